What follows belongs to an exercise in optimizing a design on an open flow for small area, a short achievable clock period and few clock cycles per item; a production flow would make more cautious choices. Where RTL was checked, it was by simulation tests only, not by an equivalence proof against the original. Runs are listed by start time; runs that overlapped did not see each other's results, and the first one shown may already differ from the original design. Not every run is shown, and edits may drop behaviour that the tests do not exercise. No functional check of the RTL was part of runs 2 to 7 and 9 to 13.

**flow/constraint.sdc**
```tcl
create_clock -name core_clock -period 7.0 [get_ports {clk}]
set_input_delay 1.4000 -clock core_clock [delete_from_list [all_inputs] [get_ports {clk}]]
set_output_delay 1.4000 -clock core_clock [all_outputs]
set_load 0.01 [all_outputs]
```
**flow/design.v**
```verilog
`timescale 1ns / 1ps
module cnn_top (
    clk,
    rst_n,
    start,
    done,
    data_bram_wen, data_bram_addr, data_bram_din,
    weight_bram_wen, weight_bram_addr, weight_bram_din,
    feature_bram_wen, feature_bram_addr, feature_bram_din,
    dense_w_bram_wen, dense_w_bram_addr, dense_w_bram_din,
    final_class_out
);
    input             clk;
    input             rst_n;
    input             start;
    output reg        done;
    input             data_bram_wen;
    input      [3:0]  data_bram_addr;
    input      [7:0]  data_bram_din;
    input             weight_bram_wen;
    input      [3:0]  weight_bram_addr;
    input      [7:0]  weight_bram_din;
    input             feature_bram_wen;
    input      [4:0]  feature_bram_addr;
    input      [23:0] feature_bram_din;
    input             dense_w_bram_wen;
    input      [4:0]  dense_w_bram_addr;
    input      [7:0]  dense_w_bram_din;
    output     [1:0]  final_class_out;
    reg [3:0] cnt;                  
    wire busy = (cnt != 4'd0);
    always @(posedge clk or negedge rst_n) begin
        if (!rst_n) begin
            cnt  <= 4'd0;
            done <= 1'b0;
        end else begin
            if (!busy)
                cnt <= start ? 4'd1 : 4'd0;
            else
                cnt <= (cnt == 4'd8) ? 4'd0 : cnt + 4'd1;
            done <= (cnt == 4'd7);
        end
    end
    wire rot_w = busy && (cnt <= 4'd6);
    reg signed [7:0] x [0:7];
    reg signed [7:0] k [0:2];
    reg signed [7:0] w0 [0:5];
    reg signed [7:0] w1 [0:5];
    reg signed [7:0] w2 [0:5];
    integer i;
    always @(posedge clk) begin
        for (i = 0; i < 8; i = i + 1)
            if (data_bram_wen && data_bram_addr == i)
                x[i] <= data_bram_din;
            else if (busy)
                x[i] <= x[(i + 1) % 8];
        for (i = 0; i < 3; i = i + 1)
            if (weight_bram_wen && weight_bram_addr == i)
                k[i] <= weight_bram_din;
        for (i = 0; i < 6; i = i + 1) begin
            if (dense_w_bram_wen && dense_w_bram_addr == i)
                w0[i] <= dense_w_bram_din;
            else if (rot_w)
                w0[i] <= w0[(i + 1) % 6];
            if (dense_w_bram_wen && dense_w_bram_addr == i + 6)
                w1[i] <= dense_w_bram_din;
            else if (rot_w)
                w1[i] <= w1[(i + 1) % 6];
            if (dense_w_bram_wen && dense_w_bram_addr == i + 12)
                w2[i] <= dense_w_bram_din;
            else if (rot_w)
                w2[i] <= w2[(i + 1) % 6];
        end
    end
    wire signed [17:0] conv = x[0] * k[0] + x[1] * k[1] + x[2] * k[2];
    reg        [15:0] feat;
    reg signed [8:0]  d1, d2;
    always @(posedge clk) begin
        feat <= conv[17] ? 16'd0 : conv[15:0];
        d1   <= w0[0] - w1[0];
        d2   <= w0[0] - w2[0];
    end
    reg signed [27:0] acc1, acc2;
    wire first = (cnt == 4'd2);
    wire signed [16:0] feat_s = {1'b0, feat};
    always @(posedge clk) begin
        acc1 <= (first ? 28'sd0 : acc1) + feat_s * d1;
        acc2 <= (first ? 28'sd0 : acc2) + feat_s * d2;
    end
    assign final_class_out = (!acc1[27] && !acc2[27]) ? 2'd0 :
                             (acc2 >= acc1)           ? 2'd1 : 2'd2;
endmodule
```
**flow/run.sh**
```bash
#!/bin/bash
# synth_recipe.tcl (not shown) runs the flow's synth.tcl, then flattens the netlist and writes it again
# the make line also repeats each setting of config.mk as NAME=value (left out here)
make -C /OpenROAD-flow-scripts/flow DESIGN_CONFIG=/design/flow/config.mk WORK_HOME=/design/flow/orfs CLKGATE_MAP_FILE= SYNTH_SCRIPT=/design/flow/synth_recipe.tcl finish
```
**flow/config.mk**
```make
export PLATFORM = sky130hd
export DESIGN_NAME = cnn_top
export DESIGN_NICKNAME = cnn_top
export VERILOG_FILES = /design/flow/design.v
export SDC_FILE = /design/flow/constraint.sdc
export NUM_CORES = 4
export LEC_CHECK = 0
export CAP_MARGIN = 20
export CORE_MARGIN = 2
export CORE_UTILIZATION = 40
export PLACE_DENSITY = 0.6
export SLEW_MARGIN = 20
```
==> results of run 1 <==
==> metrics by stage <==
step | utilization | cell area, µm² | setup WS (ps) | instances | hold WS, ps
after floorplan | - | 32800 | 624 | 3048 | 467
after global placement | 0.425 | 34700 | 272 | 4136 | 495
after detailed placement | 0.425 | 34700 | 226 | 4136 | 501
after CTS | 0.442 | 36100 | 181 | 4214 | 515
after global routing | 0.443 | 36100 | 9.36 | 4217 | 537
final | 0.443 | 36100 | 346 | 4217 | 510
==> logic make-up (layout without fill, tap and decap cells) <==
kind of cell / count (synthesis) / in the layout / synth area share
DFF: 327 / 327 / 0.271
muxes: 203 / 203 / 0.0696
AOI/OAI and AO/OA: 205 / 205 / 0.0419
and+or+nand+nor: 805 / 805 / 0.121
adders and majority gates: 757 / 757 / 0.398
xor gates and xnor gates: 76 / 76 / 0.0203
buffers and inverters: 675 / 774 / 0.0776
==> path summary, 6_finish.rpt <==
kind | from | to | cells past startpoint
worst max-delay path | x[0][7] | feat[15] | 21
min in group asynchronous | rst_n | done | 1
worst min register to register | cnt[0] | cnt[0] | 1
worst min-delay path | cnt[0] | cnt[0] | 1
max in group asynchronous | rst_n | cnt[2] | 1
worst max register to register | x[0][7] | feat[15] | 21
==> routing by layer <==
metal / vias up / track usage / part of all wire
met5: - / 0 / 0
met4: 0 / 0.0615 / 0.035
met3: 114 / 0.0218 / 0.037
met2: 343 / 0.321 / 0.50
met1: 10500 / 0.234 / 0.43
li1: 9791 / - / -
==> layout make-up <==
type	count	area, µm²	share of cell area
inverters	601	2260	0.0625
well taps	1070	1340	0.0371
repair buffers	95	838	0.0232
flip-flops and latches	327	8890	0.246
multi-input cells	2046	21400	0.592
clock buffers	57	1140	0.0315
clock inverters	21	254	0.00703
==> flip-flops by register name, summed over array words and instances (netlist names), 16 cells and up <==
name	flops
x	64
w0	48
w1	48
w2	48
acc1	28
acc2	28
k	24
feat	16
==> layout by cell type, fill, tap and decap left out, types with 13 or more instances in the layout <==
cell             synthesis  routed
nor2_1                 113     113
edfxtp_1               232     232
a21oi_1                 46      46
inv_1                  600     600
nor2b_1                 24      24
fa_1                   478     478
nand2_1                304     304
buf_4                    0      49
mux2_2                 201     201
a211oi_1                14      14
ha_1                   279     279
xnor2_1                 52      51
clkbuf_16                0      43
a21o_1                  29      29
and2_1                 221     219
clkbuf_1                72      13
nand2b_1                55      55
and3_1                  14      14
xor2_1                  24      24
o21ai_0                 48      48
clkdlybuf4s50_1          0      45
nor3_1                  26      25
dfxtp_1                 90      90
==> worst max-delay path: stages (launching register included) <==
cell      delay [ps]
edfxtp_1         590
nand2_1          190
inv_1            100
fa_1             640
inv_1            140
fa_1             480
fa_1             540
inv_1             50
fa_1             500
inv_1             50
fa_1             560
fa_1             430
fa_1             490
inv_1             40
ha_1             370
nand3_1          110
a211o_1          280
and3_1           190
o21a_1           220
a211oi_4         280
buf_12           180
nor2_1            60
==> timing repair <==
action | 4_1_cts | 5_1_grt
setup buffers | 0 | 3
setup endpoints to repair | 0 | 16
gates resized for setup | 0 | 4
==> flow_summary.toml, run 1 <==
[run_status]
outcome = "timing/DRC/antenna clean"

[clock_tree]
root_buffer = "clkbuf_16"
cts_hold_buf = 0
clockBufferDepth = 3
clk_pin_slew_ps = 60
cts_tree = "built"
cts_sinks = 327
clk_latency_ps = 590
cts_buffers = 42
cts_htree_levels = 2

[placement]
place_hpwl_um = 59300
port_buffers = 45
gp_congestion = 0.830

[logic_synthesis]
ys.flop_type = "edfxtp_1"
syn_area_mm2 = 0.0328
synth-seq-cells = 327
synth_top_cell_by_area = "fa_1"
synth_common_cells = "inv_1 (600), fa_1 (478), nand2_1 (304)"
async_flop_share = 0.0153
avgSynthCellArea_um2 = 10.8
synth_warnings = 6
synth_top_area_share = 0.292
synth.most_common_cell = "inv_1"
yosysSeqAreaShare = 0.271
synthCells = 3048
synth-edff-count = 232
synthTopCellsByArea = "fa_1 (29%), edfxtp_1 (21%), ha_1 (11%), mux2_2 (6.9%), inv_1 (6.9%)"
ys_types = 69

[finish]
layout-drive-gt1-share = 0.106
diodes = 0
syn2layout_area_growth_pct = 10.1
nets = 3943
fill_cells = 7772

[floorplanning]
die-area_mm2 = 0.0843
die_y_um = 290
initial_core_util = 0.402
die_w_um = 290
ioPinCount = 76
core_mm2 = 0.0816
rows = 105

[setup_path]
arrival_ps = 7090
critPathMaxFanout = 16
endpoint_kind = "register"
critPathKind = "reg -> reg"
r2r_slack_ps = 350
required_ps = 7440
start_kind = "register"

[route]
wl_per_cell_um = 17.4
ant_nets = 0
postRouteWirelength_um = 73600
post_drt_via_cell_ratio = 4.92
drc = 0
routed-via-count = 20800
drt_iter0_markers = 986
drt_first_pass_iters = 5

[grt]
grt_max_degree = 26
grt_pass1_wl_um = 122000
grt_use_total = 0.183
grt_overflow = 0
antenna_found_initial = 2
grt_pass1_vias = 22700

[timing]
worstMarginPinSlew_ps = 984
slew_headroom = 0.340
setup_viol = 0
slew_viol_final = 0
period_share = 0.951
setup-tns-final_ps = 0
finalHoldViolCount = 0
fmax_ghz = 0.150
rsz0062_at_grt = "false"
skew_ps = 35.8
timing.final.crit_period_ps = 6650

[flow_run]
maxCapViolCount = 0

[worst_hold_path]
hold_class = "reg -> reg"
Testbench counts, summed over its fixed seeds: cycles 5,120, inferences 320.
Power of run 1 is not shown: default switching activity piles up to over one toggle a cycle in this logic, so the estimate is an artifact.
==> inputs of run 2 (changes only) <==
==> flow/design.v (replaced) <==
module conv_s1 (
    input [7:0] x0,
    input [7:0] x1,
    input [7:0] x2,
    input [7:0] k0,
    input [7:0] k1,
    input [7:0] k2,
    output [44:0] r
);
  wire e0o1 = k0[0] ^ 1'b0;
  wire e0t2 = (k0[1] & ~k0[0] & ~1'b0) | (~k0[1] & k0[0] & 1'b0);
  wire e0n3 = k0[1];
  wire e0o4 = k0[2] ^ k0[1];
  wire e0t5 = (k0[3] & ~k0[2] & ~k0[1]) | (~k0[3] & k0[2] & k0[1]);
  wire e0n6 = k0[3];
  wire e0o7 = k0[4] ^ k0[3];
  wire e0t8 = (k0[5] & ~k0[4] & ~k0[3]) | (~k0[5] & k0[4] & k0[3]);
  wire e0n9 = k0[5];
  wire e0o10 = k0[6] ^ k0[5];
  wire e0t11 = (k0[7] & ~k0[6] & ~k0[5]) | (~k0[7] & k0[6] & k0[5]);
  wire e0n12 = k0[7];
  wire p13 = (e0o1 & x0[0]) ^ e0n3;
  wire p14 = ((e0o1 & x0[1]) | (e0t2 & x0[0])) ^ e0n3;
  wire p15 = ((e0o1 & x0[2]) | (e0t2 & x0[1])) ^ e0n3;
  wire p16 = ((e0o1 & x0[3]) | (e0t2 & x0[2])) ^ e0n3;
  wire p17 = ((e0o1 & x0[4]) | (e0t2 & x0[3])) ^ e0n3;
  wire p18 = ((e0o1 & x0[5]) | (e0t2 & x0[4])) ^ e0n3;
  wire p19 = ((e0o1 & x0[6]) | (e0t2 & x0[5])) ^ e0n3;
  wire p20 = ((e0o1 & x0[7]) | (e0t2 & x0[6])) ^ e0n3;
  wire p21 = ((e0o1 & x0[7]) | (e0t2 & x0[7])) ^ e0n3;
  wire p22 = ~p21;
  wire p23 = (e0o4 & x0[0]) ^ e0n6;
  wire p24 = ((e0o4 & x0[1]) | (e0t5 & x0[0])) ^ e0n6;
  wire p25 = ((e0o4 & x0[2]) | (e0t5 & x0[1])) ^ e0n6;
  wire p26 = ((e0o4 & x0[3]) | (e0t5 & x0[2])) ^ e0n6;
  wire p27 = ((e0o4 & x0[4]) | (e0t5 & x0[3])) ^ e0n6;
  wire p28 = ((e0o4 & x0[5]) | (e0t5 & x0[4])) ^ e0n6;
  wire p29 = ((e0o4 & x0[6]) | (e0t5 & x0[5])) ^ e0n6;
  wire p30 = ((e0o4 & x0[7]) | (e0t5 & x0[6])) ^ e0n6;
  wire p31 = ((e0o4 & x0[7]) | (e0t5 & x0[7])) ^ e0n6;
  wire p32 = ~p31;
  wire p33 = (e0o7 & x0[0]) ^ e0n9;
  wire p34 = ((e0o7 & x0[1]) | (e0t8 & x0[0])) ^ e0n9;
  wire p35 = ((e0o7 & x0[2]) | (e0t8 & x0[1])) ^ e0n9;
  wire p36 = ((e0o7 & x0[3]) | (e0t8 & x0[2])) ^ e0n9;
  wire p37 = ((e0o7 & x0[4]) | (e0t8 & x0[3])) ^ e0n9;
  wire p38 = ((e0o7 & x0[5]) | (e0t8 & x0[4])) ^ e0n9;
  wire p39 = ((e0o7 & x0[6]) | (e0t8 & x0[5])) ^ e0n9;
  wire p40 = ((e0o7 & x0[7]) | (e0t8 & x0[6])) ^ e0n9;
  wire p41 = ((e0o7 & x0[7]) | (e0t8 & x0[7])) ^ e0n9;
  wire p42 = ~p41;
  wire p43 = (e0o10 & x0[0]) ^ e0n12;
  wire p44 = ((e0o10 & x0[1]) | (e0t11 & x0[0])) ^ e0n12;
  wire p45 = ((e0o10 & x0[2]) | (e0t11 & x0[1])) ^ e0n12;
  wire p46 = ((e0o10 & x0[3]) | (e0t11 & x0[2])) ^ e0n12;
  wire p47 = ((e0o10 & x0[4]) | (e0t11 & x0[3])) ^ e0n12;
  wire p48 = ((e0o10 & x0[5]) | (e0t11 & x0[4])) ^ e0n12;
  wire p49 = ((e0o10 & x0[6]) | (e0t11 & x0[5])) ^ e0n12;
  wire p50 = ((e0o10 & x0[7]) | (e0t11 & x0[6])) ^ e0n12;
  wire p51 = ((e0o10 & x0[7]) | (e0t11 & x0[7])) ^ e0n12;
  wire p52 = ~p51;
  wire e1o53 = k1[0] ^ 1'b0;
  wire e1t54 = (k1[1] & ~k1[0] & ~1'b0) | (~k1[1] & k1[0] & 1'b0);
  wire e1n55 = k1[1];
  wire e1o56 = k1[2] ^ k1[1];
  wire e1t57 = (k1[3] & ~k1[2] & ~k1[1]) | (~k1[3] & k1[2] & k1[1]);
  wire e1n58 = k1[3];
  wire e1o59 = k1[4] ^ k1[3];
  wire e1t60 = (k1[5] & ~k1[4] & ~k1[3]) | (~k1[5] & k1[4] & k1[3]);
  wire e1n61 = k1[5];
  wire e1o62 = k1[6] ^ k1[5];
  wire e1t63 = (k1[7] & ~k1[6] & ~k1[5]) | (~k1[7] & k1[6] & k1[5]);
  wire e1n64 = k1[7];
  wire p65 = (e1o53 & x1[0]) ^ e1n55;
  wire p66 = ((e1o53 & x1[1]) | (e1t54 & x1[0])) ^ e1n55;
  wire p67 = ((e1o53 & x1[2]) | (e1t54 & x1[1])) ^ e1n55;
  wire p68 = ((e1o53 & x1[3]) | (e1t54 & x1[2])) ^ e1n55;
  wire p69 = ((e1o53 & x1[4]) | (e1t54 & x1[3])) ^ e1n55;
  wire p70 = ((e1o53 & x1[5]) | (e1t54 & x1[4])) ^ e1n55;
  wire p71 = ((e1o53 & x1[6]) | (e1t54 & x1[5])) ^ e1n55;
  wire p72 = ((e1o53 & x1[7]) | (e1t54 & x1[6])) ^ e1n55;
  wire p73 = ((e1o53 & x1[7]) | (e1t54 & x1[7])) ^ e1n55;
  wire p74 = ~p73;
  wire p75 = (e1o56 & x1[0]) ^ e1n58;
  wire p76 = ((e1o56 & x1[1]) | (e1t57 & x1[0])) ^ e1n58;
  wire p77 = ((e1o56 & x1[2]) | (e1t57 & x1[1])) ^ e1n58;
  wire p78 = ((e1o56 & x1[3]) | (e1t57 & x1[2])) ^ e1n58;
  wire p79 = ((e1o56 & x1[4]) | (e1t57 & x1[3])) ^ e1n58;
  wire p80 = ((e1o56 & x1[5]) | (e1t57 & x1[4])) ^ e1n58;
  wire p81 = ((e1o56 & x1[6]) | (e1t57 & x1[5])) ^ e1n58;
  wire p82 = ((e1o56 & x1[7]) | (e1t57 & x1[6])) ^ e1n58;
  wire p83 = ((e1o56 & x1[7]) | (e1t57 & x1[7])) ^ e1n58;
  wire p84 = ~p83;
  wire p85 = (e1o59 & x1[0]) ^ e1n61;
  wire p86 = ((e1o59 & x1[1]) | (e1t60 & x1[0])) ^ e1n61;
  wire p87 = ((e1o59 & x1[2]) | (e1t60 & x1[1])) ^ e1n61;
  wire p88 = ((e1o59 & x1[3]) | (e1t60 & x1[2])) ^ e1n61;
  wire p89 = ((e1o59 & x1[4]) | (e1t60 & x1[3])) ^ e1n61;
  wire p90 = ((e1o59 & x1[5]) | (e1t60 & x1[4])) ^ e1n61;
  wire p91 = ((e1o59 & x1[6]) | (e1t60 & x1[5])) ^ e1n61;
  wire p92 = ((e1o59 & x1[7]) | (e1t60 & x1[6])) ^ e1n61;
  wire p93 = ((e1o59 & x1[7]) | (e1t60 & x1[7])) ^ e1n61;
  wire p94 = ~p93;
  wire p95 = (e1o62 & x1[0]) ^ e1n64;
  wire p96 = ((e1o62 & x1[1]) | (e1t63 & x1[0])) ^ e1n64;
  wire p97 = ((e1o62 & x1[2]) | (e1t63 & x1[1])) ^ e1n64;
  wire p98 = ((e1o62 & x1[3]) | (e1t63 & x1[2])) ^ e1n64;
  wire p99 = ((e1o62 & x1[4]) | (e1t63 & x1[3])) ^ e1n64;
  wire p100 = ((e1o62 & x1[5]) | (e1t63 & x1[4])) ^ e1n64;
  wire p101 = ((e1o62 & x1[6]) | (e1t63 & x1[5])) ^ e1n64;
  wire p102 = ((e1o62 & x1[7]) | (e1t63 & x1[6])) ^ e1n64;
  wire p103 = ((e1o62 & x1[7]) | (e1t63 & x1[7])) ^ e1n64;
  wire p104 = ~p103;
  wire e2o105 = k2[0] ^ 1'b0;
  wire e2t106 = (k2[1] & ~k2[0] & ~1'b0) | (~k2[1] & k2[0] & 1'b0);
  wire e2n107 = k2[1];
  wire e2o108 = k2[2] ^ k2[1];
  wire e2t109 = (k2[3] & ~k2[2] & ~k2[1]) | (~k2[3] & k2[2] & k2[1]);
  wire e2n110 = k2[3];
  wire e2o111 = k2[4] ^ k2[3];
  wire e2t112 = (k2[5] & ~k2[4] & ~k2[3]) | (~k2[5] & k2[4] & k2[3]);
  wire e2n113 = k2[5];
  wire e2o114 = k2[6] ^ k2[5];
  wire e2t115 = (k2[7] & ~k2[6] & ~k2[5]) | (~k2[7] & k2[6] & k2[5]);
  wire e2n116 = k2[7];
  wire p117 = (e2o105 & x2[0]) ^ e2n107;
  wire p118 = ((e2o105 & x2[1]) | (e2t106 & x2[0])) ^ e2n107;
  wire p119 = ((e2o105 & x2[2]) | (e2t106 & x2[1])) ^ e2n107;
  wire p120 = ((e2o105 & x2[3]) | (e2t106 & x2[2])) ^ e2n107;
  wire p121 = ((e2o105 & x2[4]) | (e2t106 & x2[3])) ^ e2n107;
  wire p122 = ((e2o105 & x2[5]) | (e2t106 & x2[4])) ^ e2n107;
  wire p123 = ((e2o105 & x2[6]) | (e2t106 & x2[5])) ^ e2n107;
  wire p124 = ((e2o105 & x2[7]) | (e2t106 & x2[6])) ^ e2n107;
  wire p125 = ((e2o105 & x2[7]) | (e2t106 & x2[7])) ^ e2n107;
  wire p126 = ~p125;
  wire p127 = (e2o108 & x2[0]) ^ e2n110;
  wire p128 = ((e2o108 & x2[1]) | (e2t109 & x2[0])) ^ e2n110;
  wire p129 = ((e2o108 & x2[2]) | (e2t109 & x2[1])) ^ e2n110;
  wire p130 = ((e2o108 & x2[3]) | (e2t109 & x2[2])) ^ e2n110;
  wire p131 = ((e2o108 & x2[4]) | (e2t109 & x2[3])) ^ e2n110;
  wire p132 = ((e2o108 & x2[5]) | (e2t109 & x2[4])) ^ e2n110;
  wire p133 = ((e2o108 & x2[6]) | (e2t109 & x2[5])) ^ e2n110;
  wire p134 = ((e2o108 & x2[7]) | (e2t109 & x2[6])) ^ e2n110;
  wire p135 = ((e2o108 & x2[7]) | (e2t109 & x2[7])) ^ e2n110;
  wire p136 = ~p135;
  wire p137 = (e2o111 & x2[0]) ^ e2n113;
  wire p138 = ((e2o111 & x2[1]) | (e2t112 & x2[0])) ^ e2n113;
  wire p139 = ((e2o111 & x2[2]) | (e2t112 & x2[1])) ^ e2n113;
  wire p140 = ((e2o111 & x2[3]) | (e2t112 & x2[2])) ^ e2n113;
  wire p141 = ((e2o111 & x2[4]) | (e2t112 & x2[3])) ^ e2n113;
  wire p142 = ((e2o111 & x2[5]) | (e2t112 & x2[4])) ^ e2n113;
  wire p143 = ((e2o111 & x2[6]) | (e2t112 & x2[5])) ^ e2n113;
  wire p144 = ((e2o111 & x2[7]) | (e2t112 & x2[6])) ^ e2n113;
  wire p145 = ((e2o111 & x2[7]) | (e2t112 & x2[7])) ^ e2n113;
  wire p146 = ~p145;
  wire p147 = (e2o114 & x2[0]) ^ e2n116;
  wire p148 = ((e2o114 & x2[1]) | (e2t115 & x2[0])) ^ e2n116;
  wire p149 = ((e2o114 & x2[2]) | (e2t115 & x2[1])) ^ e2n116;
  wire p150 = ((e2o114 & x2[3]) | (e2t115 & x2[2])) ^ e2n116;
  wire p151 = ((e2o114 & x2[4]) | (e2t115 & x2[3])) ^ e2n116;
  wire p152 = ((e2o114 & x2[5]) | (e2t115 & x2[4])) ^ e2n116;
  wire p153 = ((e2o114 & x2[6]) | (e2t115 & x2[5])) ^ e2n116;
  wire p154 = ((e2o114 & x2[7]) | (e2t115 & x2[6])) ^ e2n116;
  wire p155 = ((e2o114 & x2[7]) | (e2t115 & x2[7])) ^ e2n116;
  wire p156 = ~p155;
  wire s157 = e0n3 ^ e1n55 ^ e2n107;
  wire c158 = (e0n3 & e1n55) | (e0n3 & e2n107) | (e1n55 & e2n107);
  wire s159 = p13 ^ p65 ^ p117;
  wire c160 = (p13 & p65) | (p13 & p117) | (p65 & p117);
  wire s161 = p14 ^ p66 ^ p118;
  wire c162 = (p14 & p66) | (p14 & p118) | (p66 & p118);
  wire s163 = c158 ^ c160 ^ s161;
  wire c164 = (c158 & c160) | (c158 & s161) | (c160 & s161);
  wire s165 = e0n6 ^ e1n58 ^ e2n110;
  wire c166 = (e0n6 & e1n58) | (e0n6 & e2n110) | (e1n58 & e2n110);
  wire s167 = p15 ^ p23 ^ p67;
  wire c168 = (p15 & p23) | (p15 & p67) | (p23 & p67);
  wire s169 = p75 ^ p119 ^ p127;
  wire c170 = (p75 & p119) | (p75 & p127) | (p119 & p127);
  wire s171 = s165 ^ c162 ^ s167;
  wire c172 = (s165 & c162) | (s165 & s167) | (c162 & s167);
  wire s173 = s169 ^ c164 ^ s171;
  wire c174 = (s169 & c164) | (s169 & s171) | (c164 & s171);
  wire s175 = p16 ^ p24 ^ p68;
  wire c176 = (p16 & p24) | (p16 & p68) | (p24 & p68);
  wire s177 = p76 ^ p120 ^ p128;
  wire c178 = (p76 & p120) | (p76 & p128) | (p120 & p128);
  wire s179 = c166 ^ c168 ^ c170;
  wire c180 = (c166 & c168) | (c166 & c170) | (c168 & c170);
  wire s181 = s175 ^ s177 ^ c172;
  wire c182 = (s175 & s177) | (s175 & c172) | (s177 & c172);
  wire s183 = e0n9 ^ e1n61 ^ e2n113;
  wire c184 = (e0n9 & e1n61) | (e0n9 & e2n113) | (e1n61 & e2n113);
  wire s185 = p17 ^ p25 ^ p33;
  wire c186 = (p17 & p25) | (p17 & p33) | (p25 & p33);
  wire s187 = p69 ^ p77 ^ p85;
  wire c188 = (p69 & p77) | (p69 & p85) | (p77 & p85);
  wire s189 = p121 ^ p129 ^ p137;
  wire c190 = (p121 & p129) | (p121 & p137) | (p129 & p137);
  wire s191 = s183 ^ c176 ^ c178;
  wire c192 = (s183 & c176) | (s183 & c178) | (c176 & c178);
  wire s193 = s185 ^ s187 ^ s189;
  wire c194 = (s185 & s187) | (s185 & s189) | (s187 & s189);
  wire s195 = c180 ^ s191 ^ s193;
  wire c196 = (c180 & s191) | (c180 & s193) | (s191 & s193);
  wire s197 = p18 ^ p26 ^ p34;
  wire c198 = (p18 & p26) | (p18 & p34) | (p26 & p34);
  wire s199 = p70 ^ p78 ^ p86;
  wire c200 = (p70 & p78) | (p70 & p86) | (p78 & p86);
  wire s201 = p122 ^ p130 ^ p138;
  wire c202 = (p122 & p130) | (p122 & p138) | (p130 & p138);
  wire s203 = c184 ^ c186 ^ c188;
  wire c204 = (c184 & c186) | (c184 & c188) | (c186 & c188);
  wire s205 = c190 ^ s197 ^ s199;
  wire c206 = (c190 & s197) | (c190 & s199) | (s197 & s199);
  wire s207 = s201 ^ c192 ^ c194;
  wire c208 = (s201 & c192) | (s201 & c194) | (c192 & c194);
  wire s209 = e0n12 ^ e1n64 ^ e2n116;
  wire c210 = (e0n12 & e1n64) | (e0n12 & e2n116) | (e1n64 & e2n116);
  wire s211 = p19 ^ p27 ^ p35;
  wire c212 = (p19 & p27) | (p19 & p35) | (p27 & p35);
  wire s213 = p43 ^ p71 ^ p79;
  wire c214 = (p43 & p71) | (p43 & p79) | (p71 & p79);
  wire s215 = p87 ^ p95 ^ p123;
  wire c216 = (p87 & p95) | (p87 & p123) | (p95 & p123);
  wire s217 = p131 ^ p139 ^ p147;
  wire c218 = (p131 & p139) | (p131 & p147) | (p139 & p147);
  wire s219 = s209 ^ c198 ^ c200;
  wire c220 = (s209 & c198) | (s209 & c200) | (c198 & c200);
  wire s221 = c202 ^ s211 ^ s213;
  wire c222 = (c202 & s211) | (c202 & s213) | (s211 & s213);
  wire s223 = s215 ^ s217 ^ c204;
  wire c224 = (s215 & s217) | (s215 & c204) | (s217 & c204);
  wire s225 = c206 ^ s219 ^ s221;
  wire c226 = (c206 & s219) | (c206 & s221) | (s219 & s221);
  wire s227 = p20 ^ p28 ^ p36;
  wire c228 = (p20 & p28) | (p20 & p36) | (p28 & p36);
  wire s229 = p44 ^ p72 ^ p80;
  wire c230 = (p44 & p72) | (p44 & p80) | (p72 & p80);
  wire s231 = p88 ^ p96 ^ p124;
  wire c232 = (p88 & p96) | (p88 & p124) | (p96 & p124);
  wire s233 = p132 ^ p140 ^ p148;
  wire c234 = (p132 & p140) | (p132 & p148) | (p140 & p148);
  wire s235 = c210 ^ c212 ^ c214;
  wire c236 = (c210 & c212) | (c210 & c214) | (c212 & c214);
  wire s237 = c216 ^ c218 ^ s227;
  wire c238 = (c216 & c218) | (c216 & s227) | (c218 & s227);
  wire s239 = s229 ^ s231 ^ s233;
  wire c240 = (s229 & s231) | (s229 & s233) | (s231 & s233);
  wire s241 = c220 ^ c222 ^ s235;
  wire c242 = (c220 & c222) | (c220 & s235) | (c222 & s235);
  wire s243 = p22 ^ p29 ^ p37;
  wire c244 = (p22 & p29) | (p22 & p37) | (p29 & p37);
  wire s245 = p45 ^ p74 ^ p81;
  wire c246 = (p45 & p74) | (p45 & p81) | (p74 & p81);
  wire s247 = p89 ^ p97 ^ p126;
  wire c248 = (p89 & p97) | (p89 & p126) | (p97 & p126);
  wire s249 = p133 ^ p141 ^ p149;
  wire c250 = (p133 & p141) | (p133 & p149) | (p141 & p149);
  wire s251 = c228 ^ c230 ^ c232;
  wire c252 = (c228 & c230) | (c228 & c232) | (c230 & c232);
  wire s253 = c234 ^ s243 ^ s245;
  wire c254 = (c234 & s243) | (c234 & s245) | (s243 & s245);
  wire s255 = s247 ^ s249 ^ c236;
  wire c256 = (s247 & s249) | (s247 & c236) | (s249 & c236);
  wire s257 = c238 ^ c240 ^ s251;
  wire c258 = (c238 & c240) | (c238 & s251) | (c240 & s251);
  wire s259 = p30 ^ p38 ^ p46;
  wire c260 = (p30 & p38) | (p30 & p46) | (p38 & p46);
  wire s261 = p82 ^ p90 ^ p98;
  wire c262 = (p82 & p90) | (p82 & p98) | (p90 & p98);
  wire s263 = p134 ^ p142 ^ p150;
  wire c264 = (p134 & p142) | (p134 & p150) | (p142 & p150);
  wire s265 = c244 ^ c246 ^ c248;
  wire c266 = (c244 & c246) | (c244 & c248) | (c246 & c248);
  wire s267 = c250 ^ s259 ^ s261;
  wire c268 = (c250 & s259) | (c250 & s261) | (s259 & s261);
  wire s269 = s263 ^ c252 ^ c254;
  wire c270 = (s263 & c252) | (s263 & c254) | (c252 & c254);
  wire s271 = p32 ^ p39 ^ p47;
  wire c272 = (p32 & p39) | (p32 & p47) | (p39 & p47);
  wire s273 = p84 ^ p91 ^ p99;
  wire c274 = (p84 & p91) | (p84 & p99) | (p91 & p99);
  wire s275 = p136 ^ p143 ^ p151;
  wire c276 = (p136 & p143) | (p136 & p151) | (p143 & p151);
  wire s277 = c260 ^ c262 ^ c264;
  wire c278 = (c260 & c262) | (c260 & c264) | (c262 & c264);
  wire s279 = s271 ^ s273 ^ s275;
  wire c280 = (s271 & s273) | (s271 & s275) | (s273 & s275);
  wire s281 = c266 ^ c268 ^ s277;
  wire c282 = (c266 & c268) | (c266 & s277) | (c268 & s277);
  wire s283 = p40 ^ p48 ^ p92;
  wire c284 = (p40 & p48) | (p40 & p92) | (p48 & p92);
  wire s285 = p100 ^ p144 ^ p152;
  wire c286 = (p100 & p144) | (p100 & p152) | (p144 & p152);
  wire s287 = c272 ^ c274 ^ c276;
  wire c288 = (c272 & c274) | (c272 & c276) | (c274 & c276);
  wire s289 = s283 ^ s285 ^ c278;
  wire c290 = (s283 & s285) | (s283 & c278) | (s285 & c278);
  wire s291 = p42 ^ p49 ^ p94;
  wire c292 = (p42 & p49) | (p42 & p94) | (p49 & p94);
  wire s293 = p101 ^ p146 ^ p153;
  wire c294 = (p101 & p146) | (p101 & p153) | (p146 & p153);
  wire s295 = c284 ^ c286 ^ s291;
  wire c296 = (c284 & c286) | (c284 & s291) | (c286 & s291);
  wire s297 = s293 ^ c288 ^ s295;
  wire c298 = (s293 & c288) | (s293 & s295) | (c288 & s295);
  wire s299 = p50 ^ p102 ^ p154;
  wire c300 = (p50 & p102) | (p50 & p154) | (p102 & p154);
  wire s301 = c292 ^ c294 ^ s299;
  wire c302 = (c292 & c294) | (c292 & s299) | (c294 & s299);
  wire s303 = p52 ^ p104 ^ p156;
  wire c304 = (p52 & p104) | (p52 & p156) | (p104 & p156);
  wire s305 = c300 ^ s303 ^ c302;
  wire c306 = (c300 & s303) | (c300 & c302) | (s303 & c302);
  assign r[0] = s157;
  assign r[1] = s159;
  assign r[2] = s163;
  assign r[3] = s173;
  assign r[4] = s179;
  assign r[5] = c174;
  assign r[6] = s181;
  assign r[7] = c182;
  assign r[8] = s195;
  assign r[9] = s203;
  assign r[10] = s205;
  assign r[11] = c196;
  assign r[12] = s207;
  assign r[13] = c208;
  assign r[14] = s223;
  assign r[15] = s225;
  assign r[16] = s237;
  assign r[17] = s239;
  assign r[18] = c224;
  assign r[19] = c226;
  assign r[20] = s241;
  assign r[21] = s253;
  assign r[22] = c242;
  assign r[23] = s255;
  assign r[24] = s257;
  assign r[25] = s265;
  assign r[26] = s267;
  assign r[27] = c256;
  assign r[28] = c258;
  assign r[29] = s269;
  assign r[30] = s279;
  assign r[31] = c270;
  assign r[32] = s281;
  assign r[33] = c280;
  assign r[34] = s287;
  assign r[35] = c282;
  assign r[36] = s289;
  assign r[37] = c290;
  assign r[38] = s297;
  assign r[39] = c296;
  assign r[40] = s301;
  assign r[41] = c298;
  assign r[42] = s305;
  assign r[43] = c304;
  assign r[44] = c306;
endmodule
module conv_s2 (
    input [44:0] r,
    output [15:0] feat
);
  wire s307 = r[4] ^ r[5] ^ r[6];
  wire c308 = (r[4] & r[5]) | (r[4] & r[6]) | (r[5] & r[6]);
  wire s309 = r[7] ^ r[8] ^ c308;
  wire c310 = (r[7] & r[8]) | (r[7] & c308) | (r[8] & c308);
  wire s311 = r[9] ^ r[10] ^ r[11];
  wire c312 = (r[9] & r[10]) | (r[9] & r[11]) | (r[10] & r[11]);
  wire s313 = r[12] ^ s311 ^ c310;
  wire c314 = (r[12] & s311) | (r[12] & c310) | (s311 & c310);
  wire s315 = r[13] ^ r[14] ^ r[15];
  wire c316 = (r[13] & r[14]) | (r[13] & r[15]) | (r[14] & r[15]);
  wire s317 = c312 ^ s315 ^ c314;
  wire c318 = (c312 & s315) | (c312 & c314) | (s315 & c314);
  wire s319 = r[16] ^ r[17] ^ r[18];
  wire c320 = (r[16] & r[17]) | (r[16] & r[18]) | (r[17] & r[18]);
  wire s321 = r[19] ^ r[20] ^ c316;
  wire c322 = (r[19] & r[20]) | (r[19] & c316) | (r[20] & c316);
  wire s323 = s319 ^ s321 ^ c318;
  wire c324 = (s319 & s321) | (s319 & c318) | (s321 & c318);
  wire s325 = r[21] ^ r[22] ^ r[23];
  wire c326 = (r[21] & r[22]) | (r[21] & r[23]) | (r[22] & r[23]);
  wire s327 = r[24] ^ 1'b1 ^ c320;
  wire c328 = (r[24] & 1'b1) | (r[24] & c320) | (1'b1 & c320);
  wire s329 = s325 ^ c322 ^ s327;
  wire c330 = (s325 & c322) | (s325 & s327) | (c322 & s327);
  wire s331 = r[25] ^ r[26] ^ r[27];
  wire c332 = (r[25] & r[26]) | (r[25] & r[27]) | (r[26] & r[27]);
  wire s333 = r[28] ^ r[29] ^ c326;
  wire c334 = (r[28] & r[29]) | (r[28] & c326) | (r[29] & c326);
  wire s335 = s331 ^ c328 ^ s333;
  wire c336 = (s331 & c328) | (s331 & s333) | (c328 & s333);
  wire s337 = r[30] ^ r[31] ^ r[32];
  wire c338 = (r[30] & r[31]) | (r[30] & r[32]) | (r[31] & r[32]);
  wire s339 = c332 ^ s337 ^ c334;
  wire c340 = (c332 & s337) | (c332 & c334) | (s337 & c334);
  wire s341 = r[33] ^ r[34] ^ r[35];
  wire c342 = (r[33] & r[34]) | (r[33] & r[35]) | (r[34] & r[35]);
  wire s343 = r[36] ^ c338 ^ s341;
  wire c344 = (r[36] & c338) | (r[36] & s341) | (c338 & s341);
  wire s345 = r[37] ^ r[38] ^ c342;
  wire c346 = (r[37] & r[38]) | (r[37] & c342) | (r[38] & c342);
  wire s347 = r[39] ^ r[40] ^ r[41];
  wire c348 = (r[39] & r[40]) | (r[39] & r[41]) | (r[40] & r[41]);
  wire [16:0] ra = {1'b1, r[43], r[42], c346, c344, c340, c336, c330, c324, s323, s317, s313, s309, s307, r[3], r[2], r[0]};
  wire [16:0] rb = {1'b0, r[44], c348, s347, s345, s343, s339, s335, s329, 1'b0, 1'b0, 1'b0, 1'b0, 1'b0, 1'b0, 1'b0, r[1]};
  wire [16:0] sum = ra + rb;
  assign feat = sum[16] ? 16'd0 : sum[15:0];
endmodule
module conv_pipe (
    input clk,
    input [7:0] x0,
    input [7:0] x1,
    input [7:0] x2,
    input [7:0] k0,
    input [7:0] k1,
    input [7:0] k2,
    output reg [15:0] feat
);
  wire [44:0] r;
  reg [44:0] r_q;
  wire [15:0] feat_d;
  conv_s1 u_s1 (.x0(x0), .x1(x1), .x2(x2), .k0(k0), .k1(k1), .k2(k2), .r(r));
  conv_s2 u_s2 (.r(r_q), .feat(feat_d));
  always @(posedge clk) begin
    r_q <= r;
    feat <= feat_d;
  end
endmodule
module final_cmp (
    input [27:0] s1,
    input [27:0] c1,
    input [27:0] s2,
    input [27:0] c2,
    output [1:0] cls
);
  wire s349 = s2[0] ^ c2[0] ^ ~s1[0];
  wire c350 = (s2[0] & c2[0]) | (s2[0] & ~s1[0]) | (c2[0] & ~s1[0]);
  wire s351 = s2[1] ^ c2[1] ^ 1'b1;
  wire c352 = (s2[1] & c2[1]) | (s2[1] & 1'b1) | (c2[1] & 1'b1);
  wire s353 = ~s1[1] ^ ~c1[1] ^ c350;
  wire c354 = (~s1[1] & ~c1[1]) | (~s1[1] & c350) | (~c1[1] & c350);
  wire s355 = s2[2] ^ c2[2] ^ ~s1[2];
  wire c356 = (s2[2] & c2[2]) | (s2[2] & ~s1[2]) | (c2[2] & ~s1[2]);
  wire s357 = ~c1[2] ^ c352 ^ s355;
  wire c358 = (~c1[2] & c352) | (~c1[2] & s355) | (c352 & s355);
  wire s359 = s2[3] ^ c2[3] ^ ~s1[3];
  wire c360 = (s2[3] & c2[3]) | (s2[3] & ~s1[3]) | (c2[3] & ~s1[3]);
  wire s361 = ~c1[3] ^ c356 ^ s359;
  wire c362 = (~c1[3] & c356) | (~c1[3] & s359) | (c356 & s359);
  wire s363 = s2[4] ^ c2[4] ^ ~s1[4];
  wire c364 = (s2[4] & c2[4]) | (s2[4] & ~s1[4]) | (c2[4] & ~s1[4]);
  wire s365 = ~c1[4] ^ c360 ^ s363;
  wire c366 = (~c1[4] & c360) | (~c1[4] & s363) | (c360 & s363);
  wire s367 = s2[5] ^ c2[5] ^ ~s1[5];
  wire c368 = (s2[5] & c2[5]) | (s2[5] & ~s1[5]) | (c2[5] & ~s1[5]);
  wire s369 = ~c1[5] ^ c364 ^ s367;
  wire c370 = (~c1[5] & c364) | (~c1[5] & s367) | (c364 & s367);
  wire s371 = s2[6] ^ c2[6] ^ ~s1[6];
  wire c372 = (s2[6] & c2[6]) | (s2[6] & ~s1[6]) | (c2[6] & ~s1[6]);
  wire s373 = ~c1[6] ^ c368 ^ s371;
  wire c374 = (~c1[6] & c368) | (~c1[6] & s371) | (c368 & s371);
  wire s375 = s2[7] ^ c2[7] ^ ~s1[7];
  wire c376 = (s2[7] & c2[7]) | (s2[7] & ~s1[7]) | (c2[7] & ~s1[7]);
  wire s377 = ~c1[7] ^ c372 ^ s375;
  wire c378 = (~c1[7] & c372) | (~c1[7] & s375) | (c372 & s375);
  wire s379 = s2[8] ^ c2[8] ^ ~s1[8];
  wire c380 = (s2[8] & c2[8]) | (s2[8] & ~s1[8]) | (c2[8] & ~s1[8]);
  wire s381 = ~c1[8] ^ c376 ^ s379;
  wire c382 = (~c1[8] & c376) | (~c1[8] & s379) | (c376 & s379);
  wire s383 = s2[9] ^ c2[9] ^ ~s1[9];
  wire c384 = (s2[9] & c2[9]) | (s2[9] & ~s1[9]) | (c2[9] & ~s1[9]);
  wire s385 = ~c1[9] ^ c380 ^ s383;
  wire c386 = (~c1[9] & c380) | (~c1[9] & s383) | (c380 & s383);
  wire s387 = s2[10] ^ c2[10] ^ ~s1[10];
  wire c388 = (s2[10] & c2[10]) | (s2[10] & ~s1[10]) | (c2[10] & ~s1[10]);
  wire s389 = ~c1[10] ^ c384 ^ s387;
  wire c390 = (~c1[10] & c384) | (~c1[10] & s387) | (c384 & s387);
  wire s391 = s2[11] ^ c2[11] ^ ~s1[11];
  wire c392 = (s2[11] & c2[11]) | (s2[11] & ~s1[11]) | (c2[11] & ~s1[11]);
  wire s393 = ~c1[11] ^ c388 ^ s391;
  wire c394 = (~c1[11] & c388) | (~c1[11] & s391) | (c388 & s391);
  wire s395 = s2[12] ^ c2[12] ^ ~s1[12];
  wire c396 = (s2[12] & c2[12]) | (s2[12] & ~s1[12]) | (c2[12] & ~s1[12]);
  wire s397 = ~c1[12] ^ c392 ^ s395;
  wire c398 = (~c1[12] & c392) | (~c1[12] & s395) | (c392 & s395);
  wire s399 = s2[13] ^ c2[13] ^ ~s1[13];
  wire c400 = (s2[13] & c2[13]) | (s2[13] & ~s1[13]) | (c2[13] & ~s1[13]);
  wire s401 = ~c1[13] ^ c396 ^ s399;
  wire c402 = (~c1[13] & c396) | (~c1[13] & s399) | (c396 & s399);
  wire s403 = s2[14] ^ c2[14] ^ ~s1[14];
  wire c404 = (s2[14] & c2[14]) | (s2[14] & ~s1[14]) | (c2[14] & ~s1[14]);
  wire s405 = ~c1[14] ^ c400 ^ s403;
  wire c406 = (~c1[14] & c400) | (~c1[14] & s403) | (c400 & s403);
  wire s407 = s2[15] ^ c2[15] ^ ~s1[15];
  wire c408 = (s2[15] & c2[15]) | (s2[15] & ~s1[15]) | (c2[15] & ~s1[15]);
  wire s409 = ~c1[15] ^ c404 ^ s407;
  wire c410 = (~c1[15] & c404) | (~c1[15] & s407) | (c404 & s407);
  wire s411 = s2[16] ^ c2[16] ^ ~s1[16];
  wire c412 = (s2[16] & c2[16]) | (s2[16] & ~s1[16]) | (c2[16] & ~s1[16]);
  wire s413 = ~c1[16] ^ c408 ^ s411;
  wire c414 = (~c1[16] & c408) | (~c1[16] & s411) | (c408 & s411);
  wire s415 = s2[17] ^ c2[17] ^ ~s1[17];
  wire c416 = (s2[17] & c2[17]) | (s2[17] & ~s1[17]) | (c2[17] & ~s1[17]);
  wire s417 = ~c1[17] ^ c412 ^ s415;
  wire c418 = (~c1[17] & c412) | (~c1[17] & s415) | (c412 & s415);
  wire s419 = s2[18] ^ c2[18] ^ ~s1[18];
  wire c420 = (s2[18] & c2[18]) | (s2[18] & ~s1[18]) | (c2[18] & ~s1[18]);
  wire s421 = ~c1[18] ^ c416 ^ s419;
  wire c422 = (~c1[18] & c416) | (~c1[18] & s419) | (c416 & s419);
  wire s423 = s2[19] ^ c2[19] ^ ~s1[19];
  wire c424 = (s2[19] & c2[19]) | (s2[19] & ~s1[19]) | (c2[19] & ~s1[19]);
  wire s425 = ~c1[19] ^ c420 ^ s423;
  wire c426 = (~c1[19] & c420) | (~c1[19] & s423) | (c420 & s423);
  wire s427 = s2[20] ^ c2[20] ^ ~s1[20];
  wire c428 = (s2[20] & c2[20]) | (s2[20] & ~s1[20]) | (c2[20] & ~s1[20]);
  wire s429 = ~c1[20] ^ c424 ^ s427;
  wire c430 = (~c1[20] & c424) | (~c1[20] & s427) | (c424 & s427);
  wire s431 = s2[21] ^ c2[21] ^ ~s1[21];
  wire c432 = (s2[21] & c2[21]) | (s2[21] & ~s1[21]) | (c2[21] & ~s1[21]);
  wire s433 = ~c1[21] ^ c428 ^ s431;
  wire c434 = (~c1[21] & c428) | (~c1[21] & s431) | (c428 & s431);
  wire s435 = s2[22] ^ c2[22] ^ ~s1[22];
  wire c436 = (s2[22] & c2[22]) | (s2[22] & ~s1[22]) | (c2[22] & ~s1[22]);
  wire s437 = ~c1[22] ^ c432 ^ s435;
  wire c438 = (~c1[22] & c432) | (~c1[22] & s435) | (c432 & s435);
  wire s439 = s2[23] ^ c2[23] ^ ~s1[23];
  wire c440 = (s2[23] & c2[23]) | (s2[23] & ~s1[23]) | (c2[23] & ~s1[23]);
  wire s441 = ~c1[23] ^ c436 ^ s439;
  wire c442 = (~c1[23] & c436) | (~c1[23] & s439) | (c436 & s439);
  wire s443 = s2[24] ^ c2[24] ^ ~s1[24];
  wire c444 = (s2[24] & c2[24]) | (s2[24] & ~s1[24]) | (c2[24] & ~s1[24]);
  wire s445 = ~c1[24] ^ c440 ^ s443;
  wire c446 = (~c1[24] & c440) | (~c1[24] & s443) | (c440 & s443);
  wire s447 = s2[25] ^ c2[25] ^ ~s1[25];
  wire c448 = (s2[25] & c2[25]) | (s2[25] & ~s1[25]) | (c2[25] & ~s1[25]);
  wire s449 = ~c1[25] ^ c444 ^ s447;
  wire c450 = (~c1[25] & c444) | (~c1[25] & s447) | (c444 & s447);
  wire s451 = s2[26] ^ c2[26] ^ ~s1[26];
  wire c452 = (s2[26] & c2[26]) | (s2[26] & ~s1[26]) | (c2[26] & ~s1[26]);
  wire s453 = ~c1[26] ^ c448 ^ s451;
  wire c454 = (~c1[26] & c448) | (~c1[26] & s451) | (c448 & s451);
  wire s455 = s2[27] ^ c2[27] ^ ~s1[27];
  wire c456 = (s2[27] & c2[27]) | (s2[27] & ~s1[27]) | (c2[27] & ~s1[27]);
  wire s457 = ~c1[27] ^ c452 ^ s455;
  wire c458 = (~c1[27] & c452) | (~c1[27] & s455) | (c452 & s455);
  wire [27:0] ra = {c454, c450, c446, c442, c438, c434, c430, c426, c422, c418, c414, c410, c406, c402, c398, c394, c390, c386, c382, c378, c374, c370, c366, c362, c358, c354, s351, ~c1[0]};
  wire [27:0] rb = {s457, s453, s449, s445, s441, s437, s433, s429, s425, s421, s417, s413, s409, s405, s401, s397, s393, s389, s385, s381, s377, s373, s369, s365, s361, s357, s353, s349};
  wire [27:0] t1 = s1 + c1;
  wire [27:0] t2 = s2 + c2;
  wire [27:0] t3 = ra + rb;
  assign cls = (!t1[27] && !t2[27]) ? 2'd0 : !t3[27] ? 2'd1 : 2'd2;
endmodule
module dense_mac (
    input [15:0] f,
    input [14:0] de,
    input first,
    input [27:0] as,
    input [27:0] ac,
    output [27:0] ns,
    output [27:0] nc
);
  wire [27:0] as_g = first ? 28'd262144 : as;
  wire [27:0] ac_g = first ? 28'd0 : ac;
  wire p459 = (de[0] & f[0]) ^ de[2];
  wire p460 = ((de[0] & f[1]) | (de[1] & f[0])) ^ de[2];
  wire p461 = ((de[0] & f[2]) | (de[1] & f[1])) ^ de[2];
  wire p462 = ((de[0] & f[3]) | (de[1] & f[2])) ^ de[2];
  wire p463 = ((de[0] & f[4]) | (de[1] & f[3])) ^ de[2];
  wire p464 = ((de[0] & f[5]) | (de[1] & f[4])) ^ de[2];
  wire p465 = ((de[0] & f[6]) | (de[1] & f[5])) ^ de[2];
  wire p466 = ((de[0] & f[7]) | (de[1] & f[6])) ^ de[2];
  wire p467 = ((de[0] & f[8]) | (de[1] & f[7])) ^ de[2];
  wire p468 = ((de[0] & f[9]) | (de[1] & f[8])) ^ de[2];
  wire p469 = ((de[0] & f[10]) | (de[1] & f[9])) ^ de[2];
  wire p470 = ((de[0] & f[11]) | (de[1] & f[10])) ^ de[2];
  wire p471 = ((de[0] & f[12]) | (de[1] & f[11])) ^ de[2];
  wire p472 = ((de[0] & f[13]) | (de[1] & f[12])) ^ de[2];
  wire p473 = ((de[0] & f[14]) | (de[1] & f[13])) ^ de[2];
  wire p474 = ((de[0] & f[15]) | (de[1] & f[14])) ^ de[2];
  wire p475 = ((de[0] & 1'b0) | (de[1] & f[15])) ^ de[2];
  wire p476 = ((de[0] & 1'b0) | (de[1] & 1'b0)) ^ de[2];
  wire p477 = ~p476;
  wire p478 = (de[3] & f[0]) ^ de[5];
  wire p479 = ((de[3] & f[1]) | (de[4] & f[0])) ^ de[5];
  wire p480 = ((de[3] & f[2]) | (de[4] & f[1])) ^ de[5];
  wire p481 = ((de[3] & f[3]) | (de[4] & f[2])) ^ de[5];
  wire p482 = ((de[3] & f[4]) | (de[4] & f[3])) ^ de[5];
  wire p483 = ((de[3] & f[5]) | (de[4] & f[4])) ^ de[5];
  wire p484 = ((de[3] & f[6]) | (de[4] & f[5])) ^ de[5];
  wire p485 = ((de[3] & f[7]) | (de[4] & f[6])) ^ de[5];
  wire p486 = ((de[3] & f[8]) | (de[4] & f[7])) ^ de[5];
  wire p487 = ((de[3] & f[9]) | (de[4] & f[8])) ^ de[5];
  wire p488 = ((de[3] & f[10]) | (de[4] & f[9])) ^ de[5];
  wire p489 = ((de[3] & f[11]) | (de[4] & f[10])) ^ de[5];
  wire p490 = ((de[3] & f[12]) | (de[4] & f[11])) ^ de[5];
  wire p491 = ((de[3] & f[13]) | (de[4] & f[12])) ^ de[5];
  wire p492 = ((de[3] & f[14]) | (de[4] & f[13])) ^ de[5];
  wire p493 = ((de[3] & f[15]) | (de[4] & f[14])) ^ de[5];
  wire p494 = ((de[3] & 1'b0) | (de[4] & f[15])) ^ de[5];
  wire p495 = ((de[3] & 1'b0) | (de[4] & 1'b0)) ^ de[5];
  wire p496 = ~p495;
  wire p497 = (de[6] & f[0]) ^ de[8];
  wire p498 = ((de[6] & f[1]) | (de[7] & f[0])) ^ de[8];
  wire p499 = ((de[6] & f[2]) | (de[7] & f[1])) ^ de[8];
  wire p500 = ((de[6] & f[3]) | (de[7] & f[2])) ^ de[8];
  wire p501 = ((de[6] & f[4]) | (de[7] & f[3])) ^ de[8];
  wire p502 = ((de[6] & f[5]) | (de[7] & f[4])) ^ de[8];
  wire p503 = ((de[6] & f[6]) | (de[7] & f[5])) ^ de[8];
  wire p504 = ((de[6] & f[7]) | (de[7] & f[6])) ^ de[8];
  wire p505 = ((de[6] & f[8]) | (de[7] & f[7])) ^ de[8];
  wire p506 = ((de[6] & f[9]) | (de[7] & f[8])) ^ de[8];
  wire p507 = ((de[6] & f[10]) | (de[7] & f[9])) ^ de[8];
  wire p508 = ((de[6] & f[11]) | (de[7] & f[10])) ^ de[8];
  wire p509 = ((de[6] & f[12]) | (de[7] & f[11])) ^ de[8];
  wire p510 = ((de[6] & f[13]) | (de[7] & f[12])) ^ de[8];
  wire p511 = ((de[6] & f[14]) | (de[7] & f[13])) ^ de[8];
  wire p512 = ((de[6] & f[15]) | (de[7] & f[14])) ^ de[8];
  wire p513 = ((de[6] & 1'b0) | (de[7] & f[15])) ^ de[8];
  wire p514 = ((de[6] & 1'b0) | (de[7] & 1'b0)) ^ de[8];
  wire p515 = ~p514;
  wire p516 = (de[9] & f[0]) ^ de[11];
  wire p517 = ((de[9] & f[1]) | (de[10] & f[0])) ^ de[11];
  wire p518 = ((de[9] & f[2]) | (de[10] & f[1])) ^ de[11];
  wire p519 = ((de[9] & f[3]) | (de[10] & f[2])) ^ de[11];
  wire p520 = ((de[9] & f[4]) | (de[10] & f[3])) ^ de[11];
  wire p521 = ((de[9] & f[5]) | (de[10] & f[4])) ^ de[11];
  wire p522 = ((de[9] & f[6]) | (de[10] & f[5])) ^ de[11];
  wire p523 = ((de[9] & f[7]) | (de[10] & f[6])) ^ de[11];
  wire p524 = ((de[9] & f[8]) | (de[10] & f[7])) ^ de[11];
  wire p525 = ((de[9] & f[9]) | (de[10] & f[8])) ^ de[11];
  wire p526 = ((de[9] & f[10]) | (de[10] & f[9])) ^ de[11];
  wire p527 = ((de[9] & f[11]) | (de[10] & f[10])) ^ de[11];
  wire p528 = ((de[9] & f[12]) | (de[10] & f[11])) ^ de[11];
  wire p529 = ((de[9] & f[13]) | (de[10] & f[12])) ^ de[11];
  wire p530 = ((de[9] & f[14]) | (de[10] & f[13])) ^ de[11];
  wire p531 = ((de[9] & f[15]) | (de[10] & f[14])) ^ de[11];
  wire p532 = ((de[9] & 1'b0) | (de[10] & f[15])) ^ de[11];
  wire p533 = ((de[9] & 1'b0) | (de[10] & 1'b0)) ^ de[11];
  wire p534 = ~p533;
  wire p535 = (de[12] & f[0]) ^ de[14];
  wire p536 = ((de[12] & f[1]) | (de[13] & f[0])) ^ de[14];
  wire p537 = ((de[12] & f[2]) | (de[13] & f[1])) ^ de[14];
  wire p538 = ((de[12] & f[3]) | (de[13] & f[2])) ^ de[14];
  wire p539 = ((de[12] & f[4]) | (de[13] & f[3])) ^ de[14];
  wire p540 = ((de[12] & f[5]) | (de[13] & f[4])) ^ de[14];
  wire p541 = ((de[12] & f[6]) | (de[13] & f[5])) ^ de[14];
  wire p542 = ((de[12] & f[7]) | (de[13] & f[6])) ^ de[14];
  wire p543 = ((de[12] & f[8]) | (de[13] & f[7])) ^ de[14];
  wire p544 = ((de[12] & f[9]) | (de[13] & f[8])) ^ de[14];
  wire p545 = ((de[12] & f[10]) | (de[13] & f[9])) ^ de[14];
  wire p546 = ((de[12] & f[11]) | (de[13] & f[10])) ^ de[14];
  wire p547 = ((de[12] & f[12]) | (de[13] & f[11])) ^ de[14];
  wire p548 = ((de[12] & f[13]) | (de[13] & f[12])) ^ de[14];
  wire p549 = ((de[12] & f[14]) | (de[13] & f[13])) ^ de[14];
  wire p550 = ((de[12] & f[15]) | (de[13] & f[14])) ^ de[14];
  wire p551 = ((de[12] & 1'b0) | (de[13] & f[15])) ^ de[14];
  wire p552 = ((de[12] & 1'b0) | (de[13] & 1'b0)) ^ de[14];
  wire p553 = ~p552;
  wire s554 = as_g[0] ^ ac_g[0] ^ de[2];
  wire c555 = (as_g[0] & ac_g[0]) | (as_g[0] & de[2]) | (ac_g[0] & de[2]);
  wire s556 = as_g[1] ^ ac_g[1] ^ p460;
  wire c557 = (as_g[1] & ac_g[1]) | (as_g[1] & p460) | (ac_g[1] & p460);
  wire s558 = as_g[2] ^ ac_g[2] ^ de[5];
  wire c559 = (as_g[2] & ac_g[2]) | (as_g[2] & de[5]) | (ac_g[2] & de[5]);
  wire s560 = p461 ^ p478 ^ s558;
  wire c561 = (p461 & p478) | (p461 & s558) | (p478 & s558);
  wire s562 = as_g[3] ^ ac_g[3] ^ p462;
  wire c563 = (as_g[3] & ac_g[3]) | (as_g[3] & p462) | (ac_g[3] & p462);
  wire s564 = p479 ^ c559 ^ s562;
  wire c565 = (p479 & c559) | (p479 & s562) | (c559 & s562);
  wire s566 = as_g[4] ^ ac_g[4] ^ de[8];
  wire c567 = (as_g[4] & ac_g[4]) | (as_g[4] & de[8]) | (ac_g[4] & de[8]);
  wire s568 = p463 ^ p480 ^ p497;
  wire c569 = (p463 & p480) | (p463 & p497) | (p480 & p497);
  wire s570 = s566 ^ c563 ^ s568;
  wire c571 = (s566 & c563) | (s566 & s568) | (c563 & s568);
  wire s572 = as_g[5] ^ ac_g[5] ^ p464;
  wire c573 = (as_g[5] & ac_g[5]) | (as_g[5] & p464) | (ac_g[5] & p464);
  wire s574 = p481 ^ p498 ^ c567;
  wire c575 = (p481 & p498) | (p481 & c567) | (p498 & c567);
  wire s576 = c569 ^ s572 ^ s574;
  wire c577 = (c569 & s572) | (c569 & s574) | (s572 & s574);
  wire s578 = as_g[6] ^ ac_g[6] ^ de[11];
  wire c579 = (as_g[6] & ac_g[6]) | (as_g[6] & de[11]) | (ac_g[6] & de[11]);
  wire s580 = p465 ^ p482 ^ p499;
  wire c581 = (p465 & p482) | (p465 & p499) | (p482 & p499);
  wire s582 = p516 ^ s578 ^ c573;
  wire c583 = (p516 & s578) | (p516 & c573) | (s578 & c573);
  wire s584 = s580 ^ c575 ^ s582;
  wire c585 = (s580 & c575) | (s580 & s582) | (c575 & s582);
  wire s586 = as_g[7] ^ ac_g[7] ^ p466;
  wire c587 = (as_g[7] & ac_g[7]) | (as_g[7] & p466) | (ac_g[7] & p466);
  wire s588 = p483 ^ p500 ^ p517;
  wire c589 = (p483 & p500) | (p483 & p517) | (p500 & p517);
  wire s590 = c579 ^ c581 ^ s586;
  wire c591 = (c579 & c581) | (c579 & s586) | (c581 & s586);
  wire s592 = s588 ^ c583 ^ s590;
  wire c593 = (s588 & c583) | (s588 & s590) | (c583 & s590);
  wire s594 = as_g[8] ^ ac_g[8] ^ de[14];
  wire c595 = (as_g[8] & ac_g[8]) | (as_g[8] & de[14]) | (ac_g[8] & de[14]);
  wire s596 = p467 ^ p484 ^ p501;
  wire c597 = (p467 & p484) | (p467 & p501) | (p484 & p501);
  wire s598 = p518 ^ p535 ^ s594;
  wire c599 = (p518 & p535) | (p518 & s594) | (p535 & s594);
  wire s600 = c587 ^ c589 ^ s596;
  wire c601 = (c587 & c589) | (c587 & s596) | (c589 & s596);
  wire s602 = s598 ^ c591 ^ s600;
  wire c603 = (s598 & c591) | (s598 & s600) | (c591 & s600);
  wire s604 = as_g[9] ^ ac_g[9] ^ p468;
  wire c605 = (as_g[9] & ac_g[9]) | (as_g[9] & p468) | (ac_g[9] & p468);
  wire s606 = p485 ^ p502 ^ p519;
  wire c607 = (p485 & p502) | (p485 & p519) | (p502 & p519);
  wire s608 = p536 ^ c595 ^ c597;
  wire c609 = (p536 & c595) | (p536 & c597) | (c595 & c597);
  wire s610 = s604 ^ s606 ^ c599;
  wire c611 = (s604 & s606) | (s604 & c599) | (s606 & c599);
  wire s612 = c601 ^ s608 ^ s610;
  wire c613 = (c601 & s608) | (c601 & s610) | (s608 & s610);
  wire s614 = as_g[10] ^ ac_g[10] ^ p469;
  wire c615 = (as_g[10] & ac_g[10]) | (as_g[10] & p469) | (ac_g[10] & p469);
  wire s616 = p486 ^ p503 ^ p520;
  wire c617 = (p486 & p503) | (p486 & p520) | (p503 & p520);
  wire s618 = p537 ^ c605 ^ c607;
  wire c619 = (p537 & c605) | (p537 & c607) | (c605 & c607);
  wire s620 = s614 ^ s616 ^ c609;
  wire c621 = (s614 & s616) | (s614 & c609) | (s616 & c609);
  wire s622 = s618 ^ c611 ^ s620;
  wire c623 = (s618 & c611) | (s618 & s620) | (c611 & s620);
  wire s624 = as_g[11] ^ ac_g[11] ^ p470;
  wire c625 = (as_g[11] & ac_g[11]) | (as_g[11] & p470) | (ac_g[11] & p470);
  wire s626 = p487 ^ p504 ^ p521;
  wire c627 = (p487 & p504) | (p487 & p521) | (p504 & p521);
  wire s628 = p538 ^ c615 ^ c617;
  wire c629 = (p538 & c615) | (p538 & c617) | (c615 & c617);
  wire s630 = s624 ^ s626 ^ c619;
  wire c631 = (s624 & s626) | (s624 & c619) | (s626 & c619);
  wire s632 = s628 ^ c621 ^ s630;
  wire c633 = (s628 & c621) | (s628 & s630) | (c621 & s630);
  wire s634 = as_g[12] ^ ac_g[12] ^ p471;
  wire c635 = (as_g[12] & ac_g[12]) | (as_g[12] & p471) | (ac_g[12] & p471);
  wire s636 = p488 ^ p505 ^ p522;
  wire c637 = (p488 & p505) | (p488 & p522) | (p505 & p522);
  wire s638 = p539 ^ c625 ^ c627;
  wire c639 = (p539 & c625) | (p539 & c627) | (c625 & c627);
  wire s640 = s634 ^ s636 ^ c629;
  wire c641 = (s634 & s636) | (s634 & c629) | (s636 & c629);
  wire s642 = s638 ^ c631 ^ s640;
  wire c643 = (s638 & c631) | (s638 & s640) | (c631 & s640);
  wire s644 = as_g[13] ^ ac_g[13] ^ p472;
  wire c645 = (as_g[13] & ac_g[13]) | (as_g[13] & p472) | (ac_g[13] & p472);
  wire s646 = p489 ^ p506 ^ p523;
  wire c647 = (p489 & p506) | (p489 & p523) | (p506 & p523);
  wire s648 = p540 ^ c635 ^ c637;
  wire c649 = (p540 & c635) | (p540 & c637) | (c635 & c637);
  wire s650 = s644 ^ s646 ^ c639;
  wire c651 = (s644 & s646) | (s644 & c639) | (s646 & c639);
  wire s652 = s648 ^ c641 ^ s650;
  wire c653 = (s648 & c641) | (s648 & s650) | (c641 & s650);
  wire s654 = as_g[14] ^ ac_g[14] ^ p473;
  wire c655 = (as_g[14] & ac_g[14]) | (as_g[14] & p473) | (ac_g[14] & p473);
  wire s656 = p490 ^ p507 ^ p524;
  wire c657 = (p490 & p507) | (p490 & p524) | (p507 & p524);
  wire s658 = p541 ^ c645 ^ c647;
  wire c659 = (p541 & c645) | (p541 & c647) | (c645 & c647);
  wire s660 = s654 ^ s656 ^ c649;
  wire c661 = (s654 & s656) | (s654 & c649) | (s656 & c649);
  wire s662 = s658 ^ c651 ^ s660;
  wire c663 = (s658 & c651) | (s658 & s660) | (c651 & s660);
  wire s664 = as_g[15] ^ ac_g[15] ^ p474;
  wire c665 = (as_g[15] & ac_g[15]) | (as_g[15] & p474) | (ac_g[15] & p474);
  wire s666 = p491 ^ p508 ^ p525;
  wire c667 = (p491 & p508) | (p491 & p525) | (p508 & p525);
  wire s668 = p542 ^ c655 ^ c657;
  wire c669 = (p542 & c655) | (p542 & c657) | (c655 & c657);
  wire s670 = s664 ^ s666 ^ c659;
  wire c671 = (s664 & s666) | (s664 & c659) | (s666 & c659);
  wire s672 = s668 ^ c661 ^ s670;
  wire c673 = (s668 & c661) | (s668 & s670) | (c661 & s670);
  wire s674 = as_g[16] ^ ac_g[16] ^ p475;
  wire c675 = (as_g[16] & ac_g[16]) | (as_g[16] & p475) | (ac_g[16] & p475);
  wire s676 = p492 ^ p509 ^ p526;
  wire c677 = (p492 & p509) | (p492 & p526) | (p509 & p526);
  wire s678 = p543 ^ c665 ^ c667;
  wire c679 = (p543 & c665) | (p543 & c667) | (c665 & c667);
  wire s680 = s674 ^ s676 ^ c669;
  wire c681 = (s674 & s676) | (s674 & c669) | (s676 & c669);
  wire s682 = s678 ^ c671 ^ s680;
  wire c683 = (s678 & c671) | (s678 & s680) | (c671 & s680);
  wire s684 = as_g[17] ^ ac_g[17] ^ p477;
  wire c685 = (as_g[17] & ac_g[17]) | (as_g[17] & p477) | (ac_g[17] & p477);
  wire s686 = p493 ^ p510 ^ p527;
  wire c687 = (p493 & p510) | (p493 & p527) | (p510 & p527);
  wire s688 = p544 ^ c675 ^ c677;
  wire c689 = (p544 & c675) | (p544 & c677) | (c675 & c677);
  wire s690 = s684 ^ s686 ^ c679;
  wire c691 = (s684 & s686) | (s684 & c679) | (s686 & c679);
  wire s692 = s688 ^ c681 ^ s690;
  wire c693 = (s688 & c681) | (s688 & s690) | (c681 & s690);
  wire s694 = as_g[18] ^ ac_g[18] ^ p494;
  wire c695 = (as_g[18] & ac_g[18]) | (as_g[18] & p494) | (ac_g[18] & p494);
  wire s696 = p511 ^ p528 ^ p545;
  wire c697 = (p511 & p528) | (p511 & p545) | (p528 & p545);
  wire s698 = c685 ^ c687 ^ s694;
  wire c699 = (c685 & c687) | (c685 & s694) | (c687 & s694);
  wire s700 = s696 ^ c689 ^ s698;
  wire c701 = (s696 & c689) | (s696 & s698) | (c689 & s698);
  wire s702 = c691 ^ s700 ^ c693;
  wire c703 = (c691 & s700) | (c691 & c693) | (s700 & c693);
  wire s704 = as_g[19] ^ ac_g[19] ^ p496;
  wire c705 = (as_g[19] & ac_g[19]) | (as_g[19] & p496) | (ac_g[19] & p496);
  wire s706 = p512 ^ p529 ^ p546;
  wire c707 = (p512 & p529) | (p512 & p546) | (p529 & p546);
  wire s708 = c695 ^ c697 ^ s704;
  wire c709 = (c695 & c697) | (c695 & s704) | (c697 & s704);
  wire s710 = s706 ^ c699 ^ s708;
  wire c711 = (s706 & c699) | (s706 & s708) | (c699 & s708);
  wire s712 = c701 ^ s710 ^ c703;
  wire c713 = (c701 & s710) | (c701 & c703) | (s710 & c703);
  wire s714 = as_g[20] ^ ac_g[20] ^ p513;
  wire c715 = (as_g[20] & ac_g[20]) | (as_g[20] & p513) | (ac_g[20] & p513);
  wire s716 = p530 ^ p547 ^ c705;
  wire c717 = (p530 & p547) | (p530 & c705) | (p547 & c705);
  wire s718 = c707 ^ s714 ^ c709;
  wire c719 = (c707 & s714) | (c707 & c709) | (s714 & c709);
  wire s720 = s716 ^ c711 ^ s718;
  wire c721 = (s716 & c711) | (s716 & s718) | (c711 & s718);
  wire s722 = as_g[21] ^ ac_g[21] ^ p515;
  wire c723 = (as_g[21] & ac_g[21]) | (as_g[21] & p515) | (ac_g[21] & p515);
  wire s724 = p531 ^ p548 ^ c715;
  wire c725 = (p531 & p548) | (p531 & c715) | (p548 & c715);
  wire s726 = s722 ^ c717 ^ s724;
  wire c727 = (s722 & c717) | (s722 & s724) | (c717 & s724);
  wire s728 = c719 ^ s726 ^ c721;
  wire c729 = (c719 & s726) | (c719 & c721) | (s726 & c721);
  wire s730 = as_g[22] ^ ac_g[22] ^ p532;
  wire c731 = (as_g[22] & ac_g[22]) | (as_g[22] & p532) | (ac_g[22] & p532);
  wire s732 = p549 ^ c723 ^ s730;
  wire c733 = (p549 & c723) | (p549 & s730) | (c723 & s730);
  wire s734 = c725 ^ s732 ^ c727;
  wire c735 = (c725 & s732) | (c725 & c727) | (s732 & c727);
  wire s736 = as_g[23] ^ ac_g[23] ^ p534;
  wire c737 = (as_g[23] & ac_g[23]) | (as_g[23] & p534) | (ac_g[23] & p534);
  wire s738 = p550 ^ c731 ^ s736;
  wire c739 = (p550 & c731) | (p550 & s736) | (c731 & s736);
  wire s740 = c733 ^ s738 ^ c735;
  wire c741 = (c733 & s738) | (c733 & c735) | (s738 & c735);
  wire s742 = as_g[24] ^ ac_g[24] ^ p551;
  wire c743 = (as_g[24] & ac_g[24]) | (as_g[24] & p551) | (ac_g[24] & p551);
  wire s744 = c737 ^ s742 ^ c739;
  wire c745 = (c737 & s742) | (c737 & c739) | (s742 & c739);
  wire s746 = as_g[25] ^ ac_g[25] ^ p553;
  wire c747 = (as_g[25] & ac_g[25]) | (as_g[25] & p553) | (ac_g[25] & p553);
  wire s748 = c743 ^ s746 ^ c745;
  wire c749 = (c743 & s746) | (c743 & c745) | (s746 & c745);
  wire s750 = as_g[26] ^ ac_g[26] ^ c747;
  wire c751 = (as_g[26] & ac_g[26]) | (as_g[26] & c747) | (ac_g[26] & c747);
  wire s752 = as_g[27] ^ ac_g[27] ^ c751;
  wire c753 = (as_g[27] & ac_g[27]) | (as_g[27] & c751) | (ac_g[27] & c751);
  assign ns = {s752, c749, s748, c741, s740, c729, s728, c713, s712, s702, c683, c673, c663, c653, c643, c633, c623, c613, c603, c593, c585, c577, c571, c565, c561, c557, c555, p459};
  assign nc = {1'b0, s750, 1'b0, s744, 1'b0, s734, 1'b0, s720, 1'b0, 1'b0, s692, s682, s672, s662, s652, s642, s632, s622, s612, s602, s592, s584, s576, s570, s564, s560, s556, s554};
endmodule
`timescale 1ns / 1ps
module cnn_top (
    clk,
    rst_n,
    start,
    done,
    data_bram_wen, data_bram_addr, data_bram_din,
    weight_bram_wen, weight_bram_addr, weight_bram_din,
    feature_bram_wen, feature_bram_addr, feature_bram_din,
    dense_w_bram_wen, dense_w_bram_addr, dense_w_bram_din,
    final_class_out
);
    input             clk;
    input             rst_n;
    input             start;
    output reg        done;
    input             data_bram_wen;
    input      [3:0]  data_bram_addr;
    input      [7:0]  data_bram_din;
    input             weight_bram_wen;
    input      [3:0]  weight_bram_addr;
    input      [7:0]  weight_bram_din;
    input             feature_bram_wen;
    input      [4:0]  feature_bram_addr;
    input      [23:0] feature_bram_din;
    input             dense_w_bram_wen;
    input      [4:0]  dense_w_bram_addr;
    input      [7:0]  dense_w_bram_din;
    output reg [1:0]  final_class_out;
    reg [3:0] cnt;                  
    wire busy = (cnt != 4'd0);
    always @(posedge clk or negedge rst_n) begin
        if (!rst_n) begin
            cnt  <= 4'd0;
            done <= 1'b0;
        end else begin
            if (!busy)
                cnt <= start ? 4'd1 : 4'd0;
            else
                cnt <= (cnt == 4'd10) ? 4'd0 : cnt + 4'd1;
            done <= (cnt == 4'd9);
        end
    end
    wire rot_x = busy && (cnt <= 4'd8);
    reg [7:0] x [0:7];
    reg [7:0] k [0:2];
    reg [7:0] w0 [0:5];
    reg [7:0] w1 [0:5];
    reg [7:0] w2 [0:5];
    integer i;
    always @(posedge clk) begin
        for (i = 0; i < 8; i = i + 1)
            if (data_bram_wen && data_bram_addr == i)
                x[i] <= data_bram_din;
            else if (rot_x)
                x[i] <= x[(i + 1) % 8];
        for (i = 0; i < 3; i = i + 1)
            if (weight_bram_wen && weight_bram_addr == i)
                k[i] <= weight_bram_din;
        for (i = 0; i < 6; i = i + 1) begin
            if (dense_w_bram_wen && dense_w_bram_addr == i)
                w0[i] <= dense_w_bram_din;
            if (dense_w_bram_wen && dense_w_bram_addr == i + 6)
                w1[i] <= dense_w_bram_din;
            if (dense_w_bram_wen && dense_w_bram_addr == i + 12)
                w2[i] <= dense_w_bram_din;
        end
    end
    wire [15:0] feat;
    conv_pipe u_conv (.clk(clk), .x0(x[0]), .x1(x[1]), .x2(x[2]),
                      .k0(k[0]), .k1(k[1]), .k2(k[2]), .feat(feat));
    reg [7:0] a0, a1, a2;
    always @(*) begin
        case (cnt)
            4'd3:    begin a0 = w0[1]; a1 = w1[1]; a2 = w2[1]; end
            4'd4:    begin a0 = w0[2]; a1 = w1[2]; a2 = w2[2]; end
            4'd5:    begin a0 = w0[3]; a1 = w1[3]; a2 = w2[3]; end
            4'd6:    begin a0 = w0[4]; a1 = w1[4]; a2 = w2[4]; end
            4'd7:    begin a0 = w0[5]; a1 = w1[5]; a2 = w2[5]; end
            default: begin a0 = w0[0]; a1 = w1[0]; a2 = w2[0]; end
        endcase
    end
    wire [8:0] da = {a0[7], a0} - {a1[7], a1};
    wire [8:0] db = {a0[7], a0} - {a2[7], a2};
    function [14:0] benc;           
        input [8:0] v;
        reg [10:0] b;
        integer j;
        begin
            b = {v[8], v, 1'b0};
            for (j = 0; j < 5; j = j + 1) begin
                benc[3*j]   = b[2*j+1] ^ b[2*j];
                benc[3*j+1] = (b[2*j+2] & ~b[2*j+1] & ~b[2*j]) |
                              (~b[2*j+2] & b[2*j+1] & b[2*j]);
                benc[3*j+2] = b[2*j+2];
            end
        end
    endfunction
    reg [14:0] ea, eb;
    always @(posedge clk) begin
        ea <= benc(da);
        eb <= benc(db);
    end
    reg  [27:0] s1, c1a, s2, c2a;
    wire [27:0] ns1, nc1, ns2, nc2;
    wire first = (cnt == 4'd3);
    dense_mac u_d1 (.f(feat), .de(ea), .first(first), .as(s1), .ac(c1a), .ns(ns1), .nc(nc1));
    dense_mac u_d2 (.f(feat), .de(eb), .first(first), .as(s2), .ac(c2a), .ns(ns2), .nc(nc2));
    always @(posedge clk) begin
        s1 <= ns1; c1a <= nc1;
        s2 <= ns2; c2a <= nc2;
    end
    wire [1:0] cls;
    final_cmp u_f (.s1(s1), .c1(c1a), .s2(s2), .c2(c2a), .cls(cls));
    always @(posedge clk)
        if (cnt == 4'd9)
            final_class_out <= cls;
endmodule
--- a/flow/config.mk
+++ b/flow/config.mk
@@ -7,2 +7,3 @@
 export LEC_CHECK = 0
+export ABC_CLOCK_PERIOD_IN_PS = 2800
 export CAP_MARGIN = 20
@@ -11,2 +12,3 @@
 export PLACE_DENSITY = 0.6
+export SETUP_SLACK_MARGIN = 4.0
 export SLEW_MARGIN = 20
==> run 2 against run 1 <==
First-iteration DRC count grew 95%. Hold slack gained 2.0 ps. Final cell count grew 0.90%. Critical path type unchanged. Critical endpoint is now s1[19]. Count of clock-buffer cells in the layout grew 9. Sequential share of layout area grew 4.2 points.
==> flow_summary.toml, run 2 <==
[run_status]
outcome = "timing/DRC/antenna clean"

[clock_tree]
clk_latency_ps = 620
clockBufferDepth = 3
cts_sinks = 428
clk_pin_slew_ps = 60
root_buffer = "clkbuf_16"
cts_hold_buf = 0
cts_buffers = 48
cts_htree_levels = 2
cts_tree = "built"

[setup_path]
required_ps = 7500
arrival_ps = 4130
start_kind = "register"
critPathMaxFanout = 7
endpoint_kind = "register"
critPathKind = "reg -> reg"
rr_worst_depth = 8

[logic_synthesis]
avgSynthCellArea_um2 = 10.3
synth_common_cells = "inv_1 (417), fa_1 (327), nand2_1 (270)"
syn_area_mm2 = 0.0311
synth_warnings = 12
synth.most_common_cell = "inv_1"
synth_compound_area_frac = 0.120
async_flop_share = 0.0117
synthMuxAreaShare = 0.0258
synth_top_area_share = 0.226
synth_top_family_by_area = "adder cells"
synth-adder-area-share = 0.268
synthCells = 3009
synth-seq-cells = 428
synthTopCellsByArea = "edfxtp_1 (23%), fa_1 (21%), dfxtp_1 (12%), xnor2_1 (5.7%), inv_1 (5.0%)"
synth_top_cell_by_area = "edfxtp_1"
synthXorXnorAreaFrac = 0.0679
synth-edff-count = 234
ys.flop_type = "edfxtp_1"
ys_types = 69
synthSimpleGateAreaFrac = 0.0897
yosysSeqAreaShare = 0.352

[timing]
timing.final.crit_period_ps = 3620
finalHoldViolCount = 0
rsz0062_at_grt = "true"
slew_viol_final = 0
period_share = 0.517
setup_viol = 0
slew_headroom = 0.416
worstMarginPinSlew_ps = 873
fmax_ghz = 0.276
skew_ps = 39.1
setup-tns-final_ps = 0

[grt]
grt_max_degree = 44
grt_overflow = 0
grt_pass1_wl_um = 128000
grt_use_total = 0.206
antenna_found_initial = 0
grt_pass1_vias = 22500

[worst_hold_path]
worstHoldPathCells = 2
hold_class = "reg -> reg"

[finish]
largest_reg_flops = 64
layout_commonest_cell = "inv_1"
final_core_util = 0.495
nets = 3694
syn2layout_area_growth_pct = 23.1
instances_no_fill = 4255
top_register = "x"
layout-drive-gt1-share = 0.262
most-common-layout-cells = "inv_1 (342), fa_1 (248), edfxtp_1 (234)"

[route]
drt_first_pass_iters = 6
met3_length_um = 4210
drc = 0
wl_met2_um = 40400
postRouteWirelength_um = 83100
post_drt_via_cell_ratio = 5.26
ant_nets = 0
wl_per_cell_um = 19.5
routed-via-count = 22400
drt_iter0_markers = 1925
top_layer = "met4"
met1_length_um = 35300

[floorplanning]
die_y_um = 283
die_w_um = 283
die-area_mm2 = 0.0799
ioPinCount = 76
rows = 102
initial_core_util = 0.402
core_mm2 = 0.0772

[placement]
gp_congestion = 0.849
placed_cells = 3923
port_buffers = 45
place_hpwl_um = 55100

[flow_run]
maxCapViolCount = 0
## run 2: cell types whose count changed after synthesis, moves of 99 or more
cell      change
mux2_2      -136
dfxtp_1      +99
clkbuf_1    +101
fa_1        -151
ha_1        -161
xnor2_1     +152
and2_1      -197
a22oi_1     +171
inv_1       -183
## run 2: cell type report
cell class | instances | area, µm²
fill | 6798 | 39000
timing repair buffer | 319 | 3360
clock buffer | 66 | 1410
tap | 1040 | 1300
inverter | 423 | 1630
clock inverter | 22 | 318
antenna | 1 | 2.50
sequential | 428 | 11000
multi-input combinational | 1956 | 19200
## run 2: routing by layer
| layer | GRT usage | vias to the layer above |
|---|---|---|
| li1 | - | 10400 |
| met1 | 0.274 | 11100 |
| met2 | 0.350 | 710 |
| met3 | 0.0220 | 155 |
| met4 | 0.0760 | 0 |
| met5 | 0 | - |
## run 2: logic make-up (layout without fill, tap and decap cells)
kind of cell             count (synthesis)  in the layout
buffers and inverters                  627            830
AND/OR/NAND/NOR                        608            610
AO/OA/AOI/OAI                          557            557
adder cells (fa/ha/maj)                476            476
flip-flops                             428            428
XOR/XNOR                               241            241
multiplexers                            72             72
other                                    0              1
## run 2: stage by stage
stage,hold slack [ps],instance area (µm²),setup WS (ps)
after floorplan,488,31300,3300
after global placement,501,32400,2670
after detailed placement,508,32400,2610
after CTS,516,36900,3330
after global routing,533,38300,3280
final,512,38300,3380
## run 2: what timing repair did
action / 4_1_cts / 5_1_grt
gates cloned: 10 / 7
pin swaps: 95 / 113
setup buffers: 154 / 72
gates resized for setup: 374 / 193
endpoints found under the setup margin: 166 / 154
## run 2: final timing paths
kind | from | to | slack (ps)
worst max-delay path | cnt[2] | s1[19] | 3380
worst min-delay path | s2[27] | s2[27] | 510
worst max register to register | cnt[2] | s1[19] | 3380
worst min register to register | s2[27] | s2[27] | 510
max in group asynchronous | rst_n | cnt[2] | 5800
min in group asynchronous | rst_n | done | 990
## run 2: worst max-delay path, cell delays in order, from the launching register on
cell and delay (ps):
dfrtp_4 490, or3_4 490, and2_4 180, fa_2 380, fa_2 350, fa_1 480, fa_2 370, fa_2 340
fa_1 420
Power of run 2 is left out for the same reason.
==> inputs of run 3 (changes only) <==
--- a/flow/config.mk
+++ b/flow/config.mk
@@ -7,3 +7,2 @@
 export LEC_CHECK = 0
-export ABC_CLOCK_PERIOD_IN_PS = 2800
 export CAP_MARGIN = 20
@@ -12,3 +11,2 @@
 export PLACE_DENSITY = 0.6
-export SETUP_SLACK_MARGIN = 4.0
 export SLEW_MARGIN = 20
==> run 3 against run 2 <==
Die area is the same. Still clean. Count of clock-buffer cells in the layout decreased by 5. Maximum frequency shrank 18%. Synthesized cell count stayed put. Critical path type unchanged. Non-clock buffer count fell by 241. Sequential cell count unchanged. Design area decreased by 11%. Critical path depth is 1 higher.
==> flow_summary.toml, run 3 <==
[route]
drc = 0
post_drt_via_cell_ratio = 5.23
met3_length_um = 4260
wl_met2_um = 34800
drt_first_pass_iters = 6
ant_nets = 0
postRouteWirelength_um = 74100
drt_iter0_markers = 1708
met1_length_um = 32800
top_layer = "met4"
wl_per_cell_um = 18.5
routed-via-count = 21000

[timing]
timing.final.crit_period_ps = 4430
rsz0062_at_grt = "false"
skew_ps = 50.7
slew_viol_final = 0
holdWs_ps = 516
period_share = 0.633
fmax_ghz = 0.226
worstMarginPinSlew_ps = 1050
setup_viol = 0
finalHoldViolCount = 0
setup-tns-final_ps = 0
slew_headroom = 0.300

[grt]
grt_use_total = 0.189
grt_overflow = 0
grt_pass1_vias = 21000
grt_max_degree = 59
grt_pass1_wl_um = 118000
antenna_found_initial = 0

[worst_hold_path]
min_from = "s2[27]"
hold_class = "reg -> reg"
hold_end = "s2[27]"
worstHoldPathCells = 2

[placement]
port_buffers = 45
gp_congestion = 0.866
place_hpwl_um = 54700
placed_cells = 3923

[clock_tree]
clk_pin_slew_ps = 70
cts_htree_levels = 2
post-cts-setup-buffer-count = 0
root_buffer = "clkbuf_16"
cts_tree = "built"
cts_hold_buf = 0
clk_latency_ps = 630
cts_sinks = 428
clockBufferDepth = 3
cts_buffers = 49
ctsResizeCount = 0

[logic_synthesis]
synthMuxAreaShare = 0.0258
synth_warnings = 12
syn_area_mm2 = 0.0311
synth_compound_area_frac = 0.120
avgSynthCellArea_um2 = 10.3
synthTopCellsByArea = "edfxtp_1 (23%), fa_1 (21%), dfxtp_1 (12%), xnor2_1 (5.7%), inv_1 (5.0%)"
synthXorXnorAreaFrac = 0.0679
yosysSeqAreaShare = 0.352
synth-adder-area-share = 0.268
synth_top_area_share = 0.226
synthSimpleGateAreaFrac = 0.0897
ys_types = 69
synth.most_common_cell = "inv_1"
ys.flop_type = "edfxtp_1"
synth_top_cell_by_area = "edfxtp_1"
synth-edff-count = 234
synth-seq-cells = 428
synth_top_family_by_area = "adder cells"
async_flop_share = 0.0117
synthCells = 3009
synth_common_cells = "inv_1 (417), fa_1 (327), nand2_1 (270)"

[finish]
most-common-layout-cells = "inv_1 (417), fa_1 (327), nand2_1 (270)"
top_register = "x"
multiInputGateArea_mm2 = 0.0178
fill_cells = 7231
layout_commonest_cell = "inv_1"
syn2layout_area_growth_pct = 9.75
register_area_mm2 = 0.0109
instances_no_fill = 4014
layout-drive-gt1-share = 0.0669
diodes = 0
largest_reg_flops = 64
nets = 3452

[floorplanning]
die_y_um = 283
die_w_um = 283
core_mm2 = 0.0772
rows = 102
die-area_mm2 = 0.0799
ioPinCount = 76
initial_core_util = 0.402

[setup_path]
r2r_end = "s1[19]"
arrival_ps = 4940
critPathMaxFanout = 29
start_kind = "register"
required_ps = 7510
rr_worst_depth = 9
critPathKind = "reg -> reg"
endpoint_kind = "register"
cp-startpoint = "cnt[0]"
reg2reg_from = "cnt[0]"
r2r_slack_ps = 2570

[flow_run]
maxCapViolCount = 0

[run_status]
outcome = "timing/DRC/antenna clean"
==> run 3: metrics by stage <==
step / setup WS (ps) / utilization / cell area [µm²]
2_1_floorplan: 2960 / - / 31100
3_3_place_gp: 2580 / 0.419 / 32300
6_report: 2570 / 0.442 / 34100
5_1_grt: 2370 / 0.442 / 34100
4_1_cts: 2560 / 0.442 / 34100
3_5_place_dp: 2570 / 0.419 / 32300
==> run 3: layout make-up <==
| cell class | instances | share of cell area |
|---|---|---|
| Clock buffer | 61 | 0.0406 |
| Clock inverter | 30 | 0.0118 |
| Inverter | 423 | 0.0466 |
| Multi-Input combinational cell | 1954 | 0.522 |
| Sequential cell | 428 | 0.321 |
| Tap cell | 1040 | 0.0382 |
| Timing Repair Buffer | 78 | 0.0205 |
==> run 3: how the worst max path moves through the flow <==
stage,slack (ps),cells past startpoint,end
floorplan,2960,12,s1[19]
global placement,2580,9,s1[19]
detailed placement,2570,9,s1[19]
CTS,2560,9,s1[19]
global route,2370,13,s2[19]
finish,2570,9,s1[19]
==> run 3: worst max-delay path: stages (launching register included) <==
cell and delay, ps:
dfrtp_1 530, nand2_1 190, or3_2 730, and2_1 300, fa_1 440, fa_1 430, fa_1 460, fa_1 390
fa_1 390, fa_1 430
==> run 3: logic make-up (layout without fill, tap and decap cells) <==
family | Yosys count | count (layout)
multiplexers | 72 | 72
adder cells (fa/ha/maj) | 476 | 476
AND/OR/NAND/NOR | 608 | 608
buffers and inverters | 627 | 592
AO/OA/AOI/OAI | 557 | 557
XOR/XNOR | 241 | 241
flip-flops | 428 | 428
==> run 3: routing by layer <==
layer,GRT usage,up-vias
li1,-,9917
met1,0.253,10300
met2,0.312,609
met3,0.0313,114
met4,0.0654,0
met5,0,-
Power of run 3 is left out for the same reason.
## Run 4: large edit since run 3, in outline
flow/design.v: 983 -> 1075 lines; modules unchanged: 0
  conv_s1: edited, 361 -> 325 lines, not shown
  conv_s2: edited, 51 -> 69 lines
  conv_pipe: edited, 20 -> 20 lines
  final_cmp: edited, 124 -> 180 lines, not shown
  dense_mac: edited, 309 -> 345 lines, shown in part
  cnn_top: edited, 117 -> 135 lines
==> module conv_s2 as of run 4 <==
module conv_s2 (
    input [60:0] r,
    output [15:0] feat
);
  wire s255 = r[0] ^ r[1];
  wire c256 = r[0] & r[1];
  wire s257 = r[4] ^ r[5] ^ r[6];
  wire c258 = (r[4] & r[5]) | (r[4] & r[6]) | (r[5] & r[6]);
  wire s259 = r[8] ^ r[9] ^ r[10];
  wire c260 = (r[8] & r[9]) | (r[8] & r[10]) | (r[9] & r[10]);
  wire s261 = r[12] ^ r[13] ^ r[14];
  wire c262 = (r[12] & r[13]) | (r[12] & r[14]) | (r[13] & r[14]);
  wire s263 = r[16] ^ r[17] ^ r[18];
  wire c264 = (r[16] & r[17]) | (r[16] & r[18]) | (r[17] & r[18]);
  wire s265 = r[20] ^ r[21] ^ r[22];
  wire c266 = (r[20] & r[21]) | (r[20] & r[22]) | (r[21] & r[22]);
  wire s267 = r[24] ^ r[25] ^ r[26];
  wire c268 = (r[24] & r[25]) | (r[24] & r[26]) | (r[25] & r[26]);
  wire s269 = r[28] ^ r[29] ^ r[30];
  wire c270 = (r[28] & r[29]) | (r[28] & r[30]) | (r[29] & r[30]);
  wire s271 = r[32] ^ r[33] ^ r[34];
  wire c272 = (r[32] & r[33]) | (r[32] & r[34]) | (r[33] & r[34]);
  wire s273 = r[36] ^ r[37] ^ r[38];
  wire c274 = (r[36] & r[37]) | (r[36] & r[38]) | (r[37] & r[38]);
  wire s275 = r[40] ^ r[41] ^ r[42];
  wire c276 = (r[40] & r[41]) | (r[40] & r[42]) | (r[41] & r[42]);
  wire s277 = r[44] ^ r[45] ^ r[46];
  wire c278 = (r[44] & r[45]) | (r[44] & r[46]) | (r[45] & r[46]);
  wire s279 = r[48] ^ r[49] ^ r[50];
  wire c280 = (r[48] & r[49]) | (r[48] & r[50]) | (r[49] & r[50]);
  wire s281 = r[52] ^ r[53] ^ r[54];
  wire c282 = (r[52] & r[53]) | (r[52] & r[54]) | (r[53] & r[54]);
  wire s283 = r[56] ^ r[57] ^ r[58];
  wire c284 = (r[56] & r[57]) | (r[56] & r[58]) | (r[57] & r[58]);
  wire s285 = r[2] ^ r[3];
  wire c286 = r[2] & r[3];
  wire s287 = r[7] ^ c256 ^ s257;
  wire c288 = (r[7] & c256) | (r[7] & s257) | (c256 & s257);
  wire s289 = r[11] ^ c258 ^ s259;
  wire c290 = (r[11] & c258) | (r[11] & s259) | (c258 & s259);
  wire s291 = r[15] ^ c260 ^ s261;
  wire c292 = (r[15] & c260) | (r[15] & s261) | (c260 & s261);
  wire s293 = r[19] ^ c262 ^ s263;
  wire c294 = (r[19] & c262) | (r[19] & s263) | (c262 & s263);
  wire s295 = r[23] ^ c264 ^ s265;
  wire c296 = (r[23] & c264) | (r[23] & s265) | (c264 & s265);
  wire s297 = r[27] ^ c266 ^ s267;
  wire c298 = (r[27] & c266) | (r[27] & s267) | (c266 & s267);
  wire s299 = r[31] ^ c268 ^ s269;
  wire c300 = (r[31] & c268) | (r[31] & s269) | (c268 & s269);
  wire s301 = r[35] ^ c270 ^ s271;
  wire c302 = (r[35] & c270) | (r[35] & s271) | (c270 & s271);
  wire s303 = r[39] ^ c272 ^ s273;
  wire c304 = (r[39] & c272) | (r[39] & s273) | (c272 & s273);
  wire s305 = r[43] ^ c274 ^ s275;
  wire c306 = (r[43] & c274) | (r[43] & s275) | (c274 & s275);
  wire s307 = r[47] ^ c276 ^ s277;
  wire c308 = (r[47] & c276) | (r[47] & s277) | (c276 & s277);
  wire s309 = r[51] ^ c278 ^ s279;
  wire c310 = (r[51] & c278) | (r[51] & s279) | (c278 & s279);
  wire s311 = r[55] ^ c280 ^ s281;
  wire c312 = (r[55] & c280) | (r[55] & s281) | (c280 & s281);
  wire s313 = r[59] ^ c282 ^ s283;
  wire c314 = (r[59] & c282) | (r[59] & s283) | (c282 & s283);
  wire [16:0] ra = {r[60], c314, c312, c310, c308, c306, c304, c302, c300, c298, c296, c294, c292, c290, c288, c286, s285};
  wire [16:0] rb = {1'b0, c284, s313, s311, s309, s307, s305, s303, s301, s299, s297, s295, s293, s291, s289, s287, s255};
  wire [16:0] sum = ra + rb;
  assign feat = sum[16] ? 16'd0 : sum[15:0];
endmodule
==> module conv_pipe, changes in run 4 <==
@@ -5,9 +5,9 @@
     input [7:0] x2,
-    input [7:0] k0,
-    input [7:0] k1,
-    input [7:0] k2,
+    input [11:0] k0,
+    input [11:0] k1,
+    input [11:0] k2,
     output reg [15:0] feat
 );
-  wire [44:0] r;
-  reg [44:0] r_q;
+  wire [60:0] r;
+  reg [60:0] r_q;
   wire [15:0] feat_d;
==> module dense_mac as of run 4, first 39 of 345 lines <==
module dense_mac (
    input [15:0] f,
    input [14:0] de,
    input first,
    input [27:0] as,
    input [27:0] ac,
    output [27:0] ns,
    output [27:0] nc
);
  wire [27:0] as_g = first ? 28'd262144 : as;
  wire [27:0] ac_g = first ? 28'd0 : ac;
  wire p481 = (de[0] & f[0]) ^ de[2];
  wire p482 = ((de[0] & f[1]) | (de[1] & f[0])) ^ de[2];
  wire p483 = ((de[0] & f[2]) | (de[1] & f[1])) ^ de[2];
  wire p484 = ((de[0] & f[3]) | (de[1] & f[2])) ^ de[2];
  wire p485 = ((de[0] & f[4]) | (de[1] & f[3])) ^ de[2];
  wire p486 = ((de[0] & f[5]) | (de[1] & f[4])) ^ de[2];
  wire p487 = ((de[0] & f[6]) | (de[1] & f[5])) ^ de[2];
  wire p488 = ((de[0] & f[7]) | (de[1] & f[6])) ^ de[2];
  wire p489 = ((de[0] & f[8]) | (de[1] & f[7])) ^ de[2];
  wire p490 = ((de[0] & f[9]) | (de[1] & f[8])) ^ de[2];
  wire p491 = ((de[0] & f[10]) | (de[1] & f[9])) ^ de[2];
  wire p492 = ((de[0] & f[11]) | (de[1] & f[10])) ^ de[2];
  wire p493 = ((de[0] & f[12]) | (de[1] & f[11])) ^ de[2];
  wire p494 = ((de[0] & f[13]) | (de[1] & f[12])) ^ de[2];
  wire p495 = ((de[0] & f[14]) | (de[1] & f[13])) ^ de[2];
  wire p496 = ((de[0] & f[15]) | (de[1] & f[14])) ^ de[2];
  wire p497 = ((de[0] & 1'b0) | (de[1] & f[15])) ^ de[2];
  wire p498 = ((de[0] & 1'b0) | (de[1] & 1'b0)) ^ de[2];
  wire p499 = ~p498;
  wire p500 = (de[3] & f[0]) ^ de[5];
  wire p501 = ((de[3] & f[1]) | (de[4] & f[0])) ^ de[5];
  wire p502 = ((de[3] & f[2]) | (de[4] & f[1])) ^ de[5];
  wire p503 = ((de[3] & f[3]) | (de[4] & f[2])) ^ de[5];
  wire p504 = ((de[3] & f[4]) | (de[4] & f[3])) ^ de[5];
  wire p505 = ((de[3] & f[5]) | (de[4] & f[4])) ^ de[5];
  wire p506 = ((de[3] & f[6]) | (de[4] & f[5])) ^ de[5];
  wire p507 = ((de[3] & f[7]) | (de[4] & f[6])) ^ de[5];
  wire p508 = ((de[3] & f[8]) | (de[4] & f[7])) ^ de[5];
==> module cnn_top, changes in run 4 <==
@@ -43,4 +43,18 @@
     wire rot_x = busy && (cnt <= 4'd8);
+    function [11:0] benc8;
+        input [7:0] v;
+        reg [8:0] b;
+        integer j;
+        begin
+            b = {v, 1'b0};
+            for (j = 0; j < 4; j = j + 1) begin
+                benc8[3*j]   = b[2*j+1] ^ b[2*j];
+                benc8[3*j+1] = (b[2*j+2] & ~b[2*j+1] & ~b[2*j]) |
+                               (~b[2*j+2] & b[2*j+1] & b[2*j]);
+                benc8[3*j+2] = b[2*j+2];
+            end
+        end
+    endfunction
     reg [7:0] x [0:7];
-    reg [7:0] k [0:2];
+    reg [11:0] k [0:2];             
     reg [7:0] w0 [0:5];
@@ -57,3 +71,3 @@
             if (weight_bram_wen && weight_bram_addr == i)
-                k[i] <= weight_bram_din;
+                k[i] <= benc8(weight_bram_din);
         for (i = 0; i < 6; i = i + 1) begin
@@ -70,12 +84,14 @@
                       .k0(k[0]), .k1(k[1]), .k2(k[2]), .feat(feat));
+    reg [5:0] wsel;                 
+    always @(posedge clk)
+        for (i = 0; i < 6; i = i + 1)
+            wsel[i] <= (cnt == i + 1);
     reg [7:0] a0, a1, a2;
     always @(*) begin
-        case (cnt)
-            4'd3:    begin a0 = w0[1]; a1 = w1[1]; a2 = w2[1]; end
-            4'd4:    begin a0 = w0[2]; a1 = w1[2]; a2 = w2[2]; end
-            4'd5:    begin a0 = w0[3]; a1 = w1[3]; a2 = w2[3]; end
-            4'd6:    begin a0 = w0[4]; a1 = w1[4]; a2 = w2[4]; end
-            4'd7:    begin a0 = w0[5]; a1 = w1[5]; a2 = w2[5]; end
-            default: begin a0 = w0[0]; a1 = w1[0]; a2 = w2[0]; end
-        endcase
+        a0 = 8'd0; a1 = 8'd0; a2 = 8'd0;
+        for (i = 0; i < 6; i = i + 1) begin
+            a0 = a0 | ({8{wsel[i]}} & w0[i]);
+            a1 = a1 | ({8{wsel[i]}} & w1[i]);
+            a2 = a2 | ({8{wsel[i]}} & w2[i]);
+        end
     end
@@ -104,3 +120,5 @@
     wire [27:0] ns1, nc1, ns2, nc2;
-    wire first = (cnt == 4'd3);
+    reg first;                      
+    always @(posedge clk)
+        first <= (cnt == 4'd2);
     dense_mac u_d1 (.f(feat), .de(ea), .first(first), .as(s1), .ac(c1a), .ns(ns1), .nc(nc1));
--- a/flow/config.mk
+++ b/flow/config.mk
@@ -11,2 +11,3 @@
 export PLACE_DENSITY = 0.6
+export SETUP_SLACK_MARGIN = 3.5
 export SLEW_MARGIN = 20
==> run 4 against run 3 <==
Sequential cell count is 45 higher. Register-to-register slack better by 1000 ps. Global-route usage down 1.7 points. First-iteration DRC count decreased by 35%. Maximum frequency grew 31%. Count of clock-buffer cells in the layout grew 17. Critical path type unchanged.
==> flow_summary.toml, run 4 <==
[run_status]
outcome = "timing/DRC/antenna clean"

[setup_path]
required_ps = 7470
cp-startpoint = "u_conv.feat[10]"
critPathKind = "reg -> reg"
rr_worst_depth = 9
r2r_slack_ps = 3610
endpoint_kind = "register"
start_kind = "register"
reg2reg_from = "u_conv.feat[10]"
r2r_end = "c1a[12]"
crit_end = "c1a[12]"
arrival_ps = 3860
critPathMaxFanout = 18

[logic_synthesis]
synth_common_cells = "inv_1 (416), fa_1 (328), a22oi_1 (261)"
yosysSeqAreaShare = 0.375
ys_types = 74
synth-seq-cells = 473
avgSynthCellArea_um2 = 11.5
ys.flop_type = "edfxtp_1"
synth_top_area_share = 0.232
synthCells = 2776
syn_area_mm2 = 0.0319
synthTopCellsByArea = "edfxtp_1 (23%), fa_1 (21%), dfxtp_1 (14%), ha_1 (7.5%), xnor2_1 (6.2%)"
async_flop_share = 0.0106
synth.most_common_cell = "inv_1"
synth_warnings = 12
synth_top_cell_by_area = "edfxtp_1"
synth-edff-count = 246

[route]
drt_first_pass_iters = 5
drc = 0
ant_nets = 0
postRouteWirelength_um = 69100
post_drt_via_cell_ratio = 5.05
wl_per_cell_um = 18.1
drt_iter0_markers = 1117
routed-via-count = 19300

[finish]
reg_top3 = "x (64), u_conv.r_q (60)"
nets = 3310
final_cell_area_mm2 = 0.0352
diodes = 0
largest_reg_flops = 64
layout-drive-gt1-share = 0.0873
most-common-layout-cells = "inv_1 (416), fa_1 (328), a22oi_1 (261)"
syn2layout_area_growth_pct = 10.4
top_register = "x"
layout_commonest_cell = "inv_1"

[placement]
place_hpwl_um = 51900
place_area_mm2 = 0.0331
gp_congestion = 0.853
port_buffers = 45

[grt]
grt_max_degree = 64
grt_pass1_wl_um = 113000
antenna_found_initial = 0
grt_overflow = 0
grt_pass1_vias = 20900
grt_use_total = 0.172

[floorplanning]
die-area_mm2 = 0.0819
rows = 103
die_y_um = 286
ioPinCount = 76
initial_core_util = 0.404
die_w_um = 286
core_mm2 = 0.0789

[timing]
rsz0062_at_grt = "true"
worstMarginPinSlew_ps = 1060
setup_viol = 0
fmax_ghz = 0.295
period_share = 0.484
finalHoldViolCount = 0
slew_viol_final = 0
skew_ps = 23.3
timing.final.crit_period_ps = 3390
setup-tns-final_ps = 0
holdWs_ps = 536
slew_headroom = 0.290

[flow_run]
maxCapViolCount = 0

[clock_tree]
clk_pin_slew_ps = 60
cts_tree = "built"
cts_sinks = 473
root_buffer = "clkbuf_16"
cts_buffers = 53
cts_hold_buf = 0
cts_htree_levels = 2
clk_latency_ps = 610
clockBufferDepth = 3

[worst_hold_path]
hold_class = "reg -> reg"
## run 4: cells by family (layout without fill, tap and decap cells)
group,Yosys count,after routing,share of synthesized area
xor gates and xnor gates,316,316,0.0869
buffers and inverters,594,578,0.0705
muxes,72,72,0.0252
AOI/OAI and AO/OA,422,422,0.0973
DFF,473,473,0.375
and+or+nand+nor,380,380,0.0636
adders and majority gates,519,519,0.281
## run 4: worst min-delay path by stage
stage	start	slack [ps]	cells after the start	to
CTS	x[3][3]	540	1	x[2][3]
detailed placement	x[5][0]	530	1	x[4][0]
floorplan	cnt[0]	500	1	cnt[0]
finish	x[3][3]	540	1	x[2][3]
global route	x[3][3]	550	1	x[2][3]
global placement	x[6][0]	530	1	x[5][0]
## run 4: final cells by class
type,count,area [µm²]
Sequential cell,473,12000
Fill cell,7194,43700
Clock buffer,78,1630
Inverter,418,1570
Clock inverter,19,205
Timing Repair Buffer,63,634
Tap cell,1050,1310
Multi-Input combinational cell,1709,17800
## run 4: what timing repair did
action                     CTS  global route
setup buffers                0             5
setup endpoints to repair   30            25
resized for setup           14            27
pin swaps                    6             5
## run 4: critical path, stage by stage (launching register included)
cell and delay (ps):
dfxtp_1 930, a22oi_1 230, xor2_1 200, fa_1 510, inv_1 50, fa_1 350
inv_1 80, fa_1 420, inv_1 80, fa_1 400
## run 4: per-stage QoR
| stage | instances | setup WS, ps | utilization |
|---|---|---|---|
| floorplan | 2776 | 3790 | - |
| global placement | 3708 | 3150 | 0.419 |
| detailed placement | 3708 | 3140 | 0.419 |
| CTS | 3805 | 3500 | 0.443 |
| global route | 3810 | 3450 | 0.446 |
| finish | 3810 | 3610 | 0.446 |
## run 4: layer usage
layer | GRT usage | routed length, µm
met5 | 0 | 0
met4 | 0.0500 | 1760
met3 | 0.0215 | 2900
met2 | 0.293 | 33400
met1 | 0.230 | 31100
Power of run 4 is left out for the same reason.
==> inputs of run 5 (changes only) <==
--- a/flow/config.mk
+++ b/flow/config.mk
@@ -7,2 +7,3 @@
 export LEC_CHECK = 0
+export ABC_CLOCK_PERIOD_IN_PS = 2800
 export CAP_MARGIN = 20
@@ -11,3 +12,3 @@
 export PLACE_DENSITY = 0.6
-export SETUP_SLACK_MARGIN = 3.5
+export SETUP_SLACK_MARGIN = 4.2
 export SLEW_MARGIN = 20
==> run 5 against run 4 <==
Still clean. Worst setup slack better by 170 ps. Area after synthesis stayed put. Via count is 3.7% higher. Hold slack worse by 2.8 ps. Maximum frequency increased by 5.1%. Final cell count is 2.8% higher. Routed wire length grew 6.9%. Sequential share of layout area is 2.1 points lower. Synthesized cell count unchanged. Non-clock buffer count is 106 higher. Global-route usage increased by 0.88 points. Utilization increased by 3.3 points. Critical endpoint is now final_class_out[0].
==> flow_summary.toml, run 5 <==
[run_status]
outcome = "timing/DRC/antenna clean"

[floorplanning]
rows = 103
initial_core_util = 0.404
ioPinCount = 76
die_y_um = 286
die_w_um = 286
core_mm2 = 0.0789
die-area_mm2 = 0.0819

[timing]
finalHoldViolCount = 0
fmax_ghz = 0.310
worstMarginPinSlew_ps = 1080
setup-tns-final_ps = 0
period_share = 0.460
slew_viol_final = 0
skew_ps = 50.9
rsz0062_at_grt = "true"
timing.final.crit_period_ps = 3220
setup_viol = 0
slew_headroom = 0.278

[placement]
port_buffers = 45
place_hpwl_um = 52400
gp_congestion = 0.893

[route]
drt_first_pass_iters = 6
drt_iter0_markers = 1110
ant_nets = 0
post_drt_via_cell_ratio = 5.10
routed-via-count = 20000
wl_per_cell_um = 18.9
drc = 0
postRouteWirelength_um = 73900

[logic_synthesis]
ys_types = 74
async_flop_share = 0.0106
synth_top_area_share = 0.232
ys.flop_type = "edfxtp_1"
synthTopCellsByArea = "edfxtp_1 (23%), fa_1 (21%), dfxtp_1 (14%), ha_1 (7.5%), xnor2_1 (6.2%)"
yosysSeqAreaShare = 0.375
synthCells = 2776
synth.most_common_cell = "inv_1"
synth_top_cell_by_area = "edfxtp_1"
synth_warnings = 12
syn_area_mm2 = 0.0319
synth-seq-cells = 473
synth_common_cells = "inv_1 (416), fa_1 (328), a22oi_1 (261)"
avgSynthCellArea_um2 = 11.5
synth-edff-count = 246

[clock_tree]
cts_htree_levels = 2
clockBufferDepth = 3
clk_latency_ps = 630
cts_buffers = 52
clk_pin_slew_ps = 70
cts_sinks = 473
cts_tree = "built"
root_buffer = "clkbuf_16"

[worst_hold_path]
min_from = "x[5][2]"
hold_class = "reg -> reg"

[finish]
reg_top3 = "x (64), u_conv.r_q (60)"
layout_commonest_cell = "inv_1"
syn2layout_area_growth_pct = 18.4
most-common-layout-cells = "inv_1 (358), fa_1 (271), a22oi_1 (256)"
largest_reg_flops = 64
layout-drive-gt1-share = 0.235
top_register = "x"
nets = 3415
diodes = 0

[grt]
grt_use_total = 0.181
grt_max_degree = 25
grt_pass1_vias = 21500
grt_overflow = 0
antenna_found_initial = 0
grt_pass1_wl_um = 117000

[setup_path]
cp_slowest_cell = "fa_1"
critPathTopFamily = "adder cells"
crit_chain = "ha_4, inv_2, fa_1, fa_1, inv_2, ha_4, and4_1, a221oi_2, o221ai_2, a31oi_4, xnor2_2, a21boi_2"
reg2reg_from = "c2a[16]"
critPathMaxFanout = 3
required_ps = 7360
cpPeakStageDelay_ps = 510
worst-path-buf-inv = 2
endpoint_kind = "register"
cp-startpoint = "c2a[16]"
start_kind = "register"
arrival_ps = 3580
critPathKind = "reg -> reg"

[flow_run]
maxCapViolCount = 0
-- run 5: cell counts after synthesis --
No cell type changed its count.
-- run 5: final cells by class --
class,instances,area (µm²)
multi-input combinational,1709,19100
inverter,418,1570
sequential,473,12100
clock buffer,74,1550
fill,6955,41100
clock inverter,24,234
timing repair buffer,169,1930
tap,1050,1310
-- run 5: layer usage --
| layer | vias up | track usage | routed length, µm |
|---|---|---|---|
| met4 | 0 | 0.0598 | 2190 |
| met3 | 131 | 0.0252 | 3480 |
| met5 | - | 0 | 0 |
| li1 | 9253 | - | - |
| met1 | 10100 | 0.232 | 31300 |
| met2 | 531 | 0.315 | 37000 |
-- run 5: path summary, 6_finish.rpt --
| check | endpoint | slack [ps] | depth (start not counted) |
|---|---|---|---|
| setup / recovery | final_class_out[0] | 3780 | 12 |
| hold / removal | x[4][2] | 530 | 1 |
| setup reg to reg | final_class_out[0] | 3780 | 12 |
| hold reg to reg | x[4][2] | 530 | 1 |
| max in group asynchronous | cnt[3] | 5830 | 1 |
| min in group asynchronous | done | 990 | 1 |
-- run 5: repair_timing --
action / CTS / global route
hold buffers: 0 / 0
pin swaps: 89 / 94
gates resized for setup: 244 / 188
endpoints found under the setup margin: 204 / 175
buffers inserted: 54 / 45
gates cloned: 11 / 0
-- run 5: cells by family (layout without fill, tap and decap cells) --
group,after synthesis,after routing,synth area share
AO/OA/AOI/OAI,422,422,0.0973
XOR/XNOR,316,316,0.0869
adder cells (fa/ha/maj),519,519,0.281
buffers and inverters,594,685,0.0705
flip-flops,473,473,0.375
multiplexers,72,72,0.0252
AND/OR/NAND/NOR,380,380,0.0636
-- run 5: through the flow --
stage	hold WS [ps]	area (µm²)	setup WS (ps)	cells	util
after global routing	558	37700	3630	3917	0.478
after detailed placement	530	33300	3380	3709	0.423
after global placement	531	33300	3390	3707	0.422
final	533	37700	3780	3917	0.478
after floorplan	501	32300	4020	2776	-
after CTS	541	36700	3760	3872	0.465
Power of run 5 is left out for the same reason.
==> inputs of run 6 (changes only) <==
==> flow/design.v (replaced) <==
module conv_s1 (
    input [7:0] x0,
    input [7:0] x1,
    input [7:0] x2,
    input [11:0] k0,
    input [11:0] k1,
    input [11:0] k2,
    output [60:0] r
);
  wire p1 = (k0[0] & x0[0]) ^ k0[2];
  wire p2 = ((k0[0] & x0[1]) | (k0[1] & x0[0])) ^ k0[2];
  wire p3 = ((k0[0] & x0[2]) | (k0[1] & x0[1])) ^ k0[2];
  wire p4 = ((k0[0] & x0[3]) | (k0[1] & x0[2])) ^ k0[2];
  wire p5 = ((k0[0] & x0[4]) | (k0[1] & x0[3])) ^ k0[2];
  wire p6 = ((k0[0] & x0[5]) | (k0[1] & x0[4])) ^ k0[2];
  wire p7 = ((k0[0] & x0[6]) | (k0[1] & x0[5])) ^ k0[2];
  wire p8 = ((k0[0] & x0[7]) | (k0[1] & x0[6])) ^ k0[2];
  wire p9 = ((k0[0] & x0[7]) | (k0[1] & x0[7])) ^ k0[2];
  wire p10 = ~p9;
  wire p11 = (k0[3] & x0[0]) ^ k0[5];
  wire p12 = ((k0[3] & x0[1]) | (k0[4] & x0[0])) ^ k0[5];
  wire p13 = ((k0[3] & x0[2]) | (k0[4] & x0[1])) ^ k0[5];
  wire p14 = ((k0[3] & x0[3]) | (k0[4] & x0[2])) ^ k0[5];
  wire p15 = ((k0[3] & x0[4]) | (k0[4] & x0[3])) ^ k0[5];
  wire p16 = ((k0[3] & x0[5]) | (k0[4] & x0[4])) ^ k0[5];
  wire p17 = ((k0[3] & x0[6]) | (k0[4] & x0[5])) ^ k0[5];
  wire p18 = ((k0[3] & x0[7]) | (k0[4] & x0[6])) ^ k0[5];
  wire p19 = ((k0[3] & x0[7]) | (k0[4] & x0[7])) ^ k0[5];
  wire p20 = ~p19;
  wire p21 = (k0[6] & x0[0]) ^ k0[8];
  wire p22 = ((k0[6] & x0[1]) | (k0[7] & x0[0])) ^ k0[8];
  wire p23 = ((k0[6] & x0[2]) | (k0[7] & x0[1])) ^ k0[8];
  wire p24 = ((k0[6] & x0[3]) | (k0[7] & x0[2])) ^ k0[8];
  wire p25 = ((k0[6] & x0[4]) | (k0[7] & x0[3])) ^ k0[8];
  wire p26 = ((k0[6] & x0[5]) | (k0[7] & x0[4])) ^ k0[8];
  wire p27 = ((k0[6] & x0[6]) | (k0[7] & x0[5])) ^ k0[8];
  wire p28 = ((k0[6] & x0[7]) | (k0[7] & x0[6])) ^ k0[8];
  wire p29 = ((k0[6] & x0[7]) | (k0[7] & x0[7])) ^ k0[8];
  wire p30 = ~p29;
  wire p31 = (k0[9] & x0[0]) ^ k0[11];
  wire p32 = ((k0[9] & x0[1]) | (k0[10] & x0[0])) ^ k0[11];
  wire p33 = ((k0[9] & x0[2]) | (k0[10] & x0[1])) ^ k0[11];
  wire p34 = ((k0[9] & x0[3]) | (k0[10] & x0[2])) ^ k0[11];
  wire p35 = ((k0[9] & x0[4]) | (k0[10] & x0[3])) ^ k0[11];
  wire p36 = ((k0[9] & x0[5]) | (k0[10] & x0[4])) ^ k0[11];
  wire p37 = ((k0[9] & x0[6]) | (k0[10] & x0[5])) ^ k0[11];
  wire p38 = ((k0[9] & x0[7]) | (k0[10] & x0[6])) ^ k0[11];
  wire p39 = ((k0[9] & x0[7]) | (k0[10] & x0[7])) ^ k0[11];
  wire p40 = ~p39;
  wire p41 = (k1[0] & x1[0]) ^ k1[2];
  wire p42 = ((k1[0] & x1[1]) | (k1[1] & x1[0])) ^ k1[2];
  wire p43 = ((k1[0] & x1[2]) | (k1[1] & x1[1])) ^ k1[2];
  wire p44 = ((k1[0] & x1[3]) | (k1[1] & x1[2])) ^ k1[2];
  wire p45 = ((k1[0] & x1[4]) | (k1[1] & x1[3])) ^ k1[2];
  wire p46 = ((k1[0] & x1[5]) | (k1[1] & x1[4])) ^ k1[2];
  wire p47 = ((k1[0] & x1[6]) | (k1[1] & x1[5])) ^ k1[2];
  wire p48 = ((k1[0] & x1[7]) | (k1[1] & x1[6])) ^ k1[2];
  wire p49 = ((k1[0] & x1[7]) | (k1[1] & x1[7])) ^ k1[2];
  wire p50 = ~p49;
  wire p51 = (k1[3] & x1[0]) ^ k1[5];
  wire p52 = ((k1[3] & x1[1]) | (k1[4] & x1[0])) ^ k1[5];
  wire p53 = ((k1[3] & x1[2]) | (k1[4] & x1[1])) ^ k1[5];
  wire p54 = ((k1[3] & x1[3]) | (k1[4] & x1[2])) ^ k1[5];
  wire p55 = ((k1[3] & x1[4]) | (k1[4] & x1[3])) ^ k1[5];
  wire p56 = ((k1[3] & x1[5]) | (k1[4] & x1[4])) ^ k1[5];
  wire p57 = ((k1[3] & x1[6]) | (k1[4] & x1[5])) ^ k1[5];
  wire p58 = ((k1[3] & x1[7]) | (k1[4] & x1[6])) ^ k1[5];
  wire p59 = ((k1[3] & x1[7]) | (k1[4] & x1[7])) ^ k1[5];
  wire p60 = ~p59;
  wire p61 = (k1[6] & x1[0]) ^ k1[8];
  wire p62 = ((k1[6] & x1[1]) | (k1[7] & x1[0])) ^ k1[8];
  wire p63 = ((k1[6] & x1[2]) | (k1[7] & x1[1])) ^ k1[8];
  wire p64 = ((k1[6] & x1[3]) | (k1[7] & x1[2])) ^ k1[8];
  wire p65 = ((k1[6] & x1[4]) | (k1[7] & x1[3])) ^ k1[8];
  wire p66 = ((k1[6] & x1[5]) | (k1[7] & x1[4])) ^ k1[8];
  wire p67 = ((k1[6] & x1[6]) | (k1[7] & x1[5])) ^ k1[8];
  wire p68 = ((k1[6] & x1[7]) | (k1[7] & x1[6])) ^ k1[8];
  wire p69 = ((k1[6] & x1[7]) | (k1[7] & x1[7])) ^ k1[8];
  wire p70 = ~p69;
  wire p71 = (k1[9] & x1[0]) ^ k1[11];
  wire p72 = ((k1[9] & x1[1]) | (k1[10] & x1[0])) ^ k1[11];
  wire p73 = ((k1[9] & x1[2]) | (k1[10] & x1[1])) ^ k1[11];
  wire p74 = ((k1[9] & x1[3]) | (k1[10] & x1[2])) ^ k1[11];
  wire p75 = ((k1[9] & x1[4]) | (k1[10] & x1[3])) ^ k1[11];
  wire p76 = ((k1[9] & x1[5]) | (k1[10] & x1[4])) ^ k1[11];
  wire p77 = ((k1[9] & x1[6]) | (k1[10] & x1[5])) ^ k1[11];
  wire p78 = ((k1[9] & x1[7]) | (k1[10] & x1[6])) ^ k1[11];
  wire p79 = ((k1[9] & x1[7]) | (k1[10] & x1[7])) ^ k1[11];
  wire p80 = ~p79;
  wire p81 = (k2[0] & x2[0]) ^ k2[2];
  wire p82 = ((k2[0] & x2[1]) | (k2[1] & x2[0])) ^ k2[2];
  wire p83 = ((k2[0] & x2[2]) | (k2[1] & x2[1])) ^ k2[2];
  wire p84 = ((k2[0] & x2[3]) | (k2[1] & x2[2])) ^ k2[2];
  wire p85 = ((k2[0] & x2[4]) | (k2[1] & x2[3])) ^ k2[2];
  wire p86 = ((k2[0] & x2[5]) | (k2[1] & x2[4])) ^ k2[2];
  wire p87 = ((k2[0] & x2[6]) | (k2[1] & x2[5])) ^ k2[2];
  wire p88 = ((k2[0] & x2[7]) | (k2[1] & x2[6])) ^ k2[2];
  wire p89 = ((k2[0] & x2[7]) | (k2[1] & x2[7])) ^ k2[2];
  wire p90 = ~p89;
  wire p91 = (k2[3] & x2[0]) ^ k2[5];
  wire p92 = ((k2[3] & x2[1]) | (k2[4] & x2[0])) ^ k2[5];
  wire p93 = ((k2[3] & x2[2]) | (k2[4] & x2[1])) ^ k2[5];
  wire p94 = ((k2[3] & x2[3]) | (k2[4] & x2[2])) ^ k2[5];
  wire p95 = ((k2[3] & x2[4]) | (k2[4] & x2[3])) ^ k2[5];
  wire p96 = ((k2[3] & x2[5]) | (k2[4] & x2[4])) ^ k2[5];
  wire p97 = ((k2[3] & x2[6]) | (k2[4] & x2[5])) ^ k2[5];
  wire p98 = ((k2[3] & x2[7]) | (k2[4] & x2[6])) ^ k2[5];
  wire p99 = ((k2[3] & x2[7]) | (k2[4] & x2[7])) ^ k2[5];
  wire p100 = ~p99;
  wire p101 = (k2[6] & x2[0]) ^ k2[8];
  wire p102 = ((k2[6] & x2[1]) | (k2[7] & x2[0])) ^ k2[8];
  wire p103 = ((k2[6] & x2[2]) | (k2[7] & x2[1])) ^ k2[8];
  wire p104 = ((k2[6] & x2[3]) | (k2[7] & x2[2])) ^ k2[8];
  wire p105 = ((k2[6] & x2[4]) | (k2[7] & x2[3])) ^ k2[8];
  wire p106 = ((k2[6] & x2[5]) | (k2[7] & x2[4])) ^ k2[8];
  wire p107 = ((k2[6] & x2[6]) | (k2[7] & x2[5])) ^ k2[8];
  wire p108 = ((k2[6] & x2[7]) | (k2[7] & x2[6])) ^ k2[8];
  wire p109 = ((k2[6] & x2[7]) | (k2[7] & x2[7])) ^ k2[8];
  wire p110 = ~p109;
  wire p111 = (k2[9] & x2[0]) ^ k2[11];
  wire p112 = ((k2[9] & x2[1]) | (k2[10] & x2[0])) ^ k2[11];
  wire p113 = ((k2[9] & x2[2]) | (k2[10] & x2[1])) ^ k2[11];
  wire p114 = ((k2[9] & x2[3]) | (k2[10] & x2[2])) ^ k2[11];
  wire p115 = ((k2[9] & x2[4]) | (k2[10] & x2[3])) ^ k2[11];
  wire p116 = ((k2[9] & x2[5]) | (k2[10] & x2[4])) ^ k2[11];
  wire p117 = ((k2[9] & x2[6]) | (k2[10] & x2[5])) ^ k2[11];
  wire p118 = ((k2[9] & x2[7]) | (k2[10] & x2[6])) ^ k2[11];
  wire p119 = ((k2[9] & x2[7]) | (k2[10] & x2[7])) ^ k2[11];
  wire p120 = ~p119;
  wire s121 = k0[11] ^ k1[11] ^ k2[11];
  wire c122 = (k0[11] & k1[11]) | (k0[11] & k2[11]) | (k1[11] & k2[11]);
  wire s123 = k0[8] ^ k1[8] ^ k2[8];
  wire c124 = (k0[8] & k1[8]) | (k0[8] & k2[8]) | (k1[8] & k2[8]);
  wire s125 = p5 ^ p13;
  wire c126 = p5 & p13;
  wire s127 = p6 ^ p14 ^ p22;
  wire c128 = (p6 & p14) | (p6 & p22) | (p14 & p22);
  wire s129 = p7 ^ p15 ^ p23;
  wire c130 = (p7 & p15) | (p7 & p23) | (p15 & p23);
  wire s131 = p31 ^ p47 ^ p55;
  wire c132 = (p31 & p47) | (p31 & p55) | (p47 & p55);
  wire s133 = p63 ^ p71;
  wire c134 = p63 & p71;
  wire s135 = p8 ^ p16 ^ p24;
  wire c136 = (p8 & p16) | (p8 & p24) | (p16 & p24);
  wire s137 = p32 ^ p48 ^ p56;
  wire c138 = (p32 & p48) | (p32 & p56) | (p48 & p56);
  wire s139 = p64 ^ p72 ^ p88;
  wire c140 = (p64 & p72) | (p64 & p88) | (p72 & p88);
  wire s141 = p96 ^ p104;
  wire c142 = p96 & p104;
  wire s143 = 1'b1 ^ p10 ^ p17;
  wire c144 = (1'b1 & p10) | (1'b1 & p17) | (p10 & p17);
  wire s145 = p25 ^ p33 ^ p50;
  wire c146 = (p25 & p33) | (p25 & p50) | (p33 & p50);
  wire s147 = p57 ^ p65 ^ p73;
  wire c148 = (p57 & p65) | (p57 & p73) | (p65 & p73);
  wire s149 = p90 ^ p97 ^ p105;
  wire c150 = (p90 & p97) | (p90 & p105) | (p97 & p105);
  wire s151 = p18 ^ p26 ^ p34;
  wire c152 = (p18 & p26) | (p18 & p34) | (p26 & p34);
  wire s153 = p58 ^ p66 ^ p74;
  wire c154 = (p58 & p66) | (p58 & p74) | (p66 & p74);
  wire s155 = p20 ^ p27 ^ p35;
  wire c156 = (p20 & p27) | (p20 & p35) | (p27 & p35);
  wire s157 = k0[5] ^ k1[5] ^ k2[5];
  wire c158 = (k0[5] & k1[5]) | (k0[5] & k2[5]) | (k1[5] & k2[5]);
  wire s159 = p3 ^ p11;
  wire c160 = p3 & p11;
  wire s161 = p4 ^ p12 ^ p44;
  wire c162 = (p4 & p12) | (p4 & p44) | (p12 & p44);
  wire s163 = p21 ^ p45 ^ p53;
  wire c164 = (p21 & p45) | (p21 & p53) | (p45 & p53);
  wire s165 = p61 ^ p85 ^ p93;
  wire c166 = (p61 & p85) | (p61 & p93) | (p85 & p93);
  wire s167 = p46 ^ p54 ^ p62;
  wire c168 = (p46 & p54) | (p46 & p62) | (p54 & p62);
  wire s169 = p86 ^ p94 ^ p102;
  wire c170 = (p86 & p94) | (p86 & p102) | (p94 & p102);
  wire s171 = c126 ^ c124;
  wire c172 = c126 & c124;
  wire s173 = p87 ^ p95 ^ p103;
  wire c174 = (p87 & p95) | (p87 & p103) | (p95 & p103);
  wire s175 = p111 ^ s133 ^ s121;
  wire c176 = (p111 & s133) | (p111 & s121) | (s133 & s121);
  wire s177 = c128 ^ s129 ^ s131;
  wire c178 = (c128 & s129) | (c128 & s131) | (s129 & s131);
  wire s179 = p112 ^ c134 ^ c122;
  wire c180 = (p112 & c134) | (p112 & c122) | (c134 & c122);
  wire s181 = s141 ^ c130 ^ c132;
  wire c182 = (s141 & c130) | (s141 & c132) | (c130 & c132);
  wire s183 = s135 ^ s137 ^ s139;
  wire c184 = (s135 & s137) | (s135 & s139) | (s137 & s139);
  wire s185 = p113 ^ c142 ^ c136;
  wire c186 = (p113 & c142) | (p113 & c136) | (c142 & c136);
  wire s187 = c138 ^ c140 ^ s143;
  wire c188 = (c138 & c140) | (c138 & s143) | (c140 & s143);
  wire s189 = s145 ^ s147 ^ s149;
  wire c190 = (s145 & s147) | (s145 & s149) | (s147 & s149);
  wire s191 = p98 ^ p106 ^ p114;
  wire c192 = (p98 & p106) | (p98 & p114) | (p106 & p114);
  wire s193 = c144 ^ c146 ^ c148;
  wire c194 = (c144 & c146) | (c144 & c148) | (c146 & c148);
  wire s195 = c150 ^ s151 ^ s153;
  wire c196 = (c150 & s151) | (c150 & s153) | (s151 & s153);
  wire s197 = p60 ^ p67 ^ p75;
  wire c198 = (p60 & p67) | (p60 & p75) | (p67 & p75);
  wire s199 = p100 ^ p107 ^ p115;
  wire c200 = (p100 & p107) | (p100 & p115) | (p107 & p115);
  wire s201 = c152 ^ c154 ^ s155;
  wire c202 = (c152 & c154) | (c152 & s155) | (c154 & s155);
  wire s203 = p28 ^ p36 ^ p68;
  wire c204 = (p28 & p36) | (p28 & p68) | (p36 & p68);
  wire s205 = p76 ^ p108 ^ p116;
  wire c206 = (p76 & p108) | (p76 & p116) | (p108 & p116);
  wire s207 = p30 ^ p37 ^ p70;
  wire c208 = (p30 & p37) | (p30 & p70) | (p37 & p70);
  wire s209 = k0[2] ^ k1[2] ^ k2[2];
  wire c210 = (k0[2] & k1[2]) | (k0[2] & k2[2]) | (k1[2] & k2[2]);
  wire s211 = p43 ^ p51 ^ p83;
  wire c212 = (p43 & p51) | (p43 & p83) | (p51 & p83);
  wire s213 = p52 ^ p84 ^ p92;
  wire c214 = (p52 & p84) | (p52 & p92) | (p84 & p92);
  wire s215 = c160 ^ c158;
  wire c216 = c160 & c158;
  wire s217 = p101 ^ s123 ^ s125;
  wire c218 = (p101 & s123) | (p101 & s125) | (s123 & s125);
  wire s219 = c162 ^ s163 ^ s165;
  wire c220 = (c162 & s163) | (c162 & s165) | (s163 & s165);
  wire s221 = c164 ^ c166 ^ s167;
  wire c222 = (c164 & c166) | (c164 & s167) | (c166 & s167);
  wire s223 = s169 ^ s127 ^ s171;
  wire c224 = (s169 & s127) | (s169 & s171) | (s127 & s171);
  wire s225 = c168 ^ c170 ^ s173;
  wire c226 = (c168 & c170) | (c168 & s173) | (c170 & s173);
  wire s227 = c172 ^ s175 ^ s177;
  wire c228 = (c172 & s175) | (c172 & s177) | (s175 & s177);
  wire s229 = c174 ^ c176 ^ s179;
  wire c230 = (c174 & c176) | (c174 & s179) | (c176 & s179);
  wire s231 = c178 ^ s181 ^ s183;
  wire c232 = (c178 & s181) | (c178 & s183) | (s181 & s183);
  wire s233 = c180 ^ c182 ^ c184;
  wire c234 = (c180 & c182) | (c180 & c184) | (c182 & c184);
  wire s235 = s185 ^ s187 ^ s189;
  wire c236 = (s185 & s187) | (s185 & s189) | (s187 & s189);
  wire s237 = s191 ^ c186 ^ c188;
  wire c238 = (s191 & c186) | (s191 & c188) | (c186 & c188);
  wire s239 = c190 ^ s193 ^ s195;
  wire c240 = (c190 & s193) | (c190 & s195) | (s193 & s195);
  wire s241 = c192 ^ s197 ^ s199;
  wire c242 = (c192 & s197) | (c192 & s199) | (s197 & s199);
  wire s243 = c194 ^ c196 ^ s201;
  wire c244 = (c194 & c196) | (c194 & s201) | (c196 & s201);
  wire s245 = c198 ^ c200 ^ c156;
  wire c246 = (c198 & c200) | (c198 & c156) | (c200 & c156);
  wire s247 = s203 ^ s205 ^ c202;
  wire c248 = (s203 & s205) | (s203 & c202) | (s205 & c202);
  wire s249 = p77 ^ p110 ^ p117;
  wire c250 = (p77 & p110) | (p77 & p117) | (p110 & p117);
  wire s251 = c204 ^ c206 ^ s207;
  wire c252 = (c204 & c206) | (c204 & s207) | (c206 & s207);
  wire s253 = p38 ^ p78 ^ p118;
  wire c254 = (p38 & p78) | (p38 & p118) | (p78 & p118);
  assign r[0] = s209;
  assign r[1] = p1;
  assign r[2] = p41;
  assign r[3] = p81;
  assign r[4] = c210;
  assign r[5] = p2;
  assign r[6] = p42;
  assign r[7] = p82;
  assign r[8] = s211;
  assign r[9] = p91;
  assign r[10] = s157;
  assign r[11] = s159;
  assign r[12] = c212;
  assign r[13] = s213;
  assign r[14] = s215;
  assign r[15] = s161;
  assign r[16] = c214;
  assign r[17] = c216;
  assign r[18] = s217;
  assign r[19] = s219;
  assign r[20] = c218;
  assign r[21] = c220;
  assign r[22] = s221;
  assign r[23] = s223;
  assign r[24] = c222;
  assign r[25] = c224;
  assign r[26] = s225;
  assign r[27] = s227;
  assign r[28] = c226;
  assign r[29] = c228;
  assign r[30] = s229;
  assign r[31] = s231;
  assign r[32] = c230;
  assign r[33] = c232;
  assign r[34] = s233;
  assign r[35] = s235;
  assign r[36] = c234;
  assign r[37] = c236;
  assign r[38] = s237;
  assign r[39] = s239;
  assign r[40] = c238;
  assign r[41] = c240;
  assign r[42] = s241;
  assign r[43] = s243;
  assign r[44] = c242;
  assign r[45] = c244;
  assign r[46] = s245;
  assign r[47] = s247;
  assign r[48] = c246;
  assign r[49] = c248;
  assign r[50] = s249;
  assign r[51] = s251;
  assign r[52] = c250;
  assign r[53] = c252;
  assign r[54] = s253;
  assign r[55] = c208;
  assign r[56] = c254;
  assign r[57] = p40;
  assign r[58] = p80;
  assign r[59] = p120;
  assign r[60] = 1'b1;
endmodule
module conv_s2 (
    input [60:0] r,
    output [15:0] feat
);
  wire s255 = r[0] ^ r[1];
  wire c256 = r[0] & r[1];
  wire s257 = r[4] ^ r[5] ^ r[6];
  wire c258 = (r[4] & r[5]) | (r[4] & r[6]) | (r[5] & r[6]);
  wire s259 = r[8] ^ r[9] ^ r[10];
  wire c260 = (r[8] & r[9]) | (r[8] & r[10]) | (r[9] & r[10]);
  wire s261 = r[12] ^ r[13] ^ r[14];
  wire c262 = (r[12] & r[13]) | (r[12] & r[14]) | (r[13] & r[14]);
  wire s263 = r[16] ^ r[17] ^ r[18];
  wire c264 = (r[16] & r[17]) | (r[16] & r[18]) | (r[17] & r[18]);
  wire s265 = r[20] ^ r[21] ^ r[22];
  wire c266 = (r[20] & r[21]) | (r[20] & r[22]) | (r[21] & r[22]);
  wire s267 = r[24] ^ r[25] ^ r[26];
  wire c268 = (r[24] & r[25]) | (r[24] & r[26]) | (r[25] & r[26]);
  wire s269 = r[28] ^ r[29] ^ r[30];
  wire c270 = (r[28] & r[29]) | (r[28] & r[30]) | (r[29] & r[30]);
  wire s271 = r[32] ^ r[33] ^ r[34];
  wire c272 = (r[32] & r[33]) | (r[32] & r[34]) | (r[33] & r[34]);
  wire s273 = r[36] ^ r[37] ^ r[38];
  wire c274 = (r[36] & r[37]) | (r[36] & r[38]) | (r[37] & r[38]);
  wire s275 = r[40] ^ r[41] ^ r[42];
  wire c276 = (r[40] & r[41]) | (r[40] & r[42]) | (r[41] & r[42]);
  wire s277 = r[44] ^ r[45] ^ r[46];
  wire c278 = (r[44] & r[45]) | (r[44] & r[46]) | (r[45] & r[46]);
  wire s279 = r[48] ^ r[49] ^ r[50];
  wire c280 = (r[48] & r[49]) | (r[48] & r[50]) | (r[49] & r[50]);
  wire s281 = r[52] ^ r[53] ^ r[54];
  wire c282 = (r[52] & r[53]) | (r[52] & r[54]) | (r[53] & r[54]);
  wire s283 = r[56] ^ r[57] ^ r[58];
  wire c284 = (r[56] & r[57]) | (r[56] & r[58]) | (r[57] & r[58]);
  wire s285 = r[2] ^ r[3];
  wire c286 = r[2] & r[3];
  wire s287 = r[7] ^ c256 ^ s257;
  wire c288 = (r[7] & c256) | (r[7] & s257) | (c256 & s257);
  wire s289 = r[11] ^ c258 ^ s259;
  wire c290 = (r[11] & c258) | (r[11] & s259) | (c258 & s259);
  wire s291 = r[15] ^ c260 ^ s261;
  wire c292 = (r[15] & c260) | (r[15] & s261) | (c260 & s261);
  wire s293 = r[19] ^ c262 ^ s263;
  wire c294 = (r[19] & c262) | (r[19] & s263) | (c262 & s263);
  wire s295 = r[23] ^ c264 ^ s265;
  wire c296 = (r[23] & c264) | (r[23] & s265) | (c264 & s265);
  wire s297 = r[27] ^ c266 ^ s267;
  wire c298 = (r[27] & c266) | (r[27] & s267) | (c266 & s267);
  wire s299 = r[31] ^ c268 ^ s269;
  wire c300 = (r[31] & c268) | (r[31] & s269) | (c268 & s269);
  wire s301 = r[35] ^ c270 ^ s271;
  wire c302 = (r[35] & c270) | (r[35] & s271) | (c270 & s271);
  wire s303 = r[39] ^ c272 ^ s273;
  wire c304 = (r[39] & c272) | (r[39] & s273) | (c272 & s273);
  wire s305 = r[43] ^ c274 ^ s275;
  wire c306 = (r[43] & c274) | (r[43] & s275) | (c274 & s275);
  wire s307 = r[47] ^ c276 ^ s277;
  wire c308 = (r[47] & c276) | (r[47] & s277) | (c276 & s277);
  wire s309 = r[51] ^ c278 ^ s279;
  wire c310 = (r[51] & c278) | (r[51] & s279) | (c278 & s279);
  wire s311 = r[55] ^ c280 ^ s281;
  wire c312 = (r[55] & c280) | (r[55] & s281) | (c280 & s281);
  wire s313 = r[59] ^ c282 ^ s283;
  wire c314 = (r[59] & c282) | (r[59] & s283) | (c282 & s283);
  wire [16:0] ra = {r[60], c314, c312, c310, c308, c306, c304, c302, c300, c298, c296, c294, c292, c290, c288, c286, s285};
  wire [16:0] rb = {1'b0, c284, s313, s311, s309, s307, s305, s303, s301, s299, s297, s295, s293, s291, s289, s287, s255};
  wire [16:0] sum = ra + rb;
  assign feat = sum[16] ? 16'd0 : sum[15:0];
endmodule
module conv_pipe (
    input clk,
    input [7:0] x0,
    input [7:0] x1,
    input [7:0] x2,
    input [11:0] k0,
    input [11:0] k1,
    input [11:0] k2,
    output reg [15:0] feat
);
  wire [60:0] r;
  reg [60:0] r_q;
  wire [15:0] feat_d;
  conv_s1 u_s1 (.x0(x0), .x1(x1), .x2(x2), .k0(k0), .k1(k1), .k2(k2), .r(r));
  conv_s2 u_s2 (.r(r_q), .feat(feat_d));
  always @(posedge clk) begin
    r_q <= r;
    feat <= feat_d;
  end
endmodule
module final_cmp (
    input [27:0] s1,
    input [27:0] c1,
    input [27:0] s2,
    input [27:0] c2,
    output [1:0] cls
);
  wire s315 = s2[0] ^ c2[0];
  wire c316 = s2[0] & c2[0];
  wire s317 = s2[1] ^ c2[1] ^ s1[1];
  wire c318 = (s2[1] & c2[1]) | (s2[1] & s1[1]) | (c2[1] & s1[1]);
  wire s319 = s2[2] ^ c2[2] ^ s1[2];
  wire c320 = (s2[2] & c2[2]) | (s2[2] & s1[2]) | (c2[2] & s1[2]);
  wire s321 = s2[3] ^ c2[3] ^ s1[3];
  wire c322 = (s2[3] & c2[3]) | (s2[3] & s1[3]) | (c2[3] & s1[3]);
  wire s323 = s2[4] ^ c2[4] ^ s1[4];
  wire c324 = (s2[4] & c2[4]) | (s2[4] & s1[4]) | (c2[4] & s1[4]);
  wire s325 = s2[5] ^ c2[5] ^ s1[5];
  wire c326 = (s2[5] & c2[5]) | (s2[5] & s1[5]) | (c2[5] & s1[5]);
  wire s327 = s2[6] ^ c2[6] ^ s1[6];
  wire c328 = (s2[6] & c2[6]) | (s2[6] & s1[6]) | (c2[6] & s1[6]);
  wire s329 = s2[7] ^ c2[7] ^ s1[7];
  wire c330 = (s2[7] & c2[7]) | (s2[7] & s1[7]) | (c2[7] & s1[7]);
  wire s331 = s2[8] ^ c2[8] ^ s1[8];
  wire c332 = (s2[8] & c2[8]) | (s2[8] & s1[8]) | (c2[8] & s1[8]);
  wire s333 = s2[9] ^ c2[9] ^ s1[9];
  wire c334 = (s2[9] & c2[9]) | (s2[9] & s1[9]) | (c2[9] & s1[9]);
  wire s335 = s2[10] ^ c2[10] ^ s1[10];
  wire c336 = (s2[10] & c2[10]) | (s2[10] & s1[10]) | (c2[10] & s1[10]);
  wire s337 = s2[11] ^ c2[11] ^ s1[11];
  wire c338 = (s2[11] & c2[11]) | (s2[11] & s1[11]) | (c2[11] & s1[11]);
  wire s339 = s2[12] ^ c2[12] ^ s1[12];
  wire c340 = (s2[12] & c2[12]) | (s2[12] & s1[12]) | (c2[12] & s1[12]);
  wire s341 = s2[13] ^ c2[13] ^ s1[13];
  wire c342 = (s2[13] & c2[13]) | (s2[13] & s1[13]) | (c2[13] & s1[13]);
  wire s343 = s2[14] ^ c2[14] ^ s1[14];
  wire c344 = (s2[14] & c2[14]) | (s2[14] & s1[14]) | (c2[14] & s1[14]);
  wire s345 = s2[15] ^ c2[15] ^ s1[15];
  wire c346 = (s2[15] & c2[15]) | (s2[15] & s1[15]) | (c2[15] & s1[15]);
  wire s347 = s2[16] ^ c2[16] ^ s1[16];
  wire c348 = (s2[16] & c2[16]) | (s2[16] & s1[16]) | (c2[16] & s1[16]);
  wire s349 = s2[17] ^ c2[17] ^ s1[17];
  wire c350 = (s2[17] & c2[17]) | (s2[17] & s1[17]) | (c2[17] & s1[17]);
  wire s351 = s2[18] ^ c2[18] ^ s1[18];
  wire c352 = (s2[18] & c2[18]) | (s2[18] & s1[18]) | (c2[18] & s1[18]);
  wire s353 = s2[19] ^ c2[19] ^ s1[19];
  wire c354 = (s2[19] & c2[19]) | (s2[19] & s1[19]) | (c2[19] & s1[19]);
  wire s355 = s2[20] ^ c2[20] ^ s1[20];
  wire c356 = (s2[20] & c2[20]) | (s2[20] & s1[20]) | (c2[20] & s1[20]);
  wire s357 = s2[21] ^ c2[21] ^ s1[21];
  wire c358 = (s2[21] & c2[21]) | (s2[21] & s1[21]) | (c2[21] & s1[21]);
  wire s359 = s2[22] ^ c2[22] ^ s1[22];
  wire c360 = (s2[22] & c2[22]) | (s2[22] & s1[22]) | (c2[22] & s1[22]);
  wire s361 = s2[23] ^ c2[23] ^ s1[23];
  wire c362 = (s2[23] & c2[23]) | (s2[23] & s1[23]) | (c2[23] & s1[23]);
  wire s363 = s2[24] ^ c2[24] ^ s1[24];
  wire c364 = (s2[24] & c2[24]) | (s2[24] & s1[24]) | (c2[24] & s1[24]);
  wire s365 = s2[25] ^ c2[25] ^ s1[25];
  wire c366 = (s2[25] & c2[25]) | (s2[25] & s1[25]) | (c2[25] & s1[25]);
  wire s367 = s2[26] ^ c2[26] ^ s1[26];
  wire c368 = (s2[26] & c2[26]) | (s2[26] & s1[26]) | (c2[26] & s1[26]);
  wire s369 = s2[27] ^ c2[27] ^ s1[27];
  wire c370 = (s2[27] & c2[27]) | (s2[27] & s1[27]) | (c2[27] & s1[27]);
  wire s371 = s1[0] ^ c1[0];
  wire c372 = s1[0] & c1[0];
  wire s373 = c1[1] ^ c316 ^ s317;
  wire c374 = (c1[1] & c316) | (c1[1] & s317) | (c316 & s317);
  wire s375 = c1[2] ^ c318 ^ s319;
  wire c376 = (c1[2] & c318) | (c1[2] & s319) | (c318 & s319);
  wire s377 = c1[3] ^ c320 ^ s321;
  wire c378 = (c1[3] & c320) | (c1[3] & s321) | (c320 & s321);
  wire s379 = c1[4] ^ c322 ^ s323;
  wire c380 = (c1[4] & c322) | (c1[4] & s323) | (c322 & s323);
  wire s381 = c1[5] ^ c324 ^ s325;
  wire c382 = (c1[5] & c324) | (c1[5] & s325) | (c324 & s325);
  wire s383 = c1[6] ^ c326 ^ s327;
  wire c384 = (c1[6] & c326) | (c1[6] & s327) | (c326 & s327);
  wire s385 = c1[7] ^ c328 ^ s329;
  wire c386 = (c1[7] & c328) | (c1[7] & s329) | (c328 & s329);
  wire s387 = c1[8] ^ c330 ^ s331;
  wire c388 = (c1[8] & c330) | (c1[8] & s331) | (c330 & s331);
  wire s389 = c1[9] ^ c332 ^ s333;
  wire c390 = (c1[9] & c332) | (c1[9] & s333) | (c332 & s333);
  wire s391 = c1[10] ^ c334 ^ s335;
  wire c392 = (c1[10] & c334) | (c1[10] & s335) | (c334 & s335);
  wire s393 = c1[11] ^ c336 ^ s337;
  wire c394 = (c1[11] & c336) | (c1[11] & s337) | (c336 & s337);
  wire s395 = c1[12] ^ c338 ^ s339;
  wire c396 = (c1[12] & c338) | (c1[12] & s339) | (c338 & s339);
  wire s397 = c1[13] ^ c340 ^ s341;
  wire c398 = (c1[13] & c340) | (c1[13] & s341) | (c340 & s341);
  wire s399 = c1[14] ^ c342 ^ s343;
  wire c400 = (c1[14] & c342) | (c1[14] & s343) | (c342 & s343);
  wire s401 = c1[15] ^ c344 ^ s345;
  wire c402 = (c1[15] & c344) | (c1[15] & s345) | (c344 & s345);
  wire s403 = c1[16] ^ c346 ^ s347;
  wire c404 = (c1[16] & c346) | (c1[16] & s347) | (c346 & s347);
  wire s405 = c1[17] ^ c348 ^ s349;
  wire c406 = (c1[17] & c348) | (c1[17] & s349) | (c348 & s349);
  wire s407 = c1[18] ^ c350 ^ s351;
  wire c408 = (c1[18] & c350) | (c1[18] & s351) | (c350 & s351);
  wire s409 = c1[19] ^ c352 ^ s353;
  wire c410 = (c1[19] & c352) | (c1[19] & s353) | (c352 & s353);
  wire s411 = c1[20] ^ c354 ^ s355;
  wire c412 = (c1[20] & c354) | (c1[20] & s355) | (c354 & s355);
  wire s413 = c1[21] ^ c356 ^ s357;
  wire c414 = (c1[21] & c356) | (c1[21] & s357) | (c356 & s357);
  wire s415 = c1[22] ^ c358 ^ s359;
  wire c416 = (c1[22] & c358) | (c1[22] & s359) | (c358 & s359);
  wire s417 = c1[23] ^ c360 ^ s361;
  wire c418 = (c1[23] & c360) | (c1[23] & s361) | (c360 & s361);
  wire s419 = c1[24] ^ c362 ^ s363;
  wire c420 = (c1[24] & c362) | (c1[24] & s363) | (c362 & s363);
  wire s421 = c1[25] ^ c364 ^ s365;
  wire c422 = (c1[25] & c364) | (c1[25] & s365) | (c364 & s365);
  wire s423 = c1[26] ^ c366 ^ s367;
  wire c424 = (c1[26] & c366) | (c1[26] & s367) | (c366 & s367);
  wire s425 = c1[27] ^ c368 ^ s369;
  wire c426 = (c1[27] & c368) | (c1[27] & s369) | (c368 & s369);
  wire [27:0] ra = {c424, c422, c420, c418, c416, c414, c412, c410, c408, c406, c404, c402, c400, c398, c396, c394, c392, c390, c388, c386, c384, c382, c380, c378, c376, c374, c372, s371};
  wire [27:0] rb = {s425, s423, s421, s419, s417, s415, s413, s411, s409, s407, s405, s403, s401, s399, s397, s395, s393, s391, s389, s387, s385, s383, s381, s379, s377, s375, s373, s315};
  wire [27:0] t1 = s1 + c1;
  wire [27:0] t2 = s2 + c2;
  wire [27:0] u = ra + rb;
  wire ge01 = t1[27];
  wire ge02 = !t2[27];
  wire ge12 = !u[27] | (&(ra ^ rb));
  assign cls = (ge01 && ge02) ? 2'd0 : ge12 ? 2'd1 : 2'd2;
endmodule
module dense_mac (
    input [15:0] f,
    input [14:0] de,
    input first,
    input [27:0] as,
    input [27:0] ac,
    output [27:0] ns,
    output [27:0] nc
);
  parameter INIT = 0;
  wire [27:0] as_g = first ? (28'd262144 + INIT) : as;
  wire [27:0] ac_g = first ? 28'd0 : ac;
  wire p427 = (de[0] & f[0]) ^ de[2];
  wire p428 = ((de[0] & f[1]) | (de[1] & f[0])) ^ de[2];
  wire p429 = ((de[0] & f[2]) | (de[1] & f[1])) ^ de[2];
  wire p430 = ((de[0] & f[3]) | (de[1] & f[2])) ^ de[2];
  wire p431 = ((de[0] & f[4]) | (de[1] & f[3])) ^ de[2];
  wire p432 = ((de[0] & f[5]) | (de[1] & f[4])) ^ de[2];
  wire p433 = ((de[0] & f[6]) | (de[1] & f[5])) ^ de[2];
  wire p434 = ((de[0] & f[7]) | (de[1] & f[6])) ^ de[2];
  wire p435 = ((de[0] & f[8]) | (de[1] & f[7])) ^ de[2];
  wire p436 = ((de[0] & f[9]) | (de[1] & f[8])) ^ de[2];
  wire p437 = ((de[0] & f[10]) | (de[1] & f[9])) ^ de[2];
  wire p438 = ((de[0] & f[11]) | (de[1] & f[10])) ^ de[2];
  wire p439 = ((de[0] & f[12]) | (de[1] & f[11])) ^ de[2];
  wire p440 = ((de[0] & f[13]) | (de[1] & f[12])) ^ de[2];
  wire p441 = ((de[0] & f[14]) | (de[1] & f[13])) ^ de[2];
  wire p442 = ((de[0] & f[15]) | (de[1] & f[14])) ^ de[2];
  wire p443 = ((de[0] & 1'b0) | (de[1] & f[15])) ^ de[2];
  wire p444 = ((de[0] & 1'b0) | (de[1] & 1'b0)) ^ de[2];
  wire p445 = ~p444;
  wire p446 = (de[3] & f[0]) ^ de[5];
  wire p447 = ((de[3] & f[1]) | (de[4] & f[0])) ^ de[5];
  wire p448 = ((de[3] & f[2]) | (de[4] & f[1])) ^ de[5];
  wire p449 = ((de[3] & f[3]) | (de[4] & f[2])) ^ de[5];
  wire p450 = ((de[3] & f[4]) | (de[4] & f[3])) ^ de[5];
  wire p451 = ((de[3] & f[5]) | (de[4] & f[4])) ^ de[5];
  wire p452 = ((de[3] & f[6]) | (de[4] & f[5])) ^ de[5];
  wire p453 = ((de[3] & f[7]) | (de[4] & f[6])) ^ de[5];
  wire p454 = ((de[3] & f[8]) | (de[4] & f[7])) ^ de[5];
  wire p455 = ((de[3] & f[9]) | (de[4] & f[8])) ^ de[5];
  wire p456 = ((de[3] & f[10]) | (de[4] & f[9])) ^ de[5];
  wire p457 = ((de[3] & f[11]) | (de[4] & f[10])) ^ de[5];
  wire p458 = ((de[3] & f[12]) | (de[4] & f[11])) ^ de[5];
  wire p459 = ((de[3] & f[13]) | (de[4] & f[12])) ^ de[5];
  wire p460 = ((de[3] & f[14]) | (de[4] & f[13])) ^ de[5];
  wire p461 = ((de[3] & f[15]) | (de[4] & f[14])) ^ de[5];
  wire p462 = ((de[3] & 1'b0) | (de[4] & f[15])) ^ de[5];
  wire p463 = ((de[3] & 1'b0) | (de[4] & 1'b0)) ^ de[5];
  wire p464 = ~p463;
  wire p465 = (de[6] & f[0]) ^ de[8];
  wire p466 = ((de[6] & f[1]) | (de[7] & f[0])) ^ de[8];
  wire p467 = ((de[6] & f[2]) | (de[7] & f[1])) ^ de[8];
  wire p468 = ((de[6] & f[3]) | (de[7] & f[2])) ^ de[8];
  wire p469 = ((de[6] & f[4]) | (de[7] & f[3])) ^ de[8];
  wire p470 = ((de[6] & f[5]) | (de[7] & f[4])) ^ de[8];
  wire p471 = ((de[6] & f[6]) | (de[7] & f[5])) ^ de[8];
  wire p472 = ((de[6] & f[7]) | (de[7] & f[6])) ^ de[8];
  wire p473 = ((de[6] & f[8]) | (de[7] & f[7])) ^ de[8];
  wire p474 = ((de[6] & f[9]) | (de[7] & f[8])) ^ de[8];
  wire p475 = ((de[6] & f[10]) | (de[7] & f[9])) ^ de[8];
  wire p476 = ((de[6] & f[11]) | (de[7] & f[10])) ^ de[8];
  wire p477 = ((de[6] & f[12]) | (de[7] & f[11])) ^ de[8];
  wire p478 = ((de[6] & f[13]) | (de[7] & f[12])) ^ de[8];
  wire p479 = ((de[6] & f[14]) | (de[7] & f[13])) ^ de[8];
  wire p480 = ((de[6] & f[15]) | (de[7] & f[14])) ^ de[8];
  wire p481 = ((de[6] & 1'b0) | (de[7] & f[15])) ^ de[8];
  wire p482 = ((de[6] & 1'b0) | (de[7] & 1'b0)) ^ de[8];
  wire p483 = ~p482;
  wire p484 = (de[9] & f[0]) ^ de[11];
  wire p485 = ((de[9] & f[1]) | (de[10] & f[0])) ^ de[11];
  wire p486 = ((de[9] & f[2]) | (de[10] & f[1])) ^ de[11];
  wire p487 = ((de[9] & f[3]) | (de[10] & f[2])) ^ de[11];
  wire p488 = ((de[9] & f[4]) | (de[10] & f[3])) ^ de[11];
  wire p489 = ((de[9] & f[5]) | (de[10] & f[4])) ^ de[11];
  wire p490 = ((de[9] & f[6]) | (de[10] & f[5])) ^ de[11];
  wire p491 = ((de[9] & f[7]) | (de[10] & f[6])) ^ de[11];
  wire p492 = ((de[9] & f[8]) | (de[10] & f[7])) ^ de[11];
  wire p493 = ((de[9] & f[9]) | (de[10] & f[8])) ^ de[11];
  wire p494 = ((de[9] & f[10]) | (de[10] & f[9])) ^ de[11];
  wire p495 = ((de[9] & f[11]) | (de[10] & f[10])) ^ de[11];
  wire p496 = ((de[9] & f[12]) | (de[10] & f[11])) ^ de[11];
  wire p497 = ((de[9] & f[13]) | (de[10] & f[12])) ^ de[11];
  wire p498 = ((de[9] & f[14]) | (de[10] & f[13])) ^ de[11];
  wire p499 = ((de[9] & f[15]) | (de[10] & f[14])) ^ de[11];
  wire p500 = ((de[9] & 1'b0) | (de[10] & f[15])) ^ de[11];
  wire p501 = ((de[9] & 1'b0) | (de[10] & 1'b0)) ^ de[11];
  wire p502 = ~p501;
  wire p503 = (de[12] & f[0]) ^ de[14];
  wire p504 = ((de[12] & f[1]) | (de[13] & f[0])) ^ de[14];
  wire p505 = ((de[12] & f[2]) | (de[13] & f[1])) ^ de[14];
  wire p506 = ((de[12] & f[3]) | (de[13] & f[2])) ^ de[14];
  wire p507 = ((de[12] & f[4]) | (de[13] & f[3])) ^ de[14];
  wire p508 = ((de[12] & f[5]) | (de[13] & f[4])) ^ de[14];
  wire p509 = ((de[12] & f[6]) | (de[13] & f[5])) ^ de[14];
  wire p510 = ((de[12] & f[7]) | (de[13] & f[6])) ^ de[14];
  wire p511 = ((de[12] & f[8]) | (de[13] & f[7])) ^ de[14];
  wire p512 = ((de[12] & f[9]) | (de[13] & f[8])) ^ de[14];
  wire p513 = ((de[12] & f[10]) | (de[13] & f[9])) ^ de[14];
  wire p514 = ((de[12] & f[11]) | (de[13] & f[10])) ^ de[14];
  wire p515 = ((de[12] & f[12]) | (de[13] & f[11])) ^ de[14];
  wire p516 = ((de[12] & f[13]) | (de[13] & f[12])) ^ de[14];
  wire p517 = ((de[12] & f[14]) | (de[13] & f[13])) ^ de[14];
  wire p518 = ((de[12] & f[15]) | (de[13] & f[14])) ^ de[14];
  wire p519 = ((de[12] & 1'b0) | (de[13] & f[15])) ^ de[14];
  wire p520 = ((de[12] & 1'b0) | (de[13] & 1'b0)) ^ de[14];
  wire p521 = ~p520;
  wire s522 = as_g[6] ^ ac_g[6];
  wire c523 = as_g[6] & ac_g[6];
  wire s524 = as_g[7] ^ ac_g[7];
  wire c525 = as_g[7] & ac_g[7];
  wire s526 = as_g[8] ^ ac_g[8] ^ de[14];
  wire c527 = (as_g[8] & ac_g[8]) | (as_g[8] & de[14]) | (ac_g[8] & de[14]);
  wire s528 = p435 ^ p452;
  wire c529 = p435 & p452;
  wire s530 = as_g[9] ^ ac_g[9] ^ p436;
  wire c531 = (as_g[9] & ac_g[9]) | (as_g[9] & p436) | (ac_g[9] & p436);
  wire s532 = p453 ^ p470;
  wire c533 = p453 & p470;
  wire s534 = as_g[10] ^ ac_g[10] ^ p437;
  wire c535 = (as_g[10] & ac_g[10]) | (as_g[10] & p437) | (ac_g[10] & p437);
  wire s536 = p454 ^ p471;
  wire c537 = p454 & p471;
  wire s538 = as_g[11] ^ ac_g[11] ^ p438;
  wire c539 = (as_g[11] & ac_g[11]) | (as_g[11] & p438) | (ac_g[11] & p438);
  wire s540 = p455 ^ p472;
  wire c541 = p455 & p472;
  wire s542 = as_g[12] ^ ac_g[12] ^ p439;
  wire c543 = (as_g[12] & ac_g[12]) | (as_g[12] & p439) | (ac_g[12] & p439);
  wire s544 = p456 ^ p473;
  wire c545 = p456 & p473;
  wire s546 = as_g[13] ^ ac_g[13] ^ p440;
  wire c547 = (as_g[13] & ac_g[13]) | (as_g[13] & p440) | (ac_g[13] & p440);
  wire s548 = p457 ^ p474;
  wire c549 = p457 & p474;
  wire s550 = as_g[14] ^ ac_g[14] ^ p441;
  wire c551 = (as_g[14] & ac_g[14]) | (as_g[14] & p441) | (ac_g[14] & p441);
  wire s552 = p458 ^ p475;
  wire c553 = p458 & p475;
  wire s554 = as_g[15] ^ ac_g[15] ^ p442;
  wire c555 = (as_g[15] & ac_g[15]) | (as_g[15] & p442) | (ac_g[15] & p442);
  wire s556 = p459 ^ p476;
  wire c557 = p459 & p476;
  wire s558 = as_g[16] ^ ac_g[16] ^ p443;
  wire c559 = (as_g[16] & ac_g[16]) | (as_g[16] & p443) | (ac_g[16] & p443);
  wire s560 = p460 ^ p477;
  wire c561 = p460 & p477;
  wire s562 = as_g[17] ^ ac_g[17] ^ p445;
  wire c563 = (as_g[17] & ac_g[17]) | (as_g[17] & p445) | (ac_g[17] & p445);
  wire s564 = p461 ^ p478;
  wire c565 = p461 & p478;
  wire s566 = as_g[18] ^ ac_g[18] ^ p462;
  wire c567 = (as_g[18] & ac_g[18]) | (as_g[18] & p462) | (ac_g[18] & p462);
  wire s568 = as_g[19] ^ ac_g[19];
  wire c569 = as_g[19] & ac_g[19];
  wire s570 = as_g[2] ^ ac_g[2];
  wire c571 = as_g[2] & ac_g[2];
  wire s572 = as_g[3] ^ ac_g[3];
  wire c573 = as_g[3] & ac_g[3];
  wire s574 = as_g[4] ^ ac_g[4] ^ de[8];
  wire c575 = (as_g[4] & ac_g[4]) | (as_g[4] & de[8]) | (ac_g[4] & de[8]);
  wire s576 = p431 ^ p448;
  wire c577 = p431 & p448;
  wire s578 = as_g[5] ^ ac_g[5] ^ p432;
  wire c579 = (as_g[5] & ac_g[5]) | (as_g[5] & p432) | (ac_g[5] & p432);
  wire s580 = p449 ^ p466;
  wire c581 = p449 & p466;
  wire s582 = de[11] ^ p433 ^ p450;
  wire c583 = (de[11] & p433) | (de[11] & p450) | (p433 & p450);
  wire s584 = p467 ^ p484 ^ s522;
  wire c585 = (p467 & p484) | (p467 & s522) | (p484 & s522);
  wire s586 = p434 ^ p451 ^ p468;
  wire c587 = (p434 & p451) | (p434 & p468) | (p451 & p468);
  wire s588 = p485 ^ c523 ^ s524;
  wire c589 = (p485 & c523) | (p485 & s524) | (c523 & s524);
  wire s590 = p469 ^ p486 ^ p503;
  wire c591 = (p469 & p486) | (p469 & p503) | (p486 & p503);
  wire s592 = c525 ^ s526 ^ s528;
  wire c593 = (c525 & s526) | (c525 & s528) | (s526 & s528);
  wire s594 = p487 ^ p504 ^ c529;
  wire c595 = (p487 & p504) | (p487 & c529) | (p504 & c529);
  wire s596 = c527 ^ s532 ^ s530;
  wire c597 = (c527 & s532) | (c527 & s530) | (s532 & s530);
  wire s598 = p488 ^ p505 ^ c533;
  wire c599 = (p488 & p505) | (p488 & c533) | (p505 & c533);
  wire s600 = s536 ^ c531 ^ s534;
  wire c601 = (s536 & c531) | (s536 & s534) | (c531 & s534);
  wire s602 = p489 ^ p506 ^ c537;
  wire c603 = (p489 & p506) | (p489 & c537) | (p506 & c537);
  wire s604 = s540 ^ c535 ^ s538;
  wire c605 = (s540 & c535) | (s540 & s538) | (c535 & s538);
  wire s606 = p490 ^ p507 ^ c541;
  wire c607 = (p490 & p507) | (p490 & c541) | (p507 & c541);
  wire s608 = s544 ^ c539 ^ s542;
  wire c609 = (s544 & c539) | (s544 & s542) | (c539 & s542);
  wire s610 = p491 ^ p508 ^ c545;
  wire c611 = (p491 & p508) | (p491 & c545) | (p508 & c545);
  wire s612 = s548 ^ c543 ^ s546;
  wire c613 = (s548 & c543) | (s548 & s546) | (c543 & s546);
  wire s614 = p492 ^ p509 ^ c549;
  wire c615 = (p492 & p509) | (p492 & c549) | (p509 & c549);
  wire s616 = s552 ^ c547 ^ s550;
  wire c617 = (s552 & c547) | (s552 & s550) | (c547 & s550);
  wire s618 = p493 ^ p510 ^ c553;
  wire c619 = (p493 & p510) | (p493 & c553) | (p510 & c553);
  wire s620 = s556 ^ c551 ^ s554;
  wire c621 = (s556 & c551) | (s556 & s554) | (c551 & s554);
  wire s622 = p494 ^ p511 ^ c557;
  wire c623 = (p494 & p511) | (p494 & c557) | (p511 & c557);
  wire s624 = s560 ^ c555 ^ s558;
  wire c625 = (s560 & c555) | (s560 & s558) | (c555 & s558);
  wire s626 = p495 ^ p512 ^ c561;
  wire c627 = (p495 & p512) | (p495 & c561) | (p512 & c561);
  wire s628 = s564 ^ c559 ^ s562;
  wire c629 = (s564 & c559) | (s564 & s562) | (c559 & s562);
  wire s630 = p479 ^ p496 ^ p513;
  wire c631 = (p479 & p496) | (p479 & p513) | (p496 & p513);
  wire s632 = c565 ^ c563 ^ s566;
  wire c633 = (c565 & c563) | (c565 & s566) | (c563 & s566);
  wire s634 = p464 ^ p480 ^ p497;
  wire c635 = (p464 & p480) | (p464 & p497) | (p480 & p497);
  wire s636 = p514 ^ s568 ^ c567;
  wire c637 = (p514 & s568) | (p514 & c567) | (s568 & c567);
  wire s638 = as_g[20] ^ ac_g[20] ^ p481;
  wire c639 = (as_g[20] & ac_g[20]) | (as_g[20] & p481) | (ac_g[20] & p481);
  wire s640 = p498 ^ p515 ^ c569;
  wire c641 = (p498 & p515) | (p498 & c569) | (p515 & c569);
  wire s642 = as_g[21] ^ ac_g[21] ^ p483;
  wire c643 = (as_g[21] & ac_g[21]) | (as_g[21] & p483) | (ac_g[21] & p483);
  wire s644 = p499 ^ p516;
  wire c645 = p499 & p516;
  wire s646 = as_g[22] ^ ac_g[22] ^ p500;
  wire c647 = (as_g[22] & ac_g[22]) | (as_g[22] & p500) | (ac_g[22] & p500);
  wire s648 = as_g[23] ^ ac_g[23];
  wire c649 = as_g[23] & ac_g[23];
  wire s650 = as_g[0] ^ ac_g[0];
  wire c651 = as_g[0] & ac_g[0];
  wire s652 = as_g[1] ^ ac_g[1];
  wire c653 = as_g[1] & ac_g[1];
  wire s654 = de[5] ^ p429 ^ p446;
  wire c655 = (de[5] & p429) | (de[5] & p446) | (p429 & p446);
  wire s656 = p430 ^ p447 ^ c571;
  wire c657 = (p430 & p447) | (p430 & c571) | (p447 & c571);
  wire s658 = p465 ^ c573 ^ s574;
  wire c659 = (p465 & c573) | (p465 & s574) | (c573 & s574);
  wire s660 = c577 ^ c575 ^ s580;
  wire c661 = (c577 & c575) | (c577 & s580) | (c575 & s580);
  wire s662 = c581 ^ c579 ^ s582;
  wire c663 = (c581 & c579) | (c581 & s582) | (c579 & s582);
  wire s664 = c583 ^ s586 ^ c585;
  wire c665 = (c583 & s586) | (c583 & c585) | (s586 & c585);
  wire s666 = c587 ^ s590 ^ c589;
  wire c667 = (c587 & s590) | (c587 & c589) | (s590 & c589);
  wire s668 = c591 ^ s594 ^ c593;
  wire c669 = (c591 & s594) | (c591 & c593) | (s594 & c593);
  wire s670 = c595 ^ s598 ^ c597;
  wire c671 = (c595 & s598) | (c595 & c597) | (s598 & c597);
  wire s672 = c599 ^ s602 ^ c601;
  wire c673 = (c599 & s602) | (c599 & c601) | (s602 & c601);
  wire s674 = c603 ^ s606 ^ c605;
  wire c675 = (c603 & s606) | (c603 & c605) | (s606 & c605);
  wire s676 = c607 ^ s610 ^ c609;
  wire c677 = (c607 & s610) | (c607 & c609) | (s610 & c609);
  wire s678 = c611 ^ s614 ^ c613;
  wire c679 = (c611 & s614) | (c611 & c613) | (s614 & c613);
  wire s680 = c615 ^ s618 ^ c617;
  wire c681 = (c615 & s618) | (c615 & c617) | (s618 & c617);
  wire s682 = c619 ^ s622 ^ c621;
  wire c683 = (c619 & s622) | (c619 & c621) | (s622 & c621);
  wire s684 = c623 ^ s626 ^ c625;
  wire c685 = (c623 & s626) | (c623 & c625) | (s626 & c625);
  wire s686 = s630 ^ c627 ^ c629;
  wire c687 = (s630 & c627) | (s630 & c629) | (c627 & c629);
  wire s688 = c631 ^ s634 ^ c633;
  wire c689 = (c631 & s634) | (c631 & c633) | (s634 & c633);
  wire s690 = c635 ^ s638 ^ s640;
  wire c691 = (c635 & s638) | (c635 & s640) | (s638 & s640);
  wire s692 = s644 ^ c639 ^ c641;
  wire c693 = (s644 & c639) | (s644 & c641) | (c639 & c641);
  wire s694 = p517 ^ c645 ^ c643;
  wire c695 = (p517 & c645) | (p517 & c643) | (c645 & c643);
  wire s696 = p502 ^ p518 ^ s648;
  wire c697 = (p502 & p518) | (p502 & s648) | (p518 & s648);
  wire s698 = as_g[24] ^ ac_g[24] ^ p519;
  wire c699 = (as_g[24] & ac_g[24]) | (as_g[24] & p519) | (ac_g[24] & p519);
  wire s700 = as_g[25] ^ ac_g[25];
  wire c701 = as_g[25] & ac_g[25];
  wire s702 = de[2] ^ p427;
  wire c703 = de[2] & p427;
  wire s704 = p428 ^ c651 ^ s652;
  wire c705 = (p428 & c651) | (p428 & s652) | (c651 & s652);
  wire s706 = c653 ^ s570 ^ s654;
  wire c707 = (c653 & s570) | (c653 & s654) | (s570 & s654);
  wire s708 = s572 ^ c655 ^ s656;
  wire c709 = (s572 & c655) | (s572 & s656) | (c655 & s656);
  wire s710 = s576 ^ c657 ^ s658;
  wire c711 = (s576 & c657) | (s576 & s658) | (c657 & s658);
  wire s712 = s578 ^ c659 ^ s660;
  wire c713 = (s578 & c659) | (s578 & s660) | (c659 & s660);
  wire s714 = s584 ^ c661 ^ s662;
  wire c715 = (s584 & c661) | (s584 & s662) | (c661 & s662);
  wire s716 = s588 ^ c663 ^ s664;
  wire c717 = (s588 & c663) | (s588 & s664) | (c663 & s664);
  wire s718 = s592 ^ c665 ^ s666;
  wire c719 = (s592 & c665) | (s592 & s666) | (c665 & s666);
  wire s720 = s596 ^ c667 ^ s668;
  wire c721 = (s596 & c667) | (s596 & s668) | (c667 & s668);
  wire s722 = s600 ^ c669 ^ s670;
  wire c723 = (s600 & c669) | (s600 & s670) | (c669 & s670);
  wire s724 = s604 ^ c671 ^ s672;
  wire c725 = (s604 & c671) | (s604 & s672) | (c671 & s672);
  wire s726 = s608 ^ c673 ^ s674;
  wire c727 = (s608 & c673) | (s608 & s674) | (c673 & s674);
  wire s728 = s612 ^ c675 ^ s676;
  wire c729 = (s612 & c675) | (s612 & s676) | (c675 & s676);
  wire s730 = s616 ^ c677 ^ s678;
  wire c731 = (s616 & c677) | (s616 & s678) | (c677 & s678);
  wire s732 = s620 ^ c679 ^ s680;
  wire c733 = (s620 & c679) | (s620 & s680) | (c679 & s680);
  wire s734 = s624 ^ c681 ^ s682;
  wire c735 = (s624 & c681) | (s624 & s682) | (c681 & s682);
  wire s736 = s628 ^ c683 ^ s684;
  wire c737 = (s628 & c683) | (s628 & s684) | (c683 & s684);
  wire s738 = s632 ^ c685 ^ s686;
  wire c739 = (s632 & c685) | (s632 & s686) | (c685 & s686);
  wire s740 = s636 ^ c687 ^ s688;
  wire c741 = (s636 & c687) | (s636 & s688) | (c687 & s688);
  wire s742 = c637 ^ s690 ^ c689;
  wire c743 = (c637 & s690) | (c637 & c689) | (s690 & c689);
  wire s744 = s642 ^ c691 ^ s692;
  wire c745 = (s642 & c691) | (s642 & s692) | (c691 & s692);
  wire s746 = s646 ^ c693 ^ s694;
  wire c747 = (s646 & c693) | (s646 & s694) | (c693 & s694);
  wire s748 = c647 ^ s696 ^ c695;
  wire c749 = (c647 & s696) | (c647 & c695) | (s696 & c695);
  wire s750 = c649 ^ s698 ^ c697;
  wire c751 = (c649 & s698) | (c649 & c697) | (s698 & c697);
  wire s752 = p521 ^ s700 ^ c699;
  wire c753 = (p521 & s700) | (p521 & c699) | (s700 & c699);
  wire s754 = as_g[26] ^ ac_g[26] ^ c701;
  wire c755 = (as_g[26] & ac_g[26]) | (as_g[26] & c701) | (ac_g[26] & c701);
  wire s756 = as_g[27] ^ ac_g[27];
  wire c757 = as_g[27] & ac_g[27];
  assign ns = {c755, c753, c751, c749, c747, c745, c743, c741, c739, c737, c735, c733, c731, c729, c727, c725, c723, c721, c719, c717, c715, c713, c711, c709, c707, c705, c703, s702};
  assign nc = {s756, s754, s752, s750, s748, s746, s744, s742, s740, s738, s736, s734, s732, s730, s728, s726, s724, s722, s720, s718, s716, s714, s712, s710, s708, s706, s704, s650};
endmodule
`timescale 1ns / 1ps
module cnn_top (
    clk,
    rst_n,
    start,
    done,
    data_bram_wen, data_bram_addr, data_bram_din,
    weight_bram_wen, weight_bram_addr, weight_bram_din,
    feature_bram_wen, feature_bram_addr, feature_bram_din,
    dense_w_bram_wen, dense_w_bram_addr, dense_w_bram_din,
    final_class_out
);
    input             clk;
    input             rst_n;
    input             start;
    output reg        done;
    input             data_bram_wen;
    input      [3:0]  data_bram_addr;
    input      [7:0]  data_bram_din;
    input             weight_bram_wen;
    input      [3:0]  weight_bram_addr;
    input      [7:0]  weight_bram_din;
    input             feature_bram_wen;
    input      [4:0]  feature_bram_addr;
    input      [23:0] feature_bram_din;
    input             dense_w_bram_wen;
    input      [4:0]  dense_w_bram_addr;
    input      [7:0]  dense_w_bram_din;
    output reg [1:0]  final_class_out;
    reg [3:0] cnt;                  
    wire busy = (cnt != 4'd0);
    always @(posedge clk or negedge rst_n) begin
        if (!rst_n) begin
            cnt  <= 4'd0;
            done <= 1'b0;
        end else begin
            if (!busy)
                cnt <= start ? 4'd1 : 4'd0;
            else
                cnt <= (cnt == 4'd10) ? 4'd0 : cnt + 4'd1;
            done <= (cnt == 4'd9);
        end
    end
    wire rot_x = busy && (cnt <= 4'd8);
    function [11:0] benc8;
        input [7:0] v;
        reg [8:0] b;
        integer j;
        begin
            b = {v, 1'b0};
            for (j = 0; j < 4; j = j + 1) begin
                benc8[3*j]   = b[2*j+1] ^ b[2*j];
                benc8[3*j+1] = (b[2*j+2] & ~b[2*j+1] & ~b[2*j]) |
                               (~b[2*j+2] & b[2*j+1] & b[2*j]);
                benc8[3*j+2] = b[2*j+2];
            end
        end
    endfunction
    reg [7:0] x [0:7];
    reg [11:0] k [0:2];             
    reg [7:0] w0 [0:5];
    reg [7:0] w1 [0:5];
    reg [7:0] w2 [0:5];
    integer i;
    always @(posedge clk) begin
        for (i = 0; i < 8; i = i + 1)
            if (data_bram_wen && data_bram_addr == i)
                x[i] <= data_bram_din;
            else if (rot_x)
                x[i] <= x[(i + 1) % 8];
        for (i = 0; i < 3; i = i + 1)
            if (weight_bram_wen && weight_bram_addr == i)
                k[i] <= benc8(weight_bram_din);
        for (i = 0; i < 6; i = i + 1) begin
            if (dense_w_bram_wen && dense_w_bram_addr == i)
                w0[i] <= dense_w_bram_din;
            if (dense_w_bram_wen && dense_w_bram_addr == i + 6)
                w1[i] <= dense_w_bram_din;
            if (dense_w_bram_wen && dense_w_bram_addr == i + 12)
                w2[i] <= dense_w_bram_din;
        end
    end
    wire [15:0] feat;
    conv_pipe u_conv (.clk(clk), .x0(x[0]), .x1(x[1]), .x2(x[2]),
                      .k0(k[0]), .k1(k[1]), .k2(k[2]), .feat(feat));
    reg [5:0] wsel;                 
    always @(posedge clk)
        for (i = 0; i < 6; i = i + 1)
            wsel[i] <= (cnt == i);
    reg [7:0] a0, a1, a2;
    always @(posedge clk) begin : colsel
        reg [7:0] m0, m1, m2;
        m0 = 8'd0; m1 = 8'd0; m2 = 8'd0;
        for (i = 0; i < 6; i = i + 1) begin
            m0 = m0 | ({8{wsel[i]}} & w0[i]);
            m1 = m1 | ({8{wsel[i]}} & w1[i]);
            m2 = m2 | ({8{wsel[i]}} & w2[i]);
        end
        a0 <= m0; a1 <= m1; a2 <= m2;
    end
    wire [8:0] da = {a1[7], a1} - {a0[7], a0};
    wire [8:0] db = {a0[7], a0} - {a2[7], a2};
    function [14:0] benc;           
        input [8:0] v;
        reg [10:0] b;
        integer j;
        begin
            b = {v[8], v, 1'b0};
            for (j = 0; j < 5; j = j + 1) begin
                benc[3*j]   = b[2*j+1] ^ b[2*j];
                benc[3*j+1] = (b[2*j+2] & ~b[2*j+1] & ~b[2*j]) |
                              (~b[2*j+2] & b[2*j+1] & b[2*j]);
                benc[3*j+2] = b[2*j+2];
            end
        end
    endfunction
    reg [14:0] ea, eb;
    always @(posedge clk) begin
        ea <= benc(da);
        eb <= benc(db);
    end
    reg  [27:0] s1, c1a, s2, c2a;
    wire [27:0] ns1, nc1, ns2, nc2;
    reg first;                      
    always @(posedge clk)
        first <= (cnt == 4'd2);
    dense_mac #(.INIT(-1)) u_d1 (.f(feat), .de(ea), .first(first), .as(s1), .ac(c1a), .ns(ns1), .nc(nc1));
    dense_mac u_d2 (.f(feat), .de(eb), .first(first), .as(s2), .ac(c2a), .ns(ns2), .nc(nc2));
    always @(posedge clk) begin
        s1 <= ns1; c1a <= nc1;
        s2 <= ns2; c2a <= nc2;
    end
    wire [1:0] cls;
    final_cmp u_f (.s1(s1), .c1(c1a), .s2(s2), .c2(c2a), .cls(cls));
    always @(posedge clk)           
        final_class_out <= cls;
endmodule
--- a/flow/config.mk
+++ b/flow/config.mk
@@ -7,3 +7,2 @@
 export LEC_CHECK = 0
-export ABC_CLOCK_PERIOD_IN_PS = 2800
 export CAP_MARGIN = 20
@@ -12,3 +11,3 @@
 export PLACE_DENSITY = 0.6
-export SETUP_SLACK_MARGIN = 4.2
+export SETUP_SLACK_MARGIN = 4.0
 export SLEW_MARGIN = 20
==> run 6 against run 5 <==
Synthesized cell count rose by 1.8%. Non-clock buffer count is 96 lower. Area after synthesis increased by 0.58%. Utilization is 2.5 points lower. Clock skew shrank 8.1 ps. Final cell count fell by 1.1%. Worst setup slack better by 52 ps. Count of clock-buffer cells in the layout up 2. Design area down 4.9%. Still clean on timing, DRC and antenna.
==> flow_summary.toml, run 6 <==
[timing]
skew_ps = 42.8
timing.final.crit_period_ps = 3170
finalHoldViolCount = 0
setup_slack_ps = 3830
worstMarginPinSlew_ps = 1020
period_share = 0.453
setup_viol = 0
setup-tns-final_ps = 0
fmax_ghz = 0.315
slew_viol_final = 0
rsz0062_at_grt = "true"
slew_headroom = 0.318

[route]
ant_nets = 0
postRouteWirelength_um = 72600
drc = 0
drt_first_pass_iters = 7
routed-via-count = 19800
drt_iter0_markers = 1239
wl_per_cell_um = 18.8
post_drt_via_cell_ratio = 5.11

[clock_tree]
root_buffer = "clkbuf_16"
clk_latency_ps = 630
cts_tree = "built"
cts_htree_levels = 2
cts_buffers = 54
cts_sinks = 497
clk_pin_slew_ps = 60
clockBufferDepth = 3

[finish]
instances_no_fill = 3872
reg_top3 = "x (64), u_conv.r_q (60)"
largest_reg_flops = 64
syn2layout_area_growth_pct = 12.0
diodes = 0
most-common-layout-cells = "inv_1 (440), fa_1 (324), a22oi_1 (276)"
fill_cells = 7165
nets = 3344
register_area_mm2 = 0.0125
multiInputGateArea_mm2 = 0.0176
top_register = "x"
layout-drive-gt1-share = 0.122
layout_commonest_cell = "inv_1"

[floorplanning]
core_mm2 = 0.0791
die_y_um = 287
die-area_mm2 = 0.0824
die_w_um = 287
ioPinCount = 76
initial_core_util = 0.405
rows = 103

[setup_path]
r2r_slack_ps = 3830
required_ps = 7480
r2r_end = "u_conv.feat[4]"
rr_worst_depth = 13
arrival_ps = 3650
cpPeakStageDelay_ps = 530
crit_chain = "inv_2, fa_2, fa_1, inv_2, fa_2, a211oi_4, o211ai_2, nand3_2, a31o_4, a21oi_4, a21oi_4, buf_12, nor3_2"
critPathMaxFanout = 8
start_kind = "register"
endpoint_kind = "register"
reg2reg_from = "u_conv.r_q[6]"
cp_slowest_cell = "fa_1"
critPathKind = "reg -> reg"

[logic_synthesis]
async_flop_share = 0.0101
synthCells = 2827
synth-edff-count = 244
synthTopCellsByArea = "edfxtp_1 (23%), fa_1 (21%), dfxtp_1 (15%), xnor2_1 (6.5%), ha_1 (6.5%)"
synth_common_cells = "inv_1 (449), fa_1 (329), a22oi_1 (276)"
yosysSeqAreaShare = 0.388
ys_types = 63
avgSynthCellArea_um2 = 11.3
synth_top_cell_by_area = "edfxtp_1"
synth.most_common_cell = "inv_1"
synth_top_area_share = 0.229
synth_warnings = 12
syn_area_mm2 = 0.0320
ys.flop_type = "dfxtp_1"
synth-seq-cells = 497

[placement]
place_hpwl_um = 53200
placed_cells = 3752
port_buffers = 45
pre_cts_ws_ps = 3370
gp_congestion = 0.880

[flow_run]
maxCapViolCount = 0

[grt]
grt_overflow = 0
grt_use_total = 0.179
grt_pass1_vias = 21200
antenna_found_initial = 1
grt_max_degree = 59
grt_pass1_wl_um = 117000

[worst_hold_path]
hold_class = "reg -> reg"
worstHoldPathCells = 2
min_from = "w2[0][4]"
hold_end = "a2[4]"

[run_status]
outcome = "timing/DRC/antenna clean"
==> run 6: cell types whose count changed after synthesis, sizes merged, moves of 13 or more <==
| cell | previous run | this run |
|---|---|---|
| ha | 191 | 166 |
| xnor2 | 225 | 239 |
| nand2b | 70 | 57 |
| xor2 | 91 | 73 |
| or2 | 6 | 22 |
| nand2 | 105 | 90 |
| nand3 | 19 | 33 |
| a22oi | 261 | 276 |
| dfxtp | 222 | 248 |
| a221oi | 20 | 1 |
| inv | 417 | 450 |
| nor2 | 77 | 94 |
==> run 6: logic make-up (layout without fill, tap and decap cells) <==
family / count (synthesis) / in the layout / synth area share
buf+inv: 632 / 627 / 0.0747
compound gates: 420 / 420 / 0.0938
flops: 497 / 497 / 0.388
fa+ha+maj: 495 / 495 / 0.270
simple gates: 400 / 400 / 0.0633
mux: 71 / 71 / 0.0248
xor+xnor: 312 / 312 / 0.0855
==> run 6: worst max-delay path by stage <==
stage	startpoint	endpoint	cells after the start	slack, ps
6_report	u_conv.r_q[6]	u_conv.feat[4]	13	3830
5_1_grt	u_conv.r_q[6]	u_conv.feat[4]	13	3720
3_5_place_dp	data_bram_wen	x[3][0]	4	3370
4_1_cts	u_conv.r_q[4]	u_conv.feat[4]	13	3760
2_1_floorplan	wsel[2]	c2a[9]	10	3990
3_3_place_gp	data_bram_wen	x[3][6]	4	3430
==> run 6: through the flow <==
step	utilization	cell area (µm²)	hold slack, ps
floorplan	-	32100	438
global placement	0.420	33200	451
detailed placement	0.420	33200	450
CTS	0.449	35500	464
global route	0.454	35900	491
finish	0.454	35900	463
==> run 6: worst max-delay path, delay by kind of cell (launching register included) <==
family,cells,cell delay [ps]
AOI/OAI and AO/OA,5,870
adders and majority gates,3,1360
buffers and inverters,3,280
DFF,1,320
and+or+nand+nor,2,180
==> run 6: cell type report <==
| type | count | area share |
|---|---|---|
| Clock buffer | 76 | 0.0469 |
| Timing Repair Buffer | 73 | 0.0209 |
| Multi-Input combinational cell | 1698 | 0.490 |
| Tap cell | 1050 | 0.0366 |
| Sequential cell | 497 | 0.349 |
| Inverter | 452 | 0.0473 |
| Clock inverter | 26 | 0.00920 |
==> run 6: what timing repair did <==
item | CTS | global route
hold buffers | 0 | 0
setup endpoints to repair | 94 | 119
resized for setup | 69 | 70
buffers inserted | 13 | 4
pin swaps | 14 | 21
gates cloned | 0 | 1
==> run 6: layer usage <==
metal	up-vias	GRT usage	wire length [µm]
li1	9181	-	-
met1	9991	0.237	32000
met2	501	0.307	35300
met3	112	0.0226	3280
met4	0	0.0543	2100
met5	-	0	0
Power of run 6 is left out for the same reason.
==> inputs of run 7 (changes only) <==
--- a/flow/config.mk
+++ b/flow/config.mk
@@ -9,4 +9,4 @@
 export CORE_MARGIN = 2
-export CORE_UTILIZATION = 40
-export PLACE_DENSITY = 0.6
+export CORE_UTILIZATION = 60
+export PLACE_DENSITY = 0.75
 export SETUP_SLACK_MARGIN = 4.0
==> run 7 against run 6 <==
Still clean on timing, DRC and antenna. Sequential share of layout area up 0.78 points. Count of clock-buffer cells in the layout is 6 higher. Via count increased by 1.4%. Sequential cell count is the same. Final cell count decreased by 9.3%. Die area decreased by 33%. Global-route usage is 7.8 points higher. Clock skew up 10 ps. Non-clock buffer count grew 8.
==> flow_summary.toml, run 7 <==
[logic_synthesis]
synth-edff-count = 244
synth-seq-cells = 497
synth.most_common_cell = "inv_1"
async_flop_share = 0.0101
avgSynthCellArea_um2 = 11.3
yosysSeqAreaShare = 0.388
synthCells = 2827
synth_top_cell_by_area = "edfxtp_1"
synth_top_area_share = 0.229
ys.flop_type = "dfxtp_1"
syn_area_mm2 = 0.0320
synth_warnings = 12
synthTopCellsByArea = "edfxtp_1 (23%), fa_1 (21%), dfxtp_1 (15%), xnor2_1 (6.5%), ha_1 (6.5%)"
ys_types = 63
synth_common_cells = "inv_1 (449), fa_1 (329), a22oi_1 (276)"

[finish]
layout_commonest_cell = "inv_1"
largest_reg_flops = 64
diodes = 0
layout-drive-gt1-share = 0.111
final_cell_area_mm2 = 0.0351
most-common-layout-cells = "inv_1 (441), fa_1 (325), a22oi_1 (276)"
top_register = "x"
nets = 3349
reg_top3 = "x (64), u_conv.r_q (60)"
syn2layout_area_growth_pct = 9.52
fill_cells = 3810

[floorplanning]
die-area_mm2 = 0.0553
die_w_um = 235
rows = 84
initial_core_util = 0.608
ioPinCount = 76
die_y_um = 235
core_mm2 = 0.0527

[placement]
place_area_mm2 = 0.0328
place_hpwl_um = 50700
gp_congestion = 0.905
port_buffers = 45

[setup_path]
critPathMaxFanout = 8
critPathKind = "reg -> reg"
arrival_ps = 3690
r2r_slack_ps = 3780
endpoint_kind = "register"
crit_end = "u_conv.feat[3]"
r2r_end = "u_conv.feat[3]"
rr_worst_depth = 13
required_ps = 7470
crit_chain = "inv_2, fa_1, fa_1, inv_2, fa_2, a211oi_4, o211ai_2, nand3_2, a31o_4, a21oi_4, a21oi_4, buf_12, nor3_1"
cp_slowest_cell = "fa_1"
cp-startpoint = "u_conv.r_q[6]"
start_kind = "register"
reg2reg_from = "u_conv.r_q[6]"
cpPeakStageDelay_ps = 540

[grt]
grt_max_degree = 38
grt_pass1_wl_um = 113000
grt_use_total = 0.257
grt_pass1_vias = 21300
grt_overflow = 0
antenna_found_initial = 0

[route]
routed-via-count = 20100
postRouteWirelength_um = 70400
ant_nets = 0
drt_iter0_markers = 1441
wl_per_cell_um = 20.1
post_drt_via_cell_ratio = 5.71
drt_first_pass_iters = 6
drc = 0

[worst_hold_path]
hold_class = "reg -> reg"
min_from = "w0[2][4]"
worstHoldPathCells = 2

[clock_tree]
cts_htree_levels = 2
clockBufferDepth = 3
root_buffer = "clkbuf_16"
cts_tree = "built"
cts_sinks = 497
clk_pin_slew_ps = 70
cts_buffers = 51
clk_latency_ps = 640
cts_hold_buf = 0

[timing]
setup_viol = 0
skew_ps = 53.3
rsz0062_at_grt = "true"
holdWs_ps = 466
period_share = 0.460
setup-tns-final_ps = 0
fmax_ghz = 0.310
worstMarginPinSlew_ps = 1150
timing.final.crit_period_ps = 3220
slew_viol_final = 0
finalHoldViolCount = 0
slew_headroom = 0.234

[run_status]
outcome = "timing/DRC/antenna clean"

[flow_run]
maxCapViolCount = 0
## run 7: cell counts after synthesis
Identical to the previous run, type by type.
## run 7: how the worst min path moves through the flow
stage	end	slack [ps]
after detailed placement	a2[4]	460
after CTS	a2[3]	470
after global routing	a2[3]	480
after floorplan	a0[0]	440
after global placement	a0[0]	450
final	a0[4]	470
## run 7: cell type report
type,count,area [µm²],area share
Multi-Input combinational cell,1698,17500,0.498
Sequential cell,497,12500,0.357
Inverter,452,1710,0.0487
Clock buffer,82,1510,0.0430
Tap cell,688,861,0.0245
Timing Repair Buffer,81,855,0.0244
Clock inverter,14,173,0.00492
## run 7: kinds of logic after synthesis
group	share of synthesized area
AO/OA/AOI/OAI	0.0938
adder cells (fa/ha/maj)	0.270
AND/OR/NAND/NOR	0.0633
XOR/XNOR	0.0855
flip-flops	0.388
buffers and inverters	0.0747
multiplexers	0.0248
## run 7: per-layer routing
| metal | wire length [µm] | track usage |
|---|---|---|
| met3 | 4410 | 0.0374 |
| met4 | 1550 | 0.0786 |
| met2 | 35500 | 0.439 |
| met5 | 0 | 0 |
| met1 | 29000 | 0.341 |
## run 7: per-stage QoR
stage	setup WS (ps)	utilization	instances
floorplan	3990	-	2827
detailed placement	3290	0.622	3390
finish	3780	0.666	3512
CTS	3780	0.660	3499
global placement	3360	0.622	3389
global route	3690	0.666	3512
## run 7: timing repair
action | 4_1_cts | 5_1_grt
pin swaps | 13 | 28
resized for setup | 55 | 68
cloned | 1 | 2
setup endpoints to repair | 105 | 55
setup buffers | 12 | 11
## run 7: worst max-delay path, delay by kind of cell, from the launching register on
kind	cells	cell delay, ps
fa+ha+maj	3	1400
compound gates	5	870
flops	1	320
buf+inv	3	270
simple gates	2	180
Power of run 7 is left out for the same reason.
==> inputs of run 8 (changes only) <==
--- a/flow/design.v
+++ b/flow/design.v
@@ -394,22 +394,2 @@
 endmodule
-module conv_pipe (
-    input clk,
-    input [7:0] x0,
-    input [7:0] x1,
-    input [7:0] x2,
-    input [11:0] k0,
-    input [11:0] k1,
-    input [11:0] k2,
-    output reg [15:0] feat
-);
-  wire [60:0] r;
-  reg [60:0] r_q;
-  wire [15:0] feat_d;
-  conv_s1 u_s1 (.x0(x0), .x1(x1), .x2(x2), .k0(k0), .k1(k1), .k2(k2), .r(r));
-  conv_s2 u_s2 (.r(r_q), .feat(feat_d));
-  always @(posedge clk) begin
-    r_q <= r;
-    feat <= feat_d;
-  end
-endmodule
 module final_cmp (
@@ -971,5 +951,14 @@
     end
-    wire [15:0] feat;
-    conv_pipe u_conv (.clk(clk), .x0(x[0]), .x1(x[1]), .x2(x[2]),
-                      .k0(k[0]), .k1(k[1]), .k2(k[2]), .feat(feat));
+    localparam C1_W = 61;           
+    wire [C1_W-1:0] c1;
+    reg  [C1_W-1:0] c1_q;
+    wire [15:0] feat_d;
+    reg  [15:0] feat;
+    conv_s1 u_c1 (.x0(x[0]), .x1(x[1]), .x2(x[2]),
+                  .k0(k[0]), .k1(k[1]), .k2(k[2]), .r(c1));
+    conv_s2 u_c2 (.r(c1_q), .feat(feat_d));
+    always @(posedge clk) begin
+        c1_q <= c1;
+        feat <= feat_d;
+    end
     reg [5:0] wsel;                 
==> run 8 against run 7 <==
Worst setup slack got worse by 40 ps. Final cell count rose by 0.34%. Global-route usage rose by 0.065 points. Routed wire length rose by 0.39%. Design area rose by 0.63%. Hold slack improved by 8.9 ps. Critical path depth fell by 1. Non-clock buffer count rose by 15. Clock skew fell by 15 ps. Die area fell by 0.40%. Sequential share of layout area fell by 0.13 points. Register-to-register slack got worse by 40 ps.
==> flow_summary.toml, run 8 <==
[route]
drc = 0
ant_nets = 0
drt_iter0_markers = 1626
routed-via-count = 20100
drt_first_pass_iters = 5
postRouteWirelength_um = 70700
wl_per_cell_um = 20.1
post_drt_via_cell_ratio = 5.70

[finish]
syn2layout_area_growth_pct = 10.7
most-common-layout-cells = "inv_1 (435), fa_1 (324), a22oi_1 (276)"
reg_top3 = "x (64), c1_q (60)"
register_area_mm2 = 0.0126
diodes = 0
top_register = "x"
layout-drive-gt1-share = 0.128
multiInputGateArea_mm2 = 0.0175
fill_cells = 3791
nets = 3363
layout_commonest_cell = "inv_1"
largest_reg_flops = 64

[timing]
timing.final.crit_period_ps = 3260
rsz0062_at_grt = "true"
fmax_ghz = 0.307
setup-tns-final_ps = 0
worstMarginPinSlew_ps = 1140
setup_viol = 0
finalHoldViolCount = 0
period_share = 0.466
slew_viol_final = 0
skew_ps = 37.8
slew_headroom = 0.237

[setup_path]
arrival_ps = 3780
critPathMaxFanout = 3
cp-startpoint = "s1[26]"
start_kind = "register"
endpoint_kind = "register"
critPathKind = "reg -> reg"
reg2reg_from = "s1[26]"
required_ps = 7510

[flow_run]
maxCapViolCount = 0

[floorplanning]
die-area_mm2 = 0.0550
initial_core_util = 0.607
rows = 84
die_w_um = 235
core_mm2 = 0.0526
die_y_um = 235
ioPinCount = 76

[logic_synthesis]
synthSimpleGateAreaFrac = 0.0612
ys.flop_type = "dfxtp_1"
synthCells = 2824
synthXorXnorAreaFrac = 0.0867
async_flop_share = 0.0101
synth-seq-cells = 497
synth_compound_area_frac = 0.0928
syn_area_mm2 = 0.0319
synth.most_common_cell = "inv_1"
synth_top_family_by_area = "adder cells"
synth_common_cells = "inv_1 (450), fa_1 (329), a22oi_1 (276)"
yosysSeqAreaShare = 0.389
ys_types = 56
synthMuxAreaShare = 0.0242
synth_top_area_share = 0.230
synthTopCellsByArea = "edfxtp_1 (23%), fa_1 (21%), dfxtp_1 (16%), xnor2_1 (6.6%), ha_1 (6.5%)"
avgSynthCellArea_um2 = 11.3
synth-adder-area-share = 0.271
synth_top_cell_by_area = "edfxtp_1"
synth-edff-count = 244
synth_warnings = 11

[placement]
gp_congestion = 0.916
place_hpwl_um = 50200
port_buffers = 45

[run_status]
outcome = "timing/DRC/antenna clean"

[clock_tree]
clk_latency_ps = 630
cts_hold_buf = 0
cts_tree = "built"
cts_htree_levels = 2
clk_pin_slew_ps = 60
clockBufferDepth = 3
cts_buffers = 51
root_buffer = "clkbuf_16"
cts_sinks = 497

[grt]
grt_pass1_wl_um = 113000
grt_use_total = 0.258
grt_overflow = 0
grt_pass1_vias = 21500
grt_max_degree = 57
antenna_found_initial = 0

[worst_hold_path]
min_from = "w0[2][3]"
hold_class = "reg -> reg"
## run 8: cell count changes after synthesis, sizes merged, moves of 6 or more
cell | before | now
a21o | 21 | 11
buf | 21 | 13
clkbuf | 159 | 166
nand2 | 90 | 98
o21ai | 43 | 52
o21bai | 1 | 7
## run 8: worst paths after layout
check,endpoint,slack [ps],depth (start not counted)
min in group asynchronous,cnt[3],1000,1
worst min register to register,a0[3],480,2
worst max register to register,final_class_out[1],3740,12
worst max-delay path,final_class_out[1],3740,12
max in group asynchronous,cnt[0],5810,1
worst min-delay path,a0[3],480,2
## run 8: final cells by class
class | instances | share of cell area
Multi-Input combinational cell | 1696 | 0.495
Sequential cell | 497 | 0.356
Inverter | 453 | 0.0483
Clock inverter | 25 | 0.00996
Tap cell | 688 | 0.0244
Clock buffer | 69 | 0.0404
Timing Repair Buffer | 96 | 0.0266
## run 8: through the flow
stage	std cells	hold WS (ps)	instance area, µm²	worst slack, ps	util
2_1_floorplan	2824	438	32000	3940	-
3_3_place_gp	3387	446	32700	3290	0.621
3_5_place_dp	3387	463	32700	3280	0.621
4_1_cts	3504	474	34900	3650	0.663
5_1_grt	3524	493	35300	3610	0.672
6_report	3524	475	35300	3740	0.672
## run 8: repair_timing
action	4_1_cts	5_1_grt
setup endpoints to repair	93	55
pin swaps	34	33
gates resized for setup	86	78
gates cloned	1	2
setup buffers	22	17
## run 8: cells by family after synthesis
| logic type | Yosys count |
|---|---|
| AO/OA/AOI/OAI | 420 |
| buffers and inverters | 632 |
| adder cells (fa/ha/maj) | 495 |
| XOR/XNOR | 316 |
| multiplexers | 69 |
| flip-flops | 497 |
| AND/OR/NAND/NOR | 395 |
## run 8: routing by layer
metal	routed length (µm)	vias up	track usage
li1	-	9206	-
met1	28300	10100	0.326
met2	35800	672	0.449
met3	4510	130	0.0449
met4	2170	0	0.0846
met5	0	-	0
## run 8: critical path: stages (launching register included)
cell      delay [ps]
dfxtp_2          350
inv_1             60
fa_1             480
fa_1             490
inv_1             50
ha_1             330
nand3_4          100
nor4_4           370
and2_4           230
o31a_1           310
o31ai_2          100
o21a_1           120
a21boi_2         140
Testbench counts for the RTL of run 8, summed over its fixed seeds: cycles 5,760, inferences 320.
Power of run 8 is left out for the same reason.
==> inputs of run 9 (changes only) <==
==> flow/design.v (replaced) <==
module conv_s1 (
    input [7:0] x0,
    input [7:0] x1,
    input [7:0] x2,
    input [11:0] k0,
    input [11:0] k1,
    input [11:0] k2,
    output [60:0] r
);
  wire p1 = (k0[0] & x0[0]) ^ k0[2];
  wire p2 = ((k0[0] & x0[1]) | (k0[1] & x0[0])) ^ k0[2];
  wire p3 = ((k0[0] & x0[2]) | (k0[1] & x0[1])) ^ k0[2];
  wire p4 = ((k0[0] & x0[3]) | (k0[1] & x0[2])) ^ k0[2];
  wire p5 = ((k0[0] & x0[4]) | (k0[1] & x0[3])) ^ k0[2];
  wire p6 = ((k0[0] & x0[5]) | (k0[1] & x0[4])) ^ k0[2];
  wire p7 = ((k0[0] & x0[6]) | (k0[1] & x0[5])) ^ k0[2];
  wire p8 = ((k0[0] & x0[7]) | (k0[1] & x0[6])) ^ k0[2];
  wire p9 = ((k0[0] & x0[7]) | (k0[1] & x0[7])) ^ k0[2];
  wire p10 = ~p9;
  wire p11 = (k0[3] & x0[0]) ^ k0[5];
  wire p12 = ((k0[3] & x0[1]) | (k0[4] & x0[0])) ^ k0[5];
  wire p13 = ((k0[3] & x0[2]) | (k0[4] & x0[1])) ^ k0[5];
  wire p14 = ((k0[3] & x0[3]) | (k0[4] & x0[2])) ^ k0[5];
  wire p15 = ((k0[3] & x0[4]) | (k0[4] & x0[3])) ^ k0[5];
  wire p16 = ((k0[3] & x0[5]) | (k0[4] & x0[4])) ^ k0[5];
  wire p17 = ((k0[3] & x0[6]) | (k0[4] & x0[5])) ^ k0[5];
  wire p18 = ((k0[3] & x0[7]) | (k0[4] & x0[6])) ^ k0[5];
  wire p19 = ((k0[3] & x0[7]) | (k0[4] & x0[7])) ^ k0[5];
  wire p20 = ~p19;
  wire p21 = (k0[6] & x0[0]) ^ k0[8];
  wire p22 = ((k0[6] & x0[1]) | (k0[7] & x0[0])) ^ k0[8];
  wire p23 = ((k0[6] & x0[2]) | (k0[7] & x0[1])) ^ k0[8];
  wire p24 = ((k0[6] & x0[3]) | (k0[7] & x0[2])) ^ k0[8];
  wire p25 = ((k0[6] & x0[4]) | (k0[7] & x0[3])) ^ k0[8];
  wire p26 = ((k0[6] & x0[5]) | (k0[7] & x0[4])) ^ k0[8];
  wire p27 = ((k0[6] & x0[6]) | (k0[7] & x0[5])) ^ k0[8];
  wire p28 = ((k0[6] & x0[7]) | (k0[7] & x0[6])) ^ k0[8];
  wire p29 = ((k0[6] & x0[7]) | (k0[7] & x0[7])) ^ k0[8];
  wire p30 = ~p29;
  wire p31 = (k0[9] & x0[0]) ^ k0[11];
  wire p32 = ((k0[9] & x0[1]) | (k0[10] & x0[0])) ^ k0[11];
  wire p33 = ((k0[9] & x0[2]) | (k0[10] & x0[1])) ^ k0[11];
  wire p34 = ((k0[9] & x0[3]) | (k0[10] & x0[2])) ^ k0[11];
  wire p35 = ((k0[9] & x0[4]) | (k0[10] & x0[3])) ^ k0[11];
  wire p36 = ((k0[9] & x0[5]) | (k0[10] & x0[4])) ^ k0[11];
  wire p37 = ((k0[9] & x0[6]) | (k0[10] & x0[5])) ^ k0[11];
  wire p38 = ((k0[9] & x0[7]) | (k0[10] & x0[6])) ^ k0[11];
  wire p39 = ((k0[9] & x0[7]) | (k0[10] & x0[7])) ^ k0[11];
  wire p40 = ~p39;
  wire p41 = (k1[0] & x1[0]) ^ k1[2];
  wire p42 = ((k1[0] & x1[1]) | (k1[1] & x1[0])) ^ k1[2];
  wire p43 = ((k1[0] & x1[2]) | (k1[1] & x1[1])) ^ k1[2];
  wire p44 = ((k1[0] & x1[3]) | (k1[1] & x1[2])) ^ k1[2];
  wire p45 = ((k1[0] & x1[4]) | (k1[1] & x1[3])) ^ k1[2];
  wire p46 = ((k1[0] & x1[5]) | (k1[1] & x1[4])) ^ k1[2];
  wire p47 = ((k1[0] & x1[6]) | (k1[1] & x1[5])) ^ k1[2];
  wire p48 = ((k1[0] & x1[7]) | (k1[1] & x1[6])) ^ k1[2];
  wire p49 = ((k1[0] & x1[7]) | (k1[1] & x1[7])) ^ k1[2];
  wire p50 = ~p49;
  wire p51 = (k1[3] & x1[0]) ^ k1[5];
  wire p52 = ((k1[3] & x1[1]) | (k1[4] & x1[0])) ^ k1[5];
  wire p53 = ((k1[3] & x1[2]) | (k1[4] & x1[1])) ^ k1[5];
  wire p54 = ((k1[3] & x1[3]) | (k1[4] & x1[2])) ^ k1[5];
  wire p55 = ((k1[3] & x1[4]) | (k1[4] & x1[3])) ^ k1[5];
  wire p56 = ((k1[3] & x1[5]) | (k1[4] & x1[4])) ^ k1[5];
  wire p57 = ((k1[3] & x1[6]) | (k1[4] & x1[5])) ^ k1[5];
  wire p58 = ((k1[3] & x1[7]) | (k1[4] & x1[6])) ^ k1[5];
  wire p59 = ((k1[3] & x1[7]) | (k1[4] & x1[7])) ^ k1[5];
  wire p60 = ~p59;
  wire p61 = (k1[6] & x1[0]) ^ k1[8];
  wire p62 = ((k1[6] & x1[1]) | (k1[7] & x1[0])) ^ k1[8];
  wire p63 = ((k1[6] & x1[2]) | (k1[7] & x1[1])) ^ k1[8];
  wire p64 = ((k1[6] & x1[3]) | (k1[7] & x1[2])) ^ k1[8];
  wire p65 = ((k1[6] & x1[4]) | (k1[7] & x1[3])) ^ k1[8];
  wire p66 = ((k1[6] & x1[5]) | (k1[7] & x1[4])) ^ k1[8];
  wire p67 = ((k1[6] & x1[6]) | (k1[7] & x1[5])) ^ k1[8];
  wire p68 = ((k1[6] & x1[7]) | (k1[7] & x1[6])) ^ k1[8];
  wire p69 = ((k1[6] & x1[7]) | (k1[7] & x1[7])) ^ k1[8];
  wire p70 = ~p69;
  wire p71 = (k1[9] & x1[0]) ^ k1[11];
  wire p72 = ((k1[9] & x1[1]) | (k1[10] & x1[0])) ^ k1[11];
  wire p73 = ((k1[9] & x1[2]) | (k1[10] & x1[1])) ^ k1[11];
  wire p74 = ((k1[9] & x1[3]) | (k1[10] & x1[2])) ^ k1[11];
  wire p75 = ((k1[9] & x1[4]) | (k1[10] & x1[3])) ^ k1[11];
  wire p76 = ((k1[9] & x1[5]) | (k1[10] & x1[4])) ^ k1[11];
  wire p77 = ((k1[9] & x1[6]) | (k1[10] & x1[5])) ^ k1[11];
  wire p78 = ((k1[9] & x1[7]) | (k1[10] & x1[6])) ^ k1[11];
  wire p79 = ((k1[9] & x1[7]) | (k1[10] & x1[7])) ^ k1[11];
  wire p80 = ~p79;
  wire p81 = (k2[0] & x2[0]) ^ k2[2];
  wire p82 = ((k2[0] & x2[1]) | (k2[1] & x2[0])) ^ k2[2];
  wire p83 = ((k2[0] & x2[2]) | (k2[1] & x2[1])) ^ k2[2];
  wire p84 = ((k2[0] & x2[3]) | (k2[1] & x2[2])) ^ k2[2];
  wire p85 = ((k2[0] & x2[4]) | (k2[1] & x2[3])) ^ k2[2];
  wire p86 = ((k2[0] & x2[5]) | (k2[1] & x2[4])) ^ k2[2];
  wire p87 = ((k2[0] & x2[6]) | (k2[1] & x2[5])) ^ k2[2];
  wire p88 = ((k2[0] & x2[7]) | (k2[1] & x2[6])) ^ k2[2];
  wire p89 = ((k2[0] & x2[7]) | (k2[1] & x2[7])) ^ k2[2];
  wire p90 = ~p89;
  wire p91 = (k2[3] & x2[0]) ^ k2[5];
  wire p92 = ((k2[3] & x2[1]) | (k2[4] & x2[0])) ^ k2[5];
  wire p93 = ((k2[3] & x2[2]) | (k2[4] & x2[1])) ^ k2[5];
  wire p94 = ((k2[3] & x2[3]) | (k2[4] & x2[2])) ^ k2[5];
  wire p95 = ((k2[3] & x2[4]) | (k2[4] & x2[3])) ^ k2[5];
  wire p96 = ((k2[3] & x2[5]) | (k2[4] & x2[4])) ^ k2[5];
  wire p97 = ((k2[3] & x2[6]) | (k2[4] & x2[5])) ^ k2[5];
  wire p98 = ((k2[3] & x2[7]) | (k2[4] & x2[6])) ^ k2[5];
  wire p99 = ((k2[3] & x2[7]) | (k2[4] & x2[7])) ^ k2[5];
  wire p100 = ~p99;
  wire p101 = (k2[6] & x2[0]) ^ k2[8];
  wire p102 = ((k2[6] & x2[1]) | (k2[7] & x2[0])) ^ k2[8];
  wire p103 = ((k2[6] & x2[2]) | (k2[7] & x2[1])) ^ k2[8];
  wire p104 = ((k2[6] & x2[3]) | (k2[7] & x2[2])) ^ k2[8];
  wire p105 = ((k2[6] & x2[4]) | (k2[7] & x2[3])) ^ k2[8];
  wire p106 = ((k2[6] & x2[5]) | (k2[7] & x2[4])) ^ k2[8];
  wire p107 = ((k2[6] & x2[6]) | (k2[7] & x2[5])) ^ k2[8];
  wire p108 = ((k2[6] & x2[7]) | (k2[7] & x2[6])) ^ k2[8];
  wire p109 = ((k2[6] & x2[7]) | (k2[7] & x2[7])) ^ k2[8];
  wire p110 = ~p109;
  wire p111 = (k2[9] & x2[0]) ^ k2[11];
  wire p112 = ((k2[9] & x2[1]) | (k2[10] & x2[0])) ^ k2[11];
  wire p113 = ((k2[9] & x2[2]) | (k2[10] & x2[1])) ^ k2[11];
  wire p114 = ((k2[9] & x2[3]) | (k2[10] & x2[2])) ^ k2[11];
  wire p115 = ((k2[9] & x2[4]) | (k2[10] & x2[3])) ^ k2[11];
  wire p116 = ((k2[9] & x2[5]) | (k2[10] & x2[4])) ^ k2[11];
  wire p117 = ((k2[9] & x2[6]) | (k2[10] & x2[5])) ^ k2[11];
  wire p118 = ((k2[9] & x2[7]) | (k2[10] & x2[6])) ^ k2[11];
  wire p119 = ((k2[9] & x2[7]) | (k2[10] & x2[7])) ^ k2[11];
  wire p120 = ~p119;
  wire s121, c122;
  fa3 us121 (.a(k0[11]), .b(k1[11]), .c(k2[11]), .s(s121), .co(c122));
  wire s123, c124;
  fa3 us123 (.a(k0[8]), .b(k1[8]), .c(k2[8]), .s(s123), .co(c124));
  wire s125, c126;
  ha2 us125 (.a(p5), .b(p13), .s(s125), .co(c126));
  wire s127, c128;
  fa3 us127 (.a(p6), .b(p14), .c(p22), .s(s127), .co(c128));
  wire s129, c130;
  fa3 us129 (.a(p7), .b(p15), .c(p23), .s(s129), .co(c130));
  wire s131, c132;
  fa3 us131 (.a(p31), .b(p47), .c(p55), .s(s131), .co(c132));
  wire s133, c134;
  ha2 us133 (.a(p63), .b(p71), .s(s133), .co(c134));
  wire s135, c136;
  fa3 us135 (.a(p8), .b(p16), .c(p24), .s(s135), .co(c136));
  wire s137, c138;
  fa3 us137 (.a(p32), .b(p48), .c(p56), .s(s137), .co(c138));
  wire s139, c140;
  fa3 us139 (.a(p64), .b(p72), .c(p88), .s(s139), .co(c140));
  wire s141, c142;
  ha2 us141 (.a(p96), .b(p104), .s(s141), .co(c142));
  wire s143 = ~(p10 ^ p17);
  wire c144 = p10 | p17;
  wire s145, c146;
  fa3 us145 (.a(p25), .b(p33), .c(p50), .s(s145), .co(c146));
  wire s147, c148;
  fa3 us147 (.a(p57), .b(p65), .c(p73), .s(s147), .co(c148));
  wire s149, c150;
  fa3 us149 (.a(p90), .b(p97), .c(p105), .s(s149), .co(c150));
  wire s151, c152;
  fa3 us151 (.a(p18), .b(p26), .c(p34), .s(s151), .co(c152));
  wire s153, c154;
  fa3 us153 (.a(p58), .b(p66), .c(p74), .s(s153), .co(c154));
  wire s155, c156;
  fa3 us155 (.a(p20), .b(p27), .c(p35), .s(s155), .co(c156));
  wire s157, c158;
  fa3 us157 (.a(k0[5]), .b(k1[5]), .c(k2[5]), .s(s157), .co(c158));
  wire s159, c160;
  ha2 us159 (.a(p3), .b(p11), .s(s159), .co(c160));
  wire s161, c162;
  fa3 us161 (.a(p4), .b(p12), .c(p44), .s(s161), .co(c162));
  wire s163, c164;
  fa3 us163 (.a(p21), .b(p45), .c(p53), .s(s163), .co(c164));
  wire s165, c166;
  fa3 us165 (.a(p61), .b(p85), .c(p93), .s(s165), .co(c166));
  wire s167, c168;
  fa3 us167 (.a(p46), .b(p54), .c(p62), .s(s167), .co(c168));
  wire s169, c170;
  fa3 us169 (.a(p86), .b(p94), .c(p102), .s(s169), .co(c170));
  wire s171, c172;
  ha2 us171 (.a(c126), .b(c124), .s(s171), .co(c172));
  wire s173, c174;
  fa3 us173 (.a(p87), .b(p95), .c(p103), .s(s173), .co(c174));
  wire s175, c176;
  fa3 us175 (.a(p111), .b(s133), .c(s121), .s(s175), .co(c176));
  wire s177, c178;
  fa3 us177 (.a(c128), .b(s129), .c(s131), .s(s177), .co(c178));
  wire s179, c180;
  fa3 us179 (.a(p112), .b(c134), .c(c122), .s(s179), .co(c180));
  wire s181, c182;
  fa3 us181 (.a(s141), .b(c130), .c(c132), .s(s181), .co(c182));
  wire s183, c184;
  fa3 us183 (.a(s135), .b(s137), .c(s139), .s(s183), .co(c184));
  wire s185, c186;
  fa3 us185 (.a(p113), .b(c142), .c(c136), .s(s185), .co(c186));
  wire s187, c188;
  fa3 us187 (.a(c138), .b(c140), .c(s143), .s(s187), .co(c188));
  wire s189, c190;
  fa3 us189 (.a(s145), .b(s147), .c(s149), .s(s189), .co(c190));
  wire s191, c192;
  fa3 us191 (.a(p98), .b(p106), .c(p114), .s(s191), .co(c192));
  wire s193, c194;
  fa3 us193 (.a(c144), .b(c146), .c(c148), .s(s193), .co(c194));
  wire s195, c196;
  fa3 us195 (.a(c150), .b(s151), .c(s153), .s(s195), .co(c196));
  wire s197, c198;
  fa3 us197 (.a(p60), .b(p67), .c(p75), .s(s197), .co(c198));
  wire s199, c200;
  fa3 us199 (.a(p100), .b(p107), .c(p115), .s(s199), .co(c200));
  wire s201, c202;
  fa3 us201 (.a(c152), .b(c154), .c(s155), .s(s201), .co(c202));
  wire s203, c204;
  fa3 us203 (.a(p28), .b(p36), .c(p68), .s(s203), .co(c204));
  wire s205, c206;
  fa3 us205 (.a(p76), .b(p108), .c(p116), .s(s205), .co(c206));
  wire s207, c208;
  fa3 us207 (.a(p30), .b(p37), .c(p70), .s(s207), .co(c208));
  wire s209, c210;
  fa3 us209 (.a(k0[2]), .b(k1[2]), .c(k2[2]), .s(s209), .co(c210));
  wire s211, c212;
  fa3 us211 (.a(p43), .b(p51), .c(p83), .s(s211), .co(c212));
  wire s213, c214;
  fa3 us213 (.a(p52), .b(p84), .c(p92), .s(s213), .co(c214));
  wire s215, c216;
  ha2 us215 (.a(c160), .b(c158), .s(s215), .co(c216));
  wire s217, c218;
  fa3 us217 (.a(p101), .b(s123), .c(s125), .s(s217), .co(c218));
  wire s219, c220;
  fa3 us219 (.a(c162), .b(s163), .c(s165), .s(s219), .co(c220));
  wire s221, c222;
  fa3 us221 (.a(c164), .b(c166), .c(s167), .s(s221), .co(c222));
  wire s223, c224;
  fa3 us223 (.a(s169), .b(s127), .c(s171), .s(s223), .co(c224));
  wire s225, c226;
  fa3 us225 (.a(c168), .b(c170), .c(s173), .s(s225), .co(c226));
  wire s227, c228;
  fa3 us227 (.a(c172), .b(s175), .c(s177), .s(s227), .co(c228));
  wire s229, c230;
  fa3 us229 (.a(c174), .b(c176), .c(s179), .s(s229), .co(c230));
  wire s231, c232;
  fa3 us231 (.a(c178), .b(s181), .c(s183), .s(s231), .co(c232));
  wire s233, c234;
  fa3 us233 (.a(c180), .b(c182), .c(c184), .s(s233), .co(c234));
  wire s235, c236;
  fa3 us235 (.a(s185), .b(s187), .c(s189), .s(s235), .co(c236));
  wire s237, c238;
  fa3 us237 (.a(s191), .b(c186), .c(c188), .s(s237), .co(c238));
  wire s239, c240;
  fa3 us239 (.a(c190), .b(s193), .c(s195), .s(s239), .co(c240));
  wire s241, c242;
  fa3 us241 (.a(c192), .b(s197), .c(s199), .s(s241), .co(c242));
  wire s243, c244;
  fa3 us243 (.a(c194), .b(c196), .c(s201), .s(s243), .co(c244));
  wire s245, c246;
  fa3 us245 (.a(c198), .b(c200), .c(c156), .s(s245), .co(c246));
  wire s247, c248;
  fa3 us247 (.a(s203), .b(s205), .c(c202), .s(s247), .co(c248));
  wire s249, c250;
  fa3 us249 (.a(p77), .b(p110), .c(p117), .s(s249), .co(c250));
  wire s251, c252;
  fa3 us251 (.a(c204), .b(c206), .c(s207), .s(s251), .co(c252));
  wire s253, c254;
  fa3 us253 (.a(p38), .b(p78), .c(p118), .s(s253), .co(c254));
  assign r[0] = s209;
  assign r[1] = p1;
  assign r[2] = p41;
  assign r[3] = p81;
  assign r[4] = c210;
  assign r[5] = p2;
  assign r[6] = p42;
  assign r[7] = p82;
  assign r[8] = s211;
  assign r[9] = p91;
  assign r[10] = s157;
  assign r[11] = s159;
  assign r[12] = c212;
  assign r[13] = s213;
  assign r[14] = s215;
  assign r[15] = s161;
  assign r[16] = c214;
  assign r[17] = c216;
  assign r[18] = s217;
  assign r[19] = s219;
  assign r[20] = c218;
  assign r[21] = c220;
  assign r[22] = s221;
  assign r[23] = s223;
  assign r[24] = c222;
  assign r[25] = c224;
  assign r[26] = s225;
  assign r[27] = s227;
  assign r[28] = c226;
  assign r[29] = c228;
  assign r[30] = s229;
  assign r[31] = s231;
  assign r[32] = c230;
  assign r[33] = c232;
  assign r[34] = s233;
  assign r[35] = s235;
  assign r[36] = c234;
  assign r[37] = c236;
  assign r[38] = s237;
  assign r[39] = s239;
  assign r[40] = c238;
  assign r[41] = c240;
  assign r[42] = s241;
  assign r[43] = s243;
  assign r[44] = c242;
  assign r[45] = c244;
  assign r[46] = s245;
  assign r[47] = s247;
  assign r[48] = c246;
  assign r[49] = c248;
  assign r[50] = s249;
  assign r[51] = s251;
  assign r[52] = c250;
  assign r[53] = c252;
  assign r[54] = s253;
  assign r[55] = c208;
  assign r[56] = c254;
  assign r[57] = p40;
  assign r[58] = p80;
  assign r[59] = p120;
  assign r[60] = 1'b1;
endmodule
module conv_s2 (
    input [60:0] r,
    output [15:0] feat
);
  wire s255, c256;
  ha2 us255 (.a(r[0]), .b(r[1]), .s(s255), .co(c256));
  wire s257, c258;
  fa3 us257 (.a(r[4]), .b(r[5]), .c(r[6]), .s(s257), .co(c258));
  wire s259, c260;
  fa3 us259 (.a(r[8]), .b(r[9]), .c(r[10]), .s(s259), .co(c260));
  wire s261, c262;
  fa3 us261 (.a(r[12]), .b(r[13]), .c(r[14]), .s(s261), .co(c262));
  wire s263, c264;
  fa3 us263 (.a(r[16]), .b(r[17]), .c(r[18]), .s(s263), .co(c264));
  wire s265, c266;
  fa3 us265 (.a(r[20]), .b(r[21]), .c(r[22]), .s(s265), .co(c266));
  wire s267, c268;
  fa3 us267 (.a(r[24]), .b(r[25]), .c(r[26]), .s(s267), .co(c268));
  wire s269, c270;
  fa3 us269 (.a(r[28]), .b(r[29]), .c(r[30]), .s(s269), .co(c270));
  wire s271, c272;
  fa3 us271 (.a(r[32]), .b(r[33]), .c(r[34]), .s(s271), .co(c272));
  wire s273, c274;
  fa3 us273 (.a(r[36]), .b(r[37]), .c(r[38]), .s(s273), .co(c274));
  wire s275, c276;
  fa3 us275 (.a(r[40]), .b(r[41]), .c(r[42]), .s(s275), .co(c276));
  wire s277, c278;
  fa3 us277 (.a(r[44]), .b(r[45]), .c(r[46]), .s(s277), .co(c278));
  wire s279, c280;
  fa3 us279 (.a(r[48]), .b(r[49]), .c(r[50]), .s(s279), .co(c280));
  wire s281, c282;
  fa3 us281 (.a(r[52]), .b(r[53]), .c(r[54]), .s(s281), .co(c282));
  wire s283, c284;
  fa3 us283 (.a(r[56]), .b(r[57]), .c(r[58]), .s(s283), .co(c284));
  wire s285, c286;
  ha2 us285 (.a(r[2]), .b(r[3]), .s(s285), .co(c286));
  wire s287, c288;
  fa3 us287 (.a(r[7]), .b(c256), .c(s257), .s(s287), .co(c288));
  wire s289, c290;
  fa3 us289 (.a(r[11]), .b(c258), .c(s259), .s(s289), .co(c290));
  wire s291, c292;
  fa3 us291 (.a(r[15]), .b(c260), .c(s261), .s(s291), .co(c292));
  wire s293, c294;
  fa3 us293 (.a(r[19]), .b(c262), .c(s263), .s(s293), .co(c294));
  wire s295, c296;
  fa3 us295 (.a(r[23]), .b(c264), .c(s265), .s(s295), .co(c296));
  wire s297, c298;
  fa3 us297 (.a(r[27]), .b(c266), .c(s267), .s(s297), .co(c298));
  wire s299, c300;
  fa3 us299 (.a(r[31]), .b(c268), .c(s269), .s(s299), .co(c300));
  wire s301, c302;
  fa3 us301 (.a(r[35]), .b(c270), .c(s271), .s(s301), .co(c302));
  wire s303, c304;
  fa3 us303 (.a(r[39]), .b(c272), .c(s273), .s(s303), .co(c304));
  wire s305, c306;
  fa3 us305 (.a(r[43]), .b(c274), .c(s275), .s(s305), .co(c306));
  wire s307, c308;
  fa3 us307 (.a(r[47]), .b(c276), .c(s277), .s(s307), .co(c308));
  wire s309, c310;
  fa3 us309 (.a(r[51]), .b(c278), .c(s279), .s(s309), .co(c310));
  wire s311, c312;
  fa3 us311 (.a(r[55]), .b(c280), .c(s281), .s(s311), .co(c312));
  wire s313, c314;
  fa3 us313 (.a(r[59]), .b(c282), .c(s283), .s(s313), .co(c314));
  wire [16:0] ra = {r[60], c314, c312, c310, c308, c306, c304, c302, c300, c298, c296, c294, c292, c290, c288, c286, s285};
  wire [16:0] rb = {1'b0, c284, s313, s311, s309, s307, s305, s303, s301, s299, s297, s295, s293, s291, s289, s287, s255};
  wire [16:0] sum = ra + rb;
  assign feat = sum[16] ? 16'd0 : sum[15:0];
endmodule
module final_cmp (
    input [27:0] s1,
    input [27:0] c1,
    input [27:0] s2,
    input [27:0] c2,
    output [1:0] cls
);
  wire s315, c316;
  ha2 us315 (.a(s2[0]), .b(c2[0]), .s(s315), .co(c316));
  wire s317, c318;
  fa3 us317 (.a(s2[1]), .b(c2[1]), .c(s1[1]), .s(s317), .co(c318));
  wire s319, c320;
  fa3 us319 (.a(s2[2]), .b(c2[2]), .c(s1[2]), .s(s319), .co(c320));
  wire s321, c322;
  fa3 us321 (.a(s2[3]), .b(c2[3]), .c(s1[3]), .s(s321), .co(c322));
  wire s323, c324;
  fa3 us323 (.a(s2[4]), .b(c2[4]), .c(s1[4]), .s(s323), .co(c324));
  wire s325, c326;
  fa3 us325 (.a(s2[5]), .b(c2[5]), .c(s1[5]), .s(s325), .co(c326));
  wire s327, c328;
  fa3 us327 (.a(s2[6]), .b(c2[6]), .c(s1[6]), .s(s327), .co(c328));
  wire s329, c330;
  fa3 us329 (.a(s2[7]), .b(c2[7]), .c(s1[7]), .s(s329), .co(c330));
  wire s331, c332;
  fa3 us331 (.a(s2[8]), .b(c2[8]), .c(s1[8]), .s(s331), .co(c332));
  wire s333, c334;
  fa3 us333 (.a(s2[9]), .b(c2[9]), .c(s1[9]), .s(s333), .co(c334));
  wire s335, c336;
  fa3 us335 (.a(s2[10]), .b(c2[10]), .c(s1[10]), .s(s335), .co(c336));
  wire s337, c338;
  fa3 us337 (.a(s2[11]), .b(c2[11]), .c(s1[11]), .s(s337), .co(c338));
  wire s339, c340;
  fa3 us339 (.a(s2[12]), .b(c2[12]), .c(s1[12]), .s(s339), .co(c340));
  wire s341, c342;
  fa3 us341 (.a(s2[13]), .b(c2[13]), .c(s1[13]), .s(s341), .co(c342));
  wire s343, c344;
  fa3 us343 (.a(s2[14]), .b(c2[14]), .c(s1[14]), .s(s343), .co(c344));
  wire s345, c346;
  fa3 us345 (.a(s2[15]), .b(c2[15]), .c(s1[15]), .s(s345), .co(c346));
  wire s347, c348;
  fa3 us347 (.a(s2[16]), .b(c2[16]), .c(s1[16]), .s(s347), .co(c348));
  wire s349, c350;
  fa3 us349 (.a(s2[17]), .b(c2[17]), .c(s1[17]), .s(s349), .co(c350));
  wire s351, c352;
  fa3 us351 (.a(s2[18]), .b(c2[18]), .c(s1[18]), .s(s351), .co(c352));
  wire s353, c354;
  fa3 us353 (.a(s2[19]), .b(c2[19]), .c(s1[19]), .s(s353), .co(c354));
  wire s355, c356;
  fa3 us355 (.a(s2[20]), .b(c2[20]), .c(s1[20]), .s(s355), .co(c356));
  wire s357, c358;
  fa3 us357 (.a(s2[21]), .b(c2[21]), .c(s1[21]), .s(s357), .co(c358));
  wire s359, c360;
  fa3 us359 (.a(s2[22]), .b(c2[22]), .c(s1[22]), .s(s359), .co(c360));
  wire s361, c362;
  fa3 us361 (.a(s2[23]), .b(c2[23]), .c(s1[23]), .s(s361), .co(c362));
  wire s363, c364;
  fa3 us363 (.a(s2[24]), .b(c2[24]), .c(s1[24]), .s(s363), .co(c364));
  wire s365, c366;
  fa3 us365 (.a(s2[25]), .b(c2[25]), .c(s1[25]), .s(s365), .co(c366));
  wire s367, c368;
  fa3 us367 (.a(s2[26]), .b(c2[26]), .c(s1[26]), .s(s367), .co(c368));
  wire s369, c370;
  fa3 us369 (.a(s2[27]), .b(c2[27]), .c(s1[27]), .s(s369), .co(c370));
  wire s371, c372;
  ha2 us371 (.a(s1[0]), .b(c1[0]), .s(s371), .co(c372));
  wire s373, c374;
  fa3 us373 (.a(c1[1]), .b(c316), .c(s317), .s(s373), .co(c374));
  wire s375, c376;
  fa3 us375 (.a(c1[2]), .b(c318), .c(s319), .s(s375), .co(c376));
  wire s377, c378;
  fa3 us377 (.a(c1[3]), .b(c320), .c(s321), .s(s377), .co(c378));
  wire s379, c380;
  fa3 us379 (.a(c1[4]), .b(c322), .c(s323), .s(s379), .co(c380));
  wire s381, c382;
  fa3 us381 (.a(c1[5]), .b(c324), .c(s325), .s(s381), .co(c382));
  wire s383, c384;
  fa3 us383 (.a(c1[6]), .b(c326), .c(s327), .s(s383), .co(c384));
  wire s385, c386;
  fa3 us385 (.a(c1[7]), .b(c328), .c(s329), .s(s385), .co(c386));
  wire s387, c388;
  fa3 us387 (.a(c1[8]), .b(c330), .c(s331), .s(s387), .co(c388));
  wire s389, c390;
  fa3 us389 (.a(c1[9]), .b(c332), .c(s333), .s(s389), .co(c390));
  wire s391, c392;
  fa3 us391 (.a(c1[10]), .b(c334), .c(s335), .s(s391), .co(c392));
  wire s393, c394;
  fa3 us393 (.a(c1[11]), .b(c336), .c(s337), .s(s393), .co(c394));
  wire s395, c396;
  fa3 us395 (.a(c1[12]), .b(c338), .c(s339), .s(s395), .co(c396));
  wire s397, c398;
  fa3 us397 (.a(c1[13]), .b(c340), .c(s341), .s(s397), .co(c398));
  wire s399, c400;
  fa3 us399 (.a(c1[14]), .b(c342), .c(s343), .s(s399), .co(c400));
  wire s401, c402;
  fa3 us401 (.a(c1[15]), .b(c344), .c(s345), .s(s401), .co(c402));
  wire s403, c404;
  fa3 us403 (.a(c1[16]), .b(c346), .c(s347), .s(s403), .co(c404));
  wire s405, c406;
  fa3 us405 (.a(c1[17]), .b(c348), .c(s349), .s(s405), .co(c406));
  wire s407, c408;
  fa3 us407 (.a(c1[18]), .b(c350), .c(s351), .s(s407), .co(c408));
  wire s409, c410;
  fa3 us409 (.a(c1[19]), .b(c352), .c(s353), .s(s409), .co(c410));
  wire s411, c412;
  fa3 us411 (.a(c1[20]), .b(c354), .c(s355), .s(s411), .co(c412));
  wire s413, c414;
  fa3 us413 (.a(c1[21]), .b(c356), .c(s357), .s(s413), .co(c414));
  wire s415, c416;
  fa3 us415 (.a(c1[22]), .b(c358), .c(s359), .s(s415), .co(c416));
  wire s417, c418;
  fa3 us417 (.a(c1[23]), .b(c360), .c(s361), .s(s417), .co(c418));
  wire s419, c420;
  fa3 us419 (.a(c1[24]), .b(c362), .c(s363), .s(s419), .co(c420));
  wire s421, c422;
  fa3 us421 (.a(c1[25]), .b(c364), .c(s365), .s(s421), .co(c422));
  wire s423, c424;
  fa3 us423 (.a(c1[26]), .b(c366), .c(s367), .s(s423), .co(c424));
  wire s425, c426;
  fa3 us425 (.a(c1[27]), .b(c368), .c(s369), .s(s425), .co(c426));
  wire [27:0] ra = {c424, c422, c420, c418, c416, c414, c412, c410, c408, c406, c404, c402, c400, c398, c396, c394, c392, c390, c388, c386, c384, c382, c380, c378, c376, c374, c372, s371};
  wire [27:0] rb = {s425, s423, s421, s419, s417, s415, s413, s411, s409, s407, s405, s403, s401, s399, s397, s395, s393, s391, s389, s387, s385, s383, s381, s379, s377, s375, s373, s315};
  wire [27:0] t1 = s1 + c1;
  wire [27:0] t2 = s2 + c2;
  wire [27:0] u = ra + rb;
  wire ge01 = t1[27];
  wire ge02 = !t2[27];
  wire ge12 = !u[27] | (&(ra ^ rb));
  assign cls = (ge01 && ge02) ? 2'd0 : ge12 ? 2'd1 : 2'd2;
endmodule
module dense_mac (
    input [15:0] f,
    input [14:0] de,
    input first,
    input [27:0] as,
    input [27:0] ac,
    output [27:0] ns,
    output [27:0] nc
);
  parameter INIT = 0;
  wire [27:0] as_g = first ? (28'd262144 + INIT) : as;
  wire [27:0] ac_g = first ? 28'd0 : ac;
  wire p427 = (de[0] & f[0]) ^ de[2];
  wire p428 = ((de[0] & f[1]) | (de[1] & f[0])) ^ de[2];
  wire p429 = ((de[0] & f[2]) | (de[1] & f[1])) ^ de[2];
  wire p430 = ((de[0] & f[3]) | (de[1] & f[2])) ^ de[2];
  wire p431 = ((de[0] & f[4]) | (de[1] & f[3])) ^ de[2];
  wire p432 = ((de[0] & f[5]) | (de[1] & f[4])) ^ de[2];
  wire p433 = ((de[0] & f[6]) | (de[1] & f[5])) ^ de[2];
  wire p434 = ((de[0] & f[7]) | (de[1] & f[6])) ^ de[2];
  wire p435 = ((de[0] & f[8]) | (de[1] & f[7])) ^ de[2];
  wire p436 = ((de[0] & f[9]) | (de[1] & f[8])) ^ de[2];
  wire p437 = ((de[0] & f[10]) | (de[1] & f[9])) ^ de[2];
  wire p438 = ((de[0] & f[11]) | (de[1] & f[10])) ^ de[2];
  wire p439 = ((de[0] & f[12]) | (de[1] & f[11])) ^ de[2];
  wire p440 = ((de[0] & f[13]) | (de[1] & f[12])) ^ de[2];
  wire p441 = ((de[0] & f[14]) | (de[1] & f[13])) ^ de[2];
  wire p442 = ((de[0] & f[15]) | (de[1] & f[14])) ^ de[2];
  wire p443 = ((de[0] & 1'b0) | (de[1] & f[15])) ^ de[2];
  wire p444 = ((de[0] & 1'b0) | (de[1] & 1'b0)) ^ de[2];
  wire p445 = ~p444;
  wire p446 = (de[3] & f[0]) ^ de[5];
  wire p447 = ((de[3] & f[1]) | (de[4] & f[0])) ^ de[5];
  wire p448 = ((de[3] & f[2]) | (de[4] & f[1])) ^ de[5];
  wire p449 = ((de[3] & f[3]) | (de[4] & f[2])) ^ de[5];
  wire p450 = ((de[3] & f[4]) | (de[4] & f[3])) ^ de[5];
  wire p451 = ((de[3] & f[5]) | (de[4] & f[4])) ^ de[5];
  wire p452 = ((de[3] & f[6]) | (de[4] & f[5])) ^ de[5];
  wire p453 = ((de[3] & f[7]) | (de[4] & f[6])) ^ de[5];
  wire p454 = ((de[3] & f[8]) | (de[4] & f[7])) ^ de[5];
  wire p455 = ((de[3] & f[9]) | (de[4] & f[8])) ^ de[5];
  wire p456 = ((de[3] & f[10]) | (de[4] & f[9])) ^ de[5];
  wire p457 = ((de[3] & f[11]) | (de[4] & f[10])) ^ de[5];
  wire p458 = ((de[3] & f[12]) | (de[4] & f[11])) ^ de[5];
  wire p459 = ((de[3] & f[13]) | (de[4] & f[12])) ^ de[5];
  wire p460 = ((de[3] & f[14]) | (de[4] & f[13])) ^ de[5];
  wire p461 = ((de[3] & f[15]) | (de[4] & f[14])) ^ de[5];
  wire p462 = ((de[3] & 1'b0) | (de[4] & f[15])) ^ de[5];
  wire p463 = ((de[3] & 1'b0) | (de[4] & 1'b0)) ^ de[5];
  wire p464 = ~p463;
  wire p465 = (de[6] & f[0]) ^ de[8];
  wire p466 = ((de[6] & f[1]) | (de[7] & f[0])) ^ de[8];
  wire p467 = ((de[6] & f[2]) | (de[7] & f[1])) ^ de[8];
  wire p468 = ((de[6] & f[3]) | (de[7] & f[2])) ^ de[8];
  wire p469 = ((de[6] & f[4]) | (de[7] & f[3])) ^ de[8];
  wire p470 = ((de[6] & f[5]) | (de[7] & f[4])) ^ de[8];
  wire p471 = ((de[6] & f[6]) | (de[7] & f[5])) ^ de[8];
  wire p472 = ((de[6] & f[7]) | (de[7] & f[6])) ^ de[8];
  wire p473 = ((de[6] & f[8]) | (de[7] & f[7])) ^ de[8];
  wire p474 = ((de[6] & f[9]) | (de[7] & f[8])) ^ de[8];
  wire p475 = ((de[6] & f[10]) | (de[7] & f[9])) ^ de[8];
  wire p476 = ((de[6] & f[11]) | (de[7] & f[10])) ^ de[8];
  wire p477 = ((de[6] & f[12]) | (de[7] & f[11])) ^ de[8];
  wire p478 = ((de[6] & f[13]) | (de[7] & f[12])) ^ de[8];
  wire p479 = ((de[6] & f[14]) | (de[7] & f[13])) ^ de[8];
  wire p480 = ((de[6] & f[15]) | (de[7] & f[14])) ^ de[8];
  wire p481 = ((de[6] & 1'b0) | (de[7] & f[15])) ^ de[8];
  wire p482 = ((de[6] & 1'b0) | (de[7] & 1'b0)) ^ de[8];
  wire p483 = ~p482;
  wire p484 = (de[9] & f[0]) ^ de[11];
  wire p485 = ((de[9] & f[1]) | (de[10] & f[0])) ^ de[11];
  wire p486 = ((de[9] & f[2]) | (de[10] & f[1])) ^ de[11];
  wire p487 = ((de[9] & f[3]) | (de[10] & f[2])) ^ de[11];
  wire p488 = ((de[9] & f[4]) | (de[10] & f[3])) ^ de[11];
  wire p489 = ((de[9] & f[5]) | (de[10] & f[4])) ^ de[11];
  wire p490 = ((de[9] & f[6]) | (de[10] & f[5])) ^ de[11];
  wire p491 = ((de[9] & f[7]) | (de[10] & f[6])) ^ de[11];
  wire p492 = ((de[9] & f[8]) | (de[10] & f[7])) ^ de[11];
  wire p493 = ((de[9] & f[9]) | (de[10] & f[8])) ^ de[11];
  wire p494 = ((de[9] & f[10]) | (de[10] & f[9])) ^ de[11];
  wire p495 = ((de[9] & f[11]) | (de[10] & f[10])) ^ de[11];
  wire p496 = ((de[9] & f[12]) | (de[10] & f[11])) ^ de[11];
  wire p497 = ((de[9] & f[13]) | (de[10] & f[12])) ^ de[11];
  wire p498 = ((de[9] & f[14]) | (de[10] & f[13])) ^ de[11];
  wire p499 = ((de[9] & f[15]) | (de[10] & f[14])) ^ de[11];
  wire p500 = ((de[9] & 1'b0) | (de[10] & f[15])) ^ de[11];
  wire p501 = ((de[9] & 1'b0) | (de[10] & 1'b0)) ^ de[11];
  wire p502 = ~p501;
  wire p503 = (de[12] & f[0]) ^ de[14];
  wire p504 = ((de[12] & f[1]) | (de[13] & f[0])) ^ de[14];
  wire p505 = ((de[12] & f[2]) | (de[13] & f[1])) ^ de[14];
  wire p506 = ((de[12] & f[3]) | (de[13] & f[2])) ^ de[14];
  wire p507 = ((de[12] & f[4]) | (de[13] & f[3])) ^ de[14];
  wire p508 = ((de[12] & f[5]) | (de[13] & f[4])) ^ de[14];
  wire p509 = ((de[12] & f[6]) | (de[13] & f[5])) ^ de[14];
  wire p510 = ((de[12] & f[7]) | (de[13] & f[6])) ^ de[14];
  wire p511 = ((de[12] & f[8]) | (de[13] & f[7])) ^ de[14];
  wire p512 = ((de[12] & f[9]) | (de[13] & f[8])) ^ de[14];
  wire p513 = ((de[12] & f[10]) | (de[13] & f[9])) ^ de[14];
  wire p514 = ((de[12] & f[11]) | (de[13] & f[10])) ^ de[14];
  wire p515 = ((de[12] & f[12]) | (de[13] & f[11])) ^ de[14];
  wire p516 = ((de[12] & f[13]) | (de[13] & f[12])) ^ de[14];
  wire p517 = ((de[12] & f[14]) | (de[13] & f[13])) ^ de[14];
  wire p518 = ((de[12] & f[15]) | (de[13] & f[14])) ^ de[14];
  wire p519 = ((de[12] & 1'b0) | (de[13] & f[15])) ^ de[14];
  wire p520 = ((de[12] & 1'b0) | (de[13] & 1'b0)) ^ de[14];
  wire p521 = ~p520;
  wire s522, c523;
  ha2 us522 (.a(as_g[6]), .b(ac_g[6]), .s(s522), .co(c523));
  wire s524, c525;
  ha2 us524 (.a(as_g[7]), .b(ac_g[7]), .s(s524), .co(c525));
  wire s526, c527;
  fa3 us526 (.a(as_g[8]), .b(ac_g[8]), .c(de[14]), .s(s526), .co(c527));
  wire s528, c529;
  ha2 us528 (.a(p435), .b(p452), .s(s528), .co(c529));
  wire s530, c531;
  fa3 us530 (.a(as_g[9]), .b(ac_g[9]), .c(p436), .s(s530), .co(c531));
  wire s532, c533;
  ha2 us532 (.a(p453), .b(p470), .s(s532), .co(c533));
  wire s534, c535;
  fa3 us534 (.a(as_g[10]), .b(ac_g[10]), .c(p437), .s(s534), .co(c535));
  wire s536, c537;
  ha2 us536 (.a(p454), .b(p471), .s(s536), .co(c537));
  wire s538, c539;
  fa3 us538 (.a(as_g[11]), .b(ac_g[11]), .c(p438), .s(s538), .co(c539));
  wire s540, c541;
  ha2 us540 (.a(p455), .b(p472), .s(s540), .co(c541));
  wire s542, c543;
  fa3 us542 (.a(as_g[12]), .b(ac_g[12]), .c(p439), .s(s542), .co(c543));
  wire s544, c545;
  ha2 us544 (.a(p456), .b(p473), .s(s544), .co(c545));
  wire s546, c547;
  fa3 us546 (.a(as_g[13]), .b(ac_g[13]), .c(p440), .s(s546), .co(c547));
  wire s548, c549;
  ha2 us548 (.a(p457), .b(p474), .s(s548), .co(c549));
  wire s550, c551;
  fa3 us550 (.a(as_g[14]), .b(ac_g[14]), .c(p441), .s(s550), .co(c551));
  wire s552, c553;
  ha2 us552 (.a(p458), .b(p475), .s(s552), .co(c553));
  wire s554, c555;
  fa3 us554 (.a(as_g[15]), .b(ac_g[15]), .c(p442), .s(s554), .co(c555));
  wire s556, c557;
  ha2 us556 (.a(p459), .b(p476), .s(s556), .co(c557));
  wire s558, c559;
  fa3 us558 (.a(as_g[16]), .b(ac_g[16]), .c(p443), .s(s558), .co(c559));
  wire s560, c561;
  ha2 us560 (.a(p460), .b(p477), .s(s560), .co(c561));
  wire s562, c563;
  fa3 us562 (.a(as_g[17]), .b(ac_g[17]), .c(p445), .s(s562), .co(c563));
  wire s564, c565;
  ha2 us564 (.a(p461), .b(p478), .s(s564), .co(c565));
  wire s566, c567;
  fa3 us566 (.a(as_g[18]), .b(ac_g[18]), .c(p462), .s(s566), .co(c567));
  wire s568, c569;
  ha2 us568 (.a(as_g[19]), .b(ac_g[19]), .s(s568), .co(c569));
  wire s570, c571;
  ha2 us570 (.a(as_g[2]), .b(ac_g[2]), .s(s570), .co(c571));
  wire s572, c573;
  ha2 us572 (.a(as_g[3]), .b(ac_g[3]), .s(s572), .co(c573));
  wire s574, c575;
  fa3 us574 (.a(as_g[4]), .b(ac_g[4]), .c(de[8]), .s(s574), .co(c575));
  wire s576, c577;
  ha2 us576 (.a(p431), .b(p448), .s(s576), .co(c577));
  wire s578, c579;
  fa3 us578 (.a(as_g[5]), .b(ac_g[5]), .c(p432), .s(s578), .co(c579));
  wire s580, c581;
  ha2 us580 (.a(p449), .b(p466), .s(s580), .co(c581));
  wire s582, c583;
  fa3 us582 (.a(de[11]), .b(p433), .c(p450), .s(s582), .co(c583));
  wire s584, c585;
  fa3 us584 (.a(p467), .b(p484), .c(s522), .s(s584), .co(c585));
  wire s586, c587;
  fa3 us586 (.a(p434), .b(p451), .c(p468), .s(s586), .co(c587));
  wire s588, c589;
  fa3 us588 (.a(p485), .b(c523), .c(s524), .s(s588), .co(c589));
  wire s590, c591;
  fa3 us590 (.a(p469), .b(p486), .c(p503), .s(s590), .co(c591));
  wire s592, c593;
  fa3 us592 (.a(c525), .b(s526), .c(s528), .s(s592), .co(c593));
  wire s594, c595;
  fa3 us594 (.a(p487), .b(p504), .c(c529), .s(s594), .co(c595));
  wire s596, c597;
  fa3 us596 (.a(c527), .b(s532), .c(s530), .s(s596), .co(c597));
  wire s598, c599;
  fa3 us598 (.a(p488), .b(p505), .c(c533), .s(s598), .co(c599));
  wire s600, c601;
  fa3 us600 (.a(s536), .b(c531), .c(s534), .s(s600), .co(c601));
  wire s602, c603;
  fa3 us602 (.a(p489), .b(p506), .c(c537), .s(s602), .co(c603));
  wire s604, c605;
  fa3 us604 (.a(s540), .b(c535), .c(s538), .s(s604), .co(c605));
  wire s606, c607;
  fa3 us606 (.a(p490), .b(p507), .c(c541), .s(s606), .co(c607));
  wire s608, c609;
  fa3 us608 (.a(s544), .b(c539), .c(s542), .s(s608), .co(c609));
  wire s610, c611;
  fa3 us610 (.a(p491), .b(p508), .c(c545), .s(s610), .co(c611));
  wire s612, c613;
  fa3 us612 (.a(s548), .b(c543), .c(s546), .s(s612), .co(c613));
  wire s614, c615;
  fa3 us614 (.a(p492), .b(p509), .c(c549), .s(s614), .co(c615));
  wire s616, c617;
  fa3 us616 (.a(s552), .b(c547), .c(s550), .s(s616), .co(c617));
  wire s618, c619;
  fa3 us618 (.a(p493), .b(p510), .c(c553), .s(s618), .co(c619));
  wire s620, c621;
  fa3 us620 (.a(s556), .b(c551), .c(s554), .s(s620), .co(c621));
  wire s622, c623;
  fa3 us622 (.a(p494), .b(p511), .c(c557), .s(s622), .co(c623));
  wire s624, c625;
  fa3 us624 (.a(s560), .b(c555), .c(s558), .s(s624), .co(c625));
  wire s626, c627;
  fa3 us626 (.a(p495), .b(p512), .c(c561), .s(s626), .co(c627));
  wire s628, c629;
  fa3 us628 (.a(s564), .b(c559), .c(s562), .s(s628), .co(c629));
  wire s630, c631;
  fa3 us630 (.a(p479), .b(p496), .c(p513), .s(s630), .co(c631));
  wire s632, c633;
  fa3 us632 (.a(c565), .b(c563), .c(s566), .s(s632), .co(c633));
  wire s634, c635;
  fa3 us634 (.a(p464), .b(p480), .c(p497), .s(s634), .co(c635));
  wire s636, c637;
  fa3 us636 (.a(p514), .b(s568), .c(c567), .s(s636), .co(c637));
  wire s638, c639;
  fa3 us638 (.a(as_g[20]), .b(ac_g[20]), .c(p481), .s(s638), .co(c639));
  wire s640, c641;
  fa3 us640 (.a(p498), .b(p515), .c(c569), .s(s640), .co(c641));
  wire s642, c643;
  fa3 us642 (.a(as_g[21]), .b(ac_g[21]), .c(p483), .s(s642), .co(c643));
  wire s644, c645;
  ha2 us644 (.a(p499), .b(p516), .s(s644), .co(c645));
  wire s646, c647;
  fa3 us646 (.a(as_g[22]), .b(ac_g[22]), .c(p500), .s(s646), .co(c647));
  wire s648, c649;
  ha2 us648 (.a(as_g[23]), .b(ac_g[23]), .s(s648), .co(c649));
  wire s650, c651;
  ha2 us650 (.a(as_g[0]), .b(ac_g[0]), .s(s650), .co(c651));
  wire s652, c653;
  ha2 us652 (.a(as_g[1]), .b(ac_g[1]), .s(s652), .co(c653));
  wire s654, c655;
  fa3 us654 (.a(de[5]), .b(p429), .c(p446), .s(s654), .co(c655));
  wire s656, c657;
  fa3 us656 (.a(p430), .b(p447), .c(c571), .s(s656), .co(c657));
  wire s658, c659;
  fa3 us658 (.a(p465), .b(c573), .c(s574), .s(s658), .co(c659));
  wire s660, c661;
  fa3 us660 (.a(c577), .b(c575), .c(s580), .s(s660), .co(c661));
  wire s662, c663;
  fa3 us662 (.a(c581), .b(c579), .c(s582), .s(s662), .co(c663));
  wire s664, c665;
  fa3 us664 (.a(c583), .b(s586), .c(c585), .s(s664), .co(c665));
  wire s666, c667;
  fa3 us666 (.a(c587), .b(s590), .c(c589), .s(s666), .co(c667));
  wire s668, c669;
  fa3 us668 (.a(c591), .b(s594), .c(c593), .s(s668), .co(c669));
  wire s670, c671;
  fa3 us670 (.a(c595), .b(s598), .c(c597), .s(s670), .co(c671));
  wire s672, c673;
  fa3 us672 (.a(c599), .b(s602), .c(c601), .s(s672), .co(c673));
  wire s674, c675;
  fa3 us674 (.a(c603), .b(s606), .c(c605), .s(s674), .co(c675));
  wire s676, c677;
  fa3 us676 (.a(c607), .b(s610), .c(c609), .s(s676), .co(c677));
  wire s678, c679;
  fa3 us678 (.a(c611), .b(s614), .c(c613), .s(s678), .co(c679));
  wire s680, c681;
  fa3 us680 (.a(c615), .b(s618), .c(c617), .s(s680), .co(c681));
  wire s682, c683;
  fa3 us682 (.a(c619), .b(s622), .c(c621), .s(s682), .co(c683));
  wire s684, c685;
  fa3 us684 (.a(c623), .b(s626), .c(c625), .s(s684), .co(c685));
  wire s686, c687;
  fa3 us686 (.a(s630), .b(c627), .c(c629), .s(s686), .co(c687));
  wire s688, c689;
  fa3 us688 (.a(c631), .b(s634), .c(c633), .s(s688), .co(c689));
  wire s690, c691;
  fa3 us690 (.a(c635), .b(s638), .c(s640), .s(s690), .co(c691));
  wire s692, c693;
  fa3 us692 (.a(s644), .b(c639), .c(c641), .s(s692), .co(c693));
  wire s694, c695;
  fa3 us694 (.a(p517), .b(c645), .c(c643), .s(s694), .co(c695));
  wire s696, c697;
  fa3 us696 (.a(p502), .b(p518), .c(s648), .s(s696), .co(c697));
  wire s698, c699;
  fa3 us698 (.a(as_g[24]), .b(ac_g[24]), .c(p519), .s(s698), .co(c699));
  wire s700, c701;
  ha2 us700 (.a(as_g[25]), .b(ac_g[25]), .s(s700), .co(c701));
  wire s702, c703;
  ha2 us702 (.a(de[2]), .b(p427), .s(s702), .co(c703));
  wire s704, c705;
  fa3 us704 (.a(p428), .b(c651), .c(s652), .s(s704), .co(c705));
  wire s706, c707;
  fa3 us706 (.a(c653), .b(s570), .c(s654), .s(s706), .co(c707));
  wire s708, c709;
  fa3 us708 (.a(s572), .b(c655), .c(s656), .s(s708), .co(c709));
  wire s710, c711;
  fa3 us710 (.a(s576), .b(c657), .c(s658), .s(s710), .co(c711));
  wire s712, c713;
  fa3 us712 (.a(s578), .b(c659), .c(s660), .s(s712), .co(c713));
  wire s714, c715;
  fa3 us714 (.a(s584), .b(c661), .c(s662), .s(s714), .co(c715));
  wire s716, c717;
  fa3 us716 (.a(s588), .b(c663), .c(s664), .s(s716), .co(c717));
  wire s718, c719;
  fa3 us718 (.a(s592), .b(c665), .c(s666), .s(s718), .co(c719));
  wire s720, c721;
  fa3 us720 (.a(s596), .b(c667), .c(s668), .s(s720), .co(c721));
  wire s722, c723;
  fa3 us722 (.a(s600), .b(c669), .c(s670), .s(s722), .co(c723));
  wire s724, c725;
  fa3 us724 (.a(s604), .b(c671), .c(s672), .s(s724), .co(c725));
  wire s726, c727;
  fa3 us726 (.a(s608), .b(c673), .c(s674), .s(s726), .co(c727));
  wire s728, c729;
  fa3 us728 (.a(s612), .b(c675), .c(s676), .s(s728), .co(c729));
  wire s730, c731;
  fa3 us730 (.a(s616), .b(c677), .c(s678), .s(s730), .co(c731));
  wire s732, c733;
  fa3 us732 (.a(s620), .b(c679), .c(s680), .s(s732), .co(c733));
  wire s734, c735;
  fa3 us734 (.a(s624), .b(c681), .c(s682), .s(s734), .co(c735));
  wire s736, c737;
  fa3 us736 (.a(s628), .b(c683), .c(s684), .s(s736), .co(c737));
  wire s738, c739;
  fa3 us738 (.a(s632), .b(c685), .c(s686), .s(s738), .co(c739));
  wire s740, c741;
  fa3 us740 (.a(s636), .b(c687), .c(s688), .s(s740), .co(c741));
  wire s742, c743;
  fa3 us742 (.a(c637), .b(s690), .c(c689), .s(s742), .co(c743));
  wire s744, c745;
  fa3 us744 (.a(s642), .b(c691), .c(s692), .s(s744), .co(c745));
  wire s746, c747;
  fa3 us746 (.a(s646), .b(c693), .c(s694), .s(s746), .co(c747));
  wire s748, c749;
  fa3 us748 (.a(c647), .b(s696), .c(c695), .s(s748), .co(c749));
  wire s750, c751;
  fa3 us750 (.a(c649), .b(s698), .c(c697), .s(s750), .co(c751));
  wire s752, c753;
  fa3 us752 (.a(p521), .b(s700), .c(c699), .s(s752), .co(c753));
  wire s754, c755;
  fa3 us754 (.a(as_g[26]), .b(ac_g[26]), .c(c701), .s(s754), .co(c755));
  wire s756, c757;
  ha2 us756 (.a(as_g[27]), .b(ac_g[27]), .s(s756), .co(c757));
  assign ns = {c755, c753, c751, c749, c747, c745, c743, c741, c739, c737, c735, c733, c731, c729, c727, c725, c723, c721, c719, c717, c715, c713, c711, c709, c707, c705, c703, s702};
  assign nc = {s756, s754, s752, s750, s748, s746, s744, s742, s740, s738, s736, s734, s732, s730, s728, s726, s724, s722, s720, s718, s716, s714, s712, s710, s708, s706, s704, s650};
endmodule
module fa3 (input a, input b, input c, output s, output co);
  assign s = a ^ b ^ c;
  assign co = (a & b) | (a & c) | (b & c);
endmodule
module ha2 (input a, input b, output s, output co);
  assign s = a ^ b;
  assign co = a & b;
endmodule
`timescale 1ns / 1ps
module cnn_top (
    clk,
    rst_n,
    start,
    done,
    data_bram_wen, data_bram_addr, data_bram_din,
    weight_bram_wen, weight_bram_addr, weight_bram_din,
    feature_bram_wen, feature_bram_addr, feature_bram_din,
    dense_w_bram_wen, dense_w_bram_addr, dense_w_bram_din,
    final_class_out
);
    input             clk;
    input             rst_n;
    input             start;
    output reg        done;
    input             data_bram_wen;
    input      [3:0]  data_bram_addr;
    input      [7:0]  data_bram_din;
    input             weight_bram_wen;
    input      [3:0]  weight_bram_addr;
    input      [7:0]  weight_bram_din;
    input             feature_bram_wen;
    input      [4:0]  feature_bram_addr;
    input      [23:0] feature_bram_din;
    input             dense_w_bram_wen;
    input      [4:0]  dense_w_bram_addr;
    input      [7:0]  dense_w_bram_din;
    output reg [1:0]  final_class_out;
    reg [3:0] cnt;                  
    wire busy = (cnt != 4'd0);
    always @(posedge clk or negedge rst_n) begin
        if (!rst_n) begin
            cnt  <= 4'd0;
            done <= 1'b0;
        end else begin
            if (!busy)
                cnt <= start ? 4'd1 : 4'd0;
            else
                cnt <= (cnt == 4'd10) ? 4'd0 : cnt + 4'd1;
            done <= (cnt == 4'd9);
        end
    end
    wire rot_x = busy && (cnt <= 4'd8);
    function [11:0] benc8;
        input [7:0] v;
        reg [8:0] b;
        integer j;
        begin
            b = {v, 1'b0};
            for (j = 0; j < 4; j = j + 1) begin
                benc8[3*j]   = b[2*j+1] ^ b[2*j];
                benc8[3*j+1] = (b[2*j+2] & ~b[2*j+1] & ~b[2*j]) |
                               (~b[2*j+2] & b[2*j+1] & b[2*j]);
                benc8[3*j+2] = b[2*j+2];
            end
        end
    endfunction
    reg [7:0] x [0:7];
    reg [11:0] k [0:2];             
    reg [7:0] w0 [0:5];
    reg [7:0] w1 [0:5];
    reg [7:0] w2 [0:5];
    integer i;
    always @(posedge clk) begin
        for (i = 0; i < 8; i = i + 1)
            if (data_bram_wen && data_bram_addr == i)
                x[i] <= data_bram_din;
            else if (rot_x)
                x[i] <= x[(i + 1) % 8];
        for (i = 0; i < 3; i = i + 1)
            if (weight_bram_wen && weight_bram_addr == i)
                k[i] <= benc8(weight_bram_din);
        for (i = 0; i < 6; i = i + 1) begin
            if (dense_w_bram_wen && dense_w_bram_addr == i)
                w0[i] <= dense_w_bram_din;
            if (dense_w_bram_wen && dense_w_bram_addr == i + 6)
                w1[i] <= dense_w_bram_din;
            if (dense_w_bram_wen && dense_w_bram_addr == i + 12)
                w2[i] <= dense_w_bram_din;
        end
    end
    localparam C1_W = 61;           
    wire [C1_W-1:0] c1;
    reg  [C1_W-1:0] c1_q;
    wire [15:0] feat_d;
    reg  [15:0] feat;
    conv_s1 u_c1 (.x0(x[0]), .x1(x[1]), .x2(x[2]),
                  .k0(k[0]), .k1(k[1]), .k2(k[2]), .r(c1));
    conv_s2 u_c2 (.r(c1_q), .feat(feat_d));
    always @(posedge clk) begin
        c1_q <= c1;
        feat <= feat_d;
    end
    reg [5:0] wsel;                 
    always @(posedge clk)
        for (i = 0; i < 6; i = i + 1)
            wsel[i] <= (cnt == i);
    reg [7:0] a0, a1, a2;
    always @(posedge clk) begin : colsel
        reg [7:0] m0, m1, m2;
        m0 = 8'd0; m1 = 8'd0; m2 = 8'd0;
        for (i = 0; i < 6; i = i + 1) begin
            m0 = m0 | ({8{wsel[i]}} & w0[i]);
            m1 = m1 | ({8{wsel[i]}} & w1[i]);
            m2 = m2 | ({8{wsel[i]}} & w2[i]);
        end
        a0 <= m0; a1 <= m1; a2 <= m2;
    end
    wire [8:0] da = {a1[7], a1} - {a0[7], a0};
    wire [8:0] db = {a0[7], a0} - {a2[7], a2};
    function [14:0] benc;           
        input [8:0] v;
        reg [10:0] b;
        integer j;
        begin
            b = {v[8], v, 1'b0};
            for (j = 0; j < 5; j = j + 1) begin
                benc[3*j]   = b[2*j+1] ^ b[2*j];
                benc[3*j+1] = (b[2*j+2] & ~b[2*j+1] & ~b[2*j]) |
                              (~b[2*j+2] & b[2*j+1] & b[2*j]);
                benc[3*j+2] = b[2*j+2];
            end
        end
    endfunction
    reg [14:0] ea, eb;
    always @(posedge clk) begin
        ea <= benc(da);
        eb <= benc(db);
    end
    reg  [27:0] s1, c1a, s2, c2a;
    wire [27:0] ns1, nc1, ns2, nc2;
    reg first;                      
    always @(posedge clk)
        first <= (cnt == 4'd2);
    dense_mac #(.INIT(-1)) u_d1 (.f(feat), .de(ea), .first(first), .as(s1), .ac(c1a), .ns(ns1), .nc(nc1));
    dense_mac u_d2 (.f(feat), .de(eb), .first(first), .as(s2), .ac(c2a), .ns(ns2), .nc(nc2));
    always @(posedge clk) begin
        s1 <= ns1; c1a <= nc1;
        s2 <= ns2; c2a <= nc2;
    end
    wire [1:0] cls;
    final_cmp u_f (.s1(s1), .c1(c1a), .s2(s2), .c2(c2a), .cls(cls));
    always @(posedge clk)           
        final_class_out <= cls;
endmodule
--- a/flow/config.mk
+++ b/flow/config.mk
@@ -13 +13,2 @@
 export SLEW_MARGIN = 20
+export SYNTH_HIERARCHICAL = 1
==> run 9 against run 8 <==
Still clean on timing, DRC and antenna. Synthesized cell count decreased by 6.7%. Hold slack gained 6.2 ps. Sequential cell count up 1. Critical endpoint is now feat[6]. Highest routed layer unchanged.
==> flow_summary.toml, run 9 <==
[run_status]
outcome = "timing/DRC/antenna clean"

[grt]
grt_use_total = 0.252
grt_pass1_wl_um = 114000
grt_max_degree = 37
grt_overflow = 0
antenna_found_initial = 0
grt_pass1_vias = 21000

[setup_path]
crit_chain = "fa_1, fa_1, inv_1, fa_2, and2b_2, o2111ai_4, a32oi_4, a311oi_2, a211oi_4, buf_6, buf_6, nor2_2"
required_ps = 7460
critPathMaxFanout = 6
cp_slowest_cell = "fa_1"
arrival_ps = 3880
critPathKind = "reg -> reg"
critPathTopFamily = "adder cells"
worst-path-buf-inv = 3
start_kind = "register"
cpPeakStageDelay_ps = 540
cp-startpoint = "c1_q[4]"
reg2reg_from = "c1_q[4]"
endpoint_kind = "register"

[logic_synthesis]
syn_area_mm2 = 0.0336
synth_top_cell_by_area = "edfxtp_1"
async_flop_share = 0.0100
yosysSeqAreaShare = 0.370
ys.flop_type = "dfxtp_1"
synth_common_cells = "fa_1 (333), xnor2_1 (281), dfxtp_1 (249)"
synth.most_common_cell = "fa_1"
synthTopCellsByArea = "edfxtp_1 (22%), fa_1 (20%), dfxtp_1 (15%), xnor2_1 (7.3%), ha_1 (6.4%)"
avgSynthCellArea_um2 = 12.8
synth_top_area_share = 0.218
synth-seq-cells = 498
ys_types = 76
synth_warnings = 17
synth-edff-count = 244
synthCells = 2634

[clock_tree]
clk_latency_ps = 640
cts_buffers = 52
cts_htree_levels = 2
clk_pin_slew_ps = 60
cts_hold_buf = 0
clockBufferDepth = 3
cts_tree = "built"
root_buffer = "clkbuf_16"
cts_sinks = 498

[route]
wl_per_cell_um = 22.0
ant_nets = 0
routed-via-count = 19300
drc = 0
post_drt_via_cell_ratio = 6.02
drt_iter0_markers = 1520
postRouteWirelength_um = 70600
drt_first_pass_iters = 7

[finish]
diodes = 0
nets = 2994
fill_cells = 4207
reg_top3 = "x (64), c1_q (61)"
instances_no_fill = 3208
layout_commonest_cell = "fa_1"
final_core_util = 0.628
top_register = "x"
largest_reg_flops = 64
syn2layout_area_growth_pct = 3.21
most-common-layout-cells = "fa_1 (331), xnor2_1 (281), edfxtp_1 (244)"
layout-drive-gt1-share = 0.158

[timing]
slew_headroom = 0.222
setup_viol = 0
finalHoldViolCount = 0
timing.final.crit_period_ps = 3420
worstMarginPinSlew_ps = 1160
holdWs_ps = 482
slew_viol_final = 0
setup-tns-final_ps = 0
fmax_ghz = 0.292
period_share = 0.489
skew_ps = 62.1
rsz0062_at_grt = "true"

[floorplanning]
core_mm2 = 0.0553
die_y_um = 241
ioPinCount = 76
die-area_mm2 = 0.0580
initial_core_util = 0.608
die_w_um = 241
rows = 86

[placement]
gp_congestion = 0.885
placed_cells = 3093
port_buffers = 45
place_hpwl_um = 50800

[flow_run]
maxCapViolCount = 0

[worst_hold_path]
hold_class = "reg -> reg"
min_from = "w1[4][0]"
run 9: cell count changes in the layout (fill, tap and decap cells not counted), moves of 42 or more:
| cell | change |
|---|---|
| xor2_1 | -45 |
| inv_1 | -393 |
| nor2_1 | -44 |
| a22oi_1 | -79 |
| nand2b_1 | -43 |
| nor2b_1 | +77 |
| xnor2_1 | +42 |
| a22oi_2 | +109 |
run 9: kinds of logic after synthesis:
logic type / synth area share
buf+inv: 0.0849
compound gates: 0.117
other cells: 0.000223
fa+ha+maj: 0.262
flops: 0.370
simple gates: 0.0618
xor+xnor: 0.0812
mux: 0.0227
run 9: worst min-delay path, delay by kind of cell, from the launching register on:
kind	cells	cell delay, ps
compound gates	1	60
simple gates	1	70
flops	1	320
run 9: Yosys stat by module, one instance, submodules excluded, excerpt:
module | cells | area (µm²) | copies in the design | flip-flops and latches
cnn_top | 905 | 15300 | 1 | 498
dense_mac | 339 | 2770 | 1 | 0
conv_s1 | 338 | 2740 | 1 | 0
final_cmp | 206 | 1740 | 1 | 0
conv_s2 | 119 | 923 | 1 | 0
fa3 | 1 | 20.0 | 330 | 0
ha2 | 1 | 12.5 | 58 | 0
run 9: final timing paths:
path                       endpoint  slack [ps]  depth (start not counted)
max reg2reg                 feat[6]        3580                         12
min in group asynchronous      done         980                          1
max                         feat[6]        3580                         12
min reg2reg                   a1[0]         480                          2
min                           a1[0]         480                          2
max in group asynchronous    cnt[1]        5830                          1
run 9: per-layer routing:
metal / vias up / global-route usage / wire length [µm]
met5: - / 0 / 0
met4: 0 / 0.0920 / 2350
li1: 8617 / - / -
met3: 156 / 0.0400 / 4680
met1: 9758 / 0.329 / 29200
met2: 769 / 0.427 / 34300
run 9: per-stage QoR:
step	worst slack (ps)	area, µm²
3_3_place_gp	3070	32500
4_1_cts	3600	34600
2_1_floorplan	3850	33600
3_5_place_dp	3020	32500
5_1_grt	3480	34700
6_report	3580	34700
run 9: area by class of cell:
type | instances | area (µm²) | area share
clock buffers | 71 | 1450 | 0.0418
multi-input cells | 1742 | 18500 | 0.532
clock inverters | 27 | 353 | 0.0102
inverters | 40 | 150 | 0.00433
flip-flops and latches | 498 | 12500 | 0.361
well taps | 748 | 936 | 0.0270
repair buffers | 82 | 841 | 0.0242
run 9: what timing repair did:
| action | CTS | global route |
|---|---|---|
| resized for setup | 60 | 26 |
| gates cloned | 1 | 0 |
| setup buffers | 14 | 2 |
| setup endpoints to repair | 82 | 82 |
| pin swaps | 17 | 4 |
Power of run 9 is left out for the same reason.
==> inputs of run 10 (changes only) <==
--- a/flow/design.v
+++ b/flow/design.v
@@ -7,3 +7,3 @@
     input [11:0] k2,
-    output [60:0] r
+    output [46:0] r
 );
@@ -263,130 +263,116 @@
   fa3 us253 (.a(p38), .b(p78), .c(p118), .s(s253), .co(c254));
-  assign r[0] = s209;
-  assign r[1] = p1;
-  assign r[2] = p41;
-  assign r[3] = p81;
-  assign r[4] = c210;
-  assign r[5] = p2;
-  assign r[6] = p42;
-  assign r[7] = p82;
-  assign r[8] = s211;
-  assign r[9] = p91;
-  assign r[10] = s157;
-  assign r[11] = s159;
-  assign r[12] = c212;
-  assign r[13] = s213;
-  assign r[14] = s215;
-  assign r[15] = s161;
-  assign r[16] = c214;
-  assign r[17] = c216;
-  assign r[18] = s217;
-  assign r[19] = s219;
-  assign r[20] = c218;
-  assign r[21] = c220;
-  assign r[22] = s221;
-  assign r[23] = s223;
-  assign r[24] = c222;
-  assign r[25] = c224;
-  assign r[26] = s225;
-  assign r[27] = s227;
-  assign r[28] = c226;
-  assign r[29] = c228;
-  assign r[30] = s229;
-  assign r[31] = s231;
-  assign r[32] = c230;
-  assign r[33] = c232;
-  assign r[34] = s233;
-  assign r[35] = s235;
-  assign r[36] = c234;
-  assign r[37] = c236;
-  assign r[38] = s237;
-  assign r[39] = s239;
-  assign r[40] = c238;
-  assign r[41] = c240;
-  assign r[42] = s241;
-  assign r[43] = s243;
-  assign r[44] = c242;
-  assign r[45] = c244;
-  assign r[46] = s245;
-  assign r[47] = s247;
-  assign r[48] = c246;
-  assign r[49] = c248;
-  assign r[50] = s249;
-  assign r[51] = s251;
-  assign r[52] = c250;
-  assign r[53] = c252;
-  assign r[54] = s253;
-  assign r[55] = c208;
-  assign r[56] = c254;
-  assign r[57] = p40;
-  assign r[58] = p80;
-  assign r[59] = p120;
-  assign r[60] = 1'b1;
-endmodule
-module conv_s2 (
-    input [60:0] r,
-    output [15:0] feat
-);
   wire s255, c256;
-  ha2 us255 (.a(r[0]), .b(r[1]), .s(s255), .co(c256));
+  ha2 us255 (.a(p1), .b(p41), .s(s255), .co(c256));
   wire s257, c258;
-  fa3 us257 (.a(r[4]), .b(r[5]), .c(r[6]), .s(s257), .co(c258));
+  fa3 us257 (.a(p2), .b(p42), .c(p82), .s(s257), .co(c258));
   wire s259, c260;
-  fa3 us259 (.a(r[8]), .b(r[9]), .c(r[10]), .s(s259), .co(c260));
+  fa3 us259 (.a(p91), .b(s157), .c(s159), .s(s259), .co(c260));
   wire s261, c262;
-  fa3 us261 (.a(r[12]), .b(r[13]), .c(r[14]), .s(s261), .co(c262));
+  fa3 us261 (.a(c212), .b(s213), .c(s161), .s(s261), .co(c262));
   wire s263, c264;
-  fa3 us263 (.a(r[16]), .b(r[17]), .c(r[18]), .s(s263), .co(c264));
+  fa3 us263 (.a(c214), .b(c216), .c(s217), .s(s263), .co(c264));
   wire s265, c266;
-  fa3 us265 (.a(r[20]), .b(r[21]), .c(r[22]), .s(s265), .co(c266));
+  fa3 us265 (.a(c218), .b(c220), .c(s221), .s(s265), .co(c266));
   wire s267, c268;
-  fa3 us267 (.a(r[24]), .b(r[25]), .c(r[26]), .s(s267), .co(c268));
+  fa3 us267 (.a(c222), .b(s225), .c(c224), .s(s267), .co(c268));
   wire s269, c270;
-  fa3 us269 (.a(r[28]), .b(r[29]), .c(r[30]), .s(s269), .co(c270));
+  fa3 us269 (.a(c226), .b(s229), .c(c228), .s(s269), .co(c270));
   wire s271, c272;
-  fa3 us271 (.a(r[32]), .b(r[33]), .c(r[34]), .s(s271), .co(c272));
+  fa3 us271 (.a(c230), .b(c232), .c(s233), .s(s271), .co(c272));
   wire s273, c274;
-  fa3 us273 (.a(r[36]), .b(r[37]), .c(r[38]), .s(s273), .co(c274));
+  fa3 us273 (.a(c234), .b(c236), .c(s237), .s(s273), .co(c274));
   wire s275, c276;
-  fa3 us275 (.a(r[40]), .b(r[41]), .c(r[42]), .s(s275), .co(c276));
+  fa3 us275 (.a(s241), .b(c238), .c(c240), .s(s275), .co(c276));
   wire s277, c278;
-  fa3 us277 (.a(r[44]), .b(r[45]), .c(r[46]), .s(s277), .co(c278));
+  fa3 us277 (.a(c242), .b(s245), .c(c244), .s(s277), .co(c278));
   wire s279, c280;
-  fa3 us279 (.a(r[48]), .b(r[49]), .c(r[50]), .s(s279), .co(c280));
+  fa3 us279 (.a(s249), .b(c246), .c(s251), .s(s279), .co(c280));
   wire s281, c282;
-  fa3 us281 (.a(r[52]), .b(r[53]), .c(r[54]), .s(s281), .co(c282));
+  fa3 us281 (.a(c250), .b(c208), .c(s253), .s(s281), .co(c282));
   wire s283, c284;
-  fa3 us283 (.a(r[56]), .b(r[57]), .c(r[58]), .s(s283), .co(c284));
+  fa3 us283 (.a(p40), .b(p80), .c(p120), .s(s283), .co(c284));
+  assign r[0] = s255;
+  assign r[1] = p81;
+  assign r[2] = s209;
+  assign r[3] = c256;
+  assign r[4] = s257;
+  assign r[5] = c210;
+  assign r[6] = c258;
+  assign r[7] = s259;
+  assign r[8] = s211;
+  assign r[9] = c260;
+  assign r[10] = s261;
+  assign r[11] = s215;
+  assign r[12] = c262;
+  assign r[13] = s263;
+  assign r[14] = s219;
+  assign r[15] = c264;
+  assign r[16] = s265;
+  assign r[17] = s223;
+  assign r[18] = c266;
+  assign r[19] = s267;
+  assign r[20] = s227;
+  assign r[21] = c268;
+  assign r[22] = s269;
+  assign r[23] = s231;
+  assign r[24] = c270;
+  assign r[25] = s271;
+  assign r[26] = s235;
+  assign r[27] = c272;
+  assign r[28] = s273;
+  assign r[29] = s239;
+  assign r[30] = c274;
+  assign r[31] = s275;
+  assign r[32] = s243;
+  assign r[33] = c276;
+  assign r[34] = s277;
+  assign r[35] = s247;
+  assign r[36] = c278;
+  assign r[37] = s279;
+  assign r[38] = c248;
+  assign r[39] = c280;
+  assign r[40] = s281;
+  assign r[41] = c252;
+  assign r[42] = c282;
+  assign r[43] = s283;
+  assign r[44] = c254;
+  assign r[45] = c284;
+  assign r[46] = 1'b1;
+endmodule
+module conv_s2 (
+    input [46:0] r,
+    output [15:0] feat
+);
   wire s285, c286;
-  ha2 us285 (.a(r[2]), .b(r[3]), .s(s285), .co(c286));
+  ha2 us285 (.a(r[0]), .b(r[1]), .s(s285), .co(c286));
   wire s287, c288;
-  fa3 us287 (.a(r[7]), .b(c256), .c(s257), .s(s287), .co(c288));
+  fa3 us287 (.a(r[3]), .b(r[4]), .c(r[5]), .s(s287), .co(c288));
   wire s289, c290;
-  fa3 us289 (.a(r[11]), .b(c258), .c(s259), .s(s289), .co(c290));
+  fa3 us289 (.a(r[6]), .b(r[7]), .c(r[8]), .s(s289), .co(c290));
   wire s291, c292;
-  fa3 us291 (.a(r[15]), .b(c260), .c(s261), .s(s291), .co(c292));
+  fa3 us291 (.a(r[9]), .b(r[10]), .c(r[11]), .s(s291), .co(c292));
   wire s293, c294;
-  fa3 us293 (.a(r[19]), .b(c262), .c(s263), .s(s293), .co(c294));
+  fa3 us293 (.a(r[12]), .b(r[13]), .c(r[14]), .s(s293), .co(c294));
   wire s295, c296;
-  fa3 us295 (.a(r[23]), .b(c264), .c(s265), .s(s295), .co(c296));
+  fa3 us295 (.a(r[15]), .b(r[16]), .c(r[17]), .s(s295), .co(c296));
   wire s297, c298;
-  fa3 us297 (.a(r[27]), .b(c266), .c(s267), .s(s297), .co(c298));
+  fa3 us297 (.a(r[18]), .b(r[19]), .c(r[20]), .s(s297), .co(c298));
   wire s299, c300;
-  fa3 us299 (.a(r[31]), .b(c268), .c(s269), .s(s299), .co(c300));
+  fa3 us299 (.a(r[21]), .b(r[22]), .c(r[23]), .s(s299), .co(c300));
   wire s301, c302;
-  fa3 us301 (.a(r[35]), .b(c270), .c(s271), .s(s301), .co(c302));
+  fa3 us301 (.a(r[24]), .b(r[25]), .c(r[26]), .s(s301), .co(c302));
   wire s303, c304;
-  fa3 us303 (.a(r[39]), .b(c272), .c(s273), .s(s303), .co(c304));
+  fa3 us303 (.a(r[27]), .b(r[28]), .c(r[29]), .s(s303), .co(c304));
   wire s305, c306;
-  fa3 us305 (.a(r[43]), .b(c274), .c(s275), .s(s305), .co(c306));
+  fa3 us305 (.a(r[30]), .b(r[31]), .c(r[32]), .s(s305), .co(c306));
   wire s307, c308;
-  fa3 us307 (.a(r[47]), .b(c276), .c(s277), .s(s307), .co(c308));
+  fa3 us307 (.a(r[33]), .b(r[34]), .c(r[35]), .s(s307), .co(c308));
   wire s309, c310;
-  fa3 us309 (.a(r[51]), .b(c278), .c(s279), .s(s309), .co(c310));
+  fa3 us309 (.a(r[36]), .b(r[37]), .c(r[38]), .s(s309), .co(c310));
   wire s311, c312;
-  fa3 us311 (.a(r[55]), .b(c280), .c(s281), .s(s311), .co(c312));
+  fa3 us311 (.a(r[39]), .b(r[40]), .c(r[41]), .s(s311), .co(c312));
   wire s313, c314;
-  fa3 us313 (.a(r[59]), .b(c282), .c(s283), .s(s313), .co(c314));
-  wire [16:0] ra = {r[60], c314, c312, c310, c308, c306, c304, c302, c300, c298, c296, c294, c292, c290, c288, c286, s285};
-  wire [16:0] rb = {1'b0, c284, s313, s311, s309, s307, s305, s303, s301, s299, s297, s295, s293, s291, s289, s287, s255};
+  fa3 us313 (.a(r[42]), .b(r[43]), .c(r[44]), .s(s313), .co(c314));
+  wire [16:0] ra = {r[46], c314, c312, c310, c308, c306, c304, c302, c300, c298, c296, c294, c292, c290, c288, c286, s285};
+  wire [16:0] rb = {1'b0, r[45], s313, s311, s309, s307, s305, s303, s301, s299, s297, s295, s293, s291, s289, s287, r[2]};
   wire [16:0] sum = ra + rb;
@@ -959,3 +945,3 @@
     end
-    localparam C1_W = 61;           
+    localparam C1_W = 47;           
     wire [C1_W-1:0] c1;
==> run 10 against run 9 <==
Final cell count rose by 2.6%. Critical path type unchanged. Still clean. Maximum frequency rose by 6.8%. Via count rose by 1.5%. Routed wire length rose by 0.74%. Area after synthesis fell by 1.1%. Worst setup slack improved by 220 ps. Design area rose by 1.6%.
==> flow_summary.toml, run 10 <==
[logic_synthesis]
synth_common_cells = "fa_1 (333), xnor2_1 (281), edfxtp_1 (244)"
synthTopCellsByArea = "edfxtp_1 (22%), fa_1 (20%), dfxtp_1 (14%), xnor2_1 (7.4%), ha_1 (6.5%)"
synth_warnings = 17
synth-edff-count = 244
syn_area_mm2 = 0.0332
yosysSeqAreaShare = 0.366
avgSynthCellArea_um2 = 12.8
ys.flop_type = "edfxtp_1"
synth-seq-cells = 484
synth.most_common_cell = "fa_1"
synthCells = 2606
synth_top_cell_by_area = "edfxtp_1"
synth_top_area_share = 0.220
ys_types = 76
async_flop_share = 0.0103

[floorplanning]
die-area_mm2 = 0.0573
ioPinCount = 76
rows = 86
core_mm2 = 0.0550
initial_core_util = 0.605
die_w_um = 239
die_y_um = 239

[setup_path]
worst-path-buf-inv = 0
cpPeakStageDelay_ps = 550
required_ps = 7520
endpoint_kind = "register"
start_kind = "register"
crit_chain = "fa_1, fa_1, ha_4, a21o_1, a221o_1, nand2_1, or4b_4, a21o_1, a21oi_2, a21boi_2"
critPathTopFamily = "adder cells"
arrival_ps = 3720
cp_slowest_cell = "fa_1"
critPathMaxFanout = 3
critPathKind = "reg -> reg"

[route]
drc = 0
drt_iter0_markers = 1461
post_drt_via_cell_ratio = 5.95
drt_first_pass_iters = 6
routed-via-count = 19600
wl_per_cell_um = 21.6
ant_nets = 0
postRouteWirelength_um = 71100

[placement]
place_hpwl_um = 49700
port_buffers = 45
gp_congestion = 0.885

[worst_hold_path]
hold_class = "reg -> reg"

[flow_run]
maxCapViolCount = 0

[finish]
diodes = 0
most-common-layout-cells = "fa_1 (318), xnor2_1 (280), edfxtp_1 (244)"
syn2layout_area_growth_pct = 6.06
nets = 3079
top_register = "x"
layout-drive-gt1-share = 0.203
layout_commonest_cell = "fa_1"
largest_reg_flops = 64

[timing]
slew_headroom = 0.209
period_share = 0.457
slew_viol_final = 0
setup_viol = 0
fmax_ghz = 0.312
rsz0062_at_grt = "true"
skew_ps = 53.3
finalHoldViolCount = 0
worstMarginPinSlew_ps = 1180
timing.final.crit_period_ps = 3200
setup-tns-final_ps = 0

[run_status]
outcome = "timing/DRC/antenna clean"

[grt]
grt_overflow = 0
grt_use_total = 0.250
grt_pass1_vias = 20900
grt_max_degree = 60
antenna_found_initial = 0
grt_pass1_wl_um = 112000

[clock_tree]
cts_htree_levels = 2
root_buffer = "clkbuf_16"
clk_pin_slew_ps = 70
clockBufferDepth = 3
cts_buffers = 51
cts_tree = "built"
clk_latency_ps = 630
cts_sinks = 484
cts_hold_buf = 0
[run 10: kinds of logic (layout without fill, tap and decap cells)]
family / count (synthesis) / after routing / synth area share
buf+inv: 381 / 318 / 0.0827
fa+ha+maj: 505 / 505 / 0.265
compound gates: 470 / 470 / 0.119
xor+xnor: 312 / 312 / 0.0822
other cells: 2 / 3 / 0.000226
flops: 484 / 484 / 0.366
mux: 68 / 68 / 0.0229
simple gates: 384 / 384 / 0.0625
[run 10: layout make-up]
cell class / instances / area (µm²)
Clock inverter: 26 / 273
Timing Repair Buffer: 182 / 1600
Tap cell: 748 / 936
Inverter: 40 / 150
Multi-Input combinational cell: 1742 / 18600
Clock buffer: 70 / 1470
Fill cell: 3947 / 19700
Sequential cell: 484 / 12200
[run 10: stage by stage]
stage          cell area, µm²  cells  setup slack (ps)  hold WS (ps)   util
3_3_place_gp            32200   3082              3300           444  0.586
5_1_grt                 35300   3292              3660           492  0.641
2_1_floorplan           33300   2607              4000           438      -
3_5_place_dp            32200   3082              3240           454  0.586
4_1_cts                 34500   3224              3750           466  0.627
6_report                35300   3292              3800           463  0.641
[run 10: repair_timing]
item / in CTS / in global routing
pin swaps: 5 / 19
gates cloned: 0 / 1
hold endpoints to repair: 0 / 0
setup endpoints to repair: 89 / 113
setup buffers: 46 / 66
gates resized for setup: 47 / 63
[run 10: worst min-delay path, delay by kind of cell (launching register included)]
| family | cells | cell delay (ps) |
|---|---|---|
| compound gates | 1 | 60 |
| simple gates | 1 | 60 |
| flops | 1 | 320 |
[run 10: Yosys stat by module, one instance, submodules excluded, excerpt]
| module | flip-flops and latches | times used |
|---|---|---|
| cnn_top | 484 | 1 |
| dense_mac | 0 | 1 |
| conv_s1 | 0 | 1 |
| final_cmp | 0 | 1 |
| conv_s2 | 0 | 1 |
| fa3 | 0 | 330 |
| ha2 | 0 | 58 |
[run 10: per-layer routing]
metal  vias to the layer above  part of all wire  track usage
met5                         -                 0            0
met2                       748              0.50        0.430
met3                       154             0.066       0.0458
met4                         0             0.027       0.0813
met1                      9925              0.41        0.320
li1                       8767                 -            -
[run 10: worst paths after layout]
path                           from                  to  slack, ps  cells past startpoint
max in group asynchronous     rst_n                done       5810                      1
min reg2reg                w1[3][6]               a1[6]        460                      2
max reg2reg                  c2a[4]  final_class_out[1]       3800                     10
min in group asynchronous     rst_n              cnt[1]        990                      1
max                          c2a[4]  final_class_out[1]       3800                     10
min                        w1[3][6]               a1[6]        460                      2
Power of run 10 is left out for the same reason.
==> inputs of run 11 (changes only) <==
==> flow/design.v (replaced) <==
module conv_s1 (
    input [7:0] x0,
    input [7:0] x1,
    input [7:0] x2,
    input [11:0] k0,
    input [11:0] k1,
    input [11:0] k2,
    output [46:0] r
);
  wire p1 = (k0[0] & x0[0]) ^ k0[2];
  wire p2 = ((k0[0] & x0[1]) | (k0[1] & x0[0])) ^ k0[2];
  wire p3 = ((k0[0] & x0[2]) | (k0[1] & x0[1])) ^ k0[2];
  wire p4 = ((k0[0] & x0[3]) | (k0[1] & x0[2])) ^ k0[2];
  wire p5 = ((k0[0] & x0[4]) | (k0[1] & x0[3])) ^ k0[2];
  wire p6 = ((k0[0] & x0[5]) | (k0[1] & x0[4])) ^ k0[2];
  wire p7 = ((k0[0] & x0[6]) | (k0[1] & x0[5])) ^ k0[2];
  wire p8 = ((k0[0] & x0[7]) | (k0[1] & x0[6])) ^ k0[2];
  wire p9 = ((k0[0] & x0[7]) | (k0[1] & x0[7])) ^ k0[2];
  wire p10 = ~p9;
  wire p11 = (k0[3] & x0[0]) ^ k0[5];
  wire p12 = ((k0[3] & x0[1]) | (k0[4] & x0[0])) ^ k0[5];
  wire p13 = ((k0[3] & x0[2]) | (k0[4] & x0[1])) ^ k0[5];
  wire p14 = ((k0[3] & x0[3]) | (k0[4] & x0[2])) ^ k0[5];
  wire p15 = ((k0[3] & x0[4]) | (k0[4] & x0[3])) ^ k0[5];
  wire p16 = ((k0[3] & x0[5]) | (k0[4] & x0[4])) ^ k0[5];
  wire p17 = ((k0[3] & x0[6]) | (k0[4] & x0[5])) ^ k0[5];
  wire p18 = ((k0[3] & x0[7]) | (k0[4] & x0[6])) ^ k0[5];
  wire p19 = ((k0[3] & x0[7]) | (k0[4] & x0[7])) ^ k0[5];
  wire p20 = ~p19;
  wire p21 = (k0[6] & x0[0]) ^ k0[8];
  wire p22 = ((k0[6] & x0[1]) | (k0[7] & x0[0])) ^ k0[8];
  wire p23 = ((k0[6] & x0[2]) | (k0[7] & x0[1])) ^ k0[8];
  wire p24 = ((k0[6] & x0[3]) | (k0[7] & x0[2])) ^ k0[8];
  wire p25 = ((k0[6] & x0[4]) | (k0[7] & x0[3])) ^ k0[8];
  wire p26 = ((k0[6] & x0[5]) | (k0[7] & x0[4])) ^ k0[8];
  wire p27 = ((k0[6] & x0[6]) | (k0[7] & x0[5])) ^ k0[8];
  wire p28 = ((k0[6] & x0[7]) | (k0[7] & x0[6])) ^ k0[8];
  wire p29 = ((k0[6] & x0[7]) | (k0[7] & x0[7])) ^ k0[8];
  wire p30 = ~p29;
  wire p31 = (k0[9] & x0[0]) ^ k0[11];
  wire p32 = ((k0[9] & x0[1]) | (k0[10] & x0[0])) ^ k0[11];
  wire p33 = ((k0[9] & x0[2]) | (k0[10] & x0[1])) ^ k0[11];
  wire p34 = ((k0[9] & x0[3]) | (k0[10] & x0[2])) ^ k0[11];
  wire p35 = ((k0[9] & x0[4]) | (k0[10] & x0[3])) ^ k0[11];
  wire p36 = ((k0[9] & x0[5]) | (k0[10] & x0[4])) ^ k0[11];
  wire p37 = ((k0[9] & x0[6]) | (k0[10] & x0[5])) ^ k0[11];
  wire p38 = ((k0[9] & x0[7]) | (k0[10] & x0[6])) ^ k0[11];
  wire p39 = ((k0[9] & x0[7]) | (k0[10] & x0[7])) ^ k0[11];
  wire p40 = ~p39;
  wire p41 = (k1[0] & x1[0]) ^ k1[2];
  wire p42 = ((k1[0] & x1[1]) | (k1[1] & x1[0])) ^ k1[2];
  wire p43 = ((k1[0] & x1[2]) | (k1[1] & x1[1])) ^ k1[2];
  wire p44 = ((k1[0] & x1[3]) | (k1[1] & x1[2])) ^ k1[2];
  wire p45 = ((k1[0] & x1[4]) | (k1[1] & x1[3])) ^ k1[2];
  wire p46 = ((k1[0] & x1[5]) | (k1[1] & x1[4])) ^ k1[2];
  wire p47 = ((k1[0] & x1[6]) | (k1[1] & x1[5])) ^ k1[2];
  wire p48 = ((k1[0] & x1[7]) | (k1[1] & x1[6])) ^ k1[2];
  wire p49 = ((k1[0] & x1[7]) | (k1[1] & x1[7])) ^ k1[2];
  wire p50 = ~p49;
  wire p51 = (k1[3] & x1[0]) ^ k1[5];
  wire p52 = ((k1[3] & x1[1]) | (k1[4] & x1[0])) ^ k1[5];
  wire p53 = ((k1[3] & x1[2]) | (k1[4] & x1[1])) ^ k1[5];
  wire p54 = ((k1[3] & x1[3]) | (k1[4] & x1[2])) ^ k1[5];
  wire p55 = ((k1[3] & x1[4]) | (k1[4] & x1[3])) ^ k1[5];
  wire p56 = ((k1[3] & x1[5]) | (k1[4] & x1[4])) ^ k1[5];
  wire p57 = ((k1[3] & x1[6]) | (k1[4] & x1[5])) ^ k1[5];
  wire p58 = ((k1[3] & x1[7]) | (k1[4] & x1[6])) ^ k1[5];
  wire p59 = ((k1[3] & x1[7]) | (k1[4] & x1[7])) ^ k1[5];
  wire p60 = ~p59;
  wire p61 = (k1[6] & x1[0]) ^ k1[8];
  wire p62 = ((k1[6] & x1[1]) | (k1[7] & x1[0])) ^ k1[8];
  wire p63 = ((k1[6] & x1[2]) | (k1[7] & x1[1])) ^ k1[8];
  wire p64 = ((k1[6] & x1[3]) | (k1[7] & x1[2])) ^ k1[8];
  wire p65 = ((k1[6] & x1[4]) | (k1[7] & x1[3])) ^ k1[8];
  wire p66 = ((k1[6] & x1[5]) | (k1[7] & x1[4])) ^ k1[8];
  wire p67 = ((k1[6] & x1[6]) | (k1[7] & x1[5])) ^ k1[8];
  wire p68 = ((k1[6] & x1[7]) | (k1[7] & x1[6])) ^ k1[8];
  wire p69 = ((k1[6] & x1[7]) | (k1[7] & x1[7])) ^ k1[8];
  wire p70 = ~p69;
  wire p71 = (k1[9] & x1[0]) ^ k1[11];
  wire p72 = ((k1[9] & x1[1]) | (k1[10] & x1[0])) ^ k1[11];
  wire p73 = ((k1[9] & x1[2]) | (k1[10] & x1[1])) ^ k1[11];
  wire p74 = ((k1[9] & x1[3]) | (k1[10] & x1[2])) ^ k1[11];
  wire p75 = ((k1[9] & x1[4]) | (k1[10] & x1[3])) ^ k1[11];
  wire p76 = ((k1[9] & x1[5]) | (k1[10] & x1[4])) ^ k1[11];
  wire p77 = ((k1[9] & x1[6]) | (k1[10] & x1[5])) ^ k1[11];
  wire p78 = ((k1[9] & x1[7]) | (k1[10] & x1[6])) ^ k1[11];
  wire p79 = ((k1[9] & x1[7]) | (k1[10] & x1[7])) ^ k1[11];
  wire p80 = ~p79;
  wire p81 = (k2[0] & x2[0]) ^ k2[2];
  wire p82 = ((k2[0] & x2[1]) | (k2[1] & x2[0])) ^ k2[2];
  wire p83 = ((k2[0] & x2[2]) | (k2[1] & x2[1])) ^ k2[2];
  wire p84 = ((k2[0] & x2[3]) | (k2[1] & x2[2])) ^ k2[2];
  wire p85 = ((k2[0] & x2[4]) | (k2[1] & x2[3])) ^ k2[2];
  wire p86 = ((k2[0] & x2[5]) | (k2[1] & x2[4])) ^ k2[2];
  wire p87 = ((k2[0] & x2[6]) | (k2[1] & x2[5])) ^ k2[2];
  wire p88 = ((k2[0] & x2[7]) | (k2[1] & x2[6])) ^ k2[2];
  wire p89 = ((k2[0] & x2[7]) | (k2[1] & x2[7])) ^ k2[2];
  wire p90 = ~p89;
  wire p91 = (k2[3] & x2[0]) ^ k2[5];
  wire p92 = ((k2[3] & x2[1]) | (k2[4] & x2[0])) ^ k2[5];
  wire p93 = ((k2[3] & x2[2]) | (k2[4] & x2[1])) ^ k2[5];
  wire p94 = ((k2[3] & x2[3]) | (k2[4] & x2[2])) ^ k2[5];
  wire p95 = ((k2[3] & x2[4]) | (k2[4] & x2[3])) ^ k2[5];
  wire p96 = ((k2[3] & x2[5]) | (k2[4] & x2[4])) ^ k2[5];
  wire p97 = ((k2[3] & x2[6]) | (k2[4] & x2[5])) ^ k2[5];
  wire p98 = ((k2[3] & x2[7]) | (k2[4] & x2[6])) ^ k2[5];
  wire p99 = ((k2[3] & x2[7]) | (k2[4] & x2[7])) ^ k2[5];
  wire p100 = ~p99;
  wire p101 = (k2[6] & x2[0]) ^ k2[8];
  wire p102 = ((k2[6] & x2[1]) | (k2[7] & x2[0])) ^ k2[8];
  wire p103 = ((k2[6] & x2[2]) | (k2[7] & x2[1])) ^ k2[8];
  wire p104 = ((k2[6] & x2[3]) | (k2[7] & x2[2])) ^ k2[8];
  wire p105 = ((k2[6] & x2[4]) | (k2[7] & x2[3])) ^ k2[8];
  wire p106 = ((k2[6] & x2[5]) | (k2[7] & x2[4])) ^ k2[8];
  wire p107 = ((k2[6] & x2[6]) | (k2[7] & x2[5])) ^ k2[8];
  wire p108 = ((k2[6] & x2[7]) | (k2[7] & x2[6])) ^ k2[8];
  wire p109 = ((k2[6] & x2[7]) | (k2[7] & x2[7])) ^ k2[8];
  wire p110 = ~p109;
  wire p111 = (k2[9] & x2[0]) ^ k2[11];
  wire p112 = ((k2[9] & x2[1]) | (k2[10] & x2[0])) ^ k2[11];
  wire p113 = ((k2[9] & x2[2]) | (k2[10] & x2[1])) ^ k2[11];
  wire p114 = ((k2[9] & x2[3]) | (k2[10] & x2[2])) ^ k2[11];
  wire p115 = ((k2[9] & x2[4]) | (k2[10] & x2[3])) ^ k2[11];
  wire p116 = ((k2[9] & x2[5]) | (k2[10] & x2[4])) ^ k2[11];
  wire p117 = ((k2[9] & x2[6]) | (k2[10] & x2[5])) ^ k2[11];
  wire p118 = ((k2[9] & x2[7]) | (k2[10] & x2[6])) ^ k2[11];
  wire p119 = ((k2[9] & x2[7]) | (k2[10] & x2[7])) ^ k2[11];
  wire p120 = ~p119;
  wire s121 = k0[11] ^ k1[11] ^ k2[11];
  wire c122 = (k0[11] & k1[11]) | (k0[11] & k2[11]) | (k1[11] & k2[11]);
  wire s123 = k0[8] ^ k1[8] ^ k2[8];
  wire c124 = (k0[8] & k1[8]) | (k0[8] & k2[8]) | (k1[8] & k2[8]);
  wire s125 = p5 ^ p13;
  wire c126 = p5 & p13;
  wire s127 = p6 ^ p14 ^ p22;
  wire c128 = (p6 & p14) | (p6 & p22) | (p14 & p22);
  wire s129 = p7 ^ p15 ^ p23;
  wire c130 = (p7 & p15) | (p7 & p23) | (p15 & p23);
  wire s131 = p31 ^ p47 ^ p55;
  wire c132 = (p31 & p47) | (p31 & p55) | (p47 & p55);
  wire s133 = p63 ^ p71;
  wire c134 = p63 & p71;
  wire s135 = p8 ^ p16 ^ p24;
  wire c136 = (p8 & p16) | (p8 & p24) | (p16 & p24);
  wire s137 = p32 ^ p48 ^ p56;
  wire c138 = (p32 & p48) | (p32 & p56) | (p48 & p56);
  wire s139 = p64 ^ p72 ^ p88;
  wire c140 = (p64 & p72) | (p64 & p88) | (p72 & p88);
  wire s141 = p96 ^ p104;
  wire c142 = p96 & p104;
  wire s143 = 1'b1 ^ p10 ^ p17;
  wire c144 = (1'b1 & p10) | (1'b1 & p17) | (p10 & p17);
  wire s145 = p25 ^ p33 ^ p50;
  wire c146 = (p25 & p33) | (p25 & p50) | (p33 & p50);
  wire s147 = p57 ^ p65 ^ p73;
  wire c148 = (p57 & p65) | (p57 & p73) | (p65 & p73);
  wire s149 = p90 ^ p97 ^ p105;
  wire c150 = (p90 & p97) | (p90 & p105) | (p97 & p105);
  wire s151 = p18 ^ p26 ^ p34;
  wire c152 = (p18 & p26) | (p18 & p34) | (p26 & p34);
  wire s153 = p58 ^ p66 ^ p74;
  wire c154 = (p58 & p66) | (p58 & p74) | (p66 & p74);
  wire s155 = p20 ^ p27 ^ p35;
  wire c156 = (p20 & p27) | (p20 & p35) | (p27 & p35);
  wire s157 = k0[5] ^ k1[5] ^ k2[5];
  wire c158 = (k0[5] & k1[5]) | (k0[5] & k2[5]) | (k1[5] & k2[5]);
  wire s159 = p3 ^ p11;
  wire c160 = p3 & p11;
  wire s161 = p4 ^ p12 ^ p44;
  wire c162 = (p4 & p12) | (p4 & p44) | (p12 & p44);
  wire s163 = p21 ^ p45 ^ p53;
  wire c164 = (p21 & p45) | (p21 & p53) | (p45 & p53);
  wire s165 = p61 ^ p85 ^ p93;
  wire c166 = (p61 & p85) | (p61 & p93) | (p85 & p93);
  wire s167 = p46 ^ p54 ^ p62;
  wire c168 = (p46 & p54) | (p46 & p62) | (p54 & p62);
  wire s169 = p86 ^ p94 ^ p102;
  wire c170 = (p86 & p94) | (p86 & p102) | (p94 & p102);
  wire s171 = c126 ^ c124;
  wire c172 = c126 & c124;
  wire s173 = p87 ^ p95 ^ p103;
  wire c174 = (p87 & p95) | (p87 & p103) | (p95 & p103);
  wire s175 = p111 ^ s133 ^ s121;
  wire c176 = (p111 & s133) | (p111 & s121) | (s133 & s121);
  wire s177 = c128 ^ s129 ^ s131;
  wire c178 = (c128 & s129) | (c128 & s131) | (s129 & s131);
  wire s179 = p112 ^ c134 ^ c122;
  wire c180 = (p112 & c134) | (p112 & c122) | (c134 & c122);
  wire s181 = s141 ^ c130 ^ c132;
  wire c182 = (s141 & c130) | (s141 & c132) | (c130 & c132);
  wire s183 = s135 ^ s137 ^ s139;
  wire c184 = (s135 & s137) | (s135 & s139) | (s137 & s139);
  wire s185 = p113 ^ c142 ^ c136;
  wire c186 = (p113 & c142) | (p113 & c136) | (c142 & c136);
  wire s187 = c138 ^ c140 ^ s143;
  wire c188 = (c138 & c140) | (c138 & s143) | (c140 & s143);
  wire s189 = s145 ^ s147 ^ s149;
  wire c190 = (s145 & s147) | (s145 & s149) | (s147 & s149);
  wire s191 = p98 ^ p106 ^ p114;
  wire c192 = (p98 & p106) | (p98 & p114) | (p106 & p114);
  wire s193 = c144 ^ c146 ^ c148;
  wire c194 = (c144 & c146) | (c144 & c148) | (c146 & c148);
  wire s195 = c150 ^ s151 ^ s153;
  wire c196 = (c150 & s151) | (c150 & s153) | (s151 & s153);
  wire s197 = p60 ^ p67 ^ p75;
  wire c198 = (p60 & p67) | (p60 & p75) | (p67 & p75);
  wire s199 = p100 ^ p107 ^ p115;
  wire c200 = (p100 & p107) | (p100 & p115) | (p107 & p115);
  wire s201 = c152 ^ c154 ^ s155;
  wire c202 = (c152 & c154) | (c152 & s155) | (c154 & s155);
  wire s203 = p28 ^ p36 ^ p68;
  wire c204 = (p28 & p36) | (p28 & p68) | (p36 & p68);
  wire s205 = p76 ^ p108 ^ p116;
  wire c206 = (p76 & p108) | (p76 & p116) | (p108 & p116);
  wire s207 = p30 ^ p37 ^ p70;
  wire c208 = (p30 & p37) | (p30 & p70) | (p37 & p70);
  wire s209 = k0[2] ^ k1[2] ^ k2[2];
  wire c210 = (k0[2] & k1[2]) | (k0[2] & k2[2]) | (k1[2] & k2[2]);
  wire s211 = p43 ^ p51 ^ p83;
  wire c212 = (p43 & p51) | (p43 & p83) | (p51 & p83);
  wire s213 = p52 ^ p84 ^ p92;
  wire c214 = (p52 & p84) | (p52 & p92) | (p84 & p92);
  wire s215 = c160 ^ c158;
  wire c216 = c160 & c158;
  wire s217 = p101 ^ s123 ^ s125;
  wire c218 = (p101 & s123) | (p101 & s125) | (s123 & s125);
  wire s219 = c162 ^ s163 ^ s165;
  wire c220 = (c162 & s163) | (c162 & s165) | (s163 & s165);
  wire s221 = c164 ^ c166 ^ s167;
  wire c222 = (c164 & c166) | (c164 & s167) | (c166 & s167);
  wire s223 = s169 ^ s127 ^ s171;
  wire c224 = (s169 & s127) | (s169 & s171) | (s127 & s171);
  wire s225 = c168 ^ c170 ^ s173;
  wire c226 = (c168 & c170) | (c168 & s173) | (c170 & s173);
  wire s227 = c172 ^ s175 ^ s177;
  wire c228 = (c172 & s175) | (c172 & s177) | (s175 & s177);
  wire s229 = c174 ^ c176 ^ s179;
  wire c230 = (c174 & c176) | (c174 & s179) | (c176 & s179);
  wire s231 = c178 ^ s181 ^ s183;
  wire c232 = (c178 & s181) | (c178 & s183) | (s181 & s183);
  wire s233 = c180 ^ c182 ^ c184;
  wire c234 = (c180 & c182) | (c180 & c184) | (c182 & c184);
  wire s235 = s185 ^ s187 ^ s189;
  wire c236 = (s185 & s187) | (s185 & s189) | (s187 & s189);
  wire s237 = s191 ^ c186 ^ c188;
  wire c238 = (s191 & c186) | (s191 & c188) | (c186 & c188);
  wire s239 = c190 ^ s193 ^ s195;
  wire c240 = (c190 & s193) | (c190 & s195) | (s193 & s195);
  wire s241 = c192 ^ s197 ^ s199;
  wire c242 = (c192 & s197) | (c192 & s199) | (s197 & s199);
  wire s243 = c194 ^ c196 ^ s201;
  wire c244 = (c194 & c196) | (c194 & s201) | (c196 & s201);
  wire s245 = c198 ^ c200 ^ c156;
  wire c246 = (c198 & c200) | (c198 & c156) | (c200 & c156);
  wire s247 = s203 ^ s205 ^ c202;
  wire c248 = (s203 & s205) | (s203 & c202) | (s205 & c202);
  wire s249 = p77 ^ p110 ^ p117;
  wire c250 = (p77 & p110) | (p77 & p117) | (p110 & p117);
  wire s251 = c204 ^ c206 ^ s207;
  wire c252 = (c204 & c206) | (c204 & s207) | (c206 & s207);
  wire s253 = p38 ^ p78 ^ p118;
  wire c254 = (p38 & p78) | (p38 & p118) | (p78 & p118);
  wire s255 = p1 ^ p41;
  wire c256 = p1 & p41;
  wire s257 = p2 ^ p42 ^ p82;
  wire c258 = (p2 & p42) | (p2 & p82) | (p42 & p82);
  wire s259 = p91 ^ s157 ^ s159;
  wire c260 = (p91 & s157) | (p91 & s159) | (s157 & s159);
  wire s261 = c212 ^ s213 ^ s161;
  wire c262 = (c212 & s213) | (c212 & s161) | (s213 & s161);
  wire s263 = c214 ^ c216 ^ s217;
  wire c264 = (c214 & c216) | (c214 & s217) | (c216 & s217);
  wire s265 = c218 ^ c220 ^ s221;
  wire c266 = (c218 & c220) | (c218 & s221) | (c220 & s221);
  wire s267 = c222 ^ s225 ^ c224;
  wire c268 = (c222 & s225) | (c222 & c224) | (s225 & c224);
  wire s269 = c226 ^ s229 ^ c228;
  wire c270 = (c226 & s229) | (c226 & c228) | (s229 & c228);
  wire s271 = c230 ^ c232 ^ s233;
  wire c272 = (c230 & c232) | (c230 & s233) | (c232 & s233);
  wire s273 = c234 ^ c236 ^ s237;
  wire c274 = (c234 & c236) | (c234 & s237) | (c236 & s237);
  wire s275 = s241 ^ c238 ^ c240;
  wire c276 = (s241 & c238) | (s241 & c240) | (c238 & c240);
  wire s277 = c242 ^ s245 ^ c244;
  wire c278 = (c242 & s245) | (c242 & c244) | (s245 & c244);
  wire s279 = s249 ^ c246 ^ s251;
  wire c280 = (s249 & c246) | (s249 & s251) | (c246 & s251);
  wire s281 = c250 ^ c208 ^ s253;
  wire c282 = (c250 & c208) | (c250 & s253) | (c208 & s253);
  wire s283 = p40 ^ p80 ^ p120;
  wire c284 = (p40 & p80) | (p40 & p120) | (p80 & p120);
  assign r[0] = s255;
  assign r[1] = p81;
  assign r[2] = s209;
  assign r[3] = c256;
  assign r[4] = s257;
  assign r[5] = c210;
  assign r[6] = c258;
  assign r[7] = s259;
  assign r[8] = s211;
  assign r[9] = c260;
  assign r[10] = s261;
  assign r[11] = s215;
  assign r[12] = c262;
  assign r[13] = s263;
  assign r[14] = s219;
  assign r[15] = c264;
  assign r[16] = s265;
  assign r[17] = s223;
  assign r[18] = c266;
  assign r[19] = s267;
  assign r[20] = s227;
  assign r[21] = c268;
  assign r[22] = s269;
  assign r[23] = s231;
  assign r[24] = c270;
  assign r[25] = s271;
  assign r[26] = s235;
  assign r[27] = c272;
  assign r[28] = s273;
  assign r[29] = s239;
  assign r[30] = c274;
  assign r[31] = s275;
  assign r[32] = s243;
  assign r[33] = c276;
  assign r[34] = s277;
  assign r[35] = s247;
  assign r[36] = c278;
  assign r[37] = s279;
  assign r[38] = c248;
  assign r[39] = c280;
  assign r[40] = s281;
  assign r[41] = c252;
  assign r[42] = c282;
  assign r[43] = s283;
  assign r[44] = c254;
  assign r[45] = c284;
  assign r[46] = 1'b1;
endmodule
module conv_s2 (
    input [46:0] r,
    output [15:0] feat
);
  wire s285 = r[0] ^ r[1];
  wire c286 = r[0] & r[1];
  wire s287 = r[3] ^ r[4] ^ r[5];
  wire c288 = (r[3] & r[4]) | (r[3] & r[5]) | (r[4] & r[5]);
  wire s289 = r[6] ^ r[7] ^ r[8];
  wire c290 = (r[6] & r[7]) | (r[6] & r[8]) | (r[7] & r[8]);
  wire s291 = r[9] ^ r[10] ^ r[11];
  wire c292 = (r[9] & r[10]) | (r[9] & r[11]) | (r[10] & r[11]);
  wire s293 = r[12] ^ r[13] ^ r[14];
  wire c294 = (r[12] & r[13]) | (r[12] & r[14]) | (r[13] & r[14]);
  wire s295 = r[15] ^ r[16] ^ r[17];
  wire c296 = (r[15] & r[16]) | (r[15] & r[17]) | (r[16] & r[17]);
  wire s297 = r[18] ^ r[19] ^ r[20];
  wire c298 = (r[18] & r[19]) | (r[18] & r[20]) | (r[19] & r[20]);
  wire s299 = r[21] ^ r[22] ^ r[23];
  wire c300 = (r[21] & r[22]) | (r[21] & r[23]) | (r[22] & r[23]);
  wire s301 = r[24] ^ r[25] ^ r[26];
  wire c302 = (r[24] & r[25]) | (r[24] & r[26]) | (r[25] & r[26]);
  wire s303 = r[27] ^ r[28] ^ r[29];
  wire c304 = (r[27] & r[28]) | (r[27] & r[29]) | (r[28] & r[29]);
  wire s305 = r[30] ^ r[31] ^ r[32];
  wire c306 = (r[30] & r[31]) | (r[30] & r[32]) | (r[31] & r[32]);
  wire s307 = r[33] ^ r[34] ^ r[35];
  wire c308 = (r[33] & r[34]) | (r[33] & r[35]) | (r[34] & r[35]);
  wire s309 = r[36] ^ r[37] ^ r[38];
  wire c310 = (r[36] & r[37]) | (r[36] & r[38]) | (r[37] & r[38]);
  wire s311 = r[39] ^ r[40] ^ r[41];
  wire c312 = (r[39] & r[40]) | (r[39] & r[41]) | (r[40] & r[41]);
  wire s313 = r[42] ^ r[43] ^ r[44];
  wire c314 = (r[42] & r[43]) | (r[42] & r[44]) | (r[43] & r[44]);
  wire [16:0] ra = {r[46], c314, c312, c310, c308, c306, c304, c302, c300, c298, c296, c294, c292, c290, c288, c286, s285};
  wire [16:0] rb = {1'b0, r[45], s313, s311, s309, s307, s305, s303, s301, s299, s297, s295, s293, s291, s289, s287, r[2]};
  wire [16:0] sum = ra + rb;
  assign feat = sum[16] ? 16'd0 : sum[15:0];
endmodule
module final_cmp (
    input [27:0] s1,
    input [27:0] c1,
    input [27:0] s2,
    input [27:0] c2,
    output [1:0] cls
);
  wire s315 = s2[0] ^ c2[0];
  wire c316 = s2[0] & c2[0];
  wire s317 = s2[1] ^ c2[1] ^ s1[1];
  wire c318 = (s2[1] & c2[1]) | (s2[1] & s1[1]) | (c2[1] & s1[1]);
  wire s319 = s2[2] ^ c2[2] ^ s1[2];
  wire c320 = (s2[2] & c2[2]) | (s2[2] & s1[2]) | (c2[2] & s1[2]);
  wire s321 = s2[3] ^ c2[3] ^ s1[3];
  wire c322 = (s2[3] & c2[3]) | (s2[3] & s1[3]) | (c2[3] & s1[3]);
  wire s323 = s2[4] ^ c2[4] ^ s1[4];
  wire c324 = (s2[4] & c2[4]) | (s2[4] & s1[4]) | (c2[4] & s1[4]);
  wire s325 = s2[5] ^ c2[5] ^ s1[5];
  wire c326 = (s2[5] & c2[5]) | (s2[5] & s1[5]) | (c2[5] & s1[5]);
  wire s327 = s2[6] ^ c2[6] ^ s1[6];
  wire c328 = (s2[6] & c2[6]) | (s2[6] & s1[6]) | (c2[6] & s1[6]);
  wire s329 = s2[7] ^ c2[7] ^ s1[7];
  wire c330 = (s2[7] & c2[7]) | (s2[7] & s1[7]) | (c2[7] & s1[7]);
  wire s331 = s2[8] ^ c2[8] ^ s1[8];
  wire c332 = (s2[8] & c2[8]) | (s2[8] & s1[8]) | (c2[8] & s1[8]);
  wire s333 = s2[9] ^ c2[9] ^ s1[9];
  wire c334 = (s2[9] & c2[9]) | (s2[9] & s1[9]) | (c2[9] & s1[9]);
  wire s335 = s2[10] ^ c2[10] ^ s1[10];
  wire c336 = (s2[10] & c2[10]) | (s2[10] & s1[10]) | (c2[10] & s1[10]);
  wire s337 = s2[11] ^ c2[11] ^ s1[11];
  wire c338 = (s2[11] & c2[11]) | (s2[11] & s1[11]) | (c2[11] & s1[11]);
  wire s339 = s2[12] ^ c2[12] ^ s1[12];
  wire c340 = (s2[12] & c2[12]) | (s2[12] & s1[12]) | (c2[12] & s1[12]);
  wire s341 = s2[13] ^ c2[13] ^ s1[13];
  wire c342 = (s2[13] & c2[13]) | (s2[13] & s1[13]) | (c2[13] & s1[13]);
  wire s343 = s2[14] ^ c2[14] ^ s1[14];
  wire c344 = (s2[14] & c2[14]) | (s2[14] & s1[14]) | (c2[14] & s1[14]);
  wire s345 = s2[15] ^ c2[15] ^ s1[15];
  wire c346 = (s2[15] & c2[15]) | (s2[15] & s1[15]) | (c2[15] & s1[15]);
  wire s347 = s2[16] ^ c2[16] ^ s1[16];
  wire c348 = (s2[16] & c2[16]) | (s2[16] & s1[16]) | (c2[16] & s1[16]);
  wire s349 = s2[17] ^ c2[17] ^ s1[17];
  wire c350 = (s2[17] & c2[17]) | (s2[17] & s1[17]) | (c2[17] & s1[17]);
  wire s351 = s2[18] ^ c2[18] ^ s1[18];
  wire c352 = (s2[18] & c2[18]) | (s2[18] & s1[18]) | (c2[18] & s1[18]);
  wire s353 = s2[19] ^ c2[19] ^ s1[19];
  wire c354 = (s2[19] & c2[19]) | (s2[19] & s1[19]) | (c2[19] & s1[19]);
  wire s355 = s2[20] ^ c2[20] ^ s1[20];
  wire c356 = (s2[20] & c2[20]) | (s2[20] & s1[20]) | (c2[20] & s1[20]);
  wire s357 = s2[21] ^ c2[21] ^ s1[21];
  wire c358 = (s2[21] & c2[21]) | (s2[21] & s1[21]) | (c2[21] & s1[21]);
  wire s359 = s2[22] ^ c2[22] ^ s1[22];
  wire c360 = (s2[22] & c2[22]) | (s2[22] & s1[22]) | (c2[22] & s1[22]);
  wire s361 = s2[23] ^ c2[23] ^ s1[23];
  wire c362 = (s2[23] & c2[23]) | (s2[23] & s1[23]) | (c2[23] & s1[23]);
  wire s363 = s2[24] ^ c2[24] ^ s1[24];
  wire c364 = (s2[24] & c2[24]) | (s2[24] & s1[24]) | (c2[24] & s1[24]);
  wire s365 = s2[25] ^ c2[25] ^ s1[25];
  wire c366 = (s2[25] & c2[25]) | (s2[25] & s1[25]) | (c2[25] & s1[25]);
  wire s367 = s2[26] ^ c2[26] ^ s1[26];
  wire c368 = (s2[26] & c2[26]) | (s2[26] & s1[26]) | (c2[26] & s1[26]);
  wire s369 = s2[27] ^ c2[27] ^ s1[27];
  wire c370 = (s2[27] & c2[27]) | (s2[27] & s1[27]) | (c2[27] & s1[27]);
  wire s371 = s1[0] ^ c1[0];
  wire c372 = s1[0] & c1[0];
  wire s373 = c1[1] ^ c316 ^ s317;
  wire c374 = (c1[1] & c316) | (c1[1] & s317) | (c316 & s317);
  wire s375 = c1[2] ^ c318 ^ s319;
  wire c376 = (c1[2] & c318) | (c1[2] & s319) | (c318 & s319);
  wire s377 = c1[3] ^ c320 ^ s321;
  wire c378 = (c1[3] & c320) | (c1[3] & s321) | (c320 & s321);
  wire s379 = c1[4] ^ c322 ^ s323;
  wire c380 = (c1[4] & c322) | (c1[4] & s323) | (c322 & s323);
  wire s381 = c1[5] ^ c324 ^ s325;
  wire c382 = (c1[5] & c324) | (c1[5] & s325) | (c324 & s325);
  wire s383 = c1[6] ^ c326 ^ s327;
  wire c384 = (c1[6] & c326) | (c1[6] & s327) | (c326 & s327);
  wire s385 = c1[7] ^ c328 ^ s329;
  wire c386 = (c1[7] & c328) | (c1[7] & s329) | (c328 & s329);
  wire s387 = c1[8] ^ c330 ^ s331;
  wire c388 = (c1[8] & c330) | (c1[8] & s331) | (c330 & s331);
  wire s389 = c1[9] ^ c332 ^ s333;
  wire c390 = (c1[9] & c332) | (c1[9] & s333) | (c332 & s333);
  wire s391 = c1[10] ^ c334 ^ s335;
  wire c392 = (c1[10] & c334) | (c1[10] & s335) | (c334 & s335);
  wire s393 = c1[11] ^ c336 ^ s337;
  wire c394 = (c1[11] & c336) | (c1[11] & s337) | (c336 & s337);
  wire s395 = c1[12] ^ c338 ^ s339;
  wire c396 = (c1[12] & c338) | (c1[12] & s339) | (c338 & s339);
  wire s397 = c1[13] ^ c340 ^ s341;
  wire c398 = (c1[13] & c340) | (c1[13] & s341) | (c340 & s341);
  wire s399 = c1[14] ^ c342 ^ s343;
  wire c400 = (c1[14] & c342) | (c1[14] & s343) | (c342 & s343);
  wire s401 = c1[15] ^ c344 ^ s345;
  wire c402 = (c1[15] & c344) | (c1[15] & s345) | (c344 & s345);
  wire s403 = c1[16] ^ c346 ^ s347;
  wire c404 = (c1[16] & c346) | (c1[16] & s347) | (c346 & s347);
  wire s405 = c1[17] ^ c348 ^ s349;
  wire c406 = (c1[17] & c348) | (c1[17] & s349) | (c348 & s349);
  wire s407 = c1[18] ^ c350 ^ s351;
  wire c408 = (c1[18] & c350) | (c1[18] & s351) | (c350 & s351);
  wire s409 = c1[19] ^ c352 ^ s353;
  wire c410 = (c1[19] & c352) | (c1[19] & s353) | (c352 & s353);
  wire s411 = c1[20] ^ c354 ^ s355;
  wire c412 = (c1[20] & c354) | (c1[20] & s355) | (c354 & s355);
  wire s413 = c1[21] ^ c356 ^ s357;
  wire c414 = (c1[21] & c356) | (c1[21] & s357) | (c356 & s357);
  wire s415 = c1[22] ^ c358 ^ s359;
  wire c416 = (c1[22] & c358) | (c1[22] & s359) | (c358 & s359);
  wire s417 = c1[23] ^ c360 ^ s361;
  wire c418 = (c1[23] & c360) | (c1[23] & s361) | (c360 & s361);
  wire s419 = c1[24] ^ c362 ^ s363;
  wire c420 = (c1[24] & c362) | (c1[24] & s363) | (c362 & s363);
  wire s421 = c1[25] ^ c364 ^ s365;
  wire c422 = (c1[25] & c364) | (c1[25] & s365) | (c364 & s365);
  wire s423 = c1[26] ^ c366 ^ s367;
  wire c424 = (c1[26] & c366) | (c1[26] & s367) | (c366 & s367);
  wire s425 = c1[27] ^ c368 ^ s369;
  wire c426 = (c1[27] & c368) | (c1[27] & s369) | (c368 & s369);
  wire [27:0] ra = {c424, c422, c420, c418, c416, c414, c412, c410, c408, c406, c404, c402, c400, c398, c396, c394, c392, c390, c388, c386, c384, c382, c380, c378, c376, c374, c372, s371};
  wire [27:0] rb = {s425, s423, s421, s419, s417, s415, s413, s411, s409, s407, s405, s403, s401, s399, s397, s395, s393, s391, s389, s387, s385, s383, s381, s379, s377, s375, s373, s315};
  wire [27:0] t1 = s1 + c1;
  wire [27:0] t2 = s2 + c2;
  wire [27:0] u = ra + rb;
  wire ge01 = t1[27];
  wire ge02 = !t2[27];
  wire ge12 = !u[27] | (&(ra ^ rb));
  assign cls = (ge01 && ge02) ? 2'd0 : ge12 ? 2'd1 : 2'd2;
endmodule
module dense_mac (
    input [15:0] f,
    input [14:0] de,
    input first,
    input [27:0] as,
    input [27:0] ac,
    output [27:0] ns,
    output [27:0] nc
);
  parameter INIT = 0;
  wire [27:0] as_g = first ? (28'd262144 + INIT) : as;
  wire [27:0] ac_g = first ? 28'd0 : ac;
  wire p427 = (de[0] & f[0]) ^ de[2];
  wire p428 = ((de[0] & f[1]) | (de[1] & f[0])) ^ de[2];
  wire p429 = ((de[0] & f[2]) | (de[1] & f[1])) ^ de[2];
  wire p430 = ((de[0] & f[3]) | (de[1] & f[2])) ^ de[2];
  wire p431 = ((de[0] & f[4]) | (de[1] & f[3])) ^ de[2];
  wire p432 = ((de[0] & f[5]) | (de[1] & f[4])) ^ de[2];
  wire p433 = ((de[0] & f[6]) | (de[1] & f[5])) ^ de[2];
  wire p434 = ((de[0] & f[7]) | (de[1] & f[6])) ^ de[2];
  wire p435 = ((de[0] & f[8]) | (de[1] & f[7])) ^ de[2];
  wire p436 = ((de[0] & f[9]) | (de[1] & f[8])) ^ de[2];
  wire p437 = ((de[0] & f[10]) | (de[1] & f[9])) ^ de[2];
  wire p438 = ((de[0] & f[11]) | (de[1] & f[10])) ^ de[2];
  wire p439 = ((de[0] & f[12]) | (de[1] & f[11])) ^ de[2];
  wire p440 = ((de[0] & f[13]) | (de[1] & f[12])) ^ de[2];
  wire p441 = ((de[0] & f[14]) | (de[1] & f[13])) ^ de[2];
  wire p442 = ((de[0] & f[15]) | (de[1] & f[14])) ^ de[2];
  wire p443 = ((de[0] & 1'b0) | (de[1] & f[15])) ^ de[2];
  wire p444 = ((de[0] & 1'b0) | (de[1] & 1'b0)) ^ de[2];
  wire p445 = ~p444;
  wire p446 = (de[3] & f[0]) ^ de[5];
  wire p447 = ((de[3] & f[1]) | (de[4] & f[0])) ^ de[5];
  wire p448 = ((de[3] & f[2]) | (de[4] & f[1])) ^ de[5];
  wire p449 = ((de[3] & f[3]) | (de[4] & f[2])) ^ de[5];
  wire p450 = ((de[3] & f[4]) | (de[4] & f[3])) ^ de[5];
  wire p451 = ((de[3] & f[5]) | (de[4] & f[4])) ^ de[5];
  wire p452 = ((de[3] & f[6]) | (de[4] & f[5])) ^ de[5];
  wire p453 = ((de[3] & f[7]) | (de[4] & f[6])) ^ de[5];
  wire p454 = ((de[3] & f[8]) | (de[4] & f[7])) ^ de[5];
  wire p455 = ((de[3] & f[9]) | (de[4] & f[8])) ^ de[5];
  wire p456 = ((de[3] & f[10]) | (de[4] & f[9])) ^ de[5];
  wire p457 = ((de[3] & f[11]) | (de[4] & f[10])) ^ de[5];
  wire p458 = ((de[3] & f[12]) | (de[4] & f[11])) ^ de[5];
  wire p459 = ((de[3] & f[13]) | (de[4] & f[12])) ^ de[5];
  wire p460 = ((de[3] & f[14]) | (de[4] & f[13])) ^ de[5];
  wire p461 = ((de[3] & f[15]) | (de[4] & f[14])) ^ de[5];
  wire p462 = ((de[3] & 1'b0) | (de[4] & f[15])) ^ de[5];
  wire p463 = ((de[3] & 1'b0) | (de[4] & 1'b0)) ^ de[5];
  wire p464 = ~p463;
  wire p465 = (de[6] & f[0]) ^ de[8];
  wire p466 = ((de[6] & f[1]) | (de[7] & f[0])) ^ de[8];
  wire p467 = ((de[6] & f[2]) | (de[7] & f[1])) ^ de[8];
  wire p468 = ((de[6] & f[3]) | (de[7] & f[2])) ^ de[8];
  wire p469 = ((de[6] & f[4]) | (de[7] & f[3])) ^ de[8];
  wire p470 = ((de[6] & f[5]) | (de[7] & f[4])) ^ de[8];
  wire p471 = ((de[6] & f[6]) | (de[7] & f[5])) ^ de[8];
  wire p472 = ((de[6] & f[7]) | (de[7] & f[6])) ^ de[8];
  wire p473 = ((de[6] & f[8]) | (de[7] & f[7])) ^ de[8];
  wire p474 = ((de[6] & f[9]) | (de[7] & f[8])) ^ de[8];
  wire p475 = ((de[6] & f[10]) | (de[7] & f[9])) ^ de[8];
  wire p476 = ((de[6] & f[11]) | (de[7] & f[10])) ^ de[8];
  wire p477 = ((de[6] & f[12]) | (de[7] & f[11])) ^ de[8];
  wire p478 = ((de[6] & f[13]) | (de[7] & f[12])) ^ de[8];
  wire p479 = ((de[6] & f[14]) | (de[7] & f[13])) ^ de[8];
  wire p480 = ((de[6] & f[15]) | (de[7] & f[14])) ^ de[8];
  wire p481 = ((de[6] & 1'b0) | (de[7] & f[15])) ^ de[8];
  wire p482 = ((de[6] & 1'b0) | (de[7] & 1'b0)) ^ de[8];
  wire p483 = ~p482;
  wire p484 = (de[9] & f[0]) ^ de[11];
  wire p485 = ((de[9] & f[1]) | (de[10] & f[0])) ^ de[11];
  wire p486 = ((de[9] & f[2]) | (de[10] & f[1])) ^ de[11];
  wire p487 = ((de[9] & f[3]) | (de[10] & f[2])) ^ de[11];
  wire p488 = ((de[9] & f[4]) | (de[10] & f[3])) ^ de[11];
  wire p489 = ((de[9] & f[5]) | (de[10] & f[4])) ^ de[11];
  wire p490 = ((de[9] & f[6]) | (de[10] & f[5])) ^ de[11];
  wire p491 = ((de[9] & f[7]) | (de[10] & f[6])) ^ de[11];
  wire p492 = ((de[9] & f[8]) | (de[10] & f[7])) ^ de[11];
  wire p493 = ((de[9] & f[9]) | (de[10] & f[8])) ^ de[11];
  wire p494 = ((de[9] & f[10]) | (de[10] & f[9])) ^ de[11];
  wire p495 = ((de[9] & f[11]) | (de[10] & f[10])) ^ de[11];
  wire p496 = ((de[9] & f[12]) | (de[10] & f[11])) ^ de[11];
  wire p497 = ((de[9] & f[13]) | (de[10] & f[12])) ^ de[11];
  wire p498 = ((de[9] & f[14]) | (de[10] & f[13])) ^ de[11];
  wire p499 = ((de[9] & f[15]) | (de[10] & f[14])) ^ de[11];
  wire p500 = ((de[9] & 1'b0) | (de[10] & f[15])) ^ de[11];
  wire p501 = ((de[9] & 1'b0) | (de[10] & 1'b0)) ^ de[11];
  wire p502 = ~p501;
  wire p503 = (de[12] & f[0]) ^ de[14];
  wire p504 = ((de[12] & f[1]) | (de[13] & f[0])) ^ de[14];
  wire p505 = ((de[12] & f[2]) | (de[13] & f[1])) ^ de[14];
  wire p506 = ((de[12] & f[3]) | (de[13] & f[2])) ^ de[14];
  wire p507 = ((de[12] & f[4]) | (de[13] & f[3])) ^ de[14];
  wire p508 = ((de[12] & f[5]) | (de[13] & f[4])) ^ de[14];
  wire p509 = ((de[12] & f[6]) | (de[13] & f[5])) ^ de[14];
  wire p510 = ((de[12] & f[7]) | (de[13] & f[6])) ^ de[14];
  wire p511 = ((de[12] & f[8]) | (de[13] & f[7])) ^ de[14];
  wire p512 = ((de[12] & f[9]) | (de[13] & f[8])) ^ de[14];
  wire p513 = ((de[12] & f[10]) | (de[13] & f[9])) ^ de[14];
  wire p514 = ((de[12] & f[11]) | (de[13] & f[10])) ^ de[14];
  wire p515 = ((de[12] & f[12]) | (de[13] & f[11])) ^ de[14];
  wire p516 = ((de[12] & f[13]) | (de[13] & f[12])) ^ de[14];
  wire p517 = ((de[12] & f[14]) | (de[13] & f[13])) ^ de[14];
  wire p518 = ((de[12] & f[15]) | (de[13] & f[14])) ^ de[14];
  wire p519 = ((de[12] & 1'b0) | (de[13] & f[15])) ^ de[14];
  wire p520 = ((de[12] & 1'b0) | (de[13] & 1'b0)) ^ de[14];
  wire p521 = ~p520;
  wire s522 = as_g[6] ^ ac_g[6];
  wire c523 = as_g[6] & ac_g[6];
  wire s524 = as_g[7] ^ ac_g[7];
  wire c525 = as_g[7] & ac_g[7];
  wire s526 = as_g[8] ^ ac_g[8] ^ de[14];
  wire c527 = (as_g[8] & ac_g[8]) | (as_g[8] & de[14]) | (ac_g[8] & de[14]);
  wire s528 = p435 ^ p452;
  wire c529 = p435 & p452;
  wire s530 = as_g[9] ^ ac_g[9] ^ p436;
  wire c531 = (as_g[9] & ac_g[9]) | (as_g[9] & p436) | (ac_g[9] & p436);
  wire s532 = p453 ^ p470;
  wire c533 = p453 & p470;
  wire s534 = as_g[10] ^ ac_g[10] ^ p437;
  wire c535 = (as_g[10] & ac_g[10]) | (as_g[10] & p437) | (ac_g[10] & p437);
  wire s536 = p454 ^ p471;
  wire c537 = p454 & p471;
  wire s538 = as_g[11] ^ ac_g[11] ^ p438;
  wire c539 = (as_g[11] & ac_g[11]) | (as_g[11] & p438) | (ac_g[11] & p438);
  wire s540 = p455 ^ p472;
  wire c541 = p455 & p472;
  wire s542 = as_g[12] ^ ac_g[12] ^ p439;
  wire c543 = (as_g[12] & ac_g[12]) | (as_g[12] & p439) | (ac_g[12] & p439);
  wire s544 = p456 ^ p473;
  wire c545 = p456 & p473;
  wire s546 = as_g[13] ^ ac_g[13] ^ p440;
  wire c547 = (as_g[13] & ac_g[13]) | (as_g[13] & p440) | (ac_g[13] & p440);
  wire s548 = p457 ^ p474;
  wire c549 = p457 & p474;
  wire s550 = as_g[14] ^ ac_g[14] ^ p441;
  wire c551 = (as_g[14] & ac_g[14]) | (as_g[14] & p441) | (ac_g[14] & p441);
  wire s552 = p458 ^ p475;
  wire c553 = p458 & p475;
  wire s554 = as_g[15] ^ ac_g[15] ^ p442;
  wire c555 = (as_g[15] & ac_g[15]) | (as_g[15] & p442) | (ac_g[15] & p442);
  wire s556 = p459 ^ p476;
  wire c557 = p459 & p476;
  wire s558 = as_g[16] ^ ac_g[16] ^ p443;
  wire c559 = (as_g[16] & ac_g[16]) | (as_g[16] & p443) | (ac_g[16] & p443);
  wire s560 = p460 ^ p477;
  wire c561 = p460 & p477;
  wire s562 = as_g[17] ^ ac_g[17] ^ p445;
  wire c563 = (as_g[17] & ac_g[17]) | (as_g[17] & p445) | (ac_g[17] & p445);
  wire s564 = p461 ^ p478;
  wire c565 = p461 & p478;
  wire s566 = as_g[18] ^ ac_g[18] ^ p462;
  wire c567 = (as_g[18] & ac_g[18]) | (as_g[18] & p462) | (ac_g[18] & p462);
  wire s568 = as_g[19] ^ ac_g[19];
  wire c569 = as_g[19] & ac_g[19];
  wire s570 = as_g[2] ^ ac_g[2];
  wire c571 = as_g[2] & ac_g[2];
  wire s572 = as_g[3] ^ ac_g[3];
  wire c573 = as_g[3] & ac_g[3];
  wire s574 = as_g[4] ^ ac_g[4] ^ de[8];
  wire c575 = (as_g[4] & ac_g[4]) | (as_g[4] & de[8]) | (ac_g[4] & de[8]);
  wire s576 = p431 ^ p448;
  wire c577 = p431 & p448;
  wire s578 = as_g[5] ^ ac_g[5] ^ p432;
  wire c579 = (as_g[5] & ac_g[5]) | (as_g[5] & p432) | (ac_g[5] & p432);
  wire s580 = p449 ^ p466;
  wire c581 = p449 & p466;
  wire s582 = de[11] ^ p433 ^ p450;
  wire c583 = (de[11] & p433) | (de[11] & p450) | (p433 & p450);
  wire s584 = p467 ^ p484 ^ s522;
  wire c585 = (p467 & p484) | (p467 & s522) | (p484 & s522);
  wire s586 = p434 ^ p451 ^ p468;
  wire c587 = (p434 & p451) | (p434 & p468) | (p451 & p468);
  wire s588 = p485 ^ c523 ^ s524;
  wire c589 = (p485 & c523) | (p485 & s524) | (c523 & s524);
  wire s590 = p469 ^ p486 ^ p503;
  wire c591 = (p469 & p486) | (p469 & p503) | (p486 & p503);
  wire s592 = c525 ^ s526 ^ s528;
  wire c593 = (c525 & s526) | (c525 & s528) | (s526 & s528);
  wire s594 = p487 ^ p504 ^ c529;
  wire c595 = (p487 & p504) | (p487 & c529) | (p504 & c529);
  wire s596 = c527 ^ s532 ^ s530;
  wire c597 = (c527 & s532) | (c527 & s530) | (s532 & s530);
  wire s598 = p488 ^ p505 ^ c533;
  wire c599 = (p488 & p505) | (p488 & c533) | (p505 & c533);
  wire s600 = s536 ^ c531 ^ s534;
  wire c601 = (s536 & c531) | (s536 & s534) | (c531 & s534);
  wire s602 = p489 ^ p506 ^ c537;
  wire c603 = (p489 & p506) | (p489 & c537) | (p506 & c537);
  wire s604 = s540 ^ c535 ^ s538;
  wire c605 = (s540 & c535) | (s540 & s538) | (c535 & s538);
  wire s606 = p490 ^ p507 ^ c541;
  wire c607 = (p490 & p507) | (p490 & c541) | (p507 & c541);
  wire s608 = s544 ^ c539 ^ s542;
  wire c609 = (s544 & c539) | (s544 & s542) | (c539 & s542);
  wire s610 = p491 ^ p508 ^ c545;
  wire c611 = (p491 & p508) | (p491 & c545) | (p508 & c545);
  wire s612 = s548 ^ c543 ^ s546;
  wire c613 = (s548 & c543) | (s548 & s546) | (c543 & s546);
  wire s614 = p492 ^ p509 ^ c549;
  wire c615 = (p492 & p509) | (p492 & c549) | (p509 & c549);
  wire s616 = s552 ^ c547 ^ s550;
  wire c617 = (s552 & c547) | (s552 & s550) | (c547 & s550);
  wire s618 = p493 ^ p510 ^ c553;
  wire c619 = (p493 & p510) | (p493 & c553) | (p510 & c553);
  wire s620 = s556 ^ c551 ^ s554;
  wire c621 = (s556 & c551) | (s556 & s554) | (c551 & s554);
  wire s622 = p494 ^ p511 ^ c557;
  wire c623 = (p494 & p511) | (p494 & c557) | (p511 & c557);
  wire s624 = s560 ^ c555 ^ s558;
  wire c625 = (s560 & c555) | (s560 & s558) | (c555 & s558);
  wire s626 = p495 ^ p512 ^ c561;
  wire c627 = (p495 & p512) | (p495 & c561) | (p512 & c561);
  wire s628 = s564 ^ c559 ^ s562;
  wire c629 = (s564 & c559) | (s564 & s562) | (c559 & s562);
  wire s630 = p479 ^ p496 ^ p513;
  wire c631 = (p479 & p496) | (p479 & p513) | (p496 & p513);
  wire s632 = c565 ^ c563 ^ s566;
  wire c633 = (c565 & c563) | (c565 & s566) | (c563 & s566);
  wire s634 = p464 ^ p480 ^ p497;
  wire c635 = (p464 & p480) | (p464 & p497) | (p480 & p497);
  wire s636 = p514 ^ s568 ^ c567;
  wire c637 = (p514 & s568) | (p514 & c567) | (s568 & c567);
  wire s638 = as_g[20] ^ ac_g[20] ^ p481;
  wire c639 = (as_g[20] & ac_g[20]) | (as_g[20] & p481) | (ac_g[20] & p481);
  wire s640 = p498 ^ p515 ^ c569;
  wire c641 = (p498 & p515) | (p498 & c569) | (p515 & c569);
  wire s642 = as_g[21] ^ ac_g[21] ^ p483;
  wire c643 = (as_g[21] & ac_g[21]) | (as_g[21] & p483) | (ac_g[21] & p483);
  wire s644 = p499 ^ p516;
  wire c645 = p499 & p516;
  wire s646 = as_g[22] ^ ac_g[22] ^ p500;
  wire c647 = (as_g[22] & ac_g[22]) | (as_g[22] & p500) | (ac_g[22] & p500);
  wire s648 = as_g[23] ^ ac_g[23];
  wire c649 = as_g[23] & ac_g[23];
  wire s650 = as_g[0] ^ ac_g[0];
  wire c651 = as_g[0] & ac_g[0];
  wire s652 = as_g[1] ^ ac_g[1];
  wire c653 = as_g[1] & ac_g[1];
  wire s654 = de[5] ^ p429 ^ p446;
  wire c655 = (de[5] & p429) | (de[5] & p446) | (p429 & p446);
  wire s656 = p430 ^ p447 ^ c571;
  wire c657 = (p430 & p447) | (p430 & c571) | (p447 & c571);
  wire s658 = p465 ^ c573 ^ s574;
  wire c659 = (p465 & c573) | (p465 & s574) | (c573 & s574);
  wire s660 = c577 ^ c575 ^ s580;
  wire c661 = (c577 & c575) | (c577 & s580) | (c575 & s580);
  wire s662 = c581 ^ c579 ^ s582;
  wire c663 = (c581 & c579) | (c581 & s582) | (c579 & s582);
  wire s664 = c583 ^ s586 ^ c585;
  wire c665 = (c583 & s586) | (c583 & c585) | (s586 & c585);
  wire s666 = c587 ^ s590 ^ c589;
  wire c667 = (c587 & s590) | (c587 & c589) | (s590 & c589);
  wire s668 = c591 ^ s594 ^ c593;
  wire c669 = (c591 & s594) | (c591 & c593) | (s594 & c593);
  wire s670 = c595 ^ s598 ^ c597;
  wire c671 = (c595 & s598) | (c595 & c597) | (s598 & c597);
  wire s672 = c599 ^ s602 ^ c601;
  wire c673 = (c599 & s602) | (c599 & c601) | (s602 & c601);
  wire s674 = c603 ^ s606 ^ c605;
  wire c675 = (c603 & s606) | (c603 & c605) | (s606 & c605);
  wire s676 = c607 ^ s610 ^ c609;
  wire c677 = (c607 & s610) | (c607 & c609) | (s610 & c609);
  wire s678 = c611 ^ s614 ^ c613;
  wire c679 = (c611 & s614) | (c611 & c613) | (s614 & c613);
  wire s680 = c615 ^ s618 ^ c617;
  wire c681 = (c615 & s618) | (c615 & c617) | (s618 & c617);
  wire s682 = c619 ^ s622 ^ c621;
  wire c683 = (c619 & s622) | (c619 & c621) | (s622 & c621);
  wire s684 = c623 ^ s626 ^ c625;
  wire c685 = (c623 & s626) | (c623 & c625) | (s626 & c625);
  wire s686 = s630 ^ c627 ^ c629;
  wire c687 = (s630 & c627) | (s630 & c629) | (c627 & c629);
  wire s688 = c631 ^ s634 ^ c633;
  wire c689 = (c631 & s634) | (c631 & c633) | (s634 & c633);
  wire s690 = c635 ^ s638 ^ s640;
  wire c691 = (c635 & s638) | (c635 & s640) | (s638 & s640);
  wire s692 = s644 ^ c639 ^ c641;
  wire c693 = (s644 & c639) | (s644 & c641) | (c639 & c641);
  wire s694 = p517 ^ c645 ^ c643;
  wire c695 = (p517 & c645) | (p517 & c643) | (c645 & c643);
  wire s696 = p502 ^ p518 ^ s648;
  wire c697 = (p502 & p518) | (p502 & s648) | (p518 & s648);
  wire s698 = as_g[24] ^ ac_g[24] ^ p519;
  wire c699 = (as_g[24] & ac_g[24]) | (as_g[24] & p519) | (ac_g[24] & p519);
  wire s700 = as_g[25] ^ ac_g[25];
  wire c701 = as_g[25] & ac_g[25];
  wire s702 = de[2] ^ p427;
  wire c703 = de[2] & p427;
  wire s704 = p428 ^ c651 ^ s652;
  wire c705 = (p428 & c651) | (p428 & s652) | (c651 & s652);
  wire s706 = c653 ^ s570 ^ s654;
  wire c707 = (c653 & s570) | (c653 & s654) | (s570 & s654);
  wire s708 = s572 ^ c655 ^ s656;
  wire c709 = (s572 & c655) | (s572 & s656) | (c655 & s656);
  wire s710 = s576 ^ c657 ^ s658;
  wire c711 = (s576 & c657) | (s576 & s658) | (c657 & s658);
  wire s712 = s578 ^ c659 ^ s660;
  wire c713 = (s578 & c659) | (s578 & s660) | (c659 & s660);
  wire s714 = s584 ^ c661 ^ s662;
  wire c715 = (s584 & c661) | (s584 & s662) | (c661 & s662);
  wire s716 = s588 ^ c663 ^ s664;
  wire c717 = (s588 & c663) | (s588 & s664) | (c663 & s664);
  wire s718 = s592 ^ c665 ^ s666;
  wire c719 = (s592 & c665) | (s592 & s666) | (c665 & s666);
  wire s720 = s596 ^ c667 ^ s668;
  wire c721 = (s596 & c667) | (s596 & s668) | (c667 & s668);
  wire s722 = s600 ^ c669 ^ s670;
  wire c723 = (s600 & c669) | (s600 & s670) | (c669 & s670);
  wire s724 = s604 ^ c671 ^ s672;
  wire c725 = (s604 & c671) | (s604 & s672) | (c671 & s672);
  wire s726 = s608 ^ c673 ^ s674;
  wire c727 = (s608 & c673) | (s608 & s674) | (c673 & s674);
  wire s728 = s612 ^ c675 ^ s676;
  wire c729 = (s612 & c675) | (s612 & s676) | (c675 & s676);
  wire s730 = s616 ^ c677 ^ s678;
  wire c731 = (s616 & c677) | (s616 & s678) | (c677 & s678);
  wire s732 = s620 ^ c679 ^ s680;
  wire c733 = (s620 & c679) | (s620 & s680) | (c679 & s680);
  wire s734 = s624 ^ c681 ^ s682;
  wire c735 = (s624 & c681) | (s624 & s682) | (c681 & s682);
  wire s736 = s628 ^ c683 ^ s684;
  wire c737 = (s628 & c683) | (s628 & s684) | (c683 & s684);
  wire s738 = s632 ^ c685 ^ s686;
  wire c739 = (s632 & c685) | (s632 & s686) | (c685 & s686);
  wire s740 = s636 ^ c687 ^ s688;
  wire c741 = (s636 & c687) | (s636 & s688) | (c687 & s688);
  wire s742 = c637 ^ s690 ^ c689;
  wire c743 = (c637 & s690) | (c637 & c689) | (s690 & c689);
  wire s744 = s642 ^ c691 ^ s692;
  wire c745 = (s642 & c691) | (s642 & s692) | (c691 & s692);
  wire s746 = s646 ^ c693 ^ s694;
  wire c747 = (s646 & c693) | (s646 & s694) | (c693 & s694);
  wire s748 = c647 ^ s696 ^ c695;
  wire c749 = (c647 & s696) | (c647 & c695) | (s696 & c695);
  wire s750 = c649 ^ s698 ^ c697;
  wire c751 = (c649 & s698) | (c649 & c697) | (s698 & c697);
  wire s752 = p521 ^ s700 ^ c699;
  wire c753 = (p521 & s700) | (p521 & c699) | (s700 & c699);
  wire s754 = as_g[26] ^ ac_g[26] ^ c701;
  wire c755 = (as_g[26] & ac_g[26]) | (as_g[26] & c701) | (ac_g[26] & c701);
  wire s756 = as_g[27] ^ ac_g[27];
  wire c757 = as_g[27] & ac_g[27];
  assign ns = {c755, c753, c751, c749, c747, c745, c743, c741, c739, c737, c735, c733, c731, c729, c727, c725, c723, c721, c719, c717, c715, c713, c711, c709, c707, c705, c703, s702};
  assign nc = {s756, s754, s752, s750, s748, s746, s744, s742, s740, s738, s736, s734, s732, s730, s728, s726, s724, s722, s720, s718, s716, s714, s712, s710, s708, s706, s704, s650};
endmodule
`timescale 1ns / 1ps
module cnn_top (
    clk,
    rst_n,
    start,
    done,
    data_bram_wen, data_bram_addr, data_bram_din,
    weight_bram_wen, weight_bram_addr, weight_bram_din,
    feature_bram_wen, feature_bram_addr, feature_bram_din,
    dense_w_bram_wen, dense_w_bram_addr, dense_w_bram_din,
    final_class_out
);
    input             clk;
    input             rst_n;
    input             start;
    output reg        done;
    input             data_bram_wen;
    input      [3:0]  data_bram_addr;
    input      [7:0]  data_bram_din;
    input             weight_bram_wen;
    input      [3:0]  weight_bram_addr;
    input      [7:0]  weight_bram_din;
    input             feature_bram_wen;
    input      [4:0]  feature_bram_addr;
    input      [23:0] feature_bram_din;
    input             dense_w_bram_wen;
    input      [4:0]  dense_w_bram_addr;
    input      [7:0]  dense_w_bram_din;
    output reg [1:0]  final_class_out;
    reg [3:0] cnt;                  
    wire busy = (cnt != 4'd0);
    always @(posedge clk or negedge rst_n) begin
        if (!rst_n) begin
            cnt  <= 4'd0;
            done <= 1'b0;
        end else begin
            if (!busy)
                cnt <= start ? 4'd1 : 4'd0;
            else
                cnt <= (cnt == 4'd10) ? 4'd0 : cnt + 4'd1;
            done <= (cnt == 4'd9);
        end
    end
    wire rot_x = busy && (cnt <= 4'd8);
    function [11:0] benc8;
        input [7:0] v;
        reg [8:0] b;
        integer j;
        begin
            b = {v, 1'b0};
            for (j = 0; j < 4; j = j + 1) begin
                benc8[3*j]   = b[2*j+1] ^ b[2*j];
                benc8[3*j+1] = (b[2*j+2] & ~b[2*j+1] & ~b[2*j]) |
                               (~b[2*j+2] & b[2*j+1] & b[2*j]);
                benc8[3*j+2] = b[2*j+2];
            end
        end
    endfunction
    reg [7:0] x [0:7];
    reg [11:0] k [0:2];             
    reg [7:0] w0 [0:5];
    reg [7:0] w1 [0:5];
    reg [7:0] w2 [0:5];
    integer i;
    always @(posedge clk) begin
        for (i = 0; i < 8; i = i + 1)
            if (data_bram_wen && data_bram_addr == i)
                x[i] <= data_bram_din;
            else if (rot_x)
                x[i] <= x[(i + 1) % 8];
        for (i = 0; i < 3; i = i + 1)
            if (weight_bram_wen && weight_bram_addr == i)
                k[i] <= benc8(weight_bram_din);
        for (i = 0; i < 6; i = i + 1) begin
            if (dense_w_bram_wen && dense_w_bram_addr == i)
                w0[i] <= dense_w_bram_din;
            if (dense_w_bram_wen && dense_w_bram_addr == i + 6)
                w1[i] <= dense_w_bram_din;
            if (dense_w_bram_wen && dense_w_bram_addr == i + 12)
                w2[i] <= dense_w_bram_din;
        end
    end
    localparam C1_W = 47;           
    wire [C1_W-1:0] c1;
    reg  [C1_W-1:0] c1_q;
    wire [15:0] feat_d;
    reg  [15:0] feat;
    conv_s1 u_c1 (.x0(x[0]), .x1(x[1]), .x2(x[2]),
                  .k0(k[0]), .k1(k[1]), .k2(k[2]), .r(c1));
    conv_s2 u_c2 (.r(c1_q), .feat(feat_d));
    always @(posedge clk) begin
        c1_q <= c1;
        feat <= feat_d;
    end
    reg [5:0] wsel;                 
    always @(posedge clk)
        for (i = 0; i < 6; i = i + 1)
            wsel[i] <= (cnt == i);
    reg [7:0] a0, a1, a2;
    always @(posedge clk) begin : colsel
        reg [7:0] m0, m1, m2;
        m0 = 8'd0; m1 = 8'd0; m2 = 8'd0;
        for (i = 0; i < 6; i = i + 1) begin
            m0 = m0 | ({8{wsel[i]}} & w0[i]);
            m1 = m1 | ({8{wsel[i]}} & w1[i]);
            m2 = m2 | ({8{wsel[i]}} & w2[i]);
        end
        a0 <= m0; a1 <= m1; a2 <= m2;
    end
    wire [8:0] da = {a1[7], a1} - {a0[7], a0};
    wire [8:0] db = {a0[7], a0} - {a2[7], a2};
    function [14:0] benc;           
        input [8:0] v;
        reg [10:0] b;
        integer j;
        begin
            b = {v[8], v, 1'b0};
            for (j = 0; j < 5; j = j + 1) begin
                benc[3*j]   = b[2*j+1] ^ b[2*j];
                benc[3*j+1] = (b[2*j+2] & ~b[2*j+1] & ~b[2*j]) |
                              (~b[2*j+2] & b[2*j+1] & b[2*j]);
                benc[3*j+2] = b[2*j+2];
            end
        end
    endfunction
    reg [14:0] ea, eb;
    always @(posedge clk) begin
        ea <= benc(da);
        eb <= benc(db);
    end
    reg  [27:0] s1, c1a, s2, c2a;
    wire [27:0] ns1, nc1, ns2, nc2;
    reg first;                      
    always @(posedge clk)
        first <= (cnt == 4'd2);
    dense_mac #(.INIT(-1)) u_d1 (.f(feat), .de(ea), .first(first), .as(s1), .ac(c1a), .ns(ns1), .nc(nc1));
    dense_mac u_d2 (.f(feat), .de(eb), .first(first), .as(s2), .ac(c2a), .ns(ns2), .nc(nc2));
    always @(posedge clk) begin
        s1 <= ns1; c1a <= nc1;
        s2 <= ns2; c2a <= nc2;
    end
    wire [1:0] cls;
    final_cmp u_f (.s1(s1), .c1(c1a), .s2(s2), .c2(c2a), .cls(cls));
    always @(posedge clk)           
        final_class_out <= cls;
endmodule
--- a/flow/config.mk
+++ b/flow/config.mk
@@ -13,2 +13 @@
 export SLEW_MARGIN = 20
-export SYNTH_HIERARCHICAL = 1
==> run 11 against run 10 <==
Routed wire length rose by 8.1%. Hold slack gained 7.2 ps. First-iteration DRC count is 28% higher. Critical path type unchanged. Highest routed layer unchanged.
==> flow_summary.toml, run 11 <==
[run_status]
outcome = "timing/DRC/antenna clean"

[timing]
period_share = 0.453
setup_viol = 0
rsz0062_at_grt = "true"
slew_headroom = 0.224
slew_viol_final = 0
finalHoldViolCount = 0
fmax_ghz = 0.316
setup-tns-final_ps = 0
skew_ps = 73.8
timing.final.crit_period_ps = 3170
worstMarginPinSlew_ps = 1160

[setup_path]
critPathTopFamily = "adder cells"
required_ps = 7550
r2r_slack_ps = 3830
cpPeakStageDelay_ps = 540
critPathMaxFanout = 3
endpoint_kind = "register"
crit_chain = "inv_2, fa_2, inv_1, fa_1, ha_4, nand2_2, or3_4, nor4_4, nand2_1, o2bb2ai_2, a2bb2oi_1"
arrival_ps = 3720
cp_slowest_cell = "fa_2"
critPathKind = "reg -> reg"
start_kind = "register"
worst-path-buf-inv = 2

[logic_synthesis]
async_flop_share = 0.0104
synth.most_common_cell = "inv_1"
synthTopCellsByArea = "edfxtp_1 (23%), fa_1 (21%), dfxtp_1 (15%), ha_1 (6.5%), a22oi_1 (6.5%)"
synth_common_cells = "inv_1 (430), fa_1 (329), a22oi_1 (276)"
yosysSeqAreaShare = 0.381
synth_top_area_share = 0.230
ys_types = 70
synth-edff-count = 244
avgSynthCellArea_um2 = 11.3
syn_area_mm2 = 0.0318
synth_top_cell_by_area = "edfxtp_1"
ys.flop_type = "edfxtp_1"
synth_warnings = 11
synthCells = 2812
synth-seq-cells = 483

[finish]
nets = 3471
layout_commonest_cell = "inv_1"
syn2layout_area_growth_pct = 14.5
layout-drive-gt1-share = 0.188
diodes = 0
instances_no_fill = 3633
largest_reg_flops = 64
most-common-layout-cells = "inv_1 (401), fa_1 (296), a22oi_1 (253)"
top_register = "x"

[grt]
met2_usage = 0.470
grt_pass1_wl_um = 117000
antenna_found_initial = 0
use_met3 = 0.0454
grt_max_degree = 25
grt.busiest_layer = "met2"
grt_use_total = 0.274
grt_pass1_vias = 21900
grtUsageMet1 = 0.348
grt_overflow = 0

[route]
drt_iter0_markers = 1877
ant_nets = 0
routed-via-count = 21400
postRouteWirelength_um = 76800
drt_first_pass_iters = 8
drc = 0
post_drt_via_cell_ratio = 5.90
wl_per_cell_um = 21.1

[flow_run]
maxCapViolCount = 0

[placement]
gp_congestion = 0.887
port_buffers = 45
placed_cells = 3371
place_hpwl_um = 50500

[floorplanning]
initial_core_util = 0.606
rows = 84
core_mm2 = 0.0526
die_w_um = 234
die_y_um = 234
ioPinCount = 76
die-area_mm2 = 0.0549

[worst_hold_path]
hold_class = "reg -> reg"

[clock_tree]
cts_htree_levels = 2
clk_latency_ps = 650
cts_hold_buf = 0
cts_buffers = 50
clk_pin_slew_ps = 60
cts_tree = "built"
cts_sinks = 483
root_buffer = "clkbuf_16"
clockBufferDepth = 3
run 11: changes by cell type in the layout (fill, tap and decap cells not counted), moves of 51 or more:
cell     previous run  this run
a22oi_2           116        23
xor2_1             31        82
inv_1              39       401
xnor2_1           280       215
nor2b_1           103        22
a22oi_1           190       253
run 11: layer usage:
metal	vias to the layer above	share of wire
met5	-	0
met4	0	0.046
met3	238	0.074
met2	977	0.50
met1	10700	0.38
li1	9521	-
run 11: cells by family after synthesis:
kind of cell / synth area share
XOR/XNOR: 0.0842
multiplexers: 0.0243
AO/OA/AOI/OAI: 0.102
flip-flops: 0.381
AND/OR/NAND/NOR: 0.0631
adder cells (fa/ha/maj): 0.272
buffers and inverters: 0.0728
run 11: final cells by class:
| class | instances | area [µm²] |
|---|---|---|
| Clock buffer | 68 | 1440 |
| Clock inverter | 26 | 277 |
| Fill cell | 3579 | 16100 |
| Inverter | 431 | 1620 |
| Multi-Input combinational cell | 1717 | 18000 |
| Sequential cell | 483 | 12300 |
| Tap cell | 688 | 861 |
| Timing Repair Buffer | 220 | 2020 |
run 11: metrics by stage:
step                      hold slack, ps  worst slack, ps  utilization  area, µm²
after global placement               445             3270        0.619      32500
after global routing                 498             3740        0.693      36400
after floorplan                      438             3990            -      31800
final                                471             3830        0.693      36400
after detailed placement             458             3220        0.619      32500
after CTS                            474             3840        0.670      35200
run 11: repair_timing:
action,in CTS,in global routing
setup endpoints to repair,110,53
gates cloned,5,3
gates resized for setup,76,153
setup buffers,78,82
pin swaps,14,66
run 11: tightest hold or removal path: stages, from the launching register on:
cell	delay, ps
edfxtp_1	320
a22oi_1	60
nand3_1	60
run 11: final timing paths:
check                         start                  to  cells after the start
setup / recovery             s1[22]  final_class_out[1]                     11
hold / removal             w0[2][4]               a0[4]                      2
setup reg to reg             s1[22]  final_class_out[1]                     11
hold reg to reg            w0[2][4]               a0[4]                      2
max in group asynchronous     rst_n              cnt[3]                      1
min in group asynchronous     rst_n              cnt[1]                      1
Power of run 11 is left out for the same reason.
--- run 12: outline of the changes from run 11 ---
flow/design.v: 1001 -> 1390 lines; modules unchanged: 1
  conv_s1: edited, 341 -> 341 lines, not shown
  conv_s2: edited, 39 -> 102 lines
  final_cmp: edited, 129 -> 447 lines, not shown
  dense_mac: edited, 346 -> 346 lines, shown in part
  fa3: new, 4 lines
  ha2: new, 4 lines
==> module conv_s2 as of run 12 <==
module conv_s2 (
    input [46:0] r,
    output [15:0] feat
);
  wire s285, c286;
  ha2 us285 (.a(r[0]), .b(r[1]), .s(s285), .co(c286));
  wire s287, c288;
  fa3 us287 (.a(r[3]), .b(r[4]), .c(r[5]), .s(s287), .co(c288));
  wire s289, c290;
  fa3 us289 (.a(r[6]), .b(r[7]), .c(r[8]), .s(s289), .co(c290));
  wire s291, c292;
  fa3 us291 (.a(r[9]), .b(r[10]), .c(r[11]), .s(s291), .co(c292));
  wire s293, c294;
  fa3 us293 (.a(r[12]), .b(r[13]), .c(r[14]), .s(s293), .co(c294));
  wire s295, c296;
  fa3 us295 (.a(r[15]), .b(r[16]), .c(r[17]), .s(s295), .co(c296));
  wire s297, c298;
  fa3 us297 (.a(r[18]), .b(r[19]), .c(r[20]), .s(s297), .co(c298));
  wire s299, c300;
  fa3 us299 (.a(r[21]), .b(r[22]), .c(r[23]), .s(s299), .co(c300));
  wire s301, c302;
  fa3 us301 (.a(r[24]), .b(r[25]), .c(r[26]), .s(s301), .co(c302));
  wire s303, c304;
  fa3 us303 (.a(r[27]), .b(r[28]), .c(r[29]), .s(s303), .co(c304));
  wire s305, c306;
  fa3 us305 (.a(r[30]), .b(r[31]), .c(r[32]), .s(s305), .co(c306));
  wire s307, c308;
  fa3 us307 (.a(r[33]), .b(r[34]), .c(r[35]), .s(s307), .co(c308));
  wire s309, c310;
  fa3 us309 (.a(r[36]), .b(r[37]), .c(r[38]), .s(s309), .co(c310));
  wire s311, c312;
  fa3 us311 (.a(r[39]), .b(r[40]), .c(r[41]), .s(s311), .co(c312));
  wire s313, c314;
  fa3 us313 (.a(r[42]), .b(r[43]), .c(r[44]), .s(s313), .co(c314));
  wire [16:0] ra = {r[46], c314, c312, c310, c308, c306, c304, c302, c300, c298, c296, c294, c292, c290, c288, c286, s285};
  wire [16:0] rb = {1'b0, r[45], s313, s311, s309, s307, s305, s303, s301, s299, s297, s295, s293, s291, s289, s287, r[2]};
  wire [16:0] sum = ra + rb;
  wire g315 = s285 & r[2];
  wire q316 = s285 ^ r[2];
  wire g317 = c286 & s287;
  wire q318 = c286 ^ s287;
  wire g319 = c288 & s289;
  wire q320 = c288 ^ s289;
  wire g321 = c290 & s291;
  wire q322 = c290 ^ s291;
  wire g323 = c292 & s293;
  wire q324 = c292 ^ s293;
  wire g325 = c294 & s295;
  wire q326 = c294 ^ s295;
  wire g327 = c296 & s297;
  wire q328 = c296 ^ s297;
  wire g329 = c298 & s299;
  wire q330 = c298 ^ s299;
  wire g331 = c300 & s301;
  wire q332 = c300 ^ s301;
  wire g333 = c302 & s303;
  wire q334 = c302 ^ s303;
  wire g335 = c304 & s305;
  wire q336 = c304 ^ s305;
  wire g337 = c306 & s307;
  wire q338 = c306 ^ s307;
  wire g339 = c308 & s309;
  wire q340 = c308 ^ s309;
  wire g341 = c310 & s311;
  wire q342 = c310 ^ s311;
  wire g343 = c312 & s313;
  wire q344 = c312 ^ s313;
  wire g345 = c314 & r[45];
  wire q346 = c314 ^ r[45];
  wire g347 = g317 | (q318 & g315);
  wire q348 = q318 & q316;
  wire g349 = g321 | (q322 & g319);
  wire q350 = q322 & q320;
  wire g351 = g325 | (q326 & g323);
  wire q352 = q326 & q324;
  wire g353 = g329 | (q330 & g327);
  wire q354 = q330 & q328;
  wire g355 = g333 | (q334 & g331);
  wire q356 = q334 & q332;
  wire g357 = g337 | (q338 & g335);
  wire q358 = q338 & q336;
  wire g359 = g341 | (q342 & g339);
  wire q360 = q342 & q340;
  wire g361 = g345 | (q346 & g343);
  wire q362 = q346 & q344;
  wire g363 = g349 | (q350 & g347);
  wire q364 = q350 & q348;
  wire g365 = g353 | (q354 & g351);
  wire q366 = q354 & q352;
  wire g367 = g357 | (q358 & g355);
  wire q368 = q358 & q356;
  wire g369 = g361 | (q362 & g359);
  wire q370 = q362 & q360;
  wire g371 = g365 | (q366 & g363);
  wire q372 = q366 & q364;
  wire g373 = g369 | (q370 & g367);
  wire q374 = q370 & q368;
  wire g375 = g373 | (q374 & g371);
  wire q376 = q374 & q372;
  wire m377 = r[46] ^ 1'b0 ^ g375;
  assign feat = m377 ? 16'd0 : sum[15:0];
endmodule
==> module dense_mac as of run 12, first 39 of 346 lines <==
module dense_mac (
    input [15:0] f,
    input [14:0] de,
    input first,
    input [27:0] as,
    input [27:0] ac,
    output [27:0] ns,
    output [27:0] nc
);
  parameter INIT = 0;
  wire [27:0] as_g = first ? (28'd262144 + INIT) : as;
  wire [27:0] ac_g = first ? 28'd0 : ac;
  wire p811 = (de[0] & f[0]) ^ de[2];
  wire p812 = ((de[0] & f[1]) | (de[1] & f[0])) ^ de[2];
  wire p813 = ((de[0] & f[2]) | (de[1] & f[1])) ^ de[2];
  wire p814 = ((de[0] & f[3]) | (de[1] & f[2])) ^ de[2];
  wire p815 = ((de[0] & f[4]) | (de[1] & f[3])) ^ de[2];
  wire p816 = ((de[0] & f[5]) | (de[1] & f[4])) ^ de[2];
  wire p817 = ((de[0] & f[6]) | (de[1] & f[5])) ^ de[2];
  wire p818 = ((de[0] & f[7]) | (de[1] & f[6])) ^ de[2];
  wire p819 = ((de[0] & f[8]) | (de[1] & f[7])) ^ de[2];
  wire p820 = ((de[0] & f[9]) | (de[1] & f[8])) ^ de[2];
  wire p821 = ((de[0] & f[10]) | (de[1] & f[9])) ^ de[2];
  wire p822 = ((de[0] & f[11]) | (de[1] & f[10])) ^ de[2];
  wire p823 = ((de[0] & f[12]) | (de[1] & f[11])) ^ de[2];
  wire p824 = ((de[0] & f[13]) | (de[1] & f[12])) ^ de[2];
  wire p825 = ((de[0] & f[14]) | (de[1] & f[13])) ^ de[2];
  wire p826 = ((de[0] & f[15]) | (de[1] & f[14])) ^ de[2];
  wire p827 = ((de[0] & 1'b0) | (de[1] & f[15])) ^ de[2];
  wire p828 = ((de[0] & 1'b0) | (de[1] & 1'b0)) ^ de[2];
  wire p829 = ~p828;
  wire p830 = (de[3] & f[0]) ^ de[5];
  wire p831 = ((de[3] & f[1]) | (de[4] & f[0])) ^ de[5];
  wire p832 = ((de[3] & f[2]) | (de[4] & f[1])) ^ de[5];
  wire p833 = ((de[3] & f[3]) | (de[4] & f[2])) ^ de[5];
  wire p834 = ((de[3] & f[4]) | (de[4] & f[3])) ^ de[5];
  wire p835 = ((de[3] & f[5]) | (de[4] & f[4])) ^ de[5];
  wire p836 = ((de[3] & f[6]) | (de[4] & f[5])) ^ de[5];
  wire p837 = ((de[3] & f[7]) | (de[4] & f[6])) ^ de[5];
==> module fa3 as of run 12 <==
module fa3 (input a, input b, input c, output s, output co);
  assign s = a ^ b ^ c;
  assign co = (a & b) | (a & c) | (b & c);
endmodule
==> module ha2 as of run 12 <==
module ha2 (input a, input b, output s, output co);
  assign s = a ^ b;
  assign co = a & b;
endmodule
--- a/flow/config.mk
+++ b/flow/config.mk
@@ -13 +13,2 @@
 export SLEW_MARGIN = 20
+export SYNTH_HIERARCHICAL = 1
==> run 12 against run 11 <==
Non-clock buffer count decreased by 21. Clock skew is 9.3 ps lower. Critical path type unchanged. Sequential share of layout area is 0.96 points higher. Global-route usage fell by 2.6 points. Hold slack gained 2.2 ps. Still clean on timing, DRC and antenna. Via count decreased by 8.6%. First-iteration DRC count down 28%. Die area rose by 4.5%. Maximum frequency is 1.6% higher. Design area down 2.8%. Utilization shrank 4.9 points.
==> flow_summary.toml, run 12 <==
[timing]
slew_viol_final = 0
holdWs_ps = 473
timing.final.crit_period_ps = 3120
worstMarginPinSlew_ps = 1180
skew_ps = 64.5
finalHoldViolCount = 0
slew_headroom = 0.215
period_share = 0.446
setup-tns-final_ps = 0
rsz0062_at_grt = "true"
fmax_ghz = 0.321
setup_viol = 0

[placement]
port_buffers = 45
place_area_mm2 = 0.0323
place_hpwl_um = 49600
gp_congestion = 0.886

[logic_synthesis]
synth-seq-cells = 484
yosysSeqAreaShare = 0.365
avgSynthCellArea_um2 = 12.8
ys.flop_type = "edfxtp_1"
ys_types = 74
synth_top_cell_by_area = "edfxtp_1"
synth_warnings = 17
synthCells = 2608
synth_top_area_share = 0.220
synth.most_common_cell = "fa_1"
async_flop_share = 0.0103
synth_common_cells = "fa_1 (333), xnor2_1 (282), edfxtp_1 (244)"
synth-edff-count = 244
syn_area_mm2 = 0.0333
synthTopCellsByArea = "edfxtp_1 (22%), fa_1 (20%), dfxtp_1 (14%), xnor2_1 (7.4%), ha_1 (6.4%)"

[finish]
layout_commonest_cell = "fa_1"
syn2layout_area_growth_pct = 6.40
final_cell_area_mm2 = 0.0354
most-common-layout-cells = "fa_1 (319), xnor2_1 (278), edfxtp_1 (244)"
top_register = "x"
layout-drive-gt1-share = 0.210
nets = 3097
largest_reg_flops = 64

[setup_path]
reg2reg_from = "s2[12]"
critPathKind = "reg -> reg"
endpoint_kind = "register"
start_kind = "register"
rr_worst_depth = 10
required_ps = 7550
r2r_slack_ps = 3880
r2r_end = "final_class_out[1]"
arrival_ps = 3670
critPathMaxFanout = 3

[flow_run]
maxCapViolCount = 0

[floorplanning]
die_y_um = 240
die_w_um = 240
initial_core_util = 0.606
rows = 86
core_mm2 = 0.0550
ioPinCount = 76
die-area_mm2 = 0.0574

[clock_tree]
clockBufferDepth = 3
cts_htree_levels = 2
clk_pin_slew_ps = 60
cts_sinks = 484
root_buffer = "clkbuf_16"
clk_latency_ps = 640
cts_buffers = 51
cts_tree = "built"

[grt]
grt_pass1_wl_um = 112000
grt_use_total = 0.248
antenna_found_initial = 1
grt_pass1_vias = 20500
grt_max_degree = 48
grt_overflow = 0

[worst_hold_path]
hold_class = "reg -> reg"
min_from = "w1[3][3]"
hold_end = "a1[3]"
worstHoldPathCells = 2

[route]
drt_iter0_markers = 1350
post_drt_via_cell_ratio = 5.91
drc = 0
postRouteWirelength_um = 70600
ant_nets = 0
routed-via-count = 19600
drt_first_pass_iters = 7
wl_per_cell_um = 21.3

[run_status]
outcome = "timing/DRC/antenna clean"
==> run 12: layout make-up <==
class,instances,area (µm²)
fill,3927,19600
inverter,39,146
antenna,1,2.50
timing repair buffer,199,1680
clock buffer,70,1460
clock inverter,25,322
tap,748,936
sequential,484,12300
multi-input combinational,1745,18600
==> run 12: cells by family after synthesis <==
family,count (synthesis),synth area share
buffers and inverters,380,0.0824
AO/OA/AOI/OAI,470,0.119
multiplexers,71,0.0239
flip-flops,484,0.365
AND/OR/NAND/NOR,385,0.0625
adder cells (fa/ha/maj),504,0.264
other,2,0.000226
XOR/XNOR,312,0.0826
==> run 12: worst max path at each step <==
stage | startpoint | endpoint | slack, ps
finish | s2[12] | final_class_out[1] | 3880
CTS | s2[13] | final_class_out[1] | 3870
floorplan | s2[13] | final_class_out[1] | 4000
global route | s2[9] | final_class_out[1] | 3780
detailed placement | data_bram_wen | x[1][3] | 3410
global placement | dense_w_bram_wen | w0[0][5] | 3320
==> run 12: per-module statistics from Yosys (local to each module, per instance), excerpt <==
module / copies in the design / cells inside / area, µm²
ha2: 58 / 1 / 12.5
conv_s1: 1 / 324 / 2640
final_cmp: 1 / 211 / 1790
fa3: 330 / 1 / 20.0
dense_mac: 1 / 339 / 2770
conv_s2: 1 / 119 / 923
cnn_top: 1 / 888 / 15100
==> run 12: worst max-delay path: stages (launching register included) <==
cell,delay [ps]
dfxtp_2,360
fa_1,560
fa_1,430
ha_1,290
nand4_1,180
inv_1,60
a221o_1,370
or3_4,380
a21oi_2,150
xnor2_1,140
a21boi_2,170
==> run 12: metal layers <==
| layer | track usage | wire [µm] | vias to the layer above |
|---|---|---|---|
| met5 | 0 | 0 | - |
| li1 | - | - | 8820 |
| met3 | 0.0386 | 4160 | 155 |
| met4 | 0.0720 | 1780 | 0 |
| met1 | 0.336 | 29900 | 9922 |
| met2 | 0.416 | 34700 | 674 |
==> run 12: timing repair <==
item                                   in CTS  in global routing
hold buffers                                0                  0
endpoints found under the hold margin       0                  0
setup endpoints to repair                 100                 90
buffers inserted                           66                 70
pin swaps                                   8                 28
gates resized for setup                    52                 57
==> run 12: metrics by stage <==
| stage | std cells | worst slack [ps] | utilization |
|---|---|---|---|
| 2_1_floorplan | 2609 | 4000 | - |
| 3_3_place_gp | 3079 | 3320 | 0.586 |
| 3_5_place_dp | 3079 | 3410 | 0.587 |
| 4_1_cts | 3240 | 3870 | 0.631 |
| 5_1_grt | 3310 | 3780 | 0.644 |
| 6_report | 3311 | 3880 | 0.644 |
Power of run 12 is left out for the same reason.
==> inputs of run 13 (changes only) <==
--- a/flow/config.mk
+++ b/flow/config.mk
@@ -9,4 +9,4 @@
 export CORE_MARGIN = 2
-export CORE_UTILIZATION = 60
-export PLACE_DENSITY = 0.75
+export CORE_UTILIZATION = 70
+export PLACE_DENSITY = 0.82
 export SETUP_SLACK_MARGIN = 4.0
==> run 13 against run 12 <==
Design area decreased by 0.86%. Area after synthesis unchanged. Clock skew decreased by 23 ps. Routed wire length increased by 5.4%. Non-clock buffer count decreased by 6. Maximum frequency decreased by 2.3%. First-iteration DRC count increased by 29%. Sequential share of layout area increased by 0.29 points. Critical endpoint unchanged. Global-route usage increased by 5.0 points.
==> flow_summary.toml, run 13 <==
[grt]
grt_pass1_vias = 21800
grt_overflow = 0
antenna_found_initial = 0
grt_use_total = 0.298
grt_max_degree = 36
grt_pass1_wl_um = 116000

[run_status]
outcome = "timing/DRC/antenna clean"

[route]
postRouteWirelength_um = 74300
drt_first_pass_iters = 6
drc = 0
wl_per_cell_um = 23.5
wl_met2_um = 37200
met1_length_um = 28100
top_layer = "met4"
post_drt_via_cell_ratio = 6.44
met3_length_um = 5990
ant_nets = 0
routed-via-count = 20300
drt_iter0_markers = 1747

[timing]
skew_ps = 41.3
worstMarginPinSlew_ps = 1150
slew_headroom = 0.232
setup_viol = 0
slew_viol_final = 0
finalHoldViolCount = 0
fmax_ghz = 0.313
period_share = 0.456
rsz0062_at_grt = "true"
setup-tns-final_ps = 0
timing.final.crit_period_ps = 3190

[logic_synthesis]
synthTopCellsByArea = "edfxtp_1 (22%), fa_1 (20%), dfxtp_1 (14%), xnor2_1 (7.4%), ha_1 (6.4%)"
synth-seq-cells = 484
synth-edff-count = 244
synth_warnings = 17
async_flop_share = 0.0103
synth_top_cell_by_area = "edfxtp_1"
synth_common_cells = "fa_1 (333), xnor2_1 (282), edfxtp_1 (244)"
synth_top_area_share = 0.220
avgSynthCellArea_um2 = 12.8
yosysSeqAreaShare = 0.365
ys_types = 74
synth.most_common_cell = "fa_1"
synthCells = 2608
ys.flop_type = "edfxtp_1"
syn_area_mm2 = 0.0333

[clock_tree]
cts_tree = "built"
cts_sinks = 484
clockBufferDepth = 3
cts_buffers = 49
cts_hold_buf = 0
root_buffer = "clkbuf_16"
cts_htree_levels = 2
clk_latency_ps = 620
clk_pin_slew_ps = 60

[floorplanning]
rows = 79
initial_core_util = 0.712
die_w_um = 222
die_y_um = 222
ioPinCount = 76
die-area_mm2 = 0.0493
core_mm2 = 0.0468

[setup_path]
r2r_slack_ps = 3810
r2r_end = "final_class_out[1]"
critPathKind = "reg -> reg"
endpoint_kind = "register"
rr_worst_depth = 10
required_ps = 7520
start_kind = "register"
arrival_ps = 3710
reg2reg_from = "c2a[15]"
critPathMaxFanout = 3

[finish]
multiInputGateArea_mm2 = 0.0187
layout-drive-gt1-share = 0.204
diodes = 0
most-common-layout-cells = "fa_1 (321), xnor2_1 (280), edfxtp_1 (244)"
fill_cells = 2763
register_area_mm2 = 0.0122
nets = 3089
layout_commonest_cell = "fa_1"
top_register = "x"
largest_reg_flops = 64
syn2layout_area_growth_pct = 5.49

[placement]
port_buffers = 45
place_hpwl_um = 49100
gp_congestion = 0.912

[worst_hold_path]
hold_end = "a2[1]"
min_from = "w2[3][1]"
hold_class = "reg -> reg"
worstHoldPathCells = 2

[flow_run]
maxCapViolCount = 0
==> run 13: cell counts after synthesis <==
Identical to the previous run, type by type.
==> run 13: critical path, cell delays in order (launching register included) <==
cell,delay (ps)
dfxtp_2,350
fa_1,560
fa_1,480
ha_4,300
nand4_1,180
or3_1,460
a21oi_2,170
or3_4,200
a21oi_2,70
xnor2_1,190
a21boi_2,180
==> run 13: metal layers <==
metal | vias up | GRT usage
met5 | - | 0
met4 | 0 | 0.105
met3 | 250 | 0.0501
met2 | 1033 | 0.515
met1 | 10300 | 0.383
li1 | 8804 | -
==> run 13: worst max path at each step <==
stage / to / startpoint / cells past startpoint
after global placement: c1a[9] / wsel[2] / 6
final: final_class_out[1] / c2a[15] / 10
after detailed placement: c1a[9] / wsel[2] / 6
after CTS: final_class_out[1] / c2a[13] / 10
after floorplan: final_class_out[1] / s2[13] / 10
after global routing: final_class_out[1] / c2a[15] / 10
==> run 13: metrics by stage <==
step / worst slack, ps / hold WS, ps / cell area (µm²) / instances / util
after floorplan: 4000 / 438 / 33300 / 2609 / -
after global placement: 3340 / 452 / 32100 / 2937 / 0.686
after detailed placement: 3250 / 455 / 32100 / 2937 / 0.686
after CTS: 3730 / 464 / 34500 / 3103 / 0.737
after global routing: 3720 / 491 / 35100 / 3157 / 0.751
final: 3810 / 465 / 35100 / 3157 / 0.751
==> run 13: cell type report <==
| class | instances | share of cell area |
|---|---|---|
| Clock buffer | 64 | 0.0383 |
| Sequential cell | 484 | 0.349 |
| Timing Repair Buffer | 193 | 0.0481 |
| Inverter | 39 | 0.00417 |
| Tap cell | 607 | 0.0216 |
| Multi-Input combinational cell | 1745 | 0.531 |
| Clock inverter | 25 | 0.00794 |
==> run 13: cell families after synthesis <==
kind of cell	after synthesis	synth area share
buffers and inverters	380	0.0824
other	2	0.000226
adders and majority gates	504	0.264
muxes	71	0.0239
and+or+nand+nor	385	0.0625
xor gates and xnor gates	312	0.0826
DFF	484	0.365
AOI/OAI and AO/OA	470	0.119
==> run 13: modules after synthesis (local to each module, per instance), a selection <==
module / copies in the design / cells inside / flip-flops and latches
conv_s2: 1 / 119 / 0
conv_s1: 1 / 324 / 0
cnn_top: 1 / 888 / 484
ha2: 58 / 1 / 0
dense_mac: 1 / 339 / 0
final_cmp: 1 / 211 / 0
fa3: 330 / 1 / 0
==> run 13: what timing repair did <==
item / CTS / global route
resized for setup: 47 / 63
pin swaps: 6 / 33
cloned: 1 / 1
setup buffers: 76 / 53
endpoints found under the setup margin: 100 / 92
Power of run 13 is left out for the same reason.
==> inputs of run 14 (changes only) <==
--- a/flow/design.v
+++ b/flow/design.v
@@ -129,92 +129,92 @@
   wire p120 = ~p119;
-  wire s121, c122;
-  fa3 us121 (.a(k0[11]), .b(k1[11]), .c(k2[11]), .s(s121), .co(c122));
-  wire s123, c124;
-  fa3 us123 (.a(k0[8]), .b(k1[8]), .c(k2[8]), .s(s123), .co(c124));
-  wire s125, c126;
-  ha2 us125 (.a(p5), .b(p13), .s(s125), .co(c126));
-  wire s127, c128;
-  fa3 us127 (.a(p6), .b(p14), .c(p22), .s(s127), .co(c128));
+  wire nl121 = k0[2] ^ k1[2] ^ k2[2];
+  wire nh122 = (k0[2] & k1[2]) | (k0[2] & k2[2]) | (k1[2] & k2[2]);
+  wire nl123 = k0[5] ^ k1[5] ^ k2[5];
+  wire nh124 = (k0[5] & k1[5]) | (k0[5] & k2[5]) | (k1[5] & k2[5]);
+  wire nl125 = k0[8] ^ k1[8] ^ k2[8];
+  wire nh126 = (k0[8] & k1[8]) | (k0[8] & k2[8]) | (k1[8] & k2[8]);
+  wire nl127 = k0[11] ^ k1[11] ^ k2[11];
+  wire nh128 = (k0[11] & k1[11]) | (k0[11] & k2[11]) | (k1[11] & k2[11]);
   wire s129, c130;
-  fa3 us129 (.a(p7), .b(p15), .c(p23), .s(s129), .co(c130));
+  ha2 us129 (.a(p5), .b(p13), .s(s129), .co(c130));
   wire s131, c132;
-  fa3 us131 (.a(p31), .b(p47), .c(p55), .s(s131), .co(c132));
+  fa3 us131 (.a(p6), .b(p14), .c(p22), .s(s131), .co(c132));
   wire s133, c134;
-  ha2 us133 (.a(p63), .b(p71), .s(s133), .co(c134));
+  fa3 us133 (.a(p7), .b(p15), .c(p23), .s(s133), .co(c134));
   wire s135, c136;
-  fa3 us135 (.a(p8), .b(p16), .c(p24), .s(s135), .co(c136));
+  fa3 us135 (.a(p31), .b(p47), .c(p55), .s(s135), .co(c136));
   wire s137, c138;
-  fa3 us137 (.a(p32), .b(p48), .c(p56), .s(s137), .co(c138));
+  ha2 us137 (.a(p63), .b(p71), .s(s137), .co(c138));
   wire s139, c140;
-  fa3 us139 (.a(p64), .b(p72), .c(p88), .s(s139), .co(c140));
+  fa3 us139 (.a(p8), .b(p16), .c(p24), .s(s139), .co(c140));
   wire s141, c142;
-  ha2 us141 (.a(p96), .b(p104), .s(s141), .co(c142));
-  wire s143 = ~(p10 ^ p17);
-  wire c144 = p10 | p17;
+  fa3 us141 (.a(p32), .b(p48), .c(p56), .s(s141), .co(c142));
+  wire s143, c144;
+  fa3 us143 (.a(p64), .b(p72), .c(p88), .s(s143), .co(c144));
   wire s145, c146;
-  fa3 us145 (.a(p25), .b(p33), .c(p50), .s(s145), .co(c146));
-  wire s147, c148;
-  fa3 us147 (.a(p57), .b(p65), .c(p73), .s(s147), .co(c148));
+  ha2 us145 (.a(p96), .b(p104), .s(s145), .co(c146));
+  wire s147 = ~(p10 ^ p17);
+  wire c148 = p10 | p17;
   wire s149, c150;
-  fa3 us149 (.a(p90), .b(p97), .c(p105), .s(s149), .co(c150));
+  fa3 us149 (.a(p25), .b(p33), .c(p50), .s(s149), .co(c150));
   wire s151, c152;
-  fa3 us151 (.a(p18), .b(p26), .c(p34), .s(s151), .co(c152));
+  fa3 us151 (.a(p57), .b(p65), .c(p73), .s(s151), .co(c152));
   wire s153, c154;
-  fa3 us153 (.a(p58), .b(p66), .c(p74), .s(s153), .co(c154));
+  fa3 us153 (.a(p90), .b(p97), .c(p105), .s(s153), .co(c154));
   wire s155, c156;
-  fa3 us155 (.a(p20), .b(p27), .c(p35), .s(s155), .co(c156));
+  fa3 us155 (.a(p18), .b(p26), .c(p34), .s(s155), .co(c156));
   wire s157, c158;
-  fa3 us157 (.a(k0[5]), .b(k1[5]), .c(k2[5]), .s(s157), .co(c158));
+  fa3 us157 (.a(p58), .b(p66), .c(p74), .s(s157), .co(c158));
   wire s159, c160;
-  ha2 us159 (.a(p3), .b(p11), .s(s159), .co(c160));
+  fa3 us159 (.a(p20), .b(p27), .c(p35), .s(s159), .co(c160));
   wire s161, c162;
-  fa3 us161 (.a(p4), .b(p12), .c(p44), .s(s161), .co(c162));
+  ha2 us161 (.a(p3), .b(p11), .s(s161), .co(c162));
   wire s163, c164;
-  fa3 us163 (.a(p21), .b(p45), .c(p53), .s(s163), .co(c164));
+  fa3 us163 (.a(p4), .b(p12), .c(p44), .s(s163), .co(c164));
   wire s165, c166;
-  fa3 us165 (.a(p61), .b(p85), .c(p93), .s(s165), .co(c166));
+  fa3 us165 (.a(p21), .b(p45), .c(p53), .s(s165), .co(c166));
   wire s167, c168;
-  fa3 us167 (.a(p46), .b(p54), .c(p62), .s(s167), .co(c168));
+  fa3 us167 (.a(p61), .b(p85), .c(p93), .s(s167), .co(c168));
   wire s169, c170;
-  fa3 us169 (.a(p86), .b(p94), .c(p102), .s(s169), .co(c170));
+  fa3 us169 (.a(p46), .b(p54), .c(p62), .s(s169), .co(c170));
   wire s171, c172;
-  ha2 us171 (.a(c126), .b(c124), .s(s171), .co(c172));
+  fa3 us171 (.a(p86), .b(p94), .c(p102), .s(s171), .co(c172));
   wire s173, c174;
-  fa3 us173 (.a(p87), .b(p95), .c(p103), .s(s173), .co(c174));
+  ha2 us173 (.a(nh126), .b(c130), .s(s173), .co(c174));
   wire s175, c176;
-  fa3 us175 (.a(p111), .b(s133), .c(s121), .s(s175), .co(c176));
+  fa3 us175 (.a(p87), .b(p95), .c(p103), .s(s175), .co(c176));
   wire s177, c178;
-  fa3 us177 (.a(c128), .b(s129), .c(s131), .s(s177), .co(c178));
+  fa3 us177 (.a(p111), .b(nl127), .c(s137), .s(s177), .co(c178));
   wire s179, c180;
-  fa3 us179 (.a(p112), .b(c134), .c(c122), .s(s179), .co(c180));
+  fa3 us179 (.a(c132), .b(s133), .c(s135), .s(s179), .co(c180));
   wire s181, c182;
-  fa3 us181 (.a(s141), .b(c130), .c(c132), .s(s181), .co(c182));
+  fa3 us181 (.a(p112), .b(nh128), .c(c138), .s(s181), .co(c182));
   wire s183, c184;
-  fa3 us183 (.a(s135), .b(s137), .c(s139), .s(s183), .co(c184));
+  fa3 us183 (.a(s145), .b(c134), .c(c136), .s(s183), .co(c184));
   wire s185, c186;
-  fa3 us185 (.a(p113), .b(c142), .c(c136), .s(s185), .co(c186));
+  fa3 us185 (.a(s139), .b(s141), .c(s143), .s(s185), .co(c186));
   wire s187, c188;
-  fa3 us187 (.a(c138), .b(c140), .c(s143), .s(s187), .co(c188));
+  fa3 us187 (.a(p113), .b(c146), .c(c140), .s(s187), .co(c188));
   wire s189, c190;
-  fa3 us189 (.a(s145), .b(s147), .c(s149), .s(s189), .co(c190));
+  fa3 us189 (.a(c142), .b(c144), .c(s147), .s(s189), .co(c190));
   wire s191, c192;
-  fa3 us191 (.a(p98), .b(p106), .c(p114), .s(s191), .co(c192));
+  fa3 us191 (.a(s149), .b(s151), .c(s153), .s(s191), .co(c192));
   wire s193, c194;
-  fa3 us193 (.a(c144), .b(c146), .c(c148), .s(s193), .co(c194));
+  fa3 us193 (.a(p98), .b(p106), .c(p114), .s(s193), .co(c194));
   wire s195, c196;
-  fa3 us195 (.a(c150), .b(s151), .c(s153), .s(s195), .co(c196));
+  fa3 us195 (.a(c148), .b(c150), .c(c152), .s(s195), .co(c196));
   wire s197, c198;
-  fa3 us197 (.a(p60), .b(p67), .c(p75), .s(s197), .co(c198));
+  fa3 us197 (.a(c154), .b(s155), .c(s157), .s(s197), .co(c198));
   wire s199, c200;
-  fa3 us199 (.a(p100), .b(p107), .c(p115), .s(s199), .co(c200));
+  fa3 us199 (.a(p60), .b(p67), .c(p75), .s(s199), .co(c200));
   wire s201, c202;
-  fa3 us201 (.a(c152), .b(c154), .c(s155), .s(s201), .co(c202));
+  fa3 us201 (.a(p100), .b(p107), .c(p115), .s(s201), .co(c202));
   wire s203, c204;
-  fa3 us203 (.a(p28), .b(p36), .c(p68), .s(s203), .co(c204));
+  fa3 us203 (.a(c156), .b(c158), .c(s159), .s(s203), .co(c204));
   wire s205, c206;
-  fa3 us205 (.a(p76), .b(p108), .c(p116), .s(s205), .co(c206));
+  fa3 us205 (.a(p28), .b(p36), .c(p68), .s(s205), .co(c206));
   wire s207, c208;
-  fa3 us207 (.a(p30), .b(p37), .c(p70), .s(s207), .co(c208));
+  fa3 us207 (.a(p76), .b(p108), .c(p116), .s(s207), .co(c208));
   wire s209, c210;
-  fa3 us209 (.a(k0[2]), .b(k1[2]), .c(k2[2]), .s(s209), .co(c210));
+  fa3 us209 (.a(p30), .b(p37), .c(p70), .s(s209), .co(c210));
   wire s211, c212;
@@ -224,35 +224,35 @@
   wire s215, c216;
-  ha2 us215 (.a(c160), .b(c158), .s(s215), .co(c216));
+  ha2 us215 (.a(nh124), .b(c162), .s(s215), .co(c216));
   wire s217, c218;
-  fa3 us217 (.a(p101), .b(s123), .c(s125), .s(s217), .co(c218));
+  fa3 us217 (.a(p101), .b(nl125), .c(s129), .s(s217), .co(c218));
   wire s219, c220;
-  fa3 us219 (.a(c162), .b(s163), .c(s165), .s(s219), .co(c220));
+  fa3 us219 (.a(c164), .b(s165), .c(s167), .s(s219), .co(c220));
   wire s221, c222;
-  fa3 us221 (.a(c164), .b(c166), .c(s167), .s(s221), .co(c222));
+  fa3 us221 (.a(c166), .b(c168), .c(s169), .s(s221), .co(c222));
   wire s223, c224;
-  fa3 us223 (.a(s169), .b(s127), .c(s171), .s(s223), .co(c224));
+  fa3 us223 (.a(s171), .b(s131), .c(s173), .s(s223), .co(c224));
   wire s225, c226;
-  fa3 us225 (.a(c168), .b(c170), .c(s173), .s(s225), .co(c226));
+  fa3 us225 (.a(c170), .b(c172), .c(c174), .s(s225), .co(c226));
   wire s227, c228;
-  fa3 us227 (.a(c172), .b(s175), .c(s177), .s(s227), .co(c228));
+  fa3 us227 (.a(s175), .b(s177), .c(s179), .s(s227), .co(c228));
   wire s229, c230;
-  fa3 us229 (.a(c174), .b(c176), .c(s179), .s(s229), .co(c230));
+  fa3 us229 (.a(c176), .b(s181), .c(c178), .s(s229), .co(c230));
   wire s231, c232;
-  fa3 us231 (.a(c178), .b(s181), .c(s183), .s(s231), .co(c232));
+  fa3 us231 (.a(c180), .b(s183), .c(s185), .s(s231), .co(c232));
   wire s233, c234;
-  fa3 us233 (.a(c180), .b(c182), .c(c184), .s(s233), .co(c234));
+  fa3 us233 (.a(c182), .b(c184), .c(c186), .s(s233), .co(c234));
   wire s235, c236;
-  fa3 us235 (.a(s185), .b(s187), .c(s189), .s(s235), .co(c236));
+  fa3 us235 (.a(s187), .b(s189), .c(s191), .s(s235), .co(c236));
   wire s237, c238;
-  fa3 us237 (.a(s191), .b(c186), .c(c188), .s(s237), .co(c238));
+  fa3 us237 (.a(s193), .b(c188), .c(c190), .s(s237), .co(c238));
   wire s239, c240;
-  fa3 us239 (.a(c190), .b(s193), .c(s195), .s(s239), .co(c240));
+  fa3 us239 (.a(c192), .b(s195), .c(s197), .s(s239), .co(c240));
   wire s241, c242;
-  fa3 us241 (.a(c192), .b(s197), .c(s199), .s(s241), .co(c242));
+  fa3 us241 (.a(c194), .b(s199), .c(s201), .s(s241), .co(c242));
   wire s243, c244;
-  fa3 us243 (.a(c194), .b(c196), .c(s201), .s(s243), .co(c244));
+  fa3 us243 (.a(c196), .b(c198), .c(s203), .s(s243), .co(c244));
   wire s245, c246;
-  fa3 us245 (.a(c198), .b(c200), .c(c156), .s(s245), .co(c246));
+  fa3 us245 (.a(c200), .b(c202), .c(c160), .s(s245), .co(c246));
   wire s247, c248;
-  fa3 us247 (.a(s203), .b(s205), .c(c202), .s(s247), .co(c248));
+  fa3 us247 (.a(s205), .b(s207), .c(c204), .s(s247), .co(c248));
   wire s249, c250;
@@ -260,3 +260,3 @@
   wire s251, c252;
-  fa3 us251 (.a(c204), .b(c206), .c(s207), .s(s251), .co(c252));
+  fa3 us251 (.a(c206), .b(c208), .c(s209), .s(s251), .co(c252));
   wire s253, c254;
@@ -268,5 +268,5 @@
   wire s259, c260;
-  fa3 us259 (.a(p91), .b(s157), .c(s159), .s(s259), .co(c260));
+  fa3 us259 (.a(p91), .b(nl123), .c(s161), .s(s259), .co(c260));
   wire s261, c262;
-  fa3 us261 (.a(c212), .b(s213), .c(s161), .s(s261), .co(c262));
+  fa3 us261 (.a(c212), .b(s213), .c(s163), .s(s261), .co(c262));
   wire s263, c264;
@@ -290,3 +290,3 @@
   wire s281, c282;
-  fa3 us281 (.a(c250), .b(c208), .c(s253), .s(s281), .co(c282));
+  fa3 us281 (.a(c250), .b(c210), .c(s253), .s(s281), .co(c282));
   wire s283, c284;
@@ -295,6 +295,6 @@
   assign r[1] = p81;
-  assign r[2] = s209;
+  assign r[2] = nl121;
   assign r[3] = c256;
   assign r[4] = s257;
-  assign r[5] = c210;
+  assign r[5] = nh122;
   assign r[6] = c258;
--- a/flow/config.mk
+++ b/flow/config.mk
@@ -9,4 +9,4 @@
 export CORE_MARGIN = 2
-export CORE_UTILIZATION = 70
-export PLACE_DENSITY = 0.82
+export CORE_UTILIZATION = 60
+export PLACE_DENSITY = 0.75
 export SETUP_SLACK_MARGIN = 4.0
==> run 14 against run 13 <==
Area after synthesis decreased by 0.32%. Sequential cell count unchanged. Final cell count increased by 3.9%. Non-clock buffer count increased by 24. Critical path depth unchanged. Synthesized cell count unchanged. Via count decreased by 1.9%. Critical endpoint unchanged. Largest cell class unchanged. Highest routed layer unchanged.
==> flow_summary.toml, run 14 <==
[grt]
grt_pass1_wl_um = 110000
grt_use_total = 0.246
grt_max_degree = 61
antenna_found_initial = 0
grt_overflow = 0
grt_pass1_vias = 20600

[timing]
fmax_ghz = 0.316
worstMarginPinSlew_ps = 1170
rsz0062_at_grt = "true"
slew_viol_final = 0
timing.final.crit_period_ps = 3160
setup-tns-final_ps = 0
finalHoldViolCount = 0
setup_viol = 0
period_share = 0.452
skew_ps = 39.6
slew_headroom = 0.220

[finish]
top_register = "x"
layout-drive-gt1-share = 0.216
most-common-layout-cells = "fa_1 (320), xnor2_1 (278), edfxtp_1 (244)"
largest_reg_flops = 64
nets = 3113
layout_commonest_cell = "fa_1"
diodes = 0
syn2layout_area_growth_pct = 7.26

[route]
routed-via-count = 19900
drt_first_pass_iters = 6
ant_nets = 0
drt_iter0_markers = 1366
postRouteWirelength_um = 72500
wl_per_cell_um = 22.1
drc = 0
post_drt_via_cell_ratio = 6.08

[clock_tree]
cts_hold_buf = 0
cts_tree = "built"
root_buffer = "clkbuf_16"
clockBufferDepth = 3
cts_htree_levels = 2
clk_latency_ps = 630
cts_sinks = 484
cts_buffers = 49
clk_pin_slew_ps = 60

[logic_synthesis]
synth_top_area_share = 0.221
avgSynthCellArea_um2 = 12.7
yosysSeqAreaShare = 0.366
synth-edff-count = 244
synth_warnings = 17
syn_area_mm2 = 0.0332
ys.flop_type = "edfxtp_1"
ys_types = 74
synth_top_cell_by_area = "edfxtp_1"
synthCells = 2608
synthTopCellsByArea = "edfxtp_1 (22%), fa_1 (20%), dfxtp_1 (14%), xnor2_1 (7.4%), ha_1 (6.4%)"
synth-seq-cells = 484
synth_common_cells = "fa_1 (333), xnor2_1 (282), edfxtp_1 (244)"
synth.most_common_cell = "fa_1"
async_flop_share = 0.0103

[setup_path]
start_kind = "register"
crit_top_cell = "fa_1"
cp_slowest_cell = "fa_1"
crit_chain = "fa_1, fa_1, ha_1, nand4_1, inv_1, a221o_1, or3_4, a21oi_2, xnor2_1, a21boi_2"
critPathMaxFanout = 3
required_ps = 7550
cpPeakStageDelay_ps = 550
critPathKind = "reg -> reg"
rr_worst_depth = 10
endpoint_kind = "register"
arrival_ps = 3710

[floorplanning]
ioPinCount = 76
die-area_mm2 = 0.0572
die_y_um = 239
core_mm2 = 0.0549
rows = 86
initial_core_util = 0.605
die_w_um = 239

[placement]
gp_congestion = 0.905
port_buffers = 45
place_hpwl_um = 48900

[run_status]
outcome = "timing/DRC/antenna clean"

[worst_hold_path]
worstHoldPathCells = 2
hold_class = "reg -> reg"

[flow_run]
maxCapViolCount = 0
==> run 14: cell types whose count changed in the layout (fill, tap and decap cells not counted), moves of 4 or more <==
cell / previous run / this run
buf_4: 137 / 159
bufinv_16: 4 / 9
clkbuf_1: 11 / 3
clkinvlp_4: 2 / 6
==> run 14: cell type report <==
| cell class | instances | area [µm²] |
|---|---|---|
| Clock buffer | 54 | 1260 |
| Clock inverter | 36 | 509 |
| Fill cell | 3864 | 19300 |
| Inverter | 39 | 146 |
| Multi-Input combinational cell | 1745 | 18700 |
| Sequential cell | 484 | 12300 |
| Tap cell | 704 | 881 |
| Timing Repair Buffer | 217 | 1870 |
==> run 14: kinds of logic (layout without fill, tap and decap cells) <==
logic type | after synthesis | in the layout | share of synthesized area
muxes | 71 | 71 | 0.0239
adders and majority gates | 504 | 504 | 0.265
AOI/OAI and AO/OA | 470 | 470 | 0.118
DFF | 484 | 484 | 0.366
buffers and inverters | 380 | 346 | 0.0811
xor gates and xnor gates | 312 | 312 | 0.0829
other | 2 | 3 | 0.000226
and+or+nand+nor | 385 | 385 | 0.0627
==> run 14: worst max-delay path: cells and delay by family (launching register included) <==
family,cells,cell delay [ps]
compound gates,3,700
xor+xnor,1,140
simple gates,2,560
fa+ha+maj,3,1300
buf+inv,1,70
flops,1,350
==> run 14: path summary, 6_finish.rpt <==
kind                                from                 end  slack, ps
worst min register to register  w2[3][5]               a2[5]        470
worst min-delay path            w2[3][5]               a2[5]        470
worst max-delay path              s2[15]  final_class_out[1]       3840
max in group asynchronous          rst_n              cnt[0]       5820
worst max register to register    s2[15]  final_class_out[1]       3840
min in group asynchronous          rst_n                done        990
==> run 14: modules after synthesis (local to each module, per instance), a selection <==
module / flops+latches / cell area (µm²)
cnn_top: 484 / 15100
conv_s1: 0 / 2610
conv_s2: 0 / 923
dense_mac: 0 / 2770
fa3: 0 / 20.0
final_cmp: 0 / 1790
ha2: 0 / 12.5
==> run 14: stage by stage <==
stage	std cells	worst slack [ps]	area (µm²)	hold slack, ps	util
after detailed placement	3031	3300	32100	456	0.585
after CTS	3173	3820	34400	463	0.628
after global placement	3031	3330	32100	448	0.585
final	3279	3840	35600	466	0.649
after global routing	3279	3740	35600	487	0.649
after floorplan	2609	4000	33200	438	-
==> run 14: what timing repair did <==
| item | in CTS | in global routing |
|---|---|---|
| setup buffers | 52 | 103 |
| setup endpoints to repair | 102 | 70 |
| pin swaps | 4 | 32 |
| gates resized for setup | 51 | 73 |
| cloned | 0 | 2 |
==> run 14: per-layer routing <==
| layer | vias to the layer above | GRT usage | routed length, µm |
|---|---|---|---|
| li1 | 8843 | - | - |
| met2 | 787 | 0.424 | 36600 |
| met1 | 10100 | 0.320 | 29200 |
| met3 | 187 | 0.0400 | 4490 |
| met5 | - | 0 | 0 |
| met4 | 0 | 0.0748 | 2270 |
Testbench counts for the RTL of run 14, summed over its fixed seeds: cycles 5,760, inferences 320.
Power of run 14 is left out for the same reason.
==> inputs of run 15 (changes only) <==
--- a/flow/config.mk
+++ b/flow/config.mk
@@ -10,2 +10,5 @@
 export CORE_UTILIZATION = 60
+export CTS_BUF_LIST = sky130_fd_sc_hd__clkbuf_8
+export CTS_CLUSTER_DIAMETER = 60
+export CTS_CLUSTER_SIZE = 16
 export PLACE_DENSITY = 0.75
==> run 15 against run 14 <==
Critical endpoint unchanged. Via count is 2.5% lower. Register-to-register slack hardly changed. First-iteration DRC count is 1.3% lower. Clock skew is 5.8 ps higher. Sequential share of layout area is 1.2 points higher. Die area stayed put. Global-route usage is 0.23 points lower. Critical path depth stayed put. Synthesized cell count stayed put. Sequential cell count stayed put. Area after synthesis stayed put. Worst setup slack worse by 4.1 ps.
==> flow_summary.toml, run 15 <==
[run_status]
outcome = "timing/DRC/antenna clean"

[logic_synthesis]
ys.flop_type = "edfxtp_1"
synth_top_area_share = 0.221
synth.most_common_cell = "fa_1"
synthTopCellsByArea = "edfxtp_1 (22%), fa_1 (20%), dfxtp_1 (14%), xnor2_1 (7.4%), ha_1 (6.4%)"
synth_warnings = 17
ys_types = 74
async_flop_share = 0.0103
synth_common_cells = "fa_1 (333), xnor2_1 (282), edfxtp_1 (244)"
synth-seq-cells = 484
avgSynthCellArea_um2 = 12.7
yosysSeqAreaShare = 0.366
synth-edff-count = 244
synth_top_cell_by_area = "edfxtp_1"
synthCells = 2608
syn_area_mm2 = 0.0332

[finish]
top_register = "x"
syn2layout_area_growth_pct = 3.65
nets = 3059
layout_commonest_cell = "fa_1"
layout-drive-gt1-share = 0.193
most-common-layout-cells = "fa_1 (322), xnor2_1 (278), edfxtp_1 (244)"
largest_reg_flops = 64

[grt]
grt_pass1_vias = 20400
grt_use_total = 0.244
grt_max_degree = 61
antenna_found_initial = 1
grt_pass1_wl_um = 109000
met2_usage = 0.418
grt_overflow = 0
use_met3 = 0.0347
grt.busiest_layer = "met2"
grtUsageMet1 = 0.320

[floorplanning]
die-area_mm2 = 0.0572
core_mm2 = 0.0549
ioPinCount = 76
die_y_um = 239
initial_core_util = 0.605
rows = 86
die_w_um = 239

[route]
drt_first_pass_iters = 6
drt_iter0_markers = 1348
drc = 0
post_drt_via_cell_ratio = 6.04
ant_nets = 0
postRouteWirelength_um = 70000
routed-via-count = 19500
wl_per_cell_um = 21.7

[timing]
worstMarginPinSlew_ps = 1160
fmax_ghz = 0.316
finalHoldViolCount = 0
setup_viol = 0
period_share = 0.452
setup-tns-final_ps = 0
slew_headroom = 0.224
timing.final.crit_period_ps = 3170
skew_ps = 45.4
rsz0062_at_grt = "true"
slew_viol_final = 0

[setup_path]
endpoint_kind = "register"
cpPeakStageDelay_ps = 550
crit_chain = "fa_1, fa_1, ha_1, nand4_1, inv_1, a221o_1, or3_4, a21oi_2, xnor2_1, a21boi_2"
critPathKind = "reg -> reg"
required_ps = 7610
crit_top_cell = "fa_1"
start_kind = "register"
critPathTopFamily = "adder cells"
worst-path-buf-inv = 1
r2r_slack_ps = 3830
cp_slowest_cell = "fa_1"
critPathMaxFanout = 3
arrival_ps = 3780

[clock_tree]
clk_pin_slew_ps = 100
cts_hold_buf = 0
cts_buffers = 42
clockBufferDepth = 3
cts_htree_levels = 2
cts_tree = "built"
cts_sinks = 484
clk_latency_ps = 680
root_buffer = "clkbuf_8"

[placement]
gp_congestion = 0.905
place_hpwl_um = 48900
port_buffers = 45

[flow_run]
maxCapViolCount = 0

[worst_hold_path]
hold_class = "reg -> reg"
-- run 15: cell count changes in the layout (fill, tap and decap cells not counted), sizes merged --
cell	change
dlygate4sd2	+3
inv	+16
clkbuf	-10
clkinvlp	-4
clkinv	-10
bufinv	-4
clkdlybuf4s50	-3
diode	+1
buf	-47
-- run 15: Yosys stat by module, one instance, submodules excluded, a selection --
module     times used  cells  area, µm²  flip-flops and latches
cnn_top             1    888      15100                     484
dense_mac           1    339       2770                       0
conv_s1             1    328       2610                       0
final_cmp           1    211       1790                       0
conv_s2             1    119        923                       0
fa3               326      1       20.0                       0
ha2                58      1       12.5                       0
-- run 15: area by class of cell --
cell class              instances  area, µm²
repair buffers                170       1490
clock inverters                34        350
flip-flops and latches        484      12300
inverters                      39        146
clock buffers                  44        606
well taps                     704        881
multi-input cells            1745      18700
diodes                          1       2.50
fillers                      4044      20500
-- run 15: routing by layer --
layer / wire, µm / share of wire
met1: 28500 / 0.41
met3: 4220 / 0.060
met4: 2070 / 0.029
met5: 0 / 0
met2: 35200 / 0.50
-- run 15: repair_timing --
action,CTS,global route
cloned,0,2
hold endpoints to repair,0,0
pin swaps,4,23
buffers inserted,60,49
endpoints found under the setup margin,97,55
resized for setup,49,74
-- run 15: final timing paths --
kind                       cells past startpoint            endpoint  startpoint
setup / recovery                              10  final_class_out[1]      s2[15]
hold / removal                                 2               a2[6]    w2[3][6]
setup reg to reg                              10  final_class_out[1]      s2[15]
hold reg to reg                                2               a2[6]    w2[3][6]
max in group asynchronous                      1              cnt[2]       rst_n
min in group asynchronous                      1              cnt[0]       rst_n
-- run 15: kinds of logic (layout without fill, tap and decap cells) --
kind of cell / count (synthesis) / in the layout / share of synthesized area
adder cells (fa/ha/maj): 504 / 504 / 0.265
flip-flops: 484 / 484 / 0.366
AO/OA/AOI/OAI: 470 / 470 / 0.118
AND/OR/NAND/NOR: 385 / 385 / 0.0627
buffers and inverters: 380 / 287 / 0.0811
XOR/XNOR: 312 / 312 / 0.0829
multiplexers: 71 / 71 / 0.0239
other: 2 / 4 / 0.000226
-- run 15: metrics by stage --
stage	hold WS (ps)	utilization	instances	instance area, µm²	worst slack (ps)
after CTS	450	0.613	3169	33700	3810
final	453	0.627	3221	34400	3830
after global routing	474	0.627	3221	34400	3760
after detailed placement	456	0.585	3031	32100	3300
after global placement	448	0.585	3031	32100	3330
after floorplan	438	-	2609	33200	4000
-- run 15: worst reg2reg max path, cell delays in order, from the launching register on --
cell and delay (ps):
dfxtp_2 370, fa_1 550, fa_1 430, ha_1 310, nand4_1 170, inv_1 70
a221o_1 380, or3_4 390, a21oi_2 150, xnor2_1 140, a21boi_2 170
Power of run 15 is left out for the same reason.
==> inputs of run 16 (changes only) <==
--- a/flow/config.mk
+++ b/flow/config.mk
@@ -14,3 +14,3 @@
 export PLACE_DENSITY = 0.75
-export SETUP_SLACK_MARGIN = 4.0
+export SETUP_SLACK_MARGIN = 3.7
 export SLEW_MARGIN = 20
==> run 16 against run 15 <==
Non-clock buffer count decreased by 108. Still clean on timing, DRC and antenna. Via count is 3.2% lower. Count of clock-buffer cells in the layout fell by 1. Maximum frequency is 1.1% lower. Routed wire length decreased by 4.8%. Area after synthesis unchanged. Utilization decreased by 2.3 points. Synthesized cell count is the same. Clock skew is 9.3 ps higher. Sequential cell count did not move.
==> flow_summary.toml, run 16 <==
[route]
drt_first_pass_iters = 8
met1_length_um = 28300
top_layer = "met4"
ant_nets = 0
postRouteWirelength_um = 66600
drt_iter0_markers = 1310
met3_length_um = 3650
wl_per_cell_um = 21.4
routed-via-count = 18800
post_drt_via_cell_ratio = 6.05
drc = 0
wl_met2_um = 32900

[logic_synthesis]
avgSynthCellArea_um2 = 12.7
ys_types = 74
synth_top_cell_by_area = "edfxtp_1"
synth_top_area_share = 0.221
synth-seq-cells = 484
async_flop_share = 0.0103
synth-edff-count = 244
ys.flop_type = "edfxtp_1"
synthCells = 2608
synth_warnings = 17
synth.most_common_cell = "fa_1"
synth_common_cells = "fa_1 (333), xnor2_1 (282), edfxtp_1 (244)"
syn_area_mm2 = 0.0332
yosysSeqAreaShare = 0.366
synthTopCellsByArea = "edfxtp_1 (22%), fa_1 (20%), dfxtp_1 (14%), xnor2_1 (7.4%), ha_1 (6.4%)"

[grt]
antenna_found_initial = 1
grt_overflow = 0
grt_use_total = 0.240
grt_pass1_wl_um = 108000
grt_max_degree = 61
grt_pass1_vias = 20100

[finish]
largest_reg_flops = 64
nets = 2951
fill_cells = 4178
layout-drive-gt1-share = 0.129
syn2layout_area_growth_pct = -0.0943
most-common-layout-cells = "fa_1 (333), xnor2_1 (282), edfxtp_1 (244)"
top_register = "x"
layout_commonest_cell = "fa_1"

[timing]
setup_viol = 0
slew_viol_final = 0
period_share = 0.458
finalHoldViolCount = 0
skew_ps = 54.8
slew_headroom = 0.230
setup-tns-final_ps = 0
worstMarginPinSlew_ps = 1150
rsz0062_at_grt = "true"
fmax_ghz = 0.312
timing.final.crit_period_ps = 3200

[clock_tree]
cts_buffers = 42
clockBufferDepth = 3
cts_htree_levels = 2
clk_latency_ps = 690
clk_pin_slew_ps = 110
cts_sinks = 484
cts_tree = "built"
root_buffer = "clkbuf_8"

[floorplanning]
rows = 86
initial_core_util = 0.605
ioPinCount = 76
die-area_mm2 = 0.0572
die_w_um = 239
core_mm2 = 0.0549
die_y_um = 239

[setup_path]
r2r_end = "c1a[17]"
start_kind = "register"
rr_worst_depth = 6
arrival_ps = 3750
endpoint_kind = "register"
critPathMaxFanout = 16
required_ps = 7540
reg2reg_from = "ea[6]"
r2r_slack_ps = 3800
critPathKind = "reg -> reg"

[placement]
port_buffers = 45
place_hpwl_um = 49400
gp_congestion = 0.902

[run_status]
outcome = "timing/DRC/antenna clean"

[worst_hold_path]
hold_end = "a2[3]"
worstHoldPathCells = 2
min_from = "w2[5][3]"
hold_class = "reg -> reg"

[flow_run]
maxCapViolCount = 0
==> run 16: changes by cell type in the layout (fill, tap and decap cells not counted), moves of 5 or more <==
cell | previous run | this run
dfxtp_4 | 17 | 1
buf_4 | 117 | 14
a22oi_2 | 118 | 98
fa_2 | 11 | 0
a22oi_1 | 190 | 210
dfxtp_1 | 185 | 205
fa_1 | 322 | 333
nor2_4 | 5 | 0
nor2_2 | 5 | 10
==> run 16: cell families after synthesis <==
group | count (synthesis) | share of synthesized area
multiplexers | 71 | 0.0239
XOR/XNOR | 312 | 0.0829
other | 2 | 0.000226
adder cells (fa/ha/maj) | 504 | 0.265
buffers and inverters | 380 | 0.0811
AND/OR/NAND/NOR | 385 | 0.0627
flip-flops | 484 | 0.366
AO/OA/AOI/OAI | 470 | 0.118
==> run 16: repair_timing <==
action / in CTS / in global routing
gates resized for setup: 10 / 17
hold buffers: 0 / 0
endpoints found under the setup margin: 47 / 26
gates cloned: 0 / 0
pin swaps: 1 / 2
setup buffers: 1 / 0
==> run 16: worst max-delay path, stage by stage, from the launching register on <==
cell     delay, ps
dfxtp_1        910
a22oi_1        250
xnor2_1        210
ha_1           360
fa_1           440
fa_1           510
fa_1           410
==> run 16: Yosys stat by module (local to each module, per instance), a selection <==
module / flip-flops and latches / cell area, µm² / times used / cells inside
fa3: 0 / 20.0 / 326 / 1
dense_mac: 0 / 2770 / 1 / 339
conv_s2: 0 / 923 / 1 / 119
cnn_top: 484 / 15100 / 1 / 888
final_cmp: 0 / 1790 / 1 / 211
ha2: 0 / 12.5 / 58 / 1
conv_s1: 0 / 2610 / 1 / 328
==> run 16: layout make-up <==
| class | count | area [µm²] | area share |
|---|---|---|---|
| antenna | 1 | 2.50 | 0.0000755 |
| multi-input combinational | 1745 | 18400 | 0.555 |
| clock buffer | 43 | 592 | 0.0178 |
| clock inverter | 35 | 340 | 0.0103 |
| tap | 704 | 881 | 0.0266 |
| inverter | 39 | 146 | 0.00441 |
| sequential | 484 | 12200 | 0.368 |
| timing repair buffer | 62 | 602 | 0.0181 |
==> run 16: per-layer routing <==
layer | up-vias | GRT usage
met5 | - | 0
met4 | 0 | 0.0741
met3 | 131 | 0.0315
met2 | 628 | 0.408
met1 | 9562 | 0.323
li1 | 8518 | -
==> run 16: stage by stage <==
| step | cell area (µm²) | std cells | hold WS [ps] | util | setup WS, ps |
|---|---|---|---|---|---|
| after global routing | 33200 | 3113 | 515 | 0.604 | 3700 |
| after detailed placement | 32100 | 3033 | 460 | 0.585 | 3430 |
| after floorplan | 33200 | 2609 | 438 | - | 4000 |
| after global placement | 32100 | 3032 | 448 | 0.585 | 3320 |
| after CTS | 33100 | 3112 | 467 | 0.603 | 3700 |
| final | 33200 | 3113 | 470 | 0.604 | 3800 |
==> run 16: worst max path at each step <==
stage                    end  cells past startpoint        startpoint  slack [ps]
floorplan             c1a[9]                      8           wsel[2]        4000
global placement    w0[3][3]                      4  dense_w_bram_wen        3320
detailed placement   x[3][0]                      4     data_bram_wen        3430
CTS                  c1a[14]                      6          feat[12]        3700
global route          c2a[9]                      6           wsel[2]        3700
finish               c1a[17]                      6             ea[6]        3800
Power of run 16 is left out for the same reason.
==> inputs of run 17 (changes only) <==
--- a/flow/config.mk
+++ b/flow/config.mk
@@ -14,3 +14,3 @@
 export PLACE_DENSITY = 0.75
-export SETUP_SLACK_MARGIN = 3.7
+export SETUP_SLACK_MARGIN = 3.4
 export SLEW_MARGIN = 20
==> run 17 against run 16 <==
Final cell count is essentially flat. Non-clock buffer count decreased by 1. Sequential cell count is the same. Largest cell class unchanged. Highest routed layer unchanged.
==> flow_summary.toml, run 17 <==
[run_status]
outcome = "timing/DRC/antenna clean"

[finish]
syn2layout_area_growth_pct = -0.362
multiInputGateArea_mm2 = 0.0184
nets = 2950
most-common-layout-cells = "fa_1 (333), xnor2_1 (282), edfxtp_1 (244)"
largest_reg_flops = 64
layout-drive-gt1-share = 0.119
layout_commonest_cell = "fa_1"
top_register = "x"
register_area_mm2 = 0.0122
fill_cells = 4191

[setup_path]
endpoint_kind = "register"
critPathKind = "reg -> reg"
critPathMaxFanout = 20
crit_top_cell = "fa_1"
cp_slowest_cell = "dfxtp_1"
worst-path-buf-inv = 0
cpPeakStageDelay_ps = 1120
start_kind = "register"
arrival_ps = 4010
required_ps = 7540
critPathTopFamily = "adder cells"
crit_chain = "a22oi_2, xnor2_1, fa_1, fa_1, fa_1, fa_1"

[grt]
grt.busiest_layer = "met2"
antenna_found_initial = 1
grt_pass1_vias = 20100
grt_pass1_wl_um = 108000
grt_use_total = 0.240
use_met3 = 0.0320
grtUsageMet1 = 0.322
met2_usage = 0.409
grt_max_degree = 61
grt_overflow = 0

[logic_synthesis]
synth.most_common_cell = "fa_1"
synth-edff-count = 244
ys_types = 74
syn_area_mm2 = 0.0332
synthCells = 2608
synth-seq-cells = 484
synth_common_cells = "fa_1 (333), xnor2_1 (282), edfxtp_1 (244)"
synthTopCellsByArea = "edfxtp_1 (22%), fa_1 (20%), dfxtp_1 (14%), xnor2_1 (7.4%), ha_1 (6.4%)"
avgSynthCellArea_um2 = 12.7
synth_top_area_share = 0.221
async_flop_share = 0.0103
ys.flop_type = "edfxtp_1"
synth_warnings = 17
yosysSeqAreaShare = 0.366
synth_top_cell_by_area = "edfxtp_1"

[clock_tree]
root_buffer = "clkbuf_8"
clockBufferDepth = 3
ctsResizeCount = 0
cts_sinks = 484
clk_pin_slew_ps = 110
cts_tree = "built"
post-cts-setup-buffer-count = 0
clk_latency_ps = 700
cts_buffers = 42
cts_htree_levels = 2

[flow_run]
maxCapViolCount = 0

[timing]
slew_viol_final = 0
fmax_ghz = 0.288
timing.final.crit_period_ps = 3480
finalHoldViolCount = 0
setup-tns-final_ps = 0
worstMarginPinSlew_ps = 1190
period_share = 0.496
skew_ps = 54.7
rsz0062_at_grt = "false"
slew_headroom = 0.205
setup_viol = 0

[floorplanning]
die_w_um = 239
rows = 86
core_mm2 = 0.0549
die-area_mm2 = 0.0572
die_y_um = 239
ioPinCount = 76
initial_core_util = 0.605

[placement]
port_buffers = 45
gp_congestion = 0.902
place_hpwl_um = 49400

[route]
routed-via-count = 18700
post_drt_via_cell_ratio = 6.02
ant_nets = 0
drt_iter0_markers = 1338
drc = 0
drt_first_pass_iters = 6
wl_per_cell_um = 21.4
postRouteWirelength_um = 66500

[worst_hold_path]
hold_class = "reg -> reg"
==> run 17: kinds of logic after synthesis <==
logic type	count (synthesis)	share of synthesized area
adder cells (fa/ha/maj)	504	0.265
flip-flops	484	0.366
AO/OA/AOI/OAI	470	0.118
AND/OR/NAND/NOR	385	0.0627
buffers and inverters	380	0.0811
XOR/XNOR	312	0.0829
multiplexers	71	0.0239
other	2	0.000226
==> run 17: final timing paths <==
path                                from  slack, ps  endpoint  depth (start not counted)
max in group asynchronous          rst_n       5900    cnt[0]                          1
min in group asynchronous          rst_n        920    cnt[3]                          1
worst max register to register   feat[9]       3520   c1a[11]                          6
worst min register to register  w2[5][3]        470     a2[3]                          2
worst max-delay path             feat[9]       3520   c1a[11]                          6
worst min-delay path            w2[5][3]        470     a2[3]                          2
==> run 17: metrics by stage <==
stage	setup slack (ps)	area [µm²]	utilization	hold WS [ps]	instances
3_5_place_dp	3430	32100	0.585	460	3033
2_1_floorplan	4000	33200	-	438	2609
6_report	3520	33100	0.603	470	3112
4_1_cts	3480	33100	0.602	467	3111
3_3_place_gp	3320	32100	0.585	448	3032
5_1_grt	3410	33100	0.603	515	3112
==> run 17: layout make-up <==
class                      count  area share
multi-input combinational   1745       0.555
sequential                   484       0.368
tap                          704      0.0266
clock buffer                  43      0.0179
timing repair buffer          61      0.0173
clock inverter                35      0.0103
inverter                      39     0.00443
antenna                        1   0.0000757
==> run 17: Yosys stat by module, one instance, submodules excluded, a selection <==
module | cell area (µm²) | copies in the design
conv_s2 | 923 | 1
final_cmp | 1790 | 1
cnn_top | 15100 | 1
fa3 | 20.0 | 326
dense_mac | 2770 | 1
conv_s1 | 2610 | 1
ha2 | 12.5 | 58
==> run 17: per-layer routing <==
metal / wire length [µm] / vias to the layer above
met1: 28400 / 9512
met2: 32800 / 582
met4: 1740 / 0
li1: - / 8505
met3: 3580 / 139
met5: 0 / -
==> run 17: worst reg2reg max path, delay by kind of cell, from the launching register on <==
| kind | cells | cell delay (ps) |
|---|---|---|
| adders and majority gates | 4 | 1770 |
| DFF | 1 | 1120 |
| xor gates and xnor gates | 1 | 260 |
| AOI/OAI and AO/OA | 1 | 200 |
==> run 17: timing repair <==
action | in CTS | in global routing
hold endpoints to repair | 0 | 0
endpoints found under the setup margin | 0 | 2
hold buffers | 0 | 0
Power of run 17 is left out for the same reason.
==> inputs of run 18 (changes only) <==
--- a/flow/config.mk
+++ b/flow/config.mk
@@ -14,3 +14,3 @@
 export PLACE_DENSITY = 0.75
-export SETUP_SLACK_MARGIN = 3.4
+export SETUP_SLACK_MARGIN = 3.0
 export SLEW_MARGIN = 20
==> run 18 against run 17 <==
Still clean. Maximum frequency fell by 0.83%. Synthesized cell count did not move. Non-clock buffer count did not move. Area after synthesis did not move. Die area did not move. First-iteration DRC count did not move. Highest routed layer unchanged.
==> flow_summary.toml, run 18 <==
[route]
wl_per_cell_um = 21.4
drc = 0
drt_iter0_markers = 1338
post_drt_via_cell_ratio = 6.02
routed-via-count = 18700
ant_nets = 0
drt_first_pass_iters = 6
postRouteWirelength_um = 66600

[timing]
rsz0062_at_grt = "false"
skew_ps = 54.7
timing.final.crit_period_ps = 3500
setup_viol = 0
finalHoldViolCount = 0
slew_headroom = 0.203
period_share = 0.501
fmax_ghz = 0.285
worstMarginPinSlew_ps = 1190
slew_viol_final = 0
setup-tns-final_ps = 0

[logic_synthesis]
synth_warnings = 17
synthCells = 2608
synth-seq-cells = 484
synth_top_area_share = 0.221
synthTopCellsByArea = "edfxtp_1 (22%), fa_1 (20%), dfxtp_1 (14%), xnor2_1 (7.4%), ha_1 (6.4%)"
ys_types = 74
yosysSeqAreaShare = 0.366
ys.flop_type = "edfxtp_1"
synth_top_cell_by_area = "edfxtp_1"
synth-edff-count = 244
syn_area_mm2 = 0.0332
avgSynthCellArea_um2 = 12.7
synth.most_common_cell = "fa_1"
async_flop_share = 0.0103
synth_common_cells = "fa_1 (333), xnor2_1 (282), edfxtp_1 (244)"

[floorplanning]
rows = 86
initial_core_util = 0.605
die-area_mm2 = 0.0572
die_y_um = 239
ioPinCount = 76
core_mm2 = 0.0549
die_w_um = 239

[clock_tree]
clk_pin_slew_ps = 110
cts_sinks = 484
cts_tree = "built"
ctsResizeCount = 0
post-cts-setup-buffer-count = 0
root_buffer = "clkbuf_8"
cts_buffers = 42
clockBufferDepth = 3
cts_hold_buf = 0
clk_latency_ps = 700
cts_htree_levels = 2

[setup_path]
arrival_ps = 4070
r2r_slack_ps = 3500
crit_top_cell = "fa_1"
rr_worst_depth = 9
start_kind = "register"
cp_slowest_cell = "a211oi_4"
required_ps = 7570
reg2reg_from = "c1_q[3]"
crit_chain = "fa_1, inv_1, fa_1, and2b_2, o2111ai_2, a32oi_2, a311oi_2, a211oi_4, and3b_1"
cpPeakStageDelay_ps = 760
critPathKind = "reg -> reg"
critPathTopFamily = "compound AO/OA/AOI/OAI gates"
worst-path-buf-inv = 1
r2r_end = "feat[15]"
crit_cells = 9
critPathMaxFanout = 16
endpoint_kind = "register"

[grt]
met2_usage = 0.409
grt_max_degree = 61
grt.busiest_layer = "met2"
grtUsageMet1 = 0.322
antenna_found_initial = 1
use_met3 = 0.0320
grt_overflow = 0
grt_pass1_wl_um = 108000
grt_use_total = 0.240
grt_pass1_vias = 20100

[finish]
instances_no_fill = 3112
nets = 2950
layout_commonest_cell = "fa_1"
most-common-layout-cells = "fa_1 (333), xnor2_1 (282), edfxtp_1 (244)"
layout-drive-gt1-share = 0.119
syn2layout_area_growth_pct = -0.362
largest_reg_flops = 64
top_register = "x"

[flow_run]
maxCapViolCount = 0

[worst_hold_path]
worstHoldPathCells = 2
hold_class = "reg -> reg"
hold_end = "a2[3]"
min_from = "w2[5][3]"

[placement]
gp_congestion = 0.902
port_buffers = 45
placed_cells = 3033
place_hpwl_um = 49400

[run_status]
outcome = "timing/DRC/antenna clean"
## run 18: cell counts after synthesis
Identical to the previous run, type by type.
## run 18: per-stage QoR
stage                     hold WS (ps)  utilization  cell area, µm²  setup WS [ps]
final                              468        0.603           33100           3500
after global routing               515        0.603           33100           3360
after CTS                          467        0.602           33100           3480
after detailed placement           460        0.585           32100           3430
after global placement             448        0.585           32100           3320
after floorplan                    438            -           33200           4000
## run 18: worst reg2reg max path, cell delays in order (launching register included)
cell and delay [ps]:
dfxtp_1 320, fa_1 590, inv_1 70, fa_1 390, and2b_2 250, o2111ai_2 150, a32oi_2 430, a311oi_2 200
a211oi_4 760, and3b_1 260
## run 18: layer usage
| metal | part of all wire | wire [µm] | up-vias |
|---|---|---|---|
| li1 | - | - | 8504 |
| met1 | 0.43 | 28400 | 9514 |
| met2 | 0.49 | 32800 | 579 |
| met3 | 0.054 | 3620 | 130 |
| met4 | 0.025 | 1690 | 0 |
| met5 | 0 | 0 | - |
## run 18: worst max-delay path by stage
stage / from / endpoint
after CTS: c1_q[3] / feat[15]
after floorplan: wsel[2] / c1a[9]
after global placement: dense_w_bram_wen / w0[3][3]
after detailed placement: data_bram_wen / x[3][0]
after global routing: c1_q[3] / feat[15]
final: c1_q[3] / feat[15]
## run 18: cell families (layout without fill, tap and decap cells)
group | after synthesis | count (layout) | synth area share
compound gates | 470 | 470 | 0.118
flops | 484 | 484 | 0.366
other cells | 2 | 4 | 0.000226
fa+ha+maj | 504 | 504 | 0.265
buf+inv | 380 | 178 | 0.0811
mux | 71 | 71 | 0.0239
xor+xnor | 312 | 312 | 0.0829
simple gates | 385 | 385 | 0.0627
## run 18: layout make-up
| cell class | count | area, µm² |
|---|---|---|
| diodes | 1 | 2.50 |
| clock buffers | 43 | 592 |
| clock inverters | 35 | 340 |
| fillers | 4191 | 21800 |
| inverters | 39 | 146 |
| multi-input cells | 1745 | 18400 |
| flip-flops and latches | 484 | 12200 |
| well taps | 704 | 881 |
| repair buffers | 61 | 571 |
## run 18: Yosys stat by module, one instance, submodules excluded, excerpt
module	cell area (µm²)	flops+latches	times used
dense_mac	2770	0	1
conv_s2	923	0	1
final_cmp	1790	0	1
fa3	20.0	0	326
conv_s1	2610	0	1
ha2	12.5	0	58
cnn_top	15100	484	1
Power of run 18 is left out for the same reason.
==> inputs of run 19 (changes only) <==
--- a/flow/config.mk
+++ b/flow/config.mk
@@ -14,3 +14,3 @@
 export PLACE_DENSITY = 0.75
-export SETUP_SLACK_MARGIN = 3.0
+export SETUP_SLACK_MARGIN = 3.6
 export SLEW_MARGIN = 20
==> run 19 against run 18 <==
Still clean on timing, DRC and antenna. Clock skew increased by 1.1 ps. Routed wire length hardly changed. Via count is 0.56% higher. Worst setup slack improved by 210 ps. Global-route usage is essentially flat. Sequential cell count unchanged. Final cell count barely moved. Count of clock-buffer cells in the layout stayed put. First-iteration DRC count down 4.6%. Area after synthesis unchanged. Utilization is 0.091 points higher. Critical path type unchanged.
==> flow_summary.toml, run 19 <==
[route]
post_drt_via_cell_ratio = 6.05
ant_nets = 0
drt_first_pass_iters = 5
routed-via-count = 18800
wl_per_cell_um = 21.4
drt_iter0_markers = 1276
drc = 0
postRouteWirelength_um = 66500

[finish]
fill_cells = 4184
most-common-layout-cells = "fa_1 (333), xnor2_1 (282), edfxtp_1 (244)"
layout-drive-gt1-share = 0.125
nets = 2951
largest_reg_flops = 64
top_register = "x"
layout_commonest_cell = "fa_1"
syn2layout_area_growth_pct = -0.211

[setup_path]
required_ps = 7540
critPathMaxFanout = 20
r2r_slack_ps = 3700
start_kind = "register"
critPathKind = "reg -> reg"
rr_worst_depth = 6
crit_chain = "a22oi_1, xnor2_1, fa_1, fa_1, fa_1, fa_1"
cpPeakStageDelay_ps = 920
arrival_ps = 3840
crit_cells = 6
r2r_end = "c1a[16]"
reg2reg_from = "feat[15]"
endpoint_kind = "register"
crit_top_cell = "fa_1"
cp_slowest_cell = "dfxtp_1"
worst-path-buf-inv = 0
cp-startpoint = "feat[15]"
critPathTopFamily = "adder cells"
crit_end = "c1a[16]"

[timing]
period_share = 0.471
finalHoldViolCount = 0
setup_viol = 0
rsz0062_at_grt = "false"
slew_viol_final = 0
timing.final.crit_period_ps = 3300
fmax_ghz = 0.303
worstMarginPinSlew_ps = 1150
skew_ps = 55.9
setup-tns-final_ps = 0
slew_headroom = 0.235

[placement]
port_buffers = 45
gp_congestion = 0.902
place_hpwl_um = 49400

[grt]
use_met3 = 0.0320
met2_usage = 0.409
grt_overflow = 0
grt_use_total = 0.240
grt_pass1_wl_um = 108000
grt_pass1_vias = 20100
grt.busiest_layer = "met2"
grt_max_degree = 61
antenna_found_initial = 1
grtUsageMet1 = 0.322

[logic_synthesis]
synth_warnings = 17
synth_common_cells = "fa_1 (333), xnor2_1 (282), edfxtp_1 (244)"
syn_area_mm2 = 0.0332
synth_top_area_share = 0.221
async_flop_share = 0.0103
avgSynthCellArea_um2 = 12.7
synth_top_cell_by_area = "edfxtp_1"
synth-edff-count = 244
synthCells = 2608
synth-seq-cells = 484
synth.most_common_cell = "fa_1"
ys_types = 74
yosysSeqAreaShare = 0.366
ys.flop_type = "edfxtp_1"
synthTopCellsByArea = "edfxtp_1 (22%), fa_1 (20%), dfxtp_1 (14%), xnor2_1 (7.4%), ha_1 (6.4%)"

[floorplanning]
die_w_um = 239
core_mm2 = 0.0549
initial_core_util = 0.605
die-area_mm2 = 0.0572
ioPinCount = 76
rows = 86
die_y_um = 239

[clock_tree]
clockBufferDepth = 3
root_buffer = "clkbuf_8"
cts_tree = "built"
cts_htree_levels = 2
cts_buffers = 42
cts_hold_buf = 0
clk_latency_ps = 690
cts_sinks = 484
clk_pin_slew_ps = 110

[flow_run]
maxCapViolCount = 0

[run_status]
outcome = "timing/DRC/antenna clean"

[worst_hold_path]
hold_class = "reg -> reg"
## run 19: cell counts after synthesis
No cell type changed its count.
## run 19: area by class of cell
class                   count  area [µm²]  share of cell area
multi-input cells        1745       18400               0.555
flip-flops and latches    484       12200               0.368
well taps                 704         881              0.0266
repair buffers             62         598              0.0181
clock buffers              43         592              0.0179
clock inverters            35         340              0.0103
inverters                  39         146             0.00442
diodes                      1        2.50           0.0000755
## run 19: repair_timing
action                                  CTS  global route
endpoints found under the hold margin     0             0
setup buffers                             1             0
endpoints found under the setup margin   11            23
pin swaps                                 1             0
gates resized for setup                   3            12
cloned                                    0             0
## run 19: through the flow
| stage | hold slack, ps | util | instances | setup WS, ps | instance area, µm² |
|---|---|---|---|---|---|
| floorplan | 438 | - | 2609 | 4000 | 33200 |
| global placement | 448 | 0.585 | 3032 | 3320 | 32100 |
| detailed placement | 460 | 0.585 | 3033 | 3430 | 32100 |
| CTS | 467 | 0.603 | 3112 | 3610 | 33100 |
| global route | 515 | 0.604 | 3113 | 3610 | 33100 |
| finish | 469 | 0.604 | 3113 | 3700 | 33100 |
## run 19: tightest hold or removal path: cells and delay by family (launching register included)
family / cells / cell delay, ps
flops: 1 / 330
compound gates: 1 / 60
simple gates: 1 / 60
## run 19: how the worst min path moves through the flow
stage / from / cells past startpoint / to
6_report: w2[5][3] / 2 / a2[3]
3_3_place_gp: w2[3][1] / 2 / a2[1]
2_1_floorplan: w0[3][0] / 2 / a0[0]
4_1_cts: w2[5][3] / 2 / a2[3]
3_5_place_dp: w1[3][0] / 2 / a1[0]
5_1_grt: w2[4][7] / 2 / a2[7]
## run 19: layer usage
| layer | up-vias | share of wire |
|---|---|---|
| li1 | 8512 | - |
| met5 | - | 0 |
| met3 | 135 | 0.054 |
| met1 | 9597 | 0.43 |
| met2 | 588 | 0.49 |
| met4 | 0 | 0.026 |
## run 19: Yosys stat by module, one instance, submodules excluded, excerpt
module / flops+latches / cell area [µm²] / cells
cnn_top: 484 / 15100 / 888
conv_s1: 0 / 2610 / 328
conv_s2: 0 / 923 / 119
dense_mac: 0 / 2770 / 339
fa3: 0 / 20.0 / 1
final_cmp: 0 / 1790 / 211
ha2: 0 / 12.5 / 1
## run 19: logic make-up after synthesis
group,count (synthesis),synth area share
and+or+nand+nor,385,0.0627
xor gates and xnor gates,312,0.0829
other,2,0.000226
buffers and inverters,380,0.0811
muxes,71,0.0239
adders and majority gates,504,0.265
DFF,484,0.366
AOI/OAI and AO/OA,470,0.118
Power of run 19 is left out for the same reason.
==> inputs of run 20 (changes only) <==
--- a/flow/config.mk
+++ b/flow/config.mk
@@ -14,3 +14,3 @@
 export PLACE_DENSITY = 0.75
-export SETUP_SLACK_MARGIN = 3.6
+export SETUP_SLACK_MARGIN = 3.9
 export SLEW_MARGIN = 20
==> run 20 against run 19 <==
Critical endpoint is now final_class_out[1]. Synthesized cell count unchanged. Count of clock-buffer cells in the layout unchanged. Critical path depth up 4. Sequential cell count did not move. Critical path type unchanged. Die area did not move. Via count up 2.4%. Largest cell class unchanged. Sequential share of layout area shrank 0.81 points. Worst setup slack better by 150 ps. Routed wire length increased by 3.0%. Hold slack improved by 5.1 ps. Highest routed layer unchanged. Non-clock buffer count is 93 higher. Global-route usage is 0.066 points higher.
==> flow_summary.toml, run 20 <==
[timing]
period_share = 0.450
slew_viol_final = 0
setup_viol = 0
timing.final.crit_period_ps = 3150
setup-tns-final_ps = 0
fmax_ghz = 0.317
slew_headroom = 0.230
skew_ps = 54.5
holdWs_ps = 474
worstMarginPinSlew_ps = 1150
rsz0062_at_grt = "true"
finalHoldViolCount = 0

[setup_path]
cp-startpoint = "s2[12]"
critPathMaxFanout = 3
reg2reg_from = "s2[12]"
arrival_ps = 3750
critPathKind = "reg -> reg"
required_ps = 7600
start_kind = "register"
endpoint_kind = "register"

[finish]
fill_cells = 4079
final_core_util = 0.620
register_area_mm2 = 0.0122
layout_commonest_cell = "fa_1"
syn2layout_area_growth_pct = 2.51
largest_reg_flops = 64
layout-drive-gt1-share = 0.171
top_register = "x"
multiInputGateArea_mm2 = 0.0185
nets = 3044
most-common-layout-cells = "fa_1 (333), xnor2_1 (282), edfxtp_1 (244)"

[logic_synthesis]
yosysSeqAreaShare = 0.366
ys_types = 74
synth_top_area_share = 0.221
synth-seq-cells = 484
syn_area_mm2 = 0.0332
avgSynthCellArea_um2 = 12.7
synth_top_cell_by_area = "edfxtp_1"
synth-edff-count = 244
synth.most_common_cell = "fa_1"
synth_common_cells = "fa_1 (333), xnor2_1 (282), edfxtp_1 (244)"
ys.flop_type = "edfxtp_1"
async_flop_share = 0.0103
synthTopCellsByArea = "edfxtp_1 (22%), fa_1 (20%), dfxtp_1 (14%), xnor2_1 (7.4%), ha_1 (6.4%)"
synth_warnings = 17
synthCells = 2608

[run_status]
outcome = "timing/DRC/antenna clean"

[floorplanning]
core_mm2 = 0.0549
die-area_mm2 = 0.0572
die_y_um = 239
rows = 86
ioPinCount = 76
initial_core_util = 0.605
die_w_um = 239

[flow_run]
maxCapViolCount = 0

[route]
wl_per_cell_um = 21.4
met3_length_um = 3780
ant_nets = 0
drt_iter0_markers = 1451
post_drt_via_cell_ratio = 6.02
drt_first_pass_iters = 6
wl_met2_um = 33800
drc = 0
routed-via-count = 19300
postRouteWirelength_um = 68500
met1_length_um = 29100
top_layer = "met4"

[placement]
port_buffers = 45
gp_congestion = 0.902
place_hpwl_um = 49400

[grt]
grt_pass1_vias = 20100
grt_max_degree = 61
grt_overflow = 0
grt_pass1_wl_um = 108000
grt_use_total = 0.241
antenna_found_initial = 1

[worst_hold_path]
min_from = "w2[5][3]"
hold_class = "reg -> reg"

[clock_tree]
cts_htree_levels = 2
cts_sinks = 484
clk_latency_ps = 690
cts_tree = "built"
root_buffer = "clkbuf_8"
clockBufferDepth = 3
cts_buffers = 42
clk_pin_slew_ps = 110
==> run 20: cell count changes in the layout (fill, tap and decap cells not counted), moves of 3 or more <==
cell | previous run | this run
dfxtp_4 | 1 | 13
buf_12 | 1 | 4
a22oi_2 | 98 | 106
dfxtp_1 | 213 | 191
a22oi_1 | 210 | 202
buf_4 | 14 | 101
dfxtp_2 | 21 | 31
==> run 20: cell type report <==
class                   instances  area share
repair buffers                155      0.0401
multi-input cells            1745       0.542
diodes                          1   0.0000735
clock buffers                  43      0.0174
well taps                     704      0.0259
inverters                      39     0.00430
flip-flops and latches        484       0.360
clock inverters                35      0.0100
==> run 20: timing repair <==
action                     4_1_cts  5_1_grt
gates resized for setup         38       33
hold buffers                     0        0
setup endpoints to repair       70       35
buffers inserted                 6       87
pin swaps                        3        4
cloned                           0        1
==> run 20: layer usage <==
| metal | track usage | vias to the layer above |
|---|---|---|
| met2 | 0.409 | 630 |
| met3 | 0.0320 | 137 |
| li1 | - | 8703 |
| met4 | 0.0758 | 0 |
| met5 | 0 | - |
| met1 | 0.323 | 9818 |
==> run 20: stage by stage <==
step	cells	worst slack [ps]	area [µm²]
6_report	3206	3850	34000
5_1_grt	3206	3740	34000
4_1_cts	3117	3810	33200
3_5_place_dp	3033	3430	32100
3_3_place_gp	3032	3320	32100
2_1_floorplan	2609	4000	33200
==> run 20: cell families after synthesis <==
kind of cell / count (synthesis) / synth area share
flops: 484 / 0.366
fa+ha+maj: 504 / 0.265
compound gates: 470 / 0.118
xor+xnor: 312 / 0.0829
mux: 71 / 0.0239
simple gates: 385 / 0.0627
other cells: 2 / 0.000226
buf+inv: 380 / 0.0811
==> run 20: worst paths after layout <==
kind	endpoint	slack [ps]	depth (start not counted)
max	final_class_out[1]	3850	10
max reg2reg	final_class_out[1]	3850	10
min	a2[3]	470	2
min reg2reg	a2[3]	470	2
max in group asynchronous	cnt[0]	5890	1
min in group asynchronous	cnt[3]	920	1
==> run 20: worst max-delay path, stage by stage, from the launching register on <==
cell      delay, ps
dfxtp_2         360
fa_1            460
fa_1            570
ha_4            210
a21o_1          150
a21o_1          180
a221o_1         320
or3_4           380
a21oi_2         150
xnor2_1         140
a21boi_2        170
==> run 20: Yosys stat by module, one instance, submodules excluded, excerpt <==
| module | flops+latches | cell area, µm² |
|---|---|---|
| final_cmp | 0 | 1790 |
| cnn_top | 484 | 15100 |
| conv_s2 | 0 | 923 |
| conv_s1 | 0 | 2610 |
| ha2 | 0 | 12.5 |
| fa3 | 0 | 20.0 |
| dense_mac | 0 | 2770 |
Power of run 20 is left out for the same reason.
==> inputs of run 21 (changes only) <==
--- a/flow/config.mk
+++ b/flow/config.mk
@@ -7,2 +7,3 @@
 export LEC_CHECK = 0
+export ABC_AREA = 1
 export CAP_MARGIN = 20
@@ -14,3 +15,3 @@
 export PLACE_DENSITY = 0.75
-export SETUP_SLACK_MARGIN = 3.9
+export SETUP_SLACK_MARGIN = 3.8
 export SLEW_MARGIN = 20
==> run 21 against run 20 <==
Hold slack got worse by 26 ps. Area after synthesis increased by 7.9%. Synthesized cell count increased by 58%. Critical path type unchanged. Routed wire length is 11% higher. Still clean. First-iteration DRC count grew 34%. Count of clock-buffer cells in the layout up 3.
==> flow_summary.toml, run 21 <==
[route]
met1_length_um = 32400
drt_first_pass_iters = 6
drc = 0
postRouteWirelength_um = 75800
ant_nets = 0
drt_iter0_markers = 1944
post_drt_via_cell_ratio = 5.40
routed-via-count = 25300
met3_length_um = 5240
wl_per_cell_um = 16.2
wl_met2_um = 36100
top_layer = "met4"

[logic_synthesis]
synth-edff-count = 244
syn_area_mm2 = 0.0358
avgSynthCellArea_um2 = 8.70
synthSimpleGateAreaFrac = 0.265
synth_common_cells = "nand2_1 (1630), fa_1 (333), nand3_1 (316)"
synth_top_area_share = 0.205
async_flop_share = 0.0103
synthTopCellsByArea = "edfxtp_1 (20%), fa_1 (19%), nand2_1 (17%), dfxtp_1 (13%), ha_1 (6.0%)"
synth_top_family_by_area = "simple AND/OR/NAND/NOR gates"
synthCells = 4115
ys.flop_type = "edfxtp_1"
yosysSeqAreaShare = 0.340
synth-seq-cells = 484
synth.most_common_cell = "nand2_1"
synthMuxAreaShare = 0.000944
synthXorXnorAreaFrac = 0.0139
synth_compound_area_frac = 0.0260
ys_types = 49
synth-adder-area-share = 0.246
synth_warnings = 17
synth_top_cell_by_area = "edfxtp_1"

[timing]
finalHoldViolCount = 0
fmax_ghz = 0.324
setup-tns-final_ps = 0
rsz0062_at_grt = "false"
period_share = 0.440
timing.final.crit_period_ps = 3080
skew_ps = 51.8
setup_viol = 0
slew_headroom = 0.316
slew_viol_final = 0
worstMarginPinSlew_ps = 1020

[floorplanning]
die-area_mm2 = 0.0616
initial_core_util = 0.607
ioPinCount = 76
die_w_um = 248
die_y_um = 248
core_mm2 = 0.0590
rows = 89

[clock_tree]
root_buffer = "clkbuf_8"
cts_htree_levels = 2
clk_pin_slew_ps = 100
cts_buffers = 43
cts_tree = "built"
clockBufferDepth = 3
clk_latency_ps = 700
cts_sinks = 484
cts_hold_buf = 0

[placement]
place_area_mm2 = 0.0345
port_buffers = 45
place_hpwl_um = 56700
gp_congestion = 0.896

[setup_path]
crit_chain = "buf_8, nor2_1, fa_1, fa_1, fa_1, fa_1"
critPathTopFamily = "adder cells"
arrival_ps = 3610
crit_top_cell = "fa_1"
cp_slowest_cell = "dfxtp_4"
worst-path-buf-inv = 1
start_kind = "register"
required_ps = 7530
endpoint_kind = "register"
critPathMaxFanout = 54
cpPeakStageDelay_ps = 570
critPathKind = "reg -> reg"

[finish]
top_register = "x"
layout-drive-gt1-share = 0.0708
final_cell_area_mm2 = 0.0356
fill_cells = 4982
largest_reg_flops = 64
most-common-layout-cells = "nand2_1 (1630), fa_1 (333), nand3_1 (316)"
syn2layout_area_growth_pct = -0.545
nets = 4453
layout_commonest_cell = "nand2_1"

[grt]
grt_pass1_vias = 24800
grt_overflow = 0
grt_max_degree = 55
grt_use_total = 0.256
grt_pass1_wl_um = 125000
antenna_found_initial = 1

[worst_hold_path]
hold_class = "reg -> reg"

[run_status]
outcome = "timing/DRC/antenna clean"

[flow_run]
maxCapViolCount = 0
run 21: area by class of cell:
class / instances / area, µm² / area share
Multi-Input combinational cell: 3010 / 19800 / 0.556
Sequential cell: 484 / 12200 / 0.342
Clock buffer: 46 / 633 / 0.0178
Clock inverter: 33 / 263 / 0.00738
Antenna cell: 2 / 5.00 / 0.000141
Tap cell: 773 / 967 / 0.0272
Timing Repair Buffer: 69 / 676 / 0.0190
Inverter: 268 / 1080 / 0.0304
run 21: final timing paths:
path	cells past startpoint	slack, ps	start	to
max in group asynchronous	1	5850	rst_n	cnt[2]
worst min-delay path	2	450	w1[5][4]	a1[4]
min in group asynchronous	1	940	rst_n	cnt[0]
worst min register to register	2	450	w1[5][4]	a1[4]
worst max-delay path	6	3920	wsel[2]	c1a[19]
worst max register to register	6	3920	wsel[2]	c1a[19]
run 21: per-stage QoR:
step	worst slack, ps	util	std cells	hold slack, ps
after floorplan	4010	-	4116	415
after global placement	3310	0.585	4591	424
after detailed placement	3250	0.585	4591	425
after CTS	3830	0.601	4672	448
after global routing	3820	0.603	4685	477
final	3920	0.603	4685	448
run 21: tightest hold or removal path: cells and delay by family, from the launching register on:
kind             cells  cell delay [ps]
DFF                  1              330
and+or+nand+nor      2              100
run 21: kinds of logic after synthesis:
logic type | after synthesis
and+or+nand+nor | 2283
buffers and inverters | 622
adders and majority gates | 504
DFF | 484
AOI/OAI and AO/OA | 162
xor gates and xnor gates | 55
muxes | 3
other | 2
run 21: layer usage:
layer  global-route usage  vias up
met5                    0        -
met4               0.0839        0
met3               0.0348      180
met2                0.431      856
li1                     -    12400
met1                0.342    11900
run 21: modules after synthesis (local to each module, per instance), a selection:
module	cells	flops+latches	times used	cell area, µm²
cnn_top	1153	484	1	15400
conv_s1	715	0	1	3530
dense_mac	699	0	1	3390
final_cmp	269	0	1	1850
conv_s2	213	0	1	1150
fa3	1	0	326	20.0
ha2	1	0	58	12.5
run 21: timing repair:
action | CTS | global route
resized for setup | 11 | 9
buffers inserted | 2 | 11
endpoints found under the setup margin | 42 | 33
cloned | 0 | 0
Power of run 21 is left out for the same reason.
==> inputs of run 22 (changes only) <==
--- a/flow/config.mk
+++ b/flow/config.mk
@@ -7,3 +7,2 @@
 export LEC_CHECK = 0
-export ABC_AREA = 1
 export CAP_MARGIN = 20
==> run 22 against run 21 <==
Final cell count is 33% lower. Via count is 25% lower. Maximum frequency is 2.5% lower. Critical path type unchanged. Register-to-register slack worse by 80 ps. Still clean. Routed wire length is 12% lower. First-iteration DRC count is 32% lower. Global-route usage is 1.5 points lower. Count of clock-buffer cells in the layout is 3 lower. Area after synthesis is 7.3% lower.
==> flow_summary.toml, run 22 <==
[clock_tree]
cts_tree = "built"
cts_hold_buf = 0
clockBufferDepth = 3
clk_pin_slew_ps = 110
clk_latency_ps = 690
cts_sinks = 484
cts_buffers = 42
cts_htree_levels = 2
root_buffer = "clkbuf_8"

[setup_path]
reg2reg_from = "c2a[12]"
critPathKind = "reg -> reg"
required_ps = 7610
critPathMaxFanout = 3
arrival_ps = 3770
r2r_end = "final_class_out[1]"
start_kind = "register"
r2r_slack_ps = 3840
rr_worst_depth = 10
endpoint_kind = "register"

[logic_synthesis]
synth-seq-cells = 484
synthCells = 2608
synth_warnings = 17
synthTopCellsByArea = "edfxtp_1 (22%), fa_1 (20%), dfxtp_1 (14%), xnor2_1 (7.4%), ha_1 (6.4%)"
synth_top_cell_by_area = "edfxtp_1"
yosysSeqAreaShare = 0.366
synth-edff-count = 244
syn_area_mm2 = 0.0332
avgSynthCellArea_um2 = 12.7
synth_common_cells = "fa_1 (333), xnor2_1 (282), edfxtp_1 (244)"
ys.flop_type = "edfxtp_1"
async_flop_share = 0.0103
synth_top_area_share = 0.221
ys_types = 74
synth.most_common_cell = "fa_1"

[timing]
slew_viol_final = 0
finalHoldViolCount = 0
rsz0062_at_grt = "true"
setup-tns-final_ps = 0
period_share = 0.452
setup_viol = 0
slew_headroom = 0.229
worstMarginPinSlew_ps = 1150
timing.final.crit_period_ps = 3160
skew_ps = 56.6
fmax_ghz = 0.316

[worst_hold_path]
hold_end = "a2[3]"
min_from = "w2[5][3]"
hold_class = "reg -> reg"
worstHoldPathCells = 2

[placement]
port_buffers = 45
gp_congestion = 0.902
place_hpwl_um = 49400

[floorplanning]
die_y_um = 239
core_mm2 = 0.0549
rows = 86
die-area_mm2 = 0.0572
die_w_um = 239
initial_core_util = 0.605
ioPinCount = 76

[finish]
multiInputGateArea_mm2 = 0.0184
top_register = "x"
register_area_mm2 = 0.0122
layout_commonest_cell = "fa_1"
nets = 2959
most-common-layout-cells = "fa_1 (333), xnor2_1 (282), edfxtp_1 (244)"
syn2layout_area_growth_pct = 0.185
layout-drive-gt1-share = 0.137
final_core_util = 0.606
fill_cells = 4173
largest_reg_flops = 64

[route]
drt_first_pass_iters = 5
postRouteWirelength_um = 66800
ant_nets = 0
met3_length_um = 3650
routed-via-count = 18900
wl_met2_um = 33100
wl_per_cell_um = 21.4
met1_length_um = 28500
post_drt_via_cell_ratio = 6.05
top_layer = "met4"
drt_iter0_markers = 1316
drc = 0

[grt]
grt_use_total = 0.240
grt_overflow = 0
grt_max_degree = 61
grt_pass1_vias = 20100
grt_pass1_wl_um = 108000
antenna_found_initial = 1

[run_status]
outcome = "timing/DRC/antenna clean"

[flow_run]
maxCapViolCount = 0
[run 22: cell types whose count changed after synthesis, sizes merged, moves of 21 or more]
| cell | before | now |
|---|---|---|
| nand2 | 1715 | 75 |
| nor2 | 191 | 53 |
| inv | 267 | 39 |
| o21ai | 78 | 45 |
| a221oi | 24 | 3 |
| xnor2 | 9 | 282 |
| a22oi | 0 | 308 |
| nand3 | 320 | 35 |
| mux2 | 3 | 67 |
| nor2b | 0 | 102 |
| buf | 339 | 318 |
[run 22: what timing repair did]
item,CTS,global route
pin swaps,3,0
resized for setup,27,17
setup buffers,1,8
endpoints found under the setup margin,61,31
gates cloned,0,0
[run 22: metal layers]
| layer | GRT usage | vias to the layer above |
|---|---|---|
| met4 | 0.0741 | 0 |
| met3 | 0.0315 | 131 |
| met1 | 0.323 | 9603 |
| li1 | - | 8529 |
| met2 | 0.408 | 609 |
| met5 | 0 | - |
[run 22: critical path: stages, from the launching register on]
cell      delay [ps]
dfxtp_1          440
fa_1             470
fa_1             440
ha_4             260
a21o_1           150
a21o_1           180
a221o_1          320
or3_4            380
a21oi_2          150
xnor2_1          140
a21boi_2         170
[run 22: worst max-delay path by stage]
stage	end	startpoint	cells past startpoint
5_1_grt	final_class_out[1]	c2a[12]	10
6_report	final_class_out[1]	c2a[12]	10
3_5_place_dp	x[3][0]	data_bram_wen	4
3_3_place_gp	w0[3][3]	dense_w_bram_wen	4
2_1_floorplan	c1a[9]	wsel[2]	8
4_1_cts	c2a[19]	eb[5]	5
[run 22: cells by family (layout without fill, tap and decap cells)]
family	after synthesis	count (layout)	synth area share
adders and majority gates	504	504	0.265
muxes	71	71	0.0239
DFF	484	484	0.366
buffers and inverters	380	187	0.0811
and+or+nand+nor	385	385	0.0627
other	2	4	0.000226
xor gates and xnor gates	312	312	0.0829
AOI/OAI and AO/OA	470	470	0.118
[run 22: through the flow]
stage | setup WS, ps | hold slack (ps) | cell area [µm²] | instances
after floorplan | 4000 | 438 | 33200 | 2609
after global routing | 3740 | 515 | 33300 | 3121
after CTS | 3800 | 467 | 33100 | 3112
after global placement | 3320 | 448 | 32100 | 3032
after detailed placement | 3430 | 460 | 32100 | 3033
final | 3840 | 470 | 33300 | 3121
[run 22: area by class of cell]
cell class,count,share of cell area
timing repair buffer,70,0.0203
antenna,1,0.0000753
clock buffer,43,0.0178
sequential,484,0.367
multi-input combinational,1745,0.553
inverter,39,0.00440
clock inverter,35,0.0102
tap,704,0.0265
[run 22: modules after synthesis, one instance, submodules excluded, a selection]
module	flip-flops and latches	cell area, µm²
cnn_top	484	15100
conv_s1	0	2610
conv_s2	0	923
dense_mac	0	2770
fa3	0	20.0
final_cmp	0	1790
ha2	0	12.5
Power of run 22 is left out for the same reason.
==> inputs of run 23 (changes only) <==
--- a/flow/config.mk
+++ b/flow/config.mk
@@ -9,3 +9,3 @@
 export CORE_MARGIN = 2
-export CORE_UTILIZATION = 60
+export CORE_UTILIZATION = 70
 export CTS_BUF_LIST = sky130_fd_sc_hd__clkbuf_8
@@ -13,3 +13,3 @@
 export CTS_CLUSTER_SIZE = 16
-export PLACE_DENSITY = 0.75
+export PLACE_DENSITY = 0.82
 export SETUP_SLACK_MARGIN = 3.8
==> run 23 against run 22 <==
Still clean on timing, DRC and antenna. Hold slack better by 1.7 ps. Sequential cell count unchanged. Count of clock-buffer cells in the layout up 1. Utilization up 10 points. Global-route usage up 4.3 points. Synthesized cell count unchanged. Design area down 0.30%. Maximum frequency down 2.2%. Critical path type unchanged. Critical endpoint unchanged.
==> flow_summary.toml, run 23 <==
[logic_synthesis]
synth.most_common_cell = "fa_1"
syn_area_mm2 = 0.0332
async_flop_share = 0.0103
ys.flop_type = "edfxtp_1"
synth_common_cells = "fa_1 (333), xnor2_1 (282), edfxtp_1 (244)"
synth_top_area_share = 0.221
synth_warnings = 17
yosysSeqAreaShare = 0.366
ys_types = 74
synth_top_cell_by_area = "edfxtp_1"
synthCells = 2608
avgSynthCellArea_um2 = 12.7
synthTopCellsByArea = "edfxtp_1 (22%), fa_1 (20%), dfxtp_1 (14%), xnor2_1 (7.4%), ha_1 (6.4%)"
synth-edff-count = 244
synth-seq-cells = 484

[finish]
fill_cells = 3128
layout-drive-gt1-share = 0.138
syn2layout_area_growth_pct = -0.121
nets = 2963
most-common-layout-cells = "fa_1 (332), xnor2_1 (281), edfxtp_1 (244)"
largest_reg_flops = 64
top_register = "x"
layout_commonest_cell = "fa_1"

[worst_hold_path]
min_from = "w0[3][3]"
worstHoldPathCells = 2
hold_end = "a0[3]"
hold_class = "reg -> reg"

[setup_path]
start_kind = "register"
critPathKind = "reg -> reg"
cp_slowest_cell = "fa_1"
cpPeakStageDelay_ps = 550
critPathMaxFanout = 3
arrival_ps = 3830
reg2reg_from = "s2[13]"
endpoint_kind = "register"
required_ps = 7590
r2r_end = "final_class_out[1]"
r2r_slack_ps = 3770
rr_worst_depth = 10
crit_chain = "fa_1, fa_1, ha_4, a21o_1, a21o_1, a221o_1, or3_4, a21oi_4, xnor2_2, a21boi_2"

[flow_run]
maxCapViolCount = 0

[timing]
setup_viol = 0
skew_ps = 37.2
timing.final.crit_period_ps = 3230
worstMarginPinSlew_ps = 1150
rsz0062_at_grt = "true"
holdWs_ps = 472
fmax_ghz = 0.309
period_share = 0.462
slew_headroom = 0.236
setup-tns-final_ps = 0
finalHoldViolCount = 0
slew_viol_final = 0

[route]
drt_iter0_markers = 1548
drc = 0
wl_per_cell_um = 22.4
post_drt_via_cell_ratio = 6.36
ant_nets = 0
drt_first_pass_iters = 17
routed-via-count = 19300
postRouteWirelength_um = 68000

[clock_tree]
cts_hold_buf = 0
clk_latency_ps = 680
clk_pin_slew_ps = 100
cts_htree_levels = 2
clockBufferDepth = 3
cts_sinks = 484
cts_buffers = 43
root_buffer = "clkbuf_8"
cts_tree = "built"

[run_status]
outcome = "timing/DRC/antenna clean"

[floorplanning]
rows = 79
initial_core_util = 0.711
die-area_mm2 = 0.0492
ioPinCount = 76
core_mm2 = 0.0467
die_w_um = 222
die_y_um = 222

[grt]
grt_max_degree = 59
grt_use_total = 0.283
antenna_found_initial = 0
grt_pass1_wl_um = 111000
grt_pass1_vias = 21000
grt_overflow = 0

[placement]
port_buffers = 45
gp_congestion = 0.910
place_hpwl_um = 49800
-- run 23: cell counts after synthesis --
Identical to the previous run, type by type.
-- run 23: kinds of logic after synthesis --
group,Yosys count,share of synthesized area
buffers and inverters,380,0.0811
flip-flops,484,0.366
multiplexers,71,0.0239
other,2,0.000226
adder cells (fa/ha/maj),504,0.265
AND/OR/NAND/NOR,385,0.0627
AO/OA/AOI/OAI,470,0.118
XOR/XNOR,312,0.0829
-- run 23: final cells by class --
class,instances,area (µm²),area share
inverters,39,146,0.00442
clock buffers,44,606,0.0183
clock inverters,36,283,0.00853
flip-flops and latches,484,12200,0.368
diodes,1,2.50,0.0000755
well taps,607,759,0.0229
multi-input cells,1745,18400,0.556
repair buffers,73,701,0.0211
-- run 23: worst max path at each step --
stage            start                  to  slack, ps  cells past startpoint
2_1_floorplan  wsel[2]              c1a[9]       4000                      8
3_5_place_dp   wsel[2]             c1a[13]       3250                      6
6_report        s2[13]  final_class_out[1]       3770                     10
3_3_place_gp   wsel[2]              c1a[9]       3330                      6
5_1_grt         s2[13]  final_class_out[1]       3680                     10
4_1_cts         s2[13]  final_class_out[1]       3760                     10
-- run 23: repair_timing --
action,CTS,global route
endpoints found under the setup margin,84,27
resized for setup,21,25
hold endpoints to repair,0,0
buffers inserted,5,4
pin swaps,4,2
-- run 23: through the flow --
stage | cell area [µm²] | cells | util | setup slack, ps
final | 33200 | 3029 | 0.711 | 3770
after floorplan | 33200 | 2609 | - | 4000
after CTS | 33000 | 3024 | 0.708 | 3760
after global placement | 32000 | 2939 | 0.686 | 3330
after detailed placement | 32000 | 2939 | 0.686 | 3250
after global routing | 33200 | 3028 | 0.711 | 3680
-- run 23: layer usage --
layer	up-vias	track usage	share of wire
li1	8539	-	-
met1	9799	0.371	0.40
met2	791	0.491	0.50
met3	129	0.0416	0.071
met4	2	0.0861	0.027
met5	-	0	0.0015
-- run 23: Yosys stat by module (local to each module, per instance), a selection --
module / area (µm²) / copies in the design / cells / flops+latches
cnn_top: 15100 / 1 / 888 / 484
fa3: 20.0 / 326 / 1 / 0
final_cmp: 1790 / 1 / 211 / 0
ha2: 12.5 / 58 / 1 / 0
conv_s2: 923 / 1 / 119 / 0
dense_mac: 2770 / 1 / 339 / 0
conv_s1: 2610 / 1 / 328 / 0
-- run 23: worst max-delay path, delay by kind of cell (launching register included) --
kind / cells / cell delay (ps)
XOR/XNOR: 1 / 130
AO/OA/AOI/OAI: 5 / 980
flip-flops: 1 / 370
adder cells (fa/ha/maj): 3 / 1270
AND/OR/NAND/NOR: 1 / 450
Power of run 23 is left out for the same reason.
==> inputs of run 24 (changes only) <==
--- a/flow/config.mk
+++ b/flow/config.mk
@@ -9,7 +9,7 @@
 export CORE_MARGIN = 2
-export CORE_UTILIZATION = 70
+export CORE_UTILIZATION = 60
 export CTS_BUF_LIST = sky130_fd_sc_hd__clkbuf_8
-export CTS_CLUSTER_DIAMETER = 60
-export CTS_CLUSTER_SIZE = 16
-export PLACE_DENSITY = 0.82
+export CTS_CLUSTER_DIAMETER = 50
+export CTS_CLUSTER_SIZE = 20
+export PLACE_DENSITY = 0.75
 export SETUP_SLACK_MARGIN = 3.8
==> run 24 against run 23 <==
Critical endpoint unchanged. Sequential share of layout area fell by 0.28 points. Still clean on timing, DRC and antenna. Via count down 1.9%. Maximum frequency grew 2.5%.
==> flow_summary.toml, run 24 <==
[setup_path]
arrival_ps = 3760
rr_worst_depth = 10
reg2reg_from = "s2[9]"
critPathMaxFanout = 3
critPathKind = "reg -> reg"
endpoint_kind = "register"
required_ps = 7600
r2r_slack_ps = 3850
start_kind = "register"
r2r_end = "final_class_out[1]"

[floorplanning]
core_mm2 = 0.0549
initial_core_util = 0.605
ioPinCount = 76
die_w_um = 239
die_y_um = 239
die-area_mm2 = 0.0572
rows = 86

[logic_synthesis]
syn_area_mm2 = 0.0332
avgSynthCellArea_um2 = 12.7
synth-edff-count = 244
synthCells = 2608
synth.most_common_cell = "fa_1"
synth_warnings = 17
synth_top_cell_by_area = "edfxtp_1"
synthTopCellsByArea = "edfxtp_1 (22%), fa_1 (20%), dfxtp_1 (14%), xnor2_1 (7.4%), ha_1 (6.4%)"
ys.flop_type = "edfxtp_1"
synth-seq-cells = 484
synth_top_area_share = 0.221
synth_common_cells = "fa_1 (333), xnor2_1 (282), edfxtp_1 (244)"
ys_types = 74
async_flop_share = 0.0103
yosysSeqAreaShare = 0.366

[clock_tree]
cts_tree = "built"
root_buffer = "clkbuf_8"
cts_buffers = 46
clk_pin_slew_ps = 120
cts_sinks = 484
clockBufferDepth = 3
cts_htree_levels = 2
clk_latency_ps = 680

[route]
drt_iter0_markers = 1371
drc = 0
wl_per_cell_um = 21.4
postRouteWirelength_um = 66900
drt_first_pass_iters = 6
ant_nets = 0
post_drt_via_cell_ratio = 6.03
routed-via-count = 18900

[flow_run]
maxCapViolCount = 0

[placement]
port_buffers = 45
place_area_mm2 = 0.0321
gp_congestion = 0.902
place_hpwl_um = 49400

[finish]
layout-drive-gt1-share = 0.146
fill_cells = 4143
top_register = "x"
final_core_util = 0.609
layout_commonest_cell = "fa_1"
nets = 2965
syn2layout_area_growth_pct = 0.728
largest_reg_flops = 64
most-common-layout-cells = "fa_1 (332), xnor2_1 (282), edfxtp_1 (244)"
final_cell_area_mm2 = 0.0334

[grt]
grt_pass1_vias = 20100
grt_use_total = 0.240
grt_overflow = 0
grt_max_degree = 61
antenna_found_initial = 1
grt_pass1_wl_um = 108000

[timing]
slew_headroom = 0.226
holdWs_ps = 464
period_share = 0.451
setup_viol = 0
skew_ps = 47.6
worstMarginPinSlew_ps = 1160
finalHoldViolCount = 0
fmax_ghz = 0.317
rsz0062_at_grt = "true"
setup-tns-final_ps = 0
timing.final.crit_period_ps = 3150
slew_viol_final = 0

[worst_hold_path]
worstHoldPathCells = 2
hold_class = "reg -> reg"
min_from = "w2[4][7]"
hold_end = "a2[7]"

[run_status]
outcome = "timing/DRC/antenna clean"
[run 24: cell counts after synthesis]
Identical to the previous run, type by type.
[run 24: routing by layer]
| layer | vias to the layer above | part of all wire | global-route usage |
|---|---|---|---|
| met5 | - | 0 | 0 |
| met4 | 0 | 0.029 | 0.0858 |
| met3 | 142 | 0.052 | 0.0235 |
| met2 | 595 | 0.49 | 0.408 |
| met1 | 9617 | 0.43 | 0.324 |
| li1 | 8541 | - | - |
[run 24: Yosys stat by module (local to each module, per instance), excerpt]
| module | cells inside | cell area (µm²) | flip-flops and latches |
|---|---|---|---|
| cnn_top | 888 | 15100 | 484 |
| conv_s1 | 328 | 2610 | 0 |
| dense_mac | 339 | 2770 | 0 |
| fa3 | 1 | 20.0 | 0 |
| final_cmp | 211 | 1790 | 0 |
| conv_s2 | 119 | 923 | 0 |
| ha2 | 1 | 12.5 | 0 |
[run 24: how the worst max path moves through the flow]
stage                                    end  cells past startpoint        startpoint  slack (ps)
after floorplan                       c1a[9]                      8           wsel[2]        4000
after global placement              w0[3][3]                      4  dense_w_bram_wen        3320
after detailed placement             x[3][0]                      4     data_bram_wen        3430
after CTS                 final_class_out[1]                     10            s2[13]        3800
after global routing      final_class_out[1]                     10            s2[13]        3740
final                     final_class_out[1]                     10             s2[9]        3850
[run 24: stage by stage]
stage,std cells,setup slack (ps)
final,3131,3850
after global routing,3131,3740
after CTS,3120,3800
after detailed placement,3033,3430
after global placement,3032,3320
after floorplan,2609,4000
[run 24: cell families (layout without fill, tap and decap cells)]
logic type,count (synthesis),after routing,synth area share
AOI/OAI and AO/OA,470,470,0.118
xor gates and xnor gates,312,312,0.0829
adders and majority gates,504,504,0.265
buffers and inverters,380,197,0.0811
DFF,484,484,0.366
muxes,71,71,0.0239
other,2,4,0.000226
and+or+nand+nor,385,385,0.0627
[run 24: area by class of cell]
cell class,count,area [µm²],area share
diodes,1,2.50,0.0000748
clock buffers,51,702,0.0210
clock inverters,35,389,0.0116
inverters,39,146,0.00438
multi-input cells,1745,18400,0.551
flip-flops and latches,484,12200,0.365
well taps,704,881,0.0263
repair buffers,72,689,0.0206
[run 24: critical path: stages (launching register included)]
cell and delay [ps]:
dfxtp_4 370, fa_1 560, fa_1 420, ha_1 300
a21oi_1 150, o21ai_1 100, a221o_1 380, or3_4 380
a21oi_2 150, xnor2_1 140, a21boi_2 170
[run 24: repair_timing]
item | CTS | global route
pin swaps | 3 | 1
setup buffers | 1 | 10
gates cloned | 0 | 0
endpoints found under the setup margin | 61 | 37
gates resized for setup | 30 | 19
hold buffers | 0 | 0
Power of run 24 is left out for the same reason.

what the ideal ports hide:
How much do the figures lean on ideal ports? The routed layouts below were timed once more, with nothing changed but the port constraints.
Step 1, drivers: a clkbuf_16 drives clk and a buf_2 each remaining input, both assumed.
Step 2 adds t to the input delays and takes it off the output delays; t is the mean of the earliest and latest rising clock arrival at the registers after step 1. Input paths then give back, and output paths get back, about the clock's delay inside the block.
a / b / c = ideal ports / drivers / drivers and shift; a / b = the first two.
run	t, ns	slack for setup (ns)	worst data-port slew with drivers (ns)
run 1	0.637	0.346 / 0.346 / 0.346	0.06
run 2	0.663	3.378 / 3.378 / 3.378	0.05
run 3	0.668	2.568 / 2.568 / 2.568	0.05
run 4	0.663	3.612 / 3.612 / 3.376	0.07
run 5	0.672	3.778 / 3.778 / 3.596	0.06
run 6	0.673	3.830 / 3.830 / 3.485	0.06
run 7	0.666	3.778 / 3.778 / 3.466	0.05
run 8	0.673	3.738 / 3.738 / 3.498	0.04
run 9	0.666	3.580 / 3.580 / 3.474	0.04
run 10	0.664	3.798 / 3.798 / 3.413	0.05
run 11	0.677	3.832 / 3.832 / 3.507	0.04
run 12	0.671	3.881 / 3.881 / 3.520	0.04
run 13	0.655	3.809 / 3.809 / 3.440	0.05
run 14	0.663	3.837 / 3.837 / 3.446	0.04
run 15	0.707	3.833 / 3.833 / 3.447	0.04
run 16	0.727	3.797 / 3.797 / 3.395	0.04
run 17	0.726	3.525 / 3.525 / 3.404	0.04
run 18	0.726	3.496 / 3.496 / 3.406	0.04
run 19	0.728	3.701 / 3.701 / 3.384	0.04
run 20	0.724	3.847 / 3.847 / 3.339	0.04
run 21	0.720	3.917 / 3.917 / 3.606	0.04
run 22	0.728	3.839 / 3.839 / 3.395	0.04
run 23	0.715	3.767 / 3.767 / 3.412	0.05
run 24	0.714	3.845 / 3.845 / 3.385	0.04
After both steps every run listed still meets setup and hold. For run 20, which loses most, drivers alone change the setup slack by 0.000 ns; drivers and shift together by -0.508 ns.
